From an optimization exercise on the open Yosys and OpenROAD flow, aimed at small area and a short achievable clock period; shortcuts taken in it are not production practice. Where RTL was checked, it was by simulation tests only, not by an equivalence proof against the original. The runs stand in the order in which they began. Some may have run side by side, so a run need not build on the results above it, and the first need not be the original design. Some runs may be left out. An edit can pass the tests and still lose a function that they never use. The RTL of runs 2 to 10, 12 to 19, 22 to 24, 28 to 30, 32, 33, 36 to 39, 41, 42, 45, 51, 52 and 55 to 58 was laid out without a check of its function.

==> design/flow/design.v <==
`timescale 1ns/1ns
 `timescale 1ns/1ns
module signed_shifter (input wire [4-1:0] i,
                       input wire signed [16:0] D,
                       output reg signed [16:0] Q);
always @ *
begin
Q = D >>> i;  
end
endmodule
 `timescale 1ns/1ns
module rotator (
    input wire clk,
    input wire rst,
    input wire signed  [16:0]    x_i,
    input wire signed  [16:0]    y_i,
    output wire signed [16:0]    x_o,
    output wire signed [16:0]    y_o
    );
    parameter integer iteration             = 0;  
    parameter signed [16:0] tangle = 0;  
    reg signed [16:0] x_1;
    reg signed [16:0] y_1;
    wire signed [16:0] x_i_shifted;
    wire signed [16:0] y_i_shifted;
    signed_shifter x_shifter(iteration,x_i,x_i_shifted);
    signed_shifter y_shifter(iteration,y_i,y_i_shifted);
    always @ (posedge clk)
        if (rst) begin
            x_1 <= 0;
            y_1 <= 0;
            end else begin
            if (y_i > 0) begin   
                x_1 <= x_i + y_i_shifted;  
                y_1 <= y_i - x_i_shifted;  
                end else begin
                x_1 <= x_i - y_i_shifted;  
                y_1 <= y_i + x_i_shifted;  
            end
        end
        assign x_o = x_1;
        assign y_o = y_1;
endmodule
 `timescale 1ns/1ns
module cordic (
    input wire clk,
    input wire rst,
    input wire                        valid_i,
    input wire signed [16:0]    x_i,
    input wire signed [16:0]    y_i,
    output wire                        valid_o,
    output wire signed [16:0]    x_o,
    output wire signed [16:0]    y_o
    );
    function [16:0] tanangle;
        input [3:0] i;
        begin
            case (i)
                4'b0000: tanangle = 17'd25735;     
                4'b0001: tanangle = 17'd15192;     
                4'b0010: tanangle = 17'd8027;      
                4'b0011: tanangle = 17'd4075;      
                4'b0100: tanangle = 17'd2045;      
                4'b0101: tanangle = 17'd1024;      
                4'b0110: tanangle = 17'd512;       
                4'b0111: tanangle = 17'd256;       
                4'b1000: tanangle = 17'd128;       
                4'b1001: tanangle = 17'd64;        
                4'b1010: tanangle = 17'd32;        
                4'b1011: tanangle = 17'd16;        
                4'b1100: tanangle = 17'd8;         
                4'b1101: tanangle = 17'd4;         
                4'b1110: tanangle = 17'd2;         
                4'b1111: tanangle = 17'd1;         
            endcase
        end
    endfunction
    wire signed [16:0] x [16-1:0];
    wire signed [16:0] y [16-1:0];
    assign x[0]    = x_i < 0  ? -x_i 
                                : x_i;
    assign y[0]    = y_i < 0  ? -y_i
                                : y_i;
    assign x_o     = x[16-1];
    assign y_o     = y[16-1];
    reg [16-2:0] valid_pipe;
    always @ (posedge clk)
        if (rst)
            valid_pipe <= 0;
        else
            valid_pipe <= {valid_pipe[16-3:0], valid_i};
    assign valid_o = valid_pipe[16-2];
    genvar i;
    generate
    for(i = 0;i<16-1;i = i+1)
    begin
        rotator #(.iteration(i), .tangle(tanangle(i))) U (clk,rst,x[i],y[i],x[i+1],y[i+1]);
    end
    endgenerate
endmodule
==> design/flow/run.sh <==
#!/bin/bash
# synth_recipe.tcl (not shown) runs the flow's synth.tcl, then flattens the netlist and writes it again
# the make line also repeats each setting of config.mk as NAME=value (left out here)
make -C /OpenROAD-flow-scripts/flow DESIGN_CONFIG=/design/flow/config.mk WORK_HOME=/design/flow/orfs CLKGATE_MAP_FILE= SYNTH_SCRIPT=/design/flow/synth_recipe.tcl finish
==> design/flow/config.mk <==
export PLATFORM = sky130hd
export DESIGN_NAME = cordic
export DESIGN_NICKNAME = cordic
export VERILOG_FILES = /design/flow/design.v
export SDC_FILE = /design/flow/constraint.sdc
export NUM_CORES = 4
export LEC_CHECK = 0
export CAP_MARGIN = 20
export CORE_MARGIN = 2
export CORE_UTILIZATION = 40
export SLEW_MARGIN = 20
==> design/flow/constraint.sdc <==
create_clock -name core_clock -period 4.6 [get_ports {clk}]
set_input_delay 0.9200 -clock core_clock [delete_from_list [all_inputs] [get_ports {clk}]]
set_output_delay 0.9200 -clock core_clock [all_outputs]
set_load 0.01 [all_outputs]
==> impl_summary.log, run 1 <==
[metrics] pins over their slew limit: 0
[metrics] final hold viol count: 0
[metrics] core area: a little over 0.1 mm2
[metrics] number of setup violations in the final report: 0
[metrics] count of cell types in the netlist: 73
[metrics] count of state elements after synthesis: 524
[metrics] area added between synthesis and finish: 15.4%
[metrics] relative max-transition margin: 0.487
[metrics] source-to-sink clock delay at the later pin of the worst-skew pair: between 0.6 and 0.7 ns
[metrics] syn_area_per_cell: 7.87 um2
[metrics] slew of the pin with the lowest slew margin: 0.770 ns
[metrics] highest fanout seen on the critical path: 4
[metrics] Detail Route Antenna Nets: 0
[metrics] port bufs: 71
[metrics] starting utilization of the core area: 0.403
[metrics] count of max-cap constraint violations: 0
[metrics] top achievable clock speed: 229 MHz
[metrics] Std-Cell Rows: about 120
[metrics] sinks on the clock net: 524
[metrics] horizontal die dimension: 327 um
[metrics] total of warnings raised by yosys: 47
[metrics] Critical Path End Type: flop
[metrics] top_reg_cell synth: sky130_fd_sc_hd__dfxtp_1
[metrics] Worst setup SP type: flop
[metrics] met2 Use GR: 0.353
[metrics] status: complete, no violations
[metrics] height of the die: 327 um
[metrics] first-pass iteration count of the detailed router: 5
[metrics] DRT Wirelength: roughly 110000 um
[metrics] # DRC: 0
[metrics] setup skew after layout: 0.0306 ns
[metrics] met1 capacity usage during global routing: 0.255
[metrics] routed via count divided by cell count: 5.26
[metrics] dpl cell area: 0.0453 mm2
[metrics] first-iteration detailed-routing DRC count: 1921
[metrics] number of nets at the end of the flow: 6157
[metrics] Data required, critical path: 5.13 ns
[metrics] cell area after synthesis: 0.0416 mm2
[metrics] Antenna Cells: 0
[metrics] global-route wire length before repair: 178000 um
[metrics] clock-pin slew reported for the worst setup and hold paths after clock tree synthesis: 0.06 ns
[metrics] full die area: ~0.11 mm2
[metrics] number of buffers created by CTS: 66
[metrics] final critical path time including I/O delays and setup: between 4 and 5 ns
[metrics] CTS root buf: sky130_fd_sc_hd__clkbuf_16
[metrics] final worst path period share: 0.949
[metrics] async set or reset register ratio after synthesis: 0
[metrics] total I/O pin count: 72
[metrics] number of flops mapped to enable cells by yosys: 0
[metrics] busiest layer in global routing: met2
[metrics] mean routed wirelength per cell: 15.5 um
[metrics] Crit Path Category: reg -> reg
[metrics] GRT Total Usage: 0.199
[metrics] HP Class: reg -> reg
[metrics] number of cells produced by synthesis: 5291
[metrics] sum of net half-perimeters after detailed placement: about 86000 um
[metrics] antenna violations before repair: 0
[metrics] signal arrival time at the worst endpoint: just under 5 ns
[metrics] final design instance area without fill: 0.0480 mm2
[metrics] global route overflow: 0
[metrics] met3 usage in global routing: 0.0227
[metrics] RD Place Congestion: 0.885
[metrics] clock tree from TritonCTS: yes
[metrics] via count of the first global-routing pass: 35300
[metrics] Bufs on Longest Clock Path: 3
[metrics] maximum number of pins on one net before global-route repair: 140
[metrics] fraction of final layout cells with drive strength greater than 1: 0.0828
[metrics] proportion of synthesized chip area in sequential cells: 0.252
[metrics] vias post-DR: roughly 37000
[metrics] # H-tree levels: 3
[metrics] hold buffers post-CTS: 0
[metrics] Post-Synthesis Net Count: 5919
timing repair:
action,4_1_cts,5_1_grt
gates resized for setup,12,92
hold endpoints to repair,0,0
setup buffers,0,6
endpoints found under the setup margin,15,87
cloned,0,0
pin swaps,2,24
critical path: stages (launching register included):
cell                       delay [ns]
sky130_fd_sc_hd__dfxtp_1         0.31
sky130_fd_sc_hd__inv_1           0.07
sky130_fd_sc_hd__ha_2            0.18
sky130_fd_sc_hd__or4b_4          0.49
sky130_fd_sc_hd__nor4b_4         0.26
sky130_fd_sc_hd__nand2_1         0.12
sky130_fd_sc_hd__or3_4           0.35
sky130_fd_sc_hd__nor2b_4         0.15
sky130_fd_sc_hd__buf_4           0.16
sky130_fd_sc_hd__o31ai_1         0.08
sky130_fd_sc_hd__xor2_1          0.21
sky130_fd_sc_hd__ha_1            0.29
sky130_fd_sc_hd__o21ai_2         0.09
sky130_fd_sc_hd__a21boi_2        0.09
sky130_fd_sc_hd__o21ai_2         0.19
sky130_fd_sc_hd__a21oi_2         0.09
sky130_fd_sc_hd__a41oi_2         0.27
sky130_fd_sc_hd__a211oi_2        0.12
sky130_fd_sc_hd__o31a_1          0.30
sky130_fd_sc_hd__or3_1           0.33
sky130_fd_sc_hd__a21oi_2         0.15
sequential cells by signal (all words and copies together) (netlist names):
name / flops
genblk1.U.x_1: 254
genblk1.U.y_1: 255
valid_pipe: 15
stage by stage:
| step | worst slack [ns] | TNS (ns) | cells | hold WS [ns] | util |
|---|---|---|---|---|---|
| 3_3_place_gp | -0.328 | -2.01 | 6835 | 0.419 | 0.439 |
| 3_5_place_dp | -0.376 | -3.23 | 6835 | 0.420 | 0.439 |
| 2_1_floorplan | 0.0247 | 0 | 5291 | 0.414 | - |
| 5_1_grt | -0.0427 | -0.0845 | 6958 | 0.449 | 0.465 |
| 4_1_cts | 0.0106 | 0 | 6952 | 0.433 | 0.461 |
| 6_report | 0.235 | 0 | 6958 | 0.430 | 0.465 |
final timing paths:
kind	from	slack (ns)	cells past startpoint	to
hold / removal	valid_pipe[9]$_SDFF_PP0_	0.43	1	valid_pipe[10]$_SDFF_PP0_
hold reg to reg	valid_pipe[9]$_SDFF_PP0_	0.43	1	valid_pipe[10]$_SDFF_PP0_
setup reg to reg	genblk1[1].U.y_1[3]$_SDFF_PP0_	0.23	20	genblk1[2].U.x_1[16]$_SDFF_PP0_
setup / recovery	genblk1[1].U.y_1[3]$_SDFF_PP0_	0.23	20	genblk1[2].U.x_1[16]$_SDFF_PP0_
layer usage:
metal | share of wire | up-vias | wire length, um
met5 | 0 | - | 0
met4 | 0.023 | 0 | 2420
met3 | 0.031 | 146 | 3350
met2 | 0.48 | 576 | 51200
met1 | 0.47 | 16900 | 50600
li1 | - | 19000 | -
cell type report:
class	count	area (um2)
fill	10400	55300
timing repair buffer	306	2530
inverter	376	1410
clock inverter	33	492
tap	1380	1730
multi-input combinational	4255	29600
sequential	524	10500
clock buffer	84	1810
Yosys cell counts (60+ instances only):
master,number,share of area
sky130_fd_sc_hd__nand2_1,339,0.031
sky130_fd_sc_hd__o31ai_1,66,0.012
sky130_fd_sc_hd__xor2_1,208,0.044
sky130_fd_sc_hd__nor3_1,211,0.025
sky130_fd_sc_hd__o21ai_0,261,0.031
sky130_fd_sc_hd__dfxtp_1,524,0.25
sky130_fd_sc_hd__nor2_1,706,0.064
sky130_fd_sc_hd__nand3_1,113,0.014
sky130_fd_sc_hd__clkbuf_1,110,0.0099
sky130_fd_sc_hd__ha_1,560,0.17
sky130_fd_sc_hd__a21o_1,115,0.021
sky130_fd_sc_hd__inv_1,375,0.034
sky130_fd_sc_hd__or3_1,60,0.0090
sky130_fd_sc_hd__nor2b_1,131,0.020
sky130_fd_sc_hd__nor4_1,62,0.0093
sky130_fd_sc_hd__a21oi_1,380,0.046
sky130_fd_sc_hd__nand2b_1,69,0.010
sky130_fd_sc_hd__xnor2_1,331,0.070
cell families (layout without fill, tap and decap cells):
| family | Yosys count | count (layout) | share of synthesized area |
|---|---|---|---|
| AND/OR/NAND/NOR | 1892 | 1892 | 0.215 |
| AO/OA/AOI/OAI | 1194 | 1194 | 0.180 |
| adder cells (fa/ha/maj) | 594 | 594 | 0.184 |
| XOR/XNOR | 539 | 539 | 0.113 |
| flip-flops | 524 | 524 | 0.252 |
| buffers and inverters | 512 | 799 | 0.0463 |
| multiplexers | 36 | 36 | 0.00905 |
placed cells by master, fill, tap and decap left out, types with 13 or more instances in the layout:
cell type and instances:
sky130_fd_sc_hd__a211oi_1 38, sky130_fd_sc_hd__a21boi_0 36, sky130_fd_sc_hd__a21o_1 115, sky130_fd_sc_hd__a21oi_1 369, sky130_fd_sc_hd__a31oi_1 36, sky130_fd_sc_hd__and2_1 34
sky130_fd_sc_hd__and3_1 47, sky130_fd_sc_hd__buf_4 231, sky130_fd_sc_hd__clkbuf_16 66, sky130_fd_sc_hd__clkdlybuf4s50_1 70, sky130_fd_sc_hd__dfxtp_1 524, sky130_fd_sc_hd__fa_1 30
sky130_fd_sc_hd__ha_1 558, sky130_fd_sc_hd__inv_1 373, sky130_fd_sc_hd__mux2_2 13, sky130_fd_sc_hd__mux2i_1 23, sky130_fd_sc_hd__nand2_1 339, sky130_fd_sc_hd__nand2b_1 69
sky130_fd_sc_hd__nand3_1 113, sky130_fd_sc_hd__nand4_1 22, sky130_fd_sc_hd__nor2_1 702, sky130_fd_sc_hd__nor2b_1 129, sky130_fd_sc_hd__nor3_1 207, sky130_fd_sc_hd__nor3b_1 19
sky130_fd_sc_hd__nor4_1 58, sky130_fd_sc_hd__o211ai_1 23, sky130_fd_sc_hd__o21a_1 24, sky130_fd_sc_hd__o21ai_0 242, sky130_fd_sc_hd__o21ai_1 22, sky130_fd_sc_hd__o21bai_1 44
sky130_fd_sc_hd__o31a_1 21, sky130_fd_sc_hd__o31ai_1 63, sky130_fd_sc_hd__o41ai_1 20, sky130_fd_sc_hd__or2_2 26, sky130_fd_sc_hd__or3_1 59, sky130_fd_sc_hd__or4_1 19
sky130_fd_sc_hd__xnor2_1 331, sky130_fd_sc_hd__xor2_1 208
Power of run 1 is left out: the tool's default activity adds up to more than one toggle a clock period on the data nets, which glitch-free logic cannot reach.
==> run 2: changes to the inputs <==
--- a/design/flow/design.v
+++ b/design/flow/design.v
@@ -28,6 +28,3 @@
     always @ (posedge clk)
-        if (rst) begin
-            x_1 <= 0;
-            y_1 <= 0;
-            end else begin
+        begin
             if (y_i > 0) begin   
==> impl_summary.log, run 2 <==
[metrics] Data required, critical path: 5.13 ns
[metrics] status: complete, no violations
[metrics] relative max-transition margin: 0.516
[metrics] signal arrival time at the worst endpoint: 5.00 ns
[metrics] HP Class: reg -> reg
[metrics] final critical path time including I/O delays and setup: 4.48 ns
[metrics] number of fill cells: 9582
[metrics] PnR worst setup slack: 0.123 ns
[metrics] slew of the pin with the lowest slew margin: 0.720 ns
[metrics] top cells by count, synth: sky130_fd_sc_hd__ha_1, sky130_fd_sc_hd__dfxtp_1, sky130_fd_sc_hd__nor2_1, sky130_fd_sc_hd__xnor2_1, sky130_fd_sc_hd__inv_1
[metrics] sum of net half-perimeters after detailed placement: between 80000 and 90000 um
[metrics] count of cell types in the netlist: 80
[metrics] clock-pin slew reported for the worst setup and hold paths after clock tree synthesis: about 0.06 ns
[metrics] number of setup violations in the final report: 0
[metrics] antenna violations before repair: 0
[metrics] clock tree from TritonCTS: yes
[metrics] Bufs on Longest Clock Path: 3
[metrics] Critical Path End Type: flop
[metrics] fraction of final layout cells with drive strength greater than 1: 0.0985
[metrics] # H-tree levels: 2
[metrics] routed via count divided by cell count: 5.20
[metrics] maximum number of pins on one net before global-route repair: 42
[metrics] global route overflow: 0
[metrics] main area contributors after synthesis: sky130_fd_sc_hd__dfxtp_1, sky130_fd_sc_hd__ha_1, sky130_fd_sc_hd__xnor2_1, sky130_fd_sc_hd__nor2_1, sky130_fd_sc_hd__a21oi_1
[metrics] Reg2Reg Setup Slack: 0.12 ns
[metrics] # DRC: 0
[metrics] Post-Synthesis Net Count: 5469
[metrics] share of the synthesized area in the top cell type: 0.263
[metrics] cell area after synthesis: 0.0398 mm2
[metrics] starting utilization of the core area: 0.404
[metrics] number of flops mapped to enable cells by yosys: 0
[metrics] RD Place Congestion: 0.909
[metrics] top_reg_cell synth: sky130_fd_sc_hd__dfxtp_1
[metrics] reg2reg end: genblk1[1].U.y_1[16]$_DFF_P_
[metrics] number of nets at the end of the flow: 5826
[metrics] cell taking the most area after synthesis: sky130_fd_sc_hd__dfxtp_1
[metrics] source-to-sink clock delay at the later pin of the worst-skew pair: 0.65 ns
[metrics] Worst setup SP type: flop
[metrics] total I/O pin count: slightly above 70
[metrics] leading registers by flop count: genblk1.U.x_1 x255, genblk1.U.y_1 x254, valid_pipe x15
[metrics] final hold viol count: 0
[metrics] CTS root buf: sky130_fd_sc_hd__clkbuf_16
[metrics] global-route wire length before repair: 168000 um
[metrics] vias post-DR: 34000
[metrics] Detail Route Antenna Nets: 0
[metrics] Post-Place Setup Slack: -0.427 ns
[metrics] horizontal die dimension: around 320 um
[metrics] reg-to-reg startpoint: genblk1[0].U.y_1[7]$_DFF_P_
[metrics] total of warnings raised by yosys: 47
==> run 2: worst max path at each step <==
stage / endpoint / slack, ns / depth (start not counted)
after floorplan: genblk1[1].U.y_1[16]$_DFF_P_ / -0.05 / 19
after CTS: genblk1[1].U.y_1[16]$_DFF_P_ / -0.04 / 18
after detailed placement: genblk1[0].U.y_1[15]$_DFF_P_ / -0.43 / 17
after global placement: genblk1[0].U.y_1[15]$_DFF_P_ / -0.39 / 17
final: genblk1[1].U.y_1[16]$_DFF_P_ / 0.12 / 19
after global routing: genblk1[2].U.x_1[14]$_DFF_P_ / -0.04 / 20
==> run 2: area by class of cell <==
type	count	area [um2]	share of cell area
clock inverter	41	522	0.0112
multi-input combinational	3869	27900	0.600
clock buffer	71	1580	0.0340
inverter	376	1410	0.0303
timing repair buffer	370	2970	0.0639
tap	1287	1610	0.0346
sequential	524	10500	0.226
==> run 2: repair_timing <==
item / 4_1_cts / 5_1_grt
endpoints found under the setup margin: 14 / 74
gates resized for setup: 14 / 79
pin swaps: 12 / 19
buffers inserted: 7 / 2
==> run 2: critical path, delay by kind of cell, from the launching register on <==
family / cells / cell delay (ns)
compound gates: 9 / 1.61
xor+xnor: 1 / 0.14
fa+ha+maj: 1 / 0.29
buf+inv: 1 / 0.16
flops: 1 / 0.32
simple gates: 7 / 1.84
==> run 2: cell families after synthesis <==
group                    after synthesis  synth area share
XOR/XNOR                             591             0.130
AND/OR/NAND/NOR                     1501             0.179
buffers and inverters                450            0.0432
AO/OA/AOI/OAI                       1157             0.186
flip-flops                           524             0.263
multiplexers                          29           0.00750
adder cells (fa/ha/maj)              591             0.191
==> run 2: per-layer routing <==
metal  global-route usage  share of wire  routed length, um  up-vias
met5                    0              0                  0        -
met3               0.0206          0.031               3190      155
met4               0.0756          0.035               3610        0
met1                0.244           0.45              46300    15600
li1                     -              -                  -    17700
met2                0.358           0.48              49900      570
Power of run 2 is left out for the same reason.
## Run 3: large edit since run 2, in outline
design/flow/design.v: 97 -> 3459 lines; modules unchanged: 0
  cordic: edited, 56 -> 3457 lines, shown in part
  removed: signed_shifter, rotator
  code outside the modules changed too, not shown
==> module cordic, changes in run 3, first 46 of 3511 lines <==
@@ -1,56 +1,3457 @@
 module cordic (
-    input wire clk,
-    input wire rst,
-    input wire                        valid_i,
-    input wire signed [16:0]    x_i,
-    input wire signed [16:0]    y_i,
-    output wire                        valid_o,
-    output wire signed [16:0]    x_o,
-    output wire signed [16:0]    y_o
+    input  wire        clk,
+    input  wire        rst,
+    input  wire        valid_i,
+    input  wire signed [16:0] x_i,
+    input  wire signed [16:0] y_i,
+    output wire        valid_o,
+    output wire signed [16:0] x_o,
+    output wire signed [16:0] y_o
     );
-    function [16:0] tanangle;
-        input [3:0] i;
-        begin
-            case (i)
-                4'b0000: tanangle = 17'd25735;     
-                4'b0001: tanangle = 17'd15192;     
-                4'b0010: tanangle = 17'd8027;      
-                4'b0011: tanangle = 17'd4075;      
-                4'b0100: tanangle = 17'd2045;      
-                4'b0101: tanangle = 17'd1024;      
-                4'b0110: tanangle = 17'd512;       
-                4'b0111: tanangle = 17'd256;       
-                4'b1000: tanangle = 17'd128;       
-                4'b1001: tanangle = 17'd64;        
-                4'b1010: tanangle = 17'd32;        
-                4'b1011: tanangle = 17'd16;        
-                4'b1100: tanangle = 17'd8;         
-                4'b1101: tanangle = 17'd4;         
-                4'b1110: tanangle = 17'd2;         
-                4'b1111: tanangle = 17'd1;         
-            endcase
-        end
-    endfunction
-    wire signed [16:0] x [16-1:0];
-    wire signed [16:0] y [16-1:0];
-    assign x[0]    = x_i < 0  ? -x_i 
-                                : x_i;
==> impl_summary.log, run 3 <==
[metrics] status: complete, no violations
[metrics] relative max-transition margin: 0.495
[metrics] top cells by count, synth: sky130_fd_sc_hd__dfxtp_1, sky130_fd_sc_hd__ha_1, sky130_fd_sc_hd__xnor2_1, sky130_fd_sc_hd__inv_1, sky130_fd_sc_hd__xor2_1
[metrics] placed insts: 4656
[metrics] sum of net half-perimeters after detailed placement: 57500 um
[metrics] number of well taps: 1144
[metrics] proportion of synthesized chip area in sequential cells: 0.337
[metrics] buffer count excluding the clock tree in the final layout: between 100 and 150
[metrics] top achievable clock speed: 234 MHz
[metrics] wire length on met1: 32600 um
[metrics] instance count along the most critical hold path: 1
[metrics] final design instance area without fill: 0.0389 mm2
[metrics] highest fanout seen on the critical path: 10
[metrics] final worst path period share: 0.929
[metrics] slew of the pin with the lowest slew margin: about 0.75 ns
[metrics] busiest layer in global routing: met2
[metrics] total of warnings raised by yosys: 1
[metrics] Seq Cell Count: 574
[metrics] syn_area_per_cell: 9.99 um2
[metrics] clkbuf count: 94
[metrics] Data required, critical path: 5.09 ns
[metrics] first-iteration detailed-routing DRC count: 914
[metrics] RD Place Congestion: 0.839
[metrics] hold buffers post-CTS: 0
[metrics] most used standard cell by instance count after synthesis: sky130_fd_sc_hd__dfxtp_1
[metrics] antenna violations before repair: 0
[metrics] mean routed wirelength per cell: 14.8 um
[metrics] final hold viol count: 0
[metrics] via count of the first global-routing pass: 23700
[metrics] fraction of final layout cells with drive strength greater than 1: 0.0685
[metrics] Crit Path Category: reg -> reg
[metrics] start point of the critical path: ry_a[10]$_DFF_P_
[metrics] number of buffers created by CTS: 66
[metrics] Detail Route Antenna Nets: 0
[metrics] number of setup violations in the final report: 0
[metrics] Reg2Reg Setup Slack: 0.33 ns
[metrics] core area: 0.0849 mm2
[metrics] # DRC: 0
[metrics] end point of the critical path: rd0$_DFF_P_
[metrics] highest metal layer used by the detailed router: met4
[metrics] Bufs on Longest Clock Path: 3
[metrics] top_reg_cell synth: sky130_fd_sc_hd__dfxtp_1
[metrics] number of fill cells: 8100
[metrics] global route overflow: 0
[metrics] count of cell types in the netlist: 67
[metrics] reg2reg end: rd0$_DFF_P_
[metrics] vias post-DR: around 23000
[metrics] height of the die: 296 um
[metrics] number of flops mapped to enable cells by yosys: 0
[metrics] inverters: 322
[metrics] cell taking the most area after synthesis: sky130_fd_sc_hd__dfxtp_1
[metrics] dpl cell area: 0.0366 mm2
[metrics] most used cells in the layout excluding fill and tap cells: sky130_fd_sc_hd__dfxtp_1, sky130_fd_sc_hd__ha_1, sky130_fd_sc_hd__xnor2_1, sky130_fd_sc_hd__inv_1, sky130_fd_sc_hd__xor2_1
[metrics] Layout Cells excl Fill: 4781
[metrics] reg-to-reg startpoint: ry_a[10]$_DFF_P_
[metrics] most frequent standard cell in the layout excluding fill and tap cells: sky130_fd_sc_hd__dfxtp_1
[metrics] signal arrival time at the worst endpoint: between 4 and 5 ns
[metrics] clock tree from TritonCTS: yes
[metrics] setup skew after layout: between 0.03 and 0.04 ns
[metrics] Std-Cell Rows: 107
[metrics] Post-Place Setup Slack: 0.135 ns
[metrics] port bufs: 71
[metrics] Post-Route Setup TNS: 0 ns
[metrics] count of cells along the worst register-to-register path: 20
[metrics] final core utilization: 0.458
[metrics] sequential cell area: ~0.011 mm2
[metrics] multi-input combinational cell area: 0.0213 mm2
[metrics] Seq/total area: 0.295
[metrics] global-route wire length before repair: 117000 um
[metrics] Post-Synthesis Net Count: roughly 4000
[metrics] WL met2: 34600 um
==> run 3: cell count changes after synthesis, sizes merged, moves of 59 or more <==
cell,previous run,this run
nor2,508,117
nand2,323,123
o21ai,277,91
a21oi,346,199
ha,558,422
xor2,163,268
nor2b,132,40
fa,31,120
nand3,92,14
nor3,132,73
==> run 3: worst max-delay path: stages (launching register included) <==
cell,delay [ns]
sky130_fd_sc_hd__dfxtp_1,0.34
sky130_fd_sc_hd__nor4_2,0.29
sky130_fd_sc_hd__buf_4,0.18
sky130_fd_sc_hd__a41oi_4,0.13
sky130_fd_sc_hd__buf_12,0.18
sky130_fd_sc_hd__xor2_1,0.14
sky130_fd_sc_hd__ha_1,0.31
sky130_fd_sc_hd__and3_4,0.20
sky130_fd_sc_hd__a221oi_2,0.06
sky130_fd_sc_hd__o21ai_0,0.16
sky130_fd_sc_hd__o21ba_4,0.18
sky130_fd_sc_hd__o21ai_2,0.17
sky130_fd_sc_hd__a21oi_2,0.08
sky130_fd_sc_hd__nor2b_1,0.11
sky130_fd_sc_hd__nor2_1,0.06
sky130_fd_sc_hd__fa_1,0.48
sky130_fd_sc_hd__inv_1,0.08
sky130_fd_sc_hd__nor3_2,0.17
sky130_fd_sc_hd__nand4_1,0.12
sky130_fd_sc_hd__a2111o_1,0.40
sky130_fd_sc_hd__o41a_1,0.32
==> run 3: cell families (layout without fill, tap and decap cells) <==
family,Yosys count,in the layout,synth area share
adder cells (fa/ha/maj),542,542,0.225
multiplexers,28,28,0.00876
buffers and inverters,359,578,0.0395
XOR/XNOR,672,672,0.172
AO/OA/AOI/OAI,651,651,0.126
flip-flops,574,574,0.337
AND/OR/NAND/NOR,592,592,0.0911
==> run 3: timing repair <==
item / 4_1_cts / 5_1_grt
setup buffers: 0 / 3
resized for setup: 0 / 5
endpoints found under the setup margin: 0 / 2
Power of run 3 is left out for the same reason.
==> run 4: changes to the inputs <==
--- a/design/flow/design.v
+++ b/design/flow/design.v
@@ -250,3 +250,6 @@
     reg rd0;
-    always @(posedge clk) begin rx0 <= nx0; ry0 <= ny0; rd0 <= ~ny0[16] & (|ny0[15:0]); end
+    wire [16:0] nz0;
+    assign nz0[0] = y0[0] ^ ny0_b[0] ^ d0;
+    assign nz0[16:1] = y0[16:1] ^ ny0_b[16:1] ^ (y0[15:0] | ny0_b[15:0]);
+    always @(posedge clk) begin rx0 <= nx0; ry0 <= ny0; rd0 <= ~ny0[16] & (|nz0); end
     wire [16:0] x1, y1, xs1, ys1, nx1, ny1;
@@ -479,3 +482,6 @@
     reg rd1;
-    always @(posedge clk) begin rx1 <= nx1; ry1 <= ny1; rd1 <= ~ny1[16] & (|ny1[15:0]); end
+    wire [16:0] nz1;
+    assign nz1[0] = y1[0] ^ ny1_b[0] ^ d1;
+    assign nz1[16:1] = y1[16:1] ^ ny1_b[16:1] ^ (y1[15:0] | ny1_b[15:0]);
+    always @(posedge clk) begin rx1 <= nx1; ry1 <= ny1; rd1 <= ~ny1[16] & (|nz1); end
     wire [16:0] x2, y2, xs2, ys2, nx2, ny2;
@@ -708,3 +714,6 @@
     reg rd2;
-    always @(posedge clk) begin rx2 <= nx2; ry2 <= ny2; rd2 <= ~ny2[16] & (|ny2[15:0]); end
+    wire [16:0] nz2;
+    assign nz2[0] = y2[0] ^ ny2_b[0] ^ d2;
+    assign nz2[16:1] = y2[16:1] ^ ny2_b[16:1] ^ (y2[15:0] | ny2_b[15:0]);
+    always @(posedge clk) begin rx2 <= nx2; ry2 <= ny2; rd2 <= ~ny2[16] & (|nz2); end
     wire [16:0] x3, y3, xs3, ys3, nx3, ny3;
@@ -937,3 +946,6 @@
     reg rd3;
-    always @(posedge clk) begin rx3 <= nx3; ry3 <= ny3; rd3 <= ~ny3[16] & (|ny3[15:0]); end
+    wire [16:0] nz3;
+    assign nz3[0] = y3[0] ^ ny3_b[0] ^ d3;
+    assign nz3[16:1] = y3[16:1] ^ ny3_b[16:1] ^ (y3[15:0] | ny3_b[15:0]);
+    always @(posedge clk) begin rx3 <= nx3; ry3 <= ny3; rd3 <= ~ny3[16] & (|nz3); end
     wire [16:0] x4, y4, xs4, ys4, nx4, ny4;
@@ -1166,3 +1178,6 @@
     reg rd4;
-    always @(posedge clk) begin rx4 <= nx4; ry4 <= ny4; rd4 <= ~ny4[16] & (|ny4[15:0]); end
+    wire [16:0] nz4;
+    assign nz4[0] = y4[0] ^ ny4_b[0] ^ d4;
+    assign nz4[16:1] = y4[16:1] ^ ny4_b[16:1] ^ (y4[15:0] | ny4_b[15:0]);
+    always @(posedge clk) begin rx4 <= nx4; ry4 <= ny4; rd4 <= ~ny4[16] & (|nz4); end
     wire [16:0] x5, y5, xs5, ys5, nx5, ny5;
@@ -1395,3 +1410,6 @@
     reg rd5;
-    always @(posedge clk) begin rx5 <= nx5; ry5 <= ny5; rd5 <= ~ny5[16] & (|ny5[15:0]); end
+    wire [16:0] nz5;
+    assign nz5[0] = y5[0] ^ ny5_b[0] ^ d5;
+    assign nz5[16:1] = y5[16:1] ^ ny5_b[16:1] ^ (y5[15:0] | ny5_b[15:0]);
+    always @(posedge clk) begin rx5 <= nx5; ry5 <= ny5; rd5 <= ~ny5[16] & (|nz5); end
     wire [16:0] x6, y6, xs6, ys6, nx6, ny6;
@@ -1624,3 +1642,6 @@
     reg rd6;
-    always @(posedge clk) begin rx6 <= nx6; ry6 <= ny6; rd6 <= ~ny6[16] & (|ny6[15:0]); end
+    wire [16:0] nz6;
+    assign nz6[0] = y6[0] ^ ny6_b[0] ^ d6;
+    assign nz6[16:1] = y6[16:1] ^ ny6_b[16:1] ^ (y6[15:0] | ny6_b[15:0]);
+    always @(posedge clk) begin rx6 <= nx6; ry6 <= ny6; rd6 <= ~ny6[16] & (|nz6); end
     wire [16:0] x7, y7, xs7, ys7, nx7, ny7;
@@ -1853,3 +1874,6 @@
     reg rd7;
-    always @(posedge clk) begin rx7 <= nx7; ry7 <= ny7; rd7 <= ~ny7[16] & (|ny7[15:0]); end
+    wire [16:0] nz7;
+    assign nz7[0] = y7[0] ^ ny7_b[0] ^ d7;
+    assign nz7[16:1] = y7[16:1] ^ ny7_b[16:1] ^ (y7[15:0] | ny7_b[15:0]);
+    always @(posedge clk) begin rx7 <= nx7; ry7 <= ny7; rd7 <= ~ny7[16] & (|nz7); end
     wire [16:0] x8, y8, xs8, ys8, nx8, ny8;
@@ -2082,3 +2106,6 @@
     reg rd8;
-    always @(posedge clk) begin rx8 <= nx8; ry8 <= ny8; rd8 <= ~ny8[16] & (|ny8[15:0]); end
+    wire [16:0] nz8;
+    assign nz8[0] = y8[0] ^ ny8_b[0] ^ d8;
+    assign nz8[16:1] = y8[16:1] ^ ny8_b[16:1] ^ (y8[15:0] | ny8_b[15:0]);
+    always @(posedge clk) begin rx8 <= nx8; ry8 <= ny8; rd8 <= ~ny8[16] & (|nz8); end
     wire [16:0] x9, y9, xs9, ys9, nx9, ny9;
@@ -2311,3 +2338,6 @@
     reg rd9;
-    always @(posedge clk) begin rx9 <= nx9; ry9 <= ny9; rd9 <= ~ny9[16] & (|ny9[15:0]); end
+    wire [16:0] nz9;
+    assign nz9[0] = y9[0] ^ ny9_b[0] ^ d9;
+    assign nz9[16:1] = y9[16:1] ^ ny9_b[16:1] ^ (y9[15:0] | ny9_b[15:0]);
+    always @(posedge clk) begin rx9 <= nx9; ry9 <= ny9; rd9 <= ~ny9[16] & (|nz9); end
     wire [16:0] x10, y10, xs10, ys10, nx10, ny10;
@@ -2540,3 +2570,6 @@
     reg rd10;
-    always @(posedge clk) begin rx10 <= nx10; ry10 <= ny10; rd10 <= ~ny10[16] & (|ny10[15:0]); end
+    wire [16:0] nz10;
+    assign nz10[0] = y10[0] ^ ny10_b[0] ^ d10;
+    assign nz10[16:1] = y10[16:1] ^ ny10_b[16:1] ^ (y10[15:0] | ny10_b[15:0]);
+    always @(posedge clk) begin rx10 <= nx10; ry10 <= ny10; rd10 <= ~ny10[16] & (|nz10); end
     wire [16:0] x11, y11, xs11, ys11, nx11, ny11;
@@ -2769,3 +2802,6 @@
     reg rd11;
-    always @(posedge clk) begin rx11 <= nx11; ry11 <= ny11; rd11 <= ~ny11[16] & (|ny11[15:0]); end
+    wire [16:0] nz11;
+    assign nz11[0] = y11[0] ^ ny11_b[0] ^ d11;
+    assign nz11[16:1] = y11[16:1] ^ ny11_b[16:1] ^ (y11[15:0] | ny11_b[15:0]);
+    always @(posedge clk) begin rx11 <= nx11; ry11 <= ny11; rd11 <= ~ny11[16] & (|nz11); end
     wire [16:0] x12, y12, xs12, ys12, nx12, ny12;
@@ -2998,3 +3034,6 @@
     reg rd12;
-    always @(posedge clk) begin rx12 <= nx12; ry12 <= ny12; rd12 <= ~ny12[16] & (|ny12[15:0]); end
+    wire [16:0] nz12;
+    assign nz12[0] = y12[0] ^ ny12_b[0] ^ d12;
+    assign nz12[16:1] = y12[16:1] ^ ny12_b[16:1] ^ (y12[15:0] | ny12_b[15:0]);
+    always @(posedge clk) begin rx12 <= nx12; ry12 <= ny12; rd12 <= ~ny12[16] & (|nz12); end
     wire [16:0] x13, y13, xs13, ys13, nx13, ny13;
@@ -3227,3 +3266,6 @@
     reg rd13;
-    always @(posedge clk) begin rx13 <= nx13; ry13 <= ny13; rd13 <= ~ny13[16] & (|ny13[15:0]); end
+    wire [16:0] nz13;
+    assign nz13[0] = y13[0] ^ ny13_b[0] ^ d13;
+    assign nz13[16:1] = y13[16:1] ^ ny13_b[16:1] ^ (y13[15:0] | ny13_b[15:0]);
+    always @(posedge clk) begin rx13 <= nx13; ry13 <= ny13; rd13 <= ~ny13[16] & (|nz13); end
     wire [16:0] x14, y14, xs14, ys14, nx14, ny14;
==> impl_summary.log, run 4 <==
[metrics] final core utilization: 0.452
[metrics] first-iteration detailed-routing DRC count: around 890
[metrics] RD Place Congestion: ~0.85
[metrics] number of flops mapped to enable cells by yosys: 0
[metrics] top_reg_cell synth: sky130_fd_sc_hd__dfxtp_1
[metrics] final worst path period share: 0.919
[metrics] CTS root buf: sky130_fd_sc_hd__clkbuf_16
[metrics] routed via count divided by cell count: 4.68
[metrics] fraction of the mapped netlist area in simple logic gates: 0.0704
[metrics] share of the synthesized area in the top cell type: 0.297
[metrics] PnR worst setup slack: 0.371 ns
[metrics] height of the die: between 300 and 400 um
[metrics] count of max-cap constraint violations: 0
[metrics] antenna violations before repair: 1
[metrics] Detail Route Antenna Nets: 0
[metrics] Worst setup SP type: flop
[metrics] count of cell types in the netlist: 60
[metrics] Std-Cell Rows: 114
[metrics] multiplexer area fraction after synthesis: 0.00420
[metrics] core area: 0.0964 mm2
[metrics] top achievable clock speed: roughly 240 MHz
[metrics] share of synthesized cell area in full adder, half adder and majority cells: 0.270
[metrics] global-route wire length before repair: 130000 um
[metrics] Crit Path Category: reg -> reg
[metrics] relative max-transition margin: 0.453
[metrics] number of nets at the end of the flow: a little under 5000
[metrics] combinational family with the most area after synthesis: adder cells
[metrics] clock-pin slew reported for the worst setup and hold paths after clock tree synthesis: 0.06 ns
[metrics] Bufs on Longest Clock Path: 3
[metrics] Data required, critical path: 5.18 ns
[metrics] share of the synthesized area in compound gates (AO/OA/AOI/OAI): 0.0875
[metrics] Crit-path slowest cell: sky130_fd_sc_hd__fa_1
[metrics] mean routed wirelength per cell: ~15 um
[metrics] # DRC: 0
[metrics] port bufs: 71
[metrics] delay of the slowest critical-path stage: approximately 0.45 ns
[metrics] Layout Cells excl Fill: 5441
[metrics] number of cells produced by synthesis: 3974
[metrics] Antenna Cells: 0
[metrics] placed insts: between 5000 and 6000
[metrics] most used cells in the layout excluding fill and tap cells: sky130_fd_sc_hd__ha_1, sky130_fd_sc_hd__inv_1, sky130_fd_sc_hd__dfxtp_1, sky130_fd_sc_hd__xnor2_1, sky130_fd_sc_hd__xor2_1
[metrics] slew of the pin with the lowest slew margin: 0.819 ns
[metrics] full die area: 0.0994 mm2
[metrics] sequential cell area: 0.0115 mm2
[metrics] DRT Wirelength: approximately 79000 um
[metrics] # H-tree levels: 3
[metrics] Post-Place Setup Slack: around 0.33 ns
[metrics] cell area after synthesis: 0.0388 mm2
[metrics] top cells by count, synth: sky130_fd_sc_hd__ha_1, sky130_fd_sc_hd__inv_1, sky130_fd_sc_hd__dfxtp_1, sky130_fd_sc_hd__xnor2_1, sky130_fd_sc_hd__xor2_1
[metrics] GRT Total Usage: 0.163
[metrics] clock tree from TritonCTS: yes
[metrics] starting utilization of the core area: 0.402
[metrics] fraction of final layout cells with drive strength greater than 1: 0.0420
[metrics] status: complete, no violations
[metrics] cell-by-cell listing of the critical path: nor4_2 -> buf_4 -> a41oi_4 -> xnor2_1 -> ha_1 -> nor3_1 -> a311o_1 -> a21oi_1 -> a221o_1 -> a41o_1 -> a41o_1 -> o41a_1 -> a21o_1 -> a21oi_1 -> fa_1 -> inv_1
[metrics] sum of net half-perimeters after detailed placement: 65200 um
[metrics] number of buffers created by CTS: 70
[metrics] syn_area_per_cell: just under 10 um2
[metrics] global route overflow: 0
[metrics] total of warnings raised by yosys: 1
[metrics] pins over their slew limit: 0
[metrics] number of setup violations in the final report: 0
[metrics] main area contributors after synthesis: sky130_fd_sc_hd__dfxtp_1, sky130_fd_sc_hd__ha_1, sky130_fd_sc_hd__xnor2_1, sky130_fd_sc_hd__xor2_1, sky130_fd_sc_hd__fa_1
[metrics] source-to-sink clock delay at the later pin of the worst-skew pair: approximately 0.64 ns
[metrics] area added between synthesis and finish: 12.5%
[metrics] proportion of synthesized chip area in sequential cells: 0.297
[metrics] start point of the critical path: ry_a[11]$_DFF_P_
[metrics] final critical path time including I/O delays and setup: 4.23 ns
[metrics] HP Class: reg -> reg
[metrics] Buffers & Inverters on Critical Path: 2
[metrics] # Post-CTS Setup Buffers: 0
## run 4: per-layer routing
metal	up-vias	global-route usage	wire, um
li1	13200	-	-
met4	0	0.0455	1920
met3	109	0.0241	1980
met1	11900	0.190	34800
met5	-	0	0
met2	264	0.306	40600
## run 4: per-stage QoR
stage / cell area (um2) / hold slack [ns]
detailed placement: 41200 / 0.423
global route: 43600 / 0.442
global placement: 41200 / 0.416
finish: 43600 / 0.429
floorplan: 38800 / 0.414
CTS: 43600 / 0.422
## run 4: area by class of cell
class,instances,area share
clock buffer,95,0.0455
clock inverter,31,0.00941
inverter,603,0.0519
multi-input combinational,2757,0.570
sequential,574,0.264
tap,1276,0.0366
timing repair buffer,105,0.0227
## run 4: repair_timing
| action | in CTS | in global routing |
|---|---|---|
| setup endpoints to repair | 0 | 4 |
| gates resized for setup | 0 | 3 |
| hold buffers | 0 | 0 |
## run 4: path summary, 6_finish.rpt
kind                 endpoint  slack (ns)  depth (start not counted)
min reg2reg  vp[7]$_SDFF_PP0_        0.43                          1
min          vp[7]$_SDFF_PP0_        0.43                          1
max reg2reg   rx0[15]$_DFF_P_        0.37                         16
max           rx0[15]$_DFF_P_        0.37                         16
## run 4: cell families (layout without fill, tap and decap cells)
| kind of cell | count (synthesis) | count (layout) |
|---|---|---|
| muxes | 16 | 16 |
| DFF | 574 | 574 |
| AOI/OAI and AO/OA | 520 | 520 |
| adders and majority gates | 765 | 765 |
| xor gates and xnor gates | 924 | 924 |
| buffers and inverters | 643 | 834 |
| and+or+nand+nor | 532 | 532 |
Power of run 4 is left out for the same reason.
==> run 5: changes to the inputs <==
--- a/design/flow/design.v
+++ b/design/flow/design.v
@@ -21,3 +21,4 @@
     reg [16:0] rx_a, ry_a;
-    always @(posedge clk) begin rx_a <= ax; ry_a <= ay; end
+    reg rd_a;
+    always @(posedge clk) begin rx_a <= ax; ry_a <= ay; rd_a <= |y_i[15:0]; end
     wire [16:0] x0, y0, xs0, ys0, nx0, ny0;
@@ -25,9 +26,9 @@
     assign x0 = rx_a; assign y0 = ry_a;
-    assign d0 = ~y0[16] & (|y0[15:0]);
+    assign d0 = rd_a;
     assign xs0 = $signed(x0) >>> 0;
     assign ys0 = $signed(y0) >>> 0;
-    wire [16:0] nx0_b = ys0 ^ {17{~d0}};
+    wire [16:0] nx0_b = ys0 ^ {17{1'b0}};
     wire [16:0] nx0_s;
     wire [17:0] nx0_s_p, nx0_s_g;
-    assign nx0_s_g[0] = ~d0;
+    assign nx0_s_g[0] = 1'b0;
     assign nx0_s_p[0] = 1'b0;
@@ -250,6 +251,3 @@
     reg rd0;
-    wire [16:0] nz0;
-    assign nz0[0] = y0[0] ^ ny0_b[0] ^ d0;
-    assign nz0[16:1] = y0[16:1] ^ ny0_b[16:1] ^ (y0[15:0] | ny0_b[15:0]);
-    always @(posedge clk) begin rx0 <= nx0; ry0 <= ny0; rd0 <= ~ny0[16] & (|nz0); end
+    always @(posedge clk) begin rx0 <= nx0; ry0 <= ny0; rd0 <= ~ny0[16] & (|ny0[15:0]); end
     wire [16:0] x1, y1, xs1, ys1, nx1, ny1;
@@ -482,6 +480,3 @@
     reg rd1;
-    wire [16:0] nz1;
-    assign nz1[0] = y1[0] ^ ny1_b[0] ^ d1;
-    assign nz1[16:1] = y1[16:1] ^ ny1_b[16:1] ^ (y1[15:0] | ny1_b[15:0]);
-    always @(posedge clk) begin rx1 <= nx1; ry1 <= ny1; rd1 <= ~ny1[16] & (|nz1); end
+    always @(posedge clk) begin rx1 <= nx1; ry1 <= ny1; rd1 <= ~ny1[16] & (|ny1[15:0]); end
     wire [16:0] x2, y2, xs2, ys2, nx2, ny2;
@@ -714,6 +709,3 @@
     reg rd2;
-    wire [16:0] nz2;
-    assign nz2[0] = y2[0] ^ ny2_b[0] ^ d2;
-    assign nz2[16:1] = y2[16:1] ^ ny2_b[16:1] ^ (y2[15:0] | ny2_b[15:0]);
-    always @(posedge clk) begin rx2 <= nx2; ry2 <= ny2; rd2 <= ~ny2[16] & (|nz2); end
+    always @(posedge clk) begin rx2 <= nx2; ry2 <= ny2; rd2 <= ~ny2[16] & (|ny2[15:0]); end
     wire [16:0] x3, y3, xs3, ys3, nx3, ny3;
@@ -946,6 +938,3 @@
     reg rd3;
-    wire [16:0] nz3;
-    assign nz3[0] = y3[0] ^ ny3_b[0] ^ d3;
-    assign nz3[16:1] = y3[16:1] ^ ny3_b[16:1] ^ (y3[15:0] | ny3_b[15:0]);
-    always @(posedge clk) begin rx3 <= nx3; ry3 <= ny3; rd3 <= ~ny3[16] & (|nz3); end
+    always @(posedge clk) begin rx3 <= nx3; ry3 <= ny3; rd3 <= ~ny3[16] & (|ny3[15:0]); end
     wire [16:0] x4, y4, xs4, ys4, nx4, ny4;
@@ -1178,6 +1167,3 @@
     reg rd4;
-    wire [16:0] nz4;
-    assign nz4[0] = y4[0] ^ ny4_b[0] ^ d4;
-    assign nz4[16:1] = y4[16:1] ^ ny4_b[16:1] ^ (y4[15:0] | ny4_b[15:0]);
-    always @(posedge clk) begin rx4 <= nx4; ry4 <= ny4; rd4 <= ~ny4[16] & (|nz4); end
+    always @(posedge clk) begin rx4 <= nx4; ry4 <= ny4; rd4 <= ~ny4[16] & (|ny4[15:0]); end
     wire [16:0] x5, y5, xs5, ys5, nx5, ny5;
@@ -1410,6 +1396,3 @@
     reg rd5;
-    wire [16:0] nz5;
-    assign nz5[0] = y5[0] ^ ny5_b[0] ^ d5;
-    assign nz5[16:1] = y5[16:1] ^ ny5_b[16:1] ^ (y5[15:0] | ny5_b[15:0]);
-    always @(posedge clk) begin rx5 <= nx5; ry5 <= ny5; rd5 <= ~ny5[16] & (|nz5); end
+    always @(posedge clk) begin rx5 <= nx5; ry5 <= ny5; rd5 <= ~ny5[16] & (|ny5[15:0]); end
     wire [16:0] x6, y6, xs6, ys6, nx6, ny6;
@@ -1642,6 +1625,3 @@
     reg rd6;
-    wire [16:0] nz6;
-    assign nz6[0] = y6[0] ^ ny6_b[0] ^ d6;
-    assign nz6[16:1] = y6[16:1] ^ ny6_b[16:1] ^ (y6[15:0] | ny6_b[15:0]);
-    always @(posedge clk) begin rx6 <= nx6; ry6 <= ny6; rd6 <= ~ny6[16] & (|nz6); end
+    always @(posedge clk) begin rx6 <= nx6; ry6 <= ny6; rd6 <= ~ny6[16] & (|ny6[15:0]); end
     wire [16:0] x7, y7, xs7, ys7, nx7, ny7;
@@ -1874,6 +1854,3 @@
     reg rd7;
-    wire [16:0] nz7;
-    assign nz7[0] = y7[0] ^ ny7_b[0] ^ d7;
-    assign nz7[16:1] = y7[16:1] ^ ny7_b[16:1] ^ (y7[15:0] | ny7_b[15:0]);
-    always @(posedge clk) begin rx7 <= nx7; ry7 <= ny7; rd7 <= ~ny7[16] & (|nz7); end
+    always @(posedge clk) begin rx7 <= nx7; ry7 <= ny7; rd7 <= ~ny7[16] & (|ny7[15:0]); end
     wire [16:0] x8, y8, xs8, ys8, nx8, ny8;
@@ -2106,6 +2083,3 @@
     reg rd8;
-    wire [16:0] nz8;
-    assign nz8[0] = y8[0] ^ ny8_b[0] ^ d8;
-    assign nz8[16:1] = y8[16:1] ^ ny8_b[16:1] ^ (y8[15:0] | ny8_b[15:0]);
-    always @(posedge clk) begin rx8 <= nx8; ry8 <= ny8; rd8 <= ~ny8[16] & (|nz8); end
+    always @(posedge clk) begin rx8 <= nx8; ry8 <= ny8; rd8 <= ~ny8[16] & (|ny8[15:0]); end
     wire [16:0] x9, y9, xs9, ys9, nx9, ny9;
@@ -2338,6 +2312,3 @@
     reg rd9;
-    wire [16:0] nz9;
-    assign nz9[0] = y9[0] ^ ny9_b[0] ^ d9;
-    assign nz9[16:1] = y9[16:1] ^ ny9_b[16:1] ^ (y9[15:0] | ny9_b[15:0]);
-    always @(posedge clk) begin rx9 <= nx9; ry9 <= ny9; rd9 <= ~ny9[16] & (|nz9); end
+    always @(posedge clk) begin rx9 <= nx9; ry9 <= ny9; rd9 <= ~ny9[16] & (|ny9[15:0]); end
     wire [16:0] x10, y10, xs10, ys10, nx10, ny10;
@@ -2570,6 +2541,3 @@
     reg rd10;
-    wire [16:0] nz10;
-    assign nz10[0] = y10[0] ^ ny10_b[0] ^ d10;
-    assign nz10[16:1] = y10[16:1] ^ ny10_b[16:1] ^ (y10[15:0] | ny10_b[15:0]);
-    always @(posedge clk) begin rx10 <= nx10; ry10 <= ny10; rd10 <= ~ny10[16] & (|nz10); end
+    always @(posedge clk) begin rx10 <= nx10; ry10 <= ny10; rd10 <= ~ny10[16] & (|ny10[15:0]); end
     wire [16:0] x11, y11, xs11, ys11, nx11, ny11;
@@ -2802,6 +2770,3 @@
     reg rd11;
-    wire [16:0] nz11;
-    assign nz11[0] = y11[0] ^ ny11_b[0] ^ d11;
-    assign nz11[16:1] = y11[16:1] ^ ny11_b[16:1] ^ (y11[15:0] | ny11_b[15:0]);
-    always @(posedge clk) begin rx11 <= nx11; ry11 <= ny11; rd11 <= ~ny11[16] & (|nz11); end
+    always @(posedge clk) begin rx11 <= nx11; ry11 <= ny11; rd11 <= ~ny11[16] & (|ny11[15:0]); end
     wire [16:0] x12, y12, xs12, ys12, nx12, ny12;
@@ -3034,6 +2999,3 @@
     reg rd12;
-    wire [16:0] nz12;
-    assign nz12[0] = y12[0] ^ ny12_b[0] ^ d12;
-    assign nz12[16:1] = y12[16:1] ^ ny12_b[16:1] ^ (y12[15:0] | ny12_b[15:0]);
-    always @(posedge clk) begin rx12 <= nx12; ry12 <= ny12; rd12 <= ~ny12[16] & (|nz12); end
+    always @(posedge clk) begin rx12 <= nx12; ry12 <= ny12; rd12 <= ~ny12[16] & (|ny12[15:0]); end
     wire [16:0] x13, y13, xs13, ys13, nx13, ny13;
@@ -3266,6 +3228,3 @@
     reg rd13;
-    wire [16:0] nz13;
-    assign nz13[0] = y13[0] ^ ny13_b[0] ^ d13;
-    assign nz13[16:1] = y13[16:1] ^ ny13_b[16:1] ^ (y13[15:0] | ny13_b[15:0]);
-    always @(posedge clk) begin rx13 <= nx13; ry13 <= ny13; rd13 <= ~ny13[16] & (|nz13); end
+    always @(posedge clk) begin rx13 <= nx13; ry13 <= ny13; rd13 <= ~ny13[16] & (|ny13[15:0]); end
     wire [16:0] x14, y14, xs14, ys14, nx14, ny14;
==> impl_summary.log, run 5 <==
[metrics] async set or reset register ratio after synthesis: 0
[metrics] number of cells produced by synthesis: 3339
[metrics] Data required, critical path: 5.08 ns
[metrics] reg2reg end: rd5$_DFF_P_
[metrics] Crit Path Category: reg -> reg
[metrics] syn_area_per_cell: 10.1 um2
[metrics] count of state elements after synthesis: about 580
[metrics] Antenna Cells: 0
[metrics] most used standard cell by instance count after synthesis: sky130_fd_sc_hd__dfxtp_1
[metrics] met3 layer wire length in the routed design: 1930 um
[metrics] full die area: 0.0867 mm2
[metrics] main area contributors after synthesis: sky130_fd_sc_hd__dfxtp_1, sky130_fd_sc_hd__ha_1, sky130_fd_sc_hd__xnor2_1, sky130_fd_sc_hd__xor2_1, sky130_fd_sc_hd__fa_1
[metrics] count of max-cap constraint violations: 0
[metrics] final critical path time including I/O delays and setup: approximately 4.5 ns
[metrics] wire length on met1: about 31000 um
[metrics] top cells by count, synth: sky130_fd_sc_hd__dfxtp_1, sky130_fd_sc_hd__ha_1, sky130_fd_sc_hd__xnor2_1, sky130_fd_sc_hd__inv_1, sky130_fd_sc_hd__xor2_1
[metrics] end point of the critical path: rd5$_DFF_P_
[metrics] clock tree from TritonCTS: yes
[metrics] number of buffers created by CTS: 67
[metrics] met2 Use GR: 0.307
[metrics] HP Class: reg -> reg
[metrics] Critical Path End Type: flop
[metrics] sinks on the clock net: 575
[metrics] Detail Route Antenna Nets: 0
[metrics] number of resized instances in the post-cts repair step: 10
[metrics] busiest layer in global routing: met2
[metrics] global route overflow: 0
[metrics] total I/O pin count: just over 70
[metrics] final design instance area without fill: roughly 0.039 mm2
[metrics] GRT Total Usage: 0.166
[metrics] pins over their slew limit: 0
[metrics] Worst setup SP type: flop
[metrics] final worst path period share: 0.971
[metrics] # H-tree levels: 3
[metrics] Post-Place Setup Slack: -0.169 ns
[metrics] instance count along the most critical hold path: 1
[metrics] final hold viol count: 0
[metrics] # Post-CTS Setup Buffers: 0
[metrics] WL met2: 36000 um
[metrics] port bufs: a little over 70
[metrics] Post-Route Setup TNS: 0 ns
[metrics] count of cells along the worst register-to-register path: 16
[metrics] final core utilization: 0.470
[metrics] DRT Wirelength: 70800 um
[metrics] number of setup violations in the final report: 0
[metrics] Reg2Reg Setup Slack: around 0.13 ns
[metrics] most used cells in the layout excluding fill and tap cells: sky130_fd_sc_hd__dfxtp_1, sky130_fd_sc_hd__ha_1, sky130_fd_sc_hd__xnor2_1, sky130_fd_sc_hd__inv_1, sky130_fd_sc_hd__xor2_1
[metrics] global-route wire length before repair: ~120000 um
[metrics] Endpoint, Worst Hold: vp[12]$_SDFF_PP0_
[metrics] routed via count divided by cell count: 4.88
[metrics] met1 capacity usage during global routing: 0.197
[metrics] proportion of synthesized chip area in sequential cells: 0.341
[metrics] start point of the critical path: rd4$_DFF_P_
[metrics] most frequent standard cell in the layout excluding fill and tap cells: sky130_fd_sc_hd__dfxtp_1
[metrics] first-pass iteration count of the detailed router: 6
[metrics] hold buffers post-CTS: 0
[metrics] status: complete, no violations
[metrics] HP Start: vp[11]$_SDFF_PP0_
[metrics] vias post-DR: 23000
[metrics] top_reg_cell synth: sky130_fd_sc_hd__dfxtp_1
[metrics] RD Place Congestion: 0.827
[metrics] height of the die: 294 um
[metrics] placed insts: 4563
[metrics] clock-pin slew reported for the worst setup and hold paths after clock tree synthesis: 0.05 ns
[metrics] setup skew after layout: 0.0209 ns
[metrics] via count of the first global-routing pass: 23700
[metrics] mean routed wirelength per cell: about 15 um
[metrics] reg-to-reg startpoint: rd4$_DFF_P_
[metrics] Std-Cell Rows: about 110
[metrics] signal arrival time at the worst endpoint: about 4.9 ns
[metrics] total of warnings raised by yosys: 1
[run 5: cell types whose count changed in the layout (fill, tap and decap cells not counted), sizes merged, moves of 34 or more]
cell,previous run,this run
a21o,41,97
and2,16,51
buf,34,136
ha,645,423
inv,606,307
nand2,117,71
nand2b,51,17
nor2,99,191
o21a,12,62
o21bai,58,17
o31ai,22,57
xnor2,476,340
xor2,448,293
[run 5: cell type report]
| class | instances | area, um2 |
|---|---|---|
| flip-flops and latches | 575 | 11600 |
| well taps | 1080 | 1350 |
| multi-input cells | 2426 | 21300 |
| clock buffers | 88 | 1800 |
| clock inverters | 33 | 362 |
| repair buffers | 207 | 1770 |
| inverters | 302 | 1130 |
| fillers | 7806 | 44300 |
[run 5: logic make-up (layout without fill, tap and decap cells)]
group                    Yosys count  after routing  synth area share
XOR/XNOR                         633            633             0.164
AND/OR/NAND/NOR                  628            628            0.0997
AO/OA/AOI/OAI                    607            607             0.123
flip-flops                       575            575             0.341
adder cells (fa/ha/maj)          543            543             0.228
buffers and inverters            338            630            0.0387
multiplexers                      15             15           0.00500
[run 5: critical path: stages (launching register included)]
cell	delay, ns
sky130_fd_sc_hd__dfxtp_4	0.38
sky130_fd_sc_hd__xor2_1	0.17
sky130_fd_sc_hd__ha_1	0.33
sky130_fd_sc_hd__and2_4	0.17
sky130_fd_sc_hd__nand4_1	0.12
sky130_fd_sc_hd__and3_4	0.19
sky130_fd_sc_hd__o31ai_2	0.27
sky130_fd_sc_hd__a21o_1	0.18
sky130_fd_sc_hd__a311o_1	0.21
sky130_fd_sc_hd__a21oi_2	0.08
sky130_fd_sc_hd__fa_1	0.51
sky130_fd_sc_hd__inv_1	0.05
sky130_fd_sc_hd__or4_1	0.46
sky130_fd_sc_hd__or4_1	0.41
sky130_fd_sc_hd__or4_4	0.51
sky130_fd_sc_hd__nor4_4	0.21
sky130_fd_sc_hd__a31oi_1	0.10
Power of run 5 is left out for the same reason.
==> run 6: too many edits to list; what changed since run 5 <==
design/flow/design.v: 3460 -> 3100 lines; modules unchanged: 0
  cordic: edited, 3458 -> 3098 lines, shown in part
==> module cordic as of run 6, first 49 of 3098 lines <==
module cordic (
    input  wire        clk,
    input  wire        rst,
    input  wire        valid_i,
    input  wire signed [16:0] x_i,
    input  wire signed [16:0] y_i,
    output wire        valid_o,
    output wire signed [16:0] x_o,
    output wire signed [16:0] y_o
    );
    reg [15:0] vp;
    always @(posedge clk)
        if (rst) vp <= 16'd0;
        else     vp <= {vp[14:0], valid_i};
    assign valid_o = vp[15];
    wire [16:0] ax, ay;
    assign ax = x_i[16] ? -x_i : x_i;
    assign ay = y_i[16] ? -y_i : y_i;
    reg [16:0] rx_a, ry_a;
    reg rd_a;
    always @(posedge clk) begin rx_a <= ax; ry_a <= ay; rd_a <= |y_i[15:0]; end
    wire [16:0] x0, y0, xs0, ys0, nx0, ny0;
    wire d0;
    assign x0 = rx_a; assign y0 = ry_a;
    assign d0 = rd_a;
    assign xs0 = $signed(x0) >>> 0;
    assign ys0 = $signed(y0) >>> 0;
    wire [16:0] nx0_b = ys0 ^ {17{1'b0}};
    wire [16:0] nx0_s;
    wire [17:0] nx0_s_p, nx0_s_g;
    assign nx0_s_g[0] = 1'b0;
    assign nx0_s_p[0] = 1'b0;
    assign nx0_s_p[1] = x0[0] ^ nx0_b[0];
    assign nx0_s_g[1] = x0[0] & nx0_b[0];
    assign nx0_s_p[2] = x0[1] ^ nx0_b[1];
    assign nx0_s_g[2] = x0[1] & nx0_b[1];
    assign nx0_s_p[3] = x0[2] ^ nx0_b[2];
    assign nx0_s_g[3] = x0[2] & nx0_b[2];
    assign nx0_s_p[4] = x0[3] ^ nx0_b[3];
    assign nx0_s_g[4] = x0[3] & nx0_b[3];
    assign nx0_s_p[5] = x0[4] ^ nx0_b[4];
    assign nx0_s_g[5] = x0[4] & nx0_b[4];
    assign nx0_s_p[6] = x0[5] ^ nx0_b[5];
    assign nx0_s_g[6] = x0[5] & nx0_b[5];
    assign nx0_s_p[7] = x0[6] ^ nx0_b[6];
    assign nx0_s_g[7] = x0[6] & nx0_b[6];
    assign nx0_s_p[8] = x0[7] ^ nx0_b[7];
    assign nx0_s_g[8] = x0[7] & nx0_b[7];
    assign nx0_s_p[9] = x0[8] ^ nx0_b[8];
==> impl_summary.log, run 6 <==
[metrics] status: complete, no violations
[metrics] sum of net half-perimeters after detailed placement: between 60000 and 70000 um
[metrics] critical path depth in cells: 12
[metrics] Antenna Cells: 0
[metrics] area share of xor/xnor cells in the synthesized design: 0.142
[metrics] proportion of synthesized chip area in sequential cells: 0.331
[metrics] end point of the critical path: rd9$_DFF_P_
[metrics] count of max-cap constraint violations: 0
[metrics] signal arrival time at the worst endpoint: about 4.3 ns
[metrics] # Post-CTS Setup Buffers: 0
[metrics] # H-tree levels: 3
[metrics] slew of the pin with the lowest slew margin: 0.953 ns
[metrics] Bufs on Longest Clock Path: 3
[metrics] syn_area_per_cell: 10.2 um2
[metrics] count of cell types in the netlist: 54
[metrics] number of nets at the end of the flow: about 4200
[metrics] Endpoint, Worst Hold: vp[10]$_SDFF_PP0_
[metrics] full die area: approximately 0.089 mm2
[metrics] mean routed wirelength per cell: 15.5 um
[metrics] top achievable clock speed: 261 MHz
[metrics] # DRC: 0
[metrics] port bufs: slightly above 70
[metrics] fraction of the mapped netlist area in simple logic gates: 0.0832
[metrics] most used standard cell by instance count after synthesis: sky130_fd_sc_hd__dfxtp_1
[metrics] HP Class: reg -> reg
[metrics] final hold viol count: 0
[metrics] top cells by count, synth: sky130_fd_sc_hd__dfxtp_1, sky130_fd_sc_hd__inv_1, sky130_fd_sc_hd__ha_1, sky130_fd_sc_hd__xnor2_1, sky130_fd_sc_hd__xor2_1
[metrics] cell area after synthesis: 0.0348 mm2
[metrics] Worst setup SP type: flop
[metrics] share of the synthesized area in compound gates (AO/OA/AOI/OAI): 0.0974
[metrics] cell taking the most area after synthesis: sky130_fd_sc_hd__dfxtp_1
[metrics] via count of the first global-routing pass: 23800
[metrics] hold buffers post-CTS: 0
[metrics] async set or reset register ratio after synthesis: 0
[metrics] area added between synthesis and finish: 13.0%
[metrics] horizontal die dimension: 299 um
[metrics] number of flops mapped to enable cells by yosys: 0
[metrics] Crit Path Category: reg -> reg
[metrics] Crit-path slowest cell: sky130_fd_sc_hd__dfxtp_1
[metrics] global route overflow: 0
[metrics] most frequent standard cell in the layout excluding fill and tap cells: sky130_fd_sc_hd__dfxtp_1
[metrics] share of the synthesized area in the top cell type: 0.331
[metrics] final critical path time including I/O delays and setup: 3.83 ns
[metrics] first-pass iteration count of the detailed router: 5
[metrics] height of the die: 299 um
[metrics] Layout Cells excl Fill: 4729
[metrics] global-route wire length before repair: 121000 um
[metrics] number of cells produced by synthesis: roughly 3400
[metrics] relative max-transition margin: 0.360
[metrics] maximum number of pins on one net before global-route repair: 21
[metrics] GRT Total Usage: 0.168
[metrics] placed insts: 4610
[metrics] starting utilization of the core area: 0.403
[metrics] number of buffers created by CTS: 67
[metrics] Post-Synthesis Net Count: about 4100
[metrics] family with the most delay on the worst path: simple AND/OR/NAND/NOR gates
[metrics] DRT Wirelength: 73200 um
[metrics] Reg2Reg Setup Slack: 0.77 ns
[metrics] count of cells along the worst register-to-register path: 12
[metrics] Data required, critical path: 5.07 ns
[metrics] setup skew after layout: around 0.047 ns
[metrics] share of synthesized cell area in full adder, half adder and majority cells: 0.290
[metrics] total I/O pin count: 72
[metrics] start point of the critical path: rd8$_DFF_P_
[metrics] pins over their slew limit: 0
[metrics] instance count along the most critical hold path: 1
[metrics] sinks on the clock net: 575
[metrics] routed via count divided by cell count: 4.79
[metrics] number of setup violations in the final report: 0
[metrics] Detail Route Antenna Nets: 0
[metrics] Critical Path End Type: flop
-- run 6: cell types whose count changed in the layout (fill, tap and decap cells not counted), moves of 21 or more --
cell,previous run,this run
sky130_fd_sc_hd__nand2_1,71,141
sky130_fd_sc_hd__nand4_1,31,10
sky130_fd_sc_hd__inv_1,302,439
sky130_fd_sc_hd__xnor2_1,339,309
sky130_fd_sc_hd__fa_1,120,240
sky130_fd_sc_hd__xor2_1,281,256
sky130_fd_sc_hd__nor4_1,11,65
sky130_fd_sc_hd__nor3_1,75,12
sky130_fd_sc_hd__a21oi_1,169,193
sky130_fd_sc_hd__nor2_1,191,103
sky130_fd_sc_hd__and2_1,48,24
sky130_fd_sc_hd__buf_4,130,21
sky130_fd_sc_hd__o21ai_0,58,82
-- run 6: per-layer routing --
metal / wire, um / vias up / GRT usage
li1: - / 11600 / -
met2: 38100 / 215 / 0.317
met3: 1630 / 117 / 0.0212
met5: 0 / - / 0
met1: 31500 / 10700 / 0.195
met4: 2010 / 0 / 0.0523
-- run 6: stage by stage --
stage / setup slack, ns / util / cell area [um2] / hold WS, ns
after detailed placement: 0.768 / 0.428 / 37000 / 0.422
after global routing: 0.401 / 0.455 / 39300 / 0.446
final: 0.770 / 0.455 / 39300 / 0.431
after global placement: 0.797 / 0.428 / 37000 / 0.417
after floorplan: 0.740 / - / 34800 / 0.414
after CTS: 0.729 / 0.455 / 39300 / 0.433
-- run 6: layout make-up --
cell class                      instances  area, um2
Clock buffer                           90       1910
Multi-Input combinational cell       2349      21500
Timing Repair Buffer                   92        868
Clock inverter                         29        423
Sequential cell                       575      11500
Tap cell                             1155       1450
Fill cell                            8188      47200
Inverter                              439       1650
Power of run 6 is left out for the same reason.
==> run 7: changes to the inputs <==
--- a/design/flow/config.mk
+++ b/design/flow/config.mk
@@ -10,2 +10,3 @@
 export CORE_UTILIZATION = 40
+export SETUP_SLACK_MARGIN = 1.0
 export SLEW_MARGIN = 20
==> impl_summary.log, run 7 <==
[metrics] status: complete, no violations
[metrics] area added between synthesis and finish: 13.7%
[metrics] family with the most delay on the worst path: simple AND/OR/NAND/NOR gates
[metrics] horizontal die dimension: 299 um
[metrics] mean routed wirelength per cell: 15.5 um
[metrics] Reg2Reg Setup Slack: 1.08 ns
[metrics] Std-Cell Rows: 108
[metrics] cell taking the most area after synthesis: sky130_fd_sc_hd__dfxtp_1
[metrics] final hold viol count: 0
[metrics] number of nets at the end of the flow: 4231
[metrics] highest fanout seen on the critical path: 6
[metrics] signal arrival time at the worst endpoint: 4.01 ns
[metrics] total I/O pin count: 72
[metrics] count of state elements after synthesis: about 580
[metrics] global-route wire length before repair: 121000 um
[metrics] Bufs on Longest Clock Path: 3
[metrics] top cells by count, synth: sky130_fd_sc_hd__dfxtp_1, sky130_fd_sc_hd__inv_1, sky130_fd_sc_hd__ha_1, sky130_fd_sc_hd__xnor2_1, sky130_fd_sc_hd__xor2_1
[metrics] first-pass iteration count of the detailed router: 5
[metrics] source-to-sink clock delay at the later pin of the worst-skew pair: about 0.62 ns
[metrics] Crit Path Category: reg -> reg
[metrics] sinks on the clock net: 575
[metrics] final worst path period share: 0.766
[metrics] sum of net half-perimeters after detailed placement: approximately 60000 um
[metrics] critical path depth in cells: 13
[metrics] number of cells produced by synthesis: 3398
[metrics] final design instance area without fill: 0.0396 mm2
[metrics] cell-by-cell listing of the critical path: xor2_1 -> ha_1 -> nand2_1 -> nor3b_2 -> nor4_1 -> o31ai_2 -> o21ai_2 -> o21a_1 -> fa_1 -> inv_1 -> or4_1 -> nor4_2 -> a31oi_1
[metrics] delay of the slowest critical-path stage: 0.57 ns
[metrics] Crit-path slowest cell: sky130_fd_sc_hd__or4_1
[metrics] hold buffers post-CTS: 0
[metrics] count of cells along the worst register-to-register path: 13
[metrics] final critical path time including I/O delays and setup: between 3 and 4 ns
[metrics] setup skew after layout: 0.0340 ns
[metrics] most frequent standard cell in the layout excluding fill and tap cells: sky130_fd_sc_hd__dfxtp_1
[metrics] HP Class: reg -> reg
[metrics] count of max-cap constraint violations: 0
[metrics] first-iteration detailed-routing DRC count: about 700
[metrics] number of flops mapped to enable cells by yosys: 0
[metrics] fraction of final layout cells with drive strength greater than 1: 0.0640
[metrics] global route overflow: 0
[metrics] placed insts: between 4000 and 5000
[metrics] full die area: slightly below 0.09 mm2
[metrics] antenna violations before repair: 0
[metrics] main area contributors after synthesis: sky130_fd_sc_hd__dfxtp_1, sky130_fd_sc_hd__ha_1, sky130_fd_sc_hd__fa_1, sky130_fd_sc_hd__xnor2_1, sky130_fd_sc_hd__xor2_1
[metrics] CTS root buf: sky130_fd_sc_hd__clkbuf_16
[metrics] proportion of synthesized chip area in sequential cells: 0.331
[metrics] routed via count divided by cell count: 4.78
[metrics] Worst setup SP type: flop
[metrics] async set or reset register ratio after synthesis: 0
-- run 7: worst paths after layout --
path                      from                end
min          vp[12]$_SDFF_PP0_  vp[13]$_SDFF_PP0_
min reg2reg  vp[12]$_SDFF_PP0_  vp[13]$_SDFF_PP0_
max reg2reg       rd_a$_DFF_P_        rd0$_DFF_P_
max               rd_a$_DFF_P_        rd0$_DFF_P_
-- run 7: through the flow --
stage | setup slack [ns] | utilization
floorplan | 0.967 | -
detailed placement | 0.704 | 0.428
CTS | 0.807 | 0.456
global route | 0.838 | 0.458
finish | 1.08 | 0.458
global placement | 0.808 | 0.428
-- run 7: area by class of cell --
| type | count | area, um2 |
|---|---|---|
| clock buffer | 85 | 1870 |
| clock inverter | 30 | 504 |
| fill | 8193 | 46900 |
| inverter | 439 | 1650 |
| multi-input combinational | 2349 | 21600 |
| sequential | 575 | 11600 |
| tap | 1155 | 1450 |
| timing repair buffer | 99 | 932 |
-- run 7: kinds of logic (layout without fill, tap and decap cells) --
| family | Yosys count | count (layout) | synth area share |
|---|---|---|---|
| AND/OR/NAND/NOR | 559 | 559 | 0.0832 |
| multiplexers | 15 | 15 | 0.00485 |
| flip-flops | 575 | 575 | 0.331 |
| buffers and inverters | 474 | 653 | 0.0516 |
| AO/OA/AOI/OAI | 546 | 546 | 0.0974 |
| XOR/XNOR | 566 | 566 | 0.142 |
| adder cells (fa/ha/maj) | 663 | 663 | 0.290 |
-- run 7: per-layer routing --
metal  GRT usage  wire [um]
met2       0.318      38300
met4      0.0494       1870
met1       0.193      31200
met3      0.0257       2270
met5           0          0
-- run 7: repair_timing --
item	4_1_cts	5_1_grt
setup endpoints to repair	14	19
hold endpoints to repair	0	0
pin swaps	1	13
setup buffers	0	7
resized for setup	14	35
gates cloned	0	0
Power of run 7 is left out for the same reason.
==> run 8: changes to the inputs <==
--- a/design/flow/config.mk
+++ b/design/flow/config.mk
@@ -10,3 +10,3 @@
 export CORE_UTILIZATION = 40
-export SETUP_SLACK_MARGIN = 1.0
+export SETUP_SLACK_MARGIN = 1.5
 export SLEW_MARGIN = 20
==> impl_summary.log, run 8 <==
[metrics] count of cells along the worst register-to-register path: 13
[metrics] source-to-sink clock delay at the later pin of the worst-skew pair: 0.62 ns
[metrics] Antenna Cells: 0
[metrics] status: complete, no violations
[metrics] first-iteration detailed-routing DRC count: 785
[metrics] mean routed wirelength per cell: 15.9 um
[metrics] final core utilization: 0.478
[metrics] top achievable clock speed: 305 MHz
[metrics] vias post-DR: 23200
[metrics] HP Start: vp[2]$_SDFF_PP0_
[metrics] share of the synthesized area in the top cell type: 0.331
[metrics] end point of the critical path: rd0$_DFF_P_
[metrics] final critical path time including I/O delays and setup: 3.28 ns
[metrics] number of nets at the end of the flow: 4314
[metrics] Std-Cell Rows: roughly 110
[metrics] main area contributors after synthesis: sky130_fd_sc_hd__dfxtp_1, sky130_fd_sc_hd__ha_1, sky130_fd_sc_hd__fa_1, sky130_fd_sc_hd__xnor2_1, sky130_fd_sc_hd__xor2_1
[metrics] RD Place Congestion: roughly 0.82
[metrics] GRT Total Usage: 0.174
[metrics] start point of the critical path: rd_a$_DFF_P_
[metrics] number of cells produced by synthesis: 3398
[metrics] reg2reg end: rd0$_DFF_P_
[metrics] global route overflow: 0
[metrics] number of fill cells: 8042
[metrics] WL met2: 40300 um
[metrics] core area: around 0.086 mm2
[metrics] fraction of final layout cells with drive strength greater than 1: 0.121
[metrics] clock tree from TritonCTS: yes
[metrics] highest metal layer used by the detailed router: met4
[metrics] sinks on the clock net: about 580
[metrics] first-pass iteration count of the detailed router: 5
[metrics] highest fanout seen on the critical path: 8
[metrics] Data required, critical path: between 5 and 6 ns
[metrics] family with the most delay on the worst path: simple AND/OR/NAND/NOR gates
[metrics] instance count along the most critical hold path: 1
[metrics] Reg2Reg Setup Slack: 1.32 ns
[metrics] # Post-CTS Setup Buffers: 63
[metrics] Crit-path slowest cell: sky130_fd_sc_hd__fa_1
[metrics] delay of the slowest critical-path stage: 0.53 ns
[metrics] wire length on met1: 31800 um
[metrics] reg-to-reg startpoint: rd_a$_DFF_P_
[metrics] Crit Path Category: reg -> reg
[metrics] top cells by count, synth: sky130_fd_sc_hd__dfxtp_1, sky130_fd_sc_hd__inv_1, sky130_fd_sc_hd__ha_1, sky130_fd_sc_hd__xnor2_1, sky130_fd_sc_hd__xor2_1
[metrics] syn_area_per_cell: 10.2 um2
[metrics] horizontal die dimension: approximately 300 um
[metrics] maximum number of pins on one net before global-route repair: 22
[metrics] most used standard cell by instance count after synthesis: sky130_fd_sc_hd__dfxtp_1
[metrics] hold buffers post-CTS: 0
[metrics] critical path depth in cells: 13
[metrics] Post-Route Setup TNS: 0 ns
[run 8: cell types whose count changed in the layout (fill, tap and decap cells not counted), moves of 9 or more]
| cell | previous run | this run |
|---|---|---|
| sky130_fd_sc_hd__nor4_2 | 3 | 15 |
| sky130_fd_sc_hd__o21ai_0 | 78 | 57 |
| sky130_fd_sc_hd__buf_4 | 25 | 92 |
| sky130_fd_sc_hd__xor2_1 | 251 | 235 |
| sky130_fd_sc_hd__xor2_2 | 4 | 14 |
| sky130_fd_sc_hd__a21oi_2 | 0 | 13 |
| sky130_fd_sc_hd__nor3b_1 | 17 | 7 |
| sky130_fd_sc_hd__nor4_1 | 62 | 42 |
| sky130_fd_sc_hd__o31ai_1 | 35 | 26 |
| sky130_fd_sc_hd__o21ai_2 | 2 | 15 |
| sky130_fd_sc_hd__a21oi_1 | 193 | 178 |
[run 8: cell type report]
type | instances | area, um2 | share of cell area
sequential | 575 | 11600 | 0.280
clock buffer | 90 | 1920 | 0.0464
clock inverter | 31 | 473 | 0.0115
tap | 1155 | 1450 | 0.0350
multi-input combinational | 2349 | 22600 | 0.547
inverter | 439 | 1650 | 0.0400
timing repair buffer | 181 | 1660 | 0.0403
[run 8: cell families after synthesis]
group / synth area share
xor+xnor: 0.142
compound gates: 0.0974
buf+inv: 0.0516
mux: 0.00485
simple gates: 0.0832
fa+ha+maj: 0.290
flops: 0.331
[run 8: stage by stage]
stage | cells | hold WS (ns) | cell area [um2] | setup slack (ns)
after floorplan | 3398 | 0.414 | 35300 | 1.30
after global placement | 4605 | 0.417 | 37200 | 0.925
after detailed placement | 4605 | 0.422 | 37200 | 0.856
after CTS | 4789 | 0.438 | 40400 | 1.20
after global routing | 4820 | 0.456 | 41300 | 1.11
final | 4820 | 0.436 | 41300 | 1.32
Power of run 8 is left out for the same reason.
==> run 9: changes to the inputs <==
--- a/design/flow/config.mk
+++ b/design/flow/config.mk
@@ -10,3 +10,3 @@
 export CORE_UTILIZATION = 40
-export SETUP_SLACK_MARGIN = 1.5
+export SETUP_SLACK_MARGIN = 2.0
 export SLEW_MARGIN = 20
==> impl_summary.log, run 9 <==
[metrics] status: complete, no violations
[metrics] Post-Place Setup Slack: 0.781 ns
[metrics] number of nets at the end of the flow: about 4500
[metrics] core area: approximately 0.086 mm2
[metrics] mean routed wirelength per cell: 16.7 um
[metrics] cell type with the highest occurrence count on the critical path: sky130_fd_sc_hd__nor4_4
[metrics] number of buffers created by CTS: 67
[metrics] Layout Cells excl Fill: 5022
[metrics] final hold viol count: 0
[metrics] proportion of synthesized chip area in sequential cells: 0.331
[metrics] placed insts: 4601
[metrics] number of flops mapped to enable cells by yosys: 0
[metrics] total I/O pin count: 72
[metrics] Crit-path slowest cell: sky130_fd_sc_hd__fa_1
[metrics] slew of the pin with the lowest slew margin: about 0.60 ns
[metrics] first-iteration detailed-routing DRC count: 810
[metrics] number of setup violations in the final report: 0
[metrics] via count of the first global-routing pass: 25800
[metrics] HP Class: reg -> reg
[metrics] Post-Route Setup TNS: 0 ns
[metrics] count of cells along the worst register-to-register path: 13
[metrics] Worst setup SP type: flop
[metrics] critical path depth in cells: 13
[metrics] sum of net half-perimeters after detailed placement: 61700 um
[metrics] fraction of final layout cells with drive strength greater than 1: 0.302
[metrics] source-to-sink clock delay at the later pin of the worst-skew pair: roughly 0.62 ns
[metrics] Data required, critical path: 5.09 ns
[metrics] first-pass iteration count of the detailed router: 5
[metrics] highest fanout seen on the critical path: 7
[metrics] top achievable clock speed: about 290 MHz
[metrics] full die area: 0.0894 mm2
[metrics] GRT Total Usage: 0.182
[metrics] PnR worst setup slack: 1.14 ns
[metrics] height of the die: roughly 300 um
[metrics] final worst path period share: 0.752
[metrics] # H-tree levels: 3
[metrics] antenna violations before repair: 0
[metrics] clock tree from TritonCTS: yes
[metrics] cell area after synthesis: ~0.035 mm2
[metrics] maximum number of pins on one net before global-route repair: 18
[metrics] most used standard cell by instance count after synthesis: sky130_fd_sc_hd__dfxtp_1
[metrics] vias post-DR: 24500
[metrics] Antenna Cells: 0
[metrics] Critical Path End Type: flop
[metrics] cell-by-cell listing of the critical path: xor2_1 -> ha_1 -> nand2_2 -> nor3b_4 -> nor4_4 -> o31ai_4 -> o21ai_2 -> o21a_1 -> fa_1 -> inv_1 -> or4_4 -> nor4_4 -> a31oi_1
[metrics] most frequent standard cell in the layout excluding fill and tap cells: sky130_fd_sc_hd__dfxtp_1
[metrics] count of state elements after synthesis: roughly 580
[metrics] Std-Cell Rows: 108
[metrics] start point of the critical path: rd_a$_DFF_P_
[metrics] reg-to-reg startpoint: rd_a$_DFF_P_
[metrics] reg2reg end: rd0$_DFF_P_
[metrics] Buffers & Inverters on Critical Path: 1
[metrics] horizontal die dimension: 299 um
[metrics] final critical path time including I/O delays and setup: 3.46 ns
[metrics] final core utilization: 0.544
[metrics] relative max-transition margin: 0.597
[metrics] RD Place Congestion: 0.813
[metrics] count of cell types in the netlist: 54
[metrics] clock-pin slew reported for the worst setup and hold paths after clock tree synthesis: 0.06 ns
[metrics] # DRC: 0
[metrics] Detail Route Antenna Nets: 0
[metrics] main area contributors after synthesis: sky130_fd_sc_hd__dfxtp_1, sky130_fd_sc_hd__ha_1, sky130_fd_sc_hd__fa_1, sky130_fd_sc_hd__xnor2_1, sky130_fd_sc_hd__xor2_1
[metrics] async set or reset register ratio after synthesis: 0
[metrics] signal arrival time at the worst endpoint: 3.95 ns
[metrics] Bufs on Longest Clock Path: 3
[metrics] setup skew after layout: 0.0411 ns
[metrics] Reg2Reg Setup Slack: 1.14 ns
[metrics] CTS root buf: sky130_fd_sc_hd__clkbuf_16
[metrics] post-route worst hold slack: 0.406 ns
[metrics] syn_area_per_cell: 10.2 um2
[metrics] HP Start: vp[4]$_SDFF_PP0_
run 9: cell counts after synthesis:
No cell type changed its count.
run 9: cell families after synthesis:
group | count (synthesis) | share of synthesized area
AO/OA/AOI/OAI | 546 | 0.0974
XOR/XNOR | 566 | 0.142
adder cells (fa/ha/maj) | 663 | 0.290
buffers and inverters | 474 | 0.0516
flip-flops | 575 | 0.331
multiplexers | 15 | 0.00485
AND/OR/NAND/NOR | 559 | 0.0832
run 9: cell type report:
type / instances / area, um2
Clock inverter: 32 / 415
Inverter: 439 / 1650
Sequential cell: 575 / 11600
Clock buffer: 90 / 1950
Tap cell: 1155 / 1450
Timing Repair Buffer: 382 / 3590
Multi-Input combinational cell: 2349 / 26400
Fill cell: 7296 / 39400
run 9: worst min-delay path by stage:
| stage | depth (start not counted) | endpoint | slack [ns] |
|---|---|---|---|
| 6_report | 1 | vp[5]$_SDFF_PP0_ | 0.41 |
| 5_1_grt | 1 | vp[5]$_SDFF_PP0_ | 0.43 |
| 4_1_cts | 1 | vp[5]$_SDFF_PP0_ | 0.41 |
| 3_5_place_dp | 1 | vp[15]$_SDFF_PP0_ | 0.43 |
| 3_3_place_gp | 1 | vp[6]$_SDFF_PP0_ | 0.42 |
| 2_1_floorplan | 1 | vp[10]$_SDFF_PP0_ | 0.41 |
run 9: what timing repair did:
action	CTS	global route
buffers inserted	173	126
pin swaps	244	325
cloned	0	0
endpoints found under the setup margin	329	227
hold buffers	0	0
hold endpoints to repair	0	0
resized for setup	450	496
run 9: per-layer routing:
layer / global-route usage / up-vias / wire length [um]
met3: 0.0241 / 174 / 1970
met1: 0.204 / 11900 / 33600
met5: 0 / - / 0
met4: 0.0673 / 0 / 2970
met2: 0.349 / 274 / 45300
li1: - / 12100 / -
Power of run 9 is left out for the same reason.
==> run 10: changes to the inputs <==
--- a/design/flow/config.mk
+++ b/design/flow/config.mk
@@ -10,3 +10,3 @@
 export CORE_UTILIZATION = 40
-export SETUP_SLACK_MARGIN = 2.0
+export SETUP_SLACK_MARGIN = 2.5
 export SLEW_MARGIN = 20
==> impl_summary.log, run 10 <==
[metrics] status: complete, no violations
[metrics] # H-tree levels: 3
[metrics] CTS root buf: sky130_fd_sc_hd__clkbuf_16
[metrics] async set or reset register ratio after synthesis: 0
[metrics] starting utilization of the core area: 0.403
[metrics] met1 capacity usage during global routing: 0.201
[metrics] Critical Path End Type: flop
[metrics] source-to-sink clock delay at the later pin of the worst-skew pair: between 0.6 and 0.7 ns
[metrics] DRT Wirelength: 88200 um
[metrics] final critical path time including I/O delays and setup: 3.30 ns
[metrics] Worst setup SP type: flop
[metrics] setup skew after layout: between 0.03 and 0.04 ns
[metrics] height of the die: 299 um
[metrics] global route overflow: 0
[metrics] maximum number of pins on one net before global-route repair: 18
[metrics] Data required, critical path: 5.09 ns
[metrics] main area contributors after synthesis: sky130_fd_sc_hd__dfxtp_1, sky130_fd_sc_hd__ha_1, sky130_fd_sc_hd__fa_1, sky130_fd_sc_hd__xnor2_1, sky130_fd_sc_hd__xor2_1
[metrics] highest metal layer used by the detailed router: met4
[metrics] clock tree from TritonCTS: yes
[metrics] relative max-transition margin: 0.498
[metrics] number of flops mapped to enable cells by yosys: 0
[metrics] clock-pin slew reported for the worst setup and hold paths after clock tree synthesis: approximately 0.060 ns
[metrics] RD Place Congestion: 0.829
[metrics] cell taking the most area after synthesis: sky130_fd_sc_hd__dfxtp_1
[metrics] sum of net half-perimeters after detailed placement: between 60000 and 70000 um
[metrics] global-route wire length before repair: about 140000 um
[metrics] most used standard cell by instance count after synthesis: sky130_fd_sc_hd__dfxtp_1
[metrics] hold buffers post-CTS: 0
[metrics] Std-Cell Rows: 108
[metrics] PnR worst setup slack: 1.30 ns
[metrics] number of buffers created by CTS: 67
[metrics] Detail Route Antenna Nets: 0
[metrics] core area: 0.0865 mm2
[metrics] multi-input combinational cell area: ~0.028 mm2
[metrics] port bufs: just over 70
[metrics] top cells by count, synth: sky130_fd_sc_hd__dfxtp_1, sky130_fd_sc_hd__inv_1, sky130_fd_sc_hd__ha_1, sky130_fd_sc_hd__xnor2_1, sky130_fd_sc_hd__xor2_1
[metrics] Post-Route Setup TNS: 0 ns
[metrics] final worst path period share: 0.717
[metrics] busiest layer in global routing: met2
[metrics] WL met2: 49400 um
[metrics] met3 layer wire length in the routed design: just under 2000 um
[metrics] signal arrival time at the worst endpoint: 3.79 ns
[metrics] count of state elements after synthesis: 575
[metrics] HP Class: reg -> reg
[metrics] Layout Cells excl Fill: 5063
[metrics] start point of the critical path: rd_a$_DFF_P_
[metrics] top achievable clock speed: 303 MHz
[metrics] final hold viol count: 0
[metrics] slew of the pin with the lowest slew margin: 0.750 ns
[metrics] antenna violations before repair: 0
[metrics] final core utilization: 0.568
[metrics] cell area after synthesis: 0.0348 mm2
[metrics] count of cell types in the netlist: 54
[metrics] Antenna Cells: 0
[metrics] syn_area_per_cell: 10.2 um2
[metrics] first-iteration detailed-routing DRC count: 742
[metrics] HP Start: vp[8]$_SDFF_PP0_
[metrics] mean routed wirelength per cell: 17.4 um
[metrics] number of setup violations in the final report: 0
[metrics] most frequent standard cell in the layout excluding fill and tap cells: sky130_fd_sc_hd__dfxtp_1
[metrics] number of cells produced by synthesis: 3398
[metrics] number of fill cells: 7039
[metrics] dpl cell area: roughly 0.039 mm2
[metrics] area added between synthesis and finish: 41.1%
[metrics] top_reg_cell synth: sky130_fd_sc_hd__dfxtp_1
[metrics] via count of the first global-routing pass: roughly 27000
[metrics] share of the synthesized area in the top cell type: 0.331
[metrics] # DRC: 0
[metrics] pins over their slew limit: 0
[metrics] routed via count divided by cell count: 4.91
[metrics] horizontal die dimension: ~300 um
[run 10: cell type report]
class,count,share of cell area
Clock buffer,81,0.0375
Clock inverter,36,0.0115
Inverter,439,0.0340
Multi-Input combinational cell,2349,0.568
Sequential cell,575,0.236
Tap cell,1155,0.0294
Timing Repair Buffer,428,0.0832
[run 10: kinds of logic after synthesis]
family / count (synthesis) / synth area share
adders and majority gates: 663 / 0.290
DFF: 575 / 0.331
xor gates and xnor gates: 566 / 0.142
and+or+nand+nor: 559 / 0.0832
AOI/OAI and AO/OA: 546 / 0.0974
buffers and inverters: 474 / 0.0516
muxes: 15 / 0.00485
[run 10: final timing paths]
kind,endpoint,slack (ns),cells after the start
setup / recovery,rd0$_DFF_P_,1.30,12
hold / removal,vp[9]$_SDFF_PP0_,0.43,1
setup reg to reg,rd0$_DFF_P_,1.30,12
hold reg to reg,vp[9]$_SDFF_PP0_,0.43,1
[run 10: repair_timing]
action | in CTS | in global routing
gates cloned | 2 | 1
buffers inserted | 217 | 123
gates resized for setup | 704 | 471
endpoints found under the setup margin | 460 | 429
pin swaps | 267 | 276
[run 10: critical path: stages, from the launching register on]
cell and delay, ns:
sky130_fd_sc_hd__dfxtp_4 0.39, sky130_fd_sc_hd__buf_8 0.16, sky130_fd_sc_hd__xor2_1 0.16, sky130_fd_sc_hd__ha_1 0.38, sky130_fd_sc_hd__nand3_2 0.12, sky130_fd_sc_hd__o31ai_4 0.30, sky130_fd_sc_hd__o21ai_2 0.13, sky130_fd_sc_hd__o21a_1 0.22
sky130_fd_sc_hd__fa_1 0.53, sky130_fd_sc_hd__inv_1 0.04, sky130_fd_sc_hd__or4_4 0.50, sky130_fd_sc_hd__nor4_4 0.14, sky130_fd_sc_hd__a31oi_1 0.10
Power of run 10 is left out for the same reason.
==> run 11: changes to the inputs <==
--- a/design/flow/design.v
+++ b/design/flow/design.v
@@ -27,4 +27,4 @@
     assign d0 = rd_a;
-    assign xs0 = $signed(x0) >>> 0;
-    assign ys0 = $signed(y0) >>> 0;
+    assign xs0 = x0;
+    assign ys0 = y0;
     wire [16:0] nx0_b = ys0 ^ {17{1'b0}};
@@ -232,4 +232,4 @@
     assign d1 = rd0;
-    assign xs1 = $signed(x1) >>> 1;
-    assign ys1 = $signed(y1) >>> 1;
+    assign xs1 = {{1{x1[16]}}, x1[16:1]};
+    assign ys1 = {{1{y1[16]}}, y1[16:1]};
     wire [16:0] nx1_b = ys1 ^ {17{~d1}};
@@ -437,4 +437,4 @@
     assign d2 = rd1;
-    assign xs2 = $signed(x2) >>> 2;
-    assign ys2 = $signed(y2) >>> 2;
+    assign xs2 = {{2{x2[16]}}, x2[16:2]};
+    assign ys2 = {{2{y2[16]}}, y2[16:2]};
     wire [16:0] nx2_b = ys2 ^ {17{~d2}};
@@ -642,4 +642,4 @@
     assign d3 = rd2;
-    assign xs3 = $signed(x3) >>> 3;
-    assign ys3 = $signed(y3) >>> 3;
+    assign xs3 = {{3{x3[16]}}, x3[16:3]};
+    assign ys3 = {{3{y3[16]}}, y3[16:3]};
     wire [16:0] nx3_b = ys3 ^ {17{~d3}};
@@ -847,4 +847,4 @@
     assign d4 = rd3;
-    assign xs4 = $signed(x4) >>> 4;
-    assign ys4 = $signed(y4) >>> 4;
+    assign xs4 = {{4{x4[16]}}, x4[16:4]};
+    assign ys4 = {{4{y4[16]}}, y4[16:4]};
     wire [16:0] nx4_b = ys4 ^ {17{~d4}};
@@ -1052,4 +1052,4 @@
     assign d5 = rd4;
-    assign xs5 = $signed(x5) >>> 5;
-    assign ys5 = $signed(y5) >>> 5;
+    assign xs5 = {{5{x5[16]}}, x5[16:5]};
+    assign ys5 = {{5{y5[16]}}, y5[16:5]};
     wire [16:0] nx5_b = ys5 ^ {17{~d5}};
@@ -1257,4 +1257,4 @@
     assign d6 = rd5;
-    assign xs6 = $signed(x6) >>> 6;
-    assign ys6 = $signed(y6) >>> 6;
+    assign xs6 = {{6{x6[16]}}, x6[16:6]};
+    assign ys6 = {{6{y6[16]}}, y6[16:6]};
     wire [16:0] nx6_b = ys6 ^ {17{~d6}};
@@ -1462,4 +1462,4 @@
     assign d7 = rd6;
-    assign xs7 = $signed(x7) >>> 7;
-    assign ys7 = $signed(y7) >>> 7;
+    assign xs7 = {{7{x7[16]}}, x7[16:7]};
+    assign ys7 = {{7{y7[16]}}, y7[16:7]};
     wire [16:0] nx7_b = ys7 ^ {17{~d7}};
@@ -1667,4 +1667,4 @@
     assign d8 = rd7;
-    assign xs8 = $signed(x8) >>> 8;
-    assign ys8 = $signed(y8) >>> 8;
+    assign xs8 = {{8{x8[16]}}, x8[16:8]};
+    assign ys8 = {{8{y8[16]}}, y8[16:8]};
     wire [16:0] nx8_b = ys8 ^ {17{~d8}};
@@ -1872,4 +1872,4 @@
     assign d9 = rd8;
-    assign xs9 = $signed(x9) >>> 9;
-    assign ys9 = $signed(y9) >>> 9;
+    assign xs9 = {{9{x9[16]}}, x9[16:9]};
+    assign ys9 = {{9{y9[16]}}, y9[16:9]};
     wire [16:0] nx9_b = ys9 ^ {17{~d9}};
@@ -2077,4 +2077,4 @@
     assign d10 = rd9;
-    assign xs10 = $signed(x10) >>> 10;
-    assign ys10 = $signed(y10) >>> 10;
+    assign xs10 = {{10{x10[16]}}, x10[16:10]};
+    assign ys10 = {{10{y10[16]}}, y10[16:10]};
     wire [16:0] nx10_b = ys10 ^ {17{~d10}};
@@ -2282,4 +2282,4 @@
     assign d11 = rd10;
-    assign xs11 = $signed(x11) >>> 11;
-    assign ys11 = $signed(y11) >>> 11;
+    assign xs11 = {{11{x11[16]}}, x11[16:11]};
+    assign ys11 = {{11{y11[16]}}, y11[16:11]};
     wire [16:0] nx11_b = ys11 ^ {17{~d11}};
@@ -2487,4 +2487,4 @@
     assign d12 = rd11;
-    assign xs12 = $signed(x12) >>> 12;
-    assign ys12 = $signed(y12) >>> 12;
+    assign xs12 = {{12{x12[16]}}, x12[16:12]};
+    assign ys12 = {{12{y12[16]}}, y12[16:12]};
     wire [16:0] nx12_b = ys12 ^ {17{~d12}};
@@ -2692,4 +2692,4 @@
     assign d13 = rd12;
-    assign xs13 = $signed(x13) >>> 13;
-    assign ys13 = $signed(y13) >>> 13;
+    assign xs13 = {{13{x13[16]}}, x13[16:13]};
+    assign ys13 = {{13{y13[16]}}, y13[16:13]};
     wire [16:0] nx13_b = ys13 ^ {17{~d13}};
@@ -2897,4 +2897,4 @@
     assign d14 = rd13;
-    assign xs14 = $signed(x14) >>> 14;
-    assign ys14 = $signed(y14) >>> 14;
+    assign xs14 = {{14{x14[16]}}, x14[16:14]};
+    assign ys14 = {{14{y14[16]}}, y14[16:14]};
     wire [16:0] nx14_b = ys14 ^ {17{~d14}};
--- a/design/flow/config.mk
+++ b/design/flow/config.mk
@@ -10,3 +10,3 @@
 export CORE_UTILIZATION = 40
-export SETUP_SLACK_MARGIN = 2.5
+export SETUP_SLACK_MARGIN = 1.5
 export SLEW_MARGIN = 20
==> impl_summary.log, run 11 <==
[metrics] starting utilization of the core area: 0.403
[metrics] CTS root buf: sky130_fd_sc_hd__clkbuf_16
[metrics] vias post-DR: 23200
[metrics] Detail Route Antenna Nets: 0
[metrics] number of flops mapped to enable cells by yosys: 0
[metrics] GRT Total Usage: 0.174
[metrics] busiest layer in global routing: met2
[metrics] count of cell types in the netlist: 54
[metrics] total I/O pin count: 72
[metrics] full die area: 0.0894 mm2
[metrics] share of the synthesized area in the top cell type: 0.331
[metrics] total of warnings raised by yosys: 1
[metrics] final critical path time including I/O delays and setup: 3.28 ns
[metrics] source-to-sink clock delay at the later pin of the worst-skew pair: 0.62 ns
[metrics] most frequent standard cell in the layout excluding fill and tap cells: sky130_fd_sc_hd__dfxtp_1
[metrics] final worst path period share: 0.712
[metrics] fraction of final layout cells with drive strength greater than 1: 0.121
[metrics] signal arrival time at the worst endpoint: 3.76 ns
[metrics] most used standard cell by instance count after synthesis: sky130_fd_sc_hd__dfxtp_1
[metrics] Worst setup SP type: flop
[metrics] core area: 0.0865 mm2
[metrics] Post-Route Setup TNS: 0 ns
[metrics] sequential cell area: 0.0116 mm2
[metrics] met3 usage in global routing: 0.0230
[metrics] status: complete, no violations
[metrics] Post-Place Setup Slack: 0.856 ns
[metrics] sum of net half-perimeters after detailed placement: 61900 um
[metrics] met1 capacity usage during global routing: 0.200
[metrics] Post-Synthesis Net Count: 4098
[metrics] Bufs on Longest Clock Path: 3
[metrics] Reg2Reg Setup Slack: roughly 1.3 ns
[metrics] number of fill cells: 8042
[metrics] DRT Wirelength: 76500 um
[metrics] cell taking the most area after synthesis: sky130_fd_sc_hd__dfxtp_1
[metrics] port bufs: 71
[metrics] global-route wire length before repair: roughly 130000 um
[metrics] Buffers & Inverters on Critical Path: 1
[metrics] Critical Path End Type: flop
[metrics] # H-tree levels: 3
[metrics] family with the most delay on the worst path: simple AND/OR/NAND/NOR gates
[metrics] met2 Use GR: 0.327
[metrics] top_reg_cell synth: sky130_fd_sc_hd__dfxtp_1
[metrics] share of synthesized cell area in full adder, half adder and majority cells: 0.290
[metrics] proportion of synthesized chip area in sequential cells: 0.331
[metrics] main area contributors after synthesis: sky130_fd_sc_hd__dfxtp_1, sky130_fd_sc_hd__ha_1, sky130_fd_sc_hd__fa_1, sky130_fd_sc_hd__xnor2_1, sky130_fd_sc_hd__xor2_1
[metrics] placed insts: 4605
[metrics] Crit Path Category: reg -> reg
[metrics] share of the synthesized area in compound gates (AO/OA/AOI/OAI): 0.0974
[metrics] first-pass iteration count of the detailed router: 5
[metrics] clock-pin slew reported for the worst setup and hold paths after clock tree synthesis: 0.06 ns
[metrics] multiplexer area fraction after synthesis: 0.00485
[metrics] number of nets at the end of the flow: 4314
[metrics] routed via count divided by cell count: 4.81
[metrics] clock tree from TritonCTS: yes
[metrics] count of max-cap constraint violations: 0
[metrics] number of buffers created by CTS: 68
[metrics] final hold viol count: 0
[metrics] multi-input combinational cell area: 0.0226 mm2
[metrics] combinational family with the most area after synthesis: adder cells
[metrics] Std-Cell Rows: 108
[metrics] area share of xor/xnor cells in the synthesized design: 0.142
[metrics] highest fanout seen on the critical path: 8
[metrics] async set or reset register ratio after synthesis: 0
[metrics] count of state elements after synthesis: 575
[metrics] most used cells in the layout excluding fill and tap cells: sky130_fd_sc_hd__dfxtp_1, sky130_fd_sc_hd__inv_1, sky130_fd_sc_hd__ha_1, sky130_fd_sc_hd__xnor2_1, sky130_fd_sc_hd__fa_1
[metrics] Data required, critical path: 5.09 ns
[metrics] first-iteration detailed-routing DRC count: 785
[metrics] via count of the first global-routing pass: between 20000 and 25000
[metrics] area added between synthesis and finish: 18.6%
[metrics] cell area after synthesis: 0.0348 mm2
[metrics] # DRC: 0
run 11: logic make-up after synthesis:
logic type                 after synthesis
muxes                                   15
adders and majority gates              663
DFF                                    575
buffers and inverters                  474
and+or+nand+nor                        559
AOI/OAI and AO/OA                      546
xor gates and xnor gates               566
run 11: cell type report:
type | count | area share
clock buffer | 90 | 0.0464
clock inverter | 31 | 0.0115
multi-input combinational | 2349 | 0.547
inverter | 439 | 0.0400
tap | 1155 | 0.0350
timing repair buffer | 181 | 0.0403
sequential | 575 | 0.280
run 11: routing by layer:
metal	vias up	wire length (um)	share of wire
met4	0	2430	0.032
met1	11000	31800	0.42
li1	11700	-	-
met5	-	0	0
met2	267	40300	0.53
met3	132	1920	0.025
run 11: what timing repair did:
| action | 4_1_cts | 5_1_grt |
|---|---|---|
| endpoints found under the setup margin | 124 | 59 |
| cloned | 0 | 0 |
| resized for setup | 79 | 126 |
| endpoints found under the hold margin | 0 | 0 |
| setup buffers | 63 | 31 |
| hold buffers | 0 | 0 |
| pin swaps | 56 | 79 |
run 11: stage by stage:
| step | utilization | area [um2] | hold slack [ns] |
|---|---|---|---|
| 3_3_place_gp | 0.430 | 37200 | 0.417 |
| 2_1_floorplan | - | 35300 | 0.414 |
| 4_1_cts | 0.468 | 40400 | 0.438 |
| 3_5_place_dp | 0.430 | 37200 | 0.422 |
| 5_1_grt | 0.478 | 41300 | 0.456 |
| 6_report | 0.478 | 41300 | 0.436 |
run 11: worst paths after layout:
kind / from / to / cells after the start
worst max register to register: rd_a$_DFF_P_ / rd0$_DFF_P_ / 13
worst min register to register: vp[2]$_SDFF_PP0_ / vp[3]$_SDFF_PP0_ / 1
worst min-delay path: vp[2]$_SDFF_PP0_ / vp[3]$_SDFF_PP0_ / 1
worst max-delay path: rd_a$_DFF_P_ / rd0$_DFF_P_ / 13
Power of run 11 is left out for the same reason.
==> run 12: too many edits to list; what changed since run 11 <==
design/flow/design.v: 3100 -> 3127 lines; modules unchanged: 0
  cordic: edited, 3098 -> 3125 lines, shown in part
==> module cordic, changes in run 12, first 46 of 6177 lines <==
@@ -1,8 +1,8 @@
 module cordic (
-    input  wire        clk,
-    input  wire        rst,
-    input  wire        valid_i,
+    input  wire                     clk,
+    input  wire                     rst,
+    input  wire                     valid_i,
     input  wire signed [16:0] x_i,
     input  wire signed [16:0] y_i,
-    output wire        valid_o,
+    output wire                     valid_o,
     output wire signed [16:0] x_o,
@@ -15,3084 +15,3111 @@
     assign valid_o = vp[15];
-    wire [16:0] ax, ay;
-    assign ax = x_i[16] ? -x_i : x_i;
-    assign ay = y_i[16] ? -y_i : y_i;
-    reg [16:0] rx_a, ry_a;
-    reg rd_a;
-    always @(posedge clk) begin rx_a <= ax; ry_a <= ay; rd_a <= |y_i[15:0]; end
-    wire [16:0] x0, y0, xs0, ys0, nx0, ny0;
-    wire d0;
-    assign x0 = rx_a; assign y0 = ry_a;
-    assign d0 = rd_a;
+    reg [16:0] x0, y0;
+    reg        d0;
+    always @(posedge clk) begin
+        x0 <= x_i[16] ? -x_i : x_i;
+        y0 <= y_i[16] ? -y_i : y_i;
+        d0 <= |y_i[15:0];
+    end
+    wire [16:0] xs0, ys0, t0, u0;
     assign xs0 = x0;
     assign ys0 = y0;
-    wire [16:0] nx0_b = ys0 ^ {17{1'b0}};
-    wire [16:0] nx0_s;
-    wire [17:0] nx0_s_p, nx0_s_g;
-    assign nx0_s_g[0] = 1'b0;
-    assign nx0_s_p[0] = 1'b0;
-    assign nx0_s_p[1] = x0[0] ^ nx0_b[0];
-    assign nx0_s_g[1] = x0[0] & nx0_b[0];
-    assign nx0_s_p[2] = x0[1] ^ nx0_b[1];
-    assign nx0_s_g[2] = x0[1] & nx0_b[1];
-    assign nx0_s_p[3] = x0[2] ^ nx0_b[2];
-    assign nx0_s_g[3] = x0[2] & nx0_b[2];
--- a/design/flow/config.mk
+++ b/design/flow/config.mk
@@ -10,3 +10,3 @@
 export CORE_UTILIZATION = 40
-export SETUP_SLACK_MARGIN = 1.5
+export SETUP_SLACK_MARGIN = 2.0
 export SLEW_MARGIN = 20
==> impl_summary.log, run 12 <==
[metrics] # H-tree levels: 3
[metrics] reg2reg end: y12[14]$_DFF_P_
[metrics] count of cell types in the netlist: a little over 80
[metrics] cell area after synthesis: 0.0442 mm2
[metrics] highest fanout seen on the critical path: 4
[metrics] number of nets at the end of the flow: 6333
[metrics] count of cells along the worst register-to-register path: 19
[metrics] area added between synthesis and finish: 33.4%
[metrics] hold buffers post-CTS: 0
[metrics] mean routed wirelength per cell: between 15 and 20 um
[metrics] number of flops mapped to enable cells by yosys: 0
[metrics] Endpoint, Worst Hold: vp[14]$_SDFF_PP0_
[metrics] slew of the pin with the lowest slew margin: 1.19 ns
[metrics] async set or reset register ratio after synthesis: 0
[metrics] first-iteration detailed-routing DRC count: 3311
[metrics] HP Class: reg -> reg
[metrics] count of state elements after synthesis: between 500 and 600
[metrics] final core utilization: 0.536
[metrics] Post-Route Setup TNS: 0 ns
[metrics] syn_area_per_cell: 8.17 um2
[metrics] DRT Wirelength: approximately 130000 um
[metrics] dpl cell area: 0.0467 mm2
[metrics] status: complete, no violations
[metrics] Critical Path End Type: flop
[metrics] Reg2Reg Setup Slack: 1.16 ns
[metrics] top_reg_cell synth: sky130_fd_sc_hd__dfxtp_1
[metrics] number of fill cells: 9740
[metrics] RD Place Congestion: 0.864
[metrics] number of setup violations in the final report: 0
[metrics] placed insts: about 6700
[metrics] final design instance area without fill: 0.0590 mm2
[metrics] relative max-transition margin: 0.206
[metrics] Antenna Cells: 0
[metrics] Post-Place Setup Slack: between 0.7 and 0.8 ns
[metrics] total of warnings raised by yosys: 1
[metrics] Worst setup SP type: flop
[metrics] full die area: 0.113 mm2
[metrics] final hold viol count: 0
[metrics] maximum number of pins on one net before global-route repair: 35
[metrics] PnR worst setup slack: 1.16 ns
[metrics] fraction of final layout cells with drive strength greater than 1: 0.296
[metrics] top cells by count, synth: sky130_fd_sc_hd__dfxtp_1, sky130_fd_sc_hd__xor2_1, sky130_fd_sc_hd__ha_1, sky130_fd_sc_hd__xnor2_1, sky130_fd_sc_hd__inv_1
[metrics] Detail Route Antenna Nets: 0
[metrics] port bufs: 71
[metrics] sum of net half-perimeters after detailed placement: 85800 um
[metrics] # DRC: 0
[metrics] cell taking the most area after synthesis: sky130_fd_sc_hd__dfxtp_1
[metrics] end point of the critical path: y12[14]$_DFF_P_
[metrics] setup skew after layout: 0.0330 ns
==> run 12: cells by family after synthesis <==
kind of cell / synth area share
AO/OA/AOI/OAI: 0.161
flip-flops: 0.260
buffers and inverters: 0.0678
adder cells (fa/ha/maj): 0.139
multiplexers: 0.0258
XOR/XNOR: 0.200
AND/OR/NAND/NOR: 0.147
==> run 12: worst max-delay path, stage by stage, from the launching register on <==
cell and delay, ns:
sky130_fd_sc_hd__dfxtp_4 0.35, sky130_fd_sc_hd__inv_2 0.04, sky130_fd_sc_hd__ha_4 0.24, sky130_fd_sc_hd__and4b_1 0.19, sky130_fd_sc_hd__a221oi_2 0.20, sky130_fd_sc_hd__o22ai_2 0.12
sky130_fd_sc_hd__a222oi_1 0.36, sky130_fd_sc_hd__buf_4 0.20, sky130_fd_sc_hd__o21ai_4 0.06, sky130_fd_sc_hd__nand2_2 0.08, sky130_fd_sc_hd__nand2_2 0.06, sky130_fd_sc_hd__a222oi_1 0.46
sky130_fd_sc_hd__buf_4 0.20, sky130_fd_sc_hd__buf_6 0.08, sky130_fd_sc_hd__buf_6 0.08, sky130_fd_sc_hd__buf_6 0.08, sky130_fd_sc_hd__inv_4 0.03, sky130_fd_sc_hd__ha_4 0.15
sky130_fd_sc_hd__mux2i_2 0.19, sky130_fd_sc_hd__xor2_1 0.17
==> run 12: cell type report <==
class	count	share of cell area
timing repair inverter	1	0.0000848
multi-input combinational	4058	0.586
clock inverter	27	0.00549
sequential	574	0.204
clock buffer	94	0.0334
tap	1488	0.0315
timing repair buffer	665	0.109
inverter	447	0.0303
==> run 12: metal layers <==
metal,global-route usage,routed length [um]
met1,0.303,61000
met2,0.347,59500
met3,0.0234,5470
met4,0.0640,3200
met5,0,0
==> run 12: timing repair <==
item                       in CTS  in global routing
setup buffers                 380                155
gates resized for setup       847                523
cloned                         15                  4
setup endpoints to repair     281                232
pin swaps                     342                316
Power of run 12 is left out for the same reason.
==> run 13: changes to the inputs <==
--- a/design/flow/design.v
+++ b/design/flow/design.v
@@ -221,5 +221,3 @@
     assign nx0[16] = nx0_p[17] ^ nx0_G6_16;
-    wire zs0 = ~|t0;
-    wire za0 = ~t0[0] & ~|(t0[16:1] ^ (y0[15:0] | xs0[15:0]));
-    wire nz0 = d0 ? ~zs0 : ~za0;
+    wire nz0 = |ny0[15:0];
     reg [16:0] x1, y1;
@@ -428,5 +426,3 @@
     assign nx1[16] = nx1_p[17] ^ nx1_G6_16;
-    wire zs1 = ~|t1;
-    wire za1 = ~t1[0] & ~|(t1[16:1] ^ (y1[15:0] | xs1[15:0]));
-    wire nz1 = d1 ? ~zs1 : ~za1;
+    wire nz1 = |ny1[15:0];
     reg [16:0] x2, y2;
@@ -635,5 +631,3 @@
     assign nx2[16] = nx2_p[17] ^ nx2_G6_16;
-    wire zs2 = ~|t2;
-    wire za2 = ~t2[0] & ~|(t2[16:1] ^ (y2[15:0] | xs2[15:0]));
-    wire nz2 = d2 ? ~zs2 : ~za2;
+    wire nz2 = |ny2[15:0];
     reg [16:0] x3, y3;
@@ -842,5 +836,3 @@
     assign nx3[16] = nx3_p[17] ^ nx3_G6_16;
-    wire zs3 = ~|t3;
-    wire za3 = ~t3[0] & ~|(t3[16:1] ^ (y3[15:0] | xs3[15:0]));
-    wire nz3 = d3 ? ~zs3 : ~za3;
+    wire nz3 = |ny3[15:0];
     reg [16:0] x4, y4;
@@ -1049,5 +1041,3 @@
     assign nx4[16] = nx4_p[17] ^ nx4_G6_16;
-    wire zs4 = ~|t4;
-    wire za4 = ~t4[0] & ~|(t4[16:1] ^ (y4[15:0] | xs4[15:0]));
-    wire nz4 = d4 ? ~zs4 : ~za4;
+    wire nz4 = |ny4[15:0];
     reg [16:0] x5, y5;
@@ -1256,5 +1246,3 @@
     assign nx5[16] = nx5_p[17] ^ nx5_G6_16;
-    wire zs5 = ~|t5;
-    wire za5 = ~t5[0] & ~|(t5[16:1] ^ (y5[15:0] | xs5[15:0]));
-    wire nz5 = d5 ? ~zs5 : ~za5;
+    wire nz5 = |ny5[15:0];
     reg [16:0] x6, y6;
@@ -1463,5 +1451,3 @@
     assign nx6[16] = nx6_p[17] ^ nx6_G6_16;
-    wire zs6 = ~|t6;
-    wire za6 = ~t6[0] & ~|(t6[16:1] ^ (y6[15:0] | xs6[15:0]));
-    wire nz6 = d6 ? ~zs6 : ~za6;
+    wire nz6 = |ny6[15:0];
     reg [16:0] x7, y7;
@@ -1670,5 +1656,3 @@
     assign nx7[16] = nx7_p[17] ^ nx7_G6_16;
-    wire zs7 = ~|t7;
-    wire za7 = ~t7[0] & ~|(t7[16:1] ^ (y7[15:0] | xs7[15:0]));
-    wire nz7 = d7 ? ~zs7 : ~za7;
+    wire nz7 = |ny7[15:0];
     reg [16:0] x8, y8;
@@ -1877,5 +1861,3 @@
     assign nx8[16] = nx8_p[17] ^ nx8_G6_16;
-    wire zs8 = ~|t8;
-    wire za8 = ~t8[0] & ~|(t8[16:1] ^ (y8[15:0] | xs8[15:0]));
-    wire nz8 = d8 ? ~zs8 : ~za8;
+    wire nz8 = |ny8[15:0];
     reg [16:0] x9, y9;
@@ -2084,5 +2066,3 @@
     assign nx9[16] = nx9_p[17] ^ nx9_G6_16;
-    wire zs9 = ~|t9;
-    wire za9 = ~t9[0] & ~|(t9[16:1] ^ (y9[15:0] | xs9[15:0]));
-    wire nz9 = d9 ? ~zs9 : ~za9;
+    wire nz9 = |ny9[15:0];
     reg [16:0] x10, y10;
@@ -2291,5 +2271,3 @@
     assign nx10[16] = nx10_p[17] ^ nx10_G6_16;
-    wire zs10 = ~|t10;
-    wire za10 = ~t10[0] & ~|(t10[16:1] ^ (y10[15:0] | xs10[15:0]));
-    wire nz10 = d10 ? ~zs10 : ~za10;
+    wire nz10 = |ny10[15:0];
     reg [16:0] x11, y11;
@@ -2498,5 +2476,3 @@
     assign nx11[16] = nx11_p[17] ^ nx11_G6_16;
-    wire zs11 = ~|t11;
-    wire za11 = ~t11[0] & ~|(t11[16:1] ^ (y11[15:0] | xs11[15:0]));
-    wire nz11 = d11 ? ~zs11 : ~za11;
+    wire nz11 = |ny11[15:0];
     reg [16:0] x12, y12;
@@ -2705,5 +2681,3 @@
     assign nx12[16] = nx12_p[17] ^ nx12_G6_16;
-    wire zs12 = ~|t12;
-    wire za12 = ~t12[0] & ~|(t12[16:1] ^ (y12[15:0] | xs12[15:0]));
-    wire nz12 = d12 ? ~zs12 : ~za12;
+    wire nz12 = |ny12[15:0];
     reg [16:0] x13, y13;
@@ -2912,5 +2886,3 @@
     assign nx13[16] = nx13_p[17] ^ nx13_G6_16;
-    wire zs13 = ~|t13;
-    wire za13 = ~t13[0] & ~|(t13[16:1] ^ (y13[15:0] | xs13[15:0]));
-    wire nz13 = d13 ? ~zs13 : ~za13;
+    wire nz13 = |ny13[15:0];
     reg [16:0] x14, y14;
==> impl_summary.log, run 13 <==
[metrics] Antenna Cells: 0
[metrics] family with the most delay on the worst path: compound AO/OA/AOI/OAI gates
[metrics] status: complete, no violations
[metrics] sinks on the clock net: 574
[metrics] first-iteration detailed-routing DRC count: roughly 2100
[metrics] starting utilization of the core area: 0.403
[metrics] number of cells produced by synthesis: 4772
[metrics] most used standard cell by instance count after synthesis: sky130_fd_sc_hd__xnor2_1
[metrics] Std-Cell Rows: 114
[metrics] Post-Route Setup TNS: 0 ns
[metrics] clock tree from TritonCTS: yes
[metrics] most frequent standard cell in the layout excluding fill and tap cells: sky130_fd_sc_hd__xnor2_1
[metrics] number of resized instances in the post-cts repair step: between 700 and 800
[metrics] Data required, critical path: 5.09 ns
[metrics] # H-tree levels: 3
[metrics] Critical Path End Type: flop
[metrics] Detail Route Antenna Nets: 0
[metrics] core area: 0.0964 mm2
[metrics] met1 capacity usage during global routing: 0.278
[metrics] port bufs: 71
[metrics] cell-by-cell listing of the critical path: ha_4 -> nand4_1 -> o311ai_2 -> a21o_1 -> a221o_1 -> a221o_1 -> a221o_1 -> a221o_1 -> a221o_1 -> ha_4 -> nor3_4 -> nand3_2 -> nor4_2 -> a21oi_1
[metrics] CTS root buf: sky130_fd_sc_hd__clkbuf_16
[metrics] height of the die: approximately 320 um
[metrics] met2 Use GR: 0.359
[metrics] main area contributors after synthesis: sky130_fd_sc_hd__dfxtp_1, sky130_fd_sc_hd__xnor2_1, sky130_fd_sc_hd__ha_1, sky130_fd_sc_hd__a21oi_1, sky130_fd_sc_hd__xor2_1
[metrics] global route overflow: 0
[metrics] routed via count divided by cell count: 5.52
[metrics] HP Class: reg -> reg
[metrics] number of setup violations in the final report: 0
[metrics] GRT Total Usage: 0.212
[metrics] antenna violations before repair: 0
[metrics] total of warnings raised by yosys: 1
[metrics] cell area after synthesis: 0.0388 mm2
[metrics] Crit Path Category: reg -> reg
[metrics] DRT Wirelength: roughly 110000 um
[metrics] highest fanout seen on the critical path: 4
[metrics] top achievable clock speed: 275 MHz
[metrics] mean routed wirelength per cell: between 15 and 20 um
[metrics] met3 usage in global routing: 0.0271
[metrics] # Post-CTS Setup Buffers: 250
[metrics] number of nets at the end of the flow: 5276
[metrics] count of state elements after synthesis: 574
[metrics] async set or reset register ratio after synthesis: 0
[metrics] clock-pin slew reported for the worst setup and hold paths after clock tree synthesis: 0.06 ns
[metrics] Post-Synthesis Net Count: 5067
[metrics] final worst path period share: 0.790
[metrics] slew of the pin with the lowest slew margin: 1.33 ns
[metrics] top cells by count, synth: sky130_fd_sc_hd__xnor2_1, sky130_fd_sc_hd__dfxtp_1, sky130_fd_sc_hd__a21oi_1, sky130_fd_sc_hd__nand2_1, sky130_fd_sc_hd__clkbuf_1
[metrics] number of flops mapped to enable cells by yosys: 0
[run 13: cell count changes after synthesis, sizes merged, moves of 88 or more]
cell and change:
xor2 -304, ha -223, inv -215, xnor2 +138, a21oi +134, mux2i -88
[run 13: per-stage QoR]
stage	utilization	hold WS, ns	std cells	area (um2)
after floorplan	-	0.414	4772	40200
after global placement	0.426	0.415	5813	41000
after detailed placement	0.426	0.424	5813	41000
after CTS	0.502	0.437	6188	48400
after global routing	0.542	0.462	6303	52300
final	0.542	0.433	6303	52300
[run 13: worst paths after layout]
kind	start	cells past startpoint	slack, ns	to
worst min-delay path	vp[11]$_SDFF_PP0_	1	0.43	vp[12]$_SDFF_PP0_
worst max register to register	x0[1]$_DFF_P_	14	0.97	d1$_DFF_P_
worst max-delay path	x0[1]$_DFF_P_	14	0.97	d1$_DFF_P_
worst min register to register	vp[11]$_SDFF_PP0_	1	0.43	vp[12]$_SDFF_PP0_
[run 13: area by class of cell]
cell class | count | area (um2)
clock buffer | 92 | 1940
clock inverter | 22 | 279
fill | 8406 | 44100
inverter | 229 | 896
multi-input combinational | 3614 | 30800
sequential | 574 | 12100
tap | 1276 | 1600
timing repair buffer | 496 | 4690
[run 13: cell families after synthesis]
family                   synth area share
AO/OA/AOI/OAI                       0.191
XOR/XNOR                            0.191
adder cells (fa/ha/maj)            0.0996
buffers and inverters              0.0572
flip-flops                          0.296
multiplexers                      0.00647
AND/OR/NAND/NOR                     0.159
[run 13: per-layer routing]
| metal | vias to the layer above | wire, um | share of wire |
|---|---|---|---|
| li1 | 17100 | - | - |
| met1 | 16800 | 49900 | 0.45 |
| met2 | 708 | 54600 | 0.49 |
| met3 | 203 | 4270 | 0.038 |
| met4 | 0 | 3310 | 0.029 |
| met5 | - | 0 | 0 |
Power of run 13 is left out for the same reason.
## Run 14: large edit since run 13, in outline
design/flow/design.v: 3099 -> 3639 lines; modules unchanged: 0
  rot8_lo: new, 122 lines, not shown
  rot8_hi: new, 111 lines, not shown
  rot9_lo: new, 122 lines, not shown
  rot9_hi: new, 111 lines, not shown
  rot10_lo: new, 122 lines, not shown
  rot10_hi: new, 111 lines, not shown
  rot11_lo: new, 122 lines, not shown
  rot11_hi: new, 111 lines, not shown
  rot12_lo: new, 122 lines, not shown
  rot12_hi: new, 111 lines, not shown
  rot13_lo: new, 122 lines, not shown
  rot13_hi: new, 111 lines, not shown
  rot14_lo: new, 122 lines, not shown
  rot14_hi: new, 109 lines, not shown
  rot0_lo: new, 122 lines, not shown
  rot0_hi: new, 111 lines, not shown
  rot1_lo: new, 122 lines, not shown
  rot1_hi: new, 111 lines, not shown
  rot2_lo: new, 122 lines, not shown
  rot2_hi: new, 111 lines, not shown
  rot3_lo: new, 122 lines, not shown
  rot3_hi: new, 111 lines, not shown
  rot4_lo: new, 122 lines, not shown
  rot4_hi: new, 111 lines, not shown
  rot5_lo: new, 122 lines, not shown
  rot5_hi: new, 111 lines, not shown
  rot6_lo: new, 122 lines, not shown
  rot6_hi: new, 111 lines, not shown
  rot7_lo: new, 122 lines, not shown
  rot7_hi: new, 111 lines, not shown
  cordic: edited, 3097 -> 129 lines, shown in part
  code outside the modules changed too, not shown
==> module cordic, changes in run 14, first 18 of 3191 lines <==
@@ -10,7 +10,7 @@
     );
-    reg [15:0] vp;
+    reg [30:0] vp;
     always @(posedge clk)
-        if (rst) vp <= 16'd0;
-        else     vp <= {vp[14:0], valid_i};
-    assign valid_o = vp[15];
+        if (rst) vp <= 31'd0;
+        else     vp <= {vp[29:0], valid_i};
+    assign valid_o = vp[30];
     reg [16:0] x0, y0;
@@ -22,3074 +22,106 @@
     end
-    wire [16:0] xs0, ys0, t0, u0;
-    assign xs0 = x0;
-    assign ys0 = y0;
-    assign t0 = y0 ^ xs0;
--- a/design/flow/config.mk
+++ b/design/flow/config.mk
@@ -10,3 +10,3 @@
 export CORE_UTILIZATION = 40
-export SETUP_SLACK_MARGIN = 2.0
+export SETUP_SLACK_MARGIN = 2.5
 export SLEW_MARGIN = 20
==> impl_summary.log, run 14 <==
[metrics] global-route wire length before repair: approximately 180000 um
[metrics] Post-Synthesis Net Count: 5232
[metrics] Buffers & Inverters on Critical Path: 0
[metrics] clkbuf count: 165
[metrics] Bufs on Longest Clock Path: 3
[metrics] via count of the first global-routing pass: 35200
[metrics] number of fill cells: 10000
[metrics] core area: about 0.12 mm2
[metrics] cell taking the most area after synthesis: sky130_fd_sc_hd__dfxtp_1
[metrics] starting utilization of the core area: 0.403
[metrics] reg-to-reg startpoint: u1_lo.xh[10]$_DFF_P_
[metrics] antenna violations before repair: 0
[metrics] CTS root buf: sky130_fd_sc_hd__clkbuf_16
[metrics] Reg2Reg Setup Slack: 1.23 ns
[metrics] number of buffers created by CTS: about 120
[metrics] vias post-DR: 36400
[metrics] # H-tree levels: 3
[metrics] full die area: about 0.12 mm2
[metrics] port bufs: 71
[metrics] Post-Route Setup TNS: 0 ns
[metrics] slew of the pin with the lowest slew margin: approximately 0.88 ns
[metrics] cell type with the highest occurrence count on the critical path: sky130_fd_sc_hd__maj3_2
[metrics] setup skew after layout: 0.0441 ns
[metrics] DRT Wirelength: between 100000 and 150000 um
[metrics] buffer count excluding the clock tree in the final layout: 577
[metrics] most used standard cell by instance count after synthesis: sky130_fd_sc_hd__dfxtp_1
[metrics] cell area after synthesis: about 0.048 mm2
[metrics] number of flops mapped to enable cells by yosys: 0
[metrics] mean routed wirelength per cell: between 15 and 20 um
[metrics] routed via count divided by cell count: a little over 5
[metrics] Crit Path Category: reg -> reg
[metrics] delay of the slowest critical-path stage: 0.38 ns
[metrics] count of cells along the worst register-to-register path: 17
[metrics] Post-Place Setup Slack: 0.918 ns
[metrics] total I/O pin count: 72
[metrics] final worst path period share: 0.732
[metrics] area added between synthesis and finish: 36.0%
[metrics] post-route worst hold slack: 0.315 ns
[metrics] Std-Cell Rows: roughly 130
[metrics] first-pass iteration count of the detailed router: 5
[metrics] highest fanout seen on the critical path: 4
[metrics] status: complete, no violations
[metrics] syn_area_per_cell: approximately 9.7 um2
[metrics] inverters: 181
[metrics] multi-input combinational cell area: 0.0303 mm2
[metrics] proportion of synthesized chip area in sequential cells: 0.473
[metrics] Crit-path slowest cell: sky130_fd_sc_hd__or3_4
[metrics] cell-by-cell listing of the critical path: xor2_4 -> xor2_1 -> ha_2 -> a21o_1 -> maj3_2 -> maj3_2 -> a22o_4 -> ha_4 -> a21oi_2 -> nand2_1 -> o21ai_2 -> xnor2_1 -> or3_4 -> o211ai_1 -> a31oi_1 -> o21ai_1 -> o31ai_1
[metrics] Data required, critical path: around 5.2 ns
[run 14: worst min-delay path by stage]
stage / startpoint / endpoint / slack (ns) / cells past startpoint
after floorplan: x0[9]$_DFF_P_ / u0_lo.xh[9]$_DFF_P_ / 0.31 / 0
after CTS: u6_hi.xn[16]$_DFF_P_ / u7_lo.xh[16]$_DFF_P_ / 0.32 / 0
after global routing: u1_hi.xn[12]$_DFF_P_ / u2_lo.xh[12]$_DFF_P_ / 0.32 / 0
final: u1_hi.xn[12]$_DFF_P_ / u2_lo.xh[12]$_DFF_P_ / 0.31 / 0
after detailed placement: u5_lo.xl[6]$_DFF_P_ / u5_hi.xn[6]$_DFF_P_ / 0.31 / 0
after global placement: u0_hi.yn[15]$_DFF_P_ / u1_lo.yh[15]$_DFF_P_ / 0.31 / 0
[run 14: routing by layer]
| layer | global-route usage | up-vias | share of wire |
|---|---|---|---|
| li1 | - | 18300 | - |
| met1 | 0.213 | 17300 | 0.43 |
| met2 | 0.311 | 542 | 0.51 |
| met3 | 0.0228 | 220 | 0.032 |
| met4 | 0.0569 | 0 | 0.027 |
| met5 | 0 | - | 0 |
[run 14: kinds of logic (layout without fill, tap and decap cells)]
kind of cell,Yosys count,count (layout),share of synthesized area
compound gates,1146,1146,0.146
simple gates,1145,1145,0.118
flops,1143,1143,0.473
xor+xnor,883,883,0.160
buf+inv,392,973,0.0317
fa+ha+maj,247,247,0.0624
mux,41,41,0.00864
[run 14: repair_timing]
| action | 4_1_cts | 5_1_grt |
|---|---|---|
| setup endpoints to repair | 386 | 313 |
| resized for setup | 858 | 648 |
| hold buffers | 0 | 0 |
| pin swaps | 417 | 472 |
| cloned | 7 | 2 |
| buffers inserted | 348 | 138 |
Power of run 14 is left out for the same reason.
## Run 15: large edit since run 14, in outline
design/flow/design.v: 3639 -> 3219 lines; modules unchanged: 0
  rot8: new, 209 lines, not shown
  rot9: new, 209 lines, not shown
  rot10: new, 209 lines, shown in part
  rot11: new, 209 lines, not shown
  rot12: new, 209 lines, not shown
  rot13: new, 209 lines, not shown
  rot14: new, 207 lines, not shown
  rot0: new, 209 lines, not shown
  rot1: new, 209 lines, not shown
  rot2: new, 209 lines, not shown
  rot3: new, 209 lines, not shown
  rot4: new, 209 lines, not shown
  rot5: new, 209 lines, not shown
  rot6: new, 209 lines, not shown
  rot7: new, 209 lines, not shown
  cordic: edited, 129 -> 69 lines, not shown
  removed: rot8_lo, rot8_hi, rot9_lo, rot9_hi, rot10_lo, rot10_hi, rot11_lo, rot11_hi, rot12_lo, rot12_hi, rot13_lo, rot13_hi, rot14_lo, rot14_hi, rot0_lo, rot0_hi, rot1_lo, rot1_hi, rot2_lo, rot2_hi, rot3_lo, rot3_hi, rot4_lo, rot4_hi, rot5_lo, rot5_hi, rot6_lo, rot6_hi, rot7_lo and 1 more
==> module rot10 as of run 15, first 28 of 209 lines <==
module rot10 (
    input  wire        clk,
    input  wire [16:0] x, y,
    input  wire        d,
    output reg  [16:0] xn, yn,
    output reg         dn
    );
    wire [16:0] sx;
    wire sx_co;
    wire [17:0] sx_p, sx_g;
    assign sx_g[0] = ~d;
    assign sx_p[0] = 1'b0;
    assign sx_p[1] = ~(x[0] ^ y[10] ^ d);
    assign sx_g[1] = x[0] & ~(y[10] ^ d);
    assign sx_p[2] = ~(x[1] ^ y[11] ^ d);
    assign sx_g[2] = x[1] & ~(y[11] ^ d);
    assign sx_p[3] = ~(x[2] ^ y[12] ^ d);
    assign sx_g[3] = x[2] & ~(y[12] ^ d);
    assign sx_p[4] = ~(x[3] ^ y[13] ^ d);
    assign sx_g[4] = x[3] & ~(y[13] ^ d);
    assign sx_p[5] = ~(x[4] ^ y[14] ^ d);
    assign sx_g[5] = x[4] & ~(y[14] ^ d);
    assign sx_p[6] = ~(x[5] ^ y[15] ^ d);
    assign sx_g[6] = x[5] & ~(y[15] ^ d);
    assign sx_p[7] = ~(x[6] ^ y[16] ^ d);
    assign sx_g[7] = x[6] & ~(y[16] ^ d);
    assign sx_p[8] = ~(x[7] ^ y[16] ^ d);
    assign sx_g[8] = x[7] & ~(y[16] ^ d);
--- a/design/flow/config.mk
+++ b/design/flow/config.mk
@@ -10,3 +10,4 @@
 export CORE_UTILIZATION = 40
-export SETUP_SLACK_MARGIN = 2.5
+export SETUP_SLACK_MARGIN = 1.5
 export SLEW_MARGIN = 20
+export SYNTH_HIERARCHICAL = 1
==> impl_summary.log, run 15 <==
[metrics] mean routed wirelength per cell: 16.5 um
[metrics] main area contributors after synthesis: sky130_fd_sc_hd__dfxtp_1, sky130_fd_sc_hd__xnor2_1, sky130_fd_sc_hd__ha_1, sky130_fd_sc_hd__xor2_1, sky130_fd_sc_hd__a21oi_1
[metrics] Seq/total area: 0.255
[metrics] maximum number of pins on one net before global-route repair: 39
[metrics] first-pass iteration count of the detailed router: 7
[metrics] sequential cell area: ~0.012 mm2
[metrics] Worst setup SP type: flop
[metrics] reg2reg end: u8.dn$_DFF_P_
[metrics] global-route wire length before repair: 162000 um
[metrics] first-iteration detailed-routing DRC count: roughly 1900
[metrics] number of setup violations in the final report: 0
[metrics] Multi-In Gates: 3687
[metrics] # DRC: 0
[metrics] DRT Wirelength: 102000 um
[metrics] CTS root buf: sky130_fd_sc_hd__clkbuf_16
[metrics] Antenna Cells: 0
[metrics] Post-Route Setup TNS: 0 ns
[metrics] buffer count excluding the clock tree in the final layout: 203
[metrics] share of the synthesized area in the top cell type: 0.278
[metrics] most used standard cell by instance count after synthesis: sky130_fd_sc_hd__xnor2_1
[metrics] top achievable clock speed: approximately 290 MHz
[metrics] count of state elements after synthesis: 574
[metrics] start point of the critical path: u7.yn[6]$_DFF_P_
[metrics] Std-Cell Rows: between 100 and 150
[metrics] full die area: between 0.1 and 0.15 mm2
[metrics] RD Place Congestion: 0.838
[metrics] routed via count divided by cell count: 5.42
[metrics] clkbuf count: 85
[metrics] top_reg_cell synth: sky130_fd_sc_hd__dfxtp_1
[metrics] delay of the slowest critical-path stage: 0.53 ns
[metrics] clock tree from TritonCTS: yes
[metrics] slew of the pin with the lowest slew margin: 1.01 ns
[metrics] source-to-sink clock delay at the later pin of the worst-skew pair: 0.66 ns
[metrics] setup skew after layout: around 0.044 ns
[metrics] cell area after synthesis: 0.0413 mm2
[metrics] async set or reset register ratio after synthesis: 0
[metrics] final hold viol count: 0
[metrics] fraction of final layout cells with drive strength greater than 1: 0.161
[metrics] Data required, critical path: a little over 5 ns
[metrics] total I/O pin count: 72
[metrics] Layout Cells excl Fill: 6152
[metrics] status: complete, no violations
[metrics] final core utilization: 0.458
[metrics] port bufs: roughly 70
[metrics] proportion of cell area occupied by multi-input gates: 0.604
[metrics] Reg2Reg Setup Slack: 1.20 ns
[metrics] top cells by count, synth: sky130_fd_sc_hd__xnor2_1, sky130_fd_sc_hd__dfxtp_1, sky130_fd_sc_hd__a21oi_1, sky130_fd_sc_hd__ha_1, sky130_fd_sc_hd__nand2_1
[metrics] count of cell types in the netlist: roughly 150
[metrics] signal arrival time at the worst endpoint: 3.92 ns
==> run 15: changes by cell type in the layout (fill, tap and decap cells not counted), sizes merged, moves of 26 or more <==
cell | before | now
and2 | 24 | 55
buf | 537 | 130
clkbuf | 174 | 86
clkdlybuf4s50 | 23 | 71
dfxtp | 1143 | 574
ha | 192 | 250
nand2 | 274 | 242
nand2b | 59 | 85
nor2 | 269 | 189
nor3 | 127 | 206
nor4 | 80 | 37
or4 | 18 | 50
xnor2 | 643 | 615
==> run 15: metal layers <==
metal  vias up  part of all wire  global-route usage
met1     15700              0.45               0.236
met2       603              0.49               0.323
met5         -                 0                   0
met4         0             0.022              0.0454
li1      16900                 -                   -
met3       146             0.036              0.0194
==> run 15: worst min path at each step <==
| stage | start | to | slack, ns | cells past startpoint |
|---|---|---|---|---|
| floorplan | vp[9]$_SDFF_PP0_ | vp[10]$_SDFF_PP0_ | 0.41 | 1 |
| global placement | vp[1]$_SDFF_PP0_ | vp[2]$_SDFF_PP0_ | 0.42 | 1 |
| detailed placement | vp[2]$_SDFF_PP0_ | vp[3]$_SDFF_PP0_ | 0.42 | 1 |
| CTS | vp[2]$_SDFF_PP0_ | vp[3]$_SDFF_PP0_ | 0.44 | 1 |
| global route | vp[6]$_SDFF_PP0_ | vp[7]$_SDFF_PP0_ | 0.45 | 1 |
| finish | vp[6]$_SDFF_PP0_ | vp[7]$_SDFF_PP0_ | 0.44 | 1 |
==> run 15: kinds of logic (layout without fill, tap and decap cells) <==
family,count (synthesis),after routing,synth area share
simple gates,1252,1252,0.164
compound gates,1248,1249,0.203
xor+xnor,848,848,0.184
flops,574,574,0.278
buf+inv,559,523,0.0696
fa+ha+maj,310,310,0.0929
mux,28,28,0.00812
==> run 15: what timing repair did <==
item                                    CTS  global route
cloned                                    2             1
setup buffers                            34            63
gates resized for setup                 218           250
endpoints found under the setup margin   37            28
pin swaps                                26            89
Power of run 15 is left out for the same reason.
--- run 16: outline of the changes from run 15 ---
design/flow/design.v: 3219 -> 3653 lines; modules unchanged: 0
  rot8_lo: new, 122 lines, not shown
  rot8_hi: new, 112 lines, not shown
  rot9_lo: new, 122 lines, not shown
  rot9_hi: new, 112 lines, not shown
  rot10_lo: new, 122 lines, not shown
  rot10_hi: new, 112 lines, not shown
  rot11_lo: new, 122 lines, not shown
  rot11_hi: new, 112 lines, not shown
  rot12_lo: new, 122 lines, not shown
  rot12_hi: new, 112 lines, not shown
  rot13_lo: new, 122 lines, not shown
  rot13_hi: new, 112 lines, not shown
  rot14_lo: new, 122 lines, not shown
  rot14_hi: new, 109 lines, not shown
  rot0_lo: new, 122 lines, not shown
  rot0_hi: new, 112 lines, not shown
  rot1_lo: new, 122 lines, not shown
  rot1_hi: new, 112 lines, not shown
  rot2_lo: new, 122 lines, not shown
  rot2_hi: new, 112 lines, not shown
  rot3_lo: new, 122 lines, not shown
  rot3_hi: new, 112 lines, not shown
  rot4_lo: new, 122 lines, not shown
  rot4_hi: new, 112 lines, not shown
  rot5_lo: new, 122 lines, not shown
  rot5_hi: new, 112 lines, not shown
  rot6_lo: new, 122 lines, not shown
  rot6_hi: new, 112 lines, not shown
  rot7_lo: new, 122 lines, not shown
  rot7_hi: new, 112 lines, not shown
  cordic: edited, 69 -> 129 lines, shown in part
  removed: rot8, rot9, rot10, rot11, rot12, rot13, rot14, rot0, rot1, rot2, rot3, rot4, rot5, rot6, rot7
==> module cordic, changes in run 16, first 16 of 132 lines <==
@@ -10,7 +10,7 @@
     );
-    reg [15:0] vp;
+    reg [30:0] vp;
     always @(posedge clk)
-        if (rst) vp <= 16'd0;
-        else     vp <= {vp[14:0], valid_i};
-    assign valid_o = vp[15];
+        if (rst) vp <= 31'd0;
+        else     vp <= {vp[29:0], valid_i};
+    assign valid_o = vp[30];
     reg [16:0] x0, y0;
@@ -24,44 +24,104 @@
     wire        d1;
-    rot0 u0 (.clk(clk), .x(x0), .y(y0), .d(d0), .xn(x1), .yn(y1), .dn(d1));
+    wire [8:0] xl0, yl0;
--- a/design/flow/config.mk
+++ b/design/flow/config.mk
@@ -10,3 +10,3 @@
 export CORE_UTILIZATION = 40
-export SETUP_SLACK_MARGIN = 1.5
+export SETUP_SLACK_MARGIN = 2.5
 export SLEW_MARGIN = 20
==> impl_summary.log, run 16 <==
[metrics] status: complete, no violations
[metrics] highest fanout seen on the critical path: 7
[metrics] max reg flops: 31
[metrics] full die area: roughly 0.12 mm2
[metrics] wire length on met1: around 44000 um
[metrics] instance count along the most critical hold path: 0
[metrics] PnR worst setup slack: 2.23 ns
[metrics] Post-Synthesis Net Count: 4908
[metrics] number of resized instances in the post-cts repair step: 510
[metrics] Crit Path Category: reg -> reg
[metrics] Detail Route Antenna Nets: 0
[metrics] global-route wire length before repair: 157000 um
[metrics] final design instance area without fill: 0.0634 mm2
[metrics] count of cells along the worst register-to-register path: 9
[metrics] proportion of synthesized chip area in sequential cells: 0.472
[metrics] port bufs: 71
[metrics] starting utilization of the core area: 0.404
[metrics] first-iteration detailed-routing DRC count: 1083
[metrics] maximum number of pins on one net before global-route repair: 32
[metrics] clock tree from TritonCTS: yes
[metrics] Antenna Cells: 0
[metrics] async set or reset register ratio after synthesis: 0
[metrics] Std-Cell Rows: roughly 130
[metrics] Layout Cells excl Fill: 6453
[metrics] met1 capacity usage during global routing: 0.192
[metrics] cell-by-cell listing of the critical path: buf_12 -> xnor2_4 -> ha_4 -> nand2_2 -> o311ai_4 -> a31o_2 -> a21oi_2 -> fa_2 -> inv_1
[metrics] count of max-cap constraint violations: 0
[metrics] fraction of final layout cells with drive strength greater than 1: 0.294
[metrics] Worst setup SP type: flop
[metrics] Crit-path slowest cell: sky130_fd_sc_hd__fa_2
[metrics] dpl cell area: 0.0518 mm2
[metrics] Bufs on Longest Clock Path: 3
[metrics] syn_area_per_cell: 11.5 um2
[metrics] # Post-CTS Setup Buffers: 232
[metrics] relative max-transition margin: 0.325
[metrics] reg2reg end: u9_lo.xl[7]$_DFF_P_
[metrics] pins over their slew limit: 0
[metrics] number of setup violations in the final report: 0
[metrics] final worst path period share: 0.515
[metrics] Data required, critical path: roughly 5.2 ns
[metrics] top_reg_cell synth: sky130_fd_sc_hd__dfxtp_1
[metrics] area added between synthesis and finish: 30.6%
[metrics] core area: 0.120 mm2
[metrics] first-pass iteration count of the detailed router: 5
[metrics] height of the die: 352 um
[metrics] final critical path time including I/O delays and setup: 2.37 ns
[metrics] sinks on the clock net: approximately 1100
[metrics] Endpoint, Worst Hold: u3_lo.yh[12]$_DFF_P_
[metrics] total of warnings raised by yosys: 37
[metrics] busiest layer in global routing: met2
[metrics] multi-input combinational cell area: 0.0284 mm2
[metrics] number of buffers created by CTS: 116
[metrics] GRT Total Usage: 0.154
[metrics] source-to-sink clock delay at the later pin of the worst-skew pair: 0.71 ns
[metrics] post-route worst hold slack: 0.284 ns
[metrics] top cells by count, synth: sky130_fd_sc_hd__dfxtp_1, sky130_fd_sc_hd__ha_1, sky130_fd_sc_hd__inv_1, sky130_fd_sc_hd__xnor2_1, sky130_fd_sc_hd__xor2_1
[metrics] met2 Use GR: 0.274
[metrics] met3 layer wire length in the routed design: 3100 um
[metrics] clock-pin slew reported for the worst setup and hold paths after clock tree synthesis: 0.06 ns
[metrics] hold buffers post-CTS: 0
[metrics] highest metal layer used by the detailed router: met4
[metrics] routed via count divided by cell count: 4.63
[metrics] via count of the first global-routing pass: 31100
[metrics] HP Start: u2_hi.yn[12]$_DFF_P_
[metrics] antenna violations before repair: 0
[metrics] top achievable clock speed: 422 MHz
[metrics] share of the synthesized area in the top cell type: 0.472
[metrics] sum of net half-perimeters after detailed placement: ~69000 um
[metrics] cell area after synthesis: roughly 0.049 mm2
[metrics] number of flops mapped to enable cells by yosys: 0
[metrics] count of cell types in the netlist: 89
[run 16: per-module statistics from Yosys, one instance, submodules excluded, excerpt]
module / times used / flops+latches
rot4_hi: 1 / 35
rot6_hi: 1 / 35
rot9_lo: 1 / 37
rot6_lo: 1 / 37
rot7_hi: 1 / 35
rot11_lo: 1 / 37
rot8_hi: 1 / 35
rot3_lo: 1 / 37
rot11_hi: 1 / 35
[run 16: cell type report]
| class | instances | share of cell area |
|---|---|---|
| Clock buffer | 158 | 0.0516 |
| Clock inverter | 62 | 0.0133 |
| Inverter | 461 | 0.0279 |
| Multi-Input combinational cell | 2570 | 0.448 |
| Sequential cell | 1144 | 0.364 |
| Tap cell | 1612 | 0.0318 |
| Timing Repair Buffer | 446 | 0.0636 |
[run 16: how the worst max path moves through the flow]
| stage | startpoint | end | slack [ns] | cells after the start |
|---|---|---|---|---|
| 3_5_place_dp | u2_hi.dn$_DFF_P_ | u3_lo.xl[7]$_DFF_P_ | 1.64 | 8 |
| 2_1_floorplan | u7_hi.dn$_DFF_P_ | u8_lo.xl[7]$_DFF_P_ | 2.19 | 10 |
| 5_1_grt | u9_hi.dn$_DFF_P_ | u10_lo.xl[7]$_DFF_P_ | 2.13 | 8 |
| 6_report | u8_hi.dn$_DFF_P_ | u9_lo.xl[7]$_DFF_P_ | 2.23 | 9 |
| 4_1_cts | u9_hi.dn$_DFF_P_ | u10_lo.xl[7]$_DFF_P_ | 2.22 | 9 |
| 3_3_place_gp | u1_lo.dm$_DFF_P_ | u1_hi.dn$_DFF_P_ | 1.68 | 7 |
[run 16: cell families after synthesis]
family	share of synthesized area
xor+xnor	0.125
mux	0.00533
buf+inv	0.0425
compound gates	0.0933
flops	0.472
simple gates	0.0669
fa+ha+maj	0.195
Power of run 16 is left out for the same reason.
## Run 17: large edit since run 16, in outline
design/flow/design.v: 3653 -> 3713 lines; modules unchanged: 0
  rot8_lo: edited, 122 -> 150 lines, not shown
  rot8_hi: edited, 112 -> 88 lines, not shown
  rot9_lo: edited, 122 -> 150 lines, not shown
  rot9_hi: edited, 112 -> 88 lines, not shown
  rot10_lo: edited, 122 -> 150 lines, not shown
  rot10_hi: edited, 112 -> 88 lines, shown in part
  rot11_lo: edited, 122 -> 150 lines, not shown
  rot11_hi: edited, 112 -> 88 lines, not shown
  rot12_lo: edited, 122 -> 150 lines, not shown
  rot12_hi: edited, 112 -> 88 lines, not shown
  rot13_lo: edited, 122 -> 150 lines, not shown
  rot13_hi: edited, 112 -> 88 lines, not shown
  rot14_lo: edited, 122 -> 150 lines, not shown
  rot14_hi: edited, 109 -> 85 lines, not shown
  rot0_lo: edited, 122 -> 150 lines, not shown
  rot0_hi: edited, 112 -> 88 lines, not shown
  rot1_lo: edited, 122 -> 150 lines, not shown
  rot1_hi: edited, 112 -> 88 lines, not shown
  rot2_lo: edited, 122 -> 150 lines, not shown
  rot2_hi: edited, 112 -> 88 lines, not shown
  rot3_lo: edited, 122 -> 150 lines, not shown
  rot3_hi: edited, 112 -> 88 lines, not shown
  rot4_lo: edited, 122 -> 150 lines, not shown
  rot4_hi: edited, 112 -> 88 lines, not shown
  rot5_lo: edited, 122 -> 150 lines, not shown
  rot5_hi: edited, 112 -> 88 lines, not shown
  rot6_lo: edited, 122 -> 150 lines, not shown
  rot6_hi: edited, 112 -> 88 lines, not shown
  rot7_lo: edited, 122 -> 150 lines, not shown
  rot7_hi: edited, 112 -> 88 lines, not shown
  and 1 more new or edited module, 0 of them shown
==> module rot10_hi, changes in run 17, first 22 of 132 lines <==
@@ -2,5 +2,5 @@
     input  wire        clk,
-    input  wire [8:0] xl, yl,
+    input  wire [10:0] xl, yl,
     input  wire        xc, yc,
-    input  wire [16:9] xh, yh,
+    input  wire [16:11] xh, yh,
     input  wire        d,
@@ -9,23 +9,19 @@
     );
-    wire [7:0] sx;
+    wire [5:0] sx;
     wire sx_co;
-    wire [8:0] sx_p, sx_g;
+    wire [6:0] sx_p, sx_g;
     assign sx_g[0] = xc;
     assign sx_p[0] = 1'b0;
-    assign sx_p[1] = xh[9] ^ (yh[16] ^ ~d);
-    assign sx_g[1] = xh[9] & (yh[16] ^ ~d);
-    assign sx_p[2] = xh[10] ^ (yh[16] ^ ~d);
-    assign sx_g[2] = xh[10] & (yh[16] ^ ~d);
-    assign sx_p[3] = xh[11] ^ (yh[16] ^ ~d);
==> impl_summary.log, run 17 <==
[metrics] Crit Path Category: reg -> reg
[metrics] met1 capacity usage during global routing: 0.189
[metrics] PnR worst setup slack: 2.29 ns
[metrics] async set or reset register ratio after synthesis: 0
[metrics] Bufs on Longest Clock Path: 3
[metrics] RD Place Congestion: between 0.8 and 0.9
[metrics] vias post-DR: 30600
[metrics] Post-Synthesis Net Count: between 4000 and 5000
[metrics] cell type with the highest occurrence count on the critical path: sky130_fd_sc_hd__nand2_2
[metrics] met3 usage in global routing: 0.0244
[metrics] core area: 0.120 mm2
[metrics] starting utilization of the core area: 0.404
[metrics] combinational family with the most area after synthesis: adder cells
[metrics] mean routed wirelength per cell: 15.5 um
[metrics] Endpoint, Worst Hold: u7_hi.xn[5]$_DFF_P_
[metrics] final hold viol count: 0
[metrics] Post-Place Setup Slack: 1.69 ns
[metrics] most used cells in the layout excluding fill and tap cells: sky130_fd_sc_hd__dfxtp_1, sky130_fd_sc_hd__inv_1, sky130_fd_sc_hd__ha_1, sky130_fd_sc_hd__buf_4, sky130_fd_sc_hd__xnor2_1
[metrics] final worst path period share: 0.502
[metrics] register name with the most flops: vp
[metrics] via count of the first global-routing pass: 32200
[metrics] max reg flops: 31
[metrics] share of the synthesized area in the top cell type: 0.471
[metrics] number of nets at the end of the flow: 5508
[metrics] global route overflow: 0
[metrics] antenna violations before repair: 0
[metrics] global-route wire length before repair: 161000 um
[metrics] signal arrival time at the worst endpoint: 2.94 ns
[metrics] cell taking the most area after synthesis: sky130_fd_sc_hd__dfxtp_1
[metrics] clock tree from TritonCTS: yes
[metrics] number of buffers created by CTS: 113
[metrics] count of state elements after synthesis: between 1000 and 1500
[metrics] delay of the slowest critical-path stage: 0.43 ns
[metrics] first-pass iteration count of the detailed router: 6
[metrics] top_reg_cell synth: sky130_fd_sc_hd__dfxtp_1
[metrics] Critical Path End Type: flop
[metrics] maximum number of pins on one net before global-route repair: 32
[metrics] sum of net half-perimeters after detailed placement: 69400 um
[metrics] count of max-cap constraint violations: 0
[metrics] Detail Route Antenna Nets: 0
[metrics] top cells by count, synth: sky130_fd_sc_hd__dfxtp_1, sky130_fd_sc_hd__ha_1, sky130_fd_sc_hd__inv_1, sky130_fd_sc_hd__xnor2_1, sky130_fd_sc_hd__xor2_1
[metrics] height of the die: 353 um
[metrics] status: complete, no violations
[metrics] HP Class: reg -> reg
[metrics] syn_area_per_cell: ~11 um2
[metrics] setup skew after layout: approximately 0.038 ns
[metrics] sinks on the clock net: 1144
[metrics] number of flops mapped to enable cells by yosys: 0
[metrics] total I/O pin count: 72
## run 17: cell type report
cell class                      count  area (um2)
Clock buffer                      151        3170
Timing Repair Buffer              483        4410
Tap cell                         1612        2020
Multi-Input combinational cell   2650       28700
Fill cell                       10000       56300
Inverter                          449        1710
Clock inverter                     56         913
Sequential cell                  1144       23100
## run 17: per-stage QoR
step | area (um2) | utilization | hold WS [ns] | instances
floorplan | 49600 | - | 0.310 | 4284
CTS | 60000 | 0.499 | 0.311 | 6386
finish | 64000 | 0.532 | 0.311 | 6545
detailed placement | 51900 | 0.432 | 0.312 | 5927
global route | 64000 | 0.532 | 0.319 | 6545
global placement | 51900 | 0.432 | 0.310 | 5927
## run 17: what timing repair did
| action | 4_1_cts | 5_1_grt |
|---|---|---|
| cloned | 1 | 2 |
| setup buffers | 251 | 157 |
| endpoints found under the setup margin | 374 | 266 |
| gates resized for setup | 528 | 516 |
| pin swaps | 300 | 343 |
## run 17: critical path, delay by kind of cell, from the launching register on
kind | cells | cell delay [ns]
flip-flops | 1 | 0.38
XOR/XNOR | 1 | 0.13
buffers and inverters | 2 | 0.19
AO/OA/AOI/OAI | 2 | 0.55
AND/OR/NAND/NOR | 2 | 0.20
adder cells (fa/ha/maj) | 2 | 0.76
## run 17: Yosys stat by module, one instance, submodules excluded, excerpt
module,cells inside,flip-flops and latches
rot6_lo,174,37
rot3_lo,176,37
rot7_hi,104,35
rot14_lo,149,37
rot10_hi,110,35
rot14_hi,81,34
rot13_hi,110,35
rot12_hi,110,35
rot10_lo,164,37
rot7_lo,172,37
rot13_lo,155,37
rot5_hi,104,35
cordic,197,66
rot11_hi,110,35
## run 17: routing by layer
metal,up-vias,part of all wire
li1,15400,-
met1,14700,0.43
met2,383,0.52
met3,160,0.031
met4,0,0.022
met5,-,0
Power of run 17 is left out for the same reason.
==> run 18: too many edits to list; what changed since run 17 <==
design/flow/design.v: 3713 -> 3593 lines; modules unchanged: 0
  rot8: new, 234 lines, not shown
  rot9: new, 234 lines, not shown
  rot10: new, 234 lines, shown in part
  rot11: new, 234 lines, not shown
  rot12: new, 234 lines, not shown
  rot13: new, 234 lines, not shown
  rot14: new, 231 lines, not shown
  rot0: new, 234 lines, not shown
  rot1: new, 234 lines, not shown
  rot2: new, 234 lines, not shown
  rot3: new, 234 lines, not shown
  rot4: new, 234 lines, not shown
  rot5: new, 234 lines, not shown
  rot6: new, 234 lines, not shown
  rot7: new, 234 lines, not shown
  cordic: edited, 129 -> 69 lines, not shown
  removed: rot8_lo, rot8_hi, rot9_lo, rot9_hi, rot10_lo, rot10_hi, rot11_lo, rot11_hi, rot12_lo, rot12_hi, rot13_lo, rot13_hi, rot14_lo, rot14_hi, rot0_lo, rot0_hi, rot1_lo, rot1_hi, rot2_lo, rot2_hi, rot3_lo, rot3_hi, rot4_lo, rot4_hi, rot5_lo, rot5_hi, rot6_lo, rot6_hi, rot7_lo and 1 more
==> module rot10 as of run 18, first 28 of 234 lines <==
module rot10 (
    input  wire        clk,
    input  wire [16:0] x, y,
    input  wire        d,
    output reg  [16:0] xn, yn,
    output reg         dn
    );
    wire [16:0] sx;
    wire sx_co;
    wire [17:0] sx_p, sx_g;
    assign sx_g[0] = ~d;
    assign sx_p[0] = 1'b0;
    assign sx_p[1] = x[0] ^ (y[10] ^ ~d);
    assign sx_g[1] = x[0] & (y[10] ^ ~d);
    assign sx_p[2] = x[1] ^ (y[11] ^ ~d);
    assign sx_g[2] = x[1] & (y[11] ^ ~d);
    assign sx_p[3] = x[2] ^ (y[12] ^ ~d);
    assign sx_g[3] = x[2] & (y[12] ^ ~d);
    assign sx_p[4] = x[3] ^ (y[13] ^ ~d);
    assign sx_g[4] = x[3] & (y[13] ^ ~d);
    assign sx_p[5] = x[4] ^ (y[14] ^ ~d);
    assign sx_g[5] = x[4] & (y[14] ^ ~d);
    assign sx_p[6] = x[5] ^ (y[15] ^ ~d);
    assign sx_g[6] = x[5] & (y[15] ^ ~d);
    assign sx_p[7] = x[6] ^ (y[16] ^ ~d);
    assign sx_g[7] = x[6] & (y[16] ^ ~d);
    assign sx_p[8] = x[7] ^ (y[16] ^ ~d);
    assign sx_g[8] = x[7] & (y[16] ^ ~d);
--- a/design/flow/config.mk
+++ b/design/flow/config.mk
@@ -10,4 +10,3 @@
 export CORE_UTILIZATION = 40
-export SETUP_SLACK_MARGIN = 2.5
+export SETUP_SLACK_MARGIN = 2.0
 export SLEW_MARGIN = 20
-export SYNTH_HIERARCHICAL = 1
==> impl_summary.log, run 18 <==
[metrics] status: complete, no violations
[metrics] Buffers & Inverters on Critical Path: 1
[metrics] share of the synthesized area in the top cell type: 0.288
[metrics] number of resized instances in the post-cts repair step: 587
[metrics] setup skew after layout: 0.0267 ns
[metrics] sum of net half-perimeters after detailed placement: 68600 um
[metrics] height of the die: 320 um
[metrics] dpl cell area: about 0.043 mm2
[metrics] top cells by count, synth: sky130_fd_sc_hd__ha_1, sky130_fd_sc_hd__dfxtp_1, sky130_fd_sc_hd__inv_1, sky130_fd_sc_hd__xnor2_1, sky130_fd_sc_hd__xor2_1
[metrics] slew of the pin with the lowest slew margin: 0.730 ns
[metrics] Antenna Cells: 0
[metrics] total of warnings raised by yosys: 16
[metrics] area share of xor/xnor cells in the synthesized design: 0.195
[metrics] first-iteration detailed-routing DRC count: 1370
[metrics] cell taking the most area after synthesis: sky130_fd_sc_hd__dfxtp_1
[metrics] top achievable clock speed: 335 MHz
[metrics] area added between synthesis and finish: 39.2%
[metrics] number of cells produced by synthesis: 4138
[metrics] async set or reset register ratio after synthesis: 0
[metrics] share of synthesized cell area in full adder, half adder and majority cells: 0.262
[metrics] starting utilization of the core area: 0.404
[metrics] core area: 0.0986 mm2
[metrics] routed via count divided by cell count: 4.93
[metrics] Worst setup SP type: flop
[metrics] Std-Cell Rows: 115
[metrics] number of nets at the end of the flow: 5505
[metrics] signal arrival time at the worst endpoint: 3.55 ns
[metrics] proportion of synthesized chip area in sequential cells: 0.288
[metrics] Crit-path slowest cell: sky130_fd_sc_hd__or4_4
[metrics] syn_area_per_cell: 9.63 um2
[metrics] main area contributors after synthesis: sky130_fd_sc_hd__dfxtp_1, sky130_fd_sc_hd__ha_1, sky130_fd_sc_hd__xnor2_1, sky130_fd_sc_hd__xor2_1, sky130_fd_sc_hd__fa_1
[metrics] horizontal die dimension: 320 um
[metrics] count of state elements after synthesis: 574
[metrics] hold buffers post-CTS: 0
[metrics] port bufs: 71
[metrics] placed insts: roughly 5500
[metrics] antenna violations before repair: 0
[metrics] relative max-transition margin: 0.509
[metrics] cell-by-cell listing of the critical path: xor2_4 -> ha_4 -> and2_4 -> a221o_1 -> or4_4 -> a311oi_4 -> nor3_2 -> a21oi_2 -> fa_1 -> inv_1
[metrics] Layout Cells excl Fill: approximately 6000
[metrics] final hold viol count: 0
[metrics] fraction of final layout cells with drive strength greater than 1: 0.305
[metrics] GRT Total Usage: 0.186
[metrics] delay of the slowest critical-path stage: 0.45 ns
[metrics] source-to-sink clock delay at the later pin of the worst-skew pair: 0.63 ns
[metrics] total I/O pin count: 72
[metrics] clock-pin slew reported for the worst setup and hold paths after clock tree synthesis: about 0.060 ns
[metrics] Post-Place Setup Slack: between 0.9 and 1 ns
[metrics] combinational family with the most area after synthesis: adder cells
[metrics] Detail Route Antenna Nets: 0
[metrics] multiplexer area fraction after synthesis: 0.00433
[metrics] DRT Wirelength: 99400 um
[metrics] Crit Path Category: reg -> reg
[metrics] fraction of the mapped netlist area in simple logic gates: 0.0888
[metrics] CTS root buf: sky130_fd_sc_hd__clkbuf_16
[metrics] number of buffers created by CTS: slightly below 70
[metrics] Post-Synthesis Net Count: 4938
[metrics] vias post-DR: roughly 30000
[metrics] Data required, critical path: 5.17 ns
[metrics] PnR worst setup slack: 1.61 ns
[metrics] count of cell types in the netlist: 60
[metrics] global route overflow: 0
[metrics] RD Place Congestion: about 0.83
[metrics] # H-tree levels: 3
[metrics] most used standard cell by instance count after synthesis: sky130_fd_sc_hd__ha_1
[metrics] final design instance area without fill: roughly 0.055 mm2
[metrics] final worst path period share: 0.649
[metrics] highest fanout seen on the critical path: 5
[metrics] # DRC: 0
[metrics] sinks on the clock net: 574
[metrics] maximum number of pins on one net before global-route repair: 18
## run 18: per-layer routing
metal | up-vias | global-route usage | routed length [um]
met1 | 14300 | 0.241 | 44500
met5 | - | 0 | 0
li1 | 14900 | - | -
met4 | 0 | 0.0535 | 2620
met2 | 374 | 0.322 | 49100
met3 | 151 | 0.0257 | 3110
## run 18: worst reg2reg max path, stage by stage, from the launching register on
cell,delay [ns]
sky130_fd_sc_hd__dfxtp_4,0.40
sky130_fd_sc_hd__xor2_4,0.29
sky130_fd_sc_hd__ha_4,0.25
sky130_fd_sc_hd__and2_4,0.15
sky130_fd_sc_hd__a221o_1,0.34
sky130_fd_sc_hd__or4_4,0.45
sky130_fd_sc_hd__a311oi_4,0.30
sky130_fd_sc_hd__nor3_2,0.10
sky130_fd_sc_hd__a21oi_2,0.17
sky130_fd_sc_hd__fa_1,0.43
sky130_fd_sc_hd__inv_1,0.06
## run 18: worst paths after layout
check	cells after the start	start	slack (ns)	endpoint
hold / removal	1	vp[11]$_SDFF_PP0_	0.43	vp[12]$_SDFF_PP0_
setup reg to reg	10	u13.dn$_DFF_P_	1.61	u14.yn[15]$_DFF_P_
hold reg to reg	1	vp[11]$_SDFF_PP0_	0.43	vp[12]$_SDFF_PP0_
setup / recovery	10	u13.dn$_DFF_P_	1.61	u14.yn[15]$_DFF_P_
## run 18: area by class of cell
class | instances | area [um2] | area share
clock inverter | 32 | 475 | 0.00857
sequential | 574 | 11600 | 0.209
tap | 1287 | 1610 | 0.0290
timing repair buffer | 541 | 5290 | 0.0953
clock buffer | 88 | 1880 | 0.0338
inverter | 538 | 2050 | 0.0369
multi-input combinational | 2981 | 32600 | 0.588
## run 18: per-stage QoR
step	hold WS, ns	utilization
floorplan	0.414	-
global placement	0.417	0.440
detailed placement	0.422	0.440
CTS	0.436	0.528
global route	0.461	0.563
finish	0.427	0.563
Power of run 18 is left out for the same reason.
==> run 19: changes to the inputs <==
==> design/flow/design.v: back to that of run 17 <==
--- a/design/flow/config.mk
+++ b/design/flow/config.mk
@@ -10,3 +10,5 @@
 export CORE_UTILIZATION = 40
-export SETUP_SLACK_MARGIN = 2.0
+export CTS_BUF_LIST = sky130_fd_sc_hd__clkbuf_4 sky130_fd_sc_hd__clkbuf_8
+export SETUP_SLACK_MARGIN = 1.8
 export SLEW_MARGIN = 20
+export SYNTH_HIERARCHICAL = 1
==> impl_summary.log, run 19 <==
[metrics] reg2reg end: u14_lo.yl[7]$_DFF_P_
[metrics] sum of net half-perimeters after detailed placement: 69800 um
[metrics] final design instance area without fill: 0.0555 mm2
[metrics] first-iteration detailed-routing DRC count: between 1000 and 1500
[metrics] end point of the critical path: u14_lo.yl[7]$_DFF_P_
[metrics] count of max-cap constraint violations: 0
[metrics] status: complete, no violations
[metrics] syn_area_per_cell: about 11 um2
[metrics] top cells by count, synth: sky130_fd_sc_hd__dfxtp_1, sky130_fd_sc_hd__ha_1, sky130_fd_sc_hd__inv_1, sky130_fd_sc_hd__xnor2_1, sky130_fd_sc_hd__xor2_1
[metrics] starting utilization of the core area: 0.404
[metrics] Data required, critical path: 5.38 ns
[metrics] post-route worst hold slack: 0.313 ns
[metrics] most frequent standard cell in the layout excluding fill and tap cells: sky130_fd_sc_hd__dfxtp_1
[metrics] portion of the layout cell area used by non-clock buffers: 0.0138
[metrics] signal arrival time at the worst endpoint: 3.48 ns
[metrics] global route overflow: 0
[metrics] count of cell types in the netlist: 89
[metrics] max reg flops: 31
[metrics] Post-Route Setup TNS: 0 ns
[metrics] HP Class: reg -> reg
[metrics] Critical Path End Type: flop
[metrics] clkbuf count: 270
[metrics] Bufs on Longest Clock Path: 3
[metrics] Seq Cell Count: between 1000 and 1500
[metrics] horizontal die dimension: 353 um
[metrics] core area: 0.120 mm2
[metrics] first-pass iteration count of the detailed router: 5
[metrics] mean routed wirelength per cell: 14.4 um
[metrics] # H-tree levels: 4
[metrics] source-to-sink clock delay at the later pin of the worst-skew pair: 0.85 ns
[metrics] vias post-DR: 28700
[metrics] number of well taps: 1612
[metrics] Detail Route Antenna Nets: 0
[metrics] met3 usage in global routing: 0.0267
[metrics] Crit Path Category: reg -> reg
[metrics] sequential cell area: roughly 0.023 mm2
[metrics] via count of the first global-routing pass: 30500
[metrics] Layout Cells excl Fill: between 6000 and 7000
[metrics] maximum number of pins on one net before global-route repair: 32
[metrics] final worst path period share: 0.587
[metrics] CTS root buf: sky130_fd_sc_hd__clkbuf_8
[metrics] full die area: 0.124 mm2
[metrics] placed insts: 5933
[metrics] clock-pin slew reported for the worst setup and hold paths after clock tree synthesis: 0.07 ns
[metrics] multi-input combinational cell area: ~0.024 mm2
[metrics] Seq/total area: 0.413
[metrics] height of the die: 353 um
[metrics] antenna violations before repair: 1
[metrics] DRT Wirelength: 90000 um
==> run 19: cell count changes in the layout (fill, tap and decap cells not counted), sizes merged, moves of 35 or more <==
cell	change
clkbuf	+181
fa	+60
inv	-79
xnor2	-143
ha	-193
a21o	+35
dfxtp	+570
buf	-459
a21oi	-120
nor2	+69
xor2	-99
and3	+41
nand4	-38
==> run 19: critical path, delay by kind of cell (launching register included) <==
family	cells	cell delay, ns
compound gates	2	0.56
xor+xnor	1	0.49
fa+ha+maj	2	0.79
buf+inv	1	0.06
flops	1	0.57
simple gates	2	0.17
==> run 19: cell families after synthesis <==
kind of cell             synth area share
buffers and inverters              0.0402
XOR/XNOR                            0.122
flip-flops                          0.471
adder cells (fa/ha/maj)             0.190
AND/OR/NAND/NOR                    0.0808
multiplexers                      0.00483
AO/OA/AOI/OAI                      0.0921
==> run 19: timing repair <==
item | CTS | global route
hold endpoints to repair | 0 | 0
endpoints found under the setup margin | 26 | 29
gates resized for setup | 10 | 16
==> run 19: Yosys stat by module (local to each module, per instance), excerpt <==
module / flip-flops and latches / cell area, um2 / cells inside
cordic: 66 / 2200 / 197
rot5_lo: 37 / 1870 / 174
rot1_lo: 37 / 1870 / 174
rot3_lo: 37 / 1870 / 176
rot4_lo: 37 / 1840 / 172
rot10_lo: 37 / 1780 / 164
rot13_lo: 37 / 1710 / 155
rot14_lo: 37 / 1700 / 149
rot0_lo: 36 / 1630 / 141
rot2_hi: 35 / 1390 / 119
rot13_hi: 35 / 1310 / 110
rot10_hi: 35 / 1310 / 110
rot4_hi: 35 / 1280 / 105
rot8_hi: 35 / 1260 / 104
rot6_hi: 35 / 1260 / 104
==> run 19: layer usage <==
layer  vias to the layer above  part of all wire
met2                       389              0.49
met3                       164             0.031
met5                         -                 0
li1                      14800                 -
met1                     13400              0.46
met4                         0             0.026
Power of run 19 is left out for the same reason.
==> run 20: changes to the inputs <==
==> design/flow/design.v: back to that of run 11 <==
--- a/design/flow/config.mk
+++ b/design/flow/config.mk
@@ -11,4 +11,3 @@
 export CTS_BUF_LIST = sky130_fd_sc_hd__clkbuf_4 sky130_fd_sc_hd__clkbuf_8
-export SETUP_SLACK_MARGIN = 1.8
+export SETUP_SLACK_MARGIN = 1.5
 export SLEW_MARGIN = 20
-export SYNTH_HIERARCHICAL = 1
==> impl_summary.log, run 20 <==
[metrics] critical path depth in cells: 13
[metrics] Std-Cell Rows: roughly 110
[metrics] final design instance area without fill: 0.0418 mm2
[metrics] Layout Cells excl Fill: 4908
[metrics] total of warnings raised by yosys: 1
[metrics] GRT Total Usage: 0.174
[metrics] total I/O pin count: 72
[metrics] Post-Synthesis Net Count: 4098
[metrics] port bufs: 71
[metrics] # Post-CTS Setup Buffers: 66
[metrics] Post-Place Setup Slack: 0.856 ns
[metrics] height of the die: 299 um
[metrics] Buffers & Inverters on Critical Path: 1
[metrics] clock-pin slew reported for the worst setup and hold paths after clock tree synthesis: 0.06 ns
[metrics] number of setup violations in the final report: 0
[metrics] proportion of synthesized chip area in sequential cells: 0.331
[metrics] number of cells produced by synthesis: 3398
[metrics] async set or reset register ratio after synthesis: 0
[metrics] count of cells along the worst register-to-register path: 13
[metrics] DRT Wirelength: 77200 um
[metrics] core area: 0.0865 mm2
[metrics] final worst path period share: 0.712
[metrics] # H-tree levels: 3
[metrics] reg2reg end: rd0$_DFF_P_
[metrics] dpl cell area: about 0.037 mm2
[metrics] setup skew after layout: 0.0633 ns
[metrics] Post-Route Setup TNS: 0 ns
[metrics] fraction of the mapped netlist area in simple logic gates: 0.0832
[metrics] highest fanout seen on the critical path: 8
[metrics] final hold viol count: 0
[metrics] end point of the critical path: rd0$_DFF_P_
[metrics] CTS root buf: sky130_fd_sc_hd__clkbuf_8
[metrics] signal arrival time at the worst endpoint: 3.89 ns
[metrics] share of the synthesized area in the top cell type: 0.331
[metrics] full die area: slightly below 0.09 mm2
[metrics] sinks on the clock net: 575
[metrics] first-iteration detailed-routing DRC count: 750
[metrics] area share of xor/xnor cells in the synthesized design: 0.142
[metrics] global-route wire length before repair: 125000 um
[metrics] most frequent standard cell in the layout excluding fill and tap cells: sky130_fd_sc_hd__dfxtp_1
[metrics] PnR worst setup slack: roughly 1.3 ns
[metrics] Bufs on Longest Clock Path: 3
[metrics] sum of net half-perimeters after detailed placement: 61900 um
[metrics] starting utilization of the core area: 0.403
[metrics] post-route worst hold slack: 0.386 ns
[metrics] Reg2Reg Setup Slack: 1.32 ns
[metrics] mean routed wirelength per cell: 15.7 um
[metrics] final critical path time including I/O delays and setup: 3.28 ns
[metrics] antenna violations before repair: 1
[metrics] final core utilization: 0.483
[metrics] HP Start: vp[5]$_SDFF_PP0_
[metrics] # DRC: 0
[metrics] HP Class: reg -> reg
[metrics] fraction of final layout cells with drive strength greater than 1: 0.154
[metrics] count of max-cap constraint violations: 0
[metrics] top_reg_cell synth: sky130_fd_sc_hd__dfxtp_1
[metrics] combinational family with the most area after synthesis: adder cells
[metrics] placed insts: 4605
[metrics] number of flops mapped to enable cells by yosys: 0
[metrics] global route overflow: 0
[metrics] main area contributors after synthesis: sky130_fd_sc_hd__dfxtp_1, sky130_fd_sc_hd__ha_1, sky130_fd_sc_hd__fa_1, sky130_fd_sc_hd__xnor2_1, sky130_fd_sc_hd__xor2_1
[metrics] status: complete, no violations
[metrics] cell taking the most area after synthesis: sky130_fd_sc_hd__dfxtp_1
[metrics] number of nets at the end of the flow: 4370
[metrics] pins over their slew limit: 0
[metrics] reg-to-reg startpoint: rd_a$_DFF_P_
[metrics] source-to-sink clock delay at the later pin of the worst-skew pair: 0.75 ns
[metrics] relative max-transition margin: 0.518
[metrics] Crit Path Category: reg -> reg
[metrics] multiplexer area fraction after synthesis: 0.00485
[metrics] Worst setup SP type: flop
## run 20: changes by cell type after synthesis, moves of 20 or more
| cell | before | now |
|---|---|---|
| sky130_fd_sc_hd__a21oi_1 | 150 | 193 |
| sky130_fd_sc_hd__and3_1 | 58 | 8 |
| sky130_fd_sc_hd__dfxtp_1 | 1144 | 575 |
| sky130_fd_sc_hd__fa_1 | 180 | 240 |
| sky130_fd_sc_hd__ha_1 | 450 | 423 |
| sky130_fd_sc_hd__nand3_1 | 17 | 38 |
| sky130_fd_sc_hd__nor2_1 | 174 | 103 |
| sky130_fd_sc_hd__nor2b_1 | 60 | 38 |
| sky130_fd_sc_hd__nor3_1 | 34 | 12 |
| sky130_fd_sc_hd__o21bai_1 | 22 | 0 |
| sky130_fd_sc_hd__o31ai_1 | 12 | 39 |
| sky130_fd_sc_hd__or2_1 | 26 | 0 |
| sky130_fd_sc_hd__or2_2 | 17 | 37 |
| sky130_fd_sc_hd__xnor2_1 | 353 | 310 |
## run 20: cell type report
| cell class | count | area (um2) | share of cell area |
|---|---|---|---|
| diodes | 1 | 2.50 | 0.0000599 |
| clock buffers | 143 | 1840 | 0.0439 |
| clock inverters | 40 | 587 | 0.0140 |
| inverters | 439 | 1650 | 0.0395 |
| multi-input cells | 2349 | 22800 | 0.546 |
| flip-flops and latches | 575 | 11600 | 0.277 |
| well taps | 1155 | 1450 | 0.0346 |
| repair buffers | 206 | 1880 | 0.0449 |
## run 20: layer usage
metal | vias up | GRT usage | routed length, um
met5 | - | 0 | 0
met4 | 0 | 0.0662 | 2550
met3 | 151 | 0.0273 | 2280
met2 | 300 | 0.326 | 40400
met1 | 11100 | 0.199 | 32000
li1 | 11800 | - | -
Power of run 20 is left out for the same reason.
==> run 21: changes to the inputs <==
--- a/design/flow/config.mk
+++ b/design/flow/config.mk
@@ -9,3 +9,3 @@
 export CORE_MARGIN = 2
-export CORE_UTILIZATION = 40
+export CORE_UTILIZATION = 55
 export CTS_BUF_LIST = sky130_fd_sc_hd__clkbuf_4 sky130_fd_sc_hd__clkbuf_8
==> impl_summary.log, run 21 <==
[metrics] sum of net half-perimeters after detailed placement: 63200 um
[metrics] final critical path time including I/O delays and setup: 3.33 ns
[metrics] count of state elements after synthesis: roughly 580
[metrics] number of cells produced by synthesis: 3398
[metrics] number of nets at the end of the flow: 4358
[metrics] top cells by count, synth: sky130_fd_sc_hd__dfxtp_1, sky130_fd_sc_hd__inv_1, sky130_fd_sc_hd__ha_1, sky130_fd_sc_hd__xnor2_1, sky130_fd_sc_hd__xor2_1
[metrics] total I/O pin count: 72
[metrics] first-iteration detailed-routing DRC count: 1109
[metrics] antenna violations before repair: 1
[metrics] source-to-sink clock delay at the later pin of the worst-skew pair: 0.70 ns
[metrics] relative max-transition margin: 0.579
[metrics] Critical Path End Type: flop
[metrics] number of setup violations in the final report: 0
[metrics] global-route wire length before repair: 130000 um
[metrics] count of cell types in the netlist: 54
[metrics] setup skew after layout: 0.0374 ns
[metrics] first-pass iteration count of the detailed router: 5
[metrics] reg-to-reg startpoint: rd_a$_DFF_P_
[metrics] most used cells in the layout excluding fill and tap cells: sky130_fd_sc_hd__dfxtp_1, sky130_fd_sc_hd__inv_1, sky130_fd_sc_hd__ha_1, sky130_fd_sc_hd__xnor2_1, sky130_fd_sc_hd__fa_1
[metrics] pins over their slew limit: 0
[metrics] cell area after synthesis: 0.0348 mm2
[metrics] height of the die: ~260 um
[metrics] cell-by-cell listing of the critical path: xor2_1 -> ha_1 -> nand2_2 -> nor3b_4 -> nor4_4 -> o31ai_4 -> o21ai_2 -> o21a_1 -> fa_1 -> inv_1 -> or4_4 -> nor4_2 -> a31oi_1
[metrics] Buffers & Inverters on Critical Path: 1
[metrics] clock tree from TritonCTS: yes
[metrics] Post-Place Setup Slack: 0.839 ns
[metrics] Layout Cells excl Fill: 4583
[metrics] starting utilization of the core area: 0.554
[metrics] share of the synthesized area in the top cell type: 0.331
[metrics] highest fanout seen on the critical path: 6
[metrics] number of fill cells: 5113
[metrics] slew of the pin with the lowest slew margin: 0.630 ns
[metrics] signal arrival time at the worst endpoint: about 3.9 ns
[metrics] HP Start: vp[13]$_SDFF_PP0_
[metrics] most frequent standard cell in the layout excluding fill and tap cells: sky130_fd_sc_hd__dfxtp_1
[metrics] GRT Total Usage: 0.246
[metrics] number of flops mapped to enable cells by yosys: 0
[metrics] number of buffers created by CTS: 97
[metrics] maximum number of pins on one net before global-route repair: 20
[metrics] Worst setup SP type: flop
[metrics] Std-Cell Rows: 92
[metrics] count of max-cap constraint violations: 0
[metrics] cell taking the most area after synthesis: sky130_fd_sc_hd__dfxtp_1
[metrics] final worst path period share: 0.725
[metrics] Detail Route Antenna Nets: 0
[metrics] final core utilization: 0.655
[metrics] count of cells along the worst register-to-register path: 13
[metrics] via count of the first global-routing pass: 25600
[metrics] status: complete, no violations
-- run 21: cell counts after synthesis --
Identical to the previous run, type by type.
-- run 21: area by class of cell --
class                           count  area (um2)  area share
Clock inverter                     24         337     0.00818
Tap cell                          846        1060      0.0257
Timing Repair Buffer              196        1780      0.0432
Inverter                          439        1650      0.0401
Clock buffer                      151        1900      0.0461
Multi-Input combinational cell   2349       22900       0.555
Antenna cell                        3        7.51    0.000182
Sequential cell                   575       11600       0.281
-- run 21: cell families after synthesis --
family	synth area share
compound gates	0.0974
xor+xnor	0.142
fa+ha+maj	0.290
buf+inv	0.0516
flops	0.331
mux	0.00485
simple gates	0.0832
-- run 21: layer usage --
layer / global-route usage / up-vias / share of wire
met2: 0.407 / 392 / 0.47
met3: 0.0318 / 154 / 0.033
met4: 0.0809 / 0 / 0.029
li1: - / 11800 / -
met1: 0.336 / 11600 / 0.47
met5: 0 / - / 0
-- run 21: how the worst max path moves through the flow --
stage / startpoint / slack, ns / endpoint / cells after the start
2_1_floorplan: rd_a$_DFF_P_ / 1.30 / rd0$_DFF_P_ / 15
3_3_place_gp: rd8$_DFF_P_ / 0.93 / rd9$_DFF_P_ / 10
3_5_place_dp: rd_a$_DFF_P_ / 0.84 / rd0$_DFF_P_ / 13
4_1_cts: rd_a$_DFF_P_ / 1.17 / rd0$_DFF_P_ / 13
5_1_grt: rd_a$_DFF_P_ / 1.15 / rd0$_DFF_P_ / 13
6_report: rd_a$_DFF_P_ / 1.27 / rd0$_DFF_P_ / 13
-- run 21: repair_timing --
action	CTS	global route
setup endpoints to repair	115	58
gates resized for setup	83	178
hold buffers	0	0
pin swaps	76	110
buffers inserted	69	40
Power of run 21 is left out for the same reason.
==> run 22: too many edits to list; what changed since run 21 <==
design/flow/design.v: 3100 -> 4972 lines; modules unchanged: 0
  cordic: edited, 3098 -> 4970 lines, not shown
--- a/design/flow/config.mk
+++ b/design/flow/config.mk
@@ -9,4 +9,3 @@
 export CORE_MARGIN = 2
-export CORE_UTILIZATION = 55
-export CTS_BUF_LIST = sky130_fd_sc_hd__clkbuf_4 sky130_fd_sc_hd__clkbuf_8
+export CORE_UTILIZATION = 40
 export SETUP_SLACK_MARGIN = 1.5
==> impl_summary.log, run 22 <==
[metrics] main area contributors after synthesis: sky130_fd_sc_hd__dfxtp_1, sky130_fd_sc_hd__ha_1, sky130_fd_sc_hd__xnor2_1, sky130_fd_sc_hd__xor2_1, sky130_fd_sc_hd__a21oi_1
[metrics] Antenna Cells: 0
[metrics] HP Class: reg -> reg
[metrics] top achievable clock speed: between 200 and 300 MHz
[metrics] Layout Cells excl Fill: 5737
[metrics] vias post-DR: 30100
[metrics] proportion of synthesized chip area in sequential cells: 0.304
[metrics] cell area after synthesis: 0.0378 mm2
[metrics] sum of net half-perimeters after detailed placement: 70400 um
[metrics] Post-Route Setup TNS: 0 ns
[metrics] source-to-sink clock delay at the later pin of the worst-skew pair: 0.63 ns
[metrics] horizontal die dimension: 312 um
[metrics] Crit Path Category: reg -> reg
[metrics] core area: 0.0935 mm2
[metrics] met3 layer wire length in the routed design: 3360 um
[metrics] total I/O pin count: 72
[metrics] count of max-cap constraint violations: 0
[metrics] highest fanout seen on the critical path: 6
[metrics] full die area: 0.0970 mm2
[metrics] final worst path period share: 0.836
[metrics] PnR worst setup slack: 0.752 ns
[metrics] port bufs: 71
[metrics] starting utilization of the core area: 0.405
[metrics] GRT Total Usage: 0.185
[metrics] setup skew after layout: 0.0272 ns
[metrics] total of warnings raised by yosys: 1
[metrics] sinks on the clock net: around 580
[metrics] placed insts: 5490
[metrics] number of setup violations in the final report: 0
[metrics] mean routed wirelength per cell: around 16 um
[metrics] Worst setup SP type: flop
[metrics] end point of the critical path: rdx4$_DFF_P_
[metrics] # DRC: 0
[metrics] reg-to-reg startpoint: rdx3$_DFF_P_
[metrics] instance count along the most critical hold path: 1
[metrics] status: complete, no violations
[metrics] global-route wire length before repair: approximately 150000 um
[metrics] top_reg_cell synth: sky130_fd_sc_hd__dfxtp_1
[metrics] sequential cell area: 0.0116 mm2
[metrics] most used cells in the layout excluding fill and tap cells: sky130_fd_sc_hd__dfxtp_1, sky130_fd_sc_hd__xnor2_1, sky130_fd_sc_hd__ha_1, sky130_fd_sc_hd__a21oi_1, sky130_fd_sc_hd__xor2_1
[metrics] reg2reg end: rdx4$_DFF_P_
[metrics] pins over their slew limit: 0
[metrics] cell taking the most area after synthesis: sky130_fd_sc_hd__dfxtp_1
[metrics] routed via count divided by cell count: 5.24
[metrics] count of cells along the worst register-to-register path: 10
[metrics] HP Start: vp[8]$_SDFF_PP0_
[metrics] most frequent standard cell in the layout excluding fill and tap cells: sky130_fd_sc_hd__dfxtp_1
[metrics] first-pass iteration count of the detailed router: 5
[metrics] height of the die: 312 um
[metrics] dpl cell area: 0.0403 mm2
[metrics] count of state elements after synthesis: approximately 580
[metrics] signal arrival time at the worst endpoint: 4.35 ns
[metrics] syn_area_per_cell: 9.02 um2
[metrics] wire length on met1: 47400 um
[metrics] relative max-transition margin: 0.450
[metrics] multi-input combinational cell area: 0.0267 mm2
[metrics] # H-tree levels: 3
[metrics] share of the synthesized area in the top cell type: 0.304
[metrics] highest metal layer used by the detailed router: met4
[metrics] start point of the critical path: rdx3$_DFF_P_
[metrics] most used standard cell by instance count after synthesis: sky130_fd_sc_hd__dfxtp_1
[metrics] Post-Synthesis Net Count: 4739
[metrics] number of flops mapped to enable cells by yosys: 0
[metrics] Endpoint, Worst Hold: vp[9]$_SDFF_PP0_
[metrics] DRT Wirelength: roughly 90000 um
[metrics] count of cell types in the netlist: 73
[metrics] Post-Place Setup Slack: ~0.52 ns
[metrics] clock-pin slew reported for the worst setup and hold paths after clock tree synthesis: approximately 0.06 ns
[metrics] Bufs on Longest Clock Path: 3
[metrics] Std-Cell Rows: 112
[metrics] maximum number of pins on one net before global-route repair: 20
## run 22: area by class of cell
cell class / count / share of cell area
Clock inverter: 30 / 0.00899
Clock buffer: 94 / 0.0442
Multi-Input combinational cell: 3397 / 0.596
Tap cell: 1254 / 0.0350
Timing Repair Buffer: 216 / 0.0428
Inverter: 171 / 0.0143
Sequential cell: 575 / 0.258
## run 22: layer usage
layer	global-route usage	up-vias
met5	0	-
met4	0.0505	0
met3	0.0218	130
met2	0.287	456
met1	0.269	13900
li1	-	15600
## run 22: stage by stage
step / util / hold slack, ns
floorplan: - / 0.414
global placement: 0.431 / 0.416
detailed placement: 0.431 / 0.424
CTS: 0.468 / 0.425
global route: 0.480 / 0.448
finish: 0.480 / 0.424
## run 22: cells by family after synthesis
| kind of cell | Yosys count | share of synthesized area |
|---|---|---|
| AOI/OAI and AO/OA | 1046 | 0.183 |
| and+or+nand+nor | 1056 | 0.139 |
| DFF | 575 | 0.304 |
| muxes | 16 | 0.00447 |
| xor gates and xnor gates | 769 | 0.178 |
| buffers and inverters | 220 | 0.0220 |
| adders and majority gates | 510 | 0.169 |
## run 22: critical path, stage by stage (launching register included)
cell,delay (ns)
sky130_fd_sc_hd__dfxtp_4,0.37
sky130_fd_sc_hd__xor2_1,0.17
sky130_fd_sc_hd__ha_1,0.35
sky130_fd_sc_hd__a21o_1,0.24
sky130_fd_sc_hd__a221oi_4,0.38
sky130_fd_sc_hd__xnor2_2,0.12
sky130_fd_sc_hd__or4_1,0.51
sky130_fd_sc_hd__or4_4,0.43
sky130_fd_sc_hd__or4_4,0.42
sky130_fd_sc_hd__or4_4,0.43
sky130_fd_sc_hd__o41a_1,0.33
## run 22: what timing repair did
item,CTS,global route
hold buffers,0,0
resized for setup,108,152
setup endpoints to repair,112,80
pin swaps,52,91
buffers inserted,70,52
gates cloned,1,0
Power of run 22 is left out for the same reason.
==> run 23: too many edits to list; what changed since run 22 <==
design/flow/design.v: 4972 -> 3817 lines; modules unchanged: 0
  cordic: edited, 4970 -> 3815 lines, shown in part
==> module cordic as of run 23, first 50 of 3815 lines <==
module cordic (
    input  wire        clk,
    input  wire        rst,
    input  wire        valid_i,
    input  wire signed [16:0] x_i,
    input  wire signed [16:0] y_i,
    output wire        valid_o,
    output wire signed [16:0] x_o,
    output wire signed [16:0] y_o
    );
    reg [15:0] vp;
    always @(posedge clk)
        if (rst) vp <= 16'd0;
        else     vp <= {vp[14:0], valid_i};
    assign valid_o = vp[15];
    wire [16:0] ax, ay;
    assign ax = x_i[16] ? -x_i : x_i;
    assign ay = y_i[16] ? -y_i : y_i;
    reg [16:0] rx_a, ry_a;
    reg rd_a;
    always @(posedge clk) begin rx_a <= ax; ry_a <= ay; rd_a <= |y_i[15:0]; end
    wire [16:0] x0, y0, xs0, ys0, nx0, ny0;
    wire d0;
    assign x0 = rx_a; assign y0 = ry_a;
    assign d0 = rd_a;
    assign xs0 = x0;
    assign ys0 = y0;
    wire [16:0] nx0_b = ys0 ^ {17{1'b0}};
    wire [16:0] nx0_s;
    wire [17:0] nx0_s_p, nx0_s_g;
    assign nx0_s_g[0] = 1'b0;
    assign nx0_s_p[0] = 1'b0;
    assign nx0_s_p[1] = x0[0] ^ nx0_b[0];
    assign nx0_s_g[1] = x0[0] & nx0_b[0];
    assign nx0_s_p[2] = x0[1] ^ nx0_b[1];
    assign nx0_s_g[2] = x0[1] & nx0_b[1];
    assign nx0_s_p[3] = x0[2] ^ nx0_b[2];
    assign nx0_s_g[3] = x0[2] & nx0_b[2];
    assign nx0_s_p[4] = x0[3] ^ nx0_b[3];
    assign nx0_s_g[4] = x0[3] & nx0_b[3];
    assign nx0_s_p[5] = x0[4] ^ nx0_b[4];
    assign nx0_s_g[5] = x0[4] & nx0_b[4];
    assign nx0_s_p[6] = x0[5] ^ nx0_b[5];
    assign nx0_s_g[6] = x0[5] & nx0_b[5];
    assign nx0_s_p[7] = x0[6] ^ nx0_b[6];
    assign nx0_s_g[7] = x0[6] & nx0_b[6];
    assign nx0_s_p[8] = x0[7] ^ nx0_b[7];
    assign nx0_s_g[8] = x0[7] & nx0_b[7];
    assign nx0_s_p[9] = x0[8] ^ nx0_b[8];
    assign nx0_s_g[9] = x0[8] & nx0_b[8];
==> impl_summary.log, run 23 <==
[metrics] source-to-sink clock delay at the later pin of the worst-skew pair: 0.62 ns
[metrics] count of cell types in the netlist: 74
[metrics] first-pass iteration count of the detailed router: 5
[metrics] Critical Path End Type: flop
[metrics] count of state elements after synthesis: 575
[metrics] total of warnings raised by yosys: 1
[metrics] number of cells produced by synthesis: roughly 3400
[metrics] clock-pin slew reported for the worst setup and hold paths after clock tree synthesis: 0.06 ns
[metrics] Crit Path Category: reg -> reg
[metrics] CTS root buf: sky130_fd_sc_hd__clkbuf_16
[metrics] Crit-path slowest cell: sky130_fd_sc_hd__or4_1
[metrics] via count of the first global-routing pass: 24800
[metrics] cell type with the highest occurrence count on the critical path: sky130_fd_sc_hd__or4_4
[metrics] instance count along the most critical hold path: 1
[metrics] Antenna Cells: 0
[metrics] HP Class: reg -> reg
[metrics] starting utilization of the core area: 0.405
[metrics] pins over their slew limit: 0
[metrics] sum of net half-perimeters after detailed placement: between 50000 and 60000 um
[metrics] slew of the pin with the lowest slew margin: 0.718 ns
[metrics] setup skew after layout: 0.0265 ns
[metrics] cell taking the most area after synthesis: sky130_fd_sc_hd__dfxtp_1
[metrics] routed via count divided by cell count: 4.88
[metrics] GRT Total Usage: 0.178
[metrics] maximum number of pins on one net before global-route repair: 19
[metrics] horizontal die dimension: 296 um
[metrics] Post-Synthesis Net Count: 4016
[metrics] status: complete, no violations
[metrics] Data required, critical path: 5.10 ns
[metrics] DRT Wirelength: 78400 um
[metrics] height of the die: slightly below 300 um
[metrics] final worst path period share: 0.792
[metrics] most used cells in the layout excluding fill and tap cells: sky130_fd_sc_hd__dfxtp_1, sky130_fd_sc_hd__ha_1, sky130_fd_sc_hd__xnor2_1, sky130_fd_sc_hd__xor2_1, sky130_fd_sc_hd__inv_1
[metrics] most used standard cell by instance count after synthesis: sky130_fd_sc_hd__dfxtp_1
[metrics] final design instance area without fill: 0.0433 mm2
[metrics] signal arrival time at the worst endpoint: 4.14 ns
[metrics] critical path depth in cells: 12
[metrics] main area contributors after synthesis: sky130_fd_sc_hd__dfxtp_1, sky130_fd_sc_hd__ha_1, sky130_fd_sc_hd__xnor2_1, sky130_fd_sc_hd__xor2_1, sky130_fd_sc_hd__fa_1
[metrics] number of fill cells: approximately 7500
[metrics] Post-Route Setup TNS: 0 ns
[metrics] core area: roughly 0.084 mm2
[metrics] Layout Cells excl Fill: ~5000
[metrics] vias post-DR: 24300
[metrics] placed insts: 4589
[metrics] total I/O pin count: between 70 and 80
[metrics] number of nets at the end of the flow: about 4400
[metrics] family with the most delay on the worst path: simple AND/OR/NAND/NOR gates
[metrics] highest metal layer used by the detailed router: met4
[metrics] Worst setup SP type: flop
[metrics] post-route worst hold slack: roughly 0.42 ns
[metrics] relative max-transition margin: 0.520
[metrics] sinks on the clock net: 575
[metrics] WL met2: 40900 um
[metrics] final hold viol count: 0
[metrics] cell-by-cell listing of the critical path: xor2_1 -> ha_2 -> nand3_4 -> o221ai_4 -> a21oi_2 -> xnor2_1 -> or4_1 -> or4_4 -> or4_4 -> or4_4 -> a211oi_2 -> nor2_1
[metrics] delay of the slowest critical-path stage: approximately 0.52 ns
[metrics] Std-Cell Rows: 106
[metrics] clock tree from TritonCTS: yes
[metrics] highest fanout seen on the critical path: 7
[metrics] # H-tree levels: 3
[metrics] share of the synthesized area in the top cell type: 0.338
[metrics] first-iteration detailed-routing DRC count: ~790
[metrics] # DRC: 0
[metrics] antenna violations before repair: 0
[metrics] met1 capacity usage during global routing: 0.199
[metrics] global-route wire length before repair: between 100000 and 150000 um
[metrics] busiest layer in global routing: met2
[metrics] area added between synthesis and finish: 27.4%
[metrics] RD Place Congestion: approximately 0.83
[metrics] global route overflow: 0
[metrics] Bufs on Longest Clock Path: 3
==> run 23: cell types whose count changed in the layout (fill, tap and decap cells not counted), moves of 64 or more <==
cell                      delta
sky130_fd_sc_hd__inv_1      +90
sky130_fd_sc_hd__nand2_1    -85
sky130_fd_sc_hd__fa_1      +106
sky130_fd_sc_hd__a21oi_1   -207
sky130_fd_sc_hd__o21ai_0    -94
sky130_fd_sc_hd__xnor2_1   -197
sky130_fd_sc_hd__nand3_1    -73
sky130_fd_sc_hd__nor3_1     -64
sky130_fd_sc_hd__buf_4     +104
==> run 23: final timing paths <==
check,slack [ns],startpoint,endpoint
hold / removal,0.42,vp[8]$_SDFF_PP0_,vp[9]$_SDFF_PP0_
hold reg to reg,0.42,vp[8]$_SDFF_PP0_,vp[9]$_SDFF_PP0_
setup reg to reg,0.96,rdx4$_DFF_P_,rdx5$_DFF_P_
setup / recovery,0.96,rdx4$_DFF_P_,rdx5$_DFF_P_
==> run 23: cell families (layout without fill, tap and decap cells) <==
family | Yosys count | count (layout) | share of synthesized area
fa+ha+maj | 573 | 573 | 0.237
xor+xnor | 638 | 638 | 0.164
flops | 575 | 575 | 0.338
buf+inv | 304 | 746 | 0.0338
compound gates | 558 | 558 | 0.113
mux | 15 | 15 | 0.00441
simple gates | 743 | 743 | 0.109
==> run 23: cell type report <==
cell class,count,area [um2],share of cell area
Timing Repair Buffer,363,3300,0.0762
Inverter,261,983,0.0227
Sequential cell,575,11600,0.268
Multi-Input combinational cell,2527,23700,0.546
Clock inverter,29,392,0.00904
Tap cell,1134,1420,0.0327
Clock buffer,93,1990,0.0459
==> run 23: what timing repair did <==
action                                  in CTS  in global routing
resized for setup                          220                227
pin swaps                                  145                196
endpoints found under the setup margin     158                 87
gates cloned                                 1                  0
hold buffers                                 0                  0
buffers inserted                           152                118
Power of run 23 is left out for the same reason.
--- run 24: outline of the changes from run 23 ---
design/flow/design.v: 3817 -> 3637 lines; modules unchanged: 0
  cordic: edited, 3815 -> 3635 lines, not shown
==> impl_summary.log, run 24 <==
[metrics] status: complete, no violations
[metrics] count of cells along the worst register-to-register path: 11
[metrics] final worst path period share: 0.743
[metrics] count of max-cap constraint violations: 0
[metrics] placed insts: 4833
[metrics] cell area after synthesis: 0.0353 mm2
[metrics] number of flops mapped to enable cells by yosys: 0
[metrics] number of cells produced by synthesis: 3618
[metrics] number of fill cells: 7952
[metrics] syn_area_per_cell: 9.75 um2
[metrics] full die area: 0.0906 mm2
[metrics] final core utilization: 0.505
[metrics] sum of net half-perimeters after detailed placement: 58400 um
[metrics] port bufs: between 70 and 80
[metrics] global route overflow: 0
[metrics] number of buffers created by CTS: 69
[metrics] RD Place Congestion: around 0.80
[metrics] multi-input combinational cell area: between 0.02 and 0.025 mm2
[metrics] top cells by count, synth: sky130_fd_sc_hd__dfxtp_1, sky130_fd_sc_hd__ha_1, sky130_fd_sc_hd__xnor2_1, sky130_fd_sc_hd__inv_1, sky130_fd_sc_hd__xor2_1
[metrics] most frequent standard cell in the layout excluding fill and tap cells: sky130_fd_sc_hd__dfxtp_1
[metrics] source-to-sink clock delay at the later pin of the worst-skew pair: 0.62 ns
[metrics] DRT Wirelength: 77800 um
[metrics] post-route worst hold slack: 0.432 ns
[metrics] async set or reset register ratio after synthesis: 0
[metrics] final hold viol count: 0
[metrics] Data required, critical path: 5.08 ns
[metrics] area added between synthesis and finish: 24.5%
[metrics] final critical path time including I/O delays and setup: 3.42 ns
[metrics] # H-tree levels: 3
[metrics] PnR worst setup slack: about 1.2 ns
[metrics] Post-Synthesis Net Count: 4228
[metrics] top achievable clock speed: approximately 290 MHz
[metrics] global-route wire length before repair: roughly 130000 um
[metrics] total I/O pin count: 72
[metrics] routed via count divided by cell count: 4.94
[metrics] antenna violations before repair: 0
[metrics] Worst setup SP type: flop
[metrics] first-iteration detailed-routing DRC count: slightly below 900
[metrics] sequential cell area: approximately 0.012 mm2
[metrics] hold buffers post-CTS: 0
[metrics] Bufs on Longest Clock Path: 3
[metrics] proportion of synthesized chip area in sequential cells: 0.326
[metrics] GRT Total Usage: 0.170
[metrics] horizontal die dimension: 301 um
[metrics] signal arrival time at the worst endpoint: 3.90 ns
[metrics] number of nets at the end of the flow: 4600
[metrics] HP Class: reg -> reg
[metrics] total of warnings raised by yosys: 1
[metrics] instance count along the most critical hold path: 1
[metrics] count of cell types in the netlist: 66
[metrics] final design instance area without fill: between 0.04 and 0.05 mm2
[metrics] Critical Path End Type: flop
[metrics] Antenna Cells: 0
[metrics] Layout Cells excl Fill: a little over 5000
[metrics] dpl cell area: 0.0379 mm2
[metrics] core area: 0.0870 mm2
[metrics] vias post-DR: 25700
[metrics] Std-Cell Rows: 108
[metrics] most used cells in the layout excluding fill and tap cells: sky130_fd_sc_hd__dfxtp_1, sky130_fd_sc_hd__ha_1, sky130_fd_sc_hd__xnor2_1, sky130_fd_sc_hd__inv_1, sky130_fd_sc_hd__xor2_1
[metrics] main area contributors after synthesis: sky130_fd_sc_hd__dfxtp_1, sky130_fd_sc_hd__ha_1, sky130_fd_sc_hd__xnor2_1, sky130_fd_sc_hd__xor2_1, sky130_fd_sc_hd__fa_1
[metrics] share of the synthesized area in the top cell type: 0.326
[metrics] Crit-path slowest cell: sky130_fd_sc_hd__or4_1
[metrics] maximum number of pins on one net before global-route repair: 19
[metrics] relative max-transition margin: 0.554
[metrics] CTS root buf: sky130_fd_sc_hd__clkbuf_16
[metrics] clock-pin slew reported for the worst setup and hold paths after clock tree synthesis: 0.05 ns
[metrics] Post-Place Setup Slack: 0.771 ns
[metrics] pins over their slew limit: 0
[metrics] Detail Route Antenna Nets: 0
[metrics] slew of the pin with the lowest slew margin: 0.662 ns
[metrics] highest fanout seen on the critical path: 6
run 24: logic make-up (layout without fill, tap and decap cells):
family	count (synthesis)	in the layout	share of synthesized area
muxes	17	17	0.00486
buffers and inverters	374	796	0.0401
DFF	575	575	0.326
and+or+nand+nor	778	778	0.110
AOI/OAI and AO/OA	641	641	0.126
xor gates and xnor gates	660	660	0.164
adders and majority gates	573	573	0.229
run 24: final timing paths:
kind                                  startpoint  slack, ns                to
worst max register to register     rdx12$_DFF_P_       1.18     rdx13$_DFF_P_
worst max-delay path               rdx12$_DFF_P_       1.18     rdx13$_DFF_P_
worst min-delay path            vp[0]$_SDFF_PP0_       0.43  vp[1]$_SDFF_PP0_
worst min register to register  vp[0]$_SDFF_PP0_       0.43  vp[1]$_SDFF_PP0_
run 24: layout make-up:
cell class                 instances  area share
tap                             1155      0.0329
sequential                       575       0.264
clock buffer                      94      0.0452
multi-input combinational       2669       0.553
timing repair buffer             343      0.0693
inverter                         332      0.0285
clock inverter                    27     0.00775
run 24: per-layer routing:
| metal | track usage | share of wire | up-vias |
|---|---|---|---|
| met2 | 0.301 | 0.49 | 282 |
| met3 | 0.0263 | 0.031 | 115 |
| met4 | 0.0572 | 0.026 | 0 |
| met5 | 0 | 0 | - |
| li1 | - | - | 13200 |
| met1 | 0.210 | 0.45 | 12000 |
run 24: timing repair:
item | 4_1_cts | 5_1_grt
resized for setup | 161 | 215
gates cloned | 1 | 2
buffers inserted | 99 | 139
pin swaps | 108 | 230
hold endpoints to repair | 0 | 0
endpoints found under the setup margin | 124 | 76
run 24: critical path: cells and delay by family, from the launching register on:
kind	cells	cell delay (ns)
XOR/XNOR	2	0.30
flip-flops	1	0.37
AO/OA/AOI/OAI	5	1.06
adder cells (fa/ha/maj)	1	0.33
AND/OR/NAND/NOR	3	1.21
Power of run 24 is left out for the same reason.
## Run 25: large edit since run 24, in outline
design/flow/design.v: 3637 -> 3172 lines; modules unchanged: 0
  cordic: edited, 3635 -> 3170 lines, not shown
==> impl_summary.log, run 25 <==
[metrics] maximum number of pins on one net before global-route repair: 20
[metrics] core area: 0.0854 mm2
[metrics] count of state elements after synthesis: 575
[metrics] most frequent standard cell in the layout excluding fill and tap cells: sky130_fd_sc_hd__dfxtp_1
[metrics] relative max-transition margin: 0.560
[metrics] post-route worst hold slack: 0.435 ns
[metrics] main area contributors after synthesis: sky130_fd_sc_hd__dfxtp_1, sky130_fd_sc_hd__ha_1, sky130_fd_sc_hd__fa_1, sky130_fd_sc_hd__xnor2_1, sky130_fd_sc_hd__xor2_1
[metrics] proportion of synthesized chip area in sequential cells: 0.333
[metrics] Std-Cell Rows: 107
[metrics] area added between synthesis and finish: 20.3%
[metrics] count of max-cap constraint violations: 0
[metrics] vias post-DR: between 20000 and 25000
[metrics] family with the most delay on the worst path: simple AND/OR/NAND/NOR gates
[metrics] first-pass iteration count of the detailed router: 4
[metrics] top achievable clock speed: 320 MHz
[metrics] Crit-path slowest cell: sky130_fd_sc_hd__fa_1
[metrics] routed via count divided by cell count: 4.72
[metrics] clock-pin slew reported for the worst setup and hold paths after clock tree synthesis: approximately 0.060 ns
[metrics] horizontal die dimension: roughly 300 um
[metrics] Critical Path End Type: flop
[metrics] PnR worst setup slack: 1.47 ns
[metrics] delay of the slowest critical-path stage: 0.55 ns
[metrics] CTS root buf: sky130_fd_sc_hd__clkbuf_16
[metrics] total of warnings raised by yosys: 1
[metrics] global route overflow: 0
[metrics] async set or reset register ratio after synthesis: 0
[metrics] setup skew after layout: 0.0288 ns
[metrics] Crit Path Category: reg -> reg
[metrics] number of buffers created by CTS: 66
[metrics] final critical path time including I/O delays and setup: 3.13 ns
[metrics] mean routed wirelength per cell: 15.2 um
[metrics] cell taking the most area after synthesis: sky130_fd_sc_hd__dfxtp_1
[metrics] count of cell types in the netlist: 51
[metrics] first-iteration detailed-routing DRC count: 770
[metrics] syn_area_per_cell: 10.3 um2
[metrics] Antenna Cells: 0
[metrics] number of flops mapped to enable cells by yosys: 0
[metrics] Post-Route Setup TNS: 0 ns
[metrics] full die area: a little under 0.09 mm2
[metrics] highest fanout seen on the critical path: 8
[metrics] cell-by-cell listing of the critical path: buf_12 -> xor2_1 -> ha_1 -> a21o_1 -> a31o_4 -> a31oi_4 -> nor3_4 -> nor3_2 -> fa_1 -> inv_2 -> or4_4 -> nor4_4 -> a31oi_1
[metrics] signal arrival time at the worst endpoint: 3.59 ns
[metrics] via count of the first global-routing pass: ~24000
[metrics] number of fill cells: 7852
[metrics] Post-Place Setup Slack: 0.849 ns
[metrics] sinks on the clock net: roughly 580
[metrics] HP Class: reg -> reg
[metrics] height of the die: 298 um
[metrics] fraction of final layout cells with drive strength greater than 1: 0.133
[metrics] sequential cell area: 0.0116 mm2
[metrics] final worst path period share: 0.680
[metrics] number of setup violations in the final report: 0
[metrics] Bufs on Longest Clock Path: 3
[metrics] # DRC: 0
[metrics] RD Place Congestion: 0.805
[metrics] multi-input combinational cell area: 0.0225 mm2
[metrics] Worst setup SP type: flop
[metrics] starting utilization of the core area: 0.405
[metrics] final hold viol count: 0
[metrics] clock tree from TritonCTS: yes
[metrics] number of cells produced by synthesis: 3372
[metrics] port bufs: 71
[metrics] GRT Total Usage: 0.166
[metrics] source-to-sink clock delay at the later pin of the worst-skew pair: 0.61 ns
[metrics] most used cells in the layout excluding fill and tap cells: sky130_fd_sc_hd__dfxtp_1, sky130_fd_sc_hd__inv_1, sky130_fd_sc_hd__ha_1, sky130_fd_sc_hd__xnor2_1, sky130_fd_sc_hd__fa_1
[metrics] total I/O pin count: 72
[metrics] share of the synthesized area in the top cell type: 0.333
[metrics] slew of the pin with the lowest slew margin: 0.656 ns
[metrics] status: complete, no violations
[metrics] # H-tree levels: 3
[metrics] cell area after synthesis: 0.0346 mm2
-- run 25: metrics by stage --
| step | std cells | utilization | area (um2) |
|---|---|---|---|
| floorplan | 3372 | - | 35300 |
| global placement | 4566 | 0.435 | 37200 |
| detailed placement | 4566 | 0.435 | 37200 |
| CTS | 4734 | 0.470 | 40200 |
| global route | 4803 | 0.487 | 41600 |
| finish | 4803 | 0.487 | 41600 |
-- run 25: cell type report --
cell class / count / share of cell area
multi-input cells: 2241 / 0.541
flip-flops and latches: 575 / 0.278
inverters: 521 / 0.0471
clock buffers: 86 / 0.0444
repair buffers: 200 / 0.0444
well taps: 1144 / 0.0344
clock inverters: 36 / 0.0107
-- run 25: cells by family after synthesis --
logic type,after synthesis,share of synthesized area
xor+xnor,566,0.143
buf+inv,557,0.0605
simple gates,454,0.0680
flops,575,0.333
fa+ha+maj,663,0.292
mux,15,0.00489
compound gates,542,0.0981
-- run 25: timing repair --
action,CTS,global route
hold buffers,0,0
pin swaps,38,103
gates cloned,1,1
endpoints found under the setup margin,113,45
gates resized for setup,73,165
buffers inserted,45,68
-- run 25: path summary, 6_finish.rpt --
kind               startpoint          endpoint  slack (ns)  cells after the start
min reg2reg  vp[7]$_SDFF_PP0_  vp[8]$_SDFF_PP0_        0.43                      1
max              rdx9$_DFF_P_     rdx10$_DFF_P_        1.47                     13
min          vp[7]$_SDFF_PP0_  vp[8]$_SDFF_PP0_        0.43                      1
max reg2reg      rdx9$_DFF_P_     rdx10$_DFF_P_        1.47                     13
-- run 25: per-layer routing --
metal  share of wire  GRT usage  up-vias
li1                -          -    11500
met1            0.47      0.212    10800
met2            0.48      0.288      222
met3           0.028     0.0244      106
met4           0.024     0.0510        0
met5               0          0        -
Power of run 25 is left out for the same reason.
==> run 26: changes to the inputs <==
--- a/design/flow/config.mk
+++ b/design/flow/config.mk
@@ -10,3 +10,3 @@
 export CORE_UTILIZATION = 40
-export SETUP_SLACK_MARGIN = 1.5
+export SETUP_SLACK_MARGIN = 1.8
 export SLEW_MARGIN = 20
==> impl_summary.log, run 26 <==
[metrics] status: complete, no violations
[metrics] main area contributors after synthesis: sky130_fd_sc_hd__dfxtp_1, sky130_fd_sc_hd__ha_1, sky130_fd_sc_hd__fa_1, sky130_fd_sc_hd__xnor2_1, sky130_fd_sc_hd__xor2_1
[metrics] post-route worst hold slack: 0.436 ns
[metrics] Post-Route Setup TNS: 0 ns
[metrics] vias post-DR: 23300
[metrics] clock tree from TritonCTS: yes
[metrics] reg-to-reg startpoint: rdx0$_DFF_P_
[metrics] instance count along the most critical hold path: 1
[metrics] total of warnings raised by yosys: 1
[metrics] port bufs: 71
[metrics] count of cell types in the netlist: 51
[metrics] top cells by count, synth: sky130_fd_sc_hd__dfxtp_1, sky130_fd_sc_hd__inv_1, sky130_fd_sc_hd__ha_1, sky130_fd_sc_hd__xnor2_1, sky130_fd_sc_hd__xor2_1
[metrics] async set or reset register ratio after synthesis: 0
[metrics] final critical path time including I/O delays and setup: between 3 and 4 ns
[metrics] final worst path period share: 0.702
[metrics] Std-Cell Rows: 107
[metrics] hold buffers post-CTS: 0
[metrics] core area: between 0.08 and 0.09 mm2
[metrics] pins over their slew limit: 0
[metrics] Worst setup SP type: flop
[metrics] final design instance area without fill: around 0.044 mm2
[metrics] CTS root buf: sky130_fd_sc_hd__clkbuf_16
[metrics] DRT Wirelength: ~77000 um
[metrics] Antenna Cells: 0
[metrics] top achievable clock speed: 310 MHz
[metrics] relative max-transition margin: 0.604
[metrics] starting utilization of the core area: 0.405
[metrics] share of the synthesized area in the top cell type: 0.333
[metrics] first-pass iteration count of the detailed router: 5
[metrics] via count of the first global-routing pass: ~25000
[metrics] Data required, critical path: a little over 5 ns
[metrics] most frequent standard cell in the layout excluding fill and tap cells: sky130_fd_sc_hd__dfxtp_1
[metrics] number of buffers created by CTS: 66
[metrics] final core utilization: 0.516
[metrics] signal arrival time at the worst endpoint: 3.71 ns
[metrics] proportion of synthesized chip area in sequential cells: 0.333
[metrics] number of nets at the end of the flow: around 4400
[metrics] sum of net half-perimeters after detailed placement: 58000 um
[metrics] number of setup violations in the final report: 0
[metrics] start point of the critical path: rdx0$_DFF_P_
[metrics] Post-Synthesis Net Count: 4072
[metrics] syn_area_per_cell: 10.3 um2
[metrics] count of cells along the worst register-to-register path: 14
[metrics] Reg2Reg Setup Slack: 1.37 ns
[metrics] most used cells in the layout excluding fill and tap cells: sky130_fd_sc_hd__dfxtp_1, sky130_fd_sc_hd__inv_1, sky130_fd_sc_hd__ha_1, sky130_fd_sc_hd__xnor2_1, sky130_fd_sc_hd__fa_1
[metrics] end point of the critical path: rdx1$_DFF_P_
[metrics] # Post-CTS Setup Buffers: between 100 and 150
[metrics] first-iteration detailed-routing DRC count: 743
[metrics] dpl cell area: 0.0374 mm2
[metrics] Detail Route Antenna Nets: 0
[metrics] routed via count divided by cell count: 4.76
[metrics] most used standard cell by instance count after synthesis: sky130_fd_sc_hd__dfxtp_1
[metrics] Crit Path Category: reg -> reg
[metrics] RD Place Congestion: 0.812
[metrics] cell taking the most area after synthesis: sky130_fd_sc_hd__dfxtp_1
[metrics] clock-pin slew reported for the worst setup and hold paths after clock tree synthesis: 0.06 ns
[metrics] PnR worst setup slack: 1.37 ns
[metrics] global-route wire length before repair: 124000 um
[metrics] Critical Path End Type: flop
[metrics] Post-Place Setup Slack: 0.899 ns
[metrics] number of flops mapped to enable cells by yosys: 0
[metrics] slew of the pin with the lowest slew margin: 0.593 ns
[metrics] final hold viol count: 0
[metrics] full die area: 0.0888 mm2
[metrics] sinks on the clock net: around 580
[metrics] HP Class: reg -> reg
[metrics] Layout Cells excl Fill: 4891
[metrics] height of the die: 298 um
[metrics] Endpoint, Worst Hold: vp[11]$_SDFF_PP0_
[metrics] GRT Total Usage: 0.171
[metrics] count of state elements after synthesis: around 580
## run 26: cell count changes in the layout (fill, tap and decap cells not counted), sizes merged
cell / delta
clkinv: +2
buf: +90
clkbuf: -4
bufinv: +1
inv: -1
## run 26: worst max-delay path: stages, from the launching register on
cell	delay [ns]
sky130_fd_sc_hd__dfxtp_4	0.40
sky130_fd_sc_hd__buf_12	0.16
sky130_fd_sc_hd__xor2_4	0.18
sky130_fd_sc_hd__ha_1	0.29
sky130_fd_sc_hd__o21a_1	0.14
sky130_fd_sc_hd__o21ai_2	0.05
sky130_fd_sc_hd__nand2b_1	0.12
sky130_fd_sc_hd__o41ai_4	0.13
sky130_fd_sc_hd__buf_4	0.16
sky130_fd_sc_hd__buf_4	0.12
sky130_fd_sc_hd__fa_1	0.48
sky130_fd_sc_hd__inv_1	0.05
sky130_fd_sc_hd__or4_4	0.52
sky130_fd_sc_hd__nor4_4	0.14
sky130_fd_sc_hd__a31oi_1	0.12
## run 26: kinds of logic (layout without fill, tap and decap cells)
family                   count (synthesis)  after routing  synth area share
adder cells (fa/ha/maj)                663            663             0.292
buffers and inverters                  557            931            0.0605
flip-flops                             575            575             0.333
AND/OR/NAND/NOR                        454            454            0.0680
XOR/XNOR                               566            567             0.143
multiplexers                            15             15           0.00489
AO/OA/AOI/OAI                          542            542            0.0981
## run 26: cell type report
class	count	area, um2
timing repair buffer	290	2710
clock inverter	38	493
multi-input combinational	2241	24100
tap	1144	1430
sequential	575	11600
fill	7545	41300
inverter	521	1960
clock buffer	82	1850
## run 26: per-layer routing
layer	GRT usage	vias to the layer above	share of wire
li1	-	11700	-
met1	0.219	11200	0.45
met2	0.302	231	0.50
met3	0.0250	110	0.029
met4	0.0383	0	0.018
met5	0	-	0
Power of run 26 is left out for the same reason.
==> run 27: changes to the inputs <==
--- a/design/flow/config.mk
+++ b/design/flow/config.mk
@@ -10,3 +10,3 @@
 export CORE_UTILIZATION = 40
-export SETUP_SLACK_MARGIN = 1.8
+export SETUP_SLACK_MARGIN = 1.2
 export SLEW_MARGIN = 20
==> impl_summary.log, run 27 <==
[metrics] status: complete, no violations
[metrics] cell area after synthesis: 0.0346 mm2
[metrics] global-route wire length before repair: 118000 um
[metrics] Crit-path slowest cell: sky130_fd_sc_hd__fa_1
[metrics] source-to-sink clock delay at the later pin of the worst-skew pair: 0.61 ns
[metrics] HP Class: reg -> reg
[metrics] Antenna Cells: 0
[metrics] via count of the first global-routing pass: approximately 24000
[metrics] proportion of synthesized chip area in sequential cells: 0.333
[metrics] clock-pin slew reported for the worst setup and hold paths after clock tree synthesis: 0.06 ns
[metrics] Post-Synthesis Net Count: 4072
[metrics] core area: 0.0854 mm2
[metrics] maximum number of pins on one net before global-route repair: 28
[metrics] delay of the slowest critical-path stage: about 0.5 ns
[metrics] signal arrival time at the worst endpoint: around 3.7 ns
[metrics] Std-Cell Rows: 107
[metrics] relative max-transition margin: 0.399
[metrics] Post-Route Setup TNS: 0 ns
[metrics] starting utilization of the core area: 0.405
[metrics] share of the synthesized area in the top cell type: 0.333
[metrics] Crit Path Category: reg -> reg
[metrics] count of cell types in the netlist: 51
[metrics] cell type with the highest occurrence count on the critical path: sky130_fd_sc_hd__nor3_2
[metrics] top achievable clock speed: 308 MHz
[metrics] total I/O pin count: ~70
[metrics] first-pass iteration count of the detailed router: 5
[metrics] number of nets at the end of the flow: about 4200
[metrics] final core utilization: 0.469
[metrics] Post-Place Setup Slack: 0.722 ns
[metrics] sinks on the clock net: around 580
[metrics] height of the die: 298 um
[metrics] Layout Cells excl Fill: 4735
[metrics] Detail Route Antenna Nets: 0
[metrics] mean routed wirelength per cell: 14.7 um
[metrics] number of buffers created by CTS: 69
[metrics] area share of xor/xnor cells in the synthesized design: 0.143
[metrics] family with the most delay on the worst path: simple AND/OR/NAND/NOR gates
[metrics] post-route worst hold slack: 0.425 ns
[metrics] Buffers & Inverters on Critical Path: 1
[metrics] area added between synthesis and finish: 15.8%
[metrics] global route overflow: 0
[metrics] final critical path time including I/O delays and setup: 3.24 ns
[metrics] hold buffers post-CTS: 0
[metrics] DRT Wirelength: 69800 um
[metrics] Worst setup SP type: flop
[metrics] PnR worst setup slack: 1.36 ns
[metrics] async set or reset register ratio after synthesis: 0
[metrics] horizontal die dimension: 298 um
[metrics] routed via count divided by cell count: 4.71
[metrics] antenna violations before repair: 0
[metrics] # H-tree levels: 3
[metrics] main area contributors after synthesis: sky130_fd_sc_hd__dfxtp_1, sky130_fd_sc_hd__ha_1, sky130_fd_sc_hd__fa_1, sky130_fd_sc_hd__xnor2_1, sky130_fd_sc_hd__xor2_1
[metrics] most used cells in the layout excluding fill and tap cells: sky130_fd_sc_hd__dfxtp_1, sky130_fd_sc_hd__inv_1, sky130_fd_sc_hd__ha_1, sky130_fd_sc_hd__xnor2_1, sky130_fd_sc_hd__fa_1
[metrics] clock tree from TritonCTS: yes
[metrics] sum of net half-perimeters after detailed placement: approximately 57000 um
[metrics] dpl cell area: roughly 0.037 mm2
[metrics] combinational family with the most area after synthesis: adder cells
[metrics] multiplexer area fraction after synthesis: 0.00489
[metrics] # DRC: 0
[metrics] Critical Path End Type: flop
[metrics] syn_area_per_cell: 10.3 um2
[metrics] top cells by count, synth: sky130_fd_sc_hd__dfxtp_1, sky130_fd_sc_hd__inv_1, sky130_fd_sc_hd__ha_1, sky130_fd_sc_hd__xnor2_1, sky130_fd_sc_hd__xor2_1
[metrics] final hold viol count: 0
[metrics] total of warnings raised by yosys: 1
[metrics] CTS root buf: sky130_fd_sc_hd__clkbuf_16
[metrics] cell taking the most area after synthesis: sky130_fd_sc_hd__dfxtp_1
[metrics] port bufs: 71
[metrics] count of max-cap constraint violations: 0
[metrics] final worst path period share: 0.705
[metrics] Data required, critical path: between 5 and 6 ns
[metrics] Bufs on Longest Clock Path: 3
==> run 27: per-layer routing <==
| metal | GRT usage | vias up | part of all wire |
|---|---|---|---|
| met4 | 0.0394 | 0 | 0.018 |
| li1 | - | 11400 | - |
| met2 | 0.282 | 215 | 0.48 |
| met5 | 0 | - | 0 |
| met3 | 0.0262 | 89 | 0.031 |
| met1 | 0.208 | 10600 | 0.47 |
==> run 27: worst paths after layout <==
kind,start,endpoint,slack [ns],cells after the start
max,rdx1$_DFF_P_,rdx2$_DFF_P_,1.36,12
min,vp[10]$_SDFF_PP0_,vp[11]$_SDFF_PP0_,0.43,1
max reg2reg,rdx1$_DFF_P_,rdx2$_DFF_P_,1.36,12
min reg2reg,vp[10]$_SDFF_PP0_,vp[11]$_SDFF_PP0_,0.43,1
==> run 27: logic make-up (layout without fill, tap and decap cells) <==
kind of cell	Yosys count	in the layout
muxes	15	15
AOI/OAI and AO/OA	542	542
xor gates and xnor gates	566	566
and+or+nand+nor	454	454
adders and majority gates	663	663
buffers and inverters	557	776
DFF	575	575
==> run 27: what timing repair did <==
| item | in CTS | in global routing |
|---|---|---|
| setup endpoints to repair | 30 | 17 |
| setup buffers | 7 | 28 |
| gates cloned | 0 | 1 |
| pin swaps | 2 | 14 |
| gates resized for setup | 42 | 64 |
==> run 27: final cells by class <==
type                    count  area, um2
flip-flops and latches    575      11600
well taps                1144       1430
repair buffers            128       1190
clock inverters            34        479
clock buffers              93       2010
multi-input cells        2240      21400
inverters                 521       1960
fillers                  8119      45400
Power of run 27 is left out for the same reason.
==> run 28: changes to the inputs <==
--- a/design/flow/design.v
+++ b/design/flow/design.v
@@ -12,7 +12,7 @@
     );
-    reg [15:0] vp;
+    reg [14:0] vp;
     always @(posedge clk)
-        if (rst) vp <= 16'd0;
-        else     vp <= {vp[14:0], valid_i};
-    assign valid_o = vp[15];
+        if (rst) vp <= 15'd0;
+        else     vp <= {vp[13:0], valid_i};
+    assign valid_o = vp[14];
     wire [16:0] ax, ay;
@@ -20,9 +20,6 @@
     assign ay = y_i[16] ? -y_i : y_i;
-    reg [16:0] rx_a, ry_a;
-    reg rd_a;
-    always @(posedge clk) begin rx_a <= ax; ry_a <= ay; rd_a <= |y_i[15:0]; end
     wire [16:0] x0, y0, xs0, ys0, nx0, ny0;
     wire d0;
-    assign x0 = rx_a; assign y0 = ry_a;
-    assign d0 = rd_a;
+    assign x0 = ax; assign y0 = ay;
+    assign d0 = |y_i[15:0];
     assign xs0 = x0;
--- a/design/flow/config.mk
+++ b/design/flow/config.mk
@@ -10,3 +10,3 @@
 export CORE_UTILIZATION = 40
-export SETUP_SLACK_MARGIN = 1.2
+export SETUP_SLACK_MARGIN = 1.5
 export SLEW_MARGIN = 20
==> impl_summary.log, run 28 <==
[metrics] status: failed layout checks
[metrics] set of violated layout checks: negative setup slack
[metrics] share of final layout cell area taken by clock buffers and inverters: 0.0464
[metrics] signal arrival time at the worst endpoint: about 5.3 ns
[metrics] busiest layer in global routing: met2
[metrics] number of cells produced by synthesis: 3347
[metrics] buffer count excluding the clock tree in the final layout: 388
[metrics] final critical path time including I/O delays and setup: about 4.8 ns
[metrics] cell type with the highest occurrence count on the critical path: sky130_fd_sc_hd__buf_6
[metrics] hold buffers post-CTS: 0
[metrics] multi-input combinational cell area: around 0.024 mm2
[metrics] top_reg_cell synth: sky130_fd_sc_hd__dfxtp_1
[metrics] horizontal die dimension: 295 um
[metrics] Worst setup SP type: input pin
[metrics] final design instance area without fill: 0.0436 mm2
[metrics] antenna violations before repair: 0
[metrics] number of fill cells: 7392
[metrics] PnR worst setup slack: -0.157 ns
[metrics] CTS root buf: sky130_fd_sc_hd__clkbuf_16
[metrics] most used standard cell by instance count after synthesis: sky130_fd_sc_hd__dfxtp_1
[metrics] top cells by count, synth: sky130_fd_sc_hd__dfxtp_1, sky130_fd_sc_hd__inv_1, sky130_fd_sc_hd__ha_1, sky130_fd_sc_hd__xnor2_1, sky130_fd_sc_hd__fa_1
[metrics] pins over their slew limit: 0
[metrics] full die area: just under 0.09 mm2
[metrics] async set or reset register ratio after synthesis: 0
[metrics] number of setup violations in the final report: 2
[metrics] cell taking the most area after synthesis: sky130_fd_sc_hd__dfxtp_1
[metrics] Seq/total area: 0.248
[metrics] Detail Route Antenna Nets: 0
[metrics] proportion of cell area occupied by multi-input gates: 0.550
[metrics] number of buffers created by CTS: 58
[metrics] met2 Use GR: 0.322
[metrics] global route overflow: 0
[metrics] most used cells in the layout excluding fill and tap cells: sky130_fd_sc_hd__dfxtp_1, sky130_fd_sc_hd__inv_1, sky130_fd_sc_hd__ha_1, sky130_fd_sc_hd__xnor2_1, sky130_fd_sc_hd__buf_4
[metrics] Multi-In Gates: 2259
[metrics] met3 usage in global routing: 0.0202
[metrics] routed via count divided by cell count: between 4 and 5
[metrics] first-iteration detailed-routing DRC count: 675
[metrics] via count of the first global-routing pass: 24700
[metrics] share of the synthesized area in the top cell type: 0.318
[metrics] highest metal layer used by the detailed router: met4
[metrics] DRT Wirelength: 74600 um
[metrics] first-pass iteration count of the detailed router: 5
[metrics] GRT Total Usage: 0.170
[metrics] number of well taps: ~1100
[metrics] Seq Cell Count: 538
[metrics] mean routed wirelength per cell: 15.1 um
[metrics] vias post-DR: between 20000 and 25000
[metrics] number of nets at the end of the flow: 4457
[metrics] Buffers & Inverters on Critical Path: 10
[metrics] core area: 0.0838 mm2
[metrics] final hold viol count: 0
[metrics] cell area after synthesis: 0.0339 mm2
[metrics] sinks on the clock net: 538
[metrics] count of cell types in the netlist: 60
[metrics] Post-Place Setup Slack: -1.02 ns
[metrics] Bufs on Longest Clock Path: 3
[metrics] maximum number of pins on one net before global-route repair: 19
[metrics] total of warnings raised by yosys: 1
[metrics] Crit Path Category: in -> reg
[metrics] Layout Cells excl Fill: 4941
[metrics] family with the most delay on the worst path: simple AND/OR/NAND/NOR gates
[metrics] inverters: 514
[metrics] placed insts: between 4000 and 5000
[metrics] clock tree from TritonCTS: yes
[metrics] fraction of final layout cells with drive strength greater than 1: 0.222
[metrics] sum of net half-perimeters after detailed placement: 57500 um
[metrics] HP Class: reg -> reg
[metrics] dpl cell area: 0.0374 mm2
[metrics] Std-Cell Rows: 106
[metrics] sequential cell area: 0.0108 mm2
[metrics] relative max-transition margin: 0.497
## run 28: changes by cell type in the layout (fill, tap and decap cells not counted), moves of 31 or more
cell	change
sky130_fd_sc_hd__buf_4	+203
sky130_fd_sc_hd__a21oi_1	-109
sky130_fd_sc_hd__nor2_1	+76
sky130_fd_sc_hd__nor3_1	+67
sky130_fd_sc_hd__buf_6	+52
sky130_fd_sc_hd__xor2_1	-52
sky130_fd_sc_hd__nand2_1	-51
sky130_fd_sc_hd__ha_1	-45
sky130_fd_sc_hd__dfxtp_1	-41
sky130_fd_sc_hd__o21ai_0	-36
sky130_fd_sc_hd__xor2_2	+33
sky130_fd_sc_hd__ha_4	+31
## run 28: worst paths after layout
path                                   startpoint  slack (ns)                end  cells past startpoint
worst max-delay path                       y_i[5]       -0.16       rdx0$_DFF_P_                     24
worst min-delay path            vp[10]$_SDFF_PP0_        0.42  vp[11]$_SDFF_PP0_                      1
worst max register to register        rd6$_DFF_P_        1.22       rdx7$_DFF_P_                     14
worst min register to register  vp[10]$_SDFF_PP0_        0.42  vp[11]$_SDFF_PP0_                      1
## run 28: cells by family after synthesis
logic type | share of synthesized area
flip-flops | 0.318
multiplexers | 0.00494
AO/OA/AOI/OAI | 0.0916
XOR/XNOR | 0.147
AND/OR/NAND/NOR | 0.0805
buffers and inverters | 0.0611
adder cells (fa/ha/maj) | 0.297
## run 28: repair_timing
action	4_1_cts	5_1_grt
buffers inserted	103	81
setup endpoints to repair	173	102
pin swaps	173	155
gates cloned	0	0
resized for setup	339	257
## run 28: per-stage QoR
stage	setup TNS [ns]	util
after floorplan	-0.481	-
after global placement	-3.86	0.446
after detailed placement	-4.16	0.446
after CTS	-0.0870	0.496
after global routing	-0.540	0.520
final	-0.235	0.520
Power of run 28 is left out for the same reason.
## Run 29: large edit since run 28, in outline
design/flow/design.v: 3169 -> 3726 lines; modules unchanged: 0
  cordic: edited, 3167 -> 3724 lines, not shown
==> impl_summary.log, run 29 <==
[metrics] status: complete, no violations
[metrics] CTS root buf: sky130_fd_sc_hd__clkbuf_16
[metrics] global route overflow: 0
[metrics] source-to-sink clock delay at the later pin of the worst-skew pair: ~0.62 ns
[metrics] slew of the pin with the lowest slew margin: ~0.69 ns
[metrics] proportion of synthesized chip area in sequential cells: 0.304
[metrics] family with the most delay on the worst path: compound AO/OA/AOI/OAI gates
[metrics] Worst setup SP type: flop
[metrics] via count of the first global-routing pass: around 27000
[metrics] Detail Route Antenna Nets: 0
[metrics] Critical Path End Type: flop
[metrics] total I/O pin count: between 70 and 80
[metrics] combinational family with the most area after synthesis: adder cells
[metrics] horizontal die dimension: around 320 um
[metrics] area share of xor/xnor cells in the synthesized design: 0.159
[metrics] cell area after synthesis: 0.0388 mm2
[metrics] RD Place Congestion: 0.842
[metrics] signal arrival time at the worst endpoint: 3.63 ns
[metrics] pins over their slew limit: 0
[metrics] final hold viol count: 0
[metrics] most used standard cell by instance count after synthesis: sky130_fd_sc_hd__inv_1
[metrics] total of warnings raised by yosys: 1
[metrics] critical path depth in cells: 15
[metrics] delay of the slowest critical-path stage: just under 0.5 ns
[metrics] mean routed wirelength per cell: 15.8 um
[metrics] clock-pin slew reported for the worst setup and hold paths after clock tree synthesis: 0.06 ns
[metrics] hold buffers post-CTS: 0
[metrics] vias post-DR: between 20000 and 30000
[metrics] cell type with the highest occurrence count on the critical path: sky130_fd_sc_hd__buf_4
[metrics] cell-by-cell listing of the critical path: xnor2_4 -> clkinvlp_4 -> buf_12 -> buf_4 -> ha_1 -> a21oi_1 -> nor2_1 -> a211oi_1 -> o21ai_2 -> buf_4 -> o21ai_1 -> fa_2 -> nand3_2 -> nor3_2 -> a31oi_1
[metrics] async set or reset register ratio after synthesis: 0
[metrics] count of cell types in the netlist: 47
[metrics] top achievable clock speed: between 300 and 400 MHz
[metrics] multiplexer area fraction after synthesis: 0.00387
[metrics] number of nets at the end of the flow: 4956
[metrics] core area: 0.0964 mm2
[metrics] Data required, critical path: 5.12 ns
[metrics] share of synthesized cell area in full adder, half adder and majority cells: 0.305
[metrics] # H-tree levels: 3
[metrics] most used cells in the layout excluding fill and tap cells: sky130_fd_sc_hd__inv_1, sky130_fd_sc_hd__dfxtp_1, sky130_fd_sc_hd__ha_1, sky130_fd_sc_hd__xnor2_1, sky130_fd_sc_hd__xor2_1
[metrics] DRT Wirelength: 86100 um
[metrics] sinks on the clock net: 589
[metrics] Buffers & Inverters on Critical Path: 4
[metrics] instance count along the most critical hold path: 1
[metrics] HP Class: reg -> reg
[metrics] Crit-path slowest cell: sky130_fd_sc_hd__fa_2
[metrics] starting utilization of the core area: 0.403
[metrics] main area contributors after synthesis: sky130_fd_sc_hd__dfxtp_1, sky130_fd_sc_hd__ha_1, sky130_fd_sc_hd__fa_1, sky130_fd_sc_hd__xnor2_1, sky130_fd_sc_hd__xor2_1
[metrics] share of the synthesized area in the top cell type: 0.304
[run 29: cell types whose count changed after synthesis, sizes merged, moves of 51 or more]
cell   previous run  this run
a21oi            96       180
inv             514       652
nor3             74        22
nor2            130        41
xnor2           334       387
ha              423       563
dfxtp           538       589
xor2            234       319
[run 29: layout make-up]
type | instances | area, um2
Timing Repair inverter | 2 | 12.5
Tap cell | 1276 | 1600
Inverter | 652 | 2490
Timing Repair Buffer | 210 | 1850
Clock buffer | 91 | 1990
Multi-Input combinational cell | 2591 | 26700
Fill cell | 8915 | 49400
Clock inverter | 35 | 429
Sequential cell | 589 | 11900
[run 29: routing by layer]
layer  global-route usage  up-vias  part of all wire
met2                0.296      293              0.49
met4               0.0554        0             0.025
li1                     -    13100                 -
met1                0.223    12600              0.46
met3               0.0242      132             0.029
met5                    0        -                 0
[run 29: stage by stage]
step	setup WS, ns	utilization	instance area [um2]	hold WS, ns	std cells
5_1_grt	1.31	0.488	47000	0.445	5446
3_3_place_gp	0.831	0.430	41500	0.417	5193
3_5_place_dp	0.832	0.430	41500	0.428	5193
4_1_cts	1.42	0.464	44700	0.442	5361
6_report	1.49	0.488	47000	0.435	5446
2_1_floorplan	1.15	-	39200	0.414	3868
[run 29: what timing repair did]
item | CTS | global route
setup buffers | 42 | 83
pin swaps | 27 | 132
gates cloned | 0 | 2
setup endpoints to repair | 158 | 87
resized for setup | 129 | 329
[run 29: path summary, 6_finish.rpt]
| check | to | slack [ns] | startpoint |
|---|---|---|---|
| setup / recovery | rdx13$_DFF_P_ | 1.49 | rx12[16]$_DFF_P_ |
| setup reg to reg | rdx13$_DFF_P_ | 1.49 | rx12[16]$_DFF_P_ |
| hold reg to reg | vp[12]$_SDFF_PP0_ | 0.43 | vp[11]$_SDFF_PP0_ |
| hold / removal | vp[12]$_SDFF_PP0_ | 0.43 | vp[11]$_SDFF_PP0_ |
Power of run 29 is left out for the same reason.
==> run 30: changes to the inputs <==
--- a/design/flow/design.v
+++ b/design/flow/design.v
@@ -265,3 +265,3 @@
     reg rd0;
-    wire nz0 = (|ny0[5:0]) | (ny0_s_p[7] ^ ny0_s_c[6]) | (|(ny0_s_p[16:8] ^ (ny0_s_p[15:7] | ny0_s_g[15:7])));
+    wire nz0 = (|ny0[8:0]) | (ny0_s_p[10] ^ ny0_s_c[9]) | (|(ny0_s_p[16:11] ^ (ny0_s_p[15:10] | ny0_s_g[15:10])));
     always @(posedge clk) begin rx0 <= nx0; ry0 <= ny0; rd0 <= (ny0_s_cm ? ny0_s_p[17] : ~ny0_s_p[17]) & nz0; end
@@ -512,3 +512,3 @@
     reg rd1;
-    wire nz1 = (|ny1[5:0]) | (ny1_s_p[7] ^ ny1_s_c[6]) | (|(ny1_s_p[16:8] ^ (ny1_s_p[15:7] | ny1_s_g[15:7])));
+    wire nz1 = (|ny1[8:0]) | (ny1_s_p[10] ^ ny1_s_c[9]) | (|(ny1_s_p[16:11] ^ (ny1_s_p[15:10] | ny1_s_g[15:10])));
     always @(posedge clk) begin rx1 <= nx1; ry1 <= ny1; rd1 <= (ny1_s_cm ? ny1_s_p[17] : ~ny1_s_p[17]) & nz1; end
@@ -759,3 +759,3 @@
     reg rd2;
-    wire nz2 = (|ny2[5:0]) | (ny2_s_p[7] ^ ny2_s_c[6]) | (|(ny2_s_p[16:8] ^ (ny2_s_p[15:7] | ny2_s_g[15:7])));
+    wire nz2 = (|ny2[8:0]) | (ny2_s_p[10] ^ ny2_s_c[9]) | (|(ny2_s_p[16:11] ^ (ny2_s_p[15:10] | ny2_s_g[15:10])));
     always @(posedge clk) begin rx2 <= nx2; ry2 <= ny2; rd2 <= (ny2_s_cm ? ny2_s_p[17] : ~ny2_s_p[17]) & nz2; end
@@ -1006,3 +1006,3 @@
     reg rd3;
-    wire nz3 = (|ny3[5:0]) | (ny3_s_p[7] ^ ny3_s_c[6]) | (|(ny3_s_p[16:8] ^ (ny3_s_p[15:7] | ny3_s_g[15:7])));
+    wire nz3 = (|ny3[8:0]) | (ny3_s_p[10] ^ ny3_s_c[9]) | (|(ny3_s_p[16:11] ^ (ny3_s_p[15:10] | ny3_s_g[15:10])));
     always @(posedge clk) begin rx3 <= nx3; ry3 <= ny3; rd3 <= (ny3_s_cm ? ny3_s_p[17] : ~ny3_s_p[17]) & nz3; end
@@ -1253,3 +1253,3 @@
     reg rd4;
-    wire nz4 = (|ny4[5:0]) | (ny4_s_p[7] ^ ny4_s_c[6]) | (|(ny4_s_p[16:8] ^ (ny4_s_p[15:7] | ny4_s_g[15:7])));
+    wire nz4 = (|ny4[8:0]) | (ny4_s_p[10] ^ ny4_s_c[9]) | (|(ny4_s_p[16:11] ^ (ny4_s_p[15:10] | ny4_s_g[15:10])));
     always @(posedge clk) begin rx4 <= nx4; ry4 <= ny4; rd4 <= (ny4_s_cm ? ny4_s_p[17] : ~ny4_s_p[17]) & nz4; end
@@ -1500,3 +1500,3 @@
     reg rd5;
-    wire nz5 = (|ny5[5:0]) | (ny5_s_p[7] ^ ny5_s_c[6]) | (|(ny5_s_p[16:8] ^ (ny5_s_p[15:7] | ny5_s_g[15:7])));
+    wire nz5 = (|ny5[8:0]) | (ny5_s_p[10] ^ ny5_s_c[9]) | (|(ny5_s_p[16:11] ^ (ny5_s_p[15:10] | ny5_s_g[15:10])));
     always @(posedge clk) begin rx5 <= nx5; ry5 <= ny5; rd5 <= (ny5_s_cm ? ny5_s_p[17] : ~ny5_s_p[17]) & nz5; end
@@ -1747,3 +1747,3 @@
     reg rd6;
-    wire nz6 = (|ny6[5:0]) | (ny6_s_p[7] ^ ny6_s_c[6]) | (|(ny6_s_p[16:8] ^ (ny6_s_p[15:7] | ny6_s_g[15:7])));
+    wire nz6 = (|ny6[8:0]) | (ny6_s_p[10] ^ ny6_s_c[9]) | (|(ny6_s_p[16:11] ^ (ny6_s_p[15:10] | ny6_s_g[15:10])));
     always @(posedge clk) begin rx6 <= nx6; ry6 <= ny6; rd6 <= (ny6_s_cm ? ny6_s_p[17] : ~ny6_s_p[17]) & nz6; end
@@ -1994,3 +1994,3 @@
     reg rd7;
-    wire nz7 = (|ny7[5:0]) | (ny7_s_p[7] ^ ny7_s_c[6]) | (|(ny7_s_p[16:8] ^ (ny7_s_p[15:7] | ny7_s_g[15:7])));
+    wire nz7 = (|ny7[8:0]) | (ny7_s_p[10] ^ ny7_s_c[9]) | (|(ny7_s_p[16:11] ^ (ny7_s_p[15:10] | ny7_s_g[15:10])));
     always @(posedge clk) begin rx7 <= nx7; ry7 <= ny7; rd7 <= (ny7_s_cm ? ny7_s_p[17] : ~ny7_s_p[17]) & nz7; end
@@ -2241,3 +2241,3 @@
     reg rd8;
-    wire nz8 = (|ny8[5:0]) | (ny8_s_p[7] ^ ny8_s_c[6]) | (|(ny8_s_p[16:8] ^ (ny8_s_p[15:7] | ny8_s_g[15:7])));
+    wire nz8 = (|ny8[8:0]) | (ny8_s_p[10] ^ ny8_s_c[9]) | (|(ny8_s_p[16:11] ^ (ny8_s_p[15:10] | ny8_s_g[15:10])));
     always @(posedge clk) begin rx8 <= nx8; ry8 <= ny8; rd8 <= (ny8_s_cm ? ny8_s_p[17] : ~ny8_s_p[17]) & nz8; end
@@ -2488,3 +2488,3 @@
     reg rd9;
-    wire nz9 = (|ny9[5:0]) | (ny9_s_p[7] ^ ny9_s_c[6]) | (|(ny9_s_p[16:8] ^ (ny9_s_p[15:7] | ny9_s_g[15:7])));
+    wire nz9 = (|ny9[8:0]) | (ny9_s_p[10] ^ ny9_s_c[9]) | (|(ny9_s_p[16:11] ^ (ny9_s_p[15:10] | ny9_s_g[15:10])));
     always @(posedge clk) begin rx9 <= nx9; ry9 <= ny9; rd9 <= (ny9_s_cm ? ny9_s_p[17] : ~ny9_s_p[17]) & nz9; end
@@ -2735,3 +2735,3 @@
     reg rd10;
-    wire nz10 = (|ny10[5:0]) | (ny10_s_p[7] ^ ny10_s_c[6]) | (|(ny10_s_p[16:8] ^ (ny10_s_p[15:7] | ny10_s_g[15:7])));
+    wire nz10 = (|ny10[8:0]) | (ny10_s_p[10] ^ ny10_s_c[9]) | (|(ny10_s_p[16:11] ^ (ny10_s_p[15:10] | ny10_s_g[15:10])));
     always @(posedge clk) begin rx10 <= nx10; ry10 <= ny10; rd10 <= (ny10_s_cm ? ny10_s_p[17] : ~ny10_s_p[17]) & nz10; end
@@ -2982,3 +2982,3 @@
     reg rd11;
-    wire nz11 = (|ny11[5:0]) | (ny11_s_p[7] ^ ny11_s_c[6]) | (|(ny11_s_p[16:8] ^ (ny11_s_p[15:7] | ny11_s_g[15:7])));
+    wire nz11 = (|ny11[8:0]) | (ny11_s_p[10] ^ ny11_s_c[9]) | (|(ny11_s_p[16:11] ^ (ny11_s_p[15:10] | ny11_s_g[15:10])));
     always @(posedge clk) begin rx11 <= nx11; ry11 <= ny11; rd11 <= (ny11_s_cm ? ny11_s_p[17] : ~ny11_s_p[17]) & nz11; end
@@ -3229,3 +3229,3 @@
     reg rd12;
-    wire nz12 = (|ny12[5:0]) | (ny12_s_p[7] ^ ny12_s_c[6]) | (|(ny12_s_p[16:8] ^ (ny12_s_p[15:7] | ny12_s_g[15:7])));
+    wire nz12 = (|ny12[8:0]) | (ny12_s_p[10] ^ ny12_s_c[9]) | (|(ny12_s_p[16:11] ^ (ny12_s_p[15:10] | ny12_s_g[15:10])));
     always @(posedge clk) begin rx12 <= nx12; ry12 <= ny12; rd12 <= (ny12_s_cm ? ny12_s_p[17] : ~ny12_s_p[17]) & nz12; end
@@ -3476,3 +3476,3 @@
     reg rd13;
-    wire nz13 = (|ny13[5:0]) | (ny13_s_p[7] ^ ny13_s_c[6]) | (|(ny13_s_p[16:8] ^ (ny13_s_p[15:7] | ny13_s_g[15:7])));
+    wire nz13 = (|ny13[8:0]) | (ny13_s_p[10] ^ ny13_s_c[9]) | (|(ny13_s_p[16:11] ^ (ny13_s_p[15:10] | ny13_s_g[15:10])));
     always @(posedge clk) begin rx13 <= nx13; ry13 <= ny13; rd13 <= (ny13_s_cm ? ny13_s_p[17] : ~ny13_s_p[17]) & nz13; end
==> impl_summary.log, run 30 <==
[metrics] status: complete, no violations
[metrics] Critical Path End Type: flop
[metrics] highest fanout seen on the critical path: 7
[metrics] maximum number of pins on one net before global-route repair: 18
[metrics] DRT Wirelength: 83100 um
[metrics] # H-tree levels: 3
[metrics] count of max-cap constraint violations: 0
[metrics] sinks on the clock net: 589
[metrics] async set or reset register ratio after synthesis: 0
[metrics] reg-to-reg startpoint: rd11$_DFF_P_
[metrics] global-route wire length before repair: 136000 um
[metrics] first-pass iteration count of the detailed router: 5
[metrics] # Post-CTS Setup Buffers: 46
[metrics] antenna violations before repair: 0
[metrics] met3 layer wire length in the routed design: 2220 um
[metrics] top_reg_cell synth: sky130_fd_sc_hd__dfxtp_1
[metrics] most frequent standard cell in the layout excluding fill and tap cells: sky130_fd_sc_hd__inv_1
[metrics] number of cells produced by synthesis: between 3000 and 4000
[metrics] starting utilization of the core area: 0.403
[metrics] Std-Cell Rows: 112
[metrics] main area contributors after synthesis: sky130_fd_sc_hd__dfxtp_1, sky130_fd_sc_hd__ha_1, sky130_fd_sc_hd__fa_1, sky130_fd_sc_hd__xnor2_1, sky130_fd_sc_hd__xor2_1
[metrics] family with the most delay on the worst path: compound AO/OA/AOI/OAI gates
[metrics] total of warnings raised by yosys: 1
[metrics] pins over their slew limit: 0
[metrics] setup skew after layout: ~0.041 ns
[metrics] syn_area_per_cell: 10.1 um2
[metrics] cell-by-cell listing of the critical path: xnor2_4 -> clkinvlp_4 -> buf_4 -> ha_1 -> o21ai_0 -> a21oi_1 -> o31ai_4 -> o21ai_2 -> a31oi_1 -> fa_1 -> xnor2_1 -> nor4_2 -> a21oi_1
[metrics] number of resized instances in the post-cts repair step: 104
[metrics] number of setup violations in the final report: 0
[metrics] signal arrival time at the worst endpoint: 3.65 ns
[metrics] RD Place Congestion: 0.845
[metrics] met1 capacity usage during global routing: 0.207
[metrics] dpl cell area: 0.0402 mm2
[metrics] count of cell types in the netlist: 46
[metrics] final core utilization: 0.482
[metrics] placed insts: 5015
[metrics] top cells by count, synth: sky130_fd_sc_hd__dfxtp_1, sky130_fd_sc_hd__inv_1, sky130_fd_sc_hd__ha_1, sky130_fd_sc_hd__xnor2_1, sky130_fd_sc_hd__xor2_1
[metrics] Data required, critical path: 5.11 ns
[metrics] source-to-sink clock delay at the later pin of the worst-skew pair: 0.64 ns
[metrics] Buffers & Inverters on Critical Path: 2
[metrics] final hold viol count: 0
[metrics] delay of the slowest critical-path stage: 0.42 ns
[metrics] horizontal die dimension: about 310 um
[metrics] routed via count divided by cell count: 4.79
[metrics] cell taking the most area after synthesis: sky130_fd_sc_hd__dfxtp_1
[metrics] Post-Route Setup TNS: 0 ns
[metrics] most used standard cell by instance count after synthesis: sky130_fd_sc_hd__dfxtp_1
[metrics] met2 Use GR: 0.315
[metrics] # DRC: 0
==> run 30: changes by cell type after synthesis, moves of 13 or more <==
cell,change
sky130_fd_sc_hd__inv_1,-83
sky130_fd_sc_hd__ha_1,-42
sky130_fd_sc_hd__xnor2_1,-18
sky130_fd_sc_hd__xor2_1,-24
sky130_fd_sc_hd__a21o_1,-18
sky130_fd_sc_hd__o21ai_0,+19
sky130_fd_sc_hd__or4_1,-15
sky130_fd_sc_hd__nor2b_1,+13
sky130_fd_sc_hd__nand2b_1,+17
==> run 30: cells by family (layout without fill, tap and decap cells) <==
family,count (synthesis),after routing,synth area share
buffers and inverters,605,865,0.0605
adder cells (fa/ha/maj),761,761,0.301
AO/OA/AOI/OAI,577,577,0.0933
XOR/XNOR,664,664,0.155
AND/OR/NAND/NOR,504,504,0.0734
flip-flops,589,589,0.313
multiplexers,15,15,0.00399
==> run 30: final timing paths <==
check	endpoint	slack, ns	cells past startpoint
max	rdx12$_DFF_P_	1.46	13
min	vp[2]$_SDFF_PP0_	0.43	1
max reg2reg	rdx12$_DFF_P_	1.46	13
min reg2reg	vp[2]$_SDFF_PP0_	0.43	1
==> run 30: metrics by stage <==
| stage | worst slack, ns | hold slack, ns |
|---|---|---|
| 4_1_cts | 1.43 | 0.427 |
| 6_report | 1.46 | 0.425 |
| 2_1_floorplan | 1.28 | 0.414 |
| 5_1_grt | 1.28 | 0.443 |
| 3_3_place_gp | 0.854 | 0.416 |
| 3_5_place_dp | 0.775 | 0.420 |
==> run 30: final cells by class <==
cell class                      instances  area, um2  share of cell area
Clock buffer                           91       1980              0.0441
Clock inverter                         33        457              0.0102
Inverter                              569       2180              0.0485
Multi-Input combinational cell       2521      25300               0.564
Sequential cell                       589      11900               0.264
Tap cell                             1254       1570              0.0349
Timing Repair Buffer                  172       1530              0.0341
Power of run 30 is left out for the same reason.
==> run 31: changes to the inputs <==
==> design/flow/design.v: back to that of run 25 <==
--- a/design/flow/config.mk
+++ b/design/flow/config.mk
@@ -7,2 +7,3 @@
 export LEC_CHECK = 0
+export ABC_AREA = 1
 export CAP_MARGIN = 20
@@ -10,3 +11,3 @@
 export CORE_UTILIZATION = 40
-export SETUP_SLACK_MARGIN = 1.5
+export SETUP_SLACK_MARGIN = 2.0
 export SLEW_MARGIN = 20
==> impl_summary.log, run 31 <==
[metrics] hold buffers post-CTS: 0
[metrics] cell taking the most area after synthesis: sky130_fd_sc_hd__dfxtp_1
[metrics] top_reg_cell synth: sky130_fd_sc_hd__dfxtp_1
[metrics] highest fanout seen on the critical path: 5
[metrics] post-route worst hold slack: 0.400 ns
[metrics] critical path depth in cells: 18
[metrics] share of the synthesized area in the top cell type: 0.317
[metrics] combinational family with the most area after synthesis: adder cells
[metrics] total I/O pin count: 72
[metrics] global-route wire length before repair: 128000 um
[metrics] RD Place Congestion: 0.843
[metrics] area share of xor/xnor cells in the synthesized design: 0.133
[metrics] CTS root buf: sky130_fd_sc_hd__clkbuf_16
[metrics] met3 layer wire length in the routed design: 2850 um
[metrics] # DRC: 0
[metrics] first-iteration detailed-routing DRC count: ~1100
[metrics] fraction of the mapped netlist area in simple logic gates: 0.116
[metrics] Post-Place Setup Slack: 1.26 ns
[metrics] Crit-path slowest cell: sky130_fd_sc_hd__fa_1
[metrics] sequential cell area: ~0.012 mm2
[metrics] global route overflow: 0
[metrics] multi-input combinational cell area: 0.0244 mm2
[metrics] most used standard cell by instance count after synthesis: sky130_fd_sc_hd__inv_1
[metrics] count of cells along the worst register-to-register path: 18
[metrics] clock-pin slew reported for the worst setup and hold paths after clock tree synthesis: 0.06 ns
[metrics] status: complete, no violations
[metrics] number of flops mapped to enable cells by yosys: 0
[metrics] core area: 0.0900 mm2
[metrics] vias post-DR: 25300
[metrics] Post-Synthesis Net Count: 4716
[metrics] full die area: 0.0933 mm2
[metrics] start point of the critical path: rdx3$_DFF_P_
[metrics] first-pass iteration count of the detailed router: 5
[metrics] setup skew after layout: 0.0355 ns
[metrics] Antenna Cells: 0
[metrics] final hold viol count: 0
[metrics] count of state elements after synthesis: between 500 and 600
[metrics] count of cell types in the netlist: 39
[metrics] placed insts: 5236
[metrics] total of warnings raised by yosys: 1
[metrics] Worst setup SP type: flop
[metrics] Layout Cells excl Fill: 5580
[metrics] Critical Path End Type: flop
[metrics] most used cells in the layout excluding fill and tap cells: sky130_fd_sc_hd__inv_1, sky130_fd_sc_hd__dfxtp_1, sky130_fd_sc_hd__nand2_1, sky130_fd_sc_hd__ha_1, sky130_fd_sc_hd__nor2_1
[metrics] share of the synthesized area in compound gates (AO/OA/AOI/OAI): 0.0634
[metrics] share of synthesized cell area in full adder, half adder and majority cells: 0.278
[metrics] async set or reset register ratio after synthesis: 0
[metrics] main area contributors after synthesis: sky130_fd_sc_hd__dfxtp_1, sky130_fd_sc_hd__ha_1, sky130_fd_sc_hd__fa_1, sky130_fd_sc_hd__inv_1, sky130_fd_sc_hd__xnor2_1
[metrics] antenna violations before repair: 0
-- run 31: changes by cell type after synthesis, moves of 34 or more --
cell | previous run | this run
sky130_fd_sc_hd__a21o_1 | 83 | 117
sky130_fd_sc_hd__nand3_1 | 31 | 71
sky130_fd_sc_hd__inv_1 | 569 | 827
sky130_fd_sc_hd__xor2_1 | 295 | 247
sky130_fd_sc_hd__o21ai_0 | 145 | 4
sky130_fd_sc_hd__nand2_1 | 143 | 589
sky130_fd_sc_hd__nand2b_1 | 46 | 0
sky130_fd_sc_hd__ha_1 | 521 | 423
sky130_fd_sc_hd__xnor2_1 | 369 | 261
sky130_fd_sc_hd__nor4_1 | 46 | 0
sky130_fd_sc_hd__nor2b_1 | 59 | 0
sky130_fd_sc_hd__nor2_1 | 50 | 236
-- run 31: worst min path at each step --
stage,end,startpoint
2_1_floorplan,vp[10]$_SDFF_PP0_,vp[9]$_SDFF_PP0_
3_3_place_gp,vp[5]$_SDFF_PP0_,vp[4]$_SDFF_PP0_
3_5_place_dp,vp[10]$_SDFF_PP0_,vp[9]$_SDFF_PP0_
4_1_cts,vp[4]$_SDFF_PP0_,vp[3]$_SDFF_PP0_
5_1_grt,vp[9]$_SDFF_PP0_,vp[8]$_SDFF_PP0_
6_report,vp[1]$_SDFF_PP0_,vp[0]$_SDFF_PP0_
-- run 31: cell families (layout without fill, tap and decap cells) --
| family | after synthesis | after routing |
|---|---|---|
| fa+ha+maj | 663 | 663 |
| simple gates | 1013 | 1013 |
| buf+inv | 869 | 1257 |
| compound gates | 369 | 369 |
| xor+xnor | 527 | 527 |
| flops | 575 | 575 |
-- run 31: area by class of cell --
cell class                 count  area share
timing repair inverter         1   0.0000819
timing repair buffer         301      0.0635
sequential                   575       0.253
inverter                     832      0.0691
multi-input combinational   2572       0.532
clock inverter                23     0.00707
clock buffer                 100      0.0438
tap                         1176      0.0321
Power of run 31 is left out for the same reason.
==> run 32: changes to the inputs <==
==> design/flow/design.v: back to that of run 23 <==
--- a/design/flow/config.mk
+++ b/design/flow/config.mk
@@ -11,3 +11,3 @@
 export CORE_UTILIZATION = 40
-export SETUP_SLACK_MARGIN = 2.0
+export SETUP_SLACK_MARGIN = 1.5
 export SLEW_MARGIN = 20
==> impl_summary.log, run 32 <==
[metrics] status: complete, no violations
[metrics] starting utilization of the core area: 0.404
[metrics] top achievable clock speed: roughly 340 MHz
[metrics] cell type with the highest occurrence count on the critical path: sky130_fd_sc_hd__nand2_1
[metrics] port bufs: 71
[metrics] main area contributors after synthesis: sky130_fd_sc_hd__dfxtp_1, sky130_fd_sc_hd__ha_1, sky130_fd_sc_hd__nand2_1, sky130_fd_sc_hd__inv_1, sky130_fd_sc_hd__xor2_1
[metrics] Worst setup SP type: flop
[metrics] horizontal die dimension: 311 um
[metrics] met2 Use GR: 0.297
[metrics] routed via count divided by cell count: approximately 4.6
[metrics] slew of the pin with the lowest slew margin: 0.628 ns
[metrics] Std-Cell Rows: 112
[metrics] final hold viol count: 0
[metrics] cell-by-cell listing of the critical path: buf_4 -> xnor2_1 -> ha_1 -> nand3_1 -> nand2_1 -> a31oi_1 -> o21ai_2 -> nand2_1 -> nand2_1 -> inv_1 -> nor2_1 -> nor2_1 -> fa_1 -> xnor2_1
[metrics] final critical path time including I/O delays and setup: 2.91 ns
[metrics] signal arrival time at the worst endpoint: 3.42 ns
[metrics] count of state elements after synthesis: 575
[metrics] top cells by count, synth: sky130_fd_sc_hd__nand2_1, sky130_fd_sc_hd__inv_1, sky130_fd_sc_hd__dfxtp_1, sky130_fd_sc_hd__ha_1, sky130_fd_sc_hd__xor2_1
[metrics] Crit-path slowest cell: sky130_fd_sc_hd__dfxtp_4
[metrics] mean routed wirelength per cell: 12.6 um
[metrics] antenna violations before repair: 0
[metrics] fraction of final layout cells with drive strength greater than 1: 0.0497
[metrics] cell area after synthesis: 0.0377 mm2
[metrics] Bufs on Longest Clock Path: 3
[metrics] RD Place Congestion: 0.823
[metrics] clock-pin slew reported for the worst setup and hold paths after clock tree synthesis: 0.06 ns
[metrics] Critical Path End Type: flop
[metrics] most used standard cell by instance count after synthesis: sky130_fd_sc_hd__nand2_1
[metrics] full die area: 0.0967 mm2
[metrics] vias post-DR: 28900
[metrics] number of fill cells: around 9300
[metrics] number of setup violations in the final report: 0
[metrics] sinks on the clock net: 575
[metrics] met3 usage in global routing: 0.0217
[metrics] Post-Route Setup TNS: 0 ns
[metrics] area added between synthesis and finish: 13.2%
[metrics] first-pass iteration count of the detailed router: 7
[metrics] busiest layer in global routing: met2
[metrics] highest metal layer used by the detailed router: met4
[metrics] count of max-cap constraint violations: 0
[metrics] most used cells in the layout excluding fill and tap cells: sky130_fd_sc_hd__nand2_1, sky130_fd_sc_hd__inv_1, sky130_fd_sc_hd__dfxtp_1, sky130_fd_sc_hd__ha_1, sky130_fd_sc_hd__xor2_1
[metrics] CTS root buf: sky130_fd_sc_hd__clkbuf_16
[metrics] Buffers & Inverters on Critical Path: 2
[metrics] pins over their slew limit: 0
[metrics] Post-Synthesis Net Count: about 5400
[metrics] WL met2: 37900 um
[metrics] global-route wire length before repair: 135000 um
[metrics] instance count along the most critical hold path: 2
[metrics] top_reg_cell synth: sky130_fd_sc_hd__dfxtp_1
[metrics] Data required, critical path: 5.11 ns
[metrics] # H-tree levels: 3
[metrics] HP Class: reg -> reg
[metrics] setup skew after layout: between 0.015 and 0.02 ns
[metrics] start point of the critical path: rdx7$_DFF_P_
[metrics] core area: 0.0933 mm2
[metrics] most frequent standard cell in the layout excluding fill and tap cells: sky130_fd_sc_hd__nand2_1
[metrics] final worst path period share: 0.633
[metrics] count of cells along the worst register-to-register path: 14
[metrics] hold buffers post-CTS: 0
[metrics] total I/O pin count: 72
[metrics] via count of the first global-routing pass: around 28000
[metrics] total of warnings raised by yosys: 1
[metrics] family with the most delay on the worst path: adder cells
[metrics] Crit Path Category: reg -> reg
[metrics] maximum number of pins on one net before global-route repair: 28
[metrics] wire length on met1: 37400 um
[metrics] Antenna Cells: 0
[metrics] sum of net half-perimeters after detailed placement: about 64000 um
[metrics] GRT Total Usage: 0.166
[metrics] number of buffers created by CTS: 72
[metrics] share of the synthesized area in the top cell type: 0.305
## run 32: final cells by class
cell class | instances | area [um2] | share of cell area
multi-input combinational | 3387 | 23100 | 0.541
clock inverter | 33 | 427 | 0.0100
sequential | 575 | 11500 | 0.271
inverter | 799 | 3010 | 0.0705
timing repair buffer | 104 | 1000 | 0.0235
tap | 1254 | 1570 | 0.0368
clock buffer | 96 | 2020 | 0.0474
## run 32: logic make-up after synthesis
kind of cell	Yosys count	share of synthesized area
simple gates	1889	0.210
buf+inv	843	0.0855
flops	575	0.305
fa+ha+maj	573	0.214
xor+xnor	509	0.118
compound gates	416	0.0664
## run 32: per-stage QoR
stage	cell area, um2	util	setup WS (ns)	hold WS [ns]	instances
floorplan	37700	-	1.64	0.388	4805
global placement	39900	0.428	1.01	0.389	6109
detailed placement	39900	0.428	1.01	0.392	6109
CTS	42500	0.455	1.51	0.399	6244
global route	42700	0.457	1.50	0.416	6248
finish	42700	0.457	1.69	0.398	6248
## run 32: repair_timing
action                                 CTS  global route
setup endpoints to repair               65            58
pin swaps                                1             2
resized for setup                       19            32
setup buffers                            6             4
endpoints found under the hold margin    0             0
## run 32: worst min-delay path, delay by kind of cell, from the launching register on
kind | cells | cell delay, ns
buffers and inverters | 1 | 0.04
DFF | 1 | 0.29
and+or+nand+nor | 1 | 0.03
## run 32: path summary, 6_finish.rpt
check,endpoint,slack [ns]
setup / recovery,rx8[14]$_DFF_P_,1.69
hold / removal,vp[15]$_SDFF_PP0_,0.40
setup reg to reg,rx8[14]$_DFF_P_,1.69
hold reg to reg,vp[15]$_SDFF_PP0_,0.40
Power of run 32 is left out for the same reason.
--- run 33: outline of the changes from run 32 ---
design/flow/design.v: 3817 -> 3532 lines; modules unchanged: 0
  cordic: edited, 3815 -> 3530 lines, not shown
==> impl_summary.log, run 33 <==
[metrics] status: complete, no violations
[metrics] cell taking the most area after synthesis: sky130_fd_sc_hd__dfxtp_1
[metrics] Detail Route Antenna Nets: 0
[metrics] area added between synthesis and finish: 21.8%
[metrics] fraction of final layout cells with drive strength greater than 1: 0.143
[metrics] number of cells produced by synthesis: 4721
[metrics] inverters: 839
[metrics] top_reg_cell synth: sky130_fd_sc_hd__dfxtp_1
[metrics] routed via count divided by cell count: between 4 and 5
[metrics] DRT Wirelength: ~87000 um
[metrics] proportion of cell area occupied by multi-input gates: 0.532
[metrics] share of the synthesized area in compound gates (AO/OA/AOI/OAI): 0.0794
[metrics] syn_area_per_cell: 7.92 um2
[metrics] highest metal layer used by the detailed router: met4
[metrics] Data required, critical path: 5.11 ns
[metrics] count of cell types in the netlist: 47
[metrics] met2 Use GR: 0.348
[metrics] count of state elements after synthesis: 575
[metrics] final design instance area without fill: approximately 0.046 mm2
[metrics] sum of net half-perimeters after detailed placement: 68000 um
[metrics] most frequent standard cell in the layout excluding fill and tap cells: sky130_fd_sc_hd__nand2_1
[metrics] Multi-In Gates: 3274
[metrics] fraction of the mapped netlist area in simple logic gates: 0.202
[metrics] relative max-transition margin: 0.604
[metrics] count of cells along the worst register-to-register path: 20
[metrics] Seq/total area: 0.254
[metrics] first-pass iteration count of the detailed router: 5
[metrics] pins over their slew limit: 0
[metrics] final critical path time including I/O delays and setup: 3.23 ns
[metrics] signal arrival time at the worst endpoint: 3.74 ns
[metrics] RD Place Congestion: approximately 0.85
[metrics] clkbuf count: 91
[metrics] number of nets at the end of the flow: 5622
[metrics] global-route wire length before repair: 139000 um
[metrics] number of setup violations in the final report: 0
[metrics] final worst path period share: 0.701
[metrics] top cells by count, synth: sky130_fd_sc_hd__nand2_1, sky130_fd_sc_hd__inv_1, sky130_fd_sc_hd__dfxtp_1, sky130_fd_sc_hd__ha_1, sky130_fd_sc_hd__a21oi_1
[metrics] starting utilization of the core area: 0.402
[metrics] most area-hungry cell class in the final design: multi-input combinational cells
[metrics] dpl cell area: 0.0396 mm2
[metrics] HP Class: reg -> reg
[metrics] Post-Route Setup TNS: 0 ns
[metrics] clock-pin slew reported for the worst setup and hold paths after clock tree synthesis: 0.06 ns
[metrics] start point of the critical path: rdx7$_DFF_P_
[metrics] cell area after synthesis: between 0.03 and 0.04 mm2
[metrics] global route overflow: 0
[metrics] number of buffers created by CTS: 70
[metrics] end point of the critical path: rdx8$_DFF_P_
[metrics] horizontal die dimension: a little over 300 um
[metrics] Worst setup SP type: flop
[metrics] GRT Total Usage: 0.179
[metrics] clock tree from TritonCTS: yes
[metrics] share of final layout cell area taken by clock buffers and inverters: 0.0523
[metrics] antenna violations before repair: 0
[metrics] most used cells in the layout excluding fill and tap cells: sky130_fd_sc_hd__nand2_1, sky130_fd_sc_hd__inv_1, sky130_fd_sc_hd__dfxtp_1, sky130_fd_sc_hd__ha_1, sky130_fd_sc_hd__a21oi_1
[metrics] most used standard cell by instance count after synthesis: sky130_fd_sc_hd__nand2_1
[metrics] async set or reset register ratio after synthesis: 0
[metrics] PnR worst setup slack: 1.37 ns
[metrics] share of the synthesized area in the top cell type: 0.308
[metrics] multi-input combinational cell area: roughly 0.024 mm2
[metrics] post-route worst hold slack: 0.400 ns
[metrics] setup skew after layout: around 0.046 ns
[metrics] Bufs on Longest Clock Path: 3
[metrics] Layout Cells excl Fill: ~6300
[metrics] wire length on met1: 35300 um
[metrics] met3 layer wire length in the routed design: 2090 um
[metrics] Seq Cell Count: 575
[metrics] first-iteration detailed-routing DRC count: around 1100
[metrics] highest fanout seen on the critical path: 8
[metrics] total of warnings raised by yosys: 1
[metrics] hold buffers post-CTS: 0
-- run 33: cell count changes after synthesis, moves of 19 or more --
cell,delta
sky130_fd_sc_hd__nor3_1,+22
sky130_fd_sc_hd__inv_1,+30
sky130_fd_sc_hd__nand2_1,-130
sky130_fd_sc_hd__nor2_1,-36
sky130_fd_sc_hd__nand2_2,+66
sky130_fd_sc_hd__a21oi_1,+99
sky130_fd_sc_hd__and2_1,+19
sky130_fd_sc_hd__nand3_1,-47
sky130_fd_sc_hd__o21ai_0,-37
sky130_fd_sc_hd__xnor2_1,+53
sky130_fd_sc_hd__xor2_1,-78
sky130_fd_sc_hd__ha_1,-30
sky130_fd_sc_hd__nand4_1,-45
-- run 33: repair_timing --
action                                  4_1_cts  5_1_grt
resized for setup                           123      292
pin swaps                                    50      151
endpoints found under the setup margin       37       38
buffers inserted                             70      121
gates cloned                                  2        4
-- run 33: critical path, stage by stage, from the launching register on --
cell and delay, ns:
sky130_fd_sc_hd__dfxtp_4 0.39, sky130_fd_sc_hd__buf_4 0.18, sky130_fd_sc_hd__xor2_1 0.16, sky130_fd_sc_hd__ha_1 0.35
sky130_fd_sc_hd__nand2_1 0.09, sky130_fd_sc_hd__nor2_1 0.10, sky130_fd_sc_hd__nand2_1 0.10, sky130_fd_sc_hd__nand2_4 0.12
sky130_fd_sc_hd__nand2_1 0.08, sky130_fd_sc_hd__nand2_1 0.08, sky130_fd_sc_hd__a21oi_1 0.08, sky130_fd_sc_hd__fa_1 0.50
sky130_fd_sc_hd__inv_1 0.05, sky130_fd_sc_hd__nor3_1 0.16, sky130_fd_sc_hd__nand3_1 0.10, sky130_fd_sc_hd__nor2_1 0.10
sky130_fd_sc_hd__nand3_1 0.08, sky130_fd_sc_hd__nor2_1 0.14, sky130_fd_sc_hd__nand2_1 0.07, sky130_fd_sc_hd__nor2_1 0.11
sky130_fd_sc_hd__a21oi_1 0.07
Power of run 33 is left out for the same reason.
==> run 34: changes to the inputs <==
==> design/flow/design.v: back to that of run 25 <==
==> impl_summary.log, run 34 <==
[metrics] starting utilization of the core area: 0.404
[metrics] total of warnings raised by yosys: 1
[metrics] Data required, critical path: slightly above 5 ns
[metrics] Crit Path Category: reg -> reg
[metrics] placed insts: 5242
[metrics] sequential cell area: 0.0116 mm2
[metrics] Post-Place Setup Slack: 1.09 ns
[metrics] met3 usage in global routing: 0.0261
[metrics] final hold viol count: 0
[metrics] Layout Cells excl Fill: 5438
[metrics] first-pass iteration count of the detailed router: 5
[metrics] final worst path period share: 0.646
[metrics] Crit-path slowest cell: sky130_fd_sc_hd__fa_1
[metrics] global-route wire length before repair: between 100000 and 150000 um
[metrics] top achievable clock speed: 337 MHz
[metrics] height of the die: 305 um
[metrics] most used cells in the layout excluding fill and tap cells: sky130_fd_sc_hd__inv_1, sky130_fd_sc_hd__nand2_1, sky130_fd_sc_hd__dfxtp_1, sky130_fd_sc_hd__ha_1, sky130_fd_sc_hd__xor2_1
[metrics] cell taking the most area after synthesis: sky130_fd_sc_hd__dfxtp_1
[metrics] final design instance area without fill: between 0.04 and 0.05 mm2
[metrics] Buffers & Inverters on Critical Path: 3
[metrics] sinks on the clock net: between 500 and 600
[metrics] syn_area_per_cell: 9.05 um2
[metrics] Detail Route Antenna Nets: 0
[metrics] mean routed wirelength per cell: 13.8 um
[metrics] clock-pin slew reported for the worst setup and hold paths after clock tree synthesis: 0.06 ns
[metrics] final core utilization: 0.466
[metrics] delay of the slowest critical-path stage: 0.52 ns
[metrics] number of flops mapped to enable cells by yosys: 0
[metrics] status: complete, no violations
[metrics] slew of the pin with the lowest slew margin: between 0.7 and 0.8 ns
[metrics] proportion of synthesized chip area in sequential cells: 0.317
[metrics] HP Class: reg -> reg
[metrics] vias post-DR: 24400
[metrics] Post-Route Setup TNS: 0 ns
[metrics] setup skew after layout: 0.0183 ns
[metrics] top_reg_cell synth: sky130_fd_sc_hd__dfxtp_1
[metrics] area added between synthesis and finish: 15.5%
[metrics] cell area after synthesis: 0.0363 mm2
[metrics] Worst setup SP type: flop
[metrics] main area contributors after synthesis: sky130_fd_sc_hd__dfxtp_1, sky130_fd_sc_hd__ha_1, sky130_fd_sc_hd__fa_1, sky130_fd_sc_hd__inv_1, sky130_fd_sc_hd__xnor2_1
[metrics] count of cell types in the netlist: 39
[metrics] signal arrival time at the worst endpoint: 3.45 ns
[metrics] Antenna Cells: 0
[metrics] # Post-CTS Setup Buffers: 7
[metrics] global route overflow: 0
[metrics] number of resized instances in the post-cts repair step: 27
[metrics] horizontal die dimension: ~300 um
[metrics] Critical Path End Type: flop
[metrics] clock tree from TritonCTS: yes
[run 34: cell types whose count changed after synthesis, sizes merged, moves of 20 or more]
cell    previous run  this run
nand2           1123       606
nand4              6        46
nand3            210        71
a21oi            301       154
or2               27         7
a21o              41       117
a21boi            27         2
a31oi             24        60
nor3              56        19
xnor2            239       275
fa               120       240
nand3b            51         1
[run 34: metal layers]
layer | share of wire | vias up
li1 | - | 12800
met1 | 0.45 | 11200
met2 | 0.48 | 321
met3 | 0.037 | 123
met4 | 0.031 | 0
met5 | 0 | -
[run 34: worst min-delay path, stage by stage, from the launching register on]
cell                      delay [ns]
sky130_fd_sc_hd__dfxtp_1        0.29
sky130_fd_sc_hd__inv_1          0.04
sky130_fd_sc_hd__nor2_1         0.03
[run 34: cell type report]
| cell class | count | share of cell area |
|---|---|---|
| clock buffer | 97 | 0.0475 |
| clock inverter | 24 | 0.00752 |
| inverter | 832 | 0.0749 |
| multi-input combinational | 2572 | 0.524 |
| sequential | 575 | 0.276 |
| tap | 1176 | 0.0351 |
| timing repair buffer | 162 | 0.0358 |
[run 34: final timing paths]
check | cells after the start | startpoint | slack, ns | to
setup / recovery | 20 | rdx4$_DFF_P_ | 1.63 | rdx5$_DFF_P_
hold / removal | 2 | vp[10]$_SDFF_PP0_ | 0.40 | vp[11]$_SDFF_PP0_
setup reg to reg | 20 | rdx4$_DFF_P_ | 1.63 | rdx5$_DFF_P_
hold reg to reg | 2 | vp[10]$_SDFF_PP0_ | 0.40 | vp[11]$_SDFF_PP0_
[run 34: cells by family after synthesis]
family,Yosys count,synth area share
flip-flops,575,0.317
AND/OR/NAND/NOR,1013,0.116
adder cells (fa/ha/maj),663,0.278
XOR/XNOR,527,0.133
buffers and inverters,869,0.0933
AO/OA/AOI/OAI,369,0.0634
Power of run 34 is left out for the same reason.
==> run 35: changes to the inputs <==
--- a/design/flow/config.mk
+++ b/design/flow/config.mk
@@ -11,3 +11,3 @@
 export CORE_UTILIZATION = 40
-export SETUP_SLACK_MARGIN = 1.5
+export SETUP_SLACK_MARGIN = 1.0
 export SLEW_MARGIN = 20
==> impl_summary.log, run 35 <==
[metrics] status: complete, no violations
[metrics] global route overflow: 0
[metrics] total I/O pin count: 72
[metrics] # DRC: 0
[metrics] first-pass iteration count of the detailed router: 5
[metrics] wire length on met1: 35000 um
[metrics] Detail Route Antenna Nets: 0
[metrics] met1 capacity usage during global routing: 0.213
[metrics] instance count along the most critical hold path: 2
[metrics] start point of the critical path: rdx7$_DFF_P_
[metrics] most frequent standard cell in the layout excluding fill and tap cells: sky130_fd_sc_hd__inv_1
[metrics] antenna violations before repair: 2
[metrics] cell taking the most area after synthesis: sky130_fd_sc_hd__dfxtp_1
[metrics] signal arrival time at the worst endpoint: around 3.8 ns
[metrics] core area: 0.0900 mm2
[metrics] maximum number of pins on one net before global-route repair: 23
[metrics] HP Class: reg -> reg
[metrics] Post-Place Setup Slack: around 0.7 ns
[metrics] number of buffers created by CTS: 70
[metrics] sinks on the clock net: between 500 and 600
[metrics] starting utilization of the core area: 0.404
[metrics] Reg2Reg Setup Slack: around 1.3 ns
[metrics] fraction of the mapped netlist area in simple logic gates: 0.116
[metrics] top_reg_cell synth: sky130_fd_sc_hd__dfxtp_1
[metrics] final critical path time including I/O delays and setup: 3.34 ns
[metrics] Post-Synthesis Net Count: 4716
[metrics] highest fanout seen on the critical path: 11
[metrics] total of warnings raised by yosys: 1
[metrics] Critical Path End Type: flop
[metrics] final worst path period share: 0.726
[metrics] number of nets at the end of the flow: 4843
[metrics] WL met2: 35500 um
[metrics] reg2reg end: rdx8$_DFF_P_
[metrics] count of max-cap constraint violations: 0
[metrics] pins over their slew limit: 0
[metrics] PnR worst setup slack: 1.26 ns
[metrics] share of synthesized cell area in full adder, half adder and majority cells: 0.278
[metrics] number of cells produced by synthesis: 4016
[metrics] setup skew after layout: 0.0348 ns
[metrics] CTS root buf: sky130_fd_sc_hd__clkbuf_16
[metrics] Data required, critical path: 5.10 ns
[metrics] top cells by count, synth: sky130_fd_sc_hd__inv_1, sky130_fd_sc_hd__nand2_1, sky130_fd_sc_hd__dfxtp_1, sky130_fd_sc_hd__ha_1, sky130_fd_sc_hd__xnor2_1
[metrics] area added between synthesis and finish: 13.0%
[metrics] count of cells along the worst register-to-register path: 15
[metrics] vias post-DR: 24200
[metrics] routed via count divided by cell count: 4.50
[metrics] fraction of final layout cells with drive strength greater than 1: 0.0491
[metrics] GRT Total Usage: 0.164
[metrics] end point of the critical path: rdx8$_DFF_P_
[metrics] number of setup violations in the final report: 0
[metrics] cell area after synthesis: 0.0363 mm2
[metrics] proportion of synthesized chip area in sequential cells: 0.317
[metrics] share of the synthesized area in the top cell type: 0.317
[metrics] count of state elements after synthesis: 575
[metrics] async set or reset register ratio after synthesis: 0
[metrics] DRT Wirelength: 73800 um
[metrics] area share of xor/xnor cells in the synthesized design: 0.133
[metrics] via count of the first global-routing pass: 24900
[metrics] met3 usage in global routing: 0.0238
[metrics] sum of net half-perimeters after detailed placement: 61500 um
[metrics] HP Start: vp[11]$_SDFF_PP0_
[metrics] met2 Use GR: 0.286
[metrics] number of flops mapped to enable cells by yosys: 0
[metrics] multiplexer area fraction after synthesis: 0
[metrics] Post-Route Setup TNS: 0 ns
[metrics] horizontal die dimension: 305 um
[metrics] Worst setup SP type: flop
[metrics] slew of the pin with the lowest slew margin: 0.699 ns
[metrics] combinational family with the most area after synthesis: adder cells
[metrics] port bufs: 71
[metrics] highest metal layer used by the detailed router: met4
## run 35: timing repair
item                       CTS  global route
gates resized for setup      3            13
setup endpoints to repair    3            14
setup buffers                0             6
hold buffers                 0             0
## run 35: cell families after synthesis
logic type / count (synthesis)
XOR/XNOR: 527
flip-flops: 575
buffers and inverters: 869
AND/OR/NAND/NOR: 1013
AO/OA/AOI/OAI: 369
adder cells (fa/ha/maj): 663
## run 35: area by class of cell
cell class | count | area [um2] | share of cell area
tap | 1176 | 1470 | 0.0358
clock buffer | 97 | 2100 | 0.0510
sequential | 575 | 11500 | 0.281
inverter | 832 | 3130 | 0.0762
timing repair buffer | 92 | 866 | 0.0211
multi-input combinational | 2572 | 21500 | 0.523
clock inverter | 28 | 490 | 0.0119
## run 35: stage by stage
stage,hold WS (ns),utilization,std cells
after floorplan,0.388,-,4016
after global placement,0.389,0.426,5240
after detailed placement,0.397,0.426,5241
after CTS,0.403,0.455,5366
after global routing,0.413,0.456,5372
final,0.397,0.456,5372
## run 35: worst max-delay path: stages (launching register included)
cell                      delay (ns)
sky130_fd_sc_hd__dfxtp_1        0.49
sky130_fd_sc_hd__xnor2_1        0.54
sky130_fd_sc_hd__inv_1          0.31
sky130_fd_sc_hd__ha_1           0.41
sky130_fd_sc_hd__a21o_1         0.14
sky130_fd_sc_hd__a31oi_1        0.08
sky130_fd_sc_hd__nand2_1        0.11
sky130_fd_sc_hd__a21oi_1        0.10
sky130_fd_sc_hd__fa_1           0.50
sky130_fd_sc_hd__inv_1          0.05
sky130_fd_sc_hd__nor2_1         0.08
sky130_fd_sc_hd__nand2_1        0.06
sky130_fd_sc_hd__nor2_1         0.10
sky130_fd_sc_hd__nand4_1        0.10
sky130_fd_sc_hd__nor2_1         0.09
sky130_fd_sc_hd__nor2_1         0.05
Power of run 35 is left out for the same reason.
==> run 36: changes to the inputs <==
==> design/flow/design.v: back to that of run 23 <==
--- a/design/flow/config.mk
+++ b/design/flow/config.mk
@@ -11,3 +11,3 @@
 export CORE_UTILIZATION = 40
-export SETUP_SLACK_MARGIN = 1.0
+export SETUP_SLACK_MARGIN = 1.2
 export SLEW_MARGIN = 20
==> impl_summary.log, run 36 <==
[metrics] signal arrival time at the worst endpoint: 3.68 ns
[metrics] post-route worst hold slack: 0.399 ns
[metrics] number of buffers created by CTS: 71
[metrics] final design instance area without fill: ~0.042 mm2
[metrics] count of cells along the worst register-to-register path: 15
[metrics] Detail Route Antenna Nets: 0
[metrics] relative max-transition margin: 0.455
[metrics] horizontal die dimension: 311 um
[metrics] share of the synthesized area in the top cell type: 0.305
[metrics] final hold viol count: 0
[metrics] Worst setup SP type: flop
[metrics] total I/O pin count: 72
[metrics] dpl cell area: between 0.03 and 0.04 mm2
[metrics] combinational family with the most area after synthesis: adder cells
[metrics] fraction of final layout cells with drive strength greater than 1: 0.0465
[metrics] number of resized instances in the post-cts repair step: 2
[metrics] antenna violations before repair: 0
[metrics] global-route wire length before repair: 135000 um
[metrics] Std-Cell Rows: approximately 110
[metrics] Post-Route Setup TNS: 0 ns
[metrics] status: complete, no violations
[metrics] port bufs: around 70
[metrics] RD Place Congestion: ~0.8
[metrics] full die area: between 0.09 and 0.1 mm2
[metrics] sum of net half-perimeters after detailed placement: roughly 65000 um
[metrics] # H-tree levels: 3
[metrics] hold buffers post-CTS: 0
[metrics] final critical path time including I/O delays and setup: between 3 and 4 ns
[metrics] cell area after synthesis: ~0.038 mm2
[metrics] CTS root buf: sky130_fd_sc_hd__clkbuf_16
[metrics] global route overflow: 0
[metrics] DRT Wirelength: 78700 um
[metrics] GRT Total Usage: 0.166
[metrics] Critical Path End Type: flop
[metrics] height of the die: 311 um
[metrics] final core utilization: 0.455
[metrics] final worst path period share: 0.675
[metrics] clock tree from TritonCTS: yes
[metrics] via count of the first global-routing pass: 28400
[metrics] area share of xor/xnor cells in the synthesized design: 0.118
[metrics] most used standard cell by instance count after synthesis: sky130_fd_sc_hd__nand2_1
[metrics] fraction of the mapped netlist area in simple logic gates: 0.210
[metrics] Bufs on Longest Clock Path: 3
[metrics] number of setup violations in the final report: 0
[metrics] Antenna Cells: 0
[metrics] maximum number of pins on one net before global-route repair: 31
[metrics] Data required, critical path: approximately 5.2 ns
[metrics] async set or reset register ratio after synthesis: 0
[metrics] total of warnings raised by yosys: 1
[metrics] PnR worst setup slack: approximately 1.5 ns
[metrics] setup skew after layout: 0.0292 ns
[metrics] Post-Synthesis Net Count: roughly 5400
[metrics] HP Class: reg -> reg
[metrics] count of max-cap constraint violations: 0
[metrics] share of the synthesized area in compound gates (AO/OA/AOI/OAI): 0.0664
[metrics] number of cells produced by synthesis: about 4800
[metrics] cell taking the most area after synthesis: sky130_fd_sc_hd__dfxtp_1
[metrics] count of cell types in the netlist: 43
[metrics] sinks on the clock net: 575
[metrics] vias post-DR: 28800
[metrics] first-pass iteration count of the detailed router: 4
[metrics] most frequent standard cell in the layout excluding fill and tap cells: sky130_fd_sc_hd__nand2_1
[metrics] highest fanout seen on the critical path: 14
[metrics] syn_area_per_cell: 7.84 um2
[metrics] top_reg_cell synth: sky130_fd_sc_hd__dfxtp_1
[metrics] number of nets at the end of the flow: 5544
[metrics] most used cells in the layout excluding fill and tap cells: sky130_fd_sc_hd__nand2_1, sky130_fd_sc_hd__inv_1, sky130_fd_sc_hd__dfxtp_1, sky130_fd_sc_hd__ha_1, sky130_fd_sc_hd__xor2_1
[metrics] Layout Cells excl Fill: 6246
[metrics] proportion of synthesized chip area in sequential cells: 0.305
[metrics] pins over their slew limit: 0
[metrics] placed insts: 6109
==> run 36: cell type report <==
type / instances / area [um2]
fill: 9313 / 50800
inverter: 799 / 3010
timing repair buffer: 100 / 928
sequential: 575 / 11500
tap: 1254 / 1570
clock inverter: 31 / 409
multi-input combinational: 3387 / 23000
clock buffer: 100 / 2070
==> run 36: worst max-delay path, stage by stage (launching register included) <==
cell                         delay, ns
sky130_fd_sc_hd__dfxtp_2          0.55
sky130_fd_sc_hd__xor2_1           0.18
sky130_fd_sc_hd__buf_4            0.22
sky130_fd_sc_hd__clkinvlp_4       0.14
sky130_fd_sc_hd__buf_4            0.20
sky130_fd_sc_hd__ha_1             0.33
sky130_fd_sc_hd__a21o_1           0.17
sky130_fd_sc_hd__a31oi_1          0.25
sky130_fd_sc_hd__o21ai_2          0.12
sky130_fd_sc_hd__nand2_1          0.08
sky130_fd_sc_hd__nand2_1          0.07
sky130_fd_sc_hd__inv_1            0.11
sky130_fd_sc_hd__nor2_1           0.05
sky130_fd_sc_hd__nor2_1           0.12
sky130_fd_sc_hd__fa_1             0.42
sky130_fd_sc_hd__inv_1            0.05
==> run 36: how the worst max path moves through the flow <==
stage,startpoint,endpoint,slack [ns],cells past startpoint
CTS,rdx10$_DFF_P_,rdx11$_DFF_P_,1.20,13
detailed placement,rdx13$_DFF_P_,rx14[14]$_DFF_P_,1.15,15
global placement,rdx13$_DFF_P_,rx14[13]$_DFF_P_,1.16,15
floorplan,rdx13$_DFF_P_,rx14[13]$_DFF_P_,1.38,14
global route,rdx12$_DFF_P_,rx13[13]$_DFF_P_,1.21,14
finish,rdx13$_DFF_P_,rx14[13]$_DFF_P_,1.50,15
==> run 36: per-layer routing <==
metal	wire, um	track usage
met1	37600	0.210
met4	1440	0.0433
met2	37600	0.294
met5	0	0
met3	2030	0.0237
Power of run 36 is left out for the same reason.
## Run 37: large edit since run 36, in outline
design/flow/design.v: 3817 -> 4282 lines; modules unchanged: 0
  cordic: edited, 3815 -> 4280 lines, not shown
--- a/design/flow/config.mk
+++ b/design/flow/config.mk
@@ -11,3 +11,3 @@
 export CORE_UTILIZATION = 40
-export SETUP_SLACK_MARGIN = 1.2
+export SETUP_SLACK_MARGIN = 1.5
 export SLEW_MARGIN = 20
==> impl_summary.log, run 37 <==
[metrics] instance count along the most critical hold path: 2
[metrics] share of the synthesized area in the top cell type: 0.298
[metrics] height of the die: 315 um
[metrics] Post-Synthesis Net Count: 5745
[metrics] number of cells produced by synthesis: ~5200
[metrics] total of warnings raised by yosys: 1
[metrics] full die area: 0.0992 mm2
[metrics] Post-Route Setup TNS: 0 ns
[metrics] wire length on met1: 40700 um
[metrics] global route overflow: 0
[metrics] RD Place Congestion: 0.874
[metrics] number of buffers created by CTS: 71
[metrics] highest metal layer used by the detailed router: met4
[metrics] family with the most delay on the worst path: compound AO/OA/AOI/OAI gates
[metrics] slew of the pin with the lowest slew margin: about 0.81 ns
[metrics] mean routed wirelength per cell: about 13 um
[metrics] horizontal die dimension: approximately 310 um
[metrics] total I/O pin count: 72
[metrics] starting utilization of the core area: 0.402
[metrics] CTS root buf: sky130_fd_sc_hd__clkbuf_16
[metrics] Reg2Reg Setup Slack: 1.69 ns
[metrics] busiest layer in global routing: met2
[metrics] Bufs on Longest Clock Path: 3
[metrics] GRT Total Usage: 0.175
[metrics] Critical Path End Type: flop
[metrics] final hold viol count: 0
[metrics] port bufs: 71
[metrics] routed via count divided by cell count: 4.62
[metrics] count of cell types in the netlist: 44
[metrics] WL met2: 39100 um
[metrics] syn_area_per_cell: between 7 and 8 um2
[metrics] Crit-path slowest cell: sky130_fd_sc_hd__a21oi_1
[metrics] top achievable clock speed: 344 MHz
[metrics] count of cells along the worst register-to-register path: 12
[metrics] status: complete, no violations
[metrics] final critical path time including I/O delays and setup: approximately 2.9 ns
[metrics] sum of net half-perimeters after detailed placement: 71200 um
[metrics] top_reg_cell synth: sky130_fd_sc_hd__dfxtp_1
[metrics] reg-to-reg startpoint: rdx6$_DFF_P_
[metrics] number of flops mapped to enable cells by yosys: 0
[metrics] delay of the slowest critical-path stage: approximately 0.53 ns
[metrics] clock tree from TritonCTS: yes
[metrics] highest fanout seen on the critical path: 28
[metrics] cell area after synthesis: between 0.03 and 0.04 mm2
[metrics] met1 capacity usage during global routing: 0.223
[metrics] met3 usage in global routing: 0.0295
[metrics] cell type with the highest occurrence count on the critical path: sky130_fd_sc_hd__nand2_1
[metrics] final worst path period share: 0.632
[metrics] Buffers & Inverters on Critical Path: 2
==> run 37: how the worst max path moves through the flow <==
stage | end | slack [ns] | cells past startpoint
2_1_floorplan | rdx9$_DFF_P_ | 1.67 | 16
3_3_place_gp | rdx12$_DFF_P_ | 1.48 | 13
3_5_place_dp | rdx12$_DFF_P_ | 1.44 | 13
4_1_cts | ry7[16]$_DFF_P_ | 1.54 | 15
5_1_grt | rx4[15]$_DFF_P_ | 1.48 | 15
6_report | rx7[16]$_DFF_P_ | 1.69 | 12
==> run 37: kinds of logic (layout without fill, tap and decap cells) <==
logic type	after synthesis	in the layout	share of synthesized area
and+or+nand+nor	2128	2128	0.235
buffers and inverters	870	1048	0.0859
xor gates and xnor gates	634	634	0.144
DFF	575	575	0.298
AOI/OAI and AO/OA	523	523	0.0779
adders and majority gates	489	489	0.160
==> run 37: final cells by class <==
class / instances / area [um2]
Clock buffer: 95 / 2000
Clock inverter: 32 / 452
Fill cell: 9632 / 52800
Inverter: 821 / 3080
Multi-Input combinational cell: 3774 / 23900
Sequential cell: 575 / 11500
Tap cell: 1276 / 1600
Timing Repair Buffer: 100 / 936
==> run 37: metrics by stage <==
| stage | cell area (um2) | hold WS [ns] | std cells | setup slack, ns |
|---|---|---|---|---|
| detailed placement | 41000 | 0.393 | 6546 | 1.44 |
| finish | 43500 | 0.397 | 6673 | 1.69 |
| global route | 43500 | 0.414 | 6673 | 1.48 |
| floorplan | 38700 | 0.388 | 5219 | 1.67 |
| CTS | 43400 | 0.401 | 6673 | 1.54 |
| global placement | 41000 | 0.389 | 6546 | 1.48 |
==> run 37: repair_timing <==
action	4_1_cts	5_1_grt
gates resized for setup	3	15
pin swaps	0	0
endpoints found under the setup margin	3	32
cloned	0	0
Power of run 37 is left out for the same reason.
==> run 38: too many edits to list; what changed since run 37 <==
design/flow/design.v: 4282 -> 4462 lines; modules unchanged: 0
  cordic: edited, 4280 -> 4460 lines, not shown
==> impl_summary.log, run 38 <==
[metrics] multi-input combinational cell area: 0.0245 mm2
[metrics] cell taking the most area after synthesis: sky130_fd_sc_hd__dfxtp_1
[metrics] full die area: 0.101 mm2
[metrics] Post-Place Setup Slack: roughly 1.2 ns
[metrics] cell type with the highest occurrence count on the critical path: sky130_fd_sc_hd__nand2_1
[metrics] relative max-transition margin: 0.420
[metrics] delay of the slowest critical-path stage: 0.47 ns
[metrics] share of the synthesized area in the top cell type: 0.294
[metrics] number of nets at the end of the flow: 6015
[metrics] area added between synthesis and finish: 12.2%
[metrics] total of warnings raised by yosys: 1
[metrics] Post-Route Setup TNS: 0 ns
[metrics] number of cells produced by synthesis: 5370
[metrics] pins over their slew limit: 0
[metrics] Bufs on Longest Clock Path: 3
[metrics] Std-Cell Rows: 114
[metrics] number of flops mapped to enable cells by yosys: 0
[metrics] horizontal die dimension: 317 um
[metrics] signal arrival time at the worst endpoint: roughly 3.4 ns
[metrics] starting utilization of the core area: 0.405
[metrics] cell-by-cell listing of the critical path: buf_4 -> xor2_1 -> ha_1 -> a21oi_2 -> nand2_1 -> nand2_1 -> nand3_2 -> or2_0 -> nand2_1 -> nand2_1 -> nor2_1 -> nand3_1 -> nand2_1 -> inv_1
[metrics] PnR worst setup slack: 1.75 ns
[metrics] CTS root buf: sky130_fd_sc_hd__clkbuf_16
[metrics] first-pass iteration count of the detailed router: 6
[metrics] fraction of the mapped netlist area in simple logic gates: 0.241
[metrics] buffer count excluding the clock tree in the final layout: 101
[metrics] number of fill cells: just under 10000
[metrics] combinational family with the most area after synthesis: simple AND/OR/NAND/NOR gates
[metrics] core area: 0.0969 mm2
[metrics] proportion of cell area occupied by multi-input gates: 0.556
[metrics] final hold viol count: 0
[metrics] most used standard cell by instance count after synthesis: sky130_fd_sc_hd__nand2_1
[metrics] final core utilization: 0.454
[metrics] vias post-DR: 32500
[metrics] Crit Path Category: reg -> reg
[metrics] highest fanout seen on the critical path: 12
[metrics] sinks on the clock net: 575
[metrics] most used cells in the layout excluding fill and tap cells: sky130_fd_sc_hd__nand2_1, sky130_fd_sc_hd__inv_1, sky130_fd_sc_hd__dfxtp_1, sky130_fd_sc_hd__ha_1, sky130_fd_sc_hd__xor2_1
[metrics] final worst path period share: 0.619
[metrics] status: complete, no violations
[metrics] share of synthesized cell area in full adder, half adder and majority cells: 0.156
[metrics] clkbuf count: 102
[metrics] RD Place Congestion: 0.882
[metrics] Critical Path End Type: flop
[metrics] setup skew after layout: 0.0290 ns
[metrics] antenna violations before repair: 2
[metrics] clock-pin slew reported for the worst setup and hold paths after clock tree synthesis: approximately 0.060 ns
[metrics] number of well taps: 1276
[metrics] number of setup violations in the final report: 0
==> run 38: changes by cell type after synthesis, sizes merged, moves of 14 or more <==
| cell | delta |
|---|---|
| nor2 | +82 |
| nand3 | +68 |
| a21oi | +48 |
| nand2 | -46 |
| o21ai | +34 |
| xor2 | +30 |
| a21o | -26 |
| xnor2 | -22 |
| o2111ai | +14 |
| o211ai | +14 |
==> run 38: cell families (layout without fill, tap and decap cells) <==
family / count (synthesis) / after routing
and+or+nand+nor: 2244 / 2244
buffers and inverters: 859 / 1034
xor gates and xnor gates: 642 / 642
DFF: 575 / 575
AOI/OAI and AO/OA: 565 / 565
adders and majority gates: 485 / 485
==> run 38: final timing paths <==
path                           end        startpoint  depth (start not counted)  slack (ns)
hold / removal    vp[8]$_SDFF_PP0_  vp[7]$_SDFF_PP0_                          2        0.40
setup reg to reg      rdx9$_DFF_P_      rdx8$_DFF_P_                         14        1.75
hold reg to reg   vp[8]$_SDFF_PP0_  vp[7]$_SDFF_PP0_                          2        0.40
setup / recovery      rdx9$_DFF_P_      rdx8$_DFF_P_                         14        1.75
==> run 38: what timing repair did <==
item / in CTS / in global routing
endpoints found under the hold margin: 0 / 0
endpoints found under the setup margin: 5 / 25
gates resized for setup: 5 / 15
==> run 38: metrics by stage <==
step                hold WS (ns)  cell area (um2)
finish                     0.402            44000
global route               0.414            44000
detailed placement         0.394            41500
global placement           0.389            41500
floorplan                  0.388            39200
CTS                        0.403            43900
==> run 38: metal layers <==
| layer | part of all wire | global-route usage | routed length [um] |
|---|---|---|---|
| met5 | 0.00014 | 0 | 13 |
| met4 | 0.027 | 0.0559 | 2410 |
| met3 | 0.033 | 0.0224 | 2950 |
| met2 | 0.48 | 0.325 | 43100 |
| met1 | 0.46 | 0.225 | 41900 |
Power of run 38 is left out for the same reason.
==> run 39: changes to the inputs <==
==> design/flow/design.v: back to that of run 37 <==
==> design/flow/flow/run.sh (new file) <==
#!/bin/bash
# The standard layout (standard.sh: ORFS from synthesis to the final layout), with one change:
# ADDER_MAP_FILE is empty, so ORFS's synthesis skips Yosys's full/half adder extraction and abc maps
# the adders' logic like the rest. Everything else, including the registers, is the standard flow.
set -euo pipefail
cd "$(dirname "$0")/.."
export ADDER_MAP_FILE=
bash standard.sh > standard.log 2>&1
==> design/flow/standard.sh (new file) <==
#!/bin/bash
# synth_recipe.tcl (not shown) runs the flow's synth.tcl, then flattens the netlist and writes it again
# the make line also repeats each setting of config.mk as NAME=value (left out here)
make -C /OpenROAD-flow-scripts/flow DESIGN_CONFIG=/design/flow/config.mk WORK_HOME=/design/flow/orfs CLKGATE_MAP_FILE= SYNTH_SCRIPT=/design/flow/synth_recipe.tcl "${@:-finish}"
removed: design/flow/run.sh
==> impl_summary.log, run 39 <==
[metrics] total of warnings raised by yosys: 1
[metrics] total I/O pin count: 72
[metrics] full die area: ~0.11 mm2
[metrics] start point of the critical path: rdx12$_DFF_P_
[metrics] Worst setup SP type: flop
[metrics] pins over their slew limit: 0
[metrics] CTS root buf: sky130_fd_sc_hd__clkbuf_16
[metrics] slew of the pin with the lowest slew margin: between 0.5 and 0.6 ns
[metrics] routed via count divided by cell count: 4.62
[metrics] # H-tree levels: 3
[metrics] buffer count excluding the clock tree in the final layout: 92
[metrics] Bufs on Longest Clock Path: 3
[metrics] syn_area_per_cell: ~5.9 um2
[metrics] height of the die: 328 um
[metrics] Data required, critical path: 5.14 ns
[metrics] Multi-In Gates: 5304
[metrics] proportion of cell area occupied by multi-input gates: 0.550
[metrics] vias post-DR: 39700
[metrics] GRT Total Usage: 0.191
[metrics] via count of the first global-routing pass: 36200
[metrics] fraction of final layout cells with drive strength greater than 1: 0.0644
[metrics] number of well taps: 1380
[metrics] Crit Path Category: reg -> reg
[metrics] number of setup violations in the final report: 0
[metrics] cell taking the most area after synthesis: sky130_fd_sc_hd__dfxtp_1
[metrics] delay of the slowest critical-path stage: 0.30 ns
[metrics] Seq Cell Count: 575
[metrics] sequential cell area: 0.0115 mm2
[metrics] inverters: approximately 1100
[metrics] Detail Route Antenna Nets: 0
[metrics] reg-to-reg startpoint: rdx12$_DFF_P_
[metrics] PnR worst setup slack: roughly 1.8 ns
[metrics] Post-Route Setup TNS: 0 ns
[metrics] share of the synthesized area in the top cell type: 0.274
[metrics] clock tree from TritonCTS: yes
[metrics] most area-hungry cell class in the final design: multi-input combinational cells
[metrics] number of buffers created by CTS: 69
[metrics] proportion of synthesized chip area in sequential cells: 0.274
[metrics] count of cell types in the netlist: between 60 and 70
[metrics] cell area after synthesis: 0.0420 mm2
[metrics] horizontal die dimension: around 330 um
[metrics] multi-input combinational cell area: 0.0254 mm2
[metrics] status: complete, no violations
[metrics] number of flops mapped to enable cells by yosys: 0
[metrics] portion of the layout cell area used by non-clock buffers: 0.0191
[metrics] source-to-sink clock delay at the later pin of the worst-skew pair: between 0.6 and 0.7 ns
[metrics] maximum number of pins on one net before global-route repair: 37
[metrics] mean routed wirelength per cell: 11.9 um
[metrics] Post-Synthesis Net Count: roughly 7100
## run 39: changes by cell type in the layout (fill, tap and decap cells not counted), sizes merged, moves of 77 or more
cell and delta:
ha -481, nand2 +1671, inv +315, xnor2 -108, or2 +77, a21oi -243, nand3 +209, nor2 +133
## run 39: timing repair
| action | in CTS | in global routing |
|---|---|---|
| resized for setup | 1 | 18 |
| buffers inserted | 0 | 4 |
| endpoints found under the setup margin | 2 | 35 |
| cloned | 0 | 1 |
| pin swaps | 0 | 0 |
## run 39: worst min-delay path by stage
stage / start / to / cells past startpoint
6_report: vp[2]$_SDFF_PP0_ / vp[3]$_SDFF_PP0_ / 2
3_5_place_dp: vp[0]$_SDFF_PP0_ / vp[1]$_SDFF_PP0_ / 2
2_1_floorplan: vp[9]$_SDFF_PP0_ / vp[10]$_SDFF_PP0_ / 2
3_3_place_gp: vp[10]$_SDFF_PP0_ / vp[11]$_SDFF_PP0_ / 2
4_1_cts: vp[2]$_SDFF_PP0_ / vp[3]$_SDFF_PP0_ / 2
5_1_grt: vp[2]$_SDFF_PP0_ / vp[3]$_SDFF_PP0_ / 2
## run 39: per-layer routing
metal	global-route usage	routed length, um	vias to the layer above
met5	0	0	-
met2	0.309	43800	649
met1	0.266	52100	17100
met4	0.0580	2590	0
li1	-	-	21900
met3	0.0201	3780	121
## run 39: per-stage QoR
step           instances  area [um2]   util  hold slack, ns
6_report            8601       46200  0.445           0.376
3_5_place_dp        8472       43700  0.421           0.394
2_1_floorplan       7104       42000      -           0.388
5_1_grt             8601       46200  0.445           0.383
4_1_cts             8596       46100  0.444           0.373
3_3_place_gp        8472       43700  0.421           0.389
## run 39: cells by family after synthesis
family | share of synthesized area
flip-flops | 0.274
AO/OA/AOI/OAI | 0.0606
buffers and inverters | 0.121
AND/OR/NAND/NOR | 0.448
XOR/XNOR | 0.0967
Power of run 39 is left out for the same reason.
==> run 40: changes to the inputs <==
==> design/flow/design.v: back to that of run 25 <==
==> impl_summary.log, run 40 <==
[metrics] RD Place Congestion: 0.841
[metrics] Std-Cell Rows: 112
[metrics] final critical path time including I/O delays and setup: roughly 2.7 ns
[metrics] port bufs: between 70 and 80
[metrics] count of max-cap constraint violations: 0
[metrics] cell area after synthesis: 0.0378 mm2
[metrics] vias post-DR: 33200
[metrics] main area contributors after synthesis: sky130_fd_sc_hd__dfxtp_1, sky130_fd_sc_hd__nand2_1, sky130_fd_sc_hd__inv_1, sky130_fd_sc_hd__xor2_1, sky130_fd_sc_hd__nand3_1
[metrics] top achievable clock speed: 376 MHz
[metrics] maximum number of pins on one net before global-route repair: 28
[metrics] Data required, critical path: 5.13 ns
[metrics] Detail Route Antenna Nets: 0
[metrics] source-to-sink clock delay at the later pin of the worst-skew pair: 0.66 ns
[metrics] number of setup violations in the final report: 0
[metrics] number of resized instances in the post-cts repair step: 0
[metrics] mean routed wirelength per cell: between 10 and 15 um
[metrics] horizontal die dimension: about 310 um
[metrics] count of state elements after synthesis: 575
[metrics] clock-pin slew reported for the worst setup and hold paths after clock tree synthesis: around 0.060 ns
[metrics] number of buffers created by CTS: 70
[metrics] busiest layer in global routing: met2
[metrics] most frequent standard cell in the layout excluding fill and tap cells: sky130_fd_sc_hd__nand2_1
[metrics] met1 capacity usage during global routing: 0.238
[metrics] most used standard cell by instance count after synthesis: sky130_fd_sc_hd__nand2_1
[metrics] status: complete, no violations
[metrics] Critical Path End Type: flop
[metrics] cell type with the highest occurrence count on the critical path: sky130_fd_sc_hd__nand2_1
[metrics] signal arrival time at the worst endpoint: 3.19 ns
[metrics] number of cells produced by synthesis: 6040
[metrics] DRT Wirelength: between 80000 and 90000 um
[metrics] family with the most delay on the worst path: simple AND/OR/NAND/NOR gates
[metrics] height of the die: 312 um
[metrics] first-pass iteration count of the detailed router: 7
[metrics] most used cells in the layout excluding fill and tap cells: sky130_fd_sc_hd__nand2_1, sky130_fd_sc_hd__inv_1, sky130_fd_sc_hd__dfxtp_1, sky130_fd_sc_hd__nor2_1, sky130_fd_sc_hd__nand3_1
[metrics] number of flops mapped to enable cells by yosys: 0
[metrics] core area: around 0.093 mm2
[metrics] first-iteration detailed-routing DRC count: 1510
[metrics] HP Class: reg -> reg
[metrics] sum of net half-perimeters after detailed placement: 69000 um
[metrics] met2 Use GR: 0.293
[metrics] fraction of the mapped netlist area in simple logic gates: 0.410
[metrics] Post-Route Setup TNS: 0 ns
[metrics] highest fanout seen on the critical path: 21
[metrics] relative max-transition margin: 0.633
[metrics] multiplexer area fraction after synthesis: 0.000529
[metrics] fraction of final layout cells with drive strength greater than 1: 0.0827
[metrics] CTS root buf: sky130_fd_sc_hd__clkbuf_16
[metrics] top_reg_cell synth: sky130_fd_sc_hd__dfxtp_1
[metrics] starting utilization of the core area: 0.405
-- run 40: cell types whose count changed after synthesis, moves of 36 or more --
cell / delta
sky130_fd_sc_hd__nand3_1: -191
sky130_fd_sc_hd__or2_1: +53
sky130_fd_sc_hd__o21ai_0: -36
sky130_fd_sc_hd__inv_1: -207
sky130_fd_sc_hd__nand2_2: +51
sky130_fd_sc_hd__nor2_1: -75
sky130_fd_sc_hd__nand2_1: -510
sky130_fd_sc_hd__xnor2_1: +59
sky130_fd_sc_hd__nand4_1: -105
-- run 40: kinds of logic (layout without fill, tap and decap cells) --
logic type | after synthesis | in the layout
AO/OA/AOI/OAI | 339 | 339
XOR/XNOR | 512 | 512
buffers and inverters | 987 | 1124
flip-flops | 575 | 575
AND/OR/NAND/NOR | 3625 | 3625
multiplexers | 2 | 2
-- run 40: area by class of cell --
class,instances,area [um2]
clock inverter,36,613
tap,1254,1570
timing repair buffer,80,778
sequential,575,11500
multi-input combinational,4478,22100
clock buffer,93,1970
inverter,915,3460
fill,9586,51400
-- run 40: per-layer routing --
metal	vias up	share of wire
li1	18500	-
met1	14200	0.50
met2	384	0.44
met3	111	0.039
met4	0	0.020
met5	-	0
-- run 40: final timing paths --
check | end | slack, ns | cells past startpoint | from
setup / recovery | rdx4$_DFF_P_ | 1.94 | 20 | rdx3$_DFF_P_
hold / removal | vp[7]$_SDFF_PP0_ | 0.40 | 2 | vp[6]$_SDFF_PP0_
setup reg to reg | rdx4$_DFF_P_ | 1.94 | 20 | rdx3$_DFF_P_
hold reg to reg | vp[7]$_SDFF_PP0_ | 0.40 | 2 | vp[6]$_SDFF_PP0_
-- run 40: metrics by stage --
step,cells,setup WS [ns],hold WS [ns]
global route,7431,1.57,0.413
floorplan,6040,2.15,0.388
global placement,7302,1.15,0.389
CTS,7431,1.65,0.403
detailed placement,7302,1.27,0.396
finish,7431,1.94,0.400
Power of run 40 is left out for the same reason.
==> run 41: changes to the inputs <==
==> design/flow/design.v: back to that of run 17 <==
--- a/design/flow/config.mk
+++ b/design/flow/config.mk
@@ -11,3 +11,4 @@
 export CORE_UTILIZATION = 40
-export SETUP_SLACK_MARGIN = 1.5
+export SETUP_SLACK_MARGIN = 2.2
 export SLEW_MARGIN = 20
+export SYNTH_HIERARCHICAL = 1
==> impl_summary.log, run 41 <==
[metrics] mean routed wirelength per cell: 11.4 um
[metrics] async set or reset register ratio after synthesis: 0
[metrics] met2 Use GR: 0.270
[metrics] WL met2: just under 50000 um
[metrics] hold buffers post-CTS: 0
[metrics] global route overflow: 0
[metrics] GRT Total Usage: 0.155
[metrics] port bufs: 71
[metrics] # DRC: 0
[metrics] final critical path time including I/O delays and setup: 2.28 ns
[metrics] Crit-path slowest cell: sky130_fd_sc_hd__dfxtp_1
[metrics] Bufs on Longest Clock Path: 3
[metrics] RD Place Congestion: 0.828
[metrics] Worst setup SP type: flop
[metrics] vias post-DR: 40900
[metrics] status: complete, no violations
[metrics] busiest layer in global routing: met2
[metrics] most used cells in the layout excluding fill and tap cells: sky130_fd_sc_hd__nand2_1, sky130_fd_sc_hd__dfxtp_1, sky130_fd_sc_hd__inv_1, sky130_fd_sc_hd__nand2_2, sky130_fd_sc_hd__nand3_1
[metrics] top achievable clock speed: 439 MHz
[metrics] number of flops mapped to enable cells by yosys: 0
[metrics] Detail Route Antenna Nets: 0
[metrics] number of buffers created by CTS: between 100 and 150
[metrics] clock tree from TritonCTS: yes
[metrics] cell area after synthesis: 0.0539 mm2
[metrics] Std-Cell Rows: roughly 130
[metrics] most used standard cell by instance count after synthesis: sky130_fd_sc_hd__nand2_1
[metrics] area added between synthesis and finish: 11.4%
[metrics] signal arrival time at the worst endpoint: 1.36 ns
[metrics] CTS root buf: sky130_fd_sc_hd__clkbuf_16
[metrics] syn_area_per_cell: around 7.4 um2
[metrics] placed insts: 9055
[metrics] family with the most delay on the worst path: flip-flops
[metrics] post-route worst hold slack: 0.282 ns
[metrics] top_reg_cell synth: sky130_fd_sc_hd__dfxtp_1
[metrics] main area contributors after synthesis: sky130_fd_sc_hd__dfxtp_1, sky130_fd_sc_hd__nand2_1, sky130_fd_sc_hd__inv_1, sky130_fd_sc_hd__nand2_2, sky130_fd_sc_hd__xor2_1
[metrics] first-pass iteration count of the detailed router: 5
[metrics] sinks on the clock net: 1144
[metrics] total I/O pin count: between 70 and 80
[metrics] routed via count divided by cell count: 4.41
[metrics] # H-tree levels: 3
[metrics] top cells by count, synth: sky130_fd_sc_hd__nand2_1, sky130_fd_sc_hd__dfxtp_1, sky130_fd_sc_hd__inv_1, sky130_fd_sc_hd__nand2_2, sky130_fd_sc_hd__nand3_1
[metrics] share of the synthesized area in the top cell type: 0.425
[metrics] via count of the first global-routing pass: 38200
[metrics] Buffers & Inverters on Critical Path: 1
[metrics] core area: roughly 0.13 mm2
[metrics] setup skew after layout: 0.0564 ns
[metrics] final hold viol count: 0
[metrics] delay of the slowest critical-path stage: about 0.34 ns
[metrics] met3 layer wire length in the routed design: 3920 um
[metrics] Critical Path End Type: primary output
[metrics] Post-Synthesis Net Count: around 7300
[metrics] starting utilization of the core area: 0.403
[metrics] Post-Route Setup TNS: 0 ns
[metrics] count of max-cap constraint violations: 0
[metrics] full die area: 0.138 mm2
[metrics] met1 capacity usage during global routing: 0.192
[metrics] Data required, critical path: 3.68 ns
[metrics] Post-Place Setup Slack: 2.09 ns
[metrics] pins over their slew limit: 0
[metrics] first-iteration detailed-routing DRC count: around 1800
[metrics] number of setup violations in the final report: 0
[metrics] number of cells produced by synthesis: around 7300
[metrics] met3 usage in global routing: 0.0254
[metrics] highest metal layer used by the detailed router: met4
[metrics] highest fanout seen on the critical path: 1
[metrics] count of state elements after synthesis: around 1100
[metrics] antenna violations before repair: 3
[metrics] Layout Cells excl Fill: around 9000
[metrics] register name with the most flops: vp
[metrics] wire length on met1: 49300 um
[metrics] most frequent standard cell in the layout excluding fill and tap cells: sky130_fd_sc_hd__nand2_1
## run 41: cell count changes after synthesis, sizes merged, moves of 18 or more
cell,before,now
dfxtp,575,1144
a21o,26,6
a31oi,2,27
inv,910,1034
or2,182,87
nor3,18,36
nand3,389,545
nand2,2545,2925
o31ai,0,25
nor2,390,472
## run 41: cell type report
cell class,count,area [um2],share of cell area
Clock buffer,150,3250,0.0541
Clock inverter,67,833,0.0139
Inverter,1040,3970,0.0661
Multi-Input combinational cell,5025,26100,0.435
Sequential cell,1144,22900,0.382
Tap cell,1768,2210,0.0368
Timing Repair Buffer,80,734,0.0122
Timing Repair inverter,2,15.0,0.000250
## run 41: kinds of logic (layout without fill, tap and decap cells)
group | after synthesis | after routing | share of synthesized area
flip-flops | 1144 | 1144 | 0.425
AND/OR/NAND/NOR | 4163 | 4163 | 0.362
buffers and inverters | 1118 | 1339 | 0.0907
AO/OA/AOI/OAI | 367 | 367 | 0.0411
XOR/XNOR | 495 | 495 | 0.0817
## run 41: final timing paths
check	from	endpoint	slack, ns	cells past startpoint
worst max-delay path	u14_hi.xn[3]$_DFF_P_	x_o[3]	2.32	1
worst min-delay path	u2_lo.xl[3]$_DFF_P_	u2_hi.xn[3]$_DFF_P_	0.28	0
worst max register to register	u8_hi.dn$_DFF_P_	u9_lo.xl[5]$_DFF_P_	2.42	11
worst min register to register	u2_lo.xl[3]$_DFF_P_	u2_hi.xn[3]$_DFF_P_	0.28	0
## run 41: repair_timing
action,4_1_cts,5_1_grt
gates cloned,0,2
pin swaps,0,0
setup endpoints to repair,62,45
setup buffers,0,2
resized for setup,40,10
## run 41: through the flow
stage               area [um2]   util
CTS                      60000  0.449
detailed placement       55900  0.419
floorplan                53900      -
global route             60000  0.449
finish                   60000  0.449
global placement         55900  0.419
Power of run 41 is left out for the same reason.
## Run 42: large edit since run 41, in outline
design/flow/design.v: 3713 -> 3712 lines; modules unchanged: 0
  cordic: edited, 129 -> 3710 lines, shown in part
  removed: rot8_lo, rot8_hi, rot9_lo, rot9_hi, rot10_lo, rot10_hi, rot11_lo, rot11_hi, rot12_lo, rot12_hi, rot13_lo, rot13_hi, rot14_lo, rot14_hi, rot0_lo, rot0_hi, rot1_lo, rot1_hi, rot2_lo, rot2_hi, rot3_lo, rot3_hi, rot4_lo, rot4_hi, rot5_lo, rot5_hi, rot6_lo, rot6_hi, rot7_lo and 1 more
  code outside the modules changed too, not shown
==> module cordic, changes in run 42, first 41 of 3832 lines <==
@@ -1,8 +1,8 @@
 module cordic (
-    input  wire                     clk,
-    input  wire                     rst,
-    input  wire                     valid_i,
+    input  wire        clk,
+    input  wire        rst,
+    input  wire        valid_i,
     input  wire signed [16:0] x_i,
     input  wire signed [16:0] y_i,
-    output wire                     valid_o,
+    output wire        valid_o,
     output wire signed [16:0] x_o,
@@ -10,120 +10,3701 @@
     );
-    reg [30:0] vp;
+    reg [15:0] vp;
     always @(posedge clk)
-        if (rst) vp <= 31'd0;
-        else     vp <= {vp[29:0], valid_i};
-    assign valid_o = vp[30];
-    reg [16:0] x0, y0;
-    reg        d0;
-    always @(posedge clk) begin
-        x0 <= x_i[16] ? -x_i : x_i;
-        y0 <= y_i[16] ? -y_i : y_i;
-        d0 <= |y_i[15:0];
-    end
-    wire [16:0] x1, y1;
-    wire        d1;
-    wire [10:0] xl0, yl0;
-    wire [16:11] xh0, yh0;
-    wire        xc0, yc0, dm0;
-    rot0_lo u0_lo (.clk(clk), .x(x0), .y(y0), .d(d0), .xl(xl0), .yl(yl0), .xc(xc0), .yc(yc0), .xh(xh0), .yh(yh0), .dm(dm0));
-    rot0_hi u0_hi (.clk(clk), .xl(xl0), .yl(yl0), .xc(xc0), .yc(yc0), .xh(xh0), .yh(yh0), .d(dm0), .xn(x1), .yn(y1), .dn(d1));
-    wire [16:0] x2, y2;
-    wire        d2;
-    wire [10:0] xl1, yl1;
-    wire [16:11] xh1, yh1;
-    wire        xc1, yc1, dm1;
-    rot1_lo u1_lo (.clk(clk), .x(x1), .y(y1), .d(d1), .xl(xl1), .yl(yl1), .xc(xc1), .yc(yc1), .xh(xh1), .yh(yh1), .dm(dm1));
--- a/design/flow/config.mk
+++ b/design/flow/config.mk
@@ -11,4 +11,3 @@
 export CORE_UTILIZATION = 40
-export SETUP_SLACK_MARGIN = 2.2
+export SETUP_SLACK_MARGIN = 2.0
 export SLEW_MARGIN = 20
-export SYNTH_HIERARCHICAL = 1
==> impl_summary.log, run 42 <==
[metrics] status: complete, no violations
[metrics] start point of the critical path: ry14[8]$_DFF_P_
[metrics] Bufs on Longest Clock Path: 3
[metrics] fraction of final layout cells with drive strength greater than 1: 0.0914
[metrics] Post-Place Setup Slack: 1.27 ns
[metrics] number of buffers created by CTS: 71
[metrics] top achievable clock speed: slightly above 400 MHz
[metrics] Detail Route Antenna Nets: 0
[metrics] signal arrival time at the worst endpoint: 1.53 ns
[metrics] number of well taps: 1265
[metrics] setup skew after layout: 0.0256 ns
[metrics] Buffers & Inverters on Critical Path: 1
[metrics] number of cells produced by synthesis: 6110
[metrics] via count of the first global-routing pass: 30900
[metrics] placed insts: roughly 7400
[metrics] Reg2Reg Setup Slack: about 2.2 ns
[metrics] sum of net half-perimeters after detailed placement: between 70000 and 80000 um
[metrics] main area contributors after synthesis: sky130_fd_sc_hd__dfxtp_1, sky130_fd_sc_hd__nand2_1, sky130_fd_sc_hd__inv_1, sky130_fd_sc_hd__xor2_1, sky130_fd_sc_hd__nand3_1
[metrics] final hold viol count: 0
[metrics] most area-hungry cell class in the final design: multi-input combinational cells
[metrics] vias post-DR: 33900
[metrics] Seq Cell Count: 589
[metrics] share of the synthesized area in compound gates (AO/OA/AOI/OAI): 0.0538
[metrics] final design instance area without fill: 0.0428 mm2
[metrics] core area: 0.0946 mm2
[metrics] sinks on the clock net: a little under 600
[metrics] full die area: 0.0975 mm2
[metrics] final critical path time including I/O delays and setup: between 2 and 2.5 ns
[metrics] top_reg_cell synth: sky130_fd_sc_hd__dfxtp_1
[metrics] clkbuf count: 96
[metrics] most frequent standard cell in the layout excluding fill and tap cells: sky130_fd_sc_hd__nand2_1
[metrics] maximum number of pins on one net before global-route repair: 28
[metrics] Data required, critical path: about 3.7 ns
[metrics] total I/O pin count: 72
[metrics] number of fill cells: 9739
[metrics] number of setup violations in the final report: 0
[metrics] antenna violations before repair: 0
[metrics] mean routed wirelength per cell: 11.7 um
[metrics] sequential cell area: 0.0119 mm2
[metrics] proportion of synthesized chip area in sequential cells: 0.310
[metrics] async set or reset register ratio after synthesis: 0
[metrics] proportion of cell area occupied by multi-input gates: 0.518
[metrics] Worst setup SP type: flop
[metrics] family with the most delay on the worst path: buffers and inverters
[metrics] reg2reg end: rd8$_DFF_P_
[metrics] CTS root buf: sky130_fd_sc_hd__clkbuf_16
[metrics] final core utilization: 0.453
[metrics] combinational family with the most area after synthesis: simple AND/OR/NAND/NOR gates
[metrics] clock-pin slew reported for the worst setup and hold paths after clock tree synthesis: 0.06 ns
[metrics] dpl cell area: 0.0397 mm2
[metrics] final worst path period share: 0.533
[metrics] number of nets at the end of the flow: 6257
[metrics] global-route wire length before repair: 148000 um
[metrics] most used cells in the layout excluding fill and tap cells: sky130_fd_sc_hd__nand2_1, sky130_fd_sc_hd__inv_1, sky130_fd_sc_hd__dfxtp_1, sky130_fd_sc_hd__nand3_1, sky130_fd_sc_hd__nor2_1
[metrics] DRT Wirelength: 88100 um
[metrics] Post-Synthesis Net Count: between 6000 and 7000
[metrics] count of state elements after synthesis: between 500 and 600
[metrics] count of cells along the worst register-to-register path: 19
[metrics] multi-input combinational cell area: between 0.02 and 0.025 mm2
[metrics] Crit Path Category: reg -> out
[metrics] fraction of the mapped netlist area in simple logic gates: 0.402
[metrics] RD Place Congestion: 0.856
[metrics] Crit-path slowest cell: sky130_fd_sc_hd__clkdlybuf4s50_1
[metrics] Seq/total area: 0.277
[metrics] most used standard cell by instance count after synthesis: sky130_fd_sc_hd__nand2_1
[metrics] delay of the slowest critical-path stage: roughly 0.58 ns
[metrics] total of warnings raised by yosys: 1
[metrics] share of the synthesized area in the top cell type: 0.310
[metrics] horizontal die dimension: 312 um
[metrics] multiplexer area fraction after synthesis: 0.000790
[metrics] HP Class: reg -> reg
-- run 42: changes by cell type in the layout (fill, tap and decap cells not counted), moves of 83 or more --
cell / delta
sky130_fd_sc_hd__dfxtp_1: -572
sky130_fd_sc_hd__nand2_2: -404
sky130_fd_sc_hd__or2_2: +122
sky130_fd_sc_hd__nand2_1: +101
sky130_fd_sc_hd__nand3_2: -93
sky130_fd_sc_hd__inv_2: -83
-- run 42: worst min-delay path by stage --
stage	depth (start not counted)	from	slack [ns]	end
after floorplan	2	vp[9]$_SDFF_PP0_	0.39	vp[10]$_SDFF_PP0_
after global placement	2	vp[2]$_SDFF_PP0_	0.39	vp[3]$_SDFF_PP0_
after detailed placement	2	vp[12]$_SDFF_PP0_	0.39	vp[13]$_SDFF_PP0_
after CTS	2	vp[13]$_SDFF_PP0_	0.40	vp[14]$_SDFF_PP0_
after global routing	2	vp[7]$_SDFF_PP0_	0.41	vp[8]$_SDFF_PP0_
final	2	vp[13]$_SDFF_PP0_	0.40	vp[14]$_SDFF_PP0_
-- run 42: cell families after synthesis --
| family | after synthesis |
|---|---|
| adders and majority gates | 1 |
| and+or+nand+nor | 3627 |
| AOI/OAI and AO/OA | 342 |
| muxes | 3 |
| buffers and inverters | 1032 |
| xor gates and xnor gates | 516 |
| DFF | 589 |
-- run 42: what timing repair did --
| action | 4_1_cts | 5_1_grt |
|---|---|---|
| pin swaps | 0 | 10 |
| hold buffers | 0 | 0 |
| gates resized for setup | 25 | 100 |
| buffers inserted | 5 | 25 |
| endpoints found under the setup margin | 60 | 101 |
| cloned | 1 | 1 |
-- run 42: per-layer routing --
metal,global-route usage,up-vias,share of wire
met4,0.0521,0,0.024
met3,0.0230,131,0.034
li1,-,18700,-
met5,0,-,0
met2,0.302,403,0.44
met1,0.246,14600,0.50
Power of run 42 is left out for the same reason.
==> run 43: changes to the inputs <==
==> design/flow/design.v: back to that of run 25 <==
--- a/design/flow/config.mk
+++ b/design/flow/config.mk
@@ -11,3 +11,3 @@
 export CORE_UTILIZATION = 40
-export SETUP_SLACK_MARGIN = 2.0
+export SETUP_SLACK_MARGIN = 2.5
 export SLEW_MARGIN = 20
==> impl_summary.log, run 43 <==
[metrics] reg2reg end: rdx10$_DFF_P_
[metrics] final core utilization: 0.565
[metrics] met3 usage in global routing: 0.0258
[metrics] WL met2: 51000 um
[metrics] status: complete, no violations
[metrics] async set or reset register ratio after synthesis: 0
[metrics] share of synthesized cell area in full adder, half adder and majority cells: 0
[metrics] most used standard cell by instance count after synthesis: sky130_fd_sc_hd__nand2_1
[metrics] end point of the critical path: rdx10$_DFF_P_
[metrics] instance count along the most critical hold path: 2
[metrics] top cells by count, synth: sky130_fd_sc_hd__nand2_1, sky130_fd_sc_hd__inv_1, sky130_fd_sc_hd__dfxtp_1, sky130_fd_sc_hd__nor2_1, sky130_fd_sc_hd__nand3_1
[metrics] CTS root buf: sky130_fd_sc_hd__clkbuf_16
[metrics] Critical Path End Type: flop
[metrics] antenna violations before repair: 1
[metrics] fraction of final layout cells with drive strength greater than 1: 0.357
[metrics] clkbuf count: around 100
[metrics] Antenna Cells: 0
[metrics] clock-pin slew reported for the worst setup and hold paths after clock tree synthesis: approximately 0.06 ns
[metrics] Reg2Reg Setup Slack: approximately 2.3 ns
[metrics] clock tree from TritonCTS: yes
[metrics] Seq/total area: 0.220
[metrics] count of state elements after synthesis: 575
[metrics] number of fill cells: around 8500
[metrics] Seq Cell Count: 575
[metrics] global route overflow: 0
[metrics] Std-Cell Rows: 112
[metrics] buffer count excluding the clock tree in the final layout: 563
[metrics] number of well taps: ~1300
[metrics] proportion of synthesized chip area in sequential cells: 0.304
[metrics] area added between synthesis and finish: 39.7%
[metrics] post-route worst hold slack: approximately 0.40 ns
[metrics] number of nets at the end of the flow: 6655
[metrics] full die area: ~0.097 mm2
[metrics] number of flops mapped to enable cells by yosys: 0
[metrics] number of cells produced by synthesis: 6040
[metrics] sequential cell area: 0.0116 mm2
[metrics] top achievable clock speed: 433 MHz
[metrics] Layout Cells excl Fill: 7924
[metrics] Multi-In Gates: 4488
[metrics] Post-Route Setup TNS: 0 ns
[metrics] first-iteration detailed-routing DRC count: around 1800
[metrics] combinational family with the most area after synthesis: simple AND/OR/NAND/NOR gates
[metrics] final hold viol count: 0
[metrics] top_reg_cell synth: sky130_fd_sc_hd__dfxtp_1
[metrics] proportion of cell area occupied by multi-input gates: 0.537
[metrics] Bufs on Longest Clock Path: 3
[metrics] first-pass iteration count of the detailed router: 5
[metrics] starting utilization of the core area: 0.405
[metrics] # H-tree levels: 3
[metrics] maximum number of pins on one net before global-route repair: 26
[metrics] global-route wire length before repair: 155000 um
[metrics] cell area after synthesis: between 0.03 and 0.04 mm2
[metrics] vias post-DR: 37200
[metrics] final design instance area without fill: about 0.053 mm2
[metrics] DRT Wirelength: roughly 100000 um
[metrics] most area-hungry cell class in the final design: multi-input combinational cells
[metrics] port bufs: 71
[metrics] count of cells along the worst register-to-register path: 21
[metrics] main area contributors after synthesis: sky130_fd_sc_hd__dfxtp_1, sky130_fd_sc_hd__nand2_1, sky130_fd_sc_hd__inv_1, sky130_fd_sc_hd__xor2_1, sky130_fd_sc_hd__nand3_1
[metrics] source-to-sink clock delay at the later pin of the worst-skew pair: 0.63 ns
[metrics] PnR worst setup slack: 2.29 ns
[metrics] busiest layer in global routing: met2
[metrics] HP Class: reg -> reg
[metrics] fraction of the mapped netlist area in simple logic gates: 0.410
[metrics] pins over their slew limit: 0
[metrics] Post-Synthesis Net Count: 6077
[metrics] wire length on met1: 47100 um
[metrics] sinks on the clock net: between 500 and 600
[metrics] reg-to-reg startpoint: rdx9$_DFF_P_
[metrics] HP Start: vp[0]$_SDFF_PP0_
[metrics] via count of the first global-routing pass: ~33000
==> run 43: cell types whose count changed after synthesis, moves of 8 or more <==
cell,before,now
sky130_fd_sc_hd__a21oi_2,6,17
sky130_fd_sc_hd__nand2_1,2478,2405
sky130_fd_sc_hd__nor2_1,369,377
sky130_fd_sc_hd__xor2_1,357,340
sky130_fd_sc_hd__nand2_2,80,132
sky130_fd_sc_hd__or2_2,151,110
sky130_fd_sc_hd__buf_6,36,50
sky130_fd_sc_hd__or2_1,23,64
sky130_fd_sc_hd__dfxtp_1,589,575
sky130_fd_sc_hd__inv_1,914,860
sky130_fd_sc_hd__o21ai_0,128,117
sky130_fd_sc_hd__xnor2_1,147,165
==> run 43: critical path, stage by stage, from the launching register on <==
cell and delay (ns):
sky130_fd_sc_hd__dfxtp_4 0.37, sky130_fd_sc_hd__buf_6 0.12, sky130_fd_sc_hd__buf_8 0.13, sky130_fd_sc_hd__buf_6 0.13, sky130_fd_sc_hd__nand2_4 0.06, sky130_fd_sc_hd__nand2_2 0.05, sky130_fd_sc_hd__nand2_2 0.09, sky130_fd_sc_hd__nand2_2 0.08
sky130_fd_sc_hd__inv_2 0.07, sky130_fd_sc_hd__nand2_2 0.08, sky130_fd_sc_hd__nor2_4 0.11, sky130_fd_sc_hd__nand2_4 0.08, sky130_fd_sc_hd__nand2_4 0.09, sky130_fd_sc_hd__nand2_2 0.07, sky130_fd_sc_hd__nand2_2 0.10, sky130_fd_sc_hd__nand2_2 0.06
sky130_fd_sc_hd__nand2_2 0.06, sky130_fd_sc_hd__nand2_2 0.08, sky130_fd_sc_hd__nand2_2 0.09, sky130_fd_sc_hd__nand2_2 0.06, sky130_fd_sc_hd__nor2_2 0.15, sky130_fd_sc_hd__a21oi_2 0.07
Power of run 43 is left out for the same reason.
==> run 44: changes to the inputs <==
--- a/design/flow/config.mk
+++ b/design/flow/config.mk
@@ -11,3 +11,3 @@
 export CORE_UTILIZATION = 40
-export SETUP_SLACK_MARGIN = 2.5
+export SETUP_SLACK_MARGIN = 2.0
 export SLEW_MARGIN = 20
==> impl_summary.log, run 44 <==
[metrics] status: complete, no violations
[metrics] maximum number of pins on one net before global-route repair: 28
[metrics] Worst setup SP type: flop
[metrics] most frequent standard cell in the layout excluding fill and tap cells: sky130_fd_sc_hd__nand2_1
[metrics] port bufs: 71
[metrics] first-iteration detailed-routing DRC count: 1494
[metrics] fraction of final layout cells with drive strength greater than 1: 0.0936
[metrics] met3 layer wire length in the routed design: 3090 um
[metrics] count of max-cap constraint violations: 0
[metrics] core area: 0.0935 mm2
[metrics] vias post-DR: 33300
[metrics] final design instance area without fill: between 0.04 and 0.05 mm2
[metrics] sinks on the clock net: ~580
[metrics] area added between synthesis and finish: 12.3%
[metrics] number of buffers created by CTS: 70
[metrics] Crit Path Category: reg -> out
[metrics] async set or reset register ratio after synthesis: 0
[metrics] final hold viol count: 0
[metrics] global-route wire length before repair: about 140000 um
[metrics] delay of the slowest critical-path stage: roughly 0.55 ns
[metrics] proportion of synthesized chip area in sequential cells: 0.304
[metrics] syn_area_per_cell: 6.26 um2
[metrics] placed insts: roughly 7300
[metrics] mean routed wirelength per cell: 11.4 um
[metrics] sequential cell area: 0.0116 mm2
[metrics] hold buffers post-CTS: 0
[metrics] total of warnings raised by yosys: 1
[metrics] height of the die: 312 um
[metrics] routed via count divided by cell count: around 4.5
[metrics] clock-pin slew reported for the worst setup and hold paths after clock tree synthesis: 0.06 ns
[metrics] signal arrival time at the worst endpoint: 1.55 ns
[metrics] count of cell types in the netlist: 54
[metrics] cell-by-cell listing of the critical path: clkdlybuf4s50_1
[metrics] most used cells in the layout excluding fill and tap cells: sky130_fd_sc_hd__nand2_1, sky130_fd_sc_hd__inv_1, sky130_fd_sc_hd__dfxtp_1, sky130_fd_sc_hd__nand3_1, sky130_fd_sc_hd__nor2_1
[metrics] wire length on met1: around 43000 um
[metrics] main area contributors after synthesis: sky130_fd_sc_hd__dfxtp_1, sky130_fd_sc_hd__nand2_1, sky130_fd_sc_hd__inv_1, sky130_fd_sc_hd__xor2_1, sky130_fd_sc_hd__nand3_1
[metrics] share of the synthesized area in the top cell type: 0.304
[metrics] number of setup violations in the final report: 0
[metrics] top cells by count, synth: sky130_fd_sc_hd__nand2_1, sky130_fd_sc_hd__inv_1, sky130_fd_sc_hd__dfxtp_1, sky130_fd_sc_hd__nor2_1, sky130_fd_sc_hd__nand3_1
[metrics] setup skew after layout: 0.0252 ns
[metrics] clock tree from TritonCTS: yes
[metrics] family with the most delay on the worst path: buffers and inverters
[metrics] Data required, critical path: 3.68 ns
[metrics] Layout Cells excl Fill: 7462
[metrics] # DRC: 0
[metrics] Post-Route Setup TNS: 0 ns
[metrics] number of flops mapped to enable cells by yosys: 0
[metrics] HP Start: vp[6]$_SDFF_PP0_
[metrics] number of fill cells: around 9600
run 44: changes by cell type in the layout (fill, tap and decap cells not counted), moves of 88 or more:
cell,change
sky130_fd_sc_hd__nand3_1,+102
sky130_fd_sc_hd__nand2_4,-171
sky130_fd_sc_hd__nor2_1,+103
sky130_fd_sc_hd__nand3_2,-88
sky130_fd_sc_hd__nand2_2,-545
sky130_fd_sc_hd__nand2_1,+732
sky130_fd_sc_hd__buf_4,-336
sky130_fd_sc_hd__inv_1,+95
run 44: logic make-up after synthesis:
family | synth area share
multiplexers | 0.000529
buffers and inverters | 0.111
AO/OA/AOI/OAI | 0.0545
XOR/XNOR | 0.120
flip-flops | 0.304
AND/OR/NAND/NOR | 0.410
run 44: worst paths after layout:
kind                      endpoint  cells after the start  slack, ns
setup / recovery            x_o[8]                      1       2.13
hold / removal    vp[7]$_SDFF_PP0_                      2       0.40
setup reg to reg      rdx7$_DFF_P_                     16       2.15
hold reg to reg   vp[7]$_SDFF_PP0_                      2       0.40
run 44: per-stage QoR:
step           hold slack (ns)  setup WS (ns)
2_1_floorplan            0.388           2.15
3_3_place_gp             0.389           1.15
3_5_place_dp             0.396           1.27
4_1_cts                  0.403           1.92
5_1_grt                  0.413           1.98
6_report                 0.400           2.13
run 44: routing by layer:
| layer | vias to the layer above | global-route usage |
|---|---|---|
| li1 | 18600 | - |
| met1 | 14200 | 0.238 |
| met2 | 353 | 0.293 |
| met3 | 119 | 0.0231 |
| met4 | 0 | 0.0504 |
| met5 | - | 0 |
run 44: timing repair:
action                     in CTS  in global routing
setup buffers                   2                 28
gates resized for setup        15                 83
pin swaps                       0                 12
setup endpoints to repair      63                 87
run 44: layout make-up:
type,count,share of cell area
multi-input cells,4478,0.523
flip-flops and latches,575,0.272
inverters,915,0.0819
clock buffers,93,0.0463
well taps,1254,0.0369
repair buffers,110,0.0251
clock inverters,36,0.0144
diodes,1,0.0000589
Power of run 44 is left out for the same reason.
==> run 45: changes to the inputs <==
==> design/flow/design.v: back to that of run 30 <==
==> impl_summary.log, run 45 <==
[metrics] global route overflow: 0
[metrics] number of fill cells: 9890
[metrics] proportion of synthesized chip area in sequential cells: 0.308
[metrics] syn_area_per_cell: 6.14 um2
[metrics] fraction of final layout cells with drive strength greater than 1: 0.0577
[metrics] Crit-path slowest cell: sky130_fd_sc_hd__clkdlybuf4s50_1
[metrics] relative max-transition margin: 0.610
[metrics] final critical path time including I/O delays and setup: between 2 and 2.5 ns
[metrics] fraction of the mapped netlist area in simple logic gates: 0.391
[metrics] RD Place Congestion: around 0.85
[metrics] core area: 0.0949 mm2
[metrics] HP Class: reg -> reg
[metrics] number of flops mapped to enable cells by yosys: 0
[metrics] Antenna Cells: 0
[metrics] most used standard cell by instance count after synthesis: sky130_fd_sc_hd__nand2_1
[metrics] Post-Place Setup Slack: 1.41 ns
[metrics] post-route worst hold slack: 0.401 ns
[metrics] status: complete, no violations
[metrics] signal arrival time at the worst endpoint: 1.50 ns
[metrics] final worst path period share: 0.526
[metrics] final hold viol count: 0
[metrics] source-to-sink clock delay at the later pin of the worst-skew pair: 0.64 ns
[metrics] Data required, critical path: 3.68 ns
[metrics] number of buffers created by CTS: 72
[metrics] main area contributors after synthesis: sky130_fd_sc_hd__dfxtp_1, sky130_fd_sc_hd__nand2_1, sky130_fd_sc_hd__xor2_1, sky130_fd_sc_hd__inv_1, sky130_fd_sc_hd__nand3_1
[metrics] count of state elements after synthesis: 589
[metrics] pins over their slew limit: 0
[metrics] cell taking the most area after synthesis: sky130_fd_sc_hd__dfxtp_1
[metrics] hold buffers post-CTS: 0
[metrics] Bufs on Longest Clock Path: 3
[metrics] number of setup violations in the final report: 0
[metrics] Post-Route Setup TNS: 0 ns
[metrics] top achievable clock speed: 413 MHz
[metrics] horizontal die dimension: 313 um
[metrics] sum of net half-perimeters after detailed placement: around 73000 um
[metrics] CTS root buf: sky130_fd_sc_hd__clkbuf_16
[metrics] area share of xor/xnor cells in the synthesized design: 0.131
[metrics] GRT Total Usage: 0.186
[metrics] async set or reset register ratio after synthesis: 0
[metrics] family with the most delay on the worst path: buffers and inverters
[metrics] full die area: 0.0982 mm2
[metrics] # H-tree levels: 3
[metrics] highest fanout seen on the critical path: 1
[metrics] port bufs: 71
[metrics] routed via count divided by cell count: between 4 and 5
[metrics] Detail Route Antenna Nets: 0
[metrics] via count of the first global-routing pass: 32400
[metrics] share of synthesized cell area in full adder, half adder and majority cells: 0
[metrics] combinational family with the most area after synthesis: simple AND/OR/NAND/NOR gates
run 45: changes by cell type after synthesis, moves of 41 or more:
cell,before,now
sky130_fd_sc_hd__nand2_1,2405,2661
sky130_fd_sc_hd__nor2_1,377,336
sky130_fd_sc_hd__inv_1,860,945
sky130_fd_sc_hd__or2_1,64,10
sky130_fd_sc_hd__xor2_1,340,406
sky130_fd_sc_hd__nand2_2,132,35
run 45: worst paths after layout:
path	startpoint	endpoint	slack (ns)	depth (start not counted)
setup / recovery	rx14[12]$_DFF_P_	x_o[12]	2.18	1
hold / removal	vp[9]$_SDFF_PP0_	vp[10]$_SDFF_PP0_	0.40	2
setup reg to reg	rdx7$_DFF_P_	rx8[16]$_DFF_P_	2.20	17
hold reg to reg	vp[9]$_SDFF_PP0_	vp[10]$_SDFF_PP0_	0.40	2
run 45: layout make-up:
type,count,share of cell area
sequential,589,0.277
inverter,977,0.0864
clock buffer,84,0.0455
tap,1265,0.0369
multi-input combinational,4604,0.523
clock inverter,48,0.0136
timing repair buffer,79,0.0182
run 45: timing repair:
item                       CTS  global route
setup endpoints to repair   76           124
setup buffers                2             2
gates cloned                 0             0
gates resized for setup     17            57
run 45: per-layer routing:
layer,part of all wire,track usage,up-vias
met5,0,0,-
met4,0.021,0.0478,0
met3,0.040,0.0269,110
met2,0.43,0.306,466
met1,0.51,0.256,15400
li1,-,-,19100
run 45: per-stage QoR:
stage	utilization	instance area, um2	std cells
global placement	0.423	40100	7510
CTS	0.450	42700	7644
finish	0.452	42800	7646
floorplan	-	38300	6231
detailed placement	0.423	40100	7510
global route	0.452	42800	7646
run 45: kinds of logic (layout without fill, tap and decap cells):
logic type	after synthesis	count (layout)
DFF	589	589
and+or+nand+nor	3655	3655
xor gates and xnor gates	563	563
AOI/OAI and AO/OA	386	386
buffers and inverters	1038	1188
Power of run 45 is left out for the same reason.
==> run 46: changes to the inputs <==
==> design/flow/design.v: back to that of run 25 <==
--- a/design/flow/config.mk
+++ b/design/flow/config.mk
@@ -10,3 +10,3 @@
 export CORE_MARGIN = 2
-export CORE_UTILIZATION = 40
+export CORE_UTILIZATION = 55
 export SETUP_SLACK_MARGIN = 2.0
==> impl_summary.log, run 46 <==
[metrics] status: complete, no violations
[metrics] RD Place Congestion: 0.875
[metrics] cell area after synthesis: roughly 0.038 mm2
[metrics] Data required, critical path: 5.16 ns
[metrics] count of max-cap constraint violations: 0
[metrics] post-route worst hold slack: roughly 0.40 ns
[metrics] fraction of final layout cells with drive strength greater than 1: 0.0939
[metrics] Reg2Reg Setup Slack: 2.21 ns
[metrics] area share of xor/xnor cells in the synthesized design: 0.120
[metrics] final critical path time including I/O delays and setup: 2.55 ns
[metrics] Detail Route Antenna Nets: 0
[metrics] Post-Place Setup Slack: 1.29 ns
[metrics] main area contributors after synthesis: sky130_fd_sc_hd__dfxtp_1, sky130_fd_sc_hd__nand2_1, sky130_fd_sc_hd__inv_1, sky130_fd_sc_hd__xor2_1, sky130_fd_sc_hd__nand3_1
[metrics] critical path depth in cells: 17
[metrics] final design instance area without fill: approximately 0.042 mm2
[metrics] via count of the first global-routing pass: 29900
[metrics] DRT Wirelength: 86500 um
[metrics] Antenna Cells: 0
[metrics] Crit-path slowest cell: sky130_fd_sc_hd__clkdlybuf4s50_1
[metrics] maximum number of pins on one net before global-route repair: 32
[metrics] source-to-sink clock delay at the later pin of the worst-skew pair: 0.64 ns
[metrics] family with the most delay on the worst path: simple AND/OR/NAND/NOR gates
[metrics] busiest layer in global routing: met2
[metrics] global-route wire length before repair: 143000 um
[metrics] signal arrival time at the worst endpoint: 3.11 ns
[metrics] share of synthesized cell area in full adder, half adder and majority cells: 0
[metrics] Worst setup SP type: input pin
[metrics] first-iteration detailed-routing DRC count: 1848
[metrics] Buffers & Inverters on Critical Path: 1
[metrics] count of cells along the worst register-to-register path: 13
[metrics] Critical Path End Type: flop
[metrics] number of setup violations in the final report: 0
[metrics] area added between synthesis and finish: 10.2%
[metrics] Post-Synthesis Net Count: 6077
[metrics] highest fanout seen on the critical path: 4
[metrics] number of nets at the end of the flow: 6177
[metrics] total of warnings raised by yosys: 1
[metrics] starting utilization of the core area: 0.554
[metrics] syn_area_per_cell: ~6.3 um2
[metrics] fraction of the mapped netlist area in simple logic gates: 0.410
[metrics] top achievable clock speed: between 300 and 400 MHz
[metrics] share of the synthesized area in compound gates (AO/OA/AOI/OAI): 0.0545
[metrics] relative max-transition margin: 0.606
[metrics] core area: 0.0683 mm2
[metrics] end point of the critical path: ry_a[15]$_DFF_P_
[metrics] # DRC: 0
[metrics] final hold viol count: 0
[metrics] count of state elements after synthesis: 575
[metrics] async set or reset register ratio after synthesis: 0
[metrics] Crit Path Category: in -> reg
[metrics] number of flops mapped to enable cells by yosys: 0
[metrics] sinks on the clock net: 575
[metrics] dpl cell area: 0.0390 mm2
[metrics] CTS root buf: sky130_fd_sc_hd__clkbuf_16
[metrics] GRT Total Usage: 0.242
[metrics] sum of net half-perimeters after detailed placement: just under 70000 um
[metrics] Layout Cells excl Fill: a little over 7000
[metrics] reg-to-reg startpoint: rdx4$_DFF_P_
[metrics] most used cells in the layout excluding fill and tap cells: sky130_fd_sc_hd__nand2_1, sky130_fd_sc_hd__inv_1, sky130_fd_sc_hd__dfxtp_1, sky130_fd_sc_hd__nand3_1, sky130_fd_sc_hd__nor2_1
[metrics] mean routed wirelength per cell: 12.2 um
[metrics] met1 capacity usage during global routing: 0.352
[metrics] multiplexer area fraction after synthesis: 0.000529
[metrics] routed via count divided by cell count: 4.73
[metrics] reg2reg end: rx5[10]$_DFF_P_
[metrics] top_reg_cell synth: sky130_fd_sc_hd__dfxtp_1
[metrics] Bufs on Longest Clock Path: 3
[metrics] share of the synthesized area in the top cell type: 0.304
[metrics] delay of the slowest critical-path stage: 0.47 ns
[metrics] cell type with the highest occurrence count on the critical path: sky130_fd_sc_hd__nor2_2
[metrics] proportion of synthesized chip area in sequential cells: 0.304
[metrics] horizontal die dimension: between 200 and 300 um
==> run 46: cell types whose count changed after synthesis, moves of 41 or more <==
cell and change:
sky130_fd_sc_hd__nand2_1 -256, sky130_fd_sc_hd__nand2_2 +97, sky130_fd_sc_hd__inv_1 -85, sky130_fd_sc_hd__xor2_1 -66
sky130_fd_sc_hd__or2_1 +54, sky130_fd_sc_hd__nor2_1 +41
==> run 46: worst register-to-register path: cells and delay by family (launching register included) <==
kind            cells  cell delay [ns]
compound gates      2             0.36
xor+xnor            2             0.45
buf+inv             3             0.38
flops               1             0.39
simple gates        6             0.72
==> run 46: worst min-delay path by stage <==
stage / endpoint / slack, ns / cells after the start
2_1_floorplan: vp[10]$_SDFF_PP0_ / 0.39 / 2
3_3_place_gp: vp[2]$_SDFF_PP0_ / 0.39 / 2
3_5_place_dp: vp[13]$_SDFF_PP0_ / 0.40 / 2
4_1_cts: vp[3]$_SDFF_PP0_ / 0.41 / 2
5_1_grt: vp[6]$_SDFF_PP0_ / 0.42 / 2
6_report: vp[3]$_SDFF_PP0_ / 0.40 / 2
==> run 46: layer usage <==
metal  vias to the layer above  part of all wire
met5                         -                 0
met4                         0             0.019
met3                       103             0.033
met2                       355              0.43
met1                     14500              0.52
li1                      18500                 -
==> run 46: cell type report <==
type | instances | area, um2
fill | 6689 | 26600
multi-input combinational | 4478 | 22300
sequential | 575 | 11600
inverter | 915 | 3480
clock buffer | 74 | 1670
tap | 882 | 1100
timing repair buffer | 108 | 1070
clock inverter | 38 | 542
timing repair inverter | 1 | 7.51
==> run 46: timing repair <==
item	4_1_cts	5_1_grt
gates resized for setup	17	91
hold buffers	0	0
buffers inserted	1	25
pin swaps	0	6
endpoints found under the setup margin	69	90
cloned	1	2
Power of run 46 is left out for the same reason.
==> run 47: changes to the inputs <==
--- a/design/flow/config.mk
+++ b/design/flow/config.mk
@@ -10,4 +10,4 @@
 export CORE_MARGIN = 2
-export CORE_UTILIZATION = 55
-export SETUP_SLACK_MARGIN = 2.0
+export CORE_UTILIZATION = 40
+export SETUP_SLACK_MARGIN = 2.2
 export SLEW_MARGIN = 20
==> impl_summary.log, run 47 <==
[metrics] status: complete, no violations
[metrics] routed via count divided by cell count: between 4 and 5
[metrics] Crit-path slowest cell: sky130_fd_sc_hd__dlygate4sd2_1
[metrics] number of fill cells: roughly 9500
[metrics] PnR worst setup slack: around 2.3 ns
[metrics] total I/O pin count: 72
[metrics] setup skew after layout: 0.0238 ns
[metrics] # DRC: 0
[metrics] sinks on the clock net: 575
[metrics] antenna violations before repair: 1
[metrics] signal arrival time at the worst endpoint: 2.81 ns
[metrics] Bufs on Longest Clock Path: 3
[metrics] # Post-CTS Setup Buffers: 6
[metrics] Post-Synthesis Net Count: 6077
[metrics] relative max-transition margin: 0.618
[metrics] top_reg_cell synth: sky130_fd_sc_hd__dfxtp_1
[metrics] cell area after synthesis: 0.0378 mm2
[metrics] RD Place Congestion: ~0.87
[metrics] Crit Path Category: in -> reg
[metrics] async set or reset register ratio after synthesis: 0
[metrics] multiplexer area fraction after synthesis: 0.000529
[metrics] via count of the first global-routing pass: 30600
[metrics] HP Start: vp[11]$_SDFF_PP0_
[metrics] Post-Route Setup TNS: 0 ns
[metrics] share of the synthesized area in the top cell type: 0.304
[metrics] final hold viol count: 0
[metrics] clock tree from TritonCTS: yes
[metrics] fraction of final layout cells with drive strength greater than 1: 0.147
[metrics] maximum number of pins on one net before global-route repair: 34
[metrics] source-to-sink clock delay at the later pin of the worst-skew pair: 0.63 ns
[metrics] pins over their slew limit: 0
[metrics] Detail Route Antenna Nets: 0
[metrics] global-route wire length before repair: 145000 um
[metrics] count of state elements after synthesis: 575
[metrics] area added between synthesis and finish: 17.0%
[metrics] fraction of the mapped netlist area in simple logic gates: 0.410
[metrics] # H-tree levels: 3
[metrics] global route overflow: 0
[metrics] vias post-DR: 33900
[metrics] sum of net half-perimeters after detailed placement: 69000 um
[metrics] cell-by-cell listing of the critical path: dlygate4sd2_1 -> nor2_1 -> nand2_2 -> nor2_4 -> nand2_2 -> nor2_2 -> nand2_2 -> nor2_4 -> nand2_2 -> nor2_2 -> nand2_1 -> nor2_2 -> buf_4 -> buf_4 -> buf_4 -> nor2_1 -> xor2_1
[metrics] number of cells produced by synthesis: slightly above 6000
[metrics] final critical path time including I/O delays and setup: around 2.3 ns
[metrics] syn_area_per_cell: 6.26 um2
[metrics] Std-Cell Rows: between 100 and 150
[metrics] main area contributors after synthesis: sky130_fd_sc_hd__dfxtp_1, sky130_fd_sc_hd__nand2_1, sky130_fd_sc_hd__inv_1, sky130_fd_sc_hd__xor2_1, sky130_fd_sc_hd__nand3_1
[metrics] GRT Total Usage: 0.178
[metrics] combinational family with the most area after synthesis: simple AND/OR/NAND/NOR gates
[metrics] most used standard cell by instance count after synthesis: sky130_fd_sc_hd__nand2_1
-- run 47: changes by cell type in the layout (fill, tap and decap cells not counted), moves of 26 or more --
cell,previous run,this run
sky130_fd_sc_hd__nand3_1,369,343
sky130_fd_sc_hd__nand2_1,2383,2257
sky130_fd_sc_hd__nor2_2,24,50
sky130_fd_sc_hd__clkdlybuf4s50_1,71,30
sky130_fd_sc_hd__dlygate4sd2_1,0,38
sky130_fd_sc_hd__nand2_2,151,254
sky130_fd_sc_hd__buf_4,26,98
sky130_fd_sc_hd__nor2_1,364,330
-- run 47: layout make-up --
class | count | area (um2) | share of cell area
inverters | 915 | 3560 | 0.0804
flip-flops and latches | 575 | 11600 | 0.262
clock buffers | 90 | 1940 | 0.0438
well taps | 1254 | 1570 | 0.0355
repair buffers | 194 | 1880 | 0.0425
clock inverters | 36 | 469 | 0.0106
multi-input cells | 4480 | 23200 | 0.525
diodes | 1 | 2.50 | 0.0000565
repair inverters | 3 | 20.0 | 0.000452
-- run 47: kinds of logic after synthesis --
logic type,after synthesis
AND/OR/NAND/NOR,3625
buffers and inverters,987
flip-flops,575
XOR/XNOR,512
AO/OA/AOI/OAI,339
multiplexers,2
-- run 47: routing by layer --
layer	GRT usage	wire length (um)	vias up
li1	-	-	18700
met1	0.245	44800	14700
met2	0.294	39300	414
met3	0.0226	3220	104
met4	0.0408	1530	0
met5	0	0	-
-- run 47: path summary, 6_finish.rpt --
check | end | slack (ns) | cells past startpoint
worst min register to register | vp[12]$_SDFF_PP0_ | 0.40 | 2
worst min-delay path | vp[12]$_SDFF_PP0_ | 0.40 | 2
worst max register to register | rdx1$_DFF_P_ | 2.30 | 18
worst max-delay path | ry_a[12]$_DFF_P_ | 2.29 | 17
Power of run 47 is left out for the same reason.
==> run 48: changes to the inputs <==
--- a/design/flow/config.mk
+++ b/design/flow/config.mk
@@ -11,3 +11,5 @@
 export CORE_UTILIZATION = 40
-export SETUP_SLACK_MARGIN = 2.2
+export CTS_CLUSTER_DIAMETER = 150
+export CTS_CLUSTER_SIZE = 30
+export SETUP_SLACK_MARGIN = 2.0
 export SLEW_MARGIN = 20
==> impl_summary.log, run 48 <==
[metrics] starting utilization of the core area: 0.405
[metrics] reg2reg end: rx5[14]$_DFF_P_
[metrics] # Post-CTS Setup Buffers: 2
[metrics] setup skew after layout: ~0.03 ns
[metrics] async set or reset register ratio after synthesis: 0
[metrics] Reg2Reg Setup Slack: 2.18 ns
[metrics] count of state elements after synthesis: 575
[metrics] GRT Total Usage: 0.171
[metrics] Endpoint, Worst Hold: vp[13]$_SDFF_PP0_
[metrics] # DRC: 0
[metrics] top_reg_cell synth: sky130_fd_sc_hd__dfxtp_1
[metrics] via count of the first global-routing pass: 29900
[metrics] hold buffers post-CTS: 0
[metrics] instance count along the most critical hold path: 2
[metrics] Crit Path Category: reg -> reg
[metrics] # H-tree levels: 1
[metrics] highest fanout seen on the critical path: 9
[metrics] sum of net half-perimeters after detailed placement: 69000 um
[metrics] family with the most delay on the worst path: simple AND/OR/NAND/NOR gates
[metrics] area share of xor/xnor cells in the synthesized design: 0.120
[metrics] delay of the slowest critical-path stage: 0.40 ns
[metrics] Post-Route Setup TNS: 0 ns
[metrics] HP Class: reg -> reg
[metrics] HP Start: vp[12]$_SDFF_PP0_
[metrics] global-route wire length before repair: about 140000 um
[metrics] number of nets at the end of the flow: around 6100
[metrics] relative max-transition margin: 0.634
[metrics] clock tree from TritonCTS: yes
[metrics] full die area: 0.0971 mm2
[metrics] number of setup violations in the final report: 0
[metrics] cell taking the most area after synthesis: sky130_fd_sc_hd__dfxtp_1
[metrics] core area: 0.0935 mm2
[metrics] fraction of final layout cells with drive strength greater than 1: 0.0812
[metrics] Crit-path slowest cell: sky130_fd_sc_hd__dfxtp_4
[metrics] most used standard cell by instance count after synthesis: sky130_fd_sc_hd__nand2_1
[metrics] final critical path time including I/O delays and setup: between 2 and 2.5 ns
[metrics] combinational family with the most area after synthesis: simple AND/OR/NAND/NOR gates
[metrics] clock-pin slew reported for the worst setup and hold paths after clock tree synthesis: 0.12 ns
[metrics] total of warnings raised by yosys: 1
[metrics] multiplexer area fraction after synthesis: 0.000529
[metrics] total I/O pin count: 72
[metrics] Antenna Cells: 0
[metrics] DRT Wirelength: between 80000 and 90000 um
[metrics] source-to-sink clock delay at the later pin of the worst-skew pair: 0.60 ns
[metrics] maximum number of pins on one net before global-route repair: 31
[metrics] top achievable clock speed: about 410 MHz
[metrics] most frequent standard cell in the layout excluding fill and tap cells: sky130_fd_sc_hd__nand2_1
[metrics] Worst setup SP type: flop
[metrics] most used cells in the layout excluding fill and tap cells: sky130_fd_sc_hd__nand2_1, sky130_fd_sc_hd__inv_1, sky130_fd_sc_hd__dfxtp_1, sky130_fd_sc_hd__nand3_1, sky130_fd_sc_hd__nor2_1
[metrics] cell type with the highest occurrence count on the critical path: sky130_fd_sc_hd__nand2_1
[metrics] CTS root buf: sky130_fd_sc_hd__clkbuf_16
[metrics] Buffers & Inverters on Critical Path: 2
[metrics] count of cells along the worst register-to-register path: 13
[metrics] Data required, critical path: about 5.1 ns
[metrics] share of the synthesized area in compound gates (AO/OA/AOI/OAI): 0.0545
[metrics] status: complete, no violations
[metrics] first-pass iteration count of the detailed router: 5
[metrics] share of synthesized cell area in full adder, half adder and majority cells: 0
[metrics] port bufs: 71
[metrics] Post-Synthesis Net Count: 6077
[metrics] sinks on the clock net: around 580
[metrics] syn_area_per_cell: between 6 and 7 um2
[metrics] slew of the pin with the lowest slew margin: approximately 0.54 ns
[metrics] antenna violations before repair: 0
[metrics] Std-Cell Rows: roughly 110
[metrics] routed via count divided by cell count: 4.48
[metrics] number of fill cells: 9772
[metrics] count of cell types in the netlist: 54
[metrics] RD Place Congestion: 0.841
[metrics] first-iteration detailed-routing DRC count: 1465
[metrics] Critical Path End Type: flop
[run 48: per-stage QoR]
step / setup WS (ns) / cell area (um2) / std cells / utilization / hold WS, ns
after floorplan: 2.15 / 37800 / 6040 / - / 0.388
after global placement: 1.15 / 39400 / 7302 / 0.422 / 0.389
after detailed placement: 1.27 / 39400 / 7302 / 0.422 / 0.396
after CTS: 2.01 / 40100 / 7328 / 0.429 / 0.413
after global routing: 1.84 / 40600 / 7362 / 0.434 / 0.428
final: 2.18 / 40600 / 7362 / 0.434 / 0.409
[run 48: worst max-delay path by stage]
stage            startpoint               end  slack, ns  cells past startpoint
2_1_floorplan        y_i[0]  ry_a[15]$_DFF_P_       2.15                     16
3_3_place_gp         y_i[0]  ry_a[15]$_DFF_P_       1.15                     17
3_5_place_dp         y_i[0]  ry_a[15]$_DFF_P_       1.27                     17
4_1_cts        rdx6$_DFF_P_      rdx7$_DFF_P_       2.01                     16
5_1_grt        rd_a$_DFF_P_      rdx0$_DFF_P_       1.84                     19
6_report       rdx4$_DFF_P_   rx5[14]$_DFF_P_       2.18                     13
[run 48: area by class of cell]
class,count,area (um2),share of cell area
tap,1254,1570,0.0386
clock buffer,23,576,0.0142
inverter,915,3480,0.0856
multi-input combinational,4478,22300,0.548
timing repair buffer,116,1130,0.0277
clock inverter,1,30.0,0.000740
sequential,575,11600,0.285
[run 48: layer usage]
| layer | track usage | part of all wire | vias up | routed length (um) |
|---|---|---|---|---|
| met5 | 0 | 0 | - | 0 |
| met2 | 0.293 | 0.44 | 353 | 37200 |
| li1 | - | - | 18400 | - |
| met4 | 0.0284 | 0.016 | 0 | 1350 |
| met1 | 0.238 | 0.51 | 14200 | 42600 |
| met3 | 0.0122 | 0.032 | 63 | 2650 |
Power of run 48 is left out for the same reason.
==> run 49: changes to the inputs <==
--- a/design/flow/config.mk
+++ b/design/flow/config.mk
@@ -11,5 +11,5 @@
 export CORE_UTILIZATION = 40
-export CTS_CLUSTER_DIAMETER = 150
-export CTS_CLUSTER_SIZE = 30
-export SETUP_SLACK_MARGIN = 2.0
+export CTS_CLUSTER_DIAMETER = 120
+export CTS_CLUSTER_SIZE = 25
+export SETUP_SLACK_MARGIN = 2.2
 export SLEW_MARGIN = 20
==> impl_summary.log, run 49 <==
[metrics] maximum number of pins on one net before global-route repair: 34
[metrics] top achievable clock speed: 434 MHz
[metrics] highest fanout seen on the critical path: 7
[metrics] Critical Path End Type: flop
[metrics] number of fill cells: 9580
[metrics] relative max-transition margin: 0.617
[metrics] reg-to-reg startpoint: rdx0$_DFF_P_
[metrics] source-to-sink clock delay at the later pin of the worst-skew pair: around 0.63 ns
[metrics] final hold viol count: 0
[metrics] top cells by count, synth: sky130_fd_sc_hd__nand2_1, sky130_fd_sc_hd__inv_1, sky130_fd_sc_hd__dfxtp_1, sky130_fd_sc_hd__nor2_1, sky130_fd_sc_hd__nand3_1
[metrics] height of the die: around 310 um
[metrics] cell-by-cell listing of the critical path: buf_12 -> buf_4 -> xnor2_2 -> or2_1 -> nand2_2 -> inv_2 -> nand2_4 -> nor2_2 -> nor2_2 -> nand2_2 -> nand2_2 -> nand2_2 -> nand2_2 -> nand2_2 -> nor2_2 -> nand3_1 -> nor2_1 -> nor2_1
[metrics] Crit-path slowest cell: sky130_fd_sc_hd__dfxtp_4
[metrics] port bufs: 71
[metrics] Endpoint, Worst Hold: vp[5]$_SDFF_PP0_
[metrics] total I/O pin count: 72
[metrics] most used standard cell by instance count after synthesis: sky130_fd_sc_hd__nand2_1
[metrics] syn_area_per_cell: 6.26 um2
[metrics] starting utilization of the core area: 0.405
[metrics] highest metal layer used by the detailed router: met4
[metrics] top_reg_cell synth: sky130_fd_sc_hd__dfxtp_1
[metrics] mean routed wirelength per cell: 11.8 um
[metrics] area added between synthesis and finish: 13.3%
[metrics] most frequent standard cell in the layout excluding fill and tap cells: sky130_fd_sc_hd__nand2_1
[metrics] family with the most delay on the worst path: simple AND/OR/NAND/NOR gates
[metrics] antenna violations before repair: 1
[metrics] wire length on met1: 44500 um
[metrics] via count of the first global-routing pass: 30100
[metrics] HP Class: reg -> reg
[metrics] RD Place Congestion: 0.869
[metrics] count of max-cap constraint violations: 0
[metrics] # DRC: 0
[metrics] cell type with the highest occurrence count on the critical path: sky130_fd_sc_hd__nand2_2
[metrics] status: complete, no violations
[metrics] met1 capacity usage during global routing: 0.243
[metrics] instance count along the most critical hold path: 2
[metrics] count of cell types in the netlist: 54
[metrics] signal arrival time at the worst endpoint: 2.82 ns
[metrics] met3 usage in global routing: 0.0163
[metrics] fraction of final layout cells with drive strength greater than 1: 0.141
[metrics] hold buffers post-CTS: 0
[metrics] clock-pin slew reported for the worst setup and hold paths after clock tree synthesis: 0.10 ns
[metrics] most used cells in the layout excluding fill and tap cells: sky130_fd_sc_hd__nand2_1, sky130_fd_sc_hd__inv_1, sky130_fd_sc_hd__dfxtp_1, sky130_fd_sc_hd__nand3_1, sky130_fd_sc_hd__xor2_1
[metrics] core area: ~0.093 mm2
[metrics] number of buffers created by CTS: 27
[metrics] global-route wire length before repair: 143000 um
[metrics] CTS root buf: sky130_fd_sc_hd__clkbuf_16
[metrics] Crit Path Category: reg -> reg
[metrics] vias post-DR: roughly 34000
-- run 49: area by class of cell --
cell class	instances	area (um2)	area share
repair buffers	215	2100	0.0490
repair inverters	1	8.76	0.000204
clock buffers	28	679	0.0159
diodes	2	5.00	0.000117
clock inverters	3	30.0	0.000701
flip-flops and latches	575	11600	0.270
well taps	1254	1570	0.0366
inverters	915	3560	0.0830
multi-input cells	4480	23300	0.544
-- run 49: worst max path at each step --
| stage | start | to | slack [ns] |
|---|---|---|---|
| after floorplan | y_i[0] | ry_a[15]$_DFF_P_ | 2.15 |
| after global placement | y_i[0] | ry_a[15]$_DFF_P_ | 1.23 |
| after detailed placement | y_i[0] | ry_a[15]$_DFF_P_ | 1.33 |
| after CTS | rdx1$_DFF_P_ | rdx2$_DFF_P_ | 2.14 |
| after global routing | rdx5$_DFF_P_ | rdx6$_DFF_P_ | 2.12 |
| final | rdx0$_DFF_P_ | rdx1$_DFF_P_ | 2.30 |
-- run 49: tightest hold or removal path, stage by stage (launching register included) --
cell                      delay [ns]
sky130_fd_sc_hd__dfxtp_1        0.31
sky130_fd_sc_hd__inv_1          0.04
sky130_fd_sc_hd__nor2_1         0.03
-- run 49: stage by stage --
step	hold slack, ns	util	std cells	cell area [um2]	setup slack [ns]
5_1_grt	0.419	0.458	7471	42800	2.12
6_report	0.406	0.458	7473	42800	2.30
3_5_place_dp	0.395	0.422	7302	39400	1.33
4_1_cts	0.410	0.432	7345	40400	2.14
3_3_place_gp	0.389	0.422	7302	39400	1.23
2_1_floorplan	0.388	-	6040	37800	2.15
-- run 49: logic make-up after synthesis --
logic type / synth area share
xor+xnor: 0.120
mux: 0.000529
compound gates: 0.0545
flops: 0.304
buf+inv: 0.111
simple gates: 0.410
-- run 49: what timing repair did --
item,4_1_cts,5_1_grt
cloned,1,10
endpoints found under the setup margin,197,124
pin swaps,14,142
setup buffers,11,116
resized for setup,95,427
Power of run 49 is left out for the same reason.
==> run 50: changes to the inputs <==
--- a/design/flow/config.mk
+++ b/design/flow/config.mk
@@ -12,4 +12,4 @@
 export CTS_CLUSTER_DIAMETER = 120
-export CTS_CLUSTER_SIZE = 25
-export SETUP_SLACK_MARGIN = 2.2
+export CTS_CLUSTER_SIZE = 20
+export SETUP_SLACK_MARGIN = 2.0
 export SLEW_MARGIN = 20
==> impl_summary.log, run 50 <==
[metrics] GRT Total Usage: 0.172
[metrics] HP Start: vp[12]$_SDFF_PP0_
[metrics] vias post-DR: 33000
[metrics] post-route worst hold slack: 0.404 ns
[metrics] Detail Route Antenna Nets: 0
[metrics] async set or reset register ratio after synthesis: 0
[metrics] proportion of synthesized chip area in sequential cells: 0.304
[metrics] via count of the first global-routing pass: 30000
[metrics] number of cells produced by synthesis: 6040
[metrics] port bufs: 71
[metrics] Crit-path slowest cell: sky130_fd_sc_hd__xor2_1
[metrics] top cells by count, synth: sky130_fd_sc_hd__nand2_1, sky130_fd_sc_hd__inv_1, sky130_fd_sc_hd__dfxtp_1, sky130_fd_sc_hd__nor2_1, sky130_fd_sc_hd__nand3_1
[metrics] most used cells in the layout excluding fill and tap cells: sky130_fd_sc_hd__nand2_1, sky130_fd_sc_hd__inv_1, sky130_fd_sc_hd__dfxtp_1, sky130_fd_sc_hd__nand3_1, sky130_fd_sc_hd__nor2_1
[metrics] final critical path time including I/O delays and setup: 2.42 ns
[metrics] highest fanout seen on the critical path: 23
[metrics] cell-by-cell listing of the critical path: buf_6 -> inv_4 -> nand2_1 -> nand2_2 -> inv_4 -> nand2_2 -> nand2_2 -> inv_1 -> nand2_1 -> nor2_1 -> nand3_1 -> nand3_1 -> nand2_1 -> nand2_1 -> xor2_1 -> a21oi_1
[metrics] DRT Wirelength: 84100 um
[metrics] # H-tree levels: 2
[metrics] status: complete, no violations
[metrics] main area contributors after synthesis: sky130_fd_sc_hd__dfxtp_1, sky130_fd_sc_hd__nand2_1, sky130_fd_sc_hd__inv_1, sky130_fd_sc_hd__xor2_1, sky130_fd_sc_hd__nand3_1
[metrics] global route overflow: 0
[metrics] total I/O pin count: a little over 70
[metrics] cell area after synthesis: 0.0378 mm2
[metrics] core area: 0.0935 mm2
[metrics] maximum number of pins on one net before global-route repair: 28
[metrics] reg2reg end: rdx7$_DFF_P_
[metrics] RD Place Congestion: 0.841
[metrics] clock tree from TritonCTS: yes
[metrics] Antenna Cells: 0
[metrics] Std-Cell Rows: about 110
[metrics] Critical Path End Type: flop
[metrics] syn_area_per_cell: 6.26 um2
[metrics] sum of net half-perimeters after detailed placement: 69000 um
[metrics] # DRC: 0
[metrics] number of nets at the end of the flow: 6153
[metrics] cell taking the most area after synthesis: sky130_fd_sc_hd__dfxtp_1
[metrics] final hold viol count: 0
[metrics] count of cell types in the netlist: 54
[metrics] height of the die: ~310 um
[metrics] most frequent standard cell in the layout excluding fill and tap cells: sky130_fd_sc_hd__nand2_1
[metrics] relative max-transition margin: 0.633
[metrics] count of state elements after synthesis: ~580
[metrics] Reg2Reg Setup Slack: around 2.2 ns
[metrics] Bufs on Longest Clock Path: 3
[metrics] count of max-cap constraint violations: 0
[metrics] setup skew after layout: 0.0233 ns
[metrics] Data required, critical path: 5.04 ns
[metrics] antenna violations before repair: 0
[metrics] Endpoint, Worst Hold: vp[13]$_SDFF_PP0_
run 50: layout make-up:
cell class	instances	area, um2
repair buffers	112	1090
fillers	9723	52600
clock buffers	36	880
multi-input cells	4478	22300
well taps	1254	1570
inverters	915	3470
flip-flops and latches	575	11600
clock inverters	2	38.8
run 50: metal layers:
layer / part of all wire / global-route usage / vias up / wire (um)
li1: - / - / 18400 / -
met1: 0.51 / 0.238 / 14100 / 42700
met2: 0.44 / 0.292 / 359 / 37000
met3: 0.037 / 0.0177 / 68 / 3150
met4: 0.015 / 0.0299 / 0 / 1270
met5: 0 / 0 / - / 0
run 50: cell families after synthesis:
group	synth area share
AO/OA/AOI/OAI	0.0545
buffers and inverters	0.111
multiplexers	0.000529
XOR/XNOR	0.120
AND/OR/NAND/NOR	0.410
flip-flops	0.304
run 50: worst min-delay path, delay by kind of cell (launching register included):
| family | cells | cell delay (ns) |
|---|---|---|
| flops | 1 | 0.30 |
| buf+inv | 1 | 0.04 |
| simple gates | 1 | 0.03 |
run 50: worst max-delay path by stage:
stage | end | cells past startpoint
final | rdx7$_DFF_P_ | 16
after global routing | rdx0$_DFF_P_ | 20
after CTS | ry_a[15]$_DFF_P_ | 17
after detailed placement | ry_a[15]$_DFF_P_ | 17
after global placement | ry_a[15]$_DFF_P_ | 17
after floorplan | ry_a[15]$_DFF_P_ | 16
run 50: timing repair:
item,CTS,global route
pin swaps,0,14
endpoints found under the setup margin,69,75
resized for setup,19,79
hold buffers,0,0
setup buffers,2,30
run 50: per-stage QoR:
step | setup WS, ns | std cells | util | cell area [um2]
2_1_floorplan | 2.15 | 6040 | - | 37800
3_3_place_gp | 1.15 | 7302 | 0.422 | 39400
3_5_place_dp | 1.27 | 7302 | 0.422 | 39400
4_1_cts | 2.02 | 7342 | 0.432 | 40400
5_1_grt | 1.92 | 7372 | 0.437 | 40900
6_report | 2.18 | 7372 | 0.437 | 40900
Power of run 50 is left out for the same reason.
==> run 51: changes to the inputs <==
==> design/flow/design.v: back to that of run 30 <==
==> impl_summary.log, run 51 <==
[metrics] number of setup violations in the final report: 0
[metrics] vias post-DR: 34800
[metrics] count of state elements after synthesis: 589
[metrics] Critical Path End Type: flop
[metrics] signal arrival time at the worst endpoint: 2.92 ns
[metrics] cell area after synthesis: 0.0383 mm2
[metrics] final critical path time including I/O delays and setup: 2.40 ns
[metrics] maximum number of pins on one net before global-route repair: 25
[metrics] slew of the pin with the lowest slew margin: 0.600 ns
[metrics] relative max-transition margin: 0.598
[metrics] Post-Synthesis Net Count: 6268
[metrics] sum of net half-perimeters after detailed placement: 73100 um
[metrics] Crit Path Category: in -> reg
[metrics] Worst setup SP type: input pin
[metrics] most used standard cell by instance count after synthesis: sky130_fd_sc_hd__nand2_1
[metrics] via count of the first global-routing pass: 32000
[metrics] final worst path period share: 0.521
[metrics] Detail Route Antenna Nets: 0
[metrics] antenna violations before repair: 0
[metrics] # DRC: 0
[metrics] proportion of synthesized chip area in sequential cells: 0.308
[metrics] number of nets at the end of the flow: between 6000 and 7000
[metrics] source-to-sink clock delay at the later pin of the worst-skew pair: 0.59 ns
[metrics] final hold viol count: 0
[metrics] count of max-cap constraint violations: 0
[metrics] syn_area_per_cell: 6.14 um2
[metrics] Data required, critical path: 5.13 ns
[metrics] area added between synthesis and finish: 7.86%
[metrics] GRT Total Usage: 0.183
[metrics] Std-Cell Rows: 113
[metrics] port bufs: 71
[metrics] height of the die: ~310 um
[metrics] HP Class: reg -> reg
[metrics] total of warnings raised by yosys: 1
[metrics] Antenna Cells: 0
[metrics] cell taking the most area after synthesis: sky130_fd_sc_hd__dfxtp_1
[metrics] Crit-path slowest cell: sky130_fd_sc_hd__clkdlybuf4s50_1
[metrics] RD Place Congestion: 0.846
[metrics] count of cell types in the netlist: between 50 and 60
[metrics] final core utilization: 0.435
[metrics] number of flops mapped to enable cells by yosys: 0
[metrics] highest fanout seen on the critical path: 4
[metrics] core area: 0.0949 mm2
[metrics] dpl cell area: about 0.04 mm2
[metrics] number of buffers created by CTS: 35
[metrics] Reg2Reg Setup Slack: approximately 2.2 ns
[metrics] top_reg_cell synth: sky130_fd_sc_hd__dfxtp_1
[metrics] # H-tree levels: 2
[metrics] number of cells produced by synthesis: about 6200
[metrics] total I/O pin count: 72
[metrics] cell type with the highest occurrence count on the critical path: sky130_fd_sc_hd__nand2_1
[metrics] full die area: 0.0982 mm2
[metrics] clock-pin slew reported for the worst setup and hold paths after clock tree synthesis: 0.09 ns
[metrics] share of the synthesized area in the top cell type: 0.308
[metrics] cell-by-cell listing of the critical path: clkdlybuf4s50_1 -> nor2_1 -> nand2_1 -> nor2_2 -> nand2_1 -> nor2_1 -> nand2_1 -> nor2_1 -> nand2_1 -> nor2_2 -> nand2_1 -> nor2_2 -> nand2_1 -> o21ai_2 -> xnor2_1
[metrics] first-iteration detailed-routing DRC count: 1943
[metrics] most frequent standard cell in the layout excluding fill and tap cells: sky130_fd_sc_hd__nand2_1
[metrics] hold buffers post-CTS: 0
[metrics] main area contributors after synthesis: sky130_fd_sc_hd__dfxtp_1, sky130_fd_sc_hd__nand2_1, sky130_fd_sc_hd__xor2_1, sky130_fd_sc_hd__inv_1, sky130_fd_sc_hd__nand3_1
[metrics] first-pass iteration count of the detailed router: 6
[metrics] pins over their slew limit: 0
[metrics] status: complete, no violations
[metrics] global route overflow: 0
[metrics] top cells by count, synth: sky130_fd_sc_hd__nand2_1, sky130_fd_sc_hd__inv_1, sky130_fd_sc_hd__dfxtp_1, sky130_fd_sc_hd__xor2_1, sky130_fd_sc_hd__nand3_1
[metrics] setup skew after layout: approximately 0.030 ns
[metrics] post-route worst hold slack: 0.398 ns
[metrics] Post-Route Setup TNS: 0 ns
[metrics] horizontal die dimension: 313 um
[metrics] delay of the slowest critical-path stage: 0.45 ns
[metrics] async set or reset register ratio after synthesis: 0
[metrics] top achievable clock speed: 417 MHz
[run 51: path summary, 6_finish.rpt]
| kind | from | end | cells after the start |
|---|---|---|---|
| setup / recovery | x_i[0] | rx_a[15]$_DFF_P_ | 15 |
| hold / removal | vp[6]$_SDFF_PP0_ | vp[7]$_SDFF_PP0_ | 2 |
| setup reg to reg | rd6$_DFF_P_ | ry7[13]$_DFF_P_ | 14 |
| hold reg to reg | vp[6]$_SDFF_PP0_ | vp[7]$_SDFF_PP0_ | 2 |
[run 51: worst max-delay path: cells and delay by family]
family,cells,cell delay (ns)
AND/OR/NAND/NOR,12,1.27
AO/OA/AOI/OAI,1,0.13
XOR/XNOR,1,0.13
buffers and inverters,1,0.45
[run 51: routing by layer]
layer,global-route usage,share of wire
met5,0,0
met3,0.0195,0.035
met1,0.257,0.51
met2,0.305,0.43
met4,0.0386,0.018
[run 51: logic make-up after synthesis]
group,share of synthesized area
simple gates,0.391
flops,0.308
buf+inv,0.109
xor+xnor,0.131
compound gates,0.0605
[run 51: repair_timing]
item / in CTS / in global routing
endpoints found under the setup margin: 74 / 126
setup buffers: 2 / 3
gates resized for setup: 17 / 57
gates cloned: 0 / 0
[run 51: final cells by class]
type                       count  area (um2)
sequential                   589       11900
inverter                     977        3700
fill                       10000       53600
multi-input combinational   4604       22400
clock buffer                  38         908
clock inverter                 4        62.6
tap                         1265        1580
timing repair buffer          80         786
[run 51: metrics by stage]
step	cells	setup slack, ns
6_report	7557	2.20
5_1_grt	7557	1.96
3_3_place_gp	7510	1.27
3_5_place_dp	7510	1.41
2_1_floorplan	6231	2.27
4_1_cts	7554	1.97
Power of run 51 is left out for the same reason.
==> run 52: changes to the inputs <==
==> design/flow/design.v: back to that of run 42 <==
==> impl_summary.log, run 52 <==
[metrics] total of warnings raised by yosys: 1
[metrics] DRT Wirelength: 87500 um
[metrics] first-iteration detailed-routing DRC count: 1750
[metrics] Crit Path Category: reg -> reg
[metrics] setup skew after layout: about 0.065 ns
[metrics] # H-tree levels: 2
[metrics] starting utilization of the core area: 0.402
[metrics] most used cells in the layout excluding fill and tap cells: sky130_fd_sc_hd__nand2_1, sky130_fd_sc_hd__inv_1, sky130_fd_sc_hd__dfxtp_1, sky130_fd_sc_hd__nand3_1, sky130_fd_sc_hd__nor2_1
[metrics] clock tree from TritonCTS: yes
[metrics] global route overflow: 0
[metrics] clock-pin slew reported for the worst setup and hold paths after clock tree synthesis: approximately 0.090 ns
[metrics] routed via count divided by cell count: between 4 and 5
[metrics] slew of the pin with the lowest slew margin: 0.530 ns
[metrics] busiest layer in global routing: met2
[metrics] area added between synthesis and finish: 8.79%
[metrics] fraction of final layout cells with drive strength greater than 1: 0.0821
[metrics] Post-Synthesis Net Count: roughly 6100
[metrics] cell taking the most area after synthesis: sky130_fd_sc_hd__dfxtp_1
[metrics] final hold viol count: 0
[metrics] Post-Route Setup TNS: 0 ns
[metrics] status: complete, no violations
[metrics] dpl cell area: 0.0397 mm2
[metrics] met2 Use GR: 0.300
[metrics] wire length on met1: 44000 um
[metrics] source-to-sink clock delay at the later pin of the worst-skew pair: 0.60 ns
[metrics] most used standard cell by instance count after synthesis: sky130_fd_sc_hd__nand2_1
[metrics] proportion of synthesized chip area in sequential cells: 0.310
[metrics] CTS root buf: sky130_fd_sc_hd__clkbuf_16
[metrics] count of max-cap constraint violations: 0
[metrics] antenna violations before repair: 0
[metrics] vias post-DR: ~34000
[metrics] HP Class: reg -> reg
[metrics] final critical path time including I/O delays and setup: roughly 2.5 ns
[metrics] maximum number of pins on one net before global-route repair: 28
[metrics] count of cell types in the netlist: 53
[metrics] met3 layer wire length in the routed design: 2680 um
[metrics] PnR worst setup slack: 2.12 ns
[metrics] most frequent standard cell in the layout excluding fill and tap cells: sky130_fd_sc_hd__nand2_1
[metrics] Post-Place Setup Slack: 1.27 ns
[metrics] number of buffers created by CTS: 36
[metrics] final worst path period share: 0.540
[metrics] top_reg_cell synth: sky130_fd_sc_hd__dfxtp_1
[metrics] WL met2: between 30000 and 40000 um
[metrics] met3 usage in global routing: 0.0172
[metrics] async set or reset register ratio after synthesis: 0
[metrics] sinks on the clock net: 589
[metrics] sum of net half-perimeters after detailed placement: 71400 um
[metrics] met1 capacity usage during global routing: 0.246
[metrics] number of nets at the end of the flow: between 6000 and 7000
## run 52: changes by cell type in the layout (fill, tap and decap cells not counted), sizes merged, moves of 10 or more
cell	delta
nand2	-132
or2	+79
xor2	-46
nand3	+36
nor2	+35
nor3	-25
buf	+24
o21a	-19
o21ai	-15
and3	-14
inv	-14
nand4	-14
a21oi	-10
## run 52: worst max-delay path: cells and delay by family, from the launching register on
family | cells | cell delay (ns)
buf+inv | 2 | 0.38
flops | 1 | 0.47
simple gates | 18 | 1.52
## run 52: worst paths after layout
| path | startpoint | endpoint | slack (ns) | cells past startpoint |
|---|---|---|---|---|
| hold / removal | vp[14]$_SDFF_PP0_ | vp[15]$_SDFF_PP0_ | 0.39 | 2 |
| hold reg to reg | vp[14]$_SDFF_PP0_ | vp[15]$_SDFF_PP0_ | 0.39 | 2 |
| setup / recovery | rd0$_DFF_P_ | rd1$_DFF_P_ | 2.12 | 20 |
| setup reg to reg | rd0$_DFF_P_ | rd1$_DFF_P_ | 2.12 | 20 |
## run 52: logic make-up after synthesis
family	Yosys count	synth area share
AND/OR/NAND/NOR	3627	0.402
buffers and inverters	1032	0.111
flip-flops	589	0.310
XOR/XNOR	516	0.121
AO/OA/AOI/OAI	342	0.0538
multiplexers	3	0.000790
adder cells (fa/ha/maj)	1	0.000263
## run 52: cell type report
class	instances	area, um2
clock inverters	5	57.6
repair buffers	106	1010
clock buffers	39	932
multi-input cells	4489	22200
fillers	9852	53200
repair inverters	3	22.5
well taps	1265	1580
flip-flops and latches	589	11900
inverters	965	3690
## run 52: what timing repair did
action                     CTS  global route
setup endpoints to repair   64           112
resized for setup           24           116
pin swaps                    0            15
cloned                       2             1
buffers inserted             1            33
hold buffers                 0             0
## run 52: through the flow
step,cells,util
after global placement,7380,0.420
after floorplan,6110,-
after global routing,7461,0.437
final,7461,0.437
after CTS,7427,0.431
after detailed placement,7380,0.420
Power of run 52 is left out for the same reason.
==> run 53: changes to the inputs <==
==> design/flow/design.v: back to that of run 25 <==
--- a/design/flow/config.mk
+++ b/design/flow/config.mk
@@ -13,3 +13,3 @@
 export CTS_CLUSTER_SIZE = 20
-export SETUP_SLACK_MARGIN = 2.0
+export SETUP_SLACK_MARGIN = 2.2
 export SLEW_MARGIN = 20
==> impl_summary.log, run 53 <==
[metrics] status: complete, no violations
[metrics] top achievable clock speed: 427 MHz
[metrics] count of cell types in the netlist: 54
[metrics] syn_area_per_cell: 6.26 um2
[metrics] first-pass iteration count of the detailed router: 7
[metrics] maximum number of pins on one net before global-route repair: 34
[metrics] total of warnings raised by yosys: 1
[metrics] multi-input combinational cell area: 0.0233 mm2
[metrics] signal arrival time at the worst endpoint: approximately 1.4 ns
[metrics] final worst path period share: 0.509
[metrics] core area: 0.0935 mm2
[metrics] first-iteration detailed-routing DRC count: 1478
[metrics] number of flops mapped to enable cells by yosys: 0
[metrics] slew of the pin with the lowest slew margin: 0.564 ns
[metrics] starting utilization of the core area: 0.405
[metrics] number of cells produced by synthesis: approximately 6000
[metrics] Crit-path slowest cell: sky130_fd_sc_hd__clkdlybuf4s50_1
[metrics] most used standard cell by instance count after synthesis: sky130_fd_sc_hd__nand2_1
[metrics] Critical Path End Type: primary output
[metrics] antenna violations before repair: 1
[metrics] global route overflow: 0
[metrics] most used cells in the layout excluding fill and tap cells: sky130_fd_sc_hd__nand2_1, sky130_fd_sc_hd__inv_1, sky130_fd_sc_hd__dfxtp_1, sky130_fd_sc_hd__nand3_1
[metrics] # H-tree levels: 2
[metrics] sum of net half-perimeters after detailed placement: 69000 um
[metrics] Std-Cell Rows: 112
[metrics] height of the die: ~310 um
[metrics] area added between synthesis and finish: 13.6%
[metrics] final hold viol count: 0
[metrics] final design instance area without fill: 0.0430 mm2
[metrics] Bufs on Longest Clock Path: 3
[metrics] global-route wire length before repair: roughly 140000 um
[metrics] share of the synthesized area in the top cell type: 0.304
[metrics] main area contributors after synthesis: sky130_fd_sc_hd__dfxtp_1, sky130_fd_sc_hd__nand2_1, sky130_fd_sc_hd__inv_1, sky130_fd_sc_hd__xor2_1, sky130_fd_sc_hd__nand3_1
[metrics] # DRC: 0
[metrics] CTS root buf: sky130_fd_sc_hd__clkbuf_16
[metrics] cell area after synthesis: 0.0378 mm2
[metrics] Post-Place Setup Slack: 1.33 ns
[metrics] wire length on met1: 44500 um
[metrics] count of max-cap constraint violations: 0
[metrics] pins over their slew limit: 0
[metrics] Buffers & Inverters on Critical Path: 1
[metrics] HP Class: reg -> reg
[metrics] clock-pin slew reported for the worst setup and hold paths after clock tree synthesis: roughly 0.08 ns
[metrics] delay of the slowest critical-path stage: 0.53 ns
[metrics] setup skew after layout: 0.0298 ns
[metrics] fraction of final layout cells with drive strength greater than 1: 0.141
[metrics] Layout Cells excl Fill: 7471
[metrics] sinks on the clock net: 575
[metrics] Crit Path Category: reg -> out
[metrics] highest fanout seen on the critical path: 1
[metrics] Data required, critical path: 3.68 ns
[metrics] Worst setup SP type: flop
[metrics] Post-Synthesis Net Count: 6077
[metrics] post-route worst hold slack: 0.404 ns
[metrics] full die area: 0.0971 mm2
[metrics] Post-Route Setup TNS: 0 ns
[metrics] vias post-DR: 33800
[metrics] horizontal die dimension: between 300 and 400 um
[metrics] number of buffers created by CTS: 35
[metrics] clock tree from TritonCTS: yes
[metrics] cell-by-cell listing of the critical path: clkdlybuf4s50_1
[metrics] number of fill cells: roughly 9600
[metrics] final core utilization: 0.460
[metrics] top cells by count, synth: sky130_fd_sc_hd__nand2_1, sky130_fd_sc_hd__inv_1, sky130_fd_sc_hd__dfxtp_1, sky130_fd_sc_hd__nor2_1, sky130_fd_sc_hd__nand3_1
[metrics] number of nets at the end of the flow: 6249
[metrics] dpl cell area: ~0.04 mm2
[metrics] top_reg_cell synth: sky130_fd_sc_hd__dfxtp_1
[metrics] sequential cell area: 0.0116 mm2
[metrics] RD Place Congestion: 0.869
[metrics] met3 layer wire length in the routed design: between 3000 and 4000 um
[metrics] most frequent standard cell in the layout excluding fill and tap cells: sky130_fd_sc_hd__nand2_1
run 53: changes by cell type after synthesis, sizes merged, moves of 4 or more:
cell and delta:
a21oi +7, xnor2 +20, xor2 -24, a41oi -4
or2 +6, o21bai -4, nor2 +12, inv -53
dfxtp -14, nand2 -21, buf +8
run 53: final timing paths:
path | from | endpoint | cells after the start
max | ry14[14]$_DFF_P_ | y_o[14] | 1
max reg2reg | rdx0$_DFF_P_ | rdx1$_DFF_P_ | 18
min | vp[4]$_SDFF_PP0_ | vp[5]$_SDFF_PP0_ | 2
min reg2reg | vp[4]$_SDFF_PP0_ | vp[5]$_SDFF_PP0_ | 2
run 53: routing by layer:
layer / vias to the layer above / GRT usage
li1: 18600 / -
met1: 14700 / 0.244
met2: 376 / 0.291
met3: 89 / 0.0174
met4: 0 / 0.0346
met5: - / 0
run 53: what timing repair did:
item / in CTS / in global routing
setup endpoints to repair: 181 / 132
gates cloned: 1 / 9
pin swaps: 15 / 137
buffers inserted: 12 / 105
resized for setup: 81 / 430
run 53: final cells by class:
type / instances / area share
Timing Repair inverter: 2 / 0.000291
Multi-Input combinational cell: 4479 / 0.542
Sequential cell: 575 / 0.269
Clock buffer: 36 / 0.0205
Clock inverter: 5 / 0.00146
Inverter: 915 / 0.0827
Tap cell: 1254 / 0.0365
Timing Repair Buffer: 204 / 0.0471
Antenna cell: 1 / 0.0000582
run 53: cells by family after synthesis:
family	share of synthesized area
AND/OR/NAND/NOR	0.410
multiplexers	0.000529
buffers and inverters	0.111
AO/OA/AOI/OAI	0.0545
flip-flops	0.304
XOR/XNOR	0.120
Power of run 53 is left out for the same reason.
==> run 54: changes to the inputs <==
--- a/design/flow/config.mk
+++ b/design/flow/config.mk
@@ -13,3 +13,3 @@
 export CTS_CLUSTER_SIZE = 20
-export SETUP_SLACK_MARGIN = 2.2
+export SETUP_SLACK_MARGIN = 2.4
 export SLEW_MARGIN = 20
==> impl_summary.log, run 54 <==
[metrics] total of warnings raised by yosys: 1
[metrics] via count of the first global-routing pass: 31100
[metrics] top_reg_cell synth: sky130_fd_sc_hd__dfxtp_1
[metrics] first-iteration detailed-routing DRC count: 1709
[metrics] CTS root buf: sky130_fd_sc_hd__clkbuf_16
[metrics] syn_area_per_cell: 6.26 um2
[metrics] final critical path time including I/O delays and setup: ~2.3 ns
[metrics] Post-Synthesis Net Count: 6077
[metrics] cell area after synthesis: between 0.03 and 0.04 mm2
[metrics] reg2reg end: rdx4$_DFF_P_
[metrics] clock tree from TritonCTS: yes
[metrics] async set or reset register ratio after synthesis: 0
[metrics] Reg2Reg Setup Slack: 2.31 ns
[metrics] status: complete, no violations
[metrics] area added between synthesis and finish: 25.7%
[metrics] Data required, critical path: 5.07 ns
[metrics] instance count along the most critical hold path: 2
[metrics] proportion of synthesized chip area in sequential cells: 0.304
[metrics] source-to-sink clock delay at the later pin of the worst-skew pair: 0.58 ns
[metrics] HP Start: vp[13]$_SDFF_PP0_
[metrics] global route overflow: 0
[metrics] count of cell types in the netlist: 54
[metrics] final worst path period share: 0.498
[metrics] Post-Route Setup TNS: 0 ns
[metrics] number of nets at the end of the flow: 6443
[metrics] # DRC: 0
[metrics] share of the synthesized area in the top cell type: 0.304
[metrics] Critical Path End Type: flop
[metrics] slew of the pin with the lowest slew margin: 0.691 ns
[metrics] first-pass iteration count of the detailed router: 6
[metrics] Antenna Cells: 0
[metrics] placed insts: about 7300
[metrics] cell type with the highest occurrence count on the critical path: sky130_fd_sc_hd__nand2_2
[metrics] starting utilization of the core area: 0.405
[metrics] final hold viol count: 0
[metrics] sequential cell area: 0.0116 mm2
[metrics] number of buffers created by CTS: 34
[metrics] number of fill cells: a little over 9000
[metrics] # H-tree levels: 2
[metrics] RD Place Congestion: 0.853
[metrics] mean routed wirelength per cell: between 10 and 15 um
[metrics] global-route wire length before repair: approximately 150000 um
[metrics] cell taking the most area after synthesis: sky130_fd_sc_hd__dfxtp_1
[metrics] dpl cell area: 0.0394 mm2
[metrics] Post-Place Setup Slack: around 1.3 ns
[metrics] count of state elements after synthesis: 575
[metrics] Endpoint, Worst Hold: vp[14]$_SDFF_PP0_
[metrics] sum of net half-perimeters after detailed placement: 68900 um
[metrics] final core utilization: 0.509
[metrics] multi-input combinational cell area: 0.0262 mm2
[metrics] Detail Route Antenna Nets: 0
[metrics] GRT Total Usage: 0.177
[metrics] post-route worst hold slack: 0.402 ns
[metrics] main area contributors after synthesis: sky130_fd_sc_hd__dfxtp_1, sky130_fd_sc_hd__nand2_1, sky130_fd_sc_hd__inv_1, sky130_fd_sc_hd__xor2_1, sky130_fd_sc_hd__nand3_1
[metrics] cell-by-cell listing of the critical path: buf_12 -> clkinvlp_4 -> buf_6 -> nand2_2 -> nand2_2 -> inv_2 -> nor2_4 -> nor2_4 -> nand2_4 -> nor2_4 -> nand2_2 -> nand2_2 -> nand2_2 -> nand2_2 -> nand2_2 -> nand2_1 -> nand2_1 -> nand2_2 -> nand2_1 -> nor2_1 -> nor2_1
[metrics] reg-to-reg startpoint: rdx3$_DFF_P_
[metrics] antenna violations before repair: 0
[metrics] core area: ~0.093 mm2
[metrics] Worst setup SP type: flop
[metrics] maximum number of pins on one net before global-route repair: 28
[metrics] number of cells produced by synthesis: 6040
[metrics] clock-pin slew reported for the worst setup and hold paths after clock tree synthesis: roughly 0.080 ns
[metrics] Crit Path Category: reg -> reg
[metrics] Std-Cell Rows: about 110
[metrics] most frequent standard cell in the layout excluding fill and tap cells: sky130_fd_sc_hd__nand2_1
[metrics] setup skew after layout: 0.0184 ns
[metrics] Layout Cells excl Fill: 7663
[metrics] signal arrival time at the worst endpoint: 2.76 ns
[metrics] vias post-DR: between 30000 and 40000
[metrics] highest fanout seen on the critical path: 6
[metrics] PnR worst setup slack: between 2 and 2.5 ns
-- run 54: worst max-delay path, delay by kind of cell (launching register included) --
kind,cells,cell delay (ns)
and+or+nand+nor,17,1.27
buffers and inverters,4,0.55
DFF,1,0.37
-- run 54: layout make-up --
type	count	share of cell area
clock inverter	4	0.00134
inverter	915	0.0750
multi-input combinational	4485	0.552
timing repair buffer	390	0.0765
timing repair inverter	5	0.000710
clock buffer	35	0.0180
tap	1254	0.0330
sequential	575	0.244
-- run 54: routing by layer --
metal,GRT usage,part of all wire,vias to the layer above
li1,-,-,19000
met1,0.242,0.47,15800
met2,0.297,0.47,441
met3,0.0167,0.034,129
met4,0.0480,0.025,0
met5,0,0,-
-- run 54: repair_timing --
item / 4_1_cts / 5_1_grt
pin swaps: 91 / 471
cloned: 7 / 17
setup endpoints to repair: 356 / 153
resized for setup: 321 / 1085
buffers inserted: 95 / 203
-- run 54: how the worst max path moves through the flow --
stage | cells past startpoint | to | startpoint | slack (ns)
finish | 21 | rdx4$_DFF_P_ | rdx3$_DFF_P_ | 2.31
global route | 18 | rdx1$_DFF_P_ | rdx0$_DFF_P_ | 2.13
CTS | 18 | rdx1$_DFF_P_ | rdx0$_DFF_P_ | 2.31
detailed placement | 17 | ry_a[15]$_DFF_P_ | y_i[0] | 1.29
global placement | 17 | ry_a[15]$_DFF_P_ | y_i[0] | 1.15
floorplan | 16 | ry_a[15]$_DFF_P_ | y_i[0] | 2.16
-- run 54: cells by family (layout without fill, tap and decap cells) --
group,after synthesis,in the layout,share of synthesized area
buf+inv,987,1349,0.111
flops,575,575,0.304
simple gates,3625,3632,0.410
xor+xnor,512,512,0.120
compound gates,339,339,0.0545
mux,2,2,0.000529
Power of run 54 is left out for the same reason.
==> run 55: changes to the inputs <==
--- a/design/flow/design.v
+++ b/design/flow/design.v
@@ -228,6 +228,4 @@
     reg [16:0] rx0, ry0;
-    reg rd0;
-    always @(posedge clk) begin rx0 <= nx0; ry0 <= ny0; rd0 <= (ny0_s_cm ? ny0_s_p[17] : ~ny0_s_p[17]) & (|ny0[15:0]); end
-    reg rdx0;
-    always @(posedge clk) rdx0 <= ~(ny0[16] | ~(|ny0[15:0]));
+    reg rs0;
+    always @(posedge clk) begin rx0 <= nx0; ry0 <= ny0; rs0 <= ~ny0[16]; end
     wire [16:0] x1, y1, xs1, ys1, nx1, ny1;
@@ -235,10 +233,10 @@
     assign x1 = rx0; assign y1 = ry0;
-    assign d1 = rd0;
+    wire z1 = ~|y1;
+    assign d1 = rs0 & ~z1;
     assign xs1 = {{1{x1[16]}}, x1[16:1]};
     assign ys1 = {{1{y1[16]}}, y1[16:1]};
-    wire dx1 = rdx0;
-    wire [16:0] nx1_b = ys1 ^ {17{~dx1}};
+    wire [16:0] nx1_b = ys1 ^ {17{~rs0}};
     wire [16:0] nx1_s;
     wire [17:0] nx1_s_p, nx1_s_g;
-    assign nx1_s_g[0] = ~dx1;
+    assign nx1_s_g[0] = ~rs0;
     assign nx1_s_p[0] = 1'b0;
@@ -438,6 +436,4 @@
     reg [16:0] rx1, ry1;
-    reg rd1;
-    always @(posedge clk) begin rx1 <= nx1; ry1 <= ny1; rd1 <= (ny1_s_cm ? ny1_s_p[17] : ~ny1_s_p[17]) & (|ny1[15:0]); end
-    reg rdx1;
-    always @(posedge clk) rdx1 <= ~(ny1[16] | ~(|ny1[15:0]));
+    reg rs1;
+    always @(posedge clk) begin rx1 <= nx1; ry1 <= ny1; rs1 <= ~ny1[16]; end
     wire [16:0] x2, y2, xs2, ys2, nx2, ny2;
@@ -445,10 +441,10 @@
     assign x2 = rx1; assign y2 = ry1;
-    assign d2 = rd1;
+    wire z2 = ~|y2;
+    assign d2 = rs1 & ~z2;
     assign xs2 = {{2{x2[16]}}, x2[16:2]};
     assign ys2 = {{2{y2[16]}}, y2[16:2]};
-    wire dx2 = rdx1;
-    wire [16:0] nx2_b = ys2 ^ {17{~dx2}};
+    wire [16:0] nx2_b = ys2 ^ {17{~rs1}};
     wire [16:0] nx2_s;
     wire [17:0] nx2_s_p, nx2_s_g;
-    assign nx2_s_g[0] = ~dx2;
+    assign nx2_s_g[0] = ~rs1;
     assign nx2_s_p[0] = 1'b0;
@@ -648,6 +644,4 @@
     reg [16:0] rx2, ry2;
-    reg rd2;
-    always @(posedge clk) begin rx2 <= nx2; ry2 <= ny2; rd2 <= (ny2_s_cm ? ny2_s_p[17] : ~ny2_s_p[17]) & (|ny2[15:0]); end
-    reg rdx2;
-    always @(posedge clk) rdx2 <= ~(ny2[16] | ~(|ny2[15:0]));
+    reg rs2;
+    always @(posedge clk) begin rx2 <= nx2; ry2 <= ny2; rs2 <= ~ny2[16]; end
     wire [16:0] x3, y3, xs3, ys3, nx3, ny3;
@@ -655,10 +649,10 @@
     assign x3 = rx2; assign y3 = ry2;
-    assign d3 = rd2;
+    wire z3 = ~|y3;
+    assign d3 = rs2 & ~z3;
     assign xs3 = {{3{x3[16]}}, x3[16:3]};
     assign ys3 = {{3{y3[16]}}, y3[16:3]};
-    wire dx3 = rdx2;
-    wire [16:0] nx3_b = ys3 ^ {17{~dx3}};
+    wire [16:0] nx3_b = ys3 ^ {17{~rs2}};
     wire [16:0] nx3_s;
     wire [17:0] nx3_s_p, nx3_s_g;
-    assign nx3_s_g[0] = ~dx3;
+    assign nx3_s_g[0] = ~rs2;
     assign nx3_s_p[0] = 1'b0;
@@ -858,6 +852,4 @@
     reg [16:0] rx3, ry3;
-    reg rd3;
-    always @(posedge clk) begin rx3 <= nx3; ry3 <= ny3; rd3 <= (ny3_s_cm ? ny3_s_p[17] : ~ny3_s_p[17]) & (|ny3[15:0]); end
-    reg rdx3;
-    always @(posedge clk) rdx3 <= ~(ny3[16] | ~(|ny3[15:0]));
+    reg rs3;
+    always @(posedge clk) begin rx3 <= nx3; ry3 <= ny3; rs3 <= ~ny3[16]; end
     wire [16:0] x4, y4, xs4, ys4, nx4, ny4;
@@ -865,10 +857,10 @@
     assign x4 = rx3; assign y4 = ry3;
-    assign d4 = rd3;
+    wire z4 = ~|y4;
+    assign d4 = rs3 & ~z4;
     assign xs4 = {{4{x4[16]}}, x4[16:4]};
     assign ys4 = {{4{y4[16]}}, y4[16:4]};
-    wire dx4 = rdx3;
-    wire [16:0] nx4_b = ys4 ^ {17{~dx4}};
+    wire [16:0] nx4_b = ys4 ^ {17{~rs3}};
     wire [16:0] nx4_s;
     wire [17:0] nx4_s_p, nx4_s_g;
-    assign nx4_s_g[0] = ~dx4;
+    assign nx4_s_g[0] = ~rs3;
     assign nx4_s_p[0] = 1'b0;
@@ -1068,6 +1060,4 @@
     reg [16:0] rx4, ry4;
-    reg rd4;
-    always @(posedge clk) begin rx4 <= nx4; ry4 <= ny4; rd4 <= (ny4_s_cm ? ny4_s_p[17] : ~ny4_s_p[17]) & (|ny4[15:0]); end
-    reg rdx4;
-    always @(posedge clk) rdx4 <= ~(ny4[16] | ~(|ny4[15:0]));
+    reg rs4;
+    always @(posedge clk) begin rx4 <= nx4; ry4 <= ny4; rs4 <= ~ny4[16]; end
     wire [16:0] x5, y5, xs5, ys5, nx5, ny5;
@@ -1075,10 +1065,10 @@
     assign x5 = rx4; assign y5 = ry4;
-    assign d5 = rd4;
+    wire z5 = ~|y5;
+    assign d5 = rs4 & ~z5;
     assign xs5 = {{5{x5[16]}}, x5[16:5]};
     assign ys5 = {{5{y5[16]}}, y5[16:5]};
-    wire dx5 = rdx4;
-    wire [16:0] nx5_b = ys5 ^ {17{~dx5}};
+    wire [16:0] nx5_b = ys5 ^ {17{~rs4}};
     wire [16:0] nx5_s;
     wire [17:0] nx5_s_p, nx5_s_g;
-    assign nx5_s_g[0] = ~dx5;
+    assign nx5_s_g[0] = ~rs4;
     assign nx5_s_p[0] = 1'b0;
@@ -1278,6 +1268,4 @@
     reg [16:0] rx5, ry5;
-    reg rd5;
-    always @(posedge clk) begin rx5 <= nx5; ry5 <= ny5; rd5 <= (ny5_s_cm ? ny5_s_p[17] : ~ny5_s_p[17]) & (|ny5[15:0]); end
-    reg rdx5;
-    always @(posedge clk) rdx5 <= ~(ny5[16] | ~(|ny5[15:0]));
+    reg rs5;
+    always @(posedge clk) begin rx5 <= nx5; ry5 <= ny5; rs5 <= ~ny5[16]; end
     wire [16:0] x6, y6, xs6, ys6, nx6, ny6;
@@ -1285,10 +1273,10 @@
     assign x6 = rx5; assign y6 = ry5;
-    assign d6 = rd5;
+    wire z6 = ~|y6;
+    assign d6 = rs5 & ~z6;
     assign xs6 = {{6{x6[16]}}, x6[16:6]};
     assign ys6 = {{6{y6[16]}}, y6[16:6]};
-    wire dx6 = rdx5;
-    wire [16:0] nx6_b = ys6 ^ {17{~dx6}};
+    wire [16:0] nx6_b = ys6 ^ {17{~rs5}};
     wire [16:0] nx6_s;
     wire [17:0] nx6_s_p, nx6_s_g;
-    assign nx6_s_g[0] = ~dx6;
+    assign nx6_s_g[0] = ~rs5;
     assign nx6_s_p[0] = 1'b0;
@@ -1488,6 +1476,4 @@
     reg [16:0] rx6, ry6;
-    reg rd6;
-    always @(posedge clk) begin rx6 <= nx6; ry6 <= ny6; rd6 <= (ny6_s_cm ? ny6_s_p[17] : ~ny6_s_p[17]) & (|ny6[15:0]); end
-    reg rdx6;
-    always @(posedge clk) rdx6 <= ~(ny6[16] | ~(|ny6[15:0]));
+    reg rs6;
+    always @(posedge clk) begin rx6 <= nx6; ry6 <= ny6; rs6 <= ~ny6[16]; end
     wire [16:0] x7, y7, xs7, ys7, nx7, ny7;
@@ -1495,10 +1481,10 @@
     assign x7 = rx6; assign y7 = ry6;
-    assign d7 = rd6;
+    wire z7 = ~|y7;
+    assign d7 = rs6 & ~z7;
     assign xs7 = {{7{x7[16]}}, x7[16:7]};
     assign ys7 = {{7{y7[16]}}, y7[16:7]};
-    wire dx7 = rdx6;
-    wire [16:0] nx7_b = ys7 ^ {17{~dx7}};
+    wire [16:0] nx7_b = ys7 ^ {17{~rs6}};
     wire [16:0] nx7_s;
     wire [17:0] nx7_s_p, nx7_s_g;
-    assign nx7_s_g[0] = ~dx7;
+    assign nx7_s_g[0] = ~rs6;
     assign nx7_s_p[0] = 1'b0;
@@ -1698,6 +1684,4 @@
     reg [16:0] rx7, ry7;
-    reg rd7;
-    always @(posedge clk) begin rx7 <= nx7; ry7 <= ny7; rd7 <= (ny7_s_cm ? ny7_s_p[17] : ~ny7_s_p[17]) & (|ny7[15:0]); end
-    reg rdx7;
-    always @(posedge clk) rdx7 <= ~(ny7[16] | ~(|ny7[15:0]));
+    reg rs7;
+    always @(posedge clk) begin rx7 <= nx7; ry7 <= ny7; rs7 <= ~ny7[16]; end
     wire [16:0] x8, y8, xs8, ys8, nx8, ny8;
@@ -1705,10 +1689,10 @@
     assign x8 = rx7; assign y8 = ry7;
-    assign d8 = rd7;
+    wire z8 = ~|y8;
+    assign d8 = rs7 & ~z8;
     assign xs8 = {{8{x8[16]}}, x8[16:8]};
     assign ys8 = {{8{y8[16]}}, y8[16:8]};
-    wire dx8 = rdx7;
-    wire [16:0] nx8_b = ys8 ^ {17{~dx8}};
+    wire [16:0] nx8_b = ys8 ^ {17{~rs7}};
     wire [16:0] nx8_s;
     wire [17:0] nx8_s_p, nx8_s_g;
-    assign nx8_s_g[0] = ~dx8;
+    assign nx8_s_g[0] = ~rs7;
     assign nx8_s_p[0] = 1'b0;
@@ -1908,6 +1892,4 @@
     reg [16:0] rx8, ry8;
-    reg rd8;
-    always @(posedge clk) begin rx8 <= nx8; ry8 <= ny8; rd8 <= (ny8_s_cm ? ny8_s_p[17] : ~ny8_s_p[17]) & (|ny8[15:0]); end
-    reg rdx8;
-    always @(posedge clk) rdx8 <= ~(ny8[16] | ~(|ny8[15:0]));
+    reg rs8;
+    always @(posedge clk) begin rx8 <= nx8; ry8 <= ny8; rs8 <= ~ny8[16]; end
     wire [16:0] x9, y9, xs9, ys9, nx9, ny9;
@@ -1915,10 +1897,10 @@
     assign x9 = rx8; assign y9 = ry8;
-    assign d9 = rd8;
+    wire z9 = ~|y9;
+    assign d9 = rs8 & ~z9;
     assign xs9 = {{9{x9[16]}}, x9[16:9]};
     assign ys9 = {{9{y9[16]}}, y9[16:9]};
-    wire dx9 = rdx8;
-    wire [16:0] nx9_b = ys9 ^ {17{~dx9}};
+    wire [16:0] nx9_b = ys9 ^ {17{~rs8}};
     wire [16:0] nx9_s;
     wire [17:0] nx9_s_p, nx9_s_g;
-    assign nx9_s_g[0] = ~dx9;
+    assign nx9_s_g[0] = ~rs8;
     assign nx9_s_p[0] = 1'b0;
@@ -2118,6 +2100,4 @@
     reg [16:0] rx9, ry9;
-    reg rd9;
-    always @(posedge clk) begin rx9 <= nx9; ry9 <= ny9; rd9 <= (ny9_s_cm ? ny9_s_p[17] : ~ny9_s_p[17]) & (|ny9[15:0]); end
-    reg rdx9;
-    always @(posedge clk) rdx9 <= ~(ny9[16] | ~(|ny9[15:0]));
+    reg rs9;
+    always @(posedge clk) begin rx9 <= nx9; ry9 <= ny9; rs9 <= ~ny9[16]; end
     wire [16:0] x10, y10, xs10, ys10, nx10, ny10;
@@ -2125,10 +2105,10 @@
     assign x10 = rx9; assign y10 = ry9;
-    assign d10 = rd9;
+    wire z10 = ~|y10;
+    assign d10 = rs9 & ~z10;
     assign xs10 = {{10{x10[16]}}, x10[16:10]};
     assign ys10 = {{10{y10[16]}}, y10[16:10]};
-    wire dx10 = rdx9;
-    wire [16:0] nx10_b = ys10 ^ {17{~dx10}};
+    wire [16:0] nx10_b = ys10 ^ {17{~rs9}};
     wire [16:0] nx10_s;
     wire [17:0] nx10_s_p, nx10_s_g;
-    assign nx10_s_g[0] = ~dx10;
+    assign nx10_s_g[0] = ~rs9;
     assign nx10_s_p[0] = 1'b0;
@@ -2328,6 +2308,4 @@
     reg [16:0] rx10, ry10;
-    reg rd10;
-    always @(posedge clk) begin rx10 <= nx10; ry10 <= ny10; rd10 <= (ny10_s_cm ? ny10_s_p[17] : ~ny10_s_p[17]) & (|ny10[15:0]); end
-    reg rdx10;
-    always @(posedge clk) rdx10 <= ~(ny10[16] | ~(|ny10[15:0]));
+    reg rs10;
+    always @(posedge clk) begin rx10 <= nx10; ry10 <= ny10; rs10 <= ~ny10[16]; end
     wire [16:0] x11, y11, xs11, ys11, nx11, ny11;
@@ -2335,10 +2313,10 @@
     assign x11 = rx10; assign y11 = ry10;
-    assign d11 = rd10;
+    wire z11 = ~|y11;
+    assign d11 = rs10 & ~z11;
     assign xs11 = {{11{x11[16]}}, x11[16:11]};
     assign ys11 = {{11{y11[16]}}, y11[16:11]};
-    wire dx11 = rdx10;
-    wire [16:0] nx11_b = ys11 ^ {17{~dx11}};
+    wire [16:0] nx11_b = ys11 ^ {17{~rs10}};
     wire [16:0] nx11_s;
     wire [17:0] nx11_s_p, nx11_s_g;
-    assign nx11_s_g[0] = ~dx11;
+    assign nx11_s_g[0] = ~rs10;
     assign nx11_s_p[0] = 1'b0;
@@ -2538,6 +2516,4 @@
     reg [16:0] rx11, ry11;
-    reg rd11;
-    always @(posedge clk) begin rx11 <= nx11; ry11 <= ny11; rd11 <= (ny11_s_cm ? ny11_s_p[17] : ~ny11_s_p[17]) & (|ny11[15:0]); end
-    reg rdx11;
-    always @(posedge clk) rdx11 <= ~(ny11[16] | ~(|ny11[15:0]));
+    reg rs11;
+    always @(posedge clk) begin rx11 <= nx11; ry11 <= ny11; rs11 <= ~ny11[16]; end
     wire [16:0] x12, y12, xs12, ys12, nx12, ny12;
@@ -2545,10 +2521,10 @@
     assign x12 = rx11; assign y12 = ry11;
-    assign d12 = rd11;
+    wire z12 = ~|y12;
+    assign d12 = rs11 & ~z12;
     assign xs12 = {{12{x12[16]}}, x12[16:12]};
     assign ys12 = {{12{y12[16]}}, y12[16:12]};
-    wire dx12 = rdx11;
-    wire [16:0] nx12_b = ys12 ^ {17{~dx12}};
+    wire [16:0] nx12_b = ys12 ^ {17{~rs11}};
     wire [16:0] nx12_s;
     wire [17:0] nx12_s_p, nx12_s_g;
-    assign nx12_s_g[0] = ~dx12;
+    assign nx12_s_g[0] = ~rs11;
     assign nx12_s_p[0] = 1'b0;
@@ -2748,6 +2724,4 @@
     reg [16:0] rx12, ry12;
-    reg rd12;
-    always @(posedge clk) begin rx12 <= nx12; ry12 <= ny12; rd12 <= (ny12_s_cm ? ny12_s_p[17] : ~ny12_s_p[17]) & (|ny12[15:0]); end
-    reg rdx12;
-    always @(posedge clk) rdx12 <= ~(ny12[16] | ~(|ny12[15:0]));
+    reg rs12;
+    always @(posedge clk) begin rx12 <= nx12; ry12 <= ny12; rs12 <= ~ny12[16]; end
     wire [16:0] x13, y13, xs13, ys13, nx13, ny13;
@@ -2755,10 +2729,10 @@
     assign x13 = rx12; assign y13 = ry12;
-    assign d13 = rd12;
+    wire z13 = ~|y13;
+    assign d13 = rs12 & ~z13;
     assign xs13 = {{13{x13[16]}}, x13[16:13]};
     assign ys13 = {{13{y13[16]}}, y13[16:13]};
-    wire dx13 = rdx12;
-    wire [16:0] nx13_b = ys13 ^ {17{~dx13}};
+    wire [16:0] nx13_b = ys13 ^ {17{~rs12}};
     wire [16:0] nx13_s;
     wire [17:0] nx13_s_p, nx13_s_g;
-    assign nx13_s_g[0] = ~dx13;
+    assign nx13_s_g[0] = ~rs12;
     assign nx13_s_p[0] = 1'b0;
@@ -2958,6 +2932,4 @@
     reg [16:0] rx13, ry13;
-    reg rd13;
-    always @(posedge clk) begin rx13 <= nx13; ry13 <= ny13; rd13 <= (ny13_s_cm ? ny13_s_p[17] : ~ny13_s_p[17]) & (|ny13[15:0]); end
-    reg rdx13;
-    always @(posedge clk) rdx13 <= ~(ny13[16] | ~(|ny13[15:0]));
+    reg rs13;
+    always @(posedge clk) begin rx13 <= nx13; ry13 <= ny13; rs13 <= ~ny13[16]; end
     wire [16:0] x14, y14, xs14, ys14, nx14, ny14;
@@ -2965,10 +2937,10 @@
     assign x14 = rx13; assign y14 = ry13;
-    assign d14 = rd13;
+    wire z14 = ~|y14;
+    assign d14 = rs13 & ~z14;
     assign xs14 = {{14{x14[16]}}, x14[16:14]};
     assign ys14 = {{14{y14[16]}}, y14[16:14]};
-    wire dx14 = rdx13;
-    wire [16:0] nx14_b = ys14 ^ {17{~dx14}};
+    wire [16:0] nx14_b = ys14 ^ {17{~rs13}};
     wire [16:0] nx14_s;
     wire [17:0] nx14_s_p, nx14_s_g;
-    assign nx14_s_g[0] = ~dx14;
+    assign nx14_s_g[0] = ~rs13;
     assign nx14_s_p[0] = 1'b0;
--- a/design/flow/config.mk
+++ b/design/flow/config.mk
@@ -13,3 +13,3 @@
 export CTS_CLUSTER_SIZE = 20
-export SETUP_SLACK_MARGIN = 2.4
+export SETUP_SLACK_MARGIN = 2.0
 export SLEW_MARGIN = 20
==> impl_summary.log, run 55 <==
[metrics] status: complete, no violations
[metrics] end point of the critical path: rs2$_DFF_P_
[metrics] most frequent standard cell in the layout excluding fill and tap cells: sky130_fd_sc_hd__nand2_1
[metrics] top_reg_cell synth: sky130_fd_sc_hd__dfxtp_1
[metrics] WL met2: between 30000 and 40000 um
[metrics] number of cells produced by synthesis: 5501
[metrics] number of fill cells: 9103
[metrics] mean routed wirelength per cell: 12.5 um
[metrics] placed insts: 6682
[metrics] share of the synthesized area in compound gates (AO/OA/AOI/OAI): 0.0609
[metrics] GRT Total Usage: 0.176
[metrics] source-to-sink clock delay at the later pin of the worst-skew pair: around 0.59 ns
[metrics] starting utilization of the core area: 0.404
[metrics] maximum number of pins on one net before global-route repair: 25
[metrics] total I/O pin count: 72
[metrics] core area: 0.0901 mm2
[metrics] fraction of final layout cells with drive strength greater than 1: 0.144
[metrics] Post-Route Setup TNS: 0 ns
[metrics] final design instance area without fill: 0.0419 mm2
[metrics] wire length on met1: 42200 um
[metrics] syn_area_per_cell: 6.62 um2
[metrics] hold buffers post-CTS: 0
[metrics] relative max-transition margin: 0.632
[metrics] final core utilization: 0.465
[metrics] instance count along the most critical hold path: 2
[metrics] Post-Synthesis Net Count: 5538
[metrics] clock tree from TritonCTS: yes
[metrics] cell area after synthesis: ~0.036 mm2
[metrics] global-route wire length before repair: 139000 um
[metrics] Detail Route Antenna Nets: 0
[metrics] first-iteration detailed-routing DRC count: between 1500 and 2000
[metrics] busiest layer in global routing: met2
[metrics] sinks on the clock net: ~580
[metrics] CTS root buf: sky130_fd_sc_hd__clkbuf_16
[metrics] Post-Place Setup Slack: 1.27 ns
[metrics] via count of the first global-routing pass: 28700
[metrics] HP Class: reg -> reg
[metrics] routed via count divided by cell count: between 4 and 5
[metrics] share of synthesized cell area in full adder, half adder and majority cells: 0.000275
[metrics] reg-to-reg startpoint: ry1[0]$_DFF_P_
[metrics] dpl cell area: 0.0381 mm2
[metrics] fraction of the mapped netlist area in simple logic gates: 0.341
[metrics] first-pass iteration count of the detailed router: 7
[metrics] highest fanout seen on the critical path: 7
[metrics] setup skew after layout: 0.0396 ns
[metrics] slew of the pin with the lowest slew margin: 0.545 ns
[metrics] Data required, critical path: a little over 5 ns
[metrics] full die area: 0.0935 mm2
[metrics] port bufs: 71
[metrics] count of cells along the worst register-to-register path: 18
[metrics] final hold viol count: 0
[metrics] number of nets at the end of the flow: 5743
[metrics] met3 layer wire length in the routed design: between 2000 and 3000 um
[metrics] antenna violations before repair: 1
[metrics] Crit Path Category: reg -> reg
[metrics] share of the synthesized area in the top cell type: 0.316
[metrics] # H-tree levels: 2
[metrics] Worst setup SP type: flop
[metrics] multiplexer area fraction after synthesis: 0
[metrics] Critical Path End Type: flop
[metrics] post-route worst hold slack: 0.405 ns
[metrics] area share of xor/xnor cells in the synthesized design: 0.184
[metrics] Reg2Reg Setup Slack: roughly 2.1 ns
[metrics] combinational family with the most area after synthesis: simple AND/OR/NAND/NOR gates
[metrics] proportion of synthesized chip area in sequential cells: 0.316
[metrics] sum of net half-perimeters after detailed placement: 65400 um
[metrics] highest metal layer used by the detailed router: met4
[metrics] met2 Use GR: 0.299
[metrics] # DRC: 0
[metrics] signal arrival time at the worst endpoint: 2.94 ns
[metrics] final critical path time including I/O delays and setup: 2.46 ns
==> run 55: repair_timing <==
action	4_1_cts	5_1_grt
buffers inserted	26	124
setup endpoints to repair	185	204
cloned	2	11
pin swaps	9	124
gates resized for setup	67	421
==> run 55: worst max-delay path, cell delays in order (launching register included) <==
cell and delay, ns:
sky130_fd_sc_hd__dfxtp_4 0.36, sky130_fd_sc_hd__or2_4 0.26, sky130_fd_sc_hd__nor2_4 0.14, sky130_fd_sc_hd__nand3_4 0.18, sky130_fd_sc_hd__nand2_8 0.16, sky130_fd_sc_hd__clkinvlp_4 0.17, sky130_fd_sc_hd__nand2_1 0.10, sky130_fd_sc_hd__nand2_1 0.07
sky130_fd_sc_hd__or2_0 0.20, sky130_fd_sc_hd__nand2_1 0.10, sky130_fd_sc_hd__inv_1 0.07, sky130_fd_sc_hd__nand2_2 0.08, sky130_fd_sc_hd__nor3_2 0.04, sky130_fd_sc_hd__nand2_2 0.06, sky130_fd_sc_hd__nand2_2 0.06, sky130_fd_sc_hd__nand2_2 0.09
sky130_fd_sc_hd__nand2_2 0.06, sky130_fd_sc_hd__nand2_2 0.06, sky130_fd_sc_hd__nand2_2 0.06
==> run 55: layout make-up <==
| cell class | count | area [um2] | area share |
|---|---|---|---|
| Sequential cell | 575 | 11700 | 0.279 |
| Tap cell | 1176 | 1470 | 0.0351 |
| Multi-Input combinational cell | 4067 | 22700 | 0.541 |
| Clock buffer | 37 | 915 | 0.0218 |
| Clock inverter | 4 | 52.6 | 0.00125 |
| Timing Repair Buffer | 230 | 2060 | 0.0492 |
| Inverter | 797 | 3010 | 0.0719 |
==> run 55: kinds of logic after synthesis <==
kind of cell             after synthesis
AND/OR/NAND/NOR                     2929
buffers and inverters                871
XOR/XNOR                             751
flip-flops                           575
AO/OA/AOI/OAI                        374
adder cells (fa/ha/maj)                1
Power of run 55 is left out for the same reason.
--- run 56: outline of the changes from run 55 ---
design/flow/design.v: 3144 -> 3579 lines; modules unchanged: 0
  rot8: new, 233 lines, not shown
  rot9: new, 233 lines, not shown
  rot10: new, 233 lines, shown in part
  rot11: new, 233 lines, not shown
  rot12: new, 233 lines, not shown
  rot13: new, 233 lines, not shown
  rot14: new, 231 lines, not shown
  rot0: new, 233 lines, not shown
  rot1: new, 233 lines, not shown
  rot2: new, 233 lines, not shown
  rot3: new, 233 lines, not shown
  rot4: new, 233 lines, not shown
  rot5: new, 233 lines, not shown
  rot6: new, 233 lines, not shown
  rot7: new, 233 lines, not shown
  cordic: edited, 3142 -> 69 lines, not shown
  code outside the modules changed too, not shown
==> module rot10 as of run 56, first 30 of 233 lines <==
module rot10 (
    input  wire        clk,
    input  wire [16:0] x, y,
    input  wire        d,
    output reg  [16:0] xn, yn,
    output reg         dn
    );
    wire [16:0] sx;
    wire sx_co;
    wire [17:0] sx_p, sx_g;
    assign sx_g[0] = ~d;
    assign sx_p[0] = 1'b0;
    assign sx_p[1] = x[0] ^ (y[10] ^ ~d);
    assign sx_g[1] = x[0] & (y[10] ^ ~d);
    assign sx_p[2] = x[1] ^ (y[11] ^ ~d);
    assign sx_g[2] = x[1] & (y[11] ^ ~d);
    assign sx_p[3] = x[2] ^ (y[12] ^ ~d);
    assign sx_g[3] = x[2] & (y[12] ^ ~d);
    assign sx_p[4] = x[3] ^ (y[13] ^ ~d);
    assign sx_g[4] = x[3] & (y[13] ^ ~d);
    assign sx_p[5] = x[4] ^ (y[14] ^ ~d);
    assign sx_g[5] = x[4] & (y[14] ^ ~d);
    assign sx_p[6] = x[5] ^ (y[15] ^ ~d);
    assign sx_g[6] = x[5] & (y[15] ^ ~d);
    assign sx_p[7] = x[6] ^ (y[16] ^ ~d);
    assign sx_g[7] = x[6] & (y[16] ^ ~d);
    assign sx_p[8] = x[7] ^ (y[16] ^ ~d);
    assign sx_g[8] = x[7] & (y[16] ^ ~d);
    assign sx_p[9] = x[8] ^ (y[16] ^ ~d);
    assign sx_g[9] = x[8] & (y[16] ^ ~d);
--- a/design/flow/config.mk
+++ b/design/flow/config.mk
@@ -15 +15,2 @@
 export SLEW_MARGIN = 20
+export SYNTH_HIERARCHICAL = 0
==> impl_summary.log, run 56 <==
[metrics] core area: between 0.09 and 0.1 mm2
[metrics] Buffers & Inverters on Critical Path: 1
[metrics] number of nets at the end of the flow: around 6700
[metrics] mean routed wirelength per cell: 11.6 um
[metrics] number of cells produced by synthesis: 6582
[metrics] Worst setup SP type: flop
[metrics] relative max-transition margin: 0.566
[metrics] final critical path time including I/O delays and setup: 2.51 ns
[metrics] routed via count divided by cell count: roughly 4.6
[metrics] horizontal die dimension: 318 um
[metrics] Detail Route Antenna Nets: 0
[metrics] number of setup violations in the final report: 0
[metrics] fraction of the mapped netlist area in simple logic gates: 0.414
[metrics] slew of the pin with the lowest slew margin: 0.644 ns
[metrics] status: complete, no violations
[metrics] # DRC: 0
[metrics] vias post-DR: 36300
[metrics] fraction of final layout cells with drive strength greater than 1: 0.0515
[metrics] top_reg_cell synth: sky130_fd_sc_hd__dfxtp_1
[metrics] most frequent standard cell in the layout excluding fill and tap cells: sky130_fd_sc_hd__nand2_1
[metrics] full die area: 0.101 mm2
[metrics] Crit-path slowest cell: sky130_fd_sc_hd__clkdlybuf4s50_1
[metrics] first-pass iteration count of the detailed router: 7
[metrics] RD Place Congestion: about 0.85
[metrics] multi-input combinational cell area: 0.0235 mm2
[metrics] global-route wire length before repair: roughly 150000 um
[metrics] multiplexer area fraction after synthesis: 0
[metrics] clock tree from TritonCTS: yes
[metrics] signal arrival time at the worst endpoint: 1.59 ns
[metrics] delay of the slowest critical-path stage: 0.56 ns
[metrics] count of cell types in the netlist: 58
[metrics] most used standard cell by instance count after synthesis: sky130_fd_sc_hd__nand2_1
[metrics] number of buffers created by CTS: 34
[metrics] cell area after synthesis: 0.0396 mm2
[metrics] cell taking the most area after synthesis: sky130_fd_sc_hd__dfxtp_1
[metrics] setup skew after layout: roughly 0.033 ns
[metrics] proportion of synthesized chip area in sequential cells: 0.291
[metrics] first-iteration detailed-routing DRC count: between 1500 and 2000
[metrics] Critical Path End Type: primary output
[metrics] number of flops mapped to enable cells by yosys: 0
[metrics] via count of the first global-routing pass: approximately 33000
[metrics] DRT Wirelength: roughly 92000 um
[metrics] highest fanout seen on the critical path: 1
[metrics] Std-Cell Rows: 115
[metrics] main area contributors after synthesis: sky130_fd_sc_hd__dfxtp_1, sky130_fd_sc_hd__nand2_1, sky130_fd_sc_hd__inv_1, sky130_fd_sc_hd__xor2_1, sky130_fd_sc_hd__nand3_1
[metrics] sequential cell area: 0.0115 mm2
[metrics] number of fill cells: 10400
[metrics] # H-tree levels: 2
[metrics] share of the synthesized area in compound gates (AO/OA/AOI/OAI): 0.0646
## run 56: metrics by stage
step	instance area [um2]	std cells	setup WS, ns	util
floorplan	39600	6582	2.27	-
global placement	41300	7872	1.28	0.420
detailed placement	41300	7872	1.42	0.420
CTS	42200	7911	1.93	0.430
global route	42600	7923	2.00	0.433
finish	42600	7923	2.09	0.433
## run 56: cell type report
| type | count | share of cell area |
|---|---|---|
| Multi-Input combinational cell | 4859 | 0.552 |
| Timing Repair Buffer | 92 | 0.0217 |
| Clock inverter | 3 | 0.00147 |
| Sequential cell | 575 | 0.271 |
| Tap cell | 1287 | 0.0378 |
| Clock buffer | 36 | 0.0207 |
| Timing Repair inverter | 1 | 0.000118 |
| Inverter | 1070 | 0.0953 |
## run 56: timing repair
action / 4_1_cts / 5_1_grt
gates cloned: 0 / 1
setup endpoints to repair: 64 / 116
buffers inserted: 0 / 11
gates resized for setup: 16 / 87
## run 56: logic make-up after synthesis
logic type / count (synthesis)
AND/OR/NAND/NOR: 3939
buffers and inverters: 1148
flip-flops: 575
XOR/XNOR: 490
AO/OA/AOI/OAI: 430
## run 56: worst paths after layout
check                          start               end  slack, ns  cells after the start
setup / recovery  u14.xn[10]$_DFF_P_           x_o[10]       2.09                      1
hold / removal      vp[7]$_SDFF_PP0_  vp[8]$_SDFF_PP0_       0.41                      2
setup reg to reg       u2.dn$_DFF_P_     u3.dn$_DFF_P_       2.20                     14
hold reg to reg     vp[7]$_SDFF_PP0_  vp[8]$_SDFF_PP0_       0.41                      2
## run 56: metal layers
metal | track usage | part of all wire
met1 | 0.244 | 0.50
met2 | 0.303 | 0.44
met3 | 0.0210 | 0.031
met4 | 0.0443 | 0.022
met5 | 0 | 0.00015
Power of run 56 is left out for the same reason.
==> run 57: too many edits to list; what changed since run 56 <==
design/flow/design.v: 3579 -> 3219 lines; modules unchanged: 1
  rot8: edited, 233 -> 209 lines, not shown
  rot9: edited, 233 -> 209 lines, not shown
  rot10: edited, 233 -> 209 lines, not shown
  rot11: edited, 233 -> 209 lines, not shown
  rot12: edited, 233 -> 209 lines, not shown
  rot13: edited, 233 -> 209 lines, not shown
  rot14: edited, 231 -> 207 lines, not shown
  rot0: edited, 233 -> 209 lines, not shown
  rot1: edited, 233 -> 209 lines, not shown
  rot2: edited, 233 -> 209 lines, not shown
  rot3: edited, 233 -> 209 lines, not shown
  rot4: edited, 233 -> 209 lines, not shown
  rot5: edited, 233 -> 209 lines, not shown
  rot6: edited, 233 -> 209 lines, not shown
  rot7: edited, 233 -> 209 lines, not shown
==> impl_summary.log, run 57 <==
[metrics] number of setup violations in the final report: 0
[metrics] dpl cell area: slightly below 0.04 mm2
[metrics] clock tree from TritonCTS: yes
[metrics] number of flops mapped to enable cells by yosys: 0
[metrics] final design instance area without fill: 0.0408 mm2
[metrics] total I/O pin count: between 70 and 80
[metrics] clock-pin slew reported for the worst setup and hold paths after clock tree synthesis: 0.08 ns
[metrics] slew of the pin with the lowest slew margin: 0.579 ns
[metrics] Bufs on Longest Clock Path: 3
[metrics] first-iteration detailed-routing DRC count: 1594
[metrics] cell area after synthesis: 0.0376 mm2
[metrics] top cells by count, synth: sky130_fd_sc_hd__nand2_1, sky130_fd_sc_hd__inv_1, sky130_fd_sc_hd__dfxtp_1, sky130_fd_sc_hd__nor2_1, sky130_fd_sc_hd__nand3_1
[metrics] PnR worst setup slack: roughly 2.1 ns
[metrics] proportion of synthesized chip area in sequential cells: 0.306
[metrics] sinks on the clock net: 574
[metrics] relative max-transition margin: 0.611
[metrics] placed insts: 7264
[metrics] number of cells produced by synthesis: 6001
[metrics] number of buffers created by CTS: 35
[metrics] core area: 0.0932 mm2
[metrics] Critical Path End Type: flop
[metrics] global route overflow: 0
[metrics] CTS root buf: sky130_fd_sc_hd__clkbuf_16
[metrics] area added between synthesis and finish: 8.73%
[metrics] count of cells along the worst register-to-register path: 19
[metrics] sum of net half-perimeters after detailed placement: just under 70000 um
[metrics] cell taking the most area after synthesis: sky130_fd_sc_hd__dfxtp_1
[metrics] Detail Route Antenna Nets: 0
[metrics] share of final layout cell area taken by clock buffers and inverters: 0.0236
[metrics] Data required, critical path: around 5.1 ns
[metrics] end point of the critical path: y0[15]$_DFF_P_
[metrics] height of the die: roughly 310 um
[metrics] highest fanout seen on the critical path: 3
[metrics] status: complete, no violations
[metrics] reg-to-reg startpoint: u4.dn$_DFF_P_
[metrics] horizontal die dimension: 310 um
[metrics] multi-input combinational cell area: ~0.022 mm2
[metrics] port bufs: 71
[metrics] count of state elements after synthesis: 574
[metrics] final worst path period share: 0.535
[metrics] Std-Cell Rows: 112
[metrics] Reg2Reg Setup Slack: 2.18 ns
[metrics] portion of the layout cell area used by non-clock buffers: 0.0274
[metrics] most area-hungry cell class in the final design: multi-input combinational cells
[metrics] count of max-cap constraint violations: 0
[metrics] Worst setup SP type: input pin
[metrics] sequential cell area: 0.0115 mm2
[metrics] async set or reset register ratio after synthesis: 0
[metrics] proportion of cell area occupied by multi-input gates: 0.542
[metrics] setup skew after layout: 0.0224 ns
[metrics] Layout Cells excl Fill: 7332
[metrics] final critical path time including I/O delays and setup: 2.46 ns
[metrics] HP Class: reg -> reg
[metrics] Multi-In Gates: ~4400
[metrics] global-route wire length before repair: between 100000 and 150000 um
[metrics] RD Place Congestion: 0.847
[metrics] number of well taps: 1254
[metrics] source-to-sink clock delay at the later pin of the worst-skew pair: 0.61 ns
[metrics] instance count along the most critical hold path: 2
[metrics] start point of the critical path: y_i[2]
[metrics] full die area: 0.0964 mm2
[metrics] mean routed wirelength per cell: 11.6 um
[metrics] final hold viol count: 0
[metrics] Post-Synthesis Net Count: 6038
[metrics] via count of the first global-routing pass: 30200
[metrics] number of fill cells: between 9000 and 10000
[metrics] Seq Cell Count: 574
[metrics] most used cells in the layout excluding fill and tap cells: sky130_fd_sc_hd__nand2_1, sky130_fd_sc_hd__inv_1, sky130_fd_sc_hd__dfxtp_1, sky130_fd_sc_hd__nand3_1, sky130_fd_sc_hd__nor2_1
[metrics] number of resized instances in the post-cts repair step: 24
[metrics] # Post-CTS Setup Buffers: 0
[metrics] # DRC: 0
[run 57: cell count changes in the layout (fill, tap and decap cells not counted), sizes merged, moves of 20 or more]
cell,delta
a21oi,-71
nand4,-20
nand3,-142
inv,-145
nor2,-58
nand2,-185
or2,+31
xnor2,+36
[run 57: metrics by stage]
| stage | util | hold WS, ns |
|---|---|---|
| after global routing | 0.438 | 0.414 |
| after global placement | 0.421 | 0.389 |
| after floorplan | - | 0.388 |
| final | 0.438 | 0.403 |
| after CTS | 0.432 | 0.406 |
| after detailed placement | 0.421 | 0.394 |
[run 57: cell families after synthesis]
| logic type | count (synthesis) | share of synthesized area |
|---|---|---|
| AND/OR/NAND/NOR | 3582 | 0.405 |
| AO/OA/AOI/OAI | 314 | 0.0505 |
| buffers and inverters | 994 | 0.111 |
| XOR/XNOR | 537 | 0.128 |
| flip-flops | 574 | 0.306 |
[run 57: critical path, stage by stage]
cell and delay [ns]:
sky130_fd_sc_hd__clkdlybuf4s50_1 0.40, sky130_fd_sc_hd__inv_1 0.08, sky130_fd_sc_hd__nand2_1 0.09, sky130_fd_sc_hd__nor2_2 0.14
sky130_fd_sc_hd__nand2_1 0.10, sky130_fd_sc_hd__nor2_1 0.14, sky130_fd_sc_hd__nand2_2 0.09, sky130_fd_sc_hd__nor2_4 0.14
sky130_fd_sc_hd__nand2_2 0.08, sky130_fd_sc_hd__nor2_4 0.09, sky130_fd_sc_hd__nand2_2 0.08, sky130_fd_sc_hd__nor2_4 0.10
sky130_fd_sc_hd__nand2_2 0.06, sky130_fd_sc_hd__nor2_2 0.09, sky130_fd_sc_hd__nor2_1 0.07, sky130_fd_sc_hd__a21oi_1 0.16
sky130_fd_sc_hd__xnor2_1 0.13
[run 57: layer usage]
layer	share of wire	wire length, um	track usage
met4	0.021	1760	0.0403
met1	0.50	42300	0.242
met2	0.44	37500	0.301
met5	0	0	0
met3	0.039	3320	0.0235
Power of run 57 is left out for the same reason.
==> run 58: changes to the inputs <==
--- a/design/flow/config.mk
+++ b/design/flow/config.mk
@@ -15,2 +15,2 @@
 export SLEW_MARGIN = 20
-export SYNTH_HIERARCHICAL = 0
+export SYNTH_HIERARCHICAL = 1
==> impl_summary.log, run 58 <==
[metrics] final hold viol count: 0
[metrics] maximum number of pins on one net before global-route repair: 34
[metrics] number of resized instances in the post-cts repair step: 14
[metrics] full die area: 0.101 mm2
[metrics] antenna violations before repair: 0
[metrics] Post-Route Setup TNS: 0 ns
[metrics] cell area after synthesis: 0.0395 mm2
[metrics] HP Class: reg -> reg
[metrics] count of max-cap constraint violations: 0
[metrics] source-to-sink clock delay at the later pin of the worst-skew pair: around 0.59 ns
[metrics] number of nets at the end of the flow: between 6000 and 7000
[metrics] most frequent standard cell in the layout excluding fill and tap cells: sky130_fd_sc_hd__nand2_1
[metrics] hold buffers post-CTS: 0
[metrics] Std-Cell Rows: approximately 120
[metrics] starting utilization of the core area: 0.402
[metrics] number of cells produced by synthesis: 6142
[metrics] clock-pin slew reported for the worst setup and hold paths after clock tree synthesis: 0.09 ns
[metrics] relative max-transition margin: 0.501
[metrics] signal arrival time at the worst endpoint: ~1.5 ns
[metrics] CTS root buf: sky130_fd_sc_hd__clkbuf_16
[metrics] Detail Route Antenna Nets: 0
[metrics] async set or reset register ratio after synthesis: 0
[metrics] global-route wire length before repair: 144000 um
[metrics] port bufs: roughly 70
[metrics] number of buffers created by CTS: 34
[metrics] height of the die: 318 um
[metrics] final core utilization: 0.429
[metrics] fraction of final layout cells with drive strength greater than 1: 0.126
[metrics] via count of the first global-routing pass: 30300
[metrics] syn_area_per_cell: 6.43 um2
[metrics] final critical path time including I/O delays and setup: 2.41 ns
[metrics] count of cell types in the netlist: 66
[metrics] setup skew after layout: 0.0439 ns
[metrics] placed insts: around 7400
[metrics] area added between synthesis and finish: 6.69%
[metrics] vias post-DR: 33300
[metrics] Crit-path slowest cell: sky130_fd_sc_hd__clkdlybuf4s50_1
[metrics] cell-by-cell listing of the critical path: clkdlybuf4s50_1
[metrics] RD Place Congestion: between 0.8 and 0.9
[metrics] first-iteration detailed-routing DRC count: 1659
[metrics] delay of the slowest critical-path stage: 0.57 ns
[metrics] Worst setup SP type: flop
[metrics] core area: 0.0981 mm2
[metrics] share of the synthesized area in the top cell type: 0.291
[metrics] top achievable clock speed: 415 MHz
[metrics] Crit Path Category: reg -> out
[metrics] top_reg_cell synth: sky130_fd_sc_hd__dfxtp_1
[metrics] post-route worst hold slack: a little over 0.4 ns
[metrics] number of fill cells: 10300
[metrics] count of state elements after synthesis: 574
[metrics] top cells by count, synth: sky130_fd_sc_hd__nand2_1, sky130_fd_sc_hd__inv_1, sky130_fd_sc_hd__dfxtp_1, sky130_fd_sc_hd__nand3_1, sky130_fd_sc_hd__nor2_1
[metrics] Layout Cells excl Fill: 7480
[metrics] Post-Synthesis Net Count: 6179
[metrics] proportion of synthesized chip area in sequential cells: 0.291
[metrics] first-pass iteration count of the detailed router: 6
[metrics] global route overflow: 0
[metrics] number of flops mapped to enable cells by yosys: 0
[metrics] family with the most delay on the worst path: buffers and inverters
[metrics] total of warnings raised by yosys: 22
[metrics] most used cells in the layout excluding fill and tap cells: sky130_fd_sc_hd__nand2_1, sky130_fd_sc_hd__inv_1, sky130_fd_sc_hd__dfxtp_1, sky130_fd_sc_hd__nand3_1, sky130_fd_sc_hd__nor2_1
[metrics] dpl cell area: 0.0409 mm2
[metrics] number of setup violations in the final report: 0
[metrics] mean routed wirelength per cell: 11.5 um
[metrics] sinks on the clock net: 574
[metrics] Bufs on Longest Clock Path: 3
[metrics] highest fanout seen on the critical path: 1
[metrics] Antenna Cells: 0
[metrics] cell taking the most area after synthesis: sky130_fd_sc_hd__dfxtp_1
[metrics] final design instance area without fill: 0.0421 mm2
[metrics] sum of net half-perimeters after detailed placement: between 70000 and 80000 um
[metrics] status: complete, no violations
-- run 58: cell types whose count changed after synthesis, moves of 27 or more --
cell / delta
sky130_fd_sc_hd__inv_1: -54
sky130_fd_sc_hd__nand2_1: -131
sky130_fd_sc_hd__nor2_2: +33
sky130_fd_sc_hd__xnor2_1: -32
sky130_fd_sc_hd__nor2_1: -37
sky130_fd_sc_hd__inv_2: +55
sky130_fd_sc_hd__nand2_2: +167
sky130_fd_sc_hd__nand3_1: +57
sky130_fd_sc_hd__a21oi_2: +27
-- run 58: worst paths after layout --
kind / slack, ns / end / startpoint / depth (start not counted)
setup / recovery: 2.19 / x_o[7] / u14.xn[7]$_DFF_P_ / 1
hold / removal: 0.40 / vp[10]$_SDFF_PP0_ / vp[9]$_SDFF_PP0_ / 2
setup reg to reg: 2.23 / u6.dn$_DFF_P_ / u5.dn$_DFF_P_ / 21
hold reg to reg: 0.40 / vp[10]$_SDFF_PP0_ / vp[9]$_SDFF_PP0_ / 2
-- run 58: layout make-up --
| type | count | area (um2) | area share |
|---|---|---|---|
| well taps | 1287 | 1610 | 0.0382 |
| flip-flops and latches | 574 | 11500 | 0.274 |
| clock inverters | 2 | 23.8 | 0.000565 |
| multi-input cells | 4562 | 23600 | 0.560 |
| inverters | 931 | 3550 | 0.0844 |
| repair buffers | 89 | 948 | 0.0225 |
| clock buffers | 35 | 855 | 0.0203 |
-- run 58: logic make-up after synthesis --
group | count (synthesis) | synth area share
buf+inv | 1006 | 0.113
simple gates | 3712 | 0.421
flops | 574 | 0.291
compound gates | 352 | 0.0594
xor+xnor | 498 | 0.115
-- run 58: metal layers --
layer	wire, um	part of all wire	up-vias	track usage
li1	-	-	18700	-
met1	43500	0.51	14200	0.234
met2	37900	0.44	329	0.282
met3	2960	0.034	67	0.0204
met4	1500	0.017	0	0.0345
met5	0	0	-	0
Power of run 58 is left out for the same reason.
==> run 59: changes to the inputs <==
==> design/flow/design.v: back to that of run 25 <==
--- a/design/flow/config.mk
+++ b/design/flow/config.mk
@@ -13,4 +13,4 @@
 export CTS_CLUSTER_SIZE = 20
+export GPL_ROUTABILITY_DRIVEN = 0
 export SETUP_SLACK_MARGIN = 2.0
 export SLEW_MARGIN = 20
-export SYNTH_HIERARCHICAL = 1
==> impl_summary.log, run 59 <==
[metrics] core area: 0.0935 mm2
[metrics] DRT Wirelength: 84100 um
[metrics] count of cells along the worst register-to-register path: 16
[metrics] via count of the first global-routing pass: 30000
[metrics] proportion of synthesized chip area in sequential cells: 0.304
[metrics] setup skew after layout: 0.0233 ns
[metrics] first-pass iteration count of the detailed router: 6
[metrics] slew of the pin with the lowest slew margin: 0.544 ns
[metrics] maximum number of pins on one net before global-route repair: 28
[metrics] number of nets at the end of the flow: 6153
[metrics] status: complete, no violations
[metrics] antenna violations before repair: 0
[metrics] Crit Path Category: reg -> reg
[metrics] horizontal die dimension: 312 um
[metrics] reg2reg end: rdx7$_DFF_P_
[metrics] Worst setup SP type: flop
[metrics] number of resized instances in the post-cts repair step: 19
[metrics] Critical Path End Type: flop
[metrics] count of cell types in the netlist: between 50 and 60
[metrics] number of cells produced by synthesis: approximately 6000
[metrics] vias post-DR: 33000
[metrics] start point of the critical path: rdx6$_DFF_P_
[metrics] clock tree from TritonCTS: yes
[metrics] Buffers & Inverters on Critical Path: 4
[metrics] syn_area_per_cell: 6.26 um2
[metrics] Antenna Cells: 0
[metrics] final critical path time including I/O delays and setup: about 2.4 ns
[metrics] mean routed wirelength per cell: 11.4 um
[metrics] Std-Cell Rows: 112
[metrics] pins over their slew limit: 0
[metrics] CTS root buf: sky130_fd_sc_hd__clkbuf_16
[metrics] # Post-CTS Setup Buffers: 2
[metrics] delay of the slowest critical-path stage: roughly 0.36 ns
[metrics] top cells by count, synth: sky130_fd_sc_hd__nand2_1, sky130_fd_sc_hd__inv_1, sky130_fd_sc_hd__dfxtp_1, sky130_fd_sc_hd__nor2_1, sky130_fd_sc_hd__nand3_1
[metrics] total I/O pin count: between 70 and 80
[metrics] Post-Synthesis Net Count: 6077
[metrics] number of setup violations in the final report: 0
[metrics] global route overflow: 0
[metrics] final core utilization: 0.437
[metrics] reg-to-reg startpoint: rdx6$_DFF_P_
[metrics] Detail Route Antenna Nets: 0
[metrics] relative max-transition margin: 0.633
[metrics] hold buffers post-CTS: 0
[metrics] area added between synthesis and finish: 8.04%
[metrics] first-iteration detailed-routing DRC count: 1442
[metrics] instance count along the most critical hold path: 2
[metrics] height of the die: slightly above 300 um
[metrics] number of buffers created by CTS: 34
[metrics] source-to-sink clock delay at the later pin of the worst-skew pair: 0.57 ns
[metrics] count of state elements after synthesis: 575
[metrics] Post-Route Setup TNS: 0 ns
[metrics] final hold viol count: 0
[metrics] most frequent standard cell in the layout excluding fill and tap cells: sky130_fd_sc_hd__nand2_1
[metrics] Reg2Reg Setup Slack: 2.18 ns
[metrics] cell area after synthesis: 0.0378 mm2
[metrics] # DRC: 0
[metrics] share of the synthesized area in the top cell type: 0.304
[metrics] total of warnings raised by yosys: 1
[metrics] sum of net half-perimeters after detailed placement: just under 70000 um
[metrics] number of fill cells: slightly below 10000
[metrics] final worst path period share: 0.526
[metrics] cell taking the most area after synthesis: sky130_fd_sc_hd__dfxtp_1
[metrics] routed via count divided by cell count: about 4.5
[metrics] fraction of final layout cells with drive strength greater than 1: 0.0825
[metrics] cell type with the highest occurrence count on the critical path: sky130_fd_sc_hd__nand2_1
[metrics] async set or reset register ratio after synthesis: 0
[metrics] sequential cell area: 0.0116 mm2
[metrics] Bufs on Longest Clock Path: 3
[metrics] GRT Total Usage: 0.172
[metrics] HP Start: vp[12]$_SDFF_PP0_
[metrics] signal arrival time at the worst endpoint: 2.86 ns
[run 59: cell families after synthesis]
kind of cell,after synthesis,synth area share
AND/OR/NAND/NOR,3625,0.410
buffers and inverters,987,0.111
AO/OA/AOI/OAI,339,0.0545
XOR/XNOR,512,0.120
flip-flops,575,0.304
multiplexers,2,0.000529
[run 59: worst max-delay path by stage]
stage / endpoint / slack, ns / depth (start not counted)
2_1_floorplan: ry_a[15]$_DFF_P_ / 2.15 / 16
3_3_place_gp: ry_a[15]$_DFF_P_ / 1.15 / 17
3_5_place_dp: ry_a[15]$_DFF_P_ / 1.27 / 17
4_1_cts: ry_a[15]$_DFF_P_ / 2.02 / 17
5_1_grt: rdx0$_DFF_P_ / 1.92 / 20
6_report: rdx7$_DFF_P_ / 2.18 / 16
[run 59: per-stage QoR]
stage          hold WS, ns  instance area (um2)  worst slack [ns]  std cells
2_1_floorplan        0.388                37800              2.15       6040
3_3_place_gp         0.389                39400              1.15       7302
3_5_place_dp         0.396                39400              1.27       7302
4_1_cts              0.408                40400              2.02       7342
5_1_grt              0.424                40900              1.92       7372
6_report             0.404                40900              2.18       7372
[run 59: final cells by class]
cell class,count,share of cell area
clock buffers,36,0.0215
repair buffers,112,0.0268
flip-flops and latches,575,0.283
inverters,915,0.0850
clock inverters,2,0.000949
multi-input cells,4478,0.545
well taps,1254,0.0384
[run 59: per-layer routing]
| metal | routed length [um] | vias to the layer above | global-route usage | share of wire |
|---|---|---|---|---|
| met3 | 3150 | 68 | 0.0177 | 0.037 |
| li1 | - | 18400 | - | - |
| met1 | 42700 | 14100 | 0.238 | 0.51 |
| met5 | 0 | - | 0 | 0 |
| met4 | 1270 | 0 | 0.0299 | 0.015 |
| met2 | 37000 | 359 | 0.292 | 0.44 |
Power of run 59 is left out for the same reason.
==> run 60: changes to the inputs <==
--- a/design/flow/config.mk
+++ b/design/flow/config.mk
@@ -13,4 +13,4 @@
 export CTS_CLUSTER_SIZE = 20
-export GPL_ROUTABILITY_DRIVEN = 0
-export SETUP_SLACK_MARGIN = 2.0
+export PLACE_DENSITY = 0.7
+export SETUP_SLACK_MARGIN = 2.1
 export SLEW_MARGIN = 20
==> impl_summary.log, run 60 <==
[metrics] status: complete, no violations
[metrics] reg-to-reg startpoint: rdx4$_DFF_P_
[metrics] delay of the slowest critical-path stage: between 0.5 and 0.6 ns
[metrics] antenna violations before repair: 2
[metrics] horizontal die dimension: 312 um
[metrics] starting utilization of the core area: 0.405
[metrics] DRT Wirelength: between 80000 and 90000 um
[metrics] Detail Route Antenna Nets: 0
[metrics] post-route worst hold slack: 0.401 ns
[metrics] final worst path period share: 0.523
[metrics] family with the most delay on the worst path: buffers and inverters
[metrics] Crit Path Category: reg -> out
[metrics] setup skew after layout: 0.0309 ns
[metrics] HP Start: vp[1]$_SDFF_PP0_
[metrics] total I/O pin count: 72
[metrics] number of flops mapped to enable cells by yosys: 0
[metrics] vias post-DR: 33800
[metrics] Post-Route Setup TNS: 0 ns
[metrics] most used standard cell by instance count after synthesis: sky130_fd_sc_hd__nand2_1
[metrics] height of the die: roughly 310 um
[metrics] GRT Total Usage: 0.165
[metrics] instance count along the most critical hold path: 2
[metrics] Worst setup SP type: flop
[metrics] slew of the pin with the lowest slew margin: 0.548 ns
[metrics] first-iteration detailed-routing DRC count: 1646
[metrics] CTS root buf: sky130_fd_sc_hd__clkbuf_16
[metrics] number of setup violations in the final report: 0
[metrics] multi-input combinational cell area: 0.0224 mm2
[metrics] # DRC: 0
[metrics] most frequent standard cell in the layout excluding fill and tap cells: sky130_fd_sc_hd__nand2_1
[metrics] Post-Synthesis Net Count: 6077
[metrics] number of cells produced by synthesis: 6040
[metrics] cell taking the most area after synthesis: sky130_fd_sc_hd__dfxtp_1
[metrics] number of buffers created by CTS: 34
[metrics] number of nets at the end of the flow: between 6000 and 7000
[metrics] hold buffers post-CTS: 0
[metrics] area added between synthesis and finish: 9.43%
[metrics] share of the synthesized area in the top cell type: 0.304
[metrics] proportion of synthesized chip area in sequential cells: 0.304
[metrics] Reg2Reg Setup Slack: 2.29 ns
[metrics] Critical Path End Type: primary output
[metrics] clock tree from TritonCTS: yes
[metrics] sequential cell area: between 0.01 and 0.015 mm2
[metrics] cell area after synthesis: 0.0378 mm2
[metrics] Bufs on Longest Clock Path: 3
[metrics] placed insts: 7303
[metrics] first-pass iteration count of the detailed router: 8
[metrics] Post-Place Setup Slack: 1.31 ns
[metrics] clock-pin slew reported for the worst setup and hold paths after clock tree synthesis: 0.09 ns
[metrics] Data required, critical path: 3.68 ns
[metrics] Antenna Cells: 0
[metrics] RD Place Congestion: ~0.87
[metrics] final hold viol count: 0
[metrics] fraction of final layout cells with drive strength greater than 1: 0.0938
[metrics] signal arrival time at the worst endpoint: 1.49 ns
[metrics] final design instance area without fill: 0.0414 mm2
[metrics] relative max-transition margin: 0.630
[metrics] syn_area_per_cell: 6.26 um2
[metrics] maximum number of pins on one net before global-route repair: 32
[metrics] critical path depth in cells: 1
[metrics] Std-Cell Rows: 112
[metrics] count of state elements after synthesis: 575
[metrics] Endpoint, Worst Hold: vp[2]$_SDFF_PP0_
[metrics] via count of the first global-routing pass: around 30000
[metrics] HP Class: reg -> reg
[metrics] global route overflow: 0
[metrics] port bufs: between 70 and 80
[metrics] pins over their slew limit: 0
[metrics] global-route wire length before repair: 137000 um
[metrics] highest fanout seen on the critical path: 1
[metrics] full die area: roughly 0.097 mm2
run 60: cell types whose count changed in the layout (fill, tap and decap cells not counted), moves of 4 or more:
| cell | before | now |
|---|---|---|
| sky130_fd_sc_hd__nor2_1 | 366 | 359 |
| sky130_fd_sc_hd__nor2_2 | 19 | 28 |
| sky130_fd_sc_hd__buf_4 | 31 | 58 |
| sky130_fd_sc_hd__nand2_1 | 2390 | 2372 |
| sky130_fd_sc_hd__inv_2 | 39 | 35 |
| sky130_fd_sc_hd__nand2_2 | 144 | 157 |
| sky130_fd_sc_hd__nand2_4 | 11 | 16 |
| sky130_fd_sc_hd__inv_6 | 1 | 6 |
run 60: cells by family after synthesis:
family	after synthesis	share of synthesized area
AND/OR/NAND/NOR	3625	0.410
buffers and inverters	987	0.111
flip-flops	575	0.304
XOR/XNOR	512	0.120
AO/OA/AOI/OAI	339	0.0545
multiplexers	2	0.000529
run 60: routing by layer:
metal  vias to the layer above  part of all wire  GRT usage
met5                         -                 0          0
met2                       449              0.45      0.283
li1                      18500                 -          -
met4                         0             0.027     0.0463
met1                     14700              0.49      0.218
met3                       119             0.035     0.0158
run 60: repair_timing:
item / 4_1_cts / 5_1_grt
setup buffers: 8 / 54
gates resized for setup: 36 / 131
setup endpoints to repair: 121 / 110
pin swaps: 13 / 26
cloned: 1 / 3
run 60: cell type report:
cell class / count / share of cell area
clock buffer: 36 / 0.0212
tap: 1254 / 0.0379
sequential: 575 / 0.279
clock inverter: 3 / 0.00142
inverter: 915 / 0.0849
timing repair inverter: 1 / 0.000181
multi-input combinational: 4478 / 0.541
timing repair buffer: 146 / 0.0341
run 60: worst min-delay path: cells and delay by family, from the launching register on:
family,cells,cell delay (ns)
DFF,1,0.31
buffers and inverters,1,0.04
and+or+nand+nor,1,0.03
Power of run 60 is left out for the same reason.
==> run 61: changes to the inputs <==
--- a/design/flow/config.mk
+++ b/design/flow/config.mk
@@ -13,3 +13,3 @@
 export CTS_CLUSTER_SIZE = 20
-export PLACE_DENSITY = 0.7
+export PLACE_DENSITY = 0.5
 export SETUP_SLACK_MARGIN = 2.1
==> impl_summary.log, run 61 <==
[metrics] top_reg_cell synth: sky130_fd_sc_hd__dfxtp_1
[metrics] number of cells produced by synthesis: ~6000
[metrics] signal arrival time at the worst endpoint: 2.89 ns
[metrics] proportion of synthesized chip area in sequential cells: 0.304
[metrics] placed insts: 7302
[metrics] # H-tree levels: 2
[metrics] Worst setup SP type: input pin
[metrics] status: complete, no violations
[metrics] Critical Path End Type: flop
[metrics] cell taking the most area after synthesis: sky130_fd_sc_hd__dfxtp_1
[metrics] start point of the critical path: y_i[2]
[metrics] async set or reset register ratio after synthesis: 0
[metrics] via count of the first global-routing pass: 30500
[metrics] total of warnings raised by yosys: 1
[metrics] count of state elements after synthesis: ~580
[metrics] Reg2Reg Setup Slack: 2.24 ns
[metrics] final design instance area without fill: 0.0419 mm2
[metrics] final core utilization: 0.448
[metrics] Layout Cells excl Fill: 7435
[metrics] GRT Total Usage: 0.188
[metrics] fraction of final layout cells with drive strength greater than 1: 0.105
[metrics] top cells by count, synth: sky130_fd_sc_hd__nand2_1, sky130_fd_sc_hd__inv_1, sky130_fd_sc_hd__dfxtp_1, sky130_fd_sc_hd__nor2_1, sky130_fd_sc_hd__nand3_1
[metrics] instance count along the most critical hold path: 2
[metrics] Std-Cell Rows: 112
[metrics] cell area after synthesis: 0.0378 mm2
[metrics] full die area: 0.0971 mm2
[metrics] core area: 0.0935 mm2
[metrics] reg-to-reg startpoint: rdx7$_DFF_P_
[metrics] pins over their slew limit: 0
[metrics] number of nets at the end of the flow: 6213
[metrics] Post-Route Setup TNS: 0 ns
[metrics] count of cells along the worst register-to-register path: 17
[metrics] total I/O pin count: 72
[metrics] starting utilization of the core area: 0.405
[metrics] HP Start: vp[11]$_SDFF_PP0_
[metrics] number of setup violations in the final report: 0
[metrics] end point of the critical path: ry_a[15]$_DFF_P_
[metrics] post-route worst hold slack: 0.403 ns
[metrics] main area contributors after synthesis: sky130_fd_sc_hd__dfxtp_1, sky130_fd_sc_hd__nand2_1, sky130_fd_sc_hd__inv_1, sky130_fd_sc_hd__xor2_1, sky130_fd_sc_hd__nand3_1
[metrics] height of the die: 312 um
[metrics] final worst path period share: 0.516
[metrics] maximum number of pins on one net before global-route repair: 35
[metrics] sequential cell area: approximately 0.012 mm2
[metrics] count of cell types in the netlist: 54
[metrics] DRT Wirelength: 92200 um
[metrics] RD Place Congestion: 0.821
[metrics] sinks on the clock net: 575
[metrics] global route overflow: 0
[metrics] mean routed wirelength per cell: about 12 um
[metrics] clock tree from TritonCTS: yes
[metrics] # DRC: 0
[metrics] Post-Synthesis Net Count: between 6000 and 7000
[metrics] syn_area_per_cell: 6.26 um2
[metrics] number of buffers created by CTS: 36
[metrics] clock-pin slew reported for the worst setup and hold paths after clock tree synthesis: ~0.080 ns
[metrics] most frequent standard cell in the layout excluding fill and tap cells: sky130_fd_sc_hd__nand2_1
[metrics] antenna violations before repair: 0
[metrics] Endpoint, Worst Hold: vp[12]$_SDFF_PP0_
[metrics] port bufs: 71
[metrics] count of max-cap constraint violations: 0
[metrics] multi-input combinational cell area: between 0.02 and 0.025 mm2
[metrics] Post-Place Setup Slack: roughly 1.3 ns
[metrics] setup skew after layout: ~0.026 ns
[metrics] area added between synthesis and finish: 10.8%
[metrics] hold buffers post-CTS: 0
[metrics] sum of net half-perimeters after detailed placement: 74500 um
[metrics] number of fill cells: 10000
[metrics] number of flops mapped to enable cells by yosys: 0
[metrics] vias post-DR: 33300
[metrics] CTS root buf: sky130_fd_sc_hd__clkbuf_16
[metrics] HP Class: reg -> reg
[run 61: cell counts after synthesis]
Identical to the previous run, type by type.
[run 61: metal layers]
metal / vias up / GRT usage / wire (um)
li1: 18500 / - / -
met1: 14300 / 0.281 / 49900
met2: 378 / 0.290 / 37900
met3: 72 / 0.0206 / 2890
met4: 0 / 0.0379 / 1540
met5: - / 0 / 0
[run 61: logic make-up after synthesis]
logic type                synth area share
and+or+nand+nor                      0.410
buffers and inverters                0.111
DFF                                  0.304
xor gates and xnor gates             0.120
AOI/OAI and AO/OA                   0.0545
muxes                             0.000529
[run 61: final cells by class]
type / count / share of cell area
Sequential cell: 575 / 0.276
Clock inverter: 4 / 0.00125
Clock buffer: 39 / 0.0225
Tap cell: 1254 / 0.0374
Inverter: 915 / 0.0843
Timing Repair Buffer: 170 / 0.0393
Multi-Input combinational cell: 4478 / 0.539
[run 61: critical path, stage by stage]
cell and delay (ns):
sky130_fd_sc_hd__clkdlybuf4s50_1 0.41, sky130_fd_sc_hd__inv_2 0.07, sky130_fd_sc_hd__nand2_2 0.08, sky130_fd_sc_hd__nor2_4 0.11, sky130_fd_sc_hd__nand2_2 0.08, sky130_fd_sc_hd__nor2_2 0.09
sky130_fd_sc_hd__nand2_2 0.09, sky130_fd_sc_hd__nor2_4 0.11, sky130_fd_sc_hd__nand2_2 0.08, sky130_fd_sc_hd__nor2_4 0.09, sky130_fd_sc_hd__nand2_2 0.08, sky130_fd_sc_hd__nor2_4 0.12
sky130_fd_sc_hd__nand2_2 0.07, sky130_fd_sc_hd__nor2_2 0.12, sky130_fd_sc_hd__nor2_1 0.07, sky130_fd_sc_hd__a21oi_1 0.16, sky130_fd_sc_hd__xnor2_1 0.13
[run 61: what timing repair did]
action	4_1_cts	5_1_grt
setup buffers	0	85
gates cloned	1	4
setup endpoints to repair	140	113
gates resized for setup	46	184
pin swaps	8	43
Power of run 61 is left out for the same reason.
==> run 62: changes to the inputs <==
--- a/design/flow/config.mk
+++ b/design/flow/config.mk
@@ -13,3 +13,2 @@
 export CTS_CLUSTER_SIZE = 20
-export PLACE_DENSITY = 0.5
 export SETUP_SLACK_MARGIN = 2.1
==> impl_summary.log, run 62 <==
[metrics] maximum number of pins on one net before global-route repair: 28
[metrics] via count of the first global-routing pass: 30000
[metrics] GRT Total Usage: 0.172
[metrics] number of buffers created by CTS: 34
[metrics] port bufs: 71
[metrics] count of cell types in the netlist: 54
[metrics] clock-pin slew reported for the worst setup and hold paths after clock tree synthesis: 0.08 ns
[metrics] reg-to-reg startpoint: rdx6$_DFF_P_
[metrics] Post-Route Setup TNS: 0 ns
[metrics] sinks on the clock net: 575
[metrics] Std-Cell Rows: ~110
[metrics] RD Place Congestion: 0.841
[metrics] busiest layer in global routing: met2
[metrics] combinational family with the most area after synthesis: simple AND/OR/NAND/NOR gates
[metrics] final critical path time including I/O delays and setup: between 2 and 2.5 ns
[metrics] family with the most delay on the worst path: buffers and inverters
[metrics] number of flops mapped to enable cells by yosys: 0
[metrics] top_reg_cell synth: sky130_fd_sc_hd__dfxtp_1
[metrics] setup skew after layout: 0.0236 ns
[metrics] count of cells along the worst register-to-register path: 16
[metrics] signal arrival time at the worst endpoint: 1.48 ns
[metrics] number of cells produced by synthesis: 6040
[metrics] area added between synthesis and finish: 9.50%
[metrics] starting utilization of the core area: 0.405
[metrics] delay of the slowest critical-path stage: 0.55 ns
[metrics] highest fanout seen on the critical path: 1
[metrics] Bufs on Longest Clock Path: 3
[metrics] Data required, critical path: 3.68 ns
[metrics] height of the die: roughly 310 um
[metrics] most used standard cell by instance count after synthesis: sky130_fd_sc_hd__nand2_1
[metrics] CTS root buf: sky130_fd_sc_hd__clkbuf_16
[metrics] reg2reg end: rdx7$_DFF_P_
[metrics] multiplexer area fraction after synthesis: 0.000529
[metrics] Critical Path End Type: primary output
[metrics] first-pass iteration count of the detailed router: 5
[metrics] horizontal die dimension: 312 um
[metrics] met3 usage in global routing: 0.0177
[metrics] share of synthesized cell area in full adder, half adder and majority cells: 0
[metrics] # DRC: 0
[metrics] pins over their slew limit: 0
[metrics] final worst path period share: 0.522
[metrics] most used cells in the layout excluding fill and tap cells: sky130_fd_sc_hd__nand2_1, sky130_fd_sc_hd__inv_1, sky130_fd_sc_hd__dfxtp_1, sky130_fd_sc_hd__nand3_1, sky130_fd_sc_hd__nor2_1
[metrics] count of state elements after synthesis: 575
[metrics] number of nets at the end of the flow: 6191
[metrics] final hold viol count: 0
[metrics] fraction of final layout cells with drive strength greater than 1: 0.0967
[metrics] met1 capacity usage during global routing: 0.238
[metrics] status: complete, no violations
[metrics] first-iteration detailed-routing DRC count: 1530
[metrics] cell taking the most area after synthesis: sky130_fd_sc_hd__dfxtp_1
[metrics] Worst setup SP type: flop
[metrics] mean routed wirelength per cell: 11.4 um
[metrics] core area: 0.0935 mm2
[metrics] share of the synthesized area in compound gates (AO/OA/AOI/OAI): 0.0545
[metrics] vias post-DR: 33200
[metrics] Post-Synthesis Net Count: roughly 6000
[metrics] sum of net half-perimeters after detailed placement: 69000 um
[metrics] DRT Wirelength: 84800 um
[metrics] # H-tree levels: 2
[metrics] area share of xor/xnor cells in the synthesized design: 0.120
[metrics] count of max-cap constraint violations: 0
[metrics] global route overflow: 0
[metrics] instance count along the most critical hold path: 2
[metrics] slew of the pin with the lowest slew margin: 0.541 ns
[metrics] main area contributors after synthesis: sky130_fd_sc_hd__dfxtp_1, sky130_fd_sc_hd__nand2_1, sky130_fd_sc_hd__inv_1, sky130_fd_sc_hd__xor2_1, sky130_fd_sc_hd__nand3_1
[metrics] antenna violations before repair: 0
[metrics] relative max-transition margin: 0.635
[metrics] cell-by-cell listing of the critical path: clkdlybuf4s50_1
[metrics] hold buffers post-CTS: 0
[metrics] Detail Route Antenna Nets: 0
[metrics] Crit Path Category: reg -> out
[run 62: kinds of logic after synthesis]
kind of cell / Yosys count
AOI/OAI and AO/OA: 339
and+or+nand+nor: 3625
xor gates and xnor gates: 512
DFF: 575
muxes: 2
buffers and inverters: 987
[run 62: metrics by stage]
stage                     area [um2]  instances  utilization  hold WS [ns]  worst slack, ns
after floorplan                37800       6040            -         0.388             2.15
after global placement         39400       7302        0.422         0.389             1.15
after detailed placement       39400       7302        0.422         0.396             1.27
after CTS                      40500       7347        0.433         0.408             2.05
after global routing           41400       7410        0.443         0.424             2.05
final                          41400       7410        0.443         0.404             2.20
[run 62: routing by layer]
| layer | part of all wire | up-vias | wire [um] |
|---|---|---|---|
| li1 | - | 18500 | - |
| met1 | 0.50 | 14200 | 42800 |
| met2 | 0.44 | 366 | 37600 |
| met3 | 0.038 | 68 | 3200 |
| met4 | 0.014 | 0 | 1230 |
| met5 | 0 | - | 0 |
[run 62: final cells by class]
class | instances | area (um2)
fillers | 9696 | 52000
multi-input cells | 4478 | 22400
flip-flops and latches | 575 | 11600
inverters | 915 | 3500
well taps | 1254 | 1570
repair buffers | 150 | 1450
clock buffers | 36 | 880
clock inverters | 2 | 38.8
[run 62: worst max-delay path by stage]
stage               cells after the start  slack (ns)       startpoint                to
floorplan                              16        2.15           y_i[0]  ry_a[15]$_DFF_P_
global placement                       17        1.15           y_i[0]  ry_a[15]$_DFF_P_
detailed placement                     17        1.27           y_i[0]  ry_a[15]$_DFF_P_
CTS                                    18        2.05     rdx0$_DFF_P_      rdx1$_DFF_P_
global route                           18        2.05     rdx5$_DFF_P_      rdx6$_DFF_P_
finish                                  1        2.20  rx14[8]$_DFF_P_            x_o[8]
[run 62: repair_timing]
item                       in CTS  in global routing
setup buffers                   7                 62
pin swaps                      14                 28
cloned                          0                  1
setup endpoints to repair     128                 98
gates resized for setup        37                147
Power of run 62 is left out for the same reason.
==> run 63: changes to the inputs <==
--- a/design/flow/config.mk
+++ b/design/flow/config.mk
@@ -12,3 +12,3 @@
 export CTS_CLUSTER_DIAMETER = 120
-export CTS_CLUSTER_SIZE = 20
+export CTS_CLUSTER_SIZE = 25
 export SETUP_SLACK_MARGIN = 2.1
==> impl_summary.log, run 63 <==
[metrics] relative max-transition margin: 0.634
[metrics] cell area after synthesis: ~0.038 mm2
[metrics] family with the most delay on the worst path: buffers and inverters
[metrics] number of flops mapped to enable cells by yosys: 0
[metrics] Detail Route Antenna Nets: 0
[metrics] sinks on the clock net: 575
[metrics] sum of net half-perimeters after detailed placement: about 70000 um
[metrics] full die area: 0.0971 mm2
[metrics] most used standard cell by instance count after synthesis: sky130_fd_sc_hd__nand2_1
[metrics] first-iteration detailed-routing DRC count: 1426
[metrics] placed insts: 7302
[metrics] cell taking the most area after synthesis: sky130_fd_sc_hd__dfxtp_1
[metrics] Std-Cell Rows: 112
[metrics] final worst path period share: 0.530
[metrics] share of the synthesized area in the top cell type: 0.304
[metrics] delay of the slowest critical-path stage: about 0.57 ns
[metrics] most frequent standard cell in the layout excluding fill and tap cells: sky130_fd_sc_hd__nand2_1
[metrics] clock tree from TritonCTS: yes
[metrics] count of cells along the worst register-to-register path: 13
[metrics] count of cell types in the netlist: 54
[metrics] highest fanout seen on the critical path: 1
[metrics] Worst setup SP type: flop
[metrics] async set or reset register ratio after synthesis: 0
[metrics] Crit-path slowest cell: sky130_fd_sc_hd__clkdlybuf4s50_1
[metrics] horizontal die dimension: 312 um
[metrics] setup skew after layout: between 0.02 and 0.025 ns
[metrics] count of max-cap constraint violations: 0
[metrics] clock-pin slew reported for the worst setup and hold paths after clock tree synthesis: about 0.10 ns
[metrics] total of warnings raised by yosys: 1
[metrics] Buffers & Inverters on Critical Path: 1
[metrics] source-to-sink clock delay at the later pin of the worst-skew pair: roughly 0.63 ns
[metrics] number of fill cells: 9705
[metrics] first-pass iteration count of the detailed router: 7
[metrics] Reg2Reg Setup Slack: 2.27 ns
[metrics] syn_area_per_cell: 6.26 um2
[metrics] mean routed wirelength per cell: 11.5 um
[metrics] fraction of final layout cells with drive strength greater than 1: 0.0959
[metrics] status: complete, no violations
[metrics] Critical Path End Type: primary output
[metrics] proportion of synthesized chip area in sequential cells: 0.304
[metrics] vias post-DR: 33100
[metrics] Post-Synthesis Net Count: about 6100
[metrics] signal arrival time at the worst endpoint: between 1.5 and 2 ns
[metrics] GRT Total Usage: 0.171
[metrics] Crit Path Category: reg -> out
[metrics] final critical path time including I/O delays and setup: 2.44 ns
[metrics] routed via count divided by cell count: between 4 and 5
[metrics] # DRC: 0
[metrics] cell-by-cell listing of the critical path: clkdlybuf4s50_1
[metrics] slew of the pin with the lowest slew margin: 0.543 ns
[metrics] reg2reg end: rx5[14]$_DFF_P_
[metrics] global-route wire length before repair: approximately 140000 um
[metrics] number of nets at the end of the flow: 6181
[metrics] Endpoint, Worst Hold: vp[6]$_SDFF_PP0_
[metrics] via count of the first global-routing pass: 29900
[metrics] number of cells produced by synthesis: roughly 6000
[metrics] Antenna Cells: 0
[metrics] top_reg_cell synth: sky130_fd_sc_hd__dfxtp_1
[metrics] number of setup violations in the final report: 0
[metrics] starting utilization of the core area: 0.405
[metrics] HP Start: vp[5]$_SDFF_PP0_
[metrics] end point of the critical path: y_o[11]
[metrics] final hold viol count: 0
[metrics] instance count along the most critical hold path: 2
[metrics] global route overflow: 0
[metrics] pins over their slew limit: 0
[metrics] total I/O pin count: 72
[metrics] antenna violations before repair: 0
[metrics] critical path depth in cells: 1
[metrics] core area: 0.0935 mm2
[metrics] main area contributors after synthesis: sky130_fd_sc_hd__dfxtp_1, sky130_fd_sc_hd__nand2_1, sky130_fd_sc_hd__inv_1, sky130_fd_sc_hd__xor2_1, sky130_fd_sc_hd__nand3_1
-- run 63: layout make-up --
cell class / instances / area (um2) / share of cell area
multi-input combinational: 4479 / 22400 / 0.543
clock inverter: 5 / 82.6 / 0.00200
sequential: 575 / 11600 / 0.280
inverter: 915 / 3500 / 0.0846
clock buffer: 32 / 747 / 0.0181
timing repair buffer: 145 / 1410 / 0.0340
tap: 1254 / 1570 / 0.0380
-- run 63: routing by layer --
layer  up-vias  global-route usage  wire length, um
li1      18500                   -                -
met1     14300               0.238            43000
met2       346               0.292            37700
met3        60              0.0144             2910
met4         0              0.0285             1220
met5         -                   0                0
-- run 63: cells by family after synthesis --
logic type	after synthesis	share of synthesized area
AND/OR/NAND/NOR	3625	0.410
flip-flops	575	0.304
AO/OA/AOI/OAI	339	0.0545
buffers and inverters	987	0.111
multiplexers	2	0.000529
XOR/XNOR	512	0.120
-- run 63: repair_timing --
| item | 4_1_cts | 5_1_grt |
|---|---|---|
| cloned | 0 | 2 |
| hold buffers | 0 | 0 |
| endpoints found under the setup margin | 133 | 97 |
| pin swaps | 3 | 33 |
| gates resized for setup | 36 | 147 |
| setup buffers | 2 | 62 |
-- run 63: through the flow --
stage / utilization / worst slack (ns) / instance area [um2] / hold WS (ns)
2_1_floorplan: - / 2.15 / 37800 / 0.388
3_3_place_gp: 0.422 / 1.15 / 39400 / 0.389
3_5_place_dp: 0.422 / 1.27 / 39400 / 0.396
4_1_cts: 0.432 / 2.03 / 40300 / 0.409
5_1_grt: 0.442 / 2.05 / 41300 / 0.423
6_report: 0.442 / 2.16 / 41300 / 0.404
Power of run 63 is left out for the same reason.
==> run 64: changes to the inputs <==
--- a/design/flow/config.mk
+++ b/design/flow/config.mk
@@ -10,5 +10,5 @@
 export CORE_MARGIN = 2
-export CORE_UTILIZATION = 40
+export CORE_UTILIZATION = 35
 export CTS_CLUSTER_DIAMETER = 120
-export CTS_CLUSTER_SIZE = 25
+export CTS_CLUSTER_SIZE = 20
 export SETUP_SLACK_MARGIN = 2.1
==> impl_summary.log, run 64 <==
[metrics] proportion of synthesized chip area in sequential cells: 0.304
[metrics] DRT Wirelength: 85700 um
[metrics] HP Class: reg -> reg
[metrics] most frequent standard cell in the layout excluding fill and tap cells: sky130_fd_sc_hd__nand2_1
[metrics] clock-pin slew reported for the worst setup and hold paths after clock tree synthesis: 0.08 ns
[metrics] # H-tree levels: 2
[metrics] Reg2Reg Setup Slack: 2.26 ns
[metrics] sinks on the clock net: 575
[metrics] Crit Path Category: reg -> out
[metrics] sum of net half-perimeters after detailed placement: 69100 um
[metrics] Data required, critical path: 3.68 ns
[metrics] Buffers & Inverters on Critical Path: 1
[metrics] final core utilization: 0.390
[metrics] share of the synthesized area in the top cell type: 0.304
[metrics] hold buffers post-CTS: 0
[metrics] horizontal die dimension: 333 um
[metrics] global route overflow: 0
[metrics] post-route worst hold slack: 0.404 ns
[metrics] top cells by count, synth: sky130_fd_sc_hd__nand2_1, sky130_fd_sc_hd__inv_1, sky130_fd_sc_hd__dfxtp_1, sky130_fd_sc_hd__nor2_1, sky130_fd_sc_hd__nand3_1
[metrics] number of buffers created by CTS: 35
[metrics] routed via count divided by cell count: 4.43
[metrics] most used cells in the layout excluding fill and tap cells: sky130_fd_sc_hd__nand2_1, sky130_fd_sc_hd__inv_1, sky130_fd_sc_hd__dfxtp_1, sky130_fd_sc_hd__nand3_1, sky130_fd_sc_hd__nor2_1
[metrics] RD Place Congestion: between 0.8 and 0.9
[metrics] starting utilization of the core area: 0.353
[metrics] cell area after synthesis: 0.0378 mm2
[metrics] relative max-transition margin: 0.581
[metrics] count of cell types in the netlist: 54
[metrics] mean routed wirelength per cell: between 10 and 15 um
[metrics] fraction of final layout cells with drive strength greater than 1: 0.104
[metrics] PnR worst setup slack: 2.18 ns
[metrics] final worst path period share: 0.527
[metrics] final design instance area without fill: 0.0418 mm2
[metrics] top_reg_cell synth: sky130_fd_sc_hd__dfxtp_1
[metrics] status: complete, no violations
[metrics] most used standard cell by instance count after synthesis: sky130_fd_sc_hd__nand2_1
[metrics] signal arrival time at the worst endpoint: 1.50 ns
[metrics] count of max-cap constraint violations: 0
[metrics] dpl cell area: 0.0396 mm2
[metrics] number of cells produced by synthesis: 6040
[metrics] # DRC: 0
[metrics] highest fanout seen on the critical path: 1
[metrics] antenna violations before repair: 0
[metrics] port bufs: 71
[metrics] cell taking the most area after synthesis: sky130_fd_sc_hd__dfxtp_1
[metrics] CTS root buf: sky130_fd_sc_hd__clkbuf_16
[metrics] height of the die: 333 um
[metrics] vias post-DR: about 33000
[metrics] maximum number of pins on one net before global-route repair: 28
[metrics] final hold viol count: 0
==> run 64: changes by cell type in the layout (fill, tap and decap cells not counted), moves of 6 or more <==
cell                        change
sky130_fd_sc_hd__nand3_2        +6
sky130_fd_sc_hd__nand3_1        -7
sky130_fd_sc_hd__nor2_1        -11
sky130_fd_sc_hd__buf_4          -9
sky130_fd_sc_hd__nand2_1       -30
sky130_fd_sc_hd__nor2_2         +7
sky130_fd_sc_hd__nand2_2       +24
sky130_fd_sc_hd__clkbuf_16      +6
==> run 64: cell type report <==
class	instances	area, um2
clock inverter	6	105
inverter	915	3520
timing repair buffer	135	1310
sequential	575	11600
multi-input combinational	4478	22700
fill	11500	65400
tap	1403	1760
clock buffer	36	901
==> run 64: cell families after synthesis <==
group | Yosys count | synth area share
AO/OA/AOI/OAI | 339 | 0.0545
XOR/XNOR | 512 | 0.120
buffers and inverters | 987 | 0.111
flip-flops | 575 | 0.304
multiplexers | 2 | 0.000529
AND/OR/NAND/NOR | 3625 | 0.410
==> run 64: repair_timing <==
action	CTS	global route
cloned	1	0
pin swaps	1	53
setup buffers	2	51
resized for setup	43	217
hold endpoints to repair	0	0
setup endpoints to repair	134	100
==> run 64: worst paths after layout <==
| check | from | to | cells past startpoint |
|---|---|---|---|
| hold / removal | vp[5]$_SDFF_PP0_ | vp[6]$_SDFF_PP0_ | 2 |
| hold reg to reg | vp[5]$_SDFF_PP0_ | vp[6]$_SDFF_PP0_ | 2 |
| setup / recovery | rx14[6]$_DFF_P_ | x_o[6] | 1 |
| setup reg to reg | rdx3$_DFF_P_ | rdx4$_DFF_P_ | 19 |
==> run 64: metal layers <==
layer / vias to the layer above / global-route usage / wire (um)
met5: - / 0 / 0
met4: 0 / 0.0366 / 1890
met3: 96 / 0.0180 / 2960
li1: 18500 / - / -
met2: 369 / 0.265 / 38700
met1: 14500 / 0.203 / 42200
Power of run 64 is left out for the same reason.
==> run 65: changes to the inputs <==
--- a/design/flow/config.mk
+++ b/design/flow/config.mk
@@ -10,3 +10,3 @@
 export CORE_MARGIN = 2
-export CORE_UTILIZATION = 35
+export CORE_UTILIZATION = 45
 export CTS_CLUSTER_DIAMETER = 120
==> impl_summary.log, run 65 <==
[metrics] status: complete, no violations
[metrics] pins over their slew limit: 0
[metrics] global route overflow: 0
[metrics] Buffers & Inverters on Critical Path: 9
[metrics] final design instance area without fill: 0.0412 mm2
[metrics] count of cell types in the netlist: 54
[metrics] Critical Path End Type: flop
[metrics] routed via count divided by cell count: 4.59
[metrics] total of warnings raised by yosys: 1
[metrics] cell taking the most area after synthesis: sky130_fd_sc_hd__dfxtp_1
[metrics] # DRC: 0
[metrics] number of fill cells: around 8700
[metrics] share of the synthesized area in compound gates (AO/OA/AOI/OAI): 0.0545
[metrics] clock tree from TritonCTS: yes
[metrics] total I/O pin count: 72
[metrics] signal arrival time at the worst endpoint: 2.90 ns
[metrics] mean routed wirelength per cell: about 12 um
[metrics] async set or reset register ratio after synthesis: 0
[metrics] starting utilization of the core area: 0.454
[metrics] Crit-path slowest cell: sky130_fd_sc_hd__clkdlybuf4s50_1
[metrics] number of nets at the end of the flow: 6181
[metrics] Post-Route Setup TNS: 0 ns
[metrics] Detail Route Antenna Nets: 0
[metrics] Post-Synthesis Net Count: 6077
[metrics] Bufs on Longest Clock Path: 3
[metrics] wire length on met1: 45900 um
[metrics] core area: 0.0834 mm2
[metrics] dpl cell area: 0.0392 mm2
[metrics] highest fanout seen on the critical path: 2
[metrics] top_reg_cell synth: sky130_fd_sc_hd__dfxtp_1
[metrics] fraction of the mapped netlist area in simple logic gates: 0.410
[metrics] multi-input combinational cell area: approximately 0.023 mm2
[metrics] most used cells in the layout excluding fill and tap cells: sky130_fd_sc_hd__nand2_1, sky130_fd_sc_hd__inv_1, sky130_fd_sc_hd__dfxtp_1, sky130_fd_sc_hd__nand3_1, sky130_fd_sc_hd__nor2_1
[metrics] main area contributors after synthesis: sky130_fd_sc_hd__dfxtp_1, sky130_fd_sc_hd__nand2_1, sky130_fd_sc_hd__inv_1, sky130_fd_sc_hd__xor2_1, sky130_fd_sc_hd__nand3_1
[metrics] Data required, critical path: roughly 5.1 ns
[metrics] HP Start: vp[11]$_SDFF_PP0_
[metrics] global-route wire length before repair: roughly 140000 um
[metrics] first-pass iteration count of the detailed router: 7
[metrics] height of the die: approximately 300 um
[metrics] combinational family with the most area after synthesis: simple AND/OR/NAND/NOR gates
[metrics] DRT Wirelength: 86400 um
[metrics] Reg2Reg Setup Slack: 2.28 ns
[metrics] slew of the pin with the lowest slew margin: 0.542 ns
[metrics] family with the most delay on the worst path: buffers and inverters
[metrics] horizontal die dimension: 294 um
[metrics] final hold viol count: 0
[metrics] count of max-cap constraint violations: 0
[metrics] final critical path time including I/O delays and setup: 2.40 ns
[metrics] sequential cell area: 0.0116 mm2
[metrics] HP Class: reg -> reg
[metrics] CTS root buf: sky130_fd_sc_hd__clkbuf_16
[metrics] count of state elements after synthesis: 575
[metrics] share of synthesized cell area in full adder, half adder and majority cells: 0
[metrics] maximum number of pins on one net before global-route repair: 28
[metrics] # H-tree levels: 2
[metrics] area share of xor/xnor cells in the synthesized design: 0.120
[metrics] Crit Path Category: in -> reg
[metrics] final worst path period share: 0.522
[metrics] most frequent standard cell in the layout excluding fill and tap cells: sky130_fd_sc_hd__nand2_1
[metrics] number of flops mapped to enable cells by yosys: 0
[metrics] reg-to-reg startpoint: rdx11$_DFF_P_
[metrics] relative max-transition margin: 0.637
[metrics] vias post-DR: 33200
[metrics] antenna violations before repair: 1
[metrics] sinks on the clock net: 575
[metrics] most used standard cell by instance count after synthesis: sky130_fd_sc_hd__nand2_1
[metrics] reg2reg end: rdx12$_DFF_P_
[metrics] multiplexer area fraction after synthesis: 0.000529
[metrics] Worst setup SP type: input pin
[metrics] number of setup violations in the final report: 0
[metrics] clock-pin slew reported for the worst setup and hold paths after clock tree synthesis: 0.08 ns
==> run 65: worst max path at each step <==
stage | start | to | slack (ns)
6_report | y_i[3] | ry_a[6]$_DFF_P_ | 2.20
5_1_grt | rdx1$_DFF_P_ | rdx2$_DFF_P_ | 2.03
4_1_cts | rdx1$_DFF_P_ | rdx2$_DFF_P_ | 2.01
3_5_place_dp | y_i[0] | ry_a[15]$_DFF_P_ | 1.34
3_3_place_gp | y_i[0] | ry_a[15]$_DFF_P_ | 1.28
2_1_floorplan | y_i[0] | ry_a[15]$_DFF_P_ | 2.15
==> run 65: through the flow <==
stage          cells  hold WS (ns)  setup WS [ns]
2_1_floorplan   6040         0.388           2.15
3_3_place_gp    7128         0.388           1.28
3_5_place_dp    7128         0.394           1.34
4_1_cts         7181         0.401           2.01
5_1_grt         7227         0.415           2.03
6_report        7229         0.402           2.20
==> run 65: what timing repair did <==
| action | in CTS | in global routing |
|---|---|---|
| hold buffers | 0 | 0 |
| pin swaps | 13 | 31 |
| resized for setup | 36 | 162 |
| setup buffers | 12 | 44 |
| cloned | 1 | 2 |
| setup endpoints to repair | 127 | 110 |
==> run 65: final cells by class <==
| class | count | share of cell area |
|---|---|---|
| Tap cell | 1080 | 0.0328 |
| Antenna cell | 2 | 0.000121 |
| Clock buffer | 38 | 0.0226 |
| Timing Repair Buffer | 137 | 0.0320 |
| Clock inverter | 2 | 0.000668 |
| Inverter | 915 | 0.0849 |
| Multi-Input combinational cell | 4480 | 0.546 |
| Sequential cell | 575 | 0.281 |
==> run 65: layer usage <==
layer	track usage	vias to the layer above
li1	-	18500
met5	0	-
met4	0.0393	0
met3	0.0221	78
met2	0.319	335
met1	0.288	14300
Power of run 65 is left out for the same reason.

-- separate check: timing with driven ports --
The flow's constraints put no driver on any port. The routed layouts listed below were extracted and timed again, unchanged, in two steps. Step 1, drivers: a clkbuf_16 drives clk and a buf_2 each remaining input, both assumed. Step 2 moves the port delays by t, midway between the first and last clock arrival at a register: inputs arrive t later, outputs are due t later. That takes back most of the time a late clock gives input paths. Three values: ideal, step 1, step 2; two values: the first two.
run | shift t [ns] | slack for setup (ns) | hold slack, ns | worst setup path at the end
run 1 | 0.698 | 0.235 / 0.235 / -0.332 | 0.430 / 0.430 / 0.430 | input to register
run 2 | 0.705 | 0.123 / 0.123 / -0.354 | 0.426 / 0.426 / 0.426 | input to register
run 3 | 0.650 | 0.328 / 0.328 / 0.328 | 0.417 / 0.417 / 0.417 | register to register
run 4 | 0.693 | 0.371 / 0.371 / 0.371 | 0.429 / 0.429 / 0.429 | register to register
run 5 | 0.661 | 0.134 / 0.134 / 0.134 | 0.429 / 0.429 / 0.429 | register to register
run 6 | 0.657 | 0.770 / 0.770 / 0.770 | 0.431 / 0.431 / 0.431 | register to register
run 7 | 0.657 | 1.078 / 1.078 / 1.078 | 0.419 / 0.419 / 0.419 | register to register
run 8 | 0.663 | 1.323 / 1.323 / 1.323 | 0.436 / 0.436 / 0.436 | register to register
run 9 | 0.673 | 1.143 / 1.143 / 1.143 | 0.406 / 0.406 / 0.406 | register to register
run 10 | 0.669 | 1.301 / 1.301 / 1.301 | 0.431 / 0.431 / 0.431 | register to register
run 11 | 0.663 | 1.323 / 1.323 / 1.323 | 0.436 / 0.436 / 0.436 | register to register
run 12 | 0.696 | 1.161 / 1.161 / 1.161 | 0.433 / 0.433 / 0.433 | register to register
run 13 | 0.686 | 0.968 / 0.968 / 0.968 | 0.433 / 0.433 / 0.433 | register to register
run 14 | 0.756 | 1.234 / 1.234 / 1.234 | 0.315 / 0.315 / 0.315 | register to register
run 15 | 0.710 | 1.205 / 1.205 / 1.205 | 0.435 / 0.435 / 0.435 | register to register
run 16 | 0.748 | 2.232 / 2.232 / 1.838 | 0.284 / 0.284 / 0.284 | input to register
run 17 | 0.768 | 2.292 / 2.292 / 1.822 | 0.311 / 0.311 / 0.311 | input to register
run 18 | 0.682 | 1.613 / 1.613 / 1.559 | 0.427 / 0.427 / 0.427 | input to register
run 19 | 0.899 | 1.902 / 1.902 / 1.764 | 0.313 / 0.313 / 0.313 | input to register
run 20 | 0.772 | 1.323 / 1.323 / 1.323 | 0.386 / 0.386 / 0.386 | register to register
run 21 | 0.730 | 1.267 / 1.267 / 1.267 | 0.434 / 0.434 / 0.434 | register to register
run 22 | 0.678 | 0.752 / 0.752 / 0.752 | 0.424 / 0.424 / 0.424 | register to register
run 23 | 0.669 | 0.956 / 0.956 / 0.956 | 0.424 / 0.424 / 0.424 | register to register
run 24 | 0.676 | 1.180 / 1.180 / 1.180 | 0.432 / 0.432 / 0.432 | register to register
run 25 | 0.663 | 1.474 / 1.474 / 1.366 | 0.435 / 0.435 / 0.435 | input to register
run 26 | 0.663 | 1.370 / 1.370 / 1.351 | 0.436 / 0.436 / 0.436 | input to register
run 27 | 0.659 | 1.357 / 1.357 / 1.357 | 0.425 / 0.425 / 0.425 | register to register
run 28 | 0.677 | -0.157 / -0.124 / -0.801 | 0.417 / 0.417 / 0.417 | input to register
run 29 | 0.672 | 1.486 / 1.486 / 1.475 | 0.435 / 0.435 / 0.435 | input to register
run 30 | 0.675 | 1.465 / 1.465 / 1.442 | 0.425 / 0.425 / 0.425 | input to register
run 31 | 0.677 | 1.717 / 1.717 / 1.717 | 0.400 / 0.400 / 0.400 | register to register
run 32 | 0.680 | 1.687 / 1.687 / 1.597 | 0.398 / 0.398 / 0.398 | input to register
run 33 | 0.685 | 1.374 / 1.374 / 1.374 | 0.400 / 0.400 / 0.400 | register to register
run 34 | 0.656 | 1.629 / 1.629 / 1.629 | 0.400 / 0.400 / 0.400 | register to register
run 35 | 0.674 | 1.261 / 1.261 / 1.261 | 0.397 / 0.397 / 0.397 | register to register
run 36 | 0.689 | 1.497 / 1.497 / 1.497 | 0.399 / 0.399 / 0.399 | register to register
run 37 | 0.706 | 1.695 / 1.695 / 1.606 | 0.397 / 0.397 / 0.397 | input to register
run 38 | 0.686 | 1.754 / 1.754 / 1.707 | 0.402 / 0.402 / 0.402 | input to register
run 39 | 0.701 | 1.773 / 1.773 / 1.406 | 0.376 / 0.376 / 0.376 | input to register
run 40 | 0.710 | 1.938 / 1.938 / 1.278 | 0.400 / 0.400 / 0.400 | input to register
run 41 | 0.795 | 2.323 / 2.254 / 2.121 | 0.282 / 0.282 / 0.282 | input to register
run 42 | 0.681 | 2.146 / 2.084 / 1.539 | 0.399 / 0.399 / 0.399 | input to register
run 43 | 0.682 | 2.291 / 2.291 / 1.929 | 0.399 / 0.394 / 0.399 | input to register
run 44 | 0.709 | 2.132 / 2.065 / 1.544 | 0.400 / 0.400 / 0.400 | input to register
run 45 | 0.693 | 2.179 / 2.116 / 1.540 | 0.401 / 0.401 / 0.401 | input to register
run 46 | 0.692 | 2.051 / 2.089 / 1.397 | 0.401 / 0.401 / 0.401 | input to register
run 47 | 0.673 | 2.295 / 2.304 / 1.661 | 0.401 / 0.401 / 0.401 | input to register
run 48 | 0.647 | 2.176 / 2.113 / 1.631 | 0.409 / 0.409 / 0.409 | input to register
run 49 | 0.672 | 2.297 / 2.297 / 1.665 | 0.406 / 0.406 / 0.406 | input to register
run 50 | 0.623 | 2.178 / 2.136 / 1.628 | 0.404 / 0.404 / 0.404 | input to register
run 51 | 0.639 | 2.204 / 2.152 / 1.598 | 0.398 / 0.398 / 0.398 | input to register
run 52 | 0.635 | 2.118 / 2.118 / 1.564 | 0.395 / 0.395 / 0.395 | input to register
run 53 | 0.621 | 2.258 / 2.200 / 1.769 | 0.404 / 0.404 / 0.404 | input to register
run 54 | 0.639 | 2.310 / 2.310 / 1.882 | 0.402 / 0.402 / 0.402 | input to register
run 55 | 0.635 | 2.136 / 2.115 / 1.577 | 0.405 / 0.405 / 0.405 | input to register
run 56 | 0.669 | 2.094 / 2.030 / 1.587 | 0.405 / 0.405 / 0.405 | input to register
run 57 | 0.658 | 2.140 / 2.105 / 1.525 | 0.403 / 0.403 / 0.403 | input to register
run 58 | 0.631 | 2.189 / 2.127 / 2.146 | 0.403 / 0.403 / 0.403 | input to register
run 59 | 0.623 | 2.178 / 2.136 / 1.628 | 0.404 / 0.404 / 0.404 | input to register
run 60 | 0.627 | 2.193 / 2.132 / 1.620 | 0.401 / 0.401 / 0.401 | input to register
run 61 | 0.637 | 2.228 / 2.165 / 1.634 | 0.403 / 0.403 / 0.403 | input to register
run 62 | 0.623 | 2.199 / 2.133 / 1.663 | 0.404 / 0.404 / 0.404 | input to register
run 63 | 0.683 | 2.161 / 2.096 / 1.684 | 0.404 / 0.404 / 0.404 | input to register
run 64 | 0.654 | 2.175 / 2.114 / 1.566 | 0.404 / 0.404 / 0.404 | input to register
run 65 | 0.629 | 2.200 / 2.180 / 1.615 | 0.402 / 0.402 / 0.402 | input to register
Met with ideal ports but missed after step 2: setup timing in run 1 and run 2. The setup slack of run 40, which loses most, moves by 0.000 ns with the drivers and by -0.660 ns with both steps.
